This design comes from an exercise in tuning for small area, a short achievable clock period and few clock cycles per item on the open sky130 flow, not from production work.
The RTL was checked by simulation tests, not by an equivalence proof against the original design.
The runs stand in the order in which they began. Some may have run side by side, so a run need not build on the results above it, and the first need not be the original design.
Some runs may be left out. An edit can pass the tests and still lose a function that they never use.

$ cat flow/config.mk
export PLATFORM = sky130hd
export DESIGN_NAME = divSqrtRecodedFloat64
export DESIGN_NICKNAME = divSqrtRecodedFloat64
export VERILOG_FILES = /design/flow/design.v
export SDC_FILE = /design/flow/constraint.sdc
export NUM_CORES = 4
export LEC_CHECK = 0
export CAP_MARGIN = 20
export CORE_MARGIN = 2
export CORE_UTILIZATION = 45
export PLACE_DENSITY = 0.6
export SLEW_MARGIN = 20
$ cat flow/constraint.sdc
create_clock -name core_clock -period 10.5 [get_ports {clk}]
set_input_delay 2.1000 -clock core_clock [delete_from_list [all_inputs] [get_ports {clk}]]
set_output_delay 2.1000 -clock core_clock [all_outputs]
set_load 0.01 [all_outputs]
$ cat flow/run.sh
#!/bin/bash
# synth_recipe.tcl (not shown) runs the flow's synth.tcl, then flattens the netlist and writes it again
# the make line also repeats each setting of config.mk as NAME=value (left out here)
make -C /OpenROAD-flow-scripts/flow DESIGN_CONFIG=/design/flow/config.mk WORK_HOME=/design/flow/orfs CLKGATE_MAP_FILE= SYNTH_SCRIPT=/design/flow/synth_recipe.tcl finish
$ cat flow/design.v
module divSqrtRecodedFloat64_mulAddZ31(input clk, input reset,
    output io_inReady_div,
    output io_inReady_sqrt,
    input  io_inValid,
    input  io_sqrtOp,
    input [64:0] io_a,
    input [64:0] io_b,
    input [1:0] io_roundingMode,
    output io_outValid_div,
    output io_outValid_sqrt,
    output[64:0] io_out,
    output[4:0] io_exceptionFlags,
    output[3:0] io_usingMulAdd,
    output io_latchMulAddA_0,
    output[53:0] io_mulAddA_0,
    output io_latchMulAddB_0,
    output[53:0] io_mulAddB_0,
    output[104:0] io_mulAddC_2,
    input [104:0] io_mulAddResult_3
);
  wire[104:0] T0;
  wire[104:0] T1049;
  wire[55:0] T1;
  wire[55:0] T2;
  wire[1:0] T3;
  wire[1:0] T4;
  wire T5;
  reg  extraT_E;
  wire T6;
  wire T7;
  wire[53:0] sigT_C1;
  wire[53:0] zComplSigT_C1;
  wire[53:0] T8;
  wire[53:0] T9;
  wire[53:0] T10;
  wire[52:0] T11;
  wire[52:0] T12;
  wire T13;
  wire E_C1_div;
  wire T14;
  wire cyc_C1_div;
  wire T15;
  reg  sqrtOp_PC;
  wire T16;
  wire T17;
  reg  sqrtOp_PB;
  wire T18;
  wire T19;
  reg  sqrtOp_PA;
  wire T20;
  wire entering_PA;
  wire T21;
  wire T22;
  wire T23;
  wire ready_PB;
  wire T24;
  wire valid_leaving_PB;
  wire ready_PC;
  wire T25;
  wire valid_leaving_PC;
  wire cyc_E1;
  wire T26;
  reg [2:0] cycleNum_E;
  wire[2:0] T1050;
  wire[2:0] T27;
  wire[2:0] T28;
  wire[2:0] T29;
  wire T30;
  wire T31;
  wire T32;
  wire normalCase_PC;
  wire T33;
  wire T34;
  wire isZeroB_PC;
  reg [2:0] specialCodeB_PC;
  wire[2:0] T35;
  wire[2:0] T36;
  wire[2:0] specialCodeB_S;
  wire[11:0] expB_S;
  reg [2:0] specialCodeB_PB;
  wire[2:0] T37;
  wire[2:0] T38;
  reg [2:0] specialCodeB_PA;
  wire[2:0] T39;
  wire T40;
  wire T41;
  wire isZeroA_PC;
  reg [2:0] specialCodeA_PC;
  wire[2:0] T42;
  wire[2:0] T43;
  wire[2:0] specialCodeA_S;
  wire[11:0] expA_S;
  reg [2:0] specialCodeA_PB;
  wire[2:0] T44;
  wire[2:0] T45;
  reg [2:0] specialCodeA_PA;
  wire[2:0] T46;
  wire T47;
  wire T48;
  wire T49;
  wire T50;
  wire isSpecialB_PC;
  wire[1:0] T51;
  wire T52;
  wire isSpecialA_PC;
  wire[1:0] T53;
  wire T54;
  wire T55;
  reg  sign_PC;
  wire T56;
  wire T57;
  wire sign_S;
  wire T58;
  wire signA_S;
  wire signB_S;
  reg  sign_PB;
  wire T59;
  wire T60;
  reg  sign_PA;
  wire T61;
  wire T62;
  wire T63;
  wire T64;
  wire T65;
  reg  valid_PC;
  wire T1051;
  wire T66;
  wire T67;
  wire leaving_PC;
  wire T68;
  wire cyc_C3;
  wire T69;
  reg [2:0] cycleNum_C;
  wire[2:0] T1052;
  wire[2:0] T70;
  wire[2:0] T71;
  wire[2:0] T72;
  wire[2:0] T73;
  wire cyc_B1;
  wire T74;
  reg [3:0] cycleNum_B;
  wire[3:0] T1053;
  wire[3:0] T75;
  wire[3:0] T76;
  wire[3:0] T77;
  wire[3:0] T78;
  wire cyc_A1;
  reg [2:0] cycleNum_A;
  wire[2:0] T1054;
  wire[2:0] T79;
  wire[2:0] T80;
  wire[2:0] T81;
  wire[2:0] T82;
  wire T83;
  wire[2:0] T84;
  wire[2:0] T85;
  wire cyc_A7_sqrt;
  wire normalCase_S_sqrt;
  wire T86;
  wire T87;
  wire T88;
  wire isZeroB_S;
  wire T89;
  wire isSpecialB_S;
  wire[1:0] T90;
  wire cyc_S_sqrt;
  wire T91;
  wire[2:0] T1055;
  wire[1:0] T92;
  wire cyc_A4_div;
  wire normalCase_S_div;
  wire T93;
  wire T94;
  wire T95;
  wire isZeroA_S;
  wire T96;
  wire T97;
  wire T98;
  wire isSpecialA_S;
  wire[1:0] T99;
  wire cyc_S_div;
  wire T100;
  wire T101;
  wire T102;
  wire T103;
  wire T104;
  wire T105;
  wire T106;
  wire T107;
  wire normalCase_PB;
  wire T108;
  wire T109;
  wire isZeroB_PB;
  wire T110;
  wire T111;
  wire isZeroA_PB;
  wire T112;
  wire T113;
  wire isSpecialB_PB;
  wire[1:0] T114;
  wire T115;
  wire isSpecialA_PB;
  wire[1:0] T116;
  wire T117;
  wire T118;
  wire T119;
  wire T120;
  wire T121;
  wire T122;
  wire cyc_S;
  wire entering_PA_normalCase;
  reg  valid_PA;
  wire T1056;
  wire T123;
  wire T124;
  wire leaving_PA;
  wire T125;
  wire valid_leaving_PA;
  wire valid_normalCase_leaving_PA;
  wire cyc_B7_sqrt;
  wire T126;
  wire cyc_B4_div;
  wire T127;
  wire T128;
  wire T129;
  wire cyc_B4;
  wire T130;
  wire normalCase_PA;
  wire T131;
  wire T132;
  wire isZeroB_PA;
  wire T133;
  wire T134;
  wire isZeroA_PA;
  wire T135;
  wire T136;
  wire isSpecialB_PA;
  wire[1:0] T137;
  wire T138;
  wire isSpecialA_PA;
  wire[1:0] T139;
  wire T140;
  wire T141;
  wire T142;
  wire T143;
  wire T144;
  wire entering_PB;
  wire entering_PB_S;
  wire T145;
  wire T146;
  wire T147;
  wire T148;
  wire leaving_PB;
  wire T149;
  wire T150;
  wire T151;
  wire T152;
  wire T153;
  wire normalCase_S;
  reg  valid_PB;
  wire T1057;
  wire T154;
  wire T155;
  wire entering_PC;
  wire entering_PC_S;
  wire T156;
  wire T157;
  wire T158;
  wire T159;
  wire T160;
  wire T161;
  wire[53:0] T162;
  wire[53:0] T163;
  wire[53:0] T164;
  wire T165;
  wire cyc_C1_sqrt;
  wire T166;
  wire T167;
  wire cyc_C1;
  wire T168;
  wire[1:0] T169;
  wire[1:0] T170;
  wire T171;
  wire[52:0] sigB_PC;
  wire[51:0] T172;
  reg [50:0] fractB_other_PC;
  wire[50:0] T173;
  reg [50:0] fractB_other_PB;
  wire[50:0] T174;
  reg [50:0] fractB_other_PA;
  wire[50:0] T175;
  wire[50:0] T176;
  wire[51:0] fractB_S;
  wire entering_PB_normalCase;
  wire T177;
  wire entering_PC_normalCase;
  wire T178;
  reg  fractB_51_PC;
  wire T179;
  wire T180;
  wire T181;
  reg  fractB_51_PB;
  wire T182;
  wire T183;
  wire T184;
  reg  fractB_51_PA;
  wire T185;
  wire T186;
  wire T187;
  wire T188;
  wire T189;
  wire[1:0] T190;
  wire T191;
  wire T192;
  reg [13:0] exp_PC;
  wire[13:0] T193;
  reg [13:0] exp_PB;
  wire[13:0] T194;
  reg [13:0] exp_PA;
  wire[13:0] T195;
  wire[13:0] T196;
  wire[13:0] T197;
  wire[13:0] T198;
  wire[10:0] T199;
  wire[10:0] T200;
  wire[2:0] T201;
  wire[2:0] T1058;
  wire T202;
  wire[13:0] T1059;
  wire[13:0] T1060;
  wire cyc_E3_sqrt;
  wire cyc_E3;
  wire T203;
  wire[104:0] T204;
  wire[104:0] T1061;
  wire[53:0] T205;
  wire[53:0] T206;
  reg  fractA_0_PC;
  wire T207;
  reg  fractA_0_PB;
  wire T208;
  wire T209;
  reg [50:0] fractA_other_PA;
  wire[50:0] T210;
  wire[50:0] T211;
  wire[51:0] fractA_S;
  wire T212;
  wire T213;
  reg  E_E_div;
  wire T214;
  wire cyc_E3_div;
  wire T215;
  wire[104:0] T216;
  wire[104:0] T217;
  wire[104:0] T218;
  reg [57:0] sigXN_C;
  wire[57:0] T219;
  wire[57:0] sigXNU_B3_CX;
  wire[57:0] T220;
  wire T221;
  wire cyc_C3_sqrt;
  wire T222;
  wire cyc_C5_div;
  wire T223;
  wire cyc_C5;
  wire T224;
  wire cyc_C6_sqrt;
  wire T225;
  wire cyc_C2;
  wire T226;
  wire cyc_C4_sqrt;
  wire cyc_C4;
  wire T227;
  wire[104:0] T228;
  wire[104:0] T1062;
  wire[103:0] T229;
  wire[103:0] T230;
  reg [57:0] sigX1_B;
  wire[57:0] T231;
  wire cyc_B3;
  wire T232;
  wire[104:0] T233;
  wire[104:0] T234;
  wire[53:0] T235;
  wire[53:0] T1063;
  wire[52:0] T236;
  wire[52:0] T1064;
  wire[32:0] T237;
  reg [32:0] sqrSigma1_C;
  wire[32:0] T238;
  wire[32:0] sqrSigma1_B1;
  wire[52:0] T239;
  wire[52:0] T1065;
  wire[29:0] T240;
  wire[29:0] T241;
  wire[52:0] T242;
  wire[52:0] T1066;
  wire[45:0] zSigma1_B4;
  wire[45:0] T243;
  wire[45:0] T244;
  wire[45:0] T245;
  wire[52:0] T246;
  wire[52:0] T247;
  wire[52:0] T248;
  reg [16:0] ER1_B_sqrt;
  wire[16:0] T249;
  wire[16:0] ER1_A1_sqrt;
  wire[16:0] T1067;
  wire[15:0] r1_A1;
  wire[14:0] fractR1_A1;
  wire[15:0] T250;
  wire[15:0] T251;
  wire[24:0] mulAdd9Out_A;
  wire[17:0] T252;
  wire[18:0] loMulAdd9Out_A;
  wire[18:0] T253;
  wire[17:0] T254;
  wire[24:0] mulAdd9C_A;
  wire[24:0] T1068;
  wire[23:0] T255;
  wire[23:0] T256;
  reg [8:0] fractR0_A;
  wire[8:0] T257;
  wire[8:0] T258;
  wire[8:0] zFractR0_A4_div;
  wire[13:0] T259;
  wire[13:0] T260;
  wire[24:0] T261;
  wire T262;
  wire T263;
  wire[8:0] zFractR0_A6_sqrt;
  wire[14:0] T264;
  wire[14:0] T265;
  wire[24:0] T266;
  wire T267;
  wire T268;
  wire cyc_A6_sqrt;
  wire T269;
  wire cyc_A1_div;
  wire T270;
  wire[24:0] T271;
  wire[24:0] T272;
  wire[24:0] T273;
  wire[24:0] T1069;
  wire[20:0] T274;
  wire[20:0] T275;
  reg [20:0] partNegSigma0_A;
  wire[20:0] T276;
  wire[20:0] T277;
  wire[24:0] T278;
  wire[24:0] T1070;
  wire[15:0] T279;
  wire cyc_A4_sqrt;
  wire T280;
  wire cyc_A3;
  wire T281;
  wire cyc_A2;
  wire cyc_A3_sqrt;
  wire[20:0] T282;
  wire[20:0] T283;
  wire[20:0] T284;
  wire[20:0] T285;
  wire[52:0] sigB_PA;
  wire[51:0] T286;
  wire T287;
  wire cyc_A3_div;
  wire T288;
  wire T289;
  wire T290;
  reg [9:0] hiSqrR0_A_sqrt;
  wire[9:0] T1071;
  wire[15:0] T291;
  wire[15:0] T1072;
  wire[15:0] T292;
  wire[25:0] sqrR0_A5_sqrt;
  wire[25:0] T1073;
  wire[25:0] T293;
  wire T294;
  wire cyc_A5_sqrt;
  wire[20:0] T295;
  wire[20:0] T1074;
  wire[10:0] T296;
  wire T297;
  wire T298;
  wire T299;
  wire[20:0] T300;
  wire[20:0] T1075;
  wire[19:0] T301;
  wire[19:0] T302;
  wire[19:0] T1076;
  wire[18:0] T303;
  wire[20:0] T304;
  wire[20:0] T305;
  wire[19:0] T306;
  wire[7:0] T307;
  wire[7:0] T1077;
  wire[11:0] zComplFractK0_A4_div;
  wire[11:0] T308;
  wire zLinPiece_7_A4_div;
  wire T309;
  wire[2:0] T310;
  wire[11:0] T311;
  wire[11:0] T312;
  wire zLinPiece_6_A4_div;
  wire T313;
  wire[2:0] T314;
  wire[11:0] T315;
  wire[11:0] T316;
  wire zLinPiece_5_A4_div;
  wire T317;
  wire[2:0] T318;
  wire[11:0] T319;
  wire[11:0] T320;
  wire zLinPiece_4_A4_div;
  wire T321;
  wire[2:0] T322;
  wire[11:0] T323;
  wire[11:0] T324;
  wire zLinPiece_3_A4_div;
  wire T325;
  wire[2:0] T326;
  wire[11:0] T327;
  wire[11:0] T328;
  wire zLinPiece_2_A4_div;
  wire T329;
  wire[2:0] T330;
  wire[11:0] T331;
  wire[11:0] T332;
  wire zLinPiece_1_A4_div;
  wire T333;
  wire[2:0] T334;
  wire[11:0] T335;
  wire zLinPiece_0_A4_div;
  wire T336;
  wire[2:0] T337;
  wire[20:0] T1078;
  wire[19:0] T338;
  wire[19:0] T339;
  wire[18:0] T340;
  wire[5:0] T341;
  wire[5:0] T1079;
  wire[12:0] zComplFractK0_A6_sqrt;
  wire[12:0] T342;
  wire zQuadPiece_3_A6_sqrt;
  wire T343;
  wire T344;
  wire T345;
  wire[12:0] T346;
  wire[12:0] T347;
  wire zQuadPiece_2_A6_sqrt;
  wire T348;
  wire T349;
  wire T350;
  wire T351;
  wire[12:0] T352;
  wire[12:0] T353;
  wire zQuadPiece_1_A6_sqrt;
  wire T354;
  wire T355;
  wire T356;
  wire T357;
  wire[12:0] T358;
  wire zQuadPiece_0_A6_sqrt;
  wire T359;
  wire T360;
  wire T361;
  wire T362;
  wire T363;
  wire[19:0] T364;
  wire[9:0] zComplK1_A7_sqrt;
  wire[9:0] T365;
  wire zQuadPiece_3_A7_sqrt;
  wire T366;
  wire T367;
  wire T368;
  wire[9:0] T369;
  wire[9:0] T370;
  wire zQuadPiece_2_A7_sqrt;
  wire T371;
  wire T372;
  wire T373;
  wire T374;
  wire[9:0] T375;
  wire[9:0] T376;
  wire zQuadPiece_1_A7_sqrt;
  wire T377;
  wire T378;
  wire T379;
  wire T380;
  wire[9:0] T381;
  wire zQuadPiece_0_A7_sqrt;
  wire T382;
  wire T383;
  wire T384;
  wire T385;
  wire T386;
  wire[18:0] T1080;
  wire[17:0] T387;
  wire[8:0] mulAdd9B_A;
  wire[8:0] T388;
  reg [8:0] nextMulAdd9B_A;
  wire[8:0] T389;
  wire[8:0] T390;
  wire[8:0] T391;
  wire[8:0] T392;
  wire[7:0] T393;
  wire[8:0] T394;
  wire[8:0] T395;
  wire[8:0] T396;
  wire[8:0] T397;
  wire[8:0] T398;
  wire[8:0] T399;
  wire[8:0] T400;
  wire[8:0] T401;
  wire[8:0] T402;
  wire[51:0] zFractB_A7_sqrt;
  wire T403;
  wire T404;
  wire cyc_A4;
  wire T405;
  wire T406;
  wire T407;
  wire[8:0] T408;
  wire[8:0] T409;
  wire[8:0] zK1_A4_div;
  wire[8:0] T410;
  wire[8:0] T411;
  wire[8:0] T412;
  wire[8:0] T413;
  wire[8:0] T414;
  wire[8:0] T415;
  wire[8:0] T416;
  wire[8:0] T417;
  wire[8:0] T418;
  wire[8:0] T419;
  wire[8:0] T420;
  wire[8:0] T421;
  wire[8:0] T422;
  wire[8:0] T423;
  wire[8:0] mulAdd9A_A;
  wire[8:0] T424;
  reg [8:0] nextMulAdd9A_A;
  wire[8:0] T1081;
  wire[13:0] T425;
  wire[13:0] T1082;
  wire[13:0] T426;
  wire[13:0] T1083;
  wire[8:0] zSigma0_A2;
  wire[22:0] T427;
  wire[22:0] T428;
  wire[24:0] T429;
  wire T430;
  wire T431;
  wire[13:0] T432;
  wire[13:0] T1084;
  wire[8:0] T433;
  wire[8:0] T434;
  wire T435;
  wire[13:0] T436;
  wire[13:0] T1085;
  wire[8:0] T437;
  wire[51:0] zFractB_A4_div;
  wire[13:0] T438;
  wire[13:0] T1086;
  wire[8:0] T439;
  wire[8:0] T440;
  wire[13:0] T441;
  wire[13:0] T1087;
  wire[13:0] T442;
  wire[13:0] T443;
  wire[24:0] T444;
  wire T445;
  wire T446;
  wire T447;
  wire T448;
  wire T449;
  wire T450;
  wire[8:0] T451;
  wire[8:0] zK2_A7_sqrt;
  wire[8:0] T452;
  wire[8:0] T453;
  wire[8:0] T454;
  wire[8:0] T455;
  wire[8:0] T456;
  wire[8:0] T457;
  wire[8:0] T458;
  wire[6:0] T459;
  wire[6:0] T460;
  wire[6:0] T461;
  wire[6:0] T462;
  wire T463;
  wire[15:0] T1088;
  wire[14:0] T464;
  wire[16:0] T465;
  wire T466;
  wire cyc_A1_sqrt;
  wire cyc_B6_sqrt;
  wire T467;
  wire T468;
  wire cyc_B6;
  wire T469;
  wire[52:0] T1089;
  wire[51:0] T470;
  wire[51:0] T1090;
  wire[50:0] T471;
  wire[50:0] T472;
  reg [31:0] ESqrR1_B_sqrt;
  wire[31:0] T473;
  wire[31:0] ESqrR1_B8_sqrt;
  wire cyc_B8_sqrt;
  wire T474;
  wire[51:0] T475;
  wire[51:0] T476;
  wire T477;
  wire T478;
  wire T479;
  wire T480;
  wire T481;
  wire T482;
  wire[53:0] T483;
  wire[53:0] zComplSigT_C1_sqrt;
  wire[53:0] T484;
  wire[53:0] T485;
  wire[53:0] T486;
  wire[53:0] T1091;
  wire[52:0] T487;
  wire[52:0] T488;
  wire[52:0] T489;
  wire[52:0] T1092;
  wire[45:0] T490;
  wire[45:0] T491;
  reg [30:0] u_C_sqrt;
  wire[30:0] T492;
  wire[30:0] T493;
  wire cyc_C5_sqrt;
  wire[52:0] T494;
  wire[52:0] T1093;
  wire[45:0] T495;
  wire[45:0] T496;
  wire[32:0] T497;
  wire cyc_C4_div;
  wire T498;
  wire[52:0] T499;
  wire[52:0] T1094;
  wire[45:0] T500;
  wire[45:0] T501;
  wire T502;
  wire[52:0] T503;
  wire[52:0] T1095;
  wire[33:0] T504;
  wire[52:0] T505;
  wire[52:0] T506;
  wire[52:0] sigA_PA;
  wire[51:0] T507;
  reg  fractA_51_PA;
  wire T508;
  wire T509;
  wire cyc_B6_div;
  wire T510;
  wire T511;
  wire T512;
  wire[52:0] T513;
  wire[52:0] T514;
  wire T515;
  wire[52:0] T516;
  wire[52:0] T517;
  wire T518;
  wire T519;
  wire T520;
  wire T521;
  wire T522;
  wire T523;
  wire T524;
  wire[3:0] T525;
  wire[1:0] T526;
  wire T527;
  wire cyc_B2_sqrt;
  wire T528;
  wire cyc_B2;
  wire T529;
  wire T530;
  wire T531;
  wire T532;
  wire T533;
  wire cyc_B1_sqrt;
  wire T534;
  wire T535;
  wire cyc_B3_sqrt;
  wire T536;
  wire T537;
  wire T538;
  wire cyc_B5;
  wire T539;
  wire T540;
  wire T541;
  wire T542;
  wire[1:0] T543;
  wire T544;
  wire T545;
  wire T546;
  wire cyc_B1_div;
  wire T547;
  wire T548;
  wire T549;
  wire T550;
  wire cyc_B4_sqrt;
  wire T551;
  wire T552;
  wire T553;
  wire T554;
  wire T555;
  wire T556;
  wire cyc_B9_sqrt;
  wire T557;
  wire T558;
  wire cyc_A2_div;
  wire T559;
  wire T560;
  wire T561;
  wire T562;
  wire cyc_B2_div;
  wire T563;
  wire T564;
  wire T565;
  wire T566;
  wire cyc_B5_sqrt;
  wire T567;
  wire T568;
  wire T569;
  wire T570;
  wire T571;
  wire T572;
  wire cyc_B10_sqrt;
  wire T573;
  wire T574;
  wire T575;
  wire[4:0] T576;
  wire[2:0] T577;
  wire[1:0] T578;
  wire inexact_E1;
  wire T579;
  wire inexactY_E1;
  wire anyRoundExtra_E1;
  wire T580;
  wire all1sHiRoundExtraT_E;
  wire[52:0] T581;
  wire[52:0] T1096;
  wire[51:0] T582;
  wire[52:0] roundMask_E;
  wire[26:0] T583;
  wire[13:0] T584;
  wire[6:0] T585;
  wire[3:0] T586;
  wire[1:0] T587;
  wire T588;
  wire[12:0] posExpX_E;
  wire[13:0] sExpX_E;
  wire[13:0] T1097;
  wire[12:0] T589;
  wire[12:0] T590;
  wire[12:0] T591;
  wire[13:0] T592;
  wire[13:0] T593;
  wire[13:0] expP1_PC;
  wire[13:0] T594;
  wire[12:0] T595;
  wire[13:0] T596;
  wire[12:0] T597;
  wire[13:0] expP2_PC;
  wire T598;
  wire T599;
  wire T600;
  wire T601;
  wire[13:0] T602;
  wire T603;
  wire T604;
  wire T605;
  wire[1:0] T606;
  wire posExpX_0001111_E;
  wire[6:0] T607;
  wire T608;
  wire T609;
  wire exp5X_lt_11111_E;
  wire exp3X_lt_111_E;
  wire[2:0] T610;
  wire exp5X_lt_11000_E;
  wire[1:0] T611;
  wire T612;
  wire T613;
  wire[2:0] T614;
  wire[1:0] T615;
  wire T616;
  wire T617;
  wire exp5X_lt_11110_E;
  wire exp3X_lt_110_E;
  wire[2:0] T618;
  wire T619;
  wire T620;
  wire T621;
  wire T622;
  wire exp5X_lt_11101_E;
  wire exp3X_lt_101_E;
  wire[2:0] T623;
  wire T624;
  wire T625;
  wire T626;
  wire T627;
  wire exp5X_lt_11100_E;
  wire exp3X_lt_100_E;
  wire[2:0] T628;
  wire T629;
  wire T630;
  wire[6:0] T631;
  wire[3:0] T632;
  wire[1:0] T633;
  wire T634;
  wire T635;
  wire exp5X_lt_11011_E;
  wire exp3X_lt_011_E;
  wire[2:0] T636;
  wire T637;
  wire T638;
  wire T639;
  wire T640;
  wire exp5X_lt_11010_E;
  wire exp3X_lt_010_E;
  wire[2:0] T641;
  wire T642;
  wire T643;
  wire[1:0] T644;
  wire T645;
  wire T646;
  wire exp5X_lt_11001_E;
  wire exp3X_lt_001_E;
  wire[2:0] T647;
  wire T648;
  wire T649;
  wire T650;
  wire T651;
  wire T652;
  wire T653;
  wire[2:0] T654;
  wire[1:0] T655;
  wire T656;
  wire T657;
  wire exp5X_lt_10111_E;
  wire T658;
  wire exp5X_10_E;
  wire[1:0] T659;
  wire T660;
  wire T661;
  wire T662;
  wire T663;
  wire T664;
  wire T665;
  wire exp5X_lt_10110_E;
  wire T666;
  wire T667;
  wire T668;
  wire T669;
  wire T670;
  wire T671;
  wire T672;
  wire exp5X_lt_10101_E;
  wire T673;
  wire T674;
  wire T675;
  wire T676;
  wire T677;
  wire[12:0] T678;
  wire[6:0] T679;
  wire[3:0] T680;
  wire[1:0] T681;
  wire T682;
  wire T683;
  wire exp5X_lt_10100_E;
  wire T684;
  wire T685;
  wire T686;
  wire T687;
  wire T688;
  wire T689;
  wire T690;
  wire exp5X_lt_10011_E;
  wire T691;
  wire T692;
  wire T693;
  wire T694;
  wire T695;
  wire[1:0] T696;
  wire T697;
  wire T698;
  wire exp5X_lt_10010_E;
  wire T699;
  wire T700;
  wire T701;
  wire T702;
  wire T703;
  wire T704;
  wire T705;
  wire exp5X_lt_10001_E;
  wire T706;
  wire T707;
  wire T708;
  wire T709;
  wire T710;
  wire[2:0] T711;
  wire[1:0] T712;
  wire T713;
  wire T714;
  wire exp5X_lt_10000_E;
  wire T715;
  wire T716;
  wire T717;
  wire T718;
  wire T719;
  wire exp5X_lt_01111_E;
  wire T720;
  wire exp5X_01_E;
  wire[1:0] T721;
  wire exp5X_00_E;
  wire[1:0] T722;
  wire T723;
  wire T724;
  wire T725;
  wire T726;
  wire exp5X_lt_01110_E;
  wire T727;
  wire T728;
  wire T729;
  wire[5:0] T730;
  wire[2:0] T731;
  wire[1:0] T732;
  wire T733;
  wire T734;
  wire exp5X_lt_01101_E;
  wire T735;
  wire T736;
  wire T737;
  wire T738;
  wire T739;
  wire exp5X_lt_01100_E;
  wire T740;
  wire T741;
  wire T742;
  wire T743;
  wire T744;
  wire exp5X_lt_01011_E;
  wire T745;
  wire T746;
  wire T747;
  wire[2:0] T748;
  wire[1:0] T749;
  wire T750;
  wire T751;
  wire exp5X_lt_01010_E;
  wire T752;
  wire T753;
  wire T754;
  wire T755;
  wire T756;
  wire exp5X_lt_01001_E;
  wire T757;
  wire T758;
  wire T759;
  wire T760;
  wire T761;
  wire T762;
  wire T763;
  wire[25:0] T764;
  wire[12:0] T765;
  wire[6:0] T766;
  wire[3:0] T767;
  wire[1:0] T768;
  wire T769;
  wire T770;
  wire exp5X_lt_00111_E;
  wire T771;
  wire T772;
  wire T773;
  wire T774;
  wire exp5X_lt_00110_E;
  wire T775;
  wire T776;
  wire[1:0] T777;
  wire T778;
  wire T779;
  wire exp5X_lt_00101_E;
  wire T780;
  wire T781;
  wire T782;
  wire T783;
  wire exp5X_lt_00100_E;
  wire T784;
  wire T785;
  wire[2:0] T786;
  wire[1:0] T787;
  wire T788;
  wire T789;
  wire exp5X_lt_00011_E;
  wire T790;
  wire T791;
  wire T792;
  wire T793;
  wire exp5X_lt_00010_E;
  wire T794;
  wire T795;
  wire T796;
  wire T797;
  wire exp5X_lt_00001_E;
  wire T798;
  wire T799;
  wire[5:0] T800;
  wire[2:0] T801;
  wire[1:0] T802;
  wire posExpX_00011110_E;
  wire T803;
  wire T804;
  wire T805;
  wire T806;
  wire[2:0] T807;
  wire[1:0] T808;
  wire T809;
  wire T810;
  wire T811;
  wire[12:0] T812;
  wire[6:0] T813;
  wire[3:0] T814;
  wire[1:0] T815;
  wire T816;
  wire T817;
  wire[1:0] T818;
  wire T819;
  wire T820;
  wire[2:0] T821;
  wire[1:0] T822;
  wire T823;
  wire T824;
  wire T825;
  wire[5:0] T826;
  wire[2:0] T827;
  wire[1:0] T828;
  wire T829;
  wire T830;
  wire T831;
  wire[2:0] T832;
  wire[1:0] T833;
  wire posExpX_000111100_E;
  wire T834;
  wire T835;
  wire T836;
  wire T837;
  wire[3:0] T838;
  wire T839;
  wire T840;
  wire[3:0] T841;
  wire[52:0] T842;
  reg [52:0] sigT_E;
  wire[52:0] T843;
  wire[52:0] T844;
  wire T845;
  wire T846;
  wire T847;
  reg  isZeroRemT_E;
  wire T848;
  wire T849;
  wire T850;
  wire T851;
  wire[1:0] T852;
  wire[55:0] remT_E2;
  wire T853;
  wire T854;
  wire[53:0] T855;
  wire cyc_E2;
  wire T856;
  wire hiRoundPosBit_E1;
  wire T857;
  wire T858;
  wire T859;
  wire T860;
  wire trueLtX_E1;
  reg  isNegRemT_E;
  wire T861;
  wire T862;
  wire T863;
  wire T864;
  wire T865;
  wire T866;
  wire T867;
  wire T868;
  wire hiRoundPosBitT_E;
  wire[52:0] T869;
  wire[52:0] T870;
  wire[53:0] incrPosMask_E;
  wire[53:0] T871;
  wire[53:0] T872;
  wire[53:0] T873;
  wire T874;
  wire underflow_E1;
  wire underflowY_E1;
  wire T875;
  wire T876;
  wire totalUnderflowY_E1;
  wire T877;
  wire[12:0] T878;
  wire[13:0] sExpY_E1;
  wire[13:0] T1098;
  wire[12:0] T879;
  wire[12:0] T880;
  wire[12:0] T881;
  wire T882;
  wire T883;
  wire[53:0] sigY_E1;
  wire[53:0] T884;
  wire[53:0] roundEvenMask_E1;
  wire T885;
  wire T886;
  wire T887;
  wire roundingMode_near_even_PC;
  reg [1:0] roundingMode_PC;
  wire[1:0] T888;
  wire[1:0] T889;
  reg [1:0] roundingMode_PB;
  wire[1:0] T890;
  wire[1:0] T891;
  reg [1:0] roundingMode_PA;
  wire[1:0] T892;
  wire[53:0] T893;
  wire[53:0] sigY0_E;
  wire[53:0] T894;
  wire[52:0] T895;
  wire[53:0] sigAdjT_E;
  wire[53:0] T1099;
  wire roundMagUp_PC;
  wire roundingMode_max_PC;
  wire roundingMode_min_PC;
  wire[53:0] T896;
  wire[53:0] T1100;
  wire[53:0] sigY1_E;
  wire[53:0] T897;
  wire[53:0] T898;
  wire T899;
  wire T900;
  wire T901;
  wire T902;
  wire T903;
  wire T904;
  wire T905;
  wire T906;
  wire T907;
  wire T908;
  wire T909;
  wire T910;
  wire T911;
  wire T912;
  wire T913;
  wire T914;
  wire all1sHiRoundT_E;
  wire T915;
  wire T916;
  wire T917;
  wire T918;
  wire T919;
  wire T920;
  wire T921;
  wire T922;
  wire T923;
  wire T924;
  wire T925;
  wire roundMagDown_PC;
  wire T926;
  wire T927;
  wire[13:0] T928;
  wire[13:0] T929;
  wire T930;
  wire T931;
  wire T932;
  wire T933;
  wire T934;
  wire[13:0] T935;
  wire[13:0] T936;
  wire T937;
  wire T938;
  wire T939;
  wire T940;
  wire[13:0] T941;
  wire T942;
  wire T943;
  wire T944;
  wire overflow_E1;
  wire overflowY_E1;
  wire T945;
  wire[2:0] T946;
  wire T947;
  wire T948;
  wire[1:0] T949;
  wire infinity_PC;
  wire T950;
  wire T951;
  wire T952;
  wire T953;
  wire T954;
  wire invalid_PC;
  wire notSigNaN_invalid_PC;
  wire T955;
  wire T956;
  wire isInfB_PC;
  wire T957;
  wire T958;
  wire isInfA_PC;
  wire T959;
  wire T960;
  wire T961;
  wire T962;
  wire T963;
  wire T964;
  wire T965;
  wire isNaNB_PC;
  wire T966;
  wire T967;
  wire isSigNaNB_PC;
  wire T968;
  wire T969;
  wire isSigNaNA_PC;
  wire T970;
  reg  fractA_51_PC;
  wire T971;
  wire T972;
  wire T973;
  reg  fractA_51_PB;
  wire T974;
  wire T975;
  wire T976;
  wire isNaNA_PC;
  wire T977;
  wire T978;
  wire[64:0] T979;
  wire[63:0] T980;
  wire[51:0] fractOut_E1;
  wire[51:0] T981;
  wire T982;
  wire pegMaxFiniteMagOut_E1;
  wire T983;
  wire overflowY_roundMagUp_PC;
  wire isNaNOut_PC;
  wire T984;
  wire T985;
  wire T986;
  wire[51:0] T987;
  wire[51:0] fractY_E1;
  wire T988;
  wire[11:0] expOut_E1;
  wire[11:0] T989;
  wire[11:0] T990;
  wire[11:0] T991;
  wire notNaN_isInfOut_E1;
  wire T992;
  wire T993;
  wire T994;
  wire[11:0] T995;
  wire[11:0] T996;
  wire[11:0] T997;
  wire[11:0] T998;
  wire pegMinFiniteMagOut_E1;
  wire T999;
  wire[11:0] T1000;
  wire[11:0] T1001;
  wire[11:0] T1002;
  wire[11:0] T1003;
  wire[11:0] T1004;
  wire[11:0] T1005;
  wire[11:0] T1006;
  wire[11:0] T1007;
  wire[11:0] T1008;
  wire[11:0] T1009;
  wire[11:0] T1010;
  wire[11:0] T1011;
  wire notSpecial_isZeroOut_E1;
  wire T1012;
  wire T1013;
  wire T1014;
  wire T1015;
  wire[11:0] expY_E1;
  wire signOut_PC;
  wire T1016;
  wire T1017;
  wire T1018;
  wire T1019;
  wire T1020;
  wire T1021;
  wire T1022;
  wire T1023;
  wire T1024;
  wire T1025;
  wire T1026;
  wire T1027;
  wire T1028;
  wire T1029;
  wire T1030;
  wire ready_PA;
  wire T1031;
  wire T1032;
  wire T1033;
  wire T1034;
  wire T1035;
  wire T1036;
  wire T1037;
  wire T1038;
  wire T1039;
  wire T1040;
  wire T1041;
  wire T1042;
  wire T1043;
  wire T1044;
  wire T1045;
  wire T1046;
  wire T1047;
  wire T1048;
  assign io_mulAddC_2 = T0;
  assign T0 = T204 | T1049;
  assign T1049 = {49'h0, T1};
  assign T1 = cyc_E3_sqrt ? T2 : 56'h0;
  assign T2 = T3 << 6'h36;
  assign T3 = T169 ^ T4;
  assign T4 = {T5, 1'h0};
  assign T5 = ~ extraT_E;
  assign T6 = cyc_C1 ? T7 : extraT_E;
  assign T7 = sigT_C1[1'h0:1'h0];
  assign sigT_C1 = ~ zComplSigT_C1;
  assign zComplSigT_C1 = T8;
  assign T8 = T162 | T9;
  assign T9 = T13 ? T10 : 54'h0;
  assign T10 = {1'h0, T11};
  assign T11 = ~ T12;
  assign T12 = io_mulAddResult_3[7'h66:6'h32];
  assign T13 = cyc_C1_div & E_C1_div;
  assign E_C1_div = ~ T14;
  assign T14 = io_mulAddResult_3[7'h68:7'h68];
  assign cyc_C1_div = cyc_C1 & T15;
  assign T15 = ~ sqrtOp_PC;
  assign T16 = entering_PC ? T17 : sqrtOp_PC;
  assign T17 = valid_PB ? sqrtOp_PB : io_sqrtOp;
  assign T18 = entering_PB ? T19 : sqrtOp_PB;
  assign T19 = valid_PA ? sqrtOp_PA : io_sqrtOp;
  assign T20 = entering_PA ? io_sqrtOp : sqrtOp_PA;
  assign entering_PA = entering_PA_normalCase | T21;
  assign T21 = cyc_S & T22;
  assign T22 = valid_PA | T23;
  assign T23 = ~ ready_PB;
  assign ready_PB = T24;
  assign T24 = T122 | valid_leaving_PB;
  assign valid_leaving_PB = normalCase_PB ? cyc_C3 : ready_PC;
  assign ready_PC = T25;
  assign T25 = T65 | valid_leaving_PC;
  assign valid_leaving_PC = T32 | cyc_E1;
  assign cyc_E1 = T26;
  assign T26 = cycleNum_E == 3'h1;
  assign T1050 = reset ? 3'h0 : T27;
  assign T27 = T30 ? T28 : cycleNum_E;
  assign T28 = cyc_C1 ? 3'h4 : T29;
  assign T29 = cycleNum_E - 3'h1;
  assign T30 = cyc_C1 | T31;
  assign T31 = cycleNum_E != 3'h0;
  assign T32 = ~ normalCase_PC;
  assign normalCase_PC = sqrtOp_PC ? T54 : T33;
  assign T33 = T40 & T34;
  assign T34 = ~ isZeroB_PC;
  assign isZeroB_PC = specialCodeB_PC == 3'h0;
  assign T35 = entering_PC ? T36 : specialCodeB_PC;
  assign T36 = valid_PB ? specialCodeB_PB : specialCodeB_S;
  assign specialCodeB_S = expB_S[4'hb:4'h9];
  assign expB_S = io_b[6'h3f:6'h34];
  assign T37 = entering_PB ? T38 : specialCodeB_PB;
  assign T38 = valid_PA ? specialCodeB_PA : specialCodeB_S;
  assign T39 = entering_PA ? specialCodeB_S : specialCodeB_PA;
  assign T40 = T49 & T41;
  assign T41 = ~ isZeroA_PC;
  assign isZeroA_PC = specialCodeA_PC == 3'h0;
  assign T42 = entering_PC ? T43 : specialCodeA_PC;
  assign T43 = valid_PB ? specialCodeA_PB : specialCodeA_S;
  assign specialCodeA_S = expA_S[4'hb:4'h9];
  assign expA_S = io_a[6'h3f:6'h34];
  assign T44 = entering_PB ? T45 : specialCodeA_PB;
  assign T45 = valid_PA ? specialCodeA_PA : specialCodeA_S;
  assign T46 = T47 ? specialCodeA_S : specialCodeA_PA;
  assign T47 = entering_PA & T48;
  assign T48 = ~ io_sqrtOp;
  assign T49 = T52 & T50;
  assign T50 = ~ isSpecialB_PC;
  assign isSpecialB_PC = T51 == 2'h3;
  assign T51 = specialCodeB_PC[2'h2:1'h1];
  assign T52 = ~ isSpecialA_PC;
  assign isSpecialA_PC = T53 == 2'h3;
  assign T53 = specialCodeA_PC[2'h2:1'h1];
  assign T54 = T62 & T55;
  assign T55 = ~ sign_PC;
  assign T56 = entering_PC ? T57 : sign_PC;
  assign T57 = valid_PB ? sign_PB : sign_S;
  assign sign_S = io_sqrtOp ? signB_S : T58;
  assign T58 = signA_S ^ signB_S;
  assign signA_S = io_a[7'h40:7'h40];
  assign signB_S = io_b[7'h40:7'h40];
  assign T59 = entering_PB ? T60 : sign_PB;
  assign T60 = valid_PA ? sign_PA : sign_S;
  assign T61 = entering_PA ? sign_S : sign_PA;
  assign T62 = T64 & T63;
  assign T63 = ~ isZeroB_PC;
  assign T64 = ~ isSpecialB_PC;
  assign T65 = ~ valid_PC;
  assign T1051 = reset ? 1'h0 : T66;
  assign T66 = T67 ? entering_PC : valid_PC;
  assign T67 = entering_PC | leaving_PC;
  assign leaving_PC = T68;
  assign T68 = valid_PC & valid_leaving_PC;
  assign cyc_C3 = T69;
  assign T69 = cycleNum_C == 3'h3;
  assign T1052 = reset ? 3'h0 : T70;
  assign T70 = T106 ? T71 : cycleNum_C;
  assign T71 = cyc_B1 ? T73 : T72;
  assign T72 = cycleNum_C - 3'h1;
  assign T73 = sqrtOp_PB ? 3'h6 : 3'h5;
  assign cyc_B1 = T74;
  assign T74 = cycleNum_B == 4'h1;
  assign T1053 = reset ? 4'h0 : T75;
  assign T75 = T104 ? T76 : cycleNum_B;
  assign T76 = cyc_A1 ? T78 : T77;
  assign T77 = cycleNum_B - 4'h1;
  assign T78 = sqrtOp_PA ? 4'ha : 4'h6;
  assign cyc_A1 = cycleNum_A == 3'h1;
  assign T1054 = reset ? 3'h0 : T79;
  assign T79 = T102 ? T80 : cycleNum_A;
  assign T80 = T84 | T81;
  assign T81 = T83 ? T82 : 3'h0;
  assign T82 = cycleNum_A - 3'h1;
  assign T83 = ~ entering_PA_normalCase;
  assign T84 = T1055 | T85;
  assign T85 = cyc_A7_sqrt ? 3'h6 : 3'h0;
  assign cyc_A7_sqrt = cyc_S_sqrt & normalCase_S_sqrt;
  assign normalCase_S_sqrt = T87 & T86;
  assign T86 = ~ signB_S;
  assign T87 = T89 & T88;
  assign T88 = ~ isZeroB_S;
  assign isZeroB_S = specialCodeB_S == 3'h0;
  assign T89 = ~ isSpecialB_S;
  assign isSpecialB_S = T90 == 2'h3;
  assign T90 = specialCodeB_S[2'h2:1'h1];
  assign cyc_S_sqrt = T91 & io_sqrtOp;
  assign T91 = io_inReady_sqrt & io_inValid;
  assign T1055 = {1'h0, T92};
  assign T92 = cyc_A4_div ? 2'h3 : 2'h0;
  assign cyc_A4_div = cyc_S_div & normalCase_S_div;
  assign normalCase_S_div = T94 & T93;
  assign T93 = ~ isZeroB_S;
  assign T94 = T96 & T95;
  assign T95 = ~ isZeroA_S;
  assign isZeroA_S = specialCodeA_S == 3'h0;
  assign T96 = T98 & T97;
  assign T97 = ~ isSpecialB_S;
  assign T98 = ~ isSpecialA_S;
  assign isSpecialA_S = T99 == 2'h3;
  assign T99 = specialCodeA_S[2'h2:1'h1];
  assign cyc_S_div = T101 & T100;
  assign T100 = ~ io_sqrtOp;
  assign T101 = io_inReady_div & io_inValid;
  assign T102 = entering_PA_normalCase | T103;
  assign T103 = cycleNum_A != 3'h0;
  assign T104 = cyc_A1 | T105;
  assign T105 = cycleNum_B != 4'h0;
  assign T106 = cyc_B1 | T107;
  assign T107 = cycleNum_C != 3'h0;
  assign normalCase_PB = sqrtOp_PB ? T117 : T108;
  assign T108 = T110 & T109;
  assign T109 = ~ isZeroB_PB;
  assign isZeroB_PB = specialCodeB_PB == 3'h0;
  assign T110 = T112 & T111;
  assign T111 = ~ isZeroA_PB;
  assign isZeroA_PB = specialCodeA_PB == 3'h0;
  assign T112 = T115 & T113;
  assign T113 = ~ isSpecialB_PB;
  assign isSpecialB_PB = T114 == 2'h3;
  assign T114 = specialCodeB_PB[2'h2:1'h1];
  assign T115 = ~ isSpecialA_PB;
  assign isSpecialA_PB = T116 == 2'h3;
  assign T116 = specialCodeA_PB[2'h2:1'h1];
  assign T117 = T119 & T118;
  assign T118 = ~ sign_PB;
  assign T119 = T121 & T120;
  assign T120 = ~ isZeroB_PB;
  assign T121 = ~ isSpecialB_PB;
  assign T122 = ~ valid_PB;
  assign cyc_S = cyc_S_div | cyc_S_sqrt;
  assign entering_PA_normalCase = cyc_A4_div | cyc_A7_sqrt;
  assign T1056 = reset ? 1'h0 : T123;
  assign T123 = T124 ? entering_PA : valid_PA;
  assign T124 = entering_PA | leaving_PA;
  assign leaving_PA = T125;
  assign T125 = valid_PA & valid_leaving_PA;
  assign valid_leaving_PA = normalCase_PA ? valid_normalCase_leaving_PA : ready_PB;
  assign valid_normalCase_leaving_PA = cyc_B4_div | cyc_B7_sqrt;
  assign cyc_B7_sqrt = T126;
  assign T126 = cycleNum_B == 4'h7;
  assign cyc_B4_div = T127;
  assign T127 = T129 & T128;
  assign T128 = ~ sqrtOp_PA;
  assign T129 = cyc_B4 & valid_PA;
  assign cyc_B4 = T130;
  assign T130 = cycleNum_B == 4'h4;
  assign normalCase_PA = sqrtOp_PA ? T140 : T131;
  assign T131 = T133 & T132;
  assign T132 = ~ isZeroB_PA;
  assign isZeroB_PA = specialCodeB_PA == 3'h0;
  assign T133 = T135 & T134;
  assign T134 = ~ isZeroA_PA;
  assign isZeroA_PA = specialCodeA_PA == 3'h0;
  assign T135 = T138 & T136;
  assign T136 = ~ isSpecialB_PA;
  assign isSpecialB_PA = T137 == 2'h3;
  assign T137 = specialCodeB_PA[2'h2:1'h1];
  assign T138 = ~ isSpecialA_PA;
  assign isSpecialA_PA = T139 == 2'h3;
  assign T139 = specialCodeA_PA[2'h2:1'h1];
  assign T140 = T142 & T141;
  assign T141 = ~ sign_PA;
  assign T142 = T144 & T143;
  assign T143 = ~ isZeroB_PA;
  assign T144 = ~ isSpecialB_PA;
  assign entering_PB = entering_PB_S | leaving_PA;
  assign entering_PB_S = T150 & T145;
  assign T145 = leaving_PB | T146;
  assign T146 = T148 & T147;
  assign T147 = ~ ready_PC;
  assign T148 = ~ valid_PB;
  assign leaving_PB = T149;
  assign T149 = valid_PB & valid_leaving_PB;
  assign T150 = T152 & T151;
  assign T151 = ~ valid_PA;
  assign T152 = cyc_S & T153;
  assign T153 = ~ normalCase_S;
  assign normalCase_S = io_sqrtOp ? normalCase_S_sqrt : normalCase_S_div;
  assign T1057 = reset ? 1'h0 : T154;
  assign T154 = T155 ? entering_PB : valid_PB;
  assign T155 = entering_PB | leaving_PB;
  assign entering_PC = entering_PC_S | leaving_PB;
  assign entering_PC_S = T156 & ready_PC;
  assign T156 = T158 & T157;
  assign T157 = ~ valid_PB;
  assign T158 = T160 & T159;
  assign T159 = ~ valid_PA;
  assign T160 = cyc_S & T161;
  assign T161 = ~ normalCase_S;
  assign T162 = T165 ? T163 : 54'h0;
  assign T163 = ~ T164;
  assign T164 = io_mulAddResult_3[7'h68:6'h33];
  assign T165 = T166 | cyc_C1_sqrt;
  assign cyc_C1_sqrt = cyc_C1 & sqrtOp_PC;
  assign T166 = cyc_C1_div & T167;
  assign T167 = ~ E_C1_div;
  assign cyc_C1 = T168;
  assign T168 = cycleNum_C == 3'h1;
  assign T169 = T192 ? T190 : T170;
  assign T170 = {T187, T171};
  assign T171 = sigB_PC[1'h0:1'h0];
  assign sigB_PC = {1'h1, T172};
  assign T172 = {fractB_51_PC, fractB_other_PC};
  assign T173 = entering_PC_normalCase ? fractB_other_PB : fractB_other_PC;
  assign T174 = entering_PB_normalCase ? fractB_other_PA : fractB_other_PB;
  assign T175 = entering_PA_normalCase ? T176 : fractB_other_PA;
  assign T176 = fractB_S[6'h32:1'h0];
  assign fractB_S = io_b[6'h33:1'h0];
  assign entering_PB_normalCase = T177 & valid_normalCase_leaving_PA;
  assign T177 = valid_PA & normalCase_PA;
  assign entering_PC_normalCase = T178 & cyc_C3;
  assign T178 = valid_PB & normalCase_PB;
  assign T179 = entering_PC ? T180 : fractB_51_PC;
  assign T180 = valid_PB ? fractB_51_PB : T181;
  assign T181 = fractB_S[6'h33:6'h33];
  assign T182 = entering_PB ? T183 : fractB_51_PB;
  assign T183 = valid_PA ? fractB_51_PA : T184;
  assign T184 = fractB_S[6'h33:6'h33];
  assign T185 = entering_PA ? T186 : fractB_51_PA;
  assign T186 = fractB_S[6'h33:6'h33];
  assign T187 = T189 ^ T188;
  assign T188 = sigB_PC[1'h0:1'h0];
  assign T189 = sigB_PC[1'h1:1'h1];
  assign T190 = {T191, 1'h0};
  assign T191 = sigB_PC[1'h0:1'h0];
  assign T192 = exp_PC[1'h0:1'h0];
  assign T193 = entering_PC_normalCase ? exp_PB : exp_PC;
  assign T194 = entering_PB_normalCase ? exp_PA : exp_PB;
  assign T195 = entering_PA_normalCase ? T196 : exp_PA;
  assign T196 = io_sqrtOp ? T1060 : T197;
  assign T197 = T1059 + T198;
  assign T198 = {T201, T199};
  assign T199 = ~ T200;
  assign T200 = expB_S[4'ha:1'h0];
  assign T201 = 3'h0 - T1058;
  assign T1058 = {2'h0, T202};
  assign T202 = expB_S[4'hb:4'hb];
  assign T1059 = {2'h0, expA_S};
  assign T1060 = {2'h0, expB_S};
  assign cyc_E3_sqrt = cyc_E3 & sqrtOp_PC;
  assign cyc_E3 = T203;
  assign T203 = cycleNum_E == 3'h3;
  assign T204 = T216 | T1061;
  assign T1061 = {51'h0, T205};
  assign T205 = T212 ? T206 : 54'h0;
  assign T206 = fractA_0_PC << 6'h35;
  assign T207 = entering_PC_normalCase ? fractA_0_PB : fractA_0_PC;
  assign T208 = entering_PB_normalCase ? T209 : fractA_0_PB;
  assign T209 = fractA_other_PA[1'h0:1'h0];
  assign T210 = cyc_A4_div ? T211 : fractA_other_PA;
  assign T211 = fractA_S[6'h32:1'h0];
  assign fractA_S = io_a[6'h33:1'h0];
  assign T212 = cyc_E3_div & T213;
  assign T213 = ~ E_E_div;
  assign T214 = cyc_C1 ? E_C1_div : E_E_div;
  assign cyc_E3_div = cyc_E3 & T215;
  assign T215 = ~ sqrtOp_PC;
  assign T216 = T228 | T217;
  assign T217 = T225 ? T218 : 105'h0;
  assign T218 = sigXN_C << 6'h2f;
  assign T219 = T221 ? sigXNU_B3_CX : sigXN_C;
  assign sigXNU_B3_CX = T220;
  assign T220 = io_mulAddResult_3[7'h68:6'h2f];
  assign T221 = T222 | cyc_C3_sqrt;
  assign cyc_C3_sqrt = cyc_C3 & sqrtOp_PB;
  assign T222 = cyc_C6_sqrt | cyc_C5_div;
  assign cyc_C5_div = cyc_C5 & T223;
  assign T223 = ~ sqrtOp_PB;
  assign cyc_C5 = T224;
  assign T224 = cycleNum_C == 3'h5;
  assign cyc_C6_sqrt = cycleNum_C == 3'h6;
  assign T225 = cyc_C4_sqrt | cyc_C2;
  assign cyc_C2 = T226;
  assign T226 = cycleNum_C == 3'h2;
  assign cyc_C4_sqrt = cyc_C4 & sqrtOp_PB;
  assign cyc_C4 = T227;
  assign T227 = cycleNum_C == 3'h4;
  assign T228 = T233 | T1062;
  assign T1062 = {1'h0, T229};
  assign T229 = cyc_C6_sqrt ? T230 : 104'h0;
  assign T230 = sigX1_B << 6'h2e;
  assign T231 = cyc_B3 ? sigXNU_B3_CX : sigX1_B;
  assign cyc_B3 = T232;
  assign T232 = cycleNum_B == 4'h3;
  assign T233 = cyc_B1 ? T234 : 105'h0;
  assign T234 = sigX1_B << 6'h2f;
  assign io_mulAddB_0 = T235;
  assign T235 = T1063 | zComplSigT_C1;
  assign T1063 = {1'h0, T236};
  assign T236 = T239 | T1064;
  assign T1064 = {20'h0, T237};
  assign T237 = cyc_C4 ? sqrSigma1_C : 33'h0;
  assign T238 = cyc_B1 ? sqrSigma1_B1 : sqrSigma1_C;
  assign sqrSigma1_B1 = io_mulAddResult_3[7'h4f:6'h2f];
  assign T239 = T242 | T1065;
  assign T1065 = {23'h0, T240};
  assign T240 = cyc_C6_sqrt ? T241 : 30'h0;
  assign T241 = sqrSigma1_C[5'h1e:1'h1];
  assign T242 = T246 | T1066;
  assign T1066 = {7'h0, zSigma1_B4};
  assign zSigma1_B4 = T243;
  assign T243 = cyc_B4 ? T244 : 46'h0;
  assign T244 = ~ T245;
  assign T245 = io_mulAddResult_3[7'h5a:6'h2d];
  assign T246 = T1089 | T247;
  assign T247 = cyc_B6_sqrt ? T248 : 53'h0;
  assign T248 = ER1_B_sqrt << 6'h24;
  assign T249 = cyc_A1_sqrt ? ER1_A1_sqrt : ER1_B_sqrt;
  assign ER1_A1_sqrt = T466 ? T465 : T1067;
  assign T1067 = {1'h0, r1_A1};
  assign r1_A1 = {1'h1, fractR1_A1};
  assign fractR1_A1 = T250[4'he:1'h0];
  assign T250 = sqrtOp_PA ? T1088 : T251;
  assign T251 = mulAdd9Out_A >> 4'h9;
  assign mulAdd9Out_A = {T459, T252};
  assign T252 = loMulAdd9Out_A[5'h11:1'h0];
  assign loMulAdd9Out_A = T1080 + T253;
  assign T253 = {1'h0, T254};
  assign T254 = mulAdd9C_A[5'h11:1'h0];
  assign mulAdd9C_A = T271 | T1068;
  assign T1068 = {1'h0, T255};
  assign T255 = cyc_A1_div ? T256 : 24'h0;
  assign T256 = fractR0_A << 4'hf;
  assign T257 = T269 ? T258 : fractR0_A;
  assign T258 = zFractR0_A6_sqrt | zFractR0_A4_div;
  assign zFractR0_A4_div = T259[4'h8:1'h0];
  assign T259 = T262 ? T260 : 14'h0;
  assign T260 = T261 >> 4'hb;
  assign T261 = ~ mulAdd9Out_A;
  assign T262 = cyc_A4_div & T263;
  assign T263 = mulAdd9Out_A[5'h14:5'h14];
  assign zFractR0_A6_sqrt = T264[4'h8:1'h0];
  assign T264 = T267 ? T265 : 15'h0;
  assign T265 = T266 >> 4'ha;
  assign T266 = ~ mulAdd9Out_A;
  assign T267 = cyc_A6_sqrt & T268;
  assign T268 = mulAdd9Out_A[5'h13:5'h13];
  assign cyc_A6_sqrt = cycleNum_A == 3'h6;
  assign T269 = cyc_A6_sqrt | cyc_A4_div;
  assign cyc_A1_div = cyc_A1 & T270;
  assign T270 = ~ sqrtOp_PA;
  assign T271 = T1069 | T272;
  assign T272 = cyc_A1_sqrt ? T273 : 25'h0;
  assign T273 = fractR0_A << 5'h10;
  assign T1069 = {4'h0, T274};
  assign T274 = T282 | T275;
  assign T275 = T281 ? partNegSigma0_A : 21'h0;
  assign T276 = T280 ? T277 : partNegSigma0_A;
  assign T277 = T278[5'h14:1'h0];
  assign T278 = cyc_A4_sqrt ? mulAdd9Out_A : T1070;
  assign T1070 = {9'h0, T279};
  assign T279 = mulAdd9Out_A >> 4'h9;
  assign cyc_A4_sqrt = cycleNum_A == 3'h4;
  assign T280 = cyc_A4_sqrt | cyc_A3;
  assign cyc_A3 = cycleNum_A == 3'h3;
  assign T281 = cyc_A3_sqrt | cyc_A2;
  assign cyc_A2 = cycleNum_A == 3'h2;
  assign cyc_A3_sqrt = cyc_A3 & sqrtOp_PA;
  assign T282 = T295 | T283;
  assign T283 = T287 ? T284 : 21'h0;
  assign T284 = T285 + 21'h400;
  assign T285 = sigB_PA[6'h2e:5'h1a];
  assign sigB_PA = {1'h1, T286};
  assign T286 = {fractB_51_PA, fractB_other_PA};
  assign T287 = T289 | cyc_A3_div;
  assign cyc_A3_div = cyc_A3 & T288;
  assign T288 = ~ sqrtOp_PA;
  assign T289 = cyc_A4_sqrt & T290;
  assign T290 = hiSqrR0_A_sqrt[4'h9:4'h9];
  assign T1071 = T291[4'h9:1'h0];
  assign T291 = cyc_A5_sqrt ? T292 : T1072;
  assign T1072 = {6'h0, hiSqrR0_A_sqrt};
  assign T292 = sqrR0_A5_sqrt >> 4'ha;
  assign sqrR0_A5_sqrt = T294 ? T293 : T1073;
  assign T1073 = {1'h0, mulAdd9Out_A};
  assign T293 = mulAdd9Out_A << 1'h1;
  assign T294 = exp_PA[1'h0:1'h0];
  assign cyc_A5_sqrt = cycleNum_A == 3'h5;
  assign T295 = T300 | T1074;
  assign T1074 = {10'h0, T296};
  assign T296 = T297 ? 11'h400 : 11'h0;
  assign T297 = cyc_A4_sqrt & T298;
  assign T298 = ~ T299;
  assign T299 = hiSqrR0_A_sqrt[4'h9:4'h9];
  assign T300 = T304 | T1075;
  assign T1075 = {1'h0, T301};
  assign T301 = cyc_A5_sqrt ? T302 : 20'h0;
  assign T302 = 20'h40000 + T1076;
  assign T1076 = {1'h0, T303};
  assign T303 = fractR0_A << 4'ha;
  assign T304 = T1078 | T305;
  assign T305 = {cyc_A4_div, T306};
  assign T306 = {zComplFractK0_A4_div, T307};
  assign T307 = 8'h0 - T1077;
  assign T1077 = {7'h0, cyc_A4_div};
  assign zComplFractK0_A4_div = T311 | T308;
  assign T308 = zLinPiece_7_A4_div ? 12'hef4 : 12'h0;
  assign zLinPiece_7_A4_div = cyc_A4_div & T309;
  assign T309 = T310 == 3'h7;
  assign T310 = fractB_S[6'h33:6'h31];
  assign T311 = T315 | T312;
  assign T312 = zLinPiece_6_A4_div ? 12'hdbd : 12'h0;
  assign zLinPiece_6_A4_div = cyc_A4_div & T313;
  assign T313 = T314 == 3'h6;
  assign T314 = fractB_S[6'h33:6'h31];
  assign T315 = T319 | T316;
  assign T316 = zLinPiece_5_A4_div ? 12'hc56 : 12'h0;
  assign zLinPiece_5_A4_div = cyc_A4_div & T317;
  assign T317 = T318 == 3'h5;
  assign T318 = fractB_S[6'h33:6'h31];
  assign T319 = T323 | T320;
  assign T320 = zLinPiece_4_A4_div ? 12'hab4 : 12'h0;
  assign zLinPiece_4_A4_div = cyc_A4_div & T321;
  assign T321 = T322 == 3'h4;
  assign T322 = fractB_S[6'h33:6'h31];
  assign T323 = T327 | T324;
  assign T324 = zLinPiece_3_A4_div ? 12'h8c6 : 12'h0;
  assign zLinPiece_3_A4_div = cyc_A4_div & T325;
  assign T325 = T326 == 3'h3;
  assign T326 = fractB_S[6'h33:6'h31];
  assign T327 = T331 | T328;
  assign T328 = zLinPiece_2_A4_div ? 12'h675 : 12'h0;
  assign zLinPiece_2_A4_div = cyc_A4_div & T329;
  assign T329 = T330 == 3'h2;
  assign T330 = fractB_S[6'h33:6'h31];
  assign T331 = T335 | T332;
  assign T332 = zLinPiece_1_A4_div ? 12'h3a2 : 12'h0;
  assign zLinPiece_1_A4_div = cyc_A4_div & T333;
  assign T333 = T334 == 3'h1;
  assign T334 = fractB_S[6'h33:6'h31];
  assign T335 = zLinPiece_0_A4_div ? 12'h1c : 12'h0;
  assign zLinPiece_0_A4_div = cyc_A4_div & T336;
  assign T336 = T337 == 3'h0;
  assign T337 = fractB_S[6'h33:6'h31];
  assign T1078 = {1'h0, T338};
  assign T338 = T364 | T339;
  assign T339 = {cyc_A6_sqrt, T340};
  assign T340 = {zComplFractK0_A6_sqrt, T341};
  assign T341 = 6'h0 - T1079;
  assign T1079 = {5'h0, cyc_A6_sqrt};
  assign zComplFractK0_A6_sqrt = T346 | T342;
  assign T342 = zQuadPiece_3_A6_sqrt ? 13'h1b17 : 13'h0;
  assign zQuadPiece_3_A6_sqrt = T344 & T343;
  assign T343 = sigB_PA[6'h33:6'h33];
  assign T344 = cyc_A6_sqrt & T345;
  assign T345 = exp_PA[1'h0:1'h0];
  assign T346 = T352 | T347;
  assign T347 = zQuadPiece_2_A6_sqrt ? 13'h12d3 : 13'h0;
  assign zQuadPiece_2_A6_sqrt = T350 & T348;
  assign T348 = ~ T349;
  assign T349 = sigB_PA[6'h33:6'h33];
  assign T350 = cyc_A6_sqrt & T351;
  assign T351 = exp_PA[1'h0:1'h0];
  assign T352 = T358 | T353;
  assign T353 = zQuadPiece_1_A6_sqrt ? 13'hbca : 13'h0;
  assign zQuadPiece_1_A6_sqrt = T355 & T354;
  assign T354 = sigB_PA[6'h33:6'h33];
  assign T355 = cyc_A6_sqrt & T356;
  assign T356 = ~ T357;
  assign T357 = exp_PA[1'h0:1'h0];
  assign T358 = zQuadPiece_0_A6_sqrt ? 13'h1a : 13'h0;
  assign zQuadPiece_0_A6_sqrt = T361 & T359;
  assign T359 = ~ T360;
  assign T360 = sigB_PA[6'h33:6'h33];
  assign T361 = cyc_A6_sqrt & T362;
  assign T362 = ~ T363;
  assign T363 = exp_PA[1'h0:1'h0];
  assign T364 = zComplK1_A7_sqrt << 4'ha;
  assign zComplK1_A7_sqrt = T369 | T365;
  assign T365 = zQuadPiece_3_A7_sqrt ? 10'h27e : 10'h0;
  assign zQuadPiece_3_A7_sqrt = T367 & T366;
  assign T366 = fractB_S[6'h33:6'h33];
  assign T367 = cyc_A7_sqrt & T368;
  assign T368 = expB_S[1'h0:1'h0];
  assign T369 = T375 | T370;
  assign T370 = zQuadPiece_2_A7_sqrt ? 10'h14d : 10'h0;
  assign zQuadPiece_2_A7_sqrt = T373 & T371;
  assign T371 = ~ T372;
  assign T372 = fractB_S[6'h33:6'h33];
  assign T373 = cyc_A7_sqrt & T374;
  assign T374 = expB_S[1'h0:1'h0];
  assign T375 = T381 | T376;
  assign T376 = zQuadPiece_1_A7_sqrt ? 10'h1df : 10'h0;
  assign zQuadPiece_1_A7_sqrt = T378 & T377;
  assign T377 = fractB_S[6'h33:6'h33];
  assign T378 = cyc_A7_sqrt & T379;
  assign T379 = ~ T380;
  assign T380 = expB_S[1'h0:1'h0];
  assign T381 = zQuadPiece_0_A7_sqrt ? 10'h2f : 10'h0;
  assign zQuadPiece_0_A7_sqrt = T384 & T382;
  assign T382 = ~ T383;
  assign T383 = fractB_S[6'h33:6'h33];
  assign T384 = cyc_A7_sqrt & T385;
  assign T385 = ~ T386;
  assign T386 = expB_S[1'h0:1'h0];
  assign T1080 = {1'h0, T387};
  assign T387 = mulAdd9A_A * mulAdd9B_A;
  assign mulAdd9B_A = T408 | T388;
  assign T388 = T407 ? nextMulAdd9B_A : 9'h0;
  assign T389 = T403 ? T390 : nextMulAdd9B_A;
  assign T390 = T394 | T391;
  assign T391 = cyc_A2 ? T392 : 9'h0;
  assign T392 = {1'h1, T393};
  assign T393 = fractR0_A[4'h8:1'h1];
  assign T394 = T397 | T395;
  assign T395 = cyc_A4_sqrt ? T396 : 9'h0;
  assign T396 = hiSqrR0_A_sqrt[4'h8:1'h0];
  assign T397 = T398 | zFractR0_A4_div;
  assign T398 = T401 | T399;
  assign T399 = cyc_A5_sqrt ? T400 : 9'h0;
  assign T400 = sqrR0_A5_sqrt[4'h9:1'h1];
  assign T401 = T402 | zFractR0_A6_sqrt;
  assign T402 = zFractB_A7_sqrt[6'h32:6'h2a];
  assign zFractB_A7_sqrt = cyc_A7_sqrt ? fractB_S : 52'h0;
  assign T403 = T404 | cyc_A2;
  assign T404 = T405 | cyc_A4;
  assign cyc_A4 = cyc_A4_sqrt | cyc_A4_div;
  assign T405 = T406 | cyc_A5_sqrt;
  assign T406 = cyc_A7_sqrt | cyc_A6_sqrt;
  assign T407 = ~ cyc_S;
  assign T408 = zK1_A4_div | T409;
  assign T409 = zFractB_A7_sqrt[6'h32:6'h2a];
  assign zK1_A4_div = T411 | T410;
  assign T410 = zLinPiece_7_A4_div ? 9'h89 : 9'h0;
  assign T411 = T413 | T412;
  assign T412 = zLinPiece_6_A4_div ? 9'h9c : 9'h0;
  assign T413 = T415 | T414;
  assign T414 = zLinPiece_5_A4_div ? 9'hb4 : 9'h0;
  assign T415 = T417 | T416;
  assign T416 = zLinPiece_4_A4_div ? 9'hd2 : 9'h0;
  assign T417 = T419 | T418;
  assign T418 = zLinPiece_3_A4_div ? 9'hf8 : 9'h0;
  assign T419 = T421 | T420;
  assign T420 = zLinPiece_2_A4_div ? 9'h12a : 9'h0;
  assign T421 = T423 | T422;
  assign T422 = zLinPiece_1_A4_div ? 9'h16c : 9'h0;
  assign T423 = zLinPiece_0_A4_div ? 9'h1c7 : 9'h0;
  assign mulAdd9A_A = T451 | T424;
  assign T424 = T450 ? nextMulAdd9A_A : 9'h0;
  assign T1081 = T425[4'h8:1'h0];
  assign T425 = T445 ? T426 : T1082;
  assign T1082 = {5'h0, nextMulAdd9A_A};
  assign T426 = T432 | T1083;
  assign T1083 = {5'h0, zSigma0_A2};
  assign zSigma0_A2 = T427[4'h8:1'h0];
  assign T427 = T430 ? T428 : 23'h0;
  assign T428 = T429 >> 2'h2;
  assign T429 = ~ mulAdd9Out_A;
  assign T430 = cyc_A2 & T431;
  assign T431 = mulAdd9Out_A[4'hb:4'hb];
  assign T432 = T436 | T1084;
  assign T1084 = {5'h0, T433};
  assign T433 = T435 ? T434 : 9'h0;
  assign T434 = sigB_PA[6'h34:6'h2c];
  assign T435 = cyc_A5_sqrt | cyc_A3;
  assign T436 = T438 | T1085;
  assign T1085 = {5'h0, T437};
  assign T437 = zFractB_A4_div[6'h2b:6'h23];
  assign zFractB_A4_div = cyc_A4_div ? fractB_S : 52'h0;
  assign T438 = T441 | T1086;
  assign T1086 = {5'h0, T439};
  assign T439 = cyc_A4_sqrt ? T440 : 9'h0;
  assign T440 = sigB_PA[6'h2b:6'h23];
  assign T441 = T442 | T1087;
  assign T1087 = {5'h0, zFractR0_A6_sqrt};
  assign T442 = cyc_A7_sqrt ? T443 : 14'h0;
  assign T443 = T444 >> 4'hb;
  assign T444 = ~ mulAdd9Out_A;
  assign T445 = T446 | cyc_A2;
  assign T446 = T447 | cyc_A3;
  assign T447 = T448 | cyc_A4;
  assign T448 = T449 | cyc_A5_sqrt;
  assign T449 = cyc_A7_sqrt | cyc_A6_sqrt;
  assign T450 = ~ cyc_S;
  assign T451 = T458 | zK2_A7_sqrt;
  assign zK2_A7_sqrt = T453 | T452;
  assign T452 = zQuadPiece_3_A7_sqrt ? 9'h89 : 9'h0;
  assign T453 = T455 | T454;
  assign T454 = zQuadPiece_2_A7_sqrt ? 9'h143 : 9'h0;
  assign T455 = T457 | T456;
  assign T456 = zQuadPiece_1_A7_sqrt ? 9'hc1 : 9'h0;
  assign T457 = zQuadPiece_0_A7_sqrt ? 9'h1c8 : 9'h0;
  assign T458 = zFractB_A4_div[6'h30:6'h28];
  assign T459 = T463 ? T461 : T460;
  assign T460 = mulAdd9C_A[5'h18:5'h12];
  assign T461 = T462 + 7'h1;
  assign T462 = mulAdd9C_A[5'h18:5'h12];
  assign T463 = loMulAdd9Out_A[5'h12:5'h12];
  assign T1088 = {1'h0, T464};
  assign T464 = mulAdd9Out_A >> 4'ha;
  assign T465 = r1_A1 << 1'h1;
  assign T466 = exp_PA[1'h0:1'h0];
  assign cyc_A1_sqrt = cyc_A1 & sqrtOp_PA;
  assign cyc_B6_sqrt = T467;
  assign T467 = T468 & sqrtOp_PB;
  assign T468 = cyc_B6 & valid_PB;
  assign cyc_B6 = T469;
  assign T469 = cycleNum_B == 4'h6;
  assign T1089 = {1'h0, T470};
  assign T470 = T475 | T1090;
  assign T1090 = {1'h0, T471};
  assign T471 = cyc_B7_sqrt ? T472 : 51'h0;
  assign T472 = ESqrR1_B_sqrt << 5'h13;
  assign T473 = cyc_B8_sqrt ? ESqrR1_B8_sqrt : ESqrR1_B_sqrt;
  assign ESqrR1_B8_sqrt = io_mulAddResult_3[7'h67:7'h48];
  assign cyc_B8_sqrt = T474;
  assign T474 = cycleNum_B == 4'h8;
  assign T475 = cyc_A1 ? T476 : 52'h0;
  assign T476 = r1_A1 << 6'h24;
  assign io_latchMulAddB_0 = T477;
  assign T477 = T478 | cyc_C1;
  assign T478 = T479 | cyc_C4;
  assign T479 = T480 | cyc_C6_sqrt;
  assign T480 = T481 | cyc_B4;
  assign T481 = T482 | cyc_B6_sqrt;
  assign T482 = cyc_A1 | cyc_B7_sqrt;
  assign io_mulAddA_0 = T483;
  assign T483 = T1091 | zComplSigT_C1_sqrt;
  assign zComplSigT_C1_sqrt = T484;
  assign T484 = cyc_C1_sqrt ? T485 : 54'h0;
  assign T485 = ~ T486;
  assign T486 = io_mulAddResult_3[7'h68:6'h33];
  assign T1091 = {1'h0, T487};
  assign T487 = T489 | T488;
  assign T488 = cyc_C1_div ? sigB_PC : 53'h0;
  assign T489 = T494 | T1092;
  assign T1092 = {7'h0, T490};
  assign T490 = cyc_C4_sqrt ? T491 : 46'h0;
  assign T491 = u_C_sqrt << 4'hf;
  assign T492 = cyc_C5_sqrt ? T493 : u_C_sqrt;
  assign T493 = sigXNU_B3_CX[6'h38:5'h1a];
  assign cyc_C5_sqrt = cyc_C5 & sqrtOp_PB;
  assign T494 = T499 | T1093;
  assign T1093 = {7'h0, T495};
  assign T495 = cyc_C4_div ? T496 : 46'h0;
  assign T496 = T497 << 4'hd;
  assign T497 = sigXN_C[6'h39:5'h19];
  assign cyc_C4_div = cyc_C4 & T498;
  assign T498 = ~ sqrtOp_PB;
  assign T499 = T503 | T1094;
  assign T1094 = {7'h0, T500};
  assign T500 = T502 ? T501 : 46'h0;
  assign T501 = sigXNU_B3_CX[6'h39:4'hc];
  assign T502 = cyc_B3 | cyc_C6_sqrt;
  assign T503 = T505 | T1095;
  assign T1095 = {19'h0, T504};
  assign T504 = zSigma1_B4[6'h2d:4'hc];
  assign T505 = T513 | T506;
  assign T506 = cyc_B6_div ? sigA_PA : 53'h0;
  assign sigA_PA = {1'h1, T507};
  assign T507 = {fractA_51_PA, fractA_other_PA};
  assign T508 = T47 ? T509 : fractA_51_PA;
  assign T509 = fractA_S[6'h33:6'h33];
  assign cyc_B6_div = T510;
  assign T510 = T512 & T511;
  assign T511 = ~ sqrtOp_PA;
  assign T512 = cyc_B6 & valid_PA;
  assign T513 = T516 | T514;
  assign T514 = T515 ? sigB_PA : 53'h0;
  assign T515 = cyc_B7_sqrt | cyc_A1_div;
  assign T516 = cyc_A1_sqrt ? T517 : 53'h0;
  assign T517 = ER1_A1_sqrt << 6'h24;
  assign io_latchMulAddA_0 = T518;
  assign T518 = T519 | cyc_C1;
  assign T519 = T520 | cyc_C4;
  assign T520 = T521 | cyc_C6_sqrt;
  assign T521 = T522 | cyc_B3;
  assign T522 = T523 | cyc_B4;
  assign T523 = T524 | cyc_B6_div;
  assign T524 = cyc_A1 | cyc_B7_sqrt;
  assign io_usingMulAdd = T525;
  assign T525 = {T543, T526};
  assign T526 = {T531, T527};
  assign T527 = T530 | cyc_B2_sqrt;
  assign cyc_B2_sqrt = T528;
  assign T528 = cyc_B2 & sqrtOp_PB;
  assign cyc_B2 = T529;
  assign T529 = cycleNum_B == 4'h2;
  assign T530 = io_latchMulAddA_0 | cyc_B6;
  assign T531 = T532 | cyc_C2;
  assign T532 = T533 | cyc_C5;
  assign T533 = T535 | cyc_B1_sqrt;
  assign cyc_B1_sqrt = T534;
  assign T534 = cyc_B1 & sqrtOp_PB;
  assign T535 = T537 | cyc_B3_sqrt;
  assign cyc_B3_sqrt = T536;
  assign T536 = cyc_B3 & sqrtOp_PB;
  assign T537 = T538 | cyc_B4;
  assign T538 = T540 | cyc_B5;
  assign cyc_B5 = T539;
  assign T539 = cycleNum_B == 4'h5;
  assign T540 = T541 | cyc_B7_sqrt;
  assign T541 = T542 | cyc_B8_sqrt;
  assign T542 = cyc_A2 | cyc_A1_div;
  assign T543 = {T560, T544};
  assign T544 = T545 | cyc_C3;
  assign T545 = T546 | cyc_C6_sqrt;
  assign T546 = T549 | cyc_B1_div;
  assign cyc_B1_div = T547;
  assign T547 = cyc_B1 & T548;
  assign T548 = ~ sqrtOp_PB;
  assign T549 = T550 | cyc_B2_sqrt;
  assign T550 = T553 | cyc_B4_sqrt;
  assign cyc_B4_sqrt = T551;
  assign T551 = T552 & sqrtOp_PB;
  assign T552 = cyc_B4 & valid_PB;
  assign T553 = T554 | cyc_B5;
  assign T554 = T555 | cyc_B6;
  assign T555 = T556 | cyc_B8_sqrt;
  assign T556 = T558 | cyc_B9_sqrt;
  assign cyc_B9_sqrt = T557;
  assign T557 = cycleNum_B == 4'h9;
  assign T558 = cyc_A3 | cyc_A2_div;
  assign cyc_A2_div = cyc_A2 & T559;
  assign T559 = ~ sqrtOp_PA;
  assign T560 = T561 | cyc_C4;
  assign T561 = T562 | cyc_B1_sqrt;
  assign T562 = T565 | cyc_B2_div;
  assign cyc_B2_div = T563;
  assign T563 = cyc_B2 & T564;
  assign T564 = ~ sqrtOp_PB;
  assign T565 = T566 | cyc_B3_sqrt;
  assign T566 = T569 | cyc_B5_sqrt;
  assign cyc_B5_sqrt = T567;
  assign T567 = T568 & sqrtOp_PB;
  assign T568 = cyc_B5 & valid_PB;
  assign T569 = T570 | cyc_B6;
  assign T570 = T571 | cyc_B7_sqrt;
  assign T571 = T572 | cyc_B9_sqrt;
  assign T572 = T574 | cyc_B10_sqrt;
  assign cyc_B10_sqrt = T573;
  assign T573 = cycleNum_B == 4'ha;
  assign T574 = T575 | cyc_A1_div;
  assign T575 = cyc_A4 | cyc_A3_div;
  assign io_exceptionFlags = T576;
  assign T576 = {T949, T577};
  assign T577 = {overflow_E1, T578};
  assign T578 = {underflow_E1, inexact_E1};
  assign inexact_E1 = T874 | T579;
  assign T579 = normalCase_PC & inexactY_E1;
  assign inexactY_E1 = hiRoundPosBit_E1 | anyRoundExtra_E1;
  assign anyRoundExtra_E1 = T845 | T580;
  assign T580 = ~ all1sHiRoundExtraT_E;
  assign all1sHiRoundExtraT_E = T581 == 53'h0;
  assign T581 = T842 & T1096;
  assign T1096 = {1'h0, T582};
  assign T582 = roundMask_E >> 1'h1;
  assign roundMask_E = {T764, T583};
  assign T583 = {T678, T584};
  assign T584 = {T631, T585};
  assign T585 = {T614, T586};
  assign T586 = {T606, T587};
  assign T587 = {T605, T588};
  assign T588 = posExpX_E < 13'h402;
  assign posExpX_E = sExpX_E[4'hc:1'h0];
  assign sExpX_E = T592 | T1097;
  assign T1097 = {1'h0, T589};
  assign T589 = sqrtOp_PC ? T590 : 13'h0;
  assign T590 = T591 + 13'h400;
  assign T591 = exp_PC >> 1'h1;
  assign T592 = T602 | T593;
  assign T593 = T599 ? expP1_PC : 14'h0;
  assign expP1_PC = T598 ? T596 : T594;
  assign T594 = {T595, 1'h1};
  assign T595 = exp_PC[4'hd:1'h1];
  assign T596 = {T597, 1'h0};
  assign T597 = expP2_PC[4'hd:1'h1];
  assign expP2_PC = exp_PC + 14'h2;
  assign T598 = exp_PC[1'h0:1'h0];
  assign T599 = T601 & T600;
  assign T600 = ~ E_E_div;
  assign T601 = ~ sqrtOp_PC;
  assign T602 = T603 ? exp_PC : 14'h0;
  assign T603 = T604 & E_E_div;
  assign T604 = ~ sqrtOp_PC;
  assign T605 = posExpX_E < 13'h401;
  assign T606 = {T608, posExpX_0001111_E};
  assign posExpX_0001111_E = T607 == 7'hf;
  assign T607 = posExpX_E[4'hc:3'h6];
  assign T608 = posExpX_0001111_E & T609;
  assign T609 = T612 | exp5X_lt_11111_E;
  assign exp5X_lt_11111_E = exp5X_lt_11000_E | exp3X_lt_111_E;
  assign exp3X_lt_111_E = T610 < 3'h7;
  assign T610 = sExpX_E[2'h2:1'h0];
  assign exp5X_lt_11000_E = T611 != 2'h3;
  assign T611 = sExpX_E[3'h4:2'h3];
  assign T612 = ~ T613;
  assign T613 = sExpX_E[3'h5:3'h5];
  assign T614 = {T626, T615};
  assign T615 = {T621, T616};
  assign T616 = posExpX_0001111_E & T617;
  assign T617 = T619 | exp5X_lt_11110_E;
  assign exp5X_lt_11110_E = exp5X_lt_11000_E | exp3X_lt_110_E;
  assign exp3X_lt_110_E = T618 < 3'h6;
  assign T618 = sExpX_E[2'h2:1'h0];
  assign T619 = ~ T620;
  assign T620 = sExpX_E[3'h5:3'h5];
  assign T621 = posExpX_0001111_E & T622;
  assign T622 = T624 | exp5X_lt_11101_E;
  assign exp5X_lt_11101_E = exp5X_lt_11000_E | exp3X_lt_101_E;
  assign exp3X_lt_101_E = T623 < 3'h5;
  assign T623 = sExpX_E[2'h2:1'h0];
  assign T624 = ~ T625;
  assign T625 = sExpX_E[3'h5:3'h5];
  assign T626 = posExpX_0001111_E & T627;
  assign T627 = T629 | exp5X_lt_11100_E;
  assign exp5X_lt_11100_E = exp5X_lt_11000_E | exp3X_lt_100_E;
  assign exp3X_lt_100_E = T628 < 3'h4;
  assign T628 = sExpX_E[2'h2:1'h0];
  assign T629 = ~ T630;
  assign T630 = sExpX_E[3'h5:3'h5];
  assign T631 = {T654, T632};
  assign T632 = {T644, T633};
  assign T633 = {T639, T634};
  assign T634 = posExpX_0001111_E & T635;
  assign T635 = T637 | exp5X_lt_11011_E;
  assign exp5X_lt_11011_E = exp5X_lt_11000_E | exp3X_lt_011_E;
  assign exp3X_lt_011_E = T636 < 3'h3;
  assign T636 = sExpX_E[2'h2:1'h0];
  assign T637 = ~ T638;
  assign T638 = sExpX_E[3'h5:3'h5];
  assign T639 = posExpX_0001111_E & T640;
  assign T640 = T642 | exp5X_lt_11010_E;
  assign exp5X_lt_11010_E = exp5X_lt_11000_E | exp3X_lt_010_E;
  assign exp3X_lt_010_E = T641 < 3'h2;
  assign T641 = sExpX_E[2'h2:1'h0];
  assign T642 = ~ T643;
  assign T643 = sExpX_E[3'h5:3'h5];
  assign T644 = {T650, T645};
  assign T645 = posExpX_0001111_E & T646;
  assign T646 = T648 | exp5X_lt_11001_E;
  assign exp5X_lt_11001_E = exp5X_lt_11000_E | exp3X_lt_001_E;
  assign exp3X_lt_001_E = T647 < 3'h1;
  assign T647 = sExpX_E[2'h2:1'h0];
  assign T648 = ~ T649;
  assign T649 = sExpX_E[3'h5:3'h5];
  assign T650 = posExpX_0001111_E & T651;
  assign T651 = T652 | exp5X_lt_11000_E;
  assign T652 = ~ T653;
  assign T653 = sExpX_E[3'h5:3'h5];
  assign T654 = {T671, T655};
  assign T655 = {T664, T656};
  assign T656 = posExpX_0001111_E & T657;
  assign T657 = T662 | exp5X_lt_10111_E;
  assign exp5X_lt_10111_E = T660 | T658;
  assign T658 = exp5X_10_E & exp3X_lt_111_E;
  assign exp5X_10_E = T659 == 2'h2;
  assign T659 = sExpX_E[3'h4:2'h3];
  assign T660 = ~ T661;
  assign T661 = sExpX_E[3'h4:3'h4];
  assign T662 = ~ T663;
  assign T663 = sExpX_E[3'h5:3'h5];
  assign T664 = posExpX_0001111_E & T665;
  assign T665 = T669 | exp5X_lt_10110_E;
  assign exp5X_lt_10110_E = T667 | T666;
  assign T666 = exp5X_10_E & exp3X_lt_110_E;
  assign T667 = ~ T668;
  assign T668 = sExpX_E[3'h4:3'h4];
  assign T669 = ~ T670;
  assign T670 = sExpX_E[3'h5:3'h5];
  assign T671 = posExpX_0001111_E & T672;
  assign T672 = T676 | exp5X_lt_10101_E;
  assign exp5X_lt_10101_E = T674 | T673;
  assign T673 = exp5X_10_E & exp3X_lt_101_E;
  assign T674 = ~ T675;
  assign T675 = sExpX_E[3'h4:3'h4];
  assign T676 = ~ T677;
  assign T677 = sExpX_E[3'h5:3'h5];
  assign T678 = {T730, T679};
  assign T679 = {T711, T680};
  assign T680 = {T696, T681};
  assign T681 = {T689, T682};
  assign T682 = posExpX_0001111_E & T683;
  assign T683 = T687 | exp5X_lt_10100_E;
  assign exp5X_lt_10100_E = T685 | T684;
  assign T684 = exp5X_10_E & exp3X_lt_100_E;
  assign T685 = ~ T686;
  assign T686 = sExpX_E[3'h4:3'h4];
  assign T687 = ~ T688;
  assign T688 = sExpX_E[3'h5:3'h5];
  assign T689 = posExpX_0001111_E & T690;
  assign T690 = T694 | exp5X_lt_10011_E;
  assign exp5X_lt_10011_E = T692 | T691;
  assign T691 = exp5X_10_E & exp3X_lt_011_E;
  assign T692 = ~ T693;
  assign T693 = sExpX_E[3'h4:3'h4];
  assign T694 = ~ T695;
  assign T695 = sExpX_E[3'h5:3'h5];
  assign T696 = {T704, T697};
  assign T697 = posExpX_0001111_E & T698;
  assign T698 = T702 | exp5X_lt_10010_E;
  assign exp5X_lt_10010_E = T700 | T699;
  assign T699 = exp5X_10_E & exp3X_lt_010_E;
  assign T700 = ~ T701;
  assign T701 = sExpX_E[3'h4:3'h4];
  assign T702 = ~ T703;
  assign T703 = sExpX_E[3'h5:3'h5];
  assign T704 = posExpX_0001111_E & T705;
  assign T705 = T709 | exp5X_lt_10001_E;
  assign exp5X_lt_10001_E = T707 | T706;
  assign T706 = exp5X_10_E & exp3X_lt_001_E;
  assign T707 = ~ T708;
  assign T708 = sExpX_E[3'h4:3'h4];
  assign T709 = ~ T710;
  assign T710 = sExpX_E[3'h5:3'h5];
  assign T711 = {T725, T712};
  assign T712 = {T718, T713};
  assign T713 = posExpX_0001111_E & T714;
  assign T714 = T716 | exp5X_lt_10000_E;
  assign exp5X_lt_10000_E = ~ T715;
  assign T715 = sExpX_E[3'h4:3'h4];
  assign T716 = ~ T717;
  assign T717 = sExpX_E[3'h5:3'h5];
  assign T718 = posExpX_0001111_E & T719;
  assign T719 = T723 | exp5X_lt_01111_E;
  assign exp5X_lt_01111_E = exp5X_00_E | T720;
  assign T720 = exp5X_01_E & exp3X_lt_111_E;
  assign exp5X_01_E = T721 == 2'h1;
  assign T721 = sExpX_E[3'h4:2'h3];
  assign exp5X_00_E = T722 == 2'h0;
  assign T722 = sExpX_E[3'h4:2'h3];
  assign T723 = ~ T724;
  assign T724 = sExpX_E[3'h5:3'h5];
  assign T725 = posExpX_0001111_E & T726;
  assign T726 = T728 | exp5X_lt_01110_E;
  assign exp5X_lt_01110_E = exp5X_00_E | T727;
  assign T727 = exp5X_01_E & exp3X_lt_110_E;
  assign T728 = ~ T729;
  assign T729 = sExpX_E[3'h5:3'h5];
  assign T730 = {T748, T731};
  assign T731 = {T743, T732};
  assign T732 = {T738, T733};
  assign T733 = posExpX_0001111_E & T734;
  assign T734 = T736 | exp5X_lt_01101_E;
  assign exp5X_lt_01101_E = exp5X_00_E | T735;
  assign T735 = exp5X_01_E & exp3X_lt_101_E;
  assign T736 = ~ T737;
  assign T737 = sExpX_E[3'h5:3'h5];
  assign T738 = posExpX_0001111_E & T739;
  assign T739 = T741 | exp5X_lt_01100_E;
  assign exp5X_lt_01100_E = exp5X_00_E | T740;
  assign T740 = exp5X_01_E & exp3X_lt_100_E;
  assign T741 = ~ T742;
  assign T742 = sExpX_E[3'h5:3'h5];
  assign T743 = posExpX_0001111_E & T744;
  assign T744 = T746 | exp5X_lt_01011_E;
  assign exp5X_lt_01011_E = exp5X_00_E | T745;
  assign T745 = exp5X_01_E & exp3X_lt_011_E;
  assign T746 = ~ T747;
  assign T747 = sExpX_E[3'h5:3'h5];
  assign T748 = {T760, T749};
  assign T749 = {T755, T750};
  assign T750 = posExpX_0001111_E & T751;
  assign T751 = T753 | exp5X_lt_01010_E;
  assign exp5X_lt_01010_E = exp5X_00_E | T752;
  assign T752 = exp5X_01_E & exp3X_lt_010_E;
  assign T753 = ~ T754;
  assign T754 = sExpX_E[3'h5:3'h5];
  assign T755 = posExpX_0001111_E & T756;
  assign T756 = T758 | exp5X_lt_01001_E;
  assign exp5X_lt_01001_E = exp5X_00_E | T757;
  assign T757 = exp5X_01_E & exp3X_lt_001_E;
  assign T758 = ~ T759;
  assign T759 = sExpX_E[3'h5:3'h5];
  assign T760 = posExpX_0001111_E & T761;
  assign T761 = T762 | exp5X_00_E;
  assign T762 = ~ T763;
  assign T763 = sExpX_E[3'h5:3'h5];
  assign T764 = {T812, T765};
  assign T765 = {T800, T766};
  assign T766 = {T786, T767};
  assign T767 = {T777, T768};
  assign T768 = {T773, T769};
  assign T769 = posExpX_0001111_E & T770;
  assign T770 = T771 | exp5X_lt_00111_E;
  assign exp5X_lt_00111_E = exp5X_00_E & exp3X_lt_111_E;
  assign T771 = ~ T772;
  assign T772 = sExpX_E[3'h5:3'h5];
  assign T773 = posExpX_0001111_E & T774;
  assign T774 = T775 | exp5X_lt_00110_E;
  assign exp5X_lt_00110_E = exp5X_00_E & exp3X_lt_110_E;
  assign T775 = ~ T776;
  assign T776 = sExpX_E[3'h5:3'h5];
  assign T777 = {T782, T778};
  assign T778 = posExpX_0001111_E & T779;
  assign T779 = T780 | exp5X_lt_00101_E;
  assign exp5X_lt_00101_E = exp5X_00_E & exp3X_lt_101_E;
  assign T780 = ~ T781;
  assign T781 = sExpX_E[3'h5:3'h5];
  assign T782 = posExpX_0001111_E & T783;
  assign T783 = T784 | exp5X_lt_00100_E;
  assign exp5X_lt_00100_E = exp5X_00_E & exp3X_lt_100_E;
  assign T784 = ~ T785;
  assign T785 = sExpX_E[3'h5:3'h5];
  assign T786 = {T796, T787};
  assign T787 = {T792, T788};
  assign T788 = posExpX_0001111_E & T789;
  assign T789 = T790 | exp5X_lt_00011_E;
  assign exp5X_lt_00011_E = exp5X_00_E & exp3X_lt_011_E;
  assign T790 = ~ T791;
  assign T791 = sExpX_E[3'h5:3'h5];
  assign T792 = posExpX_0001111_E & T793;
  assign T793 = T794 | exp5X_lt_00010_E;
  assign exp5X_lt_00010_E = exp5X_00_E & exp3X_lt_010_E;
  assign T794 = ~ T795;
  assign T795 = sExpX_E[3'h5:3'h5];
  assign T796 = posExpX_0001111_E & T797;
  assign T797 = T798 | exp5X_lt_00001_E;
  assign exp5X_lt_00001_E = exp5X_00_E & exp3X_lt_001_E;
  assign T798 = ~ T799;
  assign T799 = sExpX_E[3'h5:3'h5];
  assign T800 = {T807, T801};
  assign T801 = {T806, T802};
  assign T802 = {T805, posExpX_00011110_E};
  assign posExpX_00011110_E = posExpX_0001111_E & T803;
  assign T803 = ~ T804;
  assign T804 = posExpX_E[3'h5:3'h5];
  assign T805 = posExpX_00011110_E & exp5X_lt_11111_E;
  assign T806 = posExpX_00011110_E & exp5X_lt_11110_E;
  assign T807 = {T811, T808};
  assign T808 = {T810, T809};
  assign T809 = posExpX_00011110_E & exp5X_lt_11101_E;
  assign T810 = posExpX_00011110_E & exp5X_lt_11100_E;
  assign T811 = posExpX_00011110_E & exp5X_lt_11011_E;
  assign T812 = {T826, T813};
  assign T813 = {T821, T814};
  assign T814 = {T818, T815};
  assign T815 = {T817, T816};
  assign T816 = posExpX_00011110_E & exp5X_lt_11010_E;
  assign T817 = posExpX_00011110_E & exp5X_lt_11001_E;
  assign T818 = {T820, T819};
  assign T819 = posExpX_00011110_E & exp5X_lt_11000_E;
  assign T820 = posExpX_00011110_E & exp5X_lt_10111_E;
  assign T821 = {T825, T822};
  assign T822 = {T824, T823};
  assign T823 = posExpX_00011110_E & exp5X_lt_10110_E;
  assign T824 = posExpX_00011110_E & exp5X_lt_10101_E;
  assign T825 = posExpX_00011110_E & exp5X_lt_10100_E;
  assign T826 = {T832, T827};
  assign T827 = {T831, T828};
  assign T828 = {T830, T829};
  assign T829 = posExpX_00011110_E & exp5X_lt_10011_E;
  assign T830 = posExpX_00011110_E & exp5X_lt_10010_E;
  assign T831 = posExpX_00011110_E & exp5X_lt_10001_E;
  assign T832 = {T839, T833};
  assign T833 = {T836, posExpX_000111100_E};
  assign posExpX_000111100_E = posExpX_00011110_E & T834;
  assign T834 = ~ T835;
  assign T835 = posExpX_E[3'h4:3'h4];
  assign T836 = posExpX_000111100_E & T837;
  assign T837 = T838 < 4'hf;
  assign T838 = sExpX_E[2'h3:1'h0];
  assign T839 = posExpX_000111100_E & T840;
  assign T840 = T841 < 4'he;
  assign T841 = sExpX_E[2'h3:1'h0];
  assign T842 = ~ sigT_E;
  assign T843 = cyc_C1 ? T844 : sigT_E;
  assign T844 = sigT_C1[6'h35:1'h1];
  assign T845 = T847 | T846;
  assign T846 = ~ extraT_E;
  assign T847 = ~ isZeroRemT_E;
  assign T848 = cyc_E2 ? T849 : isZeroRemT_E;
  assign T849 = T854 & T850;
  assign T850 = T853 | T851;
  assign T851 = T852 == 2'h0;
  assign T852 = remT_E2[6'h37:6'h36];
  assign remT_E2 = io_mulAddResult_3[6'h37:1'h0];
  assign T853 = ~ sqrtOp_PC;
  assign T854 = T855 == 54'h0;
  assign T855 = remT_E2[6'h35:1'h0];
  assign cyc_E2 = T856;
  assign T856 = cycleNum_E == 3'h2;
  assign hiRoundPosBit_E1 = hiRoundPosBitT_E ^ T857;
  assign T857 = T858 & extraT_E;
  assign T858 = T859 & all1sHiRoundExtraT_E;
  assign T859 = T868 & T860;
  assign T860 = ~ trueLtX_E1;
  assign trueLtX_E1 = sqrtOp_PC ? T865 : isNegRemT_E;
  assign T861 = cyc_E2 ? T862 : isNegRemT_E;
  assign T862 = sqrtOp_PC ? T864 : T863;
  assign T863 = remT_E2[6'h35:6'h35];
  assign T864 = remT_E2[6'h37:6'h37];
  assign T865 = T867 & T866;
  assign T866 = ~ isZeroRemT_E;
  assign T867 = ~ isNegRemT_E;
  assign T868 = roundMask_E[1'h0:1'h0];
  assign hiRoundPosBitT_E = T869 != 53'h0;
  assign T869 = sigT_E & T870;
  assign T870 = incrPosMask_E >> 1'h1;
  assign incrPosMask_E = T872 & T871;
  assign T871 = {roundMask_E, 1'h1};
  assign T872 = ~ T873;
  assign T873 = {1'h0, roundMask_E};
  assign T874 = overflow_E1 | underflow_E1;
  assign underflow_E1 = normalCase_PC & underflowY_E1;
  assign underflowY_E1 = totalUnderflowY_E1 | T875;
  assign T875 = T876 & inexactY_E1;
  assign T876 = posExpX_E <= 13'h401;
  assign totalUnderflowY_E1 = T944 | T877;
  assign T877 = T878 < 13'h3ce;
  assign T878 = sExpY_E1[4'hc:1'h0];
  assign sExpY_E1 = T928 | T1098;
  assign T1098 = {1'h0, T879};
  assign T879 = T882 ? T880 : 13'h0;
  assign T880 = T881 + 13'h400;
  assign T881 = expP2_PC >> 1'h1;
  assign T882 = T883 & sqrtOp_PC;
  assign T883 = sigY_E1[6'h35:6'h35];
  assign sigY_E1 = T893 & T884;
  assign T884 = ~ roundEvenMask_E1;
  assign roundEvenMask_E1 = T885 ? incrPosMask_E : 54'h0;
  assign T885 = T887 & T886;
  assign T886 = ~ anyRoundExtra_E1;
  assign T887 = roundingMode_near_even_PC & hiRoundPosBit_E1;
  assign roundingMode_near_even_PC = roundingMode_PC == 2'h0;
  assign T888 = entering_PC ? T889 : roundingMode_PC;
  assign T889 = valid_PB ? roundingMode_PB : io_roundingMode;
  assign T890 = entering_PB ? T891 : roundingMode_PB;
  assign T891 = valid_PA ? roundingMode_PA : io_roundingMode;
  assign T892 = entering_PA ? io_roundingMode : roundingMode_PA;
  assign T893 = T899 ? sigY1_E : sigY0_E;
  assign sigY0_E = sigAdjT_E & T894;
  assign T894 = {1'h1, T895};
  assign T895 = ~ roundMask_E;
  assign sigAdjT_E = T896 + T1099;
  assign T1099 = {53'h0, roundMagUp_PC};
  assign roundMagUp_PC = sign_PC ? roundingMode_min_PC : roundingMode_max_PC;
  assign roundingMode_max_PC = roundingMode_PC == 2'h3;
  assign roundingMode_min_PC = roundingMode_PC == 2'h2;
  assign T896 = 54'h0 + T1100;
  assign T1100 = {1'h0, sigT_E};
  assign sigY1_E = T897 + 54'h1;
  assign T897 = sigAdjT_E | T898;
  assign T898 = {1'h0, roundMask_E};
  assign T899 = T911 | T900;
  assign T900 = roundingMode_near_even_PC & T901;
  assign T901 = T905 | T902;
  assign T902 = T903 & all1sHiRoundExtraT_E;
  assign T903 = extraT_E & T904;
  assign T904 = ~ trueLtX_E1;
  assign T905 = hiRoundPosBitT_E | T906;
  assign T906 = T909 & T907;
  assign T907 = ~ T908;
  assign T908 = roundMask_E[1'h0:1'h0];
  assign T909 = extraT_E | T910;
  assign T910 = ~ trueLtX_E1;
  assign T911 = T922 | T912;
  assign T912 = roundMagUp_PC & T913;
  assign T913 = T918 | T914;
  assign T914 = ~ all1sHiRoundT_E;
  assign all1sHiRoundT_E = T915 & all1sHiRoundExtraT_E;
  assign T915 = T916 | hiRoundPosBitT_E;
  assign T916 = ~ T917;
  assign T917 = roundMask_E[1'h0:1'h0];
  assign T918 = T920 & T919;
  assign T919 = ~ isZeroRemT_E;
  assign T920 = extraT_E & T921;
  assign T921 = ~ trueLtX_E1;
  assign T922 = T923 & all1sHiRoundT_E;
  assign T923 = T925 & T924;
  assign T924 = ~ trueLtX_E1;
  assign T925 = roundMagDown_PC & extraT_E;
  assign roundMagDown_PC = T927 & T926;
  assign T926 = ~ roundingMode_near_even_PC;
  assign T927 = ~ roundMagUp_PC;
  assign T928 = T935 | T929;
  assign T929 = T930 ? expP2_PC : 14'h0;
  assign T930 = T932 & T931;
  assign T931 = ~ E_E_div;
  assign T932 = T934 & T933;
  assign T933 = ~ sqrtOp_PC;
  assign T934 = sigY_E1[6'h35:6'h35];
  assign T935 = T941 | T936;
  assign T936 = T937 ? expP1_PC : 14'h0;
  assign T937 = T938 & E_E_div;
  assign T938 = T940 & T939;
  assign T939 = ~ sqrtOp_PC;
  assign T940 = sigY_E1[6'h35:6'h35];
  assign T941 = T942 ? sExpX_E : 14'h0;
  assign T942 = ~ T943;
  assign T943 = sigY_E1[6'h35:6'h35];
  assign T944 = sExpY_E1[4'hd:4'hd];
  assign overflow_E1 = normalCase_PC & overflowY_E1;
  assign overflowY_E1 = T947 & T945;
  assign T945 = 3'h3 <= T946;
  assign T946 = sExpY_E1[4'hc:4'ha];
  assign T947 = ~ T948;
  assign T948 = sExpY_E1[4'hd:4'hd];
  assign T949 = {invalid_PC, infinity_PC};
  assign infinity_PC = T950 & isZeroB_PC;
  assign T950 = T952 & T951;
  assign T951 = ~ isZeroA_PC;
  assign T952 = T954 & T953;
  assign T953 = ~ isSpecialA_PC;
  assign T954 = ~ sqrtOp_PC;
  assign invalid_PC = T967 | notSigNaN_invalid_PC;
  assign notSigNaN_invalid_PC = sqrtOp_PC ? T962 : T955;
  assign T955 = T961 | T956;
  assign T956 = isInfA_PC & isInfB_PC;
  assign isInfB_PC = isSpecialB_PC & T957;
  assign T957 = ~ T958;
  assign T958 = specialCodeB_PC[1'h0:1'h0];
  assign isInfA_PC = isSpecialA_PC & T959;
  assign T959 = ~ T960;
  assign T960 = specialCodeA_PC[1'h0:1'h0];
  assign T961 = isZeroA_PC & isZeroB_PC;
  assign T962 = T963 & sign_PC;
  assign T963 = T965 & T964;
  assign T964 = ~ isZeroB_PC;
  assign T965 = ~ isNaNB_PC;
  assign isNaNB_PC = isSpecialB_PC & T966;
  assign T966 = specialCodeB_PC[1'h0:1'h0];
  assign T967 = T969 | isSigNaNB_PC;
  assign isSigNaNB_PC = isNaNB_PC & T968;
  assign T968 = ~ fractB_51_PC;
  assign T969 = T978 & isSigNaNA_PC;
  assign isSigNaNA_PC = isNaNA_PC & T970;
  assign T970 = ~ fractA_51_PC;
  assign T971 = entering_PC ? T972 : fractA_51_PC;
  assign T972 = valid_PB ? fractA_51_PB : T973;
  assign T973 = fractA_S[6'h33:6'h33];
  assign T974 = entering_PB ? T975 : fractA_51_PB;
  assign T975 = valid_PA ? fractA_51_PA : T976;
  assign T976 = fractA_S[6'h33:6'h33];
  assign isNaNA_PC = isSpecialA_PC & T977;
  assign T977 = specialCodeA_PC[1'h0:1'h0];
  assign T978 = ~ sqrtOp_PC;
  assign io_out = T979;
  assign T979 = {signOut_PC, T980};
  assign T980 = {expOut_E1, fractOut_E1};
  assign fractOut_E1 = T987 | T981;
  assign T981 = T982 ? 52'hfffffffffffff : 52'h0;
  assign T982 = isNaNOut_PC | pegMaxFiniteMagOut_E1;
  assign pegMaxFiniteMagOut_E1 = overflow_E1 & T983;
  assign T983 = ~ overflowY_roundMagUp_PC;
  assign overflowY_roundMagUp_PC = roundingMode_near_even_PC | roundMagUp_PC;
  assign isNaNOut_PC = T984 | notSigNaN_invalid_PC;
  assign T984 = T985 | isNaNB_PC;
  assign T985 = T986 & isNaNA_PC;
  assign T986 = ~ sqrtOp_PC;
  assign T987 = T988 ? 52'h0 : fractY_E1;
  assign fractY_E1 = sigY_E1[6'h33:1'h0];
  assign T988 = totalUnderflowY_E1 & roundMagUp_PC;
  assign expOut_E1 = T990 | T989;
  assign T989 = isNaNOut_PC ? 12'he00 : 12'h0;
  assign T990 = T995 | T991;
  assign T991 = notNaN_isInfOut_E1 ? 12'hc00 : 12'h0;
  assign notNaN_isInfOut_E1 = sqrtOp_PC ? isInfB_PC : T992;
  assign T992 = T994 | T993;
  assign T993 = overflow_E1 & overflowY_roundMagUp_PC;
  assign T994 = isInfA_PC | isZeroB_PC;
  assign T995 = T997 | T996;
  assign T996 = pegMaxFiniteMagOut_E1 ? 12'hbff : 12'h0;
  assign T997 = T1000 | T998;
  assign T998 = pegMinFiniteMagOut_E1 ? 12'h3ce : 12'h0;
  assign pegMinFiniteMagOut_E1 = T999 & roundMagUp_PC;
  assign T999 = normalCase_PC & totalUnderflowY_E1;
  assign T1000 = T1003 & T1001;
  assign T1001 = ~ T1002;
  assign T1002 = notNaN_isInfOut_E1 ? 12'h200 : 12'h0;
  assign T1003 = T1006 & T1004;
  assign T1004 = ~ T1005;
  assign T1005 = pegMaxFiniteMagOut_E1 ? 12'h400 : 12'h0;
  assign T1006 = T1009 & T1007;
  assign T1007 = ~ T1008;
  assign T1008 = pegMinFiniteMagOut_E1 ? 12'hc31 : 12'h0;
  assign T1009 = expY_E1 & T1010;
  assign T1010 = ~ T1011;
  assign T1011 = notSpecial_isZeroOut_E1 ? 12'he00 : 12'h0;
  assign notSpecial_isZeroOut_E1 = sqrtOp_PC ? isZeroB_PC : T1012;
  assign T1012 = T1015 | T1013;
  assign T1013 = totalUnderflowY_E1 & T1014;
  assign T1014 = ~ roundMagUp_PC;
  assign T1015 = isZeroA_PC | isInfB_PC;
  assign expY_E1 = sExpY_E1[4'hb:1'h0];
  assign signOut_PC = isNaNOut_PC | T1016;
  assign T1016 = sqrtOp_PC ? T1017 : sign_PC;
  assign T1017 = isZeroB_PC & sign_PC;
  assign io_outValid_sqrt = T1018;
  assign T1018 = leaving_PC & sqrtOp_PC;
  assign io_outValid_div = T1019;
  assign T1019 = leaving_PC & T1020;
  assign T1020 = ~ sqrtOp_PC;
  assign io_inReady_sqrt = T1021;
  assign T1021 = T1023 & T1022;
  assign T1022 = ~ cyc_B1_sqrt;
  assign T1023 = T1025 & T1024;
  assign T1024 = ~ cyc_B2_div;
  assign T1025 = T1027 & T1026;
  assign T1026 = ~ cyc_B4_sqrt;
  assign T1027 = T1029 & T1028;
  assign T1028 = ~ cyc_B5_sqrt;
  assign T1029 = ready_PA & T1030;
  assign T1030 = ~ cyc_B6_sqrt;
  assign ready_PA = T1031;
  assign T1031 = T1032 | valid_leaving_PA;
  assign T1032 = ~ valid_PA;
  assign io_inReady_div = T1033;
  assign T1033 = T1035 & T1034;
  assign T1034 = ~ cyc_C4;
  assign T1035 = T1037 & T1036;
  assign T1036 = ~ cyc_C5;
  assign T1037 = T1039 & T1038;
  assign T1038 = ~ cyc_B1_sqrt;
  assign T1039 = T1041 & T1040;
  assign T1040 = ~ cyc_B2;
  assign T1041 = T1043 & T1042;
  assign T1042 = ~ cyc_B3;
  assign T1043 = T1045 & T1044;
  assign T1044 = ~ cyc_B4_sqrt;
  assign T1045 = T1047 & T1046;
  assign T1046 = ~ cyc_B5_sqrt;
  assign T1047 = ready_PA & T1048;
  assign T1048 = ~ cyc_B6_sqrt;
  always @(posedge clk) begin
    if(cyc_C1) begin
      extraT_E <= T7;
    end
    if(entering_PC) begin
      sqrtOp_PC <= T17;
    end
    if(entering_PB) begin
      sqrtOp_PB <= T19;
    end
    if(entering_PA) begin
      sqrtOp_PA <= io_sqrtOp;
    end
    if(reset) begin
      cycleNum_E <= 3'h0;
    end else if(T30) begin
      cycleNum_E <= T28;
    end
    if(entering_PC) begin
      specialCodeB_PC <= T36;
    end
    if(entering_PB) begin
      specialCodeB_PB <= T38;
    end
    if(entering_PA) begin
      specialCodeB_PA <= specialCodeB_S;
    end
    if(entering_PC) begin
      specialCodeA_PC <= T43;
    end
    if(entering_PB) begin
      specialCodeA_PB <= T45;
    end
    if(T47) begin
      specialCodeA_PA <= specialCodeA_S;
    end
    if(entering_PC) begin
      sign_PC <= T57;
    end
    if(entering_PB) begin
      sign_PB <= T60;
    end
    if(entering_PA) begin
      sign_PA <= sign_S;
    end
    if(reset) begin
      valid_PC <= 1'h0;
    end else if(T67) begin
      valid_PC <= entering_PC;
    end
    if(reset) begin
      cycleNum_C <= 3'h0;
    end else if(T106) begin
      cycleNum_C <= T71;
    end
    if(reset) begin
      cycleNum_B <= 4'h0;
    end else if(T104) begin
      cycleNum_B <= T76;
    end
    if(reset) begin
      cycleNum_A <= 3'h0;
    end else if(T102) begin
      cycleNum_A <= T80;
    end
    if(reset) begin
      valid_PA <= 1'h0;
    end else if(T124) begin
      valid_PA <= entering_PA;
    end
    if(reset) begin
      valid_PB <= 1'h0;
    end else if(T155) begin
      valid_PB <= entering_PB;
    end
    if(entering_PC_normalCase) begin
      fractB_other_PC <= fractB_other_PB;
    end
    if(entering_PB_normalCase) begin
      fractB_other_PB <= fractB_other_PA;
    end
    if(entering_PA_normalCase) begin
      fractB_other_PA <= T176;
    end
    if(entering_PC) begin
      fractB_51_PC <= T180;
    end
    if(entering_PB) begin
      fractB_51_PB <= T183;
    end
    if(entering_PA) begin
      fractB_51_PA <= T186;
    end
    if(entering_PC_normalCase) begin
      exp_PC <= exp_PB;
    end
    if(entering_PB_normalCase) begin
      exp_PB <= exp_PA;
    end
    if(entering_PA_normalCase) begin
      exp_PA <= T196;
    end
    if(entering_PC_normalCase) begin
      fractA_0_PC <= fractA_0_PB;
    end
    if(entering_PB_normalCase) begin
      fractA_0_PB <= T209;
    end
    if(cyc_A4_div) begin
      fractA_other_PA <= T211;
    end
    if(cyc_C1) begin
      E_E_div <= E_C1_div;
    end
    if(T221) begin
      sigXN_C <= sigXNU_B3_CX;
    end
    if(cyc_B3) begin
      sigX1_B <= sigXNU_B3_CX;
    end
    if(cyc_B1) begin
      sqrSigma1_C <= sqrSigma1_B1;
    end
    if(cyc_A1_sqrt) begin
      ER1_B_sqrt <= ER1_A1_sqrt;
    end
    if(T269) begin
      fractR0_A <= T258;
    end
    if(T280) begin
      partNegSigma0_A <= T277;
    end
    hiSqrR0_A_sqrt <= T1071;
    if(T403) begin
      nextMulAdd9B_A <= T390;
    end
    nextMulAdd9A_A <= T1081;
    if(cyc_B8_sqrt) begin
      ESqrR1_B_sqrt <= ESqrR1_B8_sqrt;
    end
    if(cyc_C5_sqrt) begin
      u_C_sqrt <= T493;
    end
    if(T47) begin
      fractA_51_PA <= T509;
    end
    if(cyc_C1) begin
      sigT_E <= T844;
    end
    if(cyc_E2) begin
      isZeroRemT_E <= T849;
    end
    if(cyc_E2) begin
      isNegRemT_E <= T862;
    end
    if(entering_PC) begin
      roundingMode_PC <= T889;
    end
    if(entering_PB) begin
      roundingMode_PB <= T891;
    end
    if(entering_PA) begin
      roundingMode_PA <= io_roundingMode;
    end
    if(entering_PC) begin
      fractA_51_PC <= T972;
    end
    if(entering_PB) begin
      fractA_51_PB <= T975;
    end
  end
endmodule
module mul54(input clk,
    input  io_val_s0,
    input  io_latch_a_s0,
    input [53:0] io_a_s0,
    input  io_latch_b_s0,
    input [53:0] io_b_s0,
    input [104:0] io_c_s2,
    output[104:0] io_result_s3
);
  reg [104:0] reg_result_s3;
  wire[104:0] T0;
  wire[104:0] T1;
  wire[104:0] T2;
  wire[107:0] T3;
  reg [53:0] reg_b_s2;
  wire[53:0] T4;
  reg [53:0] reg_b_s1;
  wire[53:0] T5;
  wire T6;
  reg  val_s1;
  reg [53:0] reg_a_s2;
  wire[53:0] T7;
  reg [53:0] reg_a_s1;
  wire[53:0] T8;
  wire T9;
  reg  val_s2;
  assign io_result_s3 = reg_result_s3;
  assign T0 = val_s2 ? T1 : reg_result_s3;
  assign T1 = T2 + io_c_s2;
  assign T2 = T3[7'h68:1'h0];
  assign T3 = reg_a_s2 * reg_b_s2;
  assign T4 = val_s1 ? reg_b_s1 : reg_b_s2;
  assign T5 = T6 ? io_b_s0 : reg_b_s1;
  assign T6 = io_val_s0 & io_latch_b_s0;
  assign T7 = val_s1 ? reg_a_s1 : reg_a_s2;
  assign T8 = T9 ? io_a_s0 : reg_a_s1;
  assign T9 = io_val_s0 & io_latch_a_s0;
  always @(posedge clk) begin
    if(val_s2) begin
      reg_result_s3 <= T1;
    end
    if(val_s1) begin
      reg_b_s2 <= reg_b_s1;
    end
    if(T6) begin
      reg_b_s1 <= io_b_s0;
    end
    val_s1 <= io_val_s0;
    if(val_s1) begin
      reg_a_s2 <= reg_a_s1;
    end
    if(T9) begin
      reg_a_s1 <= io_a_s0;
    end
    val_s2 <= val_s1;
  end
endmodule
module divSqrtRecodedFloat64(input clk, input reset,
    output io_inReady_div,
    output io_inReady_sqrt,
    input  io_inValid,
    input  io_sqrtOp,
    input [64:0] io_a,
    input [64:0] io_b,
    input [1:0] io_roundingMode,
    output io_outValid_div,
    output io_outValid_sqrt,
    output[64:0] io_out,
    output[4:0] io_exceptionFlags
);
  wire T0;
  wire ds_io_inReady_div;
  wire ds_io_inReady_sqrt;
  wire ds_io_outValid_div;
  wire ds_io_outValid_sqrt;
  wire[64:0] ds_io_out;
  wire[4:0] ds_io_exceptionFlags;
  wire[3:0] ds_io_usingMulAdd;
  wire ds_io_latchMulAddA_0;
  wire[53:0] ds_io_mulAddA_0;
  wire ds_io_latchMulAddB_0;
  wire[53:0] ds_io_mulAddB_0;
  wire[104:0] ds_io_mulAddC_2;
  wire[104:0] mul_io_result_s3;
  assign T0 = ds_io_usingMulAdd[1'h0:1'h0];
  assign io_exceptionFlags = ds_io_exceptionFlags;
  assign io_out = ds_io_out;
  assign io_outValid_sqrt = ds_io_outValid_sqrt;
  assign io_outValid_div = ds_io_outValid_div;
  assign io_inReady_sqrt = ds_io_inReady_sqrt;
  assign io_inReady_div = ds_io_inReady_div;
  divSqrtRecodedFloat64_mulAddZ31 ds(.clk(clk), .reset(reset),
       .io_inReady_div( ds_io_inReady_div ),
       .io_inReady_sqrt( ds_io_inReady_sqrt ),
       .io_inValid( io_inValid ),
       .io_sqrtOp( io_sqrtOp ),
       .io_a( io_a ),
       .io_b( io_b ),
       .io_roundingMode( io_roundingMode ),
       .io_outValid_div( ds_io_outValid_div ),
       .io_outValid_sqrt( ds_io_outValid_sqrt ),
       .io_out( ds_io_out ),
       .io_exceptionFlags( ds_io_exceptionFlags ),
       .io_usingMulAdd( ds_io_usingMulAdd ),
       .io_latchMulAddA_0( ds_io_latchMulAddA_0 ),
       .io_mulAddA_0( ds_io_mulAddA_0 ),
       .io_latchMulAddB_0( ds_io_latchMulAddB_0 ),
       .io_mulAddB_0( ds_io_mulAddB_0 ),
       .io_mulAddC_2( ds_io_mulAddC_2 ),
       .io_mulAddResult_3( mul_io_result_s3 )
  );
  mul54 mul(.clk(clk),
       .io_val_s0( T0 ),
       .io_latch_a_s0( ds_io_latchMulAddA_0 ),
       .io_a_s0( ds_io_mulAddA_0 ),
       .io_latch_b_s0( ds_io_latchMulAddB_0 ),
       .io_b_s0( ds_io_mulAddB_0 ),
       .io_c_s2( ds_io_mulAddC_2 ),
       .io_result_s3( mul_io_result_s3 )
  );
endmodule
==> results by group, run 1 <==
Final layout
  • Final nets: 17.8k
  • Area grow syn2layout: 9.30%
  • Most common cell after layout, fill and taps aside: inv_1
  • Share of cells above drive strength 1: 0.0611
  • Sequential cell area: 28,900 um^2
  • Fill count: 28.7k
  • Most frequent cells in the layout: 2,963 x inv_1, 2,827 x fa_1, 2,717 x nand2_1, 949 x edfxtp_1, 640 x and2_1
  • Design Area, Final: 152,000 um^2
  • Area of the multi-input gates: 96,100 um^2

CTS
  • TritonCTS Buffers: 101
  • H-tree Lvls: 3
  • Clock transition at path regs: 60 ps
  • Clock Latency Late Sink: 780 ps
  • Post-CTS Hold Buffers: 0
  • CTS tree: done
  • Root Driver: clkbuf_16
  • Clock sink count: 967
  • CTS Buffer Depth: 3

Logic synthesis
  • Largest family of logic cells by synthesized area: adder cells
  • Cells after Synth: 14.3k
  • Synth unique cells: 114
  • Post-Synthesis Net Count: 17.8k
  • Post-synthesis simple-gate area fraction: 0.136
  • Post-synth EDFFs: 949
  • Compound-cell area share of the yosys netlist: 0.0708
  • Post-synthesis mux area share: 0.00655
  • Synthesized flop and latch total: 967
  • Post-Synth Adder-Cell Area: 0.457
  • Post-synthesis sequential area ratio: 0.207
  • Xor and xnor area share after synthesis: 0.0173
  • Ys flop type: edfxtp_1
  • Ys Warns: 2
  • Synthesized area per cell: 9.75 um^2
  • Fraction of registers with async set/reset: 0
  • Cell area after synthesis: 139,000 um^2

Routing
  • Post-route ant nets: 0
  • DR DRC count: 0
  • Total number of vias: 103k
  • Vias/cell: 5.58
  • Drt wl/cell: 24.5 um
  • Initial DRC count: 10.8k
  • DR pass1 iterations: 19
  • WL final: 453 mm

Die
  • Die height: 560 um
  • Initial Utilization: 0.452
  • Die W: 560 um
  • Cell row count: 204
  • Core box area: 309,000 um^2
  • DIE AREA: 314,000 um^2
  • Number of placed I/O pins: 210

Run status
  • Status: timing/DRC/antenna clean

Worst setup path
  • FF-to-FF path depth: 35
  • Worst path max stage delay: 710 ps
  • Worst EP required: 8400 ps
  • Critical path, cell by cell: buf_6, nor2_1, a221oi_4, buf_4, nand2_1, o21ai_0, a31oi_1, a2111oi_0, and4_1, o21ai_0, or3_1, o31ai_2, mux2i_4, buf_12, o31ai_1, nor4b_1, o31a_2, buf_12, o41ai_1, buf_4, clkdlybuf4s50_1
  • Slowest-stage cell, CP: edfxtp_1
  • Worst Path Arrival: 8100 ps
  • CP max FO: 55
  • CP startpoint kind: flip-flop
  • Setup crit end kind: output port
  • Kind of critical path: flip-flop to output port

Global route
  • Vias in the first global route: 106k
  • Largest net degree at the start of global routing: 87
  • Global Route Usage Sum: 0.292
  • Grt ovf: 0
  • Global-route wire length before repair: 690 mm
  • Initial antenna violation count: 34

STA
  • Hold Slack: 326 ps
  • Max Slew Vio Count: 0
  • PnR worst setup slack: 297 ps
  • Clock Skew: 155 ps
  • Final hold violations: 0
  • Setup TNS: 0 ps
  • Final Setup Violations: 0
  • Slew @ Worst Pin: 1110 ps
  • Crit path time final: 10,200 ps
  • Worst relative slew slack: 0.255
  • FMAX: 98.0 MHz
  • Final cycle utilization of the critical path: 0.972

Worst hold path
  • Hold Crit Class: flip-flop to flip-flop
  • Hold depth: 0

Placement
  • Setup WS pre-CTS: -562 ps
  • Gpl congestion: 0.976
  • IO buf count: 209
  • Detailed Place HPWL: 364 mm
  • Total cell area at the placement stage: 148,000 um^2

Flow run
  • MaxCap Viol Count: 0
[logic make-up (layout without fill, tap and decap cells)]
group | count (synthesis) | after routing
adders and majority gates | 3396 | 3396
and+or+nand+nor | 4256 | 4257
other | 0 | 8
muxes | 85 | 85
buffers and inverters | 3883 | 3924
DFF | 967 | 967
AOI/OAI and AO/OA | 1433 | 1433
xor gates and xnor gates | 276 | 276
[state kept, by name, indices dropped and copies added (netlist names), 32 cells and up]
register            flops
mul.reg_result_s3     105
ds.sigX1_B             58
ds.sigXN_C             58
mul.reg_a_s1           54
mul.reg_a_s2           54
mul.reg_b_s1           54
mul.reg_b_s2           54
ds.sigT_E              53
ds.fractA_other_PA     51
ds.fractB_other_PA     51
ds.fractB_other_PB     51
ds.fractB_other_PC     51
ds.sqrSigma1_C         33
ds.ESqrR1_B_sqrt       32
[metal layers]
layer / wire (um) / GRT usage
met1: 184000 / 0.404
met2: 210000 / 0.468
met3: 40700 / 0.0521
met4: 17000 / 0.0904
met5: 286 / 0
[cell usage after synthesis, drive strengths merged, types with 10 or more instances]
| master | n | area share |
|---|---|---|
| o21bai | 26 | 0.0014 |
| a221o | 22 | 0.0016 |
| nor4 | 35 | 0.0018 |
| nor3 | 87 | 0.0032 |
| o221ai | 12 | 0.00075 |
| inv | 2968 | 0.080 |
| o22ai | 45 | 0.0020 |
| nor2b | 35 | 0.0016 |
| o21a | 22 | 0.0012 |
| or3 | 20 | 0.00090 |
| o2111ai | 18 | 0.0011 |
| nand3 | 118 | 0.0044 |
| a21boi | 12 | 0.00065 |
| a31oi | 52 | 0.0024 |
| edfxtp | 949 | 0.20 |
| o21ai | 324 | 0.012 |
| nand2b | 40 | 0.0018 |
| xor2 | 79 | 0.0050 |
| mux2 | 36 | 0.0029 |
| or2 | 23 | 0.0010 |
| o211ai | 68 | 0.0037 |
| a221oi | 55 | 0.0035 |
| a21oi | 305 | 0.011 |
| and2 | 644 | 0.029 |
| buf | 79 | 0.0028 |
| o31ai | 32 | 0.0018 |
| and4 | 15 | 0.00094 |
| a211oi | 20 | 0.0012 |
| a21o | 82 | 0.0044 |
| and3 | 38 | 0.0017 |
| a222oi | 128 | 0.0092 |
| clkbuf | 835 | 0.023 |
| nor3b | 10 | 0.00057 |
| a22oi | 58 | 0.0031 |
| xnor2 | 197 | 0.012 |
| ha | 568 | 0.051 |
| mux2i | 49 | 0.0036 |
| nor2 | 359 | 0.0097 |
| nand4 | 69 | 0.0032 |
| o22a | 56 | 0.0035 |
| fa | 2827 | 0.41 |
| dfxtp | 18 | 0.0026 |
| nand2 | 2724 | 0.073 |
[worst max-delay path, delay by kind of cell, from the launching register on]
family	cells	cell delay [ps]
DFF	1	710
buffers and inverters	6	1820
AOI/OAI and AO/OA	9	3200
and+or+nand+nor	5	1500
muxes	1	150
[final timing paths]
path,end,slack (ps),start
min,ds.fractB_other_PC[49],330,ds.fractB_other_PB[49]
min reg2reg,ds.fractB_other_PC[49],330,ds.fractB_other_PB[49]
max reg2reg,mul.reg_result_s3[104],360,mul.reg_a_s2[22]
max,io_out[13],300,ds.sqrtOp_PC
[per-stage QoR]
stage          instances  utilization
2_1_floorplan      14300            -
3_3_place_gp       18300        0.481
3_5_place_dp       18300        0.481
4_1_cts            18400        0.492
5_1_grt            18500        0.494
6_report           18500        0.494
[cell type report]
| class | count | share of cell area |
|---|---|---|
| Tap cell | 4120 | 0.0338 |
| Antenna cell | 8 | 0.000131 |
| Sequential cell | 967 | 0.190 |
| Timing Repair Buffer | 766 | 0.0496 |
| Multi-Input combinational cell | 9447 | 0.631 |
| Clock buffer | 114 | 0.0169 |
| Inverter | 2969 | 0.0732 |
| Clock inverter | 75 | 0.00573 |
[what timing repair did]
| action | CTS | global route |
|---|---|---|
| buffers inserted | 0 | 16 |
| pin swaps | 0 | 7 |
| endpoints found under the setup margin | 9 | 90 |
| gates cloned | 0 | 1 |
| resized for setup | 5 | 43 |
Testbench counts, summed over its fixed seeds: cycles 68,371, items 3,200.
Power of run 1 is left out: the tool's default activity adds up to more than one toggle a clock period on the data nets, which glitch-free logic cannot reach.
## Run 2: large edit since run 1, in outline
flow/design.v: 3068 -> 9198 lines; modules unchanged: 2
  mul54: edited, 57 -> 6187 lines, shown in part
==> module mul54, changes in run 2, first 55 of 6223 lines <==
@@ -8,50 +8,6180 @@
     output[104:0] io_result_s3
 );
-  reg [104:0] reg_result_s3;
-  wire[104:0] T0;
-  wire[104:0] T1;
-  wire[104:0] T2;
-  wire[107:0] T3;
-  reg [53:0] reg_b_s2;
-  wire[53:0] T4;
-  reg [53:0] reg_b_s1;
-  wire[53:0] T5;
-  wire T6;
-  reg  val_s1;
-  reg [53:0] reg_a_s2;
-  wire[53:0] T7;
-  reg [53:0] reg_a_s1;
-  wire[53:0] T8;
-  wire T9;
-  reg  val_s2;
+  reg  [53:0] reg_a_s1;
+  reg  [53:0] reg_b_s1;
+  reg         val_s1;
+  reg         val_s2;
+  reg  [104:0] sum_s2;
+  reg  [104:0] car_s2;
+  reg  [104:0] reg_result_s3;
   assign io_result_s3 = reg_result_s3;
-  assign T0 = val_s2 ? T1 : reg_result_s3;
-  assign T1 = T2 + io_c_s2;
-  assign T2 = T3[7'h68:1'h0];
-  assign T3 = reg_a_s2 * reg_b_s2;
-  assign T4 = val_s1 ? reg_b_s1 : reg_b_s2;
-  assign T5 = T6 ? io_b_s0 : reg_b_s1;
-  assign T6 = io_val_s0 & io_latch_b_s0;
-  assign T7 = val_s1 ? reg_a_s1 : reg_a_s2;
-  assign T8 = T9 ? io_a_s0 : reg_a_s1;
-  assign T9 = io_val_s0 & io_latch_a_s0;
+  wire [55:0] bx = {2'b00, reg_b_s1};
+  wire [54:0] a1 = {1'b0, reg_a_s1};
+  wire [54:0] a2 = {reg_a_s1, 1'b0};
+  wire b0_2 = bx[1], b0_1 = bx[0], b0_0 = 1'b0;
+  wire one0 = b0_1 ^ b0_0;
+  wire two0 = (b0_2 & ~b0_1 & ~b0_0) | (~b0_2 & b0_1 & b0_0);
+  wire neg0 = b0_2;
+  wire [55:0] pp0 = {56{neg0}} ^ {1'b0, ({55{one0}} & a1) | ({55{two0}} & a2)};
+  wire b1_2 = bx[3], b1_1 = bx[2], b1_0 = bx[1];
+  wire one1 = b1_1 ^ b1_0;
+  wire two1 = (b1_2 & ~b1_1 & ~b1_0) | (~b1_2 & b1_1 & b1_0);
+  wire neg1 = b1_2;
+  wire [55:0] pp1 = {56{neg1}} ^ {1'b0, ({55{one1}} & a1) | ({55{two1}} & a2)};
+  wire b2_2 = bx[5], b2_1 = bx[4], b2_0 = bx[3];
+  wire one2 = b2_1 ^ b2_0;
+  wire two2 = (b2_2 & ~b2_1 & ~b2_0) | (~b2_2 & b2_1 & b2_0);
+  wire neg2 = b2_2;
==> run 2 against run 1 <==
  * First-iteration DRC count grew 110%
  * Global-route usage grew 9.8 points
  * Sequential share of layout area shrank 0.24 points
  * Critical path type unchanged
  * Final area grew 4.6%
  * Wire length grew 50%
  * Via count grew 46%
  * Setup slack gained 29 ps
  * Non-clock buffer count grew 15
  * Highest routed layer unchanged
  * Clock skew shrank 6.1 ps
  * Core utilization shrank 1.5 points
  * Final cell count grew 23%
  * Hold slack gained 61 ps
  * Critical endpoint is now io_out[43]
==> results by group, run 2 <==
Final layout
  • Share of cells above drive strength 1: 0.0549 (-0.00615)
  • Fill count: 32.5k (+13%)
  • Area grow syn2layout: 5.93%
  • Most frequent cells in the layout: 2,106 x nor2_1, 2,083 x o21ai_0, 1,984 x inv_1, 1,634 x a21oi_1, 1,610 x nand2_1
  • Sequential cell area: 29,800 um^2 (+3.2%)
  • Most common cell after layout, fill and taps aside: nor2_1
  • Largest regs: mul.reg_result_s3 (105), mul.sum_s2 (105), mul.car_s2 (104)
  • Area of the multi-input gates: 105,000 um^2 (+9.2%)
  • Final nets: 20.3k (+14%)

Placement
  • IO buf count: 209 (unchanged)
  • Gpl congestion: 1.00 (+2.5%)
  • Detailed Place HPWL: 472 mm (+30%)

Worst setup path
  • FF-to-FF path depth: 34 (-2.9%)
  • CP max FO: 67 (+22%)
  • Worst Path Arrival: 8070 ps (-30 ps)
  • Kind of critical path: flip-flop to output port
  • Worst EP required: 8400 ps (about the same)
  • R2r setup slk: 610 ps (+250 ps)
  • CP startpoint kind: flip-flop
  • Reg2Reg Launch Point: ds.sqrtOp_PC
  • Setup crit end kind: output port
  • Reg-to-reg endpoint: mul.reg_b_s1[47]

CTS
  • H-tree Lvls: 3 (unchanged)
  • CTS Buffer Depth: 3 (unchanged)
  • Root Driver: clkbuf_16
  • Clock Latency Late Sink: 850 ps (+70 ps)
  • TritonCTS Buffers: 112 (+11%)
  • CTS tree: done
  • Clock sink count: 1,068 (+10%)
  • Post-CTS Hold Buffers: 0 (unchanged)
  • Clock transition at path regs: 70 ps (about the same)

STA
  • Slew @ Worst Pin: 1350 ps (+240 ps)
  • FMAX: 98.3 MHz (+0.29%)
  • Hold Slack: 388 ps (+61.4 ps)
  • Crit path time final: 10,170 ps (-29.4 ps)
  • Worst relative slew slack: 0.0907 (-0.165)
  • Final hold violations: 0 (unchanged)
  • Setup TNS: 0 ps (unchanged)
  • Clock Skew: 149 ps (-6.14 ps)
  • Final Setup Violations: 0 (unchanged)
  • Final cycle utilization of the critical path: 0.969 (-0.00280)
  • Max Slew Vio Count: 0 (unchanged)
  • RSZ-0062 raised after global routing: false

Global route
  • Global-route wire length before repair: 978 mm (+42%)
  • Initial antenna violation count: 52 (+53%)
  • Vias in the first global route: 138k (+29%)
  • Grt ovf: 0 (unchanged)
  • Largest net degree at the start of global routing: 166 (+91%)
  • Global Route Usage Sum: 0.390 (+0.0976)

Die
  • DIE AREA: 339,000 um^2 (+7.8%)
  • Number of placed I/O pins: 210 (unchanged)
  • Initial Utilization: 0.452 (about the same)
  • Die W: 582 um (+3.8%)
  • Die height: 582 um (+3.8%)
  • Core box area: 333,000 um^2 (+7.9%)
  • Cell row count: 212 (+3.9%)

Logic synthesis
  • Synthesized area per cell: 7.67 um^2 (-21%)
  • Synth top area share: 0.201 (-0.205)
  • Cell area after synthesis: 150,000 um^2 (+7.9%)
  • Ys Warns: 2 (unchanged)
  • Synth unique cells: 114 (unchanged)
  • Post-synthesis sequential area ratio: 0.198 (-0.00890)
  • Post-Synthesis Net Count: 21.6k (+21%)
  • Area leader, netlist: fa_1
  • Top-count cell post-synth: nor2_1
  • Top cells by count, synth: 2,134 x nor2_1, 2,085 x o21ai_0, 1,998 x inv_1
  • Top cells by area, synth: fa_1 20%, edfxtp_1 17%, o21ai_0 6.9%, a21oi_1 5.4%, nor2_1 5.3%
  • Post-synth EDFFs: 841 (-11%)
  • Ys flop type: edfxtp_1
  • Cells after Synth: 19.6k (+37%)
  • Synthesized flop and latch total: 1,068 (+10%)
  • Fraction of registers with async set/reset: 0 (unchanged)

Routing
  • Drt wl/cell: 29.9 um (+22%)
  • Total number of vias: 151k (+46%)
  • DR pass1 iterations: 11 (-8)
  • Post-route ant nets: 0 (unchanged)
  • Initial DRC count: 22.3k (+110%)
  • DR DRC count: 0 (unchanged)
  • WL final: 681 mm (+50%)
  • Vias/cell: 6.62 (+19%)

Flow run
  • MaxCap Viol Count: 0 (unchanged)

Worst hold path
  • Hold Path End: ds.fractB_other_PC[33]
  • Hold Crit Class: flip-flop to flip-flop
  • HP Start: ds.fractB_other_PB[33]
  • Hold depth: 0 (unchanged)

Run status
  • Status: timing/DRC/antenna clean
-- run 2: cell types whose count changed after synthesis, sizes merged, moves of 396 or more --
cell	delta
nand3	+452
clkbuf	+901
fa	-1318
a22oi	+563
a21oi	+1331
buf	+396
and2	-533
nor2	+1778
nand2	-1096
a211oi	+631
inv	-952
o21ai	+1773
-- run 2: worst max path at each step --
| stage | start | end | cells after the start |
|---|---|---|---|
| final | ds.sqrtOp_PC | io_out[43] | 20 |
| after global routing | ds.sqrtOp_PC | mul.reg_a_s1[40] | 34 |
| after CTS | ds.sqrtOp_PC | io_out[18] | 20 |
| after detailed placement | io_b[63] | mul.reg_b_s1[48] | 29 |
| after global placement | io_b[63] | mul.reg_b_s1[48] | 29 |
| after floorplan | io_b[63] | ds.fractR0_A[3] | 31 |
-- run 2: critical path: stages (launching register included) --
cell and delay, ps:
edfxtp_1 590, clkbuf_16 330, or4b_1 650, o311ai_4 260
buf_4 300, o22ai_1 80, buf_4 180, and3_1 300
o2111ai_1 370, or4_1 170, and4bb_1 270, o211ai_1 490
o21ba_2 250, o221ai_4 410, or4b_1 620, or2_1 450
nor2_1 270, nand3_1 120, xor2_1 170, o41ai_1 270
clkdlybuf4s50_1 600
-- run 2: layer usage --
metal,track usage,part of all wire
met1,0.499,0.37
met2,0.574,0.42
met3,0.116,0.13
met4,0.244,0.077
met5,0,0.00040
-- run 2: cell type report --
| class | count | share of cell area |
|---|---|---|
| antenna | 20 | 0.000314 |
| clock buffer | 130 | 0.0186 |
| clock inverter | 83 | 0.00812 |
| inverter | 2038 | 0.0481 |
| multi-input combinational | 14300 | 0.659 |
| sequential | 1068 | 0.187 |
| tap | 4387 | 0.0345 |
| timing repair buffer | 781 | 0.0444 |
-- run 2: cells by family after synthesis --
| logic type | count (synthesis) | synth area share |
|---|---|---|
| DFF | 1068 | 0.198 |
| xor gates and xnor gates | 388 | 0.0226 |
| buffers and inverters | 4249 | 0.107 |
| adders and majority gates | 2154 | 0.250 |
| and+or+nand+nor | 4932 | 0.139 |
| muxes | 100 | 0.00701 |
| AOI/OAI and AO/OA | 6706 | 0.277 |
-- run 2: what timing repair did --
| item | 4_1_cts | 5_1_grt |
|---|---|---|
| buffers inserted | 1 | 3 |
| pin swaps | 1 | 2 |
| hold endpoints to repair | 0 | 0 |
| resized for setup | 7 | 18 |
| cloned | 1 | 1 |
| endpoints found under the setup margin | 25 | 92 |
-- run 2: per-stage QoR --
stage	cells	instance area, um^2	util	worst slack [ps]
floorplan	19600	150000	-	221
global placement	22500	155000	0.465	232
detailed placement	22500	155000	0.465	233
CTS	22800	159000	0.478	124
global route	22800	159000	0.478	40.9
finish	22800	159000	0.478	326
Testbench counts for the RTL of run 2, summed over its fixed seeds: cycles 68,371, items 3,200.
Power of run 2 is left out for the same reason.
==> inputs of run 3 (changes only) <==
==> flow/design.v (replaced) <==
module divSqrtRecodedFloat64(input clk, input reset,
    output io_inReady_div,
    output io_inReady_sqrt,
    input  io_inValid,
    input  io_sqrtOp,
    input [64:0] io_a,
    input [64:0] io_b,
    input [1:0] io_roundingMode,
    output io_outValid_div,
    output io_outValid_sqrt,
    output[64:0] io_out,
    output[4:0] io_exceptionFlags
);
  localparam [3:0] S_IDLE  = 4'd0,
                   S_FIRST = 4'd1,
                   S_ITER  = 4'd2,
                   S_ROUND = 4'd3,
                   S_NORM  = 4'd4,
                   S_DONE  = 4'd5,
                   S_SQA   = 4'd6,    
                   S_SQM   = 4'd7,    
                   S_SQR   = 4'd10,   
                   S_SQT   = 4'd8,    
                   S_SQF   = 4'd9;    
  reg  [3:0]  state;
  reg         rdy, vdiv, vsqrt;
  reg         sqrtOp, sign;
  reg  [1:0]  rm;
  reg         normal, nanOut, infOut;
  reg  [4:0]  flags;
  reg  [57:0] R;       
  reg  [53:0] S;       
  reg  [55:0] Q;       
  reg  [13:0] X;       
  reg  [11:0] EB;      
  reg  [5:0]  cnt;     
  reg  [54:0] Cc;      
  reg         cy;      
  reg  [3:0]  sop;     
  reg  [57:0] XR;      
  reg  [45:0] Z;       
  reg  [32:0] S1;      
  reg  [16:0] ER1;     
  reg  [1:0]  sb10;    
  reg  [8:0]  nA, nB, r0;
  reg  [9:0]  hiSq;
  reg  [20:0] pns;
  reg         aph;     
  reg  [18:0] plo;
  reg  [6:0]  phi;
  assign io_inReady_div   = rdy;
  assign io_inReady_sqrt  = rdy;
  assign io_outValid_div  = vdiv;
  assign io_outValid_sqrt = vsqrt;
  assign io_out = {sign, X[11:0], Q[51:0]};
  assign io_exceptionFlags = flags;
  wire        accept = io_inValid & rdy;
  wire        sA = io_a[64], sB = io_b[64];
  wire [11:0] eA = io_a[63:52], eB = io_b[63:52];
  wire [51:0] fA = io_a[51:0], fB = io_b[51:0];
  wire zA = (eA[11:9] == 3'b000), zB = (eB[11:9] == 3'b000);
  wire spA = (eA[11:10] == 2'b11), spB = (eB[11:10] == 2'b11);
  wire nanA = spA & eA[9], nanB = spB & eB[9];
  wire infA = spA & ~eA[9], infB = spB & ~eB[9];
  wire snanA = nanA & ~fA[51], snanB = nanB & ~fB[51];
  wire inv_d = snanA | snanB | (zA & zB) | (infA & infB);
  wire inv_s = snanB | (sB & ~nanB & ~zB);
  wire in_inv    = io_sqrtOp ? inv_s : inv_d;
  wire in_nan    = io_sqrtOp ? (nanB | inv_s) : (nanA | nanB | inv_d);
  wire in_inf    = io_sqrtOp ? infB : (infA | zB);
  wire in_dz     = ~io_sqrtOp & ~spA & ~zA & zB;
  wire in_normal = io_sqrtOp ? (~spB & ~zB & ~sB) : (~spA & ~spB & ~zA & ~zB);
  wire [10:0] hB = eB[11:1];
  wire [62:0] ms, mcar;
  csa8 u_csa (.as_(R[54:0]), .ac(Cc), .mc(S), .mq(Q[7:0]), .s(ms), .c(mcar));
  wire [8:0]  mlo = {1'b0, ms[7:0]} + {1'b0, mcar[7:0]} + {8'd0, cy};
  reg  [58:0] adA, adB;
  reg         adC;
  always @(*) begin
    adA = {3'b000, R[54:0], 1'b0};
    adB = ~{5'b00000, S};
    adC = 1'b1;
    if (state == S_SQR) begin
      adA = {4'd0, R[54:0]};
      adB = {4'd0, Cc};
      adC = cy;
    end else if (state == S_SQT) begin
      adB = {1'b0, XR};
      adC = 1'b0;
      case (sop)
        4'd5:    adA = {R[56:0], Q[55:54]};
        4'd6:    adA = {1'b0, R[56:0], Q[55]};
        4'd7:    adA = {16'd0, R[57:15]};
        default: adA = {1'b0, R};
      endcase
    end
  end
  wire [58:0] sum = adA + adB + {58'd0, adC};
  wire        q = ~sum[58];
  wire [57:0] R_step = q ? {3'b000, sum[54:0]} : {3'b000, R[53:0], 1'b0};
  wire [55:0] Q_step = {Q[54:0], q};
  wire [13:0] Epre  = X - {2'b00, EB} + 14'd2047;
  wire [13:0] EpreP = X - {2'b00, EB} + 14'd2048;
  wire [13:0] d     = X - {2'b00, EB} + 14'd1075;    
  wire        d_neg = d[13];
  wire        d_big = ~d[13] & (d[12:0] >= 13'd54);
  wire [5:0]  rem_d = d_big ? (q ? 6'd53 : 6'd54) : d[5:0];
  wire        rbit   = Q[0];
  wire        lsb    = Q[1];
  wire        sticky = |R[54:0];
  wire        inexact = rbit | sticky;
  wire        magUp  = (rm == 2'd3 & ~sign) | (rm == 2'd2 & sign);
  wire        inc    = (rm == 2'd0) ? (rbit & (sticky | lsb)) : (magUp & inexact);
  wire [53:0] Qr     = {1'b0, Q[53:1]} + {53'd0, inc};
  wire        sub    = X[13] | (X[12:0] < 13'd1026);
  wire [13:0] Ef     = X + {13'd0, Qr[53]};
  wire        ovf    = ~sub & ~Ef[13] & (Ef[12:0] >= 13'd3072);
  wire        e0 = EB[0];
  wire [1:0]  pc = {EB[0], XR[51]};
  reg  [8:0]  k2;
  reg  [9:0]  ck1;
  reg  [12:0] ck0;
  always @(*) begin
    case (pc)
      2'd0: begin k2 = 9'h1c8; ck1 = 10'h2f;  ck0 = 13'h1a;   end
      2'd1: begin k2 = 9'h0c1; ck1 = 10'h1df; ck0 = 13'hbca;  end
      2'd2: begin k2 = 9'h143; ck1 = 10'h14d; ck0 = 13'h12d3; end
      default: begin k2 = 9'h089; ck1 = 10'h27e; ck0 = 13'h1b17; end
    endcase
  end
  reg  [24:0] c9;
  always @(*) begin
    case (cnt[2:0])
      3'd7: c9 = {5'd0, ck1, 10'd0};
      3'd6: c9 = {5'd0, 1'b1, ck0, 6'h3f};
      3'd5: c9 = 25'h40000 + {6'd0, r0, 10'd0};
      3'd4: c9 = hiSq[9] ? {4'd0, XR[46:26] + 21'h400} : 25'h400;
      3'd1: c9 = {r0, 16'd0};
      default: c9 = {4'd0, pns};
    endcase
  end
  wire [8:0]  a9 = (cnt[2:0] == 3'd7) ? k2 : nA;
  wire [8:0]  b9 = (cnt[2:0] == 3'd7) ? XR[50:42] : nB;
  wire [18:0] lo9 = a9 * b9 + {1'b0, c9[17:0]};
  wire [6:0]  hi9 = phi + {6'd0, plo[18]};
  wire [24:0] o9 = {hi9, plo[17:0]};
  wire [24:0] no9 = ~o9;
  wire [25:0] sq9 = e0 ? {o9, 1'b0} : {1'b0, o9};
  wire [8:0]  r0v = o9[19] ? no9[18:10] : 9'd0;
  wire [8:0]  zs0 = o9[11] ? no9[10:2] : 9'd0;
  wire [15:0] r1v = {1'b1, o9[24:10]};
  wire [15:0] r1  = e0 ? ER1[16:1] : ER1[15:0];
  wire [1:0]  cc0   = e0 ? {sb10[0], 1'b0} : {sb10[1] ^ sb10[0], sb10[0]};
  wire        extraT = XR[0];
  wire [1:0]  cc    = cc0 ^ {~extraT, 1'b0};
  wire [1:0]  rtop  = Q[55:54] + cc;
  wire        isNeg = rtop[1];
  wire        isZero = (rtop == 2'b00) & ~|Q[53:0];
  wire        sq_trueLtX = ~isNeg & ~isZero;
  wire        sq_inexact = ~isZero | ~extraT;
  wire        sq_magUp = (rm == 2'd3);
  wire        sq_rne = (rm == 2'd0);
  wire        sq_sel = (~sq_magUp & ~sq_rne & extraT & ~sq_trueLtX)
                     | (sq_magUp & extraT & ~sq_trueLtX & ~isZero)
                     | (sq_rne & (extraT | ~sq_trueLtX));
  wire [53:0] sigY = {1'b0, XR[53:1]} + {52'd0, sq_magUp & sq_sel, sq_magUp ^ sq_sel};
  always @(posedge clk) begin
    if (reset) begin
      state <= S_IDLE;
      rdy   <= 1'b1;
      vdiv  <= 1'b0;
      vsqrt <= 1'b0;
    end else begin
      vdiv  <= 1'b0;
      vsqrt <= 1'b0;
      case (state)
        S_IDLE, S_DONE: begin
          if (accept) begin
            state <= S_FIRST;
            rdy   <= 1'b0;
          end else begin
            state <= S_IDLE;
          end
        end
        S_FIRST: begin
          if (~normal) begin
            state <= S_DONE;
            rdy   <= 1'b1;
            vdiv  <= ~sqrtOp;
            vsqrt <= sqrtOp;
          end else if (sqrtOp) begin
            state <= S_SQA;
          end else if (d_neg || (~d_big && d[5:0] == 6'd0)) begin
            state <= S_ROUND;
          end else begin
            state <= S_ITER;
          end
        end
        S_ITER: begin
          if (cnt == 6'd1) state <= S_ROUND;
        end
        S_ROUND: begin
          if (~ovf & sub & ~Qr[52]) begin
            state <= S_NORM;
          end else begin
            state <= S_DONE;
            rdy   <= 1'b1;
            vdiv  <= 1'b1;
          end
        end
        S_NORM: begin
          if (Q[52] | ~|Q[53:0]) begin
            state <= S_DONE;
            rdy   <= 1'b1;
            vdiv  <= 1'b1;
          end
        end
        S_SQA: begin
          if (aph && cnt[2:0] == 3'd1) state <= S_SQT;
        end
        S_SQM: begin
          if (cnt == 6'd1) state <= (sop == 4'd9) ? S_SQF : S_SQR;
        end
        S_SQR: begin
          state <= S_SQT;
        end
        S_SQT: begin
          if (sop != 4'd5) state <= S_SQM;
        end
        S_SQF: begin
          state <= S_DONE;
          rdy   <= 1'b1;
          vsqrt <= 1'b1;
        end
        default: begin
          state <= S_IDLE;
          rdy   <= 1'b1;
        end
      endcase
    end
  end
  always @(posedge clk) begin
    case (state)
      S_IDLE, S_DONE: begin
        if (accept) begin
          sqrtOp <= io_sqrtOp;
          sign   <= io_sqrtOp ? sB : (sA ^ sB);
          rm     <= io_roundingMode;
          normal <= in_normal;
          nanOut <= in_nan;
          infOut <= in_inf;
          flags  <= {in_inv, in_dz, 3'b000};
          R      <= {5'd0, 1'b1, fA};
          S      <= {1'b1, fB, 1'b0};
          Q      <= 56'd0;
          X      <= io_sqrtOp ? {2'b00, hB[10], ~hB[10], hB[9:0]} : {2'b00, eA};
          EB     <= eB;
          XR     <= {5'd0, 1'b1, fB};
          sb10   <= fB[1:0];
        end
      end
      S_FIRST: begin
        if (~normal) begin
          X <= nanOut ? 14'h0e00 : infOut ? 14'h0c00 : 14'h0000;
        end else if (sqrtOp) begin
          cnt <= 6'd7;
          aph <= 1'b0;
        end else if (d_neg) begin
          X   <= Epre;
        end else begin
          R   <= R_step;
          Q   <= Q_step;
          X   <= q ? EpreP : Epre;
          cnt <= rem_d;
        end
      end
      S_ITER: begin
        R   <= R_step;
        Q   <= Q_step;
        cnt <= cnt - 6'd1;
      end
      S_ROUND: begin
        flags[2] <= ovf;
        flags[1] <= sub & inexact;
        flags[0] <= inexact | ovf;
        if (ovf) begin
          if (rm == 2'd0 | magUp) begin
            X <= 14'h0c00;
          end else begin
            X <= 14'h0bff;
            Q <= {56{1'b1}};
          end
        end else if (sub) begin
          X <= 14'd1026;
          Q <= {2'b00, Qr};
        end else begin
          X <= Ef;
          Q <= {2'b00, Qr};
        end
      end
      S_NORM: begin
        if (~Q[52]) begin
          if (~|Q[53:0]) begin
            X <= 14'h0000;
          end else begin
            Q <= {Q[54:0], 1'b0};
            X <= X - 14'd1;
          end
        end
      end
      S_SQA: begin
        aph <= ~aph;
        if (~aph) begin
          plo <= lo9;
          phi <= c9[24:18];
        end else begin
        cnt <= cnt - 6'd1;
        case (cnt[2:0])
          3'd7: begin nA <= no9[19:11]; nB <= XR[50:42]; end
          3'd6: begin r0 <= r0v; nA <= r0v; nB <= r0v; end
          3'd5: begin hiSq <= sq9[19:10]; nA <= XR[52:44]; nB <= sq9[9:1]; end
          3'd4: begin pns <= o9[20:0]; nA <= XR[43:35]; nB <= hiSq[8:0]; end
          3'd3: begin pns <= o9[24:9] ; nA <= XR[52:44]; end
          3'd2: begin nA <= zs0; nB <= {1'b1, r0[8:1]}; end
          default: begin
            ER1 <= e0 ? {r1v, 1'b0} : {1'b0, r1v};
            sop <= 4'd0;
          end
        endcase
        end
      end
      S_SQM: begin
        R     <= {3'b000, ms[62:8]};
        Cc    <= mcar[62:8];
        Q     <= {mlo[7:0], Q[55:8]};
        cy    <= mlo[8];
        cnt   <= cnt - 6'd1;
      end
      S_SQR: begin
        R     <= {3'b000, sum[54:0]};
      end
      S_SQT: begin
        Cc    <= 55'd0;
        cy    <= 1'b0;
        R     <= 58'd0;
        sop   <= sop + 4'd1;
        case (sop)
          4'd0: begin    
            S <= {37'd0, ER1};
            Q <= {40'd0, r1};
            cnt <= 6'd2;
          end
          4'd1: begin    
            S <= XR[53:0];
            Q <= {24'd0, R[15:0], Q[55:40]};
            cnt <= 6'd4;
          end
          4'd2: begin    
            Z <= ~{R[39:0], Q[55:50]};
            S <= XR[53:0];
            Q <= {39'd0, ER1};
            cnt <= 6'd3;
          end
          4'd3: begin    
            XR <= {R[44:0], Q[55:43]};
            S <= {8'd0, Z};
            Q <= {22'd0, Z[45:12]};
            cnt <= 6'd5;
          end
          4'd4: begin    
            S1 <= R[39:7];
            S <= {8'd0, XR[57:12]};
            Q <= {10'd0, Z};
            cnt <= 6'd6;
          end
          4'd5: begin    
            Z <= {15'd0, sum[57:27]};
            R <= R;
          end
          4'd6: begin    
            XR <= sum[57:0];
            S <= {8'd0, sum[57:12]};
            Q <= {26'd0, S1[30:1]};
            cnt <= 6'd4;
          end
          4'd7: begin    
            XR <= sum[57:0];
            S <= {21'd0, S1};
            Q <= {25'd0, Z[30:0]};
            cnt <= 6'd4;
          end
          default: begin    
            XR <= {4'd0, sum[57:4]};
            S <= ~sum[57:4];
            Q <= {2'b00, ~sum[57:4]};
            cnt <= 6'd7;
          end
        endcase
      end
      S_SQF: begin
        flags[0] <= sq_inexact;
        X <= X + {13'd0, sigY[53]};
        Q <= {4'd0, sigY[51:0]};
      end
      default: ;
    endcase
  end
endmodule
module csa8(input [54:0] as_, input [54:0] ac, input [53:0] mc, input [7:0] mq,
            output [62:0] s, output [62:0] c);
  wire [53:0] pp0 = mc & {54{mq[0]}};
  wire [53:0] pp1 = mc & {54{mq[1]}};
  wire [53:0] pp2 = mc & {54{mq[2]}};
  wire [53:0] pp3 = mc & {54{mq[3]}};
  wire [53:0] pp4 = mc & {54{mq[4]}};
  wire [53:0] pp5 = mc & {54{mq[5]}};
  wire [53:0] pp6 = mc & {54{mq[6]}};
  wire [53:0] pp7 = mc & {54{mq[7]}};
  wire t1;
  wire t2;
  wire t3;
  wire t4;
  wire t5;
  wire t6;
  wire t7;
  wire t8;
  wire t9;
  wire t10;
  wire t11;
  wire t12;
  wire t13;
  wire t14;
  wire t15;
  wire t16;
  wire t17;
  wire t18;
  wire t19;
  wire t20;
  wire t21;
  wire t22;
  wire t23;
  wire t24;
  wire t25;
  wire t26;
  wire t27;
  wire t28;
  wire t29;
  wire t30;
  wire t31;
  wire t32;
  wire t33;
  wire t34;
  wire t35;
  wire t36;
  wire t37;
  wire t38;
  wire t39;
  wire t40;
  wire t41;
  wire t42;
  wire t43;
  wire t44;
  wire t45;
  wire t46;
  wire t47;
  wire t48;
  wire t49;
  wire t50;
  wire t51;
  wire t52;
  wire t53;
  wire t54;
  wire t55;
  wire t56;
  wire t57;
  wire t58;
  wire t59;
  wire t60;
  wire t61;
  wire t62;
  wire t63;
  wire t64;
  wire t65;
  wire t66;
  wire t67;
  wire t68;
  wire t69;
  wire t70;
  wire t71;
  wire t72;
  wire t73;
  wire t74;
  wire t75;
  wire t76;
  wire t77;
  wire t78;
  wire t79;
  wire t80;
  wire t81;
  wire t82;
  wire t83;
  wire t84;
  wire t85;
  wire t86;
  wire t87;
  wire t88;
  wire t89;
  wire t90;
  wire t91;
  wire t92;
  wire t93;
  wire t94;
  wire t95;
  wire t96;
  wire t97;
  wire t98;
  wire t99;
  wire t100;
  wire t101;
  wire t102;
  wire t103;
  wire t104;
  wire t105;
  wire t106;
  wire t107;
  wire t108;
  wire t109;
  wire t110;
  wire t111;
  wire t112;
  wire t113;
  wire t114;
  wire t115;
  wire t116;
  wire t117;
  wire t118;
  wire t119;
  wire t120;
  wire t121;
  wire t122;
  wire t123;
  wire t124;
  wire t125;
  wire t126;
  wire t127;
  wire t128;
  wire t129;
  wire t130;
  wire t131;
  wire t132;
  wire t133;
  wire t134;
  wire t135;
  wire t136;
  wire t137;
  wire t138;
  wire t139;
  wire t140;
  wire t141;
  wire t142;
  wire t143;
  wire t144;
  wire t145;
  wire t146;
  wire t147;
  wire t148;
  wire t149;
  wire t150;
  wire t151;
  wire t152;
  wire t153;
  wire t154;
  wire t155;
  wire t156;
  wire t157;
  wire t158;
  wire t159;
  wire t160;
  wire t161;
  wire t162;
  wire t163;
  wire t164;
  wire t165;
  wire t166;
  wire t167;
  wire t168;
  wire t169;
  wire t170;
  wire t171;
  wire t172;
  wire t173;
  wire t174;
  wire t175;
  wire t176;
  wire t177;
  wire t178;
  wire t179;
  wire t180;
  wire t181;
  wire t182;
  wire t183;
  wire t184;
  wire t185;
  wire t186;
  wire t187;
  wire t188;
  wire t189;
  wire t190;
  wire t191;
  wire t192;
  wire t193;
  wire t194;
  wire t195;
  wire t196;
  wire t197;
  wire t198;
  wire t199;
  wire t200;
  wire t201;
  wire t202;
  wire t203;
  wire t204;
  wire t205;
  wire t206;
  wire t207;
  wire t208;
  wire t209;
  wire t210;
  wire t211;
  wire t212;
  wire t213;
  wire t214;
  wire t215;
  wire t216;
  wire t217;
  wire t218;
  wire t219;
  wire t220;
  wire t221;
  wire t222;
  wire t223;
  wire t224;
  wire t225;
  wire t226;
  wire t227;
  wire t228;
  wire t229;
  wire t230;
  wire t231;
  wire t232;
  wire t233;
  wire t234;
  wire t235;
  wire t236;
  wire t237;
  wire t238;
  wire t239;
  wire t240;
  wire t241;
  wire t242;
  wire t243;
  wire t244;
  wire t245;
  wire t246;
  wire t247;
  wire t248;
  wire t249;
  wire t250;
  wire t251;
  wire t252;
  wire t253;
  wire t254;
  wire t255;
  wire t256;
  wire t257;
  wire t258;
  wire t259;
  wire t260;
  wire t261;
  wire t262;
  wire t263;
  wire t264;
  wire t265;
  wire t266;
  wire t267;
  wire t268;
  wire t269;
  wire t270;
  wire t271;
  wire t272;
  wire t273;
  wire t274;
  wire t275;
  wire t276;
  wire t277;
  wire t278;
  wire t279;
  wire t280;
  wire t281;
  wire t282;
  wire t283;
  wire t284;
  wire t285;
  wire t286;
  wire t287;
  wire t288;
  wire t289;
  wire t290;
  wire t291;
  wire t292;
  wire t293;
  wire t294;
  wire t295;
  wire t296;
  wire t297;
  wire t298;
  wire t299;
  wire t300;
  wire t301;
  wire t302;
  wire t303;
  wire t304;
  wire t305;
  wire t306;
  wire t307;
  wire t308;
  wire t309;
  wire t310;
  wire t311;
  wire t312;
  wire t313;
  wire t314;
  wire t315;
  wire t316;
  wire t317;
  wire t318;
  wire t319;
  wire t320;
  wire t321;
  wire t322;
  wire t323;
  wire t324;
  wire t325;
  wire t326;
  wire t327;
  wire t328;
  wire t329;
  wire t330;
  wire t331;
  wire t332;
  wire t333;
  wire t334;
  wire t335;
  wire t336;
  wire t337;
  wire t338;
  wire t339;
  wire t340;
  wire t341;
  wire t342;
  wire t343;
  wire t344;
  wire t345;
  wire t346;
  wire t347;
  wire t348;
  wire t349;
  wire t350;
  wire t351;
  wire t352;
  wire t353;
  wire t354;
  wire t355;
  wire t356;
  wire t357;
  wire t358;
  wire t359;
  wire t360;
  wire t361;
  wire t362;
  wire t363;
  wire t364;
  wire t365;
  wire t366;
  wire t367;
  wire t368;
  wire t369;
  wire t370;
  wire t371;
  wire t372;
  wire t373;
  wire t374;
  wire t375;
  wire t376;
  wire t377;
  wire t378;
  wire t379;
  wire t380;
  wire t381;
  wire t382;
  wire t383;
  wire t384;
  wire t385;
  wire t386;
  wire t387;
  wire t388;
  wire t389;
  wire t390;
  wire t391;
  wire t392;
  wire t393;
  wire t394;
  wire t395;
  wire t396;
  wire t397;
  wire t398;
  wire t399;
  wire t400;
  wire t401;
  wire t402;
  wire t403;
  wire t404;
  wire t405;
  wire t406;
  wire t407;
  wire t408;
  wire t409;
  wire t410;
  wire t411;
  wire t412;
  wire t413;
  wire t414;
  wire t415;
  wire t416;
  wire t417;
  wire t418;
  wire t419;
  wire t420;
  wire t421;
  wire t422;
  wire t423;
  wire t424;
  wire t425;
  wire t426;
  wire t427;
  wire t428;
  wire t429;
  wire t430;
  wire t431;
  wire t432;
  wire t433;
  wire t434;
  wire t435;
  wire t436;
  wire t437;
  wire t438;
  wire t439;
  wire t440;
  wire t441;
  wire t442;
  wire t443;
  wire t444;
  wire t445;
  wire t446;
  wire t447;
  wire t448;
  wire t449;
  wire t450;
  wire t451;
  wire t452;
  wire t453;
  wire t454;
  wire t455;
  wire t456;
  wire t457;
  wire t458;
  wire t459;
  wire t460;
  wire t461;
  wire t462;
  wire t463;
  wire t464;
  wire t465;
  wire t466;
  wire t467;
  wire t468;
  wire t469;
  wire t470;
  wire t471;
  wire t472;
  wire t473;
  wire t474;
  wire t475;
  wire t476;
  wire t477;
  wire t478;
  wire t479;
  wire t480;
  wire t481;
  wire t482;
  wire t483;
  wire t484;
  wire t485;
  wire t486;
  wire t487;
  wire t488;
  wire t489;
  wire t490;
  wire t491;
  wire t492;
  wire t493;
  wire t494;
  wire t495;
  wire t496;
  wire t497;
  wire t498;
  wire t499;
  wire t500;
  wire t501;
  wire t502;
  wire t503;
  wire t504;
  wire t505;
  wire t506;
  wire t507;
  wire t508;
  wire t509;
  wire t510;
  wire t511;
  wire t512;
  wire t513;
  wire t514;
  wire t515;
  wire t516;
  wire t517;
  wire t518;
  wire t519;
  wire t520;
  wire t521;
  wire t522;
  wire t523;
  wire t524;
  wire t525;
  wire t526;
  wire t527;
  wire t528;
  wire t529;
  wire t530;
  wire t531;
  wire t532;
  wire t533;
  wire t534;
  wire t535;
  wire t536;
  wire t537;
  wire t538;
  wire t539;
  wire t540;
  wire t541;
  wire t542;
  wire t543;
  wire t544;
  wire t545;
  wire t546;
  wire t547;
  wire t548;
  wire t549;
  wire t550;
  wire t551;
  wire t552;
  wire t553;
  wire t554;
  wire t555;
  wire t556;
  wire t557;
  wire t558;
  wire t559;
  wire t560;
  wire t561;
  wire t562;
  wire t563;
  wire t564;
  wire t565;
  wire t566;
  wire t567;
  wire t568;
  wire t569;
  wire t570;
  wire t571;
  wire t572;
  wire t573;
  wire t574;
  wire t575;
  wire t576;
  wire t577;
  wire t578;
  wire t579;
  wire t580;
  wire t581;
  wire t582;
  wire t583;
  wire t584;
  wire t585;
  wire t586;
  wire t587;
  wire t588;
  wire t589;
  wire t590;
  wire t591;
  wire t592;
  wire t593;
  wire t594;
  wire t595;
  wire t596;
  wire t597;
  wire t598;
  wire t599;
  wire t600;
  wire t601;
  wire t602;
  wire t603;
  wire t604;
  wire t605;
  wire t606;
  wire t607;
  wire t608;
  wire t609;
  wire t610;
  wire t611;
  wire t612;
  wire t613;
  wire t614;
  wire t615;
  wire t616;
  wire t617;
  wire t618;
  wire t619;
  wire t620;
  wire t621;
  wire t622;
  wire t623;
  wire t624;
  wire t625;
  wire t626;
  wire t627;
  wire t628;
  wire t629;
  wire t630;
  wire t631;
  wire t632;
  wire t633;
  wire t634;
  wire t635;
  wire t636;
  wire t637;
  wire t638;
  wire t639;
  wire t640;
  wire t641;
  wire t642;
  wire t643;
  wire t644;
  wire t645;
  wire t646;
  wire t647;
  wire t648;
  wire t649;
  wire t650;
  wire t651;
  wire t652;
  wire t653;
  wire t654;
  wire t655;
  wire t656;
  wire t657;
  wire t658;
  wire t659;
  wire t660;
  wire t661;
  wire t662;
  wire t663;
  wire t664;
  wire t665;
  wire t666;
  wire t667;
  wire t668;
  wire t669;
  wire t670;
  wire t671;
  wire t672;
  wire t673;
  wire t674;
  wire t675;
  wire t676;
  wire t677;
  wire t678;
  wire t679;
  wire t680;
  wire t681;
  wire t682;
  wire t683;
  wire t684;
  wire t685;
  wire t686;
  wire t687;
  wire t688;
  wire t689;
  wire t690;
  wire t691;
  wire t692;
  wire t693;
  wire t694;
  wire t695;
  wire t696;
  wire t697;
  wire t698;
  wire t699;
  wire t700;
  wire t701;
  wire t702;
  wire t703;
  wire t704;
  wire t705;
  wire t706;
  wire t707;
  wire t708;
  wire t709;
  wire t710;
  wire t711;
  wire t712;
  wire t713;
  wire t714;
  wire t715;
  wire t716;
  wire t717;
  wire t718;
  wire t719;
  wire t720;
  wire t721;
  wire t722;
  wire t723;
  wire t724;
  wire t725;
  wire t726;
  wire t727;
  wire t728;
  wire t729;
  wire t730;
  wire t731;
  wire t732;
  wire t733;
  wire t734;
  wire t735;
  wire t736;
  wire t737;
  wire t738;
  wire t739;
  wire t740;
  wire t741;
  wire t742;
  wire t743;
  wire t744;
  wire t745;
  wire t746;
  wire t747;
  wire t748;
  wire t749;
  wire t750;
  wire t751;
  wire t752;
  wire t753;
  wire t754;
  wire t755;
  wire t756;
  wire t757;
  wire t758;
  wire t759;
  wire t760;
  wire t761;
  wire t762;
  wire t763;
  wire t764;
  wire t765;
  wire t766;
  wire t767;
  wire t768;
  wire t769;
  wire t770;
  wire t771;
  wire t772;
  wire t773;
  wire t774;
  wire t775;
  wire t776;
  wire t777;
  wire t778;
  wire t779;
  wire t780;
  wire t781;
  wire t782;
  wire t783;
  wire t784;
  wire t785;
  wire t786;
  wire t787;
  wire t788;
  wire t789;
  wire t790;
  wire t791;
  wire t792;
  wire t793;
  wire t794;
  wire t795;
  wire t796;
  wire t797;
  wire t798;
  wire t799;
  wire t800;
  wire t801;
  wire t802;
  wire t803;
  wire t804;
  wire t805;
  wire t806;
  wire t807;
  wire t808;
  wire t809;
  wire t810;
  wire t811;
  wire t812;
  wire t813;
  wire t814;
  wire t815;
  wire t816;
  wire t817;
  wire t818;
  wire t819;
  wire t820;
  wire t821;
  wire t822;
  wire t823;
  wire t824;
  wire t825;
  wire t826;
  wire t827;
  wire t828;
  wire t829;
  wire t830;
  wire t831;
  wire t832;
  wire t833;
  wire t834;
  wire t835;
  wire t836;
  wire t837;
  wire t838;
  wire t839;
  wire t840;
  wire t841;
  wire t842;
  wire t843;
  wire t844;
  wire t845;
  wire t846;
  wire t847;
  wire t848;
  wire t849;
  wire t850;
  wire t851;
  wire t852;
  wire t853;
  wire t854;
  wire t855;
  wire t856;
  wire t857;
  wire t858;
  wire t859;
  wire t860;
  wire t861;
  wire t862;
  wire t863;
  wire t864;
  wire t865;
  wire t866;
  assign t1 = as_[7] ^ ac[7];
  assign t2 = as_[7] & ac[7];
  assign t3 = as_[8] ^ ac[8] ^ pp0[8];
  assign t4 = (as_[8] & ac[8]) | (as_[8] & pp0[8]) | (ac[8] & pp0[8]);
  assign t5 = as_[9] ^ ac[9] ^ pp0[9];
  assign t6 = (as_[9] & ac[9]) | (as_[9] & pp0[9]) | (ac[9] & pp0[9]);
  assign t7 = as_[10] ^ ac[10] ^ pp0[10];
  assign t8 = (as_[10] & ac[10]) | (as_[10] & pp0[10]) | (ac[10] & pp0[10]);
  assign t9 = as_[11] ^ ac[11] ^ pp0[11];
  assign t10 = (as_[11] & ac[11]) | (as_[11] & pp0[11]) | (ac[11] & pp0[11]);
  assign t11 = as_[12] ^ ac[12] ^ pp0[12];
  assign t12 = (as_[12] & ac[12]) | (as_[12] & pp0[12]) | (ac[12] & pp0[12]);
  assign t13 = as_[13] ^ ac[13] ^ pp0[13];
  assign t14 = (as_[13] & ac[13]) | (as_[13] & pp0[13]) | (ac[13] & pp0[13]);
  assign t15 = as_[14] ^ ac[14] ^ pp0[14];
  assign t16 = (as_[14] & ac[14]) | (as_[14] & pp0[14]) | (ac[14] & pp0[14]);
  assign t17 = as_[15] ^ ac[15] ^ pp0[15];
  assign t18 = (as_[15] & ac[15]) | (as_[15] & pp0[15]) | (ac[15] & pp0[15]);
  assign t19 = as_[16] ^ ac[16] ^ pp0[16];
  assign t20 = (as_[16] & ac[16]) | (as_[16] & pp0[16]) | (ac[16] & pp0[16]);
  assign t21 = as_[17] ^ ac[17] ^ pp0[17];
  assign t22 = (as_[17] & ac[17]) | (as_[17] & pp0[17]) | (ac[17] & pp0[17]);
  assign t23 = as_[18] ^ ac[18] ^ pp0[18];
  assign t24 = (as_[18] & ac[18]) | (as_[18] & pp0[18]) | (ac[18] & pp0[18]);
  assign t25 = as_[19] ^ ac[19] ^ pp0[19];
  assign t26 = (as_[19] & ac[19]) | (as_[19] & pp0[19]) | (ac[19] & pp0[19]);
  assign t27 = as_[20] ^ ac[20] ^ pp0[20];
  assign t28 = (as_[20] & ac[20]) | (as_[20] & pp0[20]) | (ac[20] & pp0[20]);
  assign t29 = as_[21] ^ ac[21] ^ pp0[21];
  assign t30 = (as_[21] & ac[21]) | (as_[21] & pp0[21]) | (ac[21] & pp0[21]);
  assign t31 = as_[22] ^ ac[22] ^ pp0[22];
  assign t32 = (as_[22] & ac[22]) | (as_[22] & pp0[22]) | (ac[22] & pp0[22]);
  assign t33 = as_[23] ^ ac[23] ^ pp0[23];
  assign t34 = (as_[23] & ac[23]) | (as_[23] & pp0[23]) | (ac[23] & pp0[23]);
  assign t35 = as_[24] ^ ac[24] ^ pp0[24];
  assign t36 = (as_[24] & ac[24]) | (as_[24] & pp0[24]) | (ac[24] & pp0[24]);
  assign t37 = as_[25] ^ ac[25] ^ pp0[25];
  assign t38 = (as_[25] & ac[25]) | (as_[25] & pp0[25]) | (ac[25] & pp0[25]);
  assign t39 = as_[26] ^ ac[26] ^ pp0[26];
  assign t40 = (as_[26] & ac[26]) | (as_[26] & pp0[26]) | (ac[26] & pp0[26]);
  assign t41 = as_[27] ^ ac[27] ^ pp0[27];
  assign t42 = (as_[27] & ac[27]) | (as_[27] & pp0[27]) | (ac[27] & pp0[27]);
  assign t43 = as_[28] ^ ac[28] ^ pp0[28];
  assign t44 = (as_[28] & ac[28]) | (as_[28] & pp0[28]) | (ac[28] & pp0[28]);
  assign t45 = as_[29] ^ ac[29] ^ pp0[29];
  assign t46 = (as_[29] & ac[29]) | (as_[29] & pp0[29]) | (ac[29] & pp0[29]);
  assign t47 = as_[30] ^ ac[30] ^ pp0[30];
  assign t48 = (as_[30] & ac[30]) | (as_[30] & pp0[30]) | (ac[30] & pp0[30]);
  assign t49 = as_[31] ^ ac[31] ^ pp0[31];
  assign t50 = (as_[31] & ac[31]) | (as_[31] & pp0[31]) | (ac[31] & pp0[31]);
  assign t51 = as_[32] ^ ac[32] ^ pp0[32];
  assign t52 = (as_[32] & ac[32]) | (as_[32] & pp0[32]) | (ac[32] & pp0[32]);
  assign t53 = as_[33] ^ ac[33] ^ pp0[33];
  assign t54 = (as_[33] & ac[33]) | (as_[33] & pp0[33]) | (ac[33] & pp0[33]);
  assign t55 = as_[34] ^ ac[34] ^ pp0[34];
  assign t56 = (as_[34] & ac[34]) | (as_[34] & pp0[34]) | (ac[34] & pp0[34]);
  assign t57 = as_[35] ^ ac[35] ^ pp0[35];
  assign t58 = (as_[35] & ac[35]) | (as_[35] & pp0[35]) | (ac[35] & pp0[35]);
  assign t59 = as_[36] ^ ac[36] ^ pp0[36];
  assign t60 = (as_[36] & ac[36]) | (as_[36] & pp0[36]) | (ac[36] & pp0[36]);
  assign t61 = as_[37] ^ ac[37] ^ pp0[37];
  assign t62 = (as_[37] & ac[37]) | (as_[37] & pp0[37]) | (ac[37] & pp0[37]);
  assign t63 = as_[38] ^ ac[38] ^ pp0[38];
  assign t64 = (as_[38] & ac[38]) | (as_[38] & pp0[38]) | (ac[38] & pp0[38]);
  assign t65 = as_[39] ^ ac[39] ^ pp0[39];
  assign t66 = (as_[39] & ac[39]) | (as_[39] & pp0[39]) | (ac[39] & pp0[39]);
  assign t67 = as_[40] ^ ac[40] ^ pp0[40];
  assign t68 = (as_[40] & ac[40]) | (as_[40] & pp0[40]) | (ac[40] & pp0[40]);
  assign t69 = as_[41] ^ ac[41] ^ pp0[41];
  assign t70 = (as_[41] & ac[41]) | (as_[41] & pp0[41]) | (ac[41] & pp0[41]);
  assign t71 = as_[42] ^ ac[42] ^ pp0[42];
  assign t72 = (as_[42] & ac[42]) | (as_[42] & pp0[42]) | (ac[42] & pp0[42]);
  assign t73 = as_[43] ^ ac[43] ^ pp0[43];
  assign t74 = (as_[43] & ac[43]) | (as_[43] & pp0[43]) | (ac[43] & pp0[43]);
  assign t75 = as_[44] ^ ac[44] ^ pp0[44];
  assign t76 = (as_[44] & ac[44]) | (as_[44] & pp0[44]) | (ac[44] & pp0[44]);
  assign t77 = as_[45] ^ ac[45] ^ pp0[45];
  assign t78 = (as_[45] & ac[45]) | (as_[45] & pp0[45]) | (ac[45] & pp0[45]);
  assign t79 = as_[46] ^ ac[46] ^ pp0[46];
  assign t80 = (as_[46] & ac[46]) | (as_[46] & pp0[46]) | (ac[46] & pp0[46]);
  assign t81 = as_[47] ^ ac[47] ^ pp0[47];
  assign t82 = (as_[47] & ac[47]) | (as_[47] & pp0[47]) | (ac[47] & pp0[47]);
  assign t83 = as_[48] ^ ac[48] ^ pp0[48];
  assign t84 = (as_[48] & ac[48]) | (as_[48] & pp0[48]) | (ac[48] & pp0[48]);
  assign t85 = as_[49] ^ ac[49] ^ pp0[49];
  assign t86 = (as_[49] & ac[49]) | (as_[49] & pp0[49]) | (ac[49] & pp0[49]);
  assign t87 = as_[50] ^ ac[50] ^ pp0[50];
  assign t88 = (as_[50] & ac[50]) | (as_[50] & pp0[50]) | (ac[50] & pp0[50]);
  assign t89 = as_[51] ^ ac[51] ^ pp0[51];
  assign t90 = (as_[51] & ac[51]) | (as_[51] & pp0[51]) | (ac[51] & pp0[51]);
  assign t91 = as_[52] ^ ac[52] ^ pp0[52];
  assign t92 = (as_[52] & ac[52]) | (as_[52] & pp0[52]) | (ac[52] & pp0[52]);
  assign t93 = as_[53] ^ ac[53] ^ pp0[53];
  assign t94 = (as_[53] & ac[53]) | (as_[53] & pp0[53]) | (ac[53] & pp0[53]);
  assign t95 = as_[54] ^ ac[54];
  assign t96 = as_[54] & ac[54];
  assign t97 = as_[4] ^ ac[4];
  assign t98 = as_[4] & ac[4];
  assign t99 = as_[5] ^ ac[5] ^ pp0[5];
  assign t100 = (as_[5] & ac[5]) | (as_[5] & pp0[5]) | (ac[5] & pp0[5]);
  assign t101 = pp1[4] ^ pp2[3];
  assign t102 = pp1[4] & pp2[3];
  assign t103 = as_[6] ^ ac[6] ^ pp0[6];
  assign t104 = (as_[6] & ac[6]) | (as_[6] & pp0[6]) | (ac[6] & pp0[6]);
  assign t105 = pp1[5] ^ pp2[4] ^ pp3[3];
  assign t106 = (pp1[5] & pp2[4]) | (pp1[5] & pp3[3]) | (pp2[4] & pp3[3]);
  assign t107 = pp4[2] ^ pp5[1];
  assign t108 = pp4[2] & pp5[1];
  assign t109 = t1 ^ pp0[7] ^ pp1[6];
  assign t110 = (t1 & pp0[7]) | (t1 & pp1[6]) | (pp0[7] & pp1[6]);
  assign t111 = pp2[5] ^ pp3[4] ^ pp4[3];
  assign t112 = (pp2[5] & pp3[4]) | (pp2[5] & pp4[3]) | (pp3[4] & pp4[3]);
  assign t113 = pp5[2] ^ pp6[1] ^ pp7[0];
  assign t114 = (pp5[2] & pp6[1]) | (pp5[2] & pp7[0]) | (pp6[1] & pp7[0]);
  assign t115 = t2 ^ t3 ^ pp1[7];
  assign t116 = (t2 & t3) | (t2 & pp1[7]) | (t3 & pp1[7]);
  assign t117 = pp2[6] ^ pp3[5] ^ pp4[4];
  assign t118 = (pp2[6] & pp3[5]) | (pp2[6] & pp4[4]) | (pp3[5] & pp4[4]);
  assign t119 = pp5[3] ^ pp6[2] ^ pp7[1];
  assign t120 = (pp5[3] & pp6[2]) | (pp5[3] & pp7[1]) | (pp6[2] & pp7[1]);
  assign t121 = t4 ^ t5 ^ pp1[8];
  assign t122 = (t4 & t5) | (t4 & pp1[8]) | (t5 & pp1[8]);
  assign t123 = pp2[7] ^ pp3[6] ^ pp4[5];
  assign t124 = (pp2[7] & pp3[6]) | (pp2[7] & pp4[5]) | (pp3[6] & pp4[5]);
  assign t125 = pp5[4] ^ pp6[3] ^ pp7[2];
  assign t126 = (pp5[4] & pp6[3]) | (pp5[4] & pp7[2]) | (pp6[3] & pp7[2]);
  assign t127 = t6 ^ t7 ^ pp1[9];
  assign t128 = (t6 & t7) | (t6 & pp1[9]) | (t7 & pp1[9]);
  assign t129 = pp2[8] ^ pp3[7] ^ pp4[6];
  assign t130 = (pp2[8] & pp3[7]) | (pp2[8] & pp4[6]) | (pp3[7] & pp4[6]);
  assign t131 = pp5[5] ^ pp6[4] ^ pp7[3];
  assign t132 = (pp5[5] & pp6[4]) | (pp5[5] & pp7[3]) | (pp6[4] & pp7[3]);
  assign t133 = t8 ^ t9 ^ pp1[10];
  assign t134 = (t8 & t9) | (t8 & pp1[10]) | (t9 & pp1[10]);
  assign t135 = pp2[9] ^ pp3[8] ^ pp4[7];
  assign t136 = (pp2[9] & pp3[8]) | (pp2[9] & pp4[7]) | (pp3[8] & pp4[7]);
  assign t137 = pp5[6] ^ pp6[5] ^ pp7[4];
  assign t138 = (pp5[6] & pp6[5]) | (pp5[6] & pp7[4]) | (pp6[5] & pp7[4]);
  assign t139 = t10 ^ t11 ^ pp1[11];
  assign t140 = (t10 & t11) | (t10 & pp1[11]) | (t11 & pp1[11]);
  assign t141 = pp2[10] ^ pp3[9] ^ pp4[8];
  assign t142 = (pp2[10] & pp3[9]) | (pp2[10] & pp4[8]) | (pp3[9] & pp4[8]);
  assign t143 = pp5[7] ^ pp6[6] ^ pp7[5];
  assign t144 = (pp5[7] & pp6[6]) | (pp5[7] & pp7[5]) | (pp6[6] & pp7[5]);
  assign t145 = t12 ^ t13 ^ pp1[12];
  assign t146 = (t12 & t13) | (t12 & pp1[12]) | (t13 & pp1[12]);
  assign t147 = pp2[11] ^ pp3[10] ^ pp4[9];
  assign t148 = (pp2[11] & pp3[10]) | (pp2[11] & pp4[9]) | (pp3[10] & pp4[9]);
  assign t149 = pp5[8] ^ pp6[7] ^ pp7[6];
  assign t150 = (pp5[8] & pp6[7]) | (pp5[8] & pp7[6]) | (pp6[7] & pp7[6]);
  assign t151 = t14 ^ t15 ^ pp1[13];
  assign t152 = (t14 & t15) | (t14 & pp1[13]) | (t15 & pp1[13]);
  assign t153 = pp2[12] ^ pp3[11] ^ pp4[10];
  assign t154 = (pp2[12] & pp3[11]) | (pp2[12] & pp4[10]) | (pp3[11] & pp4[10]);
  assign t155 = pp5[9] ^ pp6[8] ^ pp7[7];
  assign t156 = (pp5[9] & pp6[8]) | (pp5[9] & pp7[7]) | (pp6[8] & pp7[7]);
  assign t157 = t16 ^ t17 ^ pp1[14];
  assign t158 = (t16 & t17) | (t16 & pp1[14]) | (t17 & pp1[14]);
  assign t159 = pp2[13] ^ pp3[12] ^ pp4[11];
  assign t160 = (pp2[13] & pp3[12]) | (pp2[13] & pp4[11]) | (pp3[12] & pp4[11]);
  assign t161 = pp5[10] ^ pp6[9] ^ pp7[8];
  assign t162 = (pp5[10] & pp6[9]) | (pp5[10] & pp7[8]) | (pp6[9] & pp7[8]);
  assign t163 = t18 ^ t19 ^ pp1[15];
  assign t164 = (t18 & t19) | (t18 & pp1[15]) | (t19 & pp1[15]);
  assign t165 = pp2[14] ^ pp3[13] ^ pp4[12];
  assign t166 = (pp2[14] & pp3[13]) | (pp2[14] & pp4[12]) | (pp3[13] & pp4[12]);
  assign t167 = pp5[11] ^ pp6[10] ^ pp7[9];
  assign t168 = (pp5[11] & pp6[10]) | (pp5[11] & pp7[9]) | (pp6[10] & pp7[9]);
  assign t169 = t20 ^ t21 ^ pp1[16];
  assign t170 = (t20 & t21) | (t20 & pp1[16]) | (t21 & pp1[16]);
  assign t171 = pp2[15] ^ pp3[14] ^ pp4[13];
  assign t172 = (pp2[15] & pp3[14]) | (pp2[15] & pp4[13]) | (pp3[14] & pp4[13]);
  assign t173 = pp5[12] ^ pp6[11] ^ pp7[10];
  assign t174 = (pp5[12] & pp6[11]) | (pp5[12] & pp7[10]) | (pp6[11] & pp7[10]);
  assign t175 = t22 ^ t23 ^ pp1[17];
  assign t176 = (t22 & t23) | (t22 & pp1[17]) | (t23 & pp1[17]);
  assign t177 = pp2[16] ^ pp3[15] ^ pp4[14];
  assign t178 = (pp2[16] & pp3[15]) | (pp2[16] & pp4[14]) | (pp3[15] & pp4[14]);
  assign t179 = pp5[13] ^ pp6[12] ^ pp7[11];
  assign t180 = (pp5[13] & pp6[12]) | (pp5[13] & pp7[11]) | (pp6[12] & pp7[11]);
  assign t181 = t24 ^ t25 ^ pp1[18];
  assign t182 = (t24 & t25) | (t24 & pp1[18]) | (t25 & pp1[18]);
  assign t183 = pp2[17] ^ pp3[16] ^ pp4[15];
  assign t184 = (pp2[17] & pp3[16]) | (pp2[17] & pp4[15]) | (pp3[16] & pp4[15]);
  assign t185 = pp5[14] ^ pp6[13] ^ pp7[12];
  assign t186 = (pp5[14] & pp6[13]) | (pp5[14] & pp7[12]) | (pp6[13] & pp7[12]);
  assign t187 = t26 ^ t27 ^ pp1[19];
  assign t188 = (t26 & t27) | (t26 & pp1[19]) | (t27 & pp1[19]);
  assign t189 = pp2[18] ^ pp3[17] ^ pp4[16];
  assign t190 = (pp2[18] & pp3[17]) | (pp2[18] & pp4[16]) | (pp3[17] & pp4[16]);
  assign t191 = pp5[15] ^ pp6[14] ^ pp7[13];
  assign t192 = (pp5[15] & pp6[14]) | (pp5[15] & pp7[13]) | (pp6[14] & pp7[13]);
  assign t193 = t28 ^ t29 ^ pp1[20];
  assign t194 = (t28 & t29) | (t28 & pp1[20]) | (t29 & pp1[20]);
  assign t195 = pp2[19] ^ pp3[18] ^ pp4[17];
  assign t196 = (pp2[19] & pp3[18]) | (pp2[19] & pp4[17]) | (pp3[18] & pp4[17]);
  assign t197 = pp5[16] ^ pp6[15] ^ pp7[14];
  assign t198 = (pp5[16] & pp6[15]) | (pp5[16] & pp7[14]) | (pp6[15] & pp7[14]);
  assign t199 = t30 ^ t31 ^ pp1[21];
  assign t200 = (t30 & t31) | (t30 & pp1[21]) | (t31 & pp1[21]);
  assign t201 = pp2[20] ^ pp3[19] ^ pp4[18];
  assign t202 = (pp2[20] & pp3[19]) | (pp2[20] & pp4[18]) | (pp3[19] & pp4[18]);
  assign t203 = pp5[17] ^ pp6[16] ^ pp7[15];
  assign t204 = (pp5[17] & pp6[16]) | (pp5[17] & pp7[15]) | (pp6[16] & pp7[15]);
  assign t205 = t32 ^ t33 ^ pp1[22];
  assign t206 = (t32 & t33) | (t32 & pp1[22]) | (t33 & pp1[22]);
  assign t207 = pp2[21] ^ pp3[20] ^ pp4[19];
  assign t208 = (pp2[21] & pp3[20]) | (pp2[21] & pp4[19]) | (pp3[20] & pp4[19]);
  assign t209 = pp5[18] ^ pp6[17] ^ pp7[16];
  assign t210 = (pp5[18] & pp6[17]) | (pp5[18] & pp7[16]) | (pp6[17] & pp7[16]);
  assign t211 = t34 ^ t35 ^ pp1[23];
  assign t212 = (t34 & t35) | (t34 & pp1[23]) | (t35 & pp1[23]);
  assign t213 = pp2[22] ^ pp3[21] ^ pp4[20];
  assign t214 = (pp2[22] & pp3[21]) | (pp2[22] & pp4[20]) | (pp3[21] & pp4[20]);
  assign t215 = pp5[19] ^ pp6[18] ^ pp7[17];
  assign t216 = (pp5[19] & pp6[18]) | (pp5[19] & pp7[17]) | (pp6[18] & pp7[17]);
  assign t217 = t36 ^ t37 ^ pp1[24];
  assign t218 = (t36 & t37) | (t36 & pp1[24]) | (t37 & pp1[24]);
  assign t219 = pp2[23] ^ pp3[22] ^ pp4[21];
  assign t220 = (pp2[23] & pp3[22]) | (pp2[23] & pp4[21]) | (pp3[22] & pp4[21]);
  assign t221 = pp5[20] ^ pp6[19] ^ pp7[18];
  assign t222 = (pp5[20] & pp6[19]) | (pp5[20] & pp7[18]) | (pp6[19] & pp7[18]);
  assign t223 = t38 ^ t39 ^ pp1[25];
  assign t224 = (t38 & t39) | (t38 & pp1[25]) | (t39 & pp1[25]);
  assign t225 = pp2[24] ^ pp3[23] ^ pp4[22];
  assign t226 = (pp2[24] & pp3[23]) | (pp2[24] & pp4[22]) | (pp3[23] & pp4[22]);
  assign t227 = pp5[21] ^ pp6[20] ^ pp7[19];
  assign t228 = (pp5[21] & pp6[20]) | (pp5[21] & pp7[19]) | (pp6[20] & pp7[19]);
  assign t229 = t40 ^ t41 ^ pp1[26];
  assign t230 = (t40 & t41) | (t40 & pp1[26]) | (t41 & pp1[26]);
  assign t231 = pp2[25] ^ pp3[24] ^ pp4[23];
  assign t232 = (pp2[25] & pp3[24]) | (pp2[25] & pp4[23]) | (pp3[24] & pp4[23]);
  assign t233 = pp5[22] ^ pp6[21] ^ pp7[20];
  assign t234 = (pp5[22] & pp6[21]) | (pp5[22] & pp7[20]) | (pp6[21] & pp7[20]);
  assign t235 = t42 ^ t43 ^ pp1[27];
  assign t236 = (t42 & t43) | (t42 & pp1[27]) | (t43 & pp1[27]);
  assign t237 = pp2[26] ^ pp3[25] ^ pp4[24];
  assign t238 = (pp2[26] & pp3[25]) | (pp2[26] & pp4[24]) | (pp3[25] & pp4[24]);
  assign t239 = pp5[23] ^ pp6[22] ^ pp7[21];
  assign t240 = (pp5[23] & pp6[22]) | (pp5[23] & pp7[21]) | (pp6[22] & pp7[21]);
  assign t241 = t44 ^ t45 ^ pp1[28];
  assign t242 = (t44 & t45) | (t44 & pp1[28]) | (t45 & pp1[28]);
  assign t243 = pp2[27] ^ pp3[26] ^ pp4[25];
  assign t244 = (pp2[27] & pp3[26]) | (pp2[27] & pp4[25]) | (pp3[26] & pp4[25]);
  assign t245 = pp5[24] ^ pp6[23] ^ pp7[22];
  assign t246 = (pp5[24] & pp6[23]) | (pp5[24] & pp7[22]) | (pp6[23] & pp7[22]);
  assign t247 = t46 ^ t47 ^ pp1[29];
  assign t248 = (t46 & t47) | (t46 & pp1[29]) | (t47 & pp1[29]);
  assign t249 = pp2[28] ^ pp3[27] ^ pp4[26];
  assign t250 = (pp2[28] & pp3[27]) | (pp2[28] & pp4[26]) | (pp3[27] & pp4[26]);
  assign t251 = pp5[25] ^ pp6[24] ^ pp7[23];
  assign t252 = (pp5[25] & pp6[24]) | (pp5[25] & pp7[23]) | (pp6[24] & pp7[23]);
  assign t253 = t48 ^ t49 ^ pp1[30];
  assign t254 = (t48 & t49) | (t48 & pp1[30]) | (t49 & pp1[30]);
  assign t255 = pp2[29] ^ pp3[28] ^ pp4[27];
  assign t256 = (pp2[29] & pp3[28]) | (pp2[29] & pp4[27]) | (pp3[28] & pp4[27]);
  assign t257 = pp5[26] ^ pp6[25] ^ pp7[24];
  assign t258 = (pp5[26] & pp6[25]) | (pp5[26] & pp7[24]) | (pp6[25] & pp7[24]);
  assign t259 = t50 ^ t51 ^ pp1[31];
  assign t260 = (t50 & t51) | (t50 & pp1[31]) | (t51 & pp1[31]);
  assign t261 = pp2[30] ^ pp3[29] ^ pp4[28];
  assign t262 = (pp2[30] & pp3[29]) | (pp2[30] & pp4[28]) | (pp3[29] & pp4[28]);
  assign t263 = pp5[27] ^ pp6[26] ^ pp7[25];
  assign t264 = (pp5[27] & pp6[26]) | (pp5[27] & pp7[25]) | (pp6[26] & pp7[25]);
  assign t265 = t52 ^ t53 ^ pp1[32];
  assign t266 = (t52 & t53) | (t52 & pp1[32]) | (t53 & pp1[32]);
  assign t267 = pp2[31] ^ pp3[30] ^ pp4[29];
  assign t268 = (pp2[31] & pp3[30]) | (pp2[31] & pp4[29]) | (pp3[30] & pp4[29]);
  assign t269 = pp5[28] ^ pp6[27] ^ pp7[26];
  assign t270 = (pp5[28] & pp6[27]) | (pp5[28] & pp7[26]) | (pp6[27] & pp7[26]);
  assign t271 = t54 ^ t55 ^ pp1[33];
  assign t272 = (t54 & t55) | (t54 & pp1[33]) | (t55 & pp1[33]);
  assign t273 = pp2[32] ^ pp3[31] ^ pp4[30];
  assign t274 = (pp2[32] & pp3[31]) | (pp2[32] & pp4[30]) | (pp3[31] & pp4[30]);
  assign t275 = pp5[29] ^ pp6[28] ^ pp7[27];
  assign t276 = (pp5[29] & pp6[28]) | (pp5[29] & pp7[27]) | (pp6[28] & pp7[27]);
  assign t277 = t56 ^ t57 ^ pp1[34];
  assign t278 = (t56 & t57) | (t56 & pp1[34]) | (t57 & pp1[34]);
  assign t279 = pp2[33] ^ pp3[32] ^ pp4[31];
  assign t280 = (pp2[33] & pp3[32]) | (pp2[33] & pp4[31]) | (pp3[32] & pp4[31]);
  assign t281 = pp5[30] ^ pp6[29] ^ pp7[28];
  assign t282 = (pp5[30] & pp6[29]) | (pp5[30] & pp7[28]) | (pp6[29] & pp7[28]);
  assign t283 = t58 ^ t59 ^ pp1[35];
  assign t284 = (t58 & t59) | (t58 & pp1[35]) | (t59 & pp1[35]);
  assign t285 = pp2[34] ^ pp3[33] ^ pp4[32];
  assign t286 = (pp2[34] & pp3[33]) | (pp2[34] & pp4[32]) | (pp3[33] & pp4[32]);
  assign t287 = pp5[31] ^ pp6[30] ^ pp7[29];
  assign t288 = (pp5[31] & pp6[30]) | (pp5[31] & pp7[29]) | (pp6[30] & pp7[29]);
  assign t289 = t60 ^ t61 ^ pp1[36];
  assign t290 = (t60 & t61) | (t60 & pp1[36]) | (t61 & pp1[36]);
  assign t291 = pp2[35] ^ pp3[34] ^ pp4[33];
  assign t292 = (pp2[35] & pp3[34]) | (pp2[35] & pp4[33]) | (pp3[34] & pp4[33]);
  assign t293 = pp5[32] ^ pp6[31] ^ pp7[30];
  assign t294 = (pp5[32] & pp6[31]) | (pp5[32] & pp7[30]) | (pp6[31] & pp7[30]);
  assign t295 = t62 ^ t63 ^ pp1[37];
  assign t296 = (t62 & t63) | (t62 & pp1[37]) | (t63 & pp1[37]);
  assign t297 = pp2[36] ^ pp3[35] ^ pp4[34];
  assign t298 = (pp2[36] & pp3[35]) | (pp2[36] & pp4[34]) | (pp3[35] & pp4[34]);
  assign t299 = pp5[33] ^ pp6[32] ^ pp7[31];
  assign t300 = (pp5[33] & pp6[32]) | (pp5[33] & pp7[31]) | (pp6[32] & pp7[31]);
  assign t301 = t64 ^ t65 ^ pp1[38];
  assign t302 = (t64 & t65) | (t64 & pp1[38]) | (t65 & pp1[38]);
  assign t303 = pp2[37] ^ pp3[36] ^ pp4[35];
  assign t304 = (pp2[37] & pp3[36]) | (pp2[37] & pp4[35]) | (pp3[36] & pp4[35]);
  assign t305 = pp5[34] ^ pp6[33] ^ pp7[32];
  assign t306 = (pp5[34] & pp6[33]) | (pp5[34] & pp7[32]) | (pp6[33] & pp7[32]);
  assign t307 = t66 ^ t67 ^ pp1[39];
  assign t308 = (t66 & t67) | (t66 & pp1[39]) | (t67 & pp1[39]);
  assign t309 = pp2[38] ^ pp3[37] ^ pp4[36];
  assign t310 = (pp2[38] & pp3[37]) | (pp2[38] & pp4[36]) | (pp3[37] & pp4[36]);
  assign t311 = pp5[35] ^ pp6[34] ^ pp7[33];
  assign t312 = (pp5[35] & pp6[34]) | (pp5[35] & pp7[33]) | (pp6[34] & pp7[33]);
  assign t313 = t68 ^ t69 ^ pp1[40];
  assign t314 = (t68 & t69) | (t68 & pp1[40]) | (t69 & pp1[40]);
  assign t315 = pp2[39] ^ pp3[38] ^ pp4[37];
  assign t316 = (pp2[39] & pp3[38]) | (pp2[39] & pp4[37]) | (pp3[38] & pp4[37]);
  assign t317 = pp5[36] ^ pp6[35] ^ pp7[34];
  assign t318 = (pp5[36] & pp6[35]) | (pp5[36] & pp7[34]) | (pp6[35] & pp7[34]);
  assign t319 = t70 ^ t71 ^ pp1[41];
  assign t320 = (t70 & t71) | (t70 & pp1[41]) | (t71 & pp1[41]);
  assign t321 = pp2[40] ^ pp3[39] ^ pp4[38];
  assign t322 = (pp2[40] & pp3[39]) | (pp2[40] & pp4[38]) | (pp3[39] & pp4[38]);
  assign t323 = pp5[37] ^ pp6[36] ^ pp7[35];
  assign t324 = (pp5[37] & pp6[36]) | (pp5[37] & pp7[35]) | (pp6[36] & pp7[35]);
  assign t325 = t72 ^ t73 ^ pp1[42];
  assign t326 = (t72 & t73) | (t72 & pp1[42]) | (t73 & pp1[42]);
  assign t327 = pp2[41] ^ pp3[40] ^ pp4[39];
  assign t328 = (pp2[41] & pp3[40]) | (pp2[41] & pp4[39]) | (pp3[40] & pp4[39]);
  assign t329 = pp5[38] ^ pp6[37] ^ pp7[36];
  assign t330 = (pp5[38] & pp6[37]) | (pp5[38] & pp7[36]) | (pp6[37] & pp7[36]);
  assign t331 = t74 ^ t75 ^ pp1[43];
  assign t332 = (t74 & t75) | (t74 & pp1[43]) | (t75 & pp1[43]);
  assign t333 = pp2[42] ^ pp3[41] ^ pp4[40];
  assign t334 = (pp2[42] & pp3[41]) | (pp2[42] & pp4[40]) | (pp3[41] & pp4[40]);
  assign t335 = pp5[39] ^ pp6[38] ^ pp7[37];
  assign t336 = (pp5[39] & pp6[38]) | (pp5[39] & pp7[37]) | (pp6[38] & pp7[37]);
  assign t337 = t76 ^ t77 ^ pp1[44];
  assign t338 = (t76 & t77) | (t76 & pp1[44]) | (t77 & pp1[44]);
  assign t339 = pp2[43] ^ pp3[42] ^ pp4[41];
  assign t340 = (pp2[43] & pp3[42]) | (pp2[43] & pp4[41]) | (pp3[42] & pp4[41]);
  assign t341 = pp5[40] ^ pp6[39] ^ pp7[38];
  assign t342 = (pp5[40] & pp6[39]) | (pp5[40] & pp7[38]) | (pp6[39] & pp7[38]);
  assign t343 = t78 ^ t79 ^ pp1[45];
  assign t344 = (t78 & t79) | (t78 & pp1[45]) | (t79 & pp1[45]);
  assign t345 = pp2[44] ^ pp3[43] ^ pp4[42];
  assign t346 = (pp2[44] & pp3[43]) | (pp2[44] & pp4[42]) | (pp3[43] & pp4[42]);
  assign t347 = pp5[41] ^ pp6[40] ^ pp7[39];
  assign t348 = (pp5[41] & pp6[40]) | (pp5[41] & pp7[39]) | (pp6[40] & pp7[39]);
  assign t349 = t80 ^ t81 ^ pp1[46];
  assign t350 = (t80 & t81) | (t80 & pp1[46]) | (t81 & pp1[46]);
  assign t351 = pp2[45] ^ pp3[44] ^ pp4[43];
  assign t352 = (pp2[45] & pp3[44]) | (pp2[45] & pp4[43]) | (pp3[44] & pp4[43]);
  assign t353 = pp5[42] ^ pp6[41] ^ pp7[40];
  assign t354 = (pp5[42] & pp6[41]) | (pp5[42] & pp7[40]) | (pp6[41] & pp7[40]);
  assign t355 = t82 ^ t83 ^ pp1[47];
  assign t356 = (t82 & t83) | (t82 & pp1[47]) | (t83 & pp1[47]);
  assign t357 = pp2[46] ^ pp3[45] ^ pp4[44];
  assign t358 = (pp2[46] & pp3[45]) | (pp2[46] & pp4[44]) | (pp3[45] & pp4[44]);
  assign t359 = pp5[43] ^ pp6[42] ^ pp7[41];
  assign t360 = (pp5[43] & pp6[42]) | (pp5[43] & pp7[41]) | (pp6[42] & pp7[41]);
  assign t361 = t84 ^ t85 ^ pp1[48];
  assign t362 = (t84 & t85) | (t84 & pp1[48]) | (t85 & pp1[48]);
  assign t363 = pp2[47] ^ pp3[46] ^ pp4[45];
  assign t364 = (pp2[47] & pp3[46]) | (pp2[47] & pp4[45]) | (pp3[46] & pp4[45]);
  assign t365 = pp5[44] ^ pp6[43] ^ pp7[42];
  assign t366 = (pp5[44] & pp6[43]) | (pp5[44] & pp7[42]) | (pp6[43] & pp7[42]);
  assign t367 = t86 ^ t87 ^ pp1[49];
  assign t368 = (t86 & t87) | (t86 & pp1[49]) | (t87 & pp1[49]);
  assign t369 = pp2[48] ^ pp3[47] ^ pp4[46];
  assign t370 = (pp2[48] & pp3[47]) | (pp2[48] & pp4[46]) | (pp3[47] & pp4[46]);
  assign t371 = pp5[45] ^ pp6[44] ^ pp7[43];
  assign t372 = (pp5[45] & pp6[44]) | (pp5[45] & pp7[43]) | (pp6[44] & pp7[43]);
  assign t373 = t88 ^ t89 ^ pp1[50];
  assign t374 = (t88 & t89) | (t88 & pp1[50]) | (t89 & pp1[50]);
  assign t375 = pp2[49] ^ pp3[48] ^ pp4[47];
  assign t376 = (pp2[49] & pp3[48]) | (pp2[49] & pp4[47]) | (pp3[48] & pp4[47]);
  assign t377 = pp5[46] ^ pp6[45] ^ pp7[44];
  assign t378 = (pp5[46] & pp6[45]) | (pp5[46] & pp7[44]) | (pp6[45] & pp7[44]);
  assign t379 = t90 ^ t91 ^ pp1[51];
  assign t380 = (t90 & t91) | (t90 & pp1[51]) | (t91 & pp1[51]);
  assign t381 = pp2[50] ^ pp3[49] ^ pp4[48];
  assign t382 = (pp2[50] & pp3[49]) | (pp2[50] & pp4[48]) | (pp3[49] & pp4[48]);
  assign t383 = pp5[47] ^ pp6[46] ^ pp7[45];
  assign t384 = (pp5[47] & pp6[46]) | (pp5[47] & pp7[45]) | (pp6[46] & pp7[45]);
  assign t385 = t92 ^ t93 ^ pp1[52];
  assign t386 = (t92 & t93) | (t92 & pp1[52]) | (t93 & pp1[52]);
  assign t387 = pp2[51] ^ pp3[50] ^ pp4[49];
  assign t388 = (pp2[51] & pp3[50]) | (pp2[51] & pp4[49]) | (pp3[50] & pp4[49]);
  assign t389 = pp5[48] ^ pp6[47] ^ pp7[46];
  assign t390 = (pp5[48] & pp6[47]) | (pp5[48] & pp7[46]) | (pp6[47] & pp7[46]);
  assign t391 = t94 ^ t95 ^ pp1[53];
  assign t392 = (t94 & t95) | (t94 & pp1[53]) | (t95 & pp1[53]);
  assign t393 = pp2[52] ^ pp3[51] ^ pp4[50];
  assign t394 = (pp2[52] & pp3[51]) | (pp2[52] & pp4[50]) | (pp3[51] & pp4[50]);
  assign t395 = pp5[49] ^ pp6[48] ^ pp7[47];
  assign t396 = (pp5[49] & pp6[48]) | (pp5[49] & pp7[47]) | (pp6[48] & pp7[47]);
  assign t397 = t96 ^ pp2[53] ^ pp3[52];
  assign t398 = (t96 & pp2[53]) | (t96 & pp3[52]) | (pp2[53] & pp3[52]);
  assign t399 = pp4[51] ^ pp5[50] ^ pp6[49];
  assign t400 = (pp4[51] & pp5[50]) | (pp4[51] & pp6[49]) | (pp5[50] & pp6[49]);
  assign t401 = pp3[53] ^ pp4[52];
  assign t402 = pp3[53] & pp4[52];
  assign t403 = as_[2] ^ ac[2];
  assign t404 = as_[2] & ac[2];
  assign t405 = as_[3] ^ ac[3] ^ pp0[3];
  assign t406 = (as_[3] & ac[3]) | (as_[3] & pp0[3]) | (ac[3] & pp0[3]);
  assign t407 = pp1[2] ^ pp2[1];
  assign t408 = pp1[2] & pp2[1];
  assign t409 = t97 ^ pp0[4] ^ pp1[3];
  assign t410 = (t97 & pp0[4]) | (t97 & pp1[3]) | (pp0[4] & pp1[3]);
  assign t411 = pp2[2] ^ pp3[1] ^ pp4[0];
  assign t412 = (pp2[2] & pp3[1]) | (pp2[2] & pp4[0]) | (pp3[1] & pp4[0]);
  assign t413 = t98 ^ t99 ^ t101;
  assign t414 = (t98 & t99) | (t98 & t101) | (t99 & t101);
  assign t415 = pp3[2] ^ pp4[1] ^ pp5[0];
  assign t416 = (pp3[2] & pp4[1]) | (pp3[2] & pp5[0]) | (pp4[1] & pp5[0]);
  assign t417 = t100 ^ t102 ^ t103;
  assign t418 = (t100 & t102) | (t100 & t103) | (t102 & t103);
  assign t419 = t105 ^ t107 ^ pp6[0];
  assign t420 = (t105 & t107) | (t105 & pp6[0]) | (t107 & pp6[0]);
  assign t421 = t104 ^ t106 ^ t108;
  assign t422 = (t104 & t106) | (t104 & t108) | (t106 & t108);
  assign t423 = t109 ^ t111 ^ t113;
  assign t424 = (t109 & t111) | (t109 & t113) | (t111 & t113);
  assign t425 = t110 ^ t112 ^ t114;
  assign t426 = (t110 & t112) | (t110 & t114) | (t112 & t114);
  assign t427 = t115 ^ t117 ^ t119;
  assign t428 = (t115 & t117) | (t115 & t119) | (t117 & t119);
  assign t429 = t116 ^ t118 ^ t120;
  assign t430 = (t116 & t118) | (t116 & t120) | (t118 & t120);
  assign t431 = t121 ^ t123 ^ t125;
  assign t432 = (t121 & t123) | (t121 & t125) | (t123 & t125);
  assign t433 = t122 ^ t124 ^ t126;
  assign t434 = (t122 & t124) | (t122 & t126) | (t124 & t126);
  assign t435 = t127 ^ t129 ^ t131;
  assign t436 = (t127 & t129) | (t127 & t131) | (t129 & t131);
  assign t437 = t128 ^ t130 ^ t132;
  assign t438 = (t128 & t130) | (t128 & t132) | (t130 & t132);
  assign t439 = t133 ^ t135 ^ t137;
  assign t440 = (t133 & t135) | (t133 & t137) | (t135 & t137);
  assign t441 = t134 ^ t136 ^ t138;
  assign t442 = (t134 & t136) | (t134 & t138) | (t136 & t138);
  assign t443 = t139 ^ t141 ^ t143;
  assign t444 = (t139 & t141) | (t139 & t143) | (t141 & t143);
  assign t445 = t140 ^ t142 ^ t144;
  assign t446 = (t140 & t142) | (t140 & t144) | (t142 & t144);
  assign t447 = t145 ^ t147 ^ t149;
  assign t448 = (t145 & t147) | (t145 & t149) | (t147 & t149);
  assign t449 = t146 ^ t148 ^ t150;
  assign t450 = (t146 & t148) | (t146 & t150) | (t148 & t150);
  assign t451 = t151 ^ t153 ^ t155;
  assign t452 = (t151 & t153) | (t151 & t155) | (t153 & t155);
  assign t453 = t152 ^ t154 ^ t156;
  assign t454 = (t152 & t154) | (t152 & t156) | (t154 & t156);
  assign t455 = t157 ^ t159 ^ t161;
  assign t456 = (t157 & t159) | (t157 & t161) | (t159 & t161);
  assign t457 = t158 ^ t160 ^ t162;
  assign t458 = (t158 & t160) | (t158 & t162) | (t160 & t162);
  assign t459 = t163 ^ t165 ^ t167;
  assign t460 = (t163 & t165) | (t163 & t167) | (t165 & t167);
  assign t461 = t164 ^ t166 ^ t168;
  assign t462 = (t164 & t166) | (t164 & t168) | (t166 & t168);
  assign t463 = t169 ^ t171 ^ t173;
  assign t464 = (t169 & t171) | (t169 & t173) | (t171 & t173);
  assign t465 = t170 ^ t172 ^ t174;
  assign t466 = (t170 & t172) | (t170 & t174) | (t172 & t174);
  assign t467 = t175 ^ t177 ^ t179;
  assign t468 = (t175 & t177) | (t175 & t179) | (t177 & t179);
  assign t469 = t176 ^ t178 ^ t180;
  assign t470 = (t176 & t178) | (t176 & t180) | (t178 & t180);
  assign t471 = t181 ^ t183 ^ t185;
  assign t472 = (t181 & t183) | (t181 & t185) | (t183 & t185);
  assign t473 = t182 ^ t184 ^ t186;
  assign t474 = (t182 & t184) | (t182 & t186) | (t184 & t186);
  assign t475 = t187 ^ t189 ^ t191;
  assign t476 = (t187 & t189) | (t187 & t191) | (t189 & t191);
  assign t477 = t188 ^ t190 ^ t192;
  assign t478 = (t188 & t190) | (t188 & t192) | (t190 & t192);
  assign t479 = t193 ^ t195 ^ t197;
  assign t480 = (t193 & t195) | (t193 & t197) | (t195 & t197);
  assign t481 = t194 ^ t196 ^ t198;
  assign t482 = (t194 & t196) | (t194 & t198) | (t196 & t198);
  assign t483 = t199 ^ t201 ^ t203;
  assign t484 = (t199 & t201) | (t199 & t203) | (t201 & t203);
  assign t485 = t200 ^ t202 ^ t204;
  assign t486 = (t200 & t202) | (t200 & t204) | (t202 & t204);
  assign t487 = t205 ^ t207 ^ t209;
  assign t488 = (t205 & t207) | (t205 & t209) | (t207 & t209);
  assign t489 = t206 ^ t208 ^ t210;
  assign t490 = (t206 & t208) | (t206 & t210) | (t208 & t210);
  assign t491 = t211 ^ t213 ^ t215;
  assign t492 = (t211 & t213) | (t211 & t215) | (t213 & t215);
  assign t493 = t212 ^ t214 ^ t216;
  assign t494 = (t212 & t214) | (t212 & t216) | (t214 & t216);
  assign t495 = t217 ^ t219 ^ t221;
  assign t496 = (t217 & t219) | (t217 & t221) | (t219 & t221);
  assign t497 = t218 ^ t220 ^ t222;
  assign t498 = (t218 & t220) | (t218 & t222) | (t220 & t222);
  assign t499 = t223 ^ t225 ^ t227;
  assign t500 = (t223 & t225) | (t223 & t227) | (t225 & t227);
  assign t501 = t224 ^ t226 ^ t228;
  assign t502 = (t224 & t226) | (t224 & t228) | (t226 & t228);
  assign t503 = t229 ^ t231 ^ t233;
  assign t504 = (t229 & t231) | (t229 & t233) | (t231 & t233);
  assign t505 = t230 ^ t232 ^ t234;
  assign t506 = (t230 & t232) | (t230 & t234) | (t232 & t234);
  assign t507 = t235 ^ t237 ^ t239;
  assign t508 = (t235 & t237) | (t235 & t239) | (t237 & t239);
  assign t509 = t236 ^ t238 ^ t240;
  assign t510 = (t236 & t238) | (t236 & t240) | (t238 & t240);
  assign t511 = t241 ^ t243 ^ t245;
  assign t512 = (t241 & t243) | (t241 & t245) | (t243 & t245);
  assign t513 = t242 ^ t244 ^ t246;
  assign t514 = (t242 & t244) | (t242 & t246) | (t244 & t246);
  assign t515 = t247 ^ t249 ^ t251;
  assign t516 = (t247 & t249) | (t247 & t251) | (t249 & t251);
  assign t517 = t248 ^ t250 ^ t252;
  assign t518 = (t248 & t250) | (t248 & t252) | (t250 & t252);
  assign t519 = t253 ^ t255 ^ t257;
  assign t520 = (t253 & t255) | (t253 & t257) | (t255 & t257);
  assign t521 = t254 ^ t256 ^ t258;
  assign t522 = (t254 & t256) | (t254 & t258) | (t256 & t258);
  assign t523 = t259 ^ t261 ^ t263;
  assign t524 = (t259 & t261) | (t259 & t263) | (t261 & t263);
  assign t525 = t260 ^ t262 ^ t264;
  assign t526 = (t260 & t262) | (t260 & t264) | (t262 & t264);
  assign t527 = t265 ^ t267 ^ t269;
  assign t528 = (t265 & t267) | (t265 & t269) | (t267 & t269);
  assign t529 = t266 ^ t268 ^ t270;
  assign t530 = (t266 & t268) | (t266 & t270) | (t268 & t270);
  assign t531 = t271 ^ t273 ^ t275;
  assign t532 = (t271 & t273) | (t271 & t275) | (t273 & t275);
  assign t533 = t272 ^ t274 ^ t276;
  assign t534 = (t272 & t274) | (t272 & t276) | (t274 & t276);
  assign t535 = t277 ^ t279 ^ t281;
  assign t536 = (t277 & t279) | (t277 & t281) | (t279 & t281);
  assign t537 = t278 ^ t280 ^ t282;
  assign t538 = (t278 & t280) | (t278 & t282) | (t280 & t282);
  assign t539 = t283 ^ t285 ^ t287;
  assign t540 = (t283 & t285) | (t283 & t287) | (t285 & t287);
  assign t541 = t284 ^ t286 ^ t288;
  assign t542 = (t284 & t286) | (t284 & t288) | (t286 & t288);
  assign t543 = t289 ^ t291 ^ t293;
  assign t544 = (t289 & t291) | (t289 & t293) | (t291 & t293);
  assign t545 = t290 ^ t292 ^ t294;
  assign t546 = (t290 & t292) | (t290 & t294) | (t292 & t294);
  assign t547 = t295 ^ t297 ^ t299;
  assign t548 = (t295 & t297) | (t295 & t299) | (t297 & t299);
  assign t549 = t296 ^ t298 ^ t300;
  assign t550 = (t296 & t298) | (t296 & t300) | (t298 & t300);
  assign t551 = t301 ^ t303 ^ t305;
  assign t552 = (t301 & t303) | (t301 & t305) | (t303 & t305);
  assign t553 = t302 ^ t304 ^ t306;
  assign t554 = (t302 & t304) | (t302 & t306) | (t304 & t306);
  assign t555 = t307 ^ t309 ^ t311;
  assign t556 = (t307 & t309) | (t307 & t311) | (t309 & t311);
  assign t557 = t308 ^ t310 ^ t312;
  assign t558 = (t308 & t310) | (t308 & t312) | (t310 & t312);
  assign t559 = t313 ^ t315 ^ t317;
  assign t560 = (t313 & t315) | (t313 & t317) | (t315 & t317);
  assign t561 = t314 ^ t316 ^ t318;
  assign t562 = (t314 & t316) | (t314 & t318) | (t316 & t318);
  assign t563 = t319 ^ t321 ^ t323;
  assign t564 = (t319 & t321) | (t319 & t323) | (t321 & t323);
  assign t565 = t320 ^ t322 ^ t324;
  assign t566 = (t320 & t322) | (t320 & t324) | (t322 & t324);
  assign t567 = t325 ^ t327 ^ t329;
  assign t568 = (t325 & t327) | (t325 & t329) | (t327 & t329);
  assign t569 = t326 ^ t328 ^ t330;
  assign t570 = (t326 & t328) | (t326 & t330) | (t328 & t330);
  assign t571 = t331 ^ t333 ^ t335;
  assign t572 = (t331 & t333) | (t331 & t335) | (t333 & t335);
  assign t573 = t332 ^ t334 ^ t336;
  assign t574 = (t332 & t334) | (t332 & t336) | (t334 & t336);
  assign t575 = t337 ^ t339 ^ t341;
  assign t576 = (t337 & t339) | (t337 & t341) | (t339 & t341);
  assign t577 = t338 ^ t340 ^ t342;
  assign t578 = (t338 & t340) | (t338 & t342) | (t340 & t342);
  assign t579 = t343 ^ t345 ^ t347;
  assign t580 = (t343 & t345) | (t343 & t347) | (t345 & t347);
  assign t581 = t344 ^ t346 ^ t348;
  assign t582 = (t344 & t346) | (t344 & t348) | (t346 & t348);
  assign t583 = t349 ^ t351 ^ t353;
  assign t584 = (t349 & t351) | (t349 & t353) | (t351 & t353);
  assign t585 = t350 ^ t352 ^ t354;
  assign t586 = (t350 & t352) | (t350 & t354) | (t352 & t354);
  assign t587 = t355 ^ t357 ^ t359;
  assign t588 = (t355 & t357) | (t355 & t359) | (t357 & t359);
  assign t589 = t356 ^ t358 ^ t360;
  assign t590 = (t356 & t358) | (t356 & t360) | (t358 & t360);
  assign t591 = t361 ^ t363 ^ t365;
  assign t592 = (t361 & t363) | (t361 & t365) | (t363 & t365);
  assign t593 = t362 ^ t364 ^ t366;
  assign t594 = (t362 & t364) | (t362 & t366) | (t364 & t366);
  assign t595 = t367 ^ t369 ^ t371;
  assign t596 = (t367 & t369) | (t367 & t371) | (t369 & t371);
  assign t597 = t368 ^ t370 ^ t372;
  assign t598 = (t368 & t370) | (t368 & t372) | (t370 & t372);
  assign t599 = t373 ^ t375 ^ t377;
  assign t600 = (t373 & t375) | (t373 & t377) | (t375 & t377);
  assign t601 = t374 ^ t376 ^ t378;
  assign t602 = (t374 & t376) | (t374 & t378) | (t376 & t378);
  assign t603 = t379 ^ t381 ^ t383;
  assign t604 = (t379 & t381) | (t379 & t383) | (t381 & t383);
  assign t605 = t380 ^ t382 ^ t384;
  assign t606 = (t380 & t382) | (t380 & t384) | (t382 & t384);
  assign t607 = t385 ^ t387 ^ t389;
  assign t608 = (t385 & t387) | (t385 & t389) | (t387 & t389);
  assign t609 = t386 ^ t388 ^ t390;
  assign t610 = (t386 & t388) | (t386 & t390) | (t388 & t390);
  assign t611 = t391 ^ t393 ^ t395;
  assign t612 = (t391 & t393) | (t391 & t395) | (t393 & t395);
  assign t613 = t392 ^ t394 ^ t396;
  assign t614 = (t392 & t394) | (t392 & t396) | (t394 & t396);
  assign t615 = t397 ^ t399 ^ pp7[48];
  assign t616 = (t397 & t399) | (t397 & pp7[48]) | (t399 & pp7[48]);
  assign t617 = t398 ^ t400 ^ t401;
  assign t618 = (t398 & t400) | (t398 & t401) | (t400 & t401);
  assign t619 = pp5[51] ^ pp6[50] ^ pp7[49];
  assign t620 = (pp5[51] & pp6[50]) | (pp5[51] & pp7[49]) | (pp6[50] & pp7[49]);
  assign t621 = t402 ^ pp4[53] ^ pp5[52];
  assign t622 = (t402 & pp4[53]) | (t402 & pp5[52]) | (pp4[53] & pp5[52]);
  assign t623 = pp6[51] ^ pp7[50];
  assign t624 = pp6[51] & pp7[50];
  assign t625 = pp5[53] ^ pp6[52];
  assign t626 = pp5[53] & pp6[52];
  assign t627 = as_[1] ^ ac[1];
  assign t628 = as_[1] & ac[1];
  assign t629 = t403 ^ pp0[2] ^ pp1[1];
  assign t630 = (t403 & pp0[2]) | (t403 & pp1[1]) | (pp0[2] & pp1[1]);
  assign t631 = t404 ^ t405 ^ t407;
  assign t632 = (t404 & t405) | (t404 & t407) | (t405 & t407);
  assign t633 = t406 ^ t408 ^ t409;
  assign t634 = (t406 & t408) | (t406 & t409) | (t408 & t409);
  assign t635 = t410 ^ t412 ^ t413;
  assign t636 = (t410 & t412) | (t410 & t413) | (t412 & t413);
  assign t637 = t414 ^ t416 ^ t417;
  assign t638 = (t414 & t416) | (t414 & t417) | (t416 & t417);
  assign t639 = t418 ^ t420 ^ t421;
  assign t640 = (t418 & t420) | (t418 & t421) | (t420 & t421);
  assign t641 = t422 ^ t424 ^ t425;
  assign t642 = (t422 & t424) | (t422 & t425) | (t424 & t425);
  assign t643 = t426 ^ t428 ^ t429;
  assign t644 = (t426 & t428) | (t426 & t429) | (t428 & t429);
  assign t645 = t430 ^ t432 ^ t433;
  assign t646 = (t430 & t432) | (t430 & t433) | (t432 & t433);
  assign t647 = t434 ^ t436 ^ t437;
  assign t648 = (t434 & t436) | (t434 & t437) | (t436 & t437);
  assign t649 = t438 ^ t440 ^ t441;
  assign t650 = (t438 & t440) | (t438 & t441) | (t440 & t441);
  assign t651 = t442 ^ t444 ^ t445;
  assign t652 = (t442 & t444) | (t442 & t445) | (t444 & t445);
  assign t653 = t446 ^ t448 ^ t449;
  assign t654 = (t446 & t448) | (t446 & t449) | (t448 & t449);
  assign t655 = t450 ^ t452 ^ t453;
  assign t656 = (t450 & t452) | (t450 & t453) | (t452 & t453);
  assign t657 = t454 ^ t456 ^ t457;
  assign t658 = (t454 & t456) | (t454 & t457) | (t456 & t457);
  assign t659 = t458 ^ t460 ^ t461;
  assign t660 = (t458 & t460) | (t458 & t461) | (t460 & t461);
  assign t661 = t462 ^ t464 ^ t465;
  assign t662 = (t462 & t464) | (t462 & t465) | (t464 & t465);
  assign t663 = t466 ^ t468 ^ t469;
  assign t664 = (t466 & t468) | (t466 & t469) | (t468 & t469);
  assign t665 = t470 ^ t472 ^ t473;
  assign t666 = (t470 & t472) | (t470 & t473) | (t472 & t473);
  assign t667 = t474 ^ t476 ^ t477;
  assign t668 = (t474 & t476) | (t474 & t477) | (t476 & t477);
  assign t669 = t478 ^ t480 ^ t481;
  assign t670 = (t478 & t480) | (t478 & t481) | (t480 & t481);
  assign t671 = t482 ^ t484 ^ t485;
  assign t672 = (t482 & t484) | (t482 & t485) | (t484 & t485);
  assign t673 = t486 ^ t488 ^ t489;
  assign t674 = (t486 & t488) | (t486 & t489) | (t488 & t489);
  assign t675 = t490 ^ t492 ^ t493;
  assign t676 = (t490 & t492) | (t490 & t493) | (t492 & t493);
  assign t677 = t494 ^ t496 ^ t497;
  assign t678 = (t494 & t496) | (t494 & t497) | (t496 & t497);
  assign t679 = t498 ^ t500 ^ t501;
  assign t680 = (t498 & t500) | (t498 & t501) | (t500 & t501);
  assign t681 = t502 ^ t504 ^ t505;
  assign t682 = (t502 & t504) | (t502 & t505) | (t504 & t505);
  assign t683 = t506 ^ t508 ^ t509;
  assign t684 = (t506 & t508) | (t506 & t509) | (t508 & t509);
  assign t685 = t510 ^ t512 ^ t513;
  assign t686 = (t510 & t512) | (t510 & t513) | (t512 & t513);
  assign t687 = t514 ^ t516 ^ t517;
  assign t688 = (t514 & t516) | (t514 & t517) | (t516 & t517);
  assign t689 = t518 ^ t520 ^ t521;
  assign t690 = (t518 & t520) | (t518 & t521) | (t520 & t521);
  assign t691 = t522 ^ t524 ^ t525;
  assign t692 = (t522 & t524) | (t522 & t525) | (t524 & t525);
  assign t693 = t526 ^ t528 ^ t529;
  assign t694 = (t526 & t528) | (t526 & t529) | (t528 & t529);
  assign t695 = t530 ^ t532 ^ t533;
  assign t696 = (t530 & t532) | (t530 & t533) | (t532 & t533);
  assign t697 = t534 ^ t536 ^ t537;
  assign t698 = (t534 & t536) | (t534 & t537) | (t536 & t537);
  assign t699 = t538 ^ t540 ^ t541;
  assign t700 = (t538 & t540) | (t538 & t541) | (t540 & t541);
  assign t701 = t542 ^ t544 ^ t545;
  assign t702 = (t542 & t544) | (t542 & t545) | (t544 & t545);
  assign t703 = t546 ^ t548 ^ t549;
  assign t704 = (t546 & t548) | (t546 & t549) | (t548 & t549);
  assign t705 = t550 ^ t552 ^ t553;
  assign t706 = (t550 & t552) | (t550 & t553) | (t552 & t553);
  assign t707 = t554 ^ t556 ^ t557;
  assign t708 = (t554 & t556) | (t554 & t557) | (t556 & t557);
  assign t709 = t558 ^ t560 ^ t561;
  assign t710 = (t558 & t560) | (t558 & t561) | (t560 & t561);
  assign t711 = t562 ^ t564 ^ t565;
  assign t712 = (t562 & t564) | (t562 & t565) | (t564 & t565);
  assign t713 = t566 ^ t568 ^ t569;
  assign t714 = (t566 & t568) | (t566 & t569) | (t568 & t569);
  assign t715 = t570 ^ t572 ^ t573;
  assign t716 = (t570 & t572) | (t570 & t573) | (t572 & t573);
  assign t717 = t574 ^ t576 ^ t577;
  assign t718 = (t574 & t576) | (t574 & t577) | (t576 & t577);
  assign t719 = t578 ^ t580 ^ t581;
  assign t720 = (t578 & t580) | (t578 & t581) | (t580 & t581);
  assign t721 = t582 ^ t584 ^ t585;
  assign t722 = (t582 & t584) | (t582 & t585) | (t584 & t585);
  assign t723 = t586 ^ t588 ^ t589;
  assign t724 = (t586 & t588) | (t586 & t589) | (t588 & t589);
  assign t725 = t590 ^ t592 ^ t593;
  assign t726 = (t590 & t592) | (t590 & t593) | (t592 & t593);
  assign t727 = t594 ^ t596 ^ t597;
  assign t728 = (t594 & t596) | (t594 & t597) | (t596 & t597);
  assign t729 = t598 ^ t600 ^ t601;
  assign t730 = (t598 & t600) | (t598 & t601) | (t600 & t601);
  assign t731 = t602 ^ t604 ^ t605;
  assign t732 = (t602 & t604) | (t602 & t605) | (t604 & t605);
  assign t733 = t606 ^ t608 ^ t609;
  assign t734 = (t606 & t608) | (t606 & t609) | (t608 & t609);
  assign t735 = t610 ^ t612 ^ t613;
  assign t736 = (t610 & t612) | (t610 & t613) | (t612 & t613);
  assign t737 = t614 ^ t616 ^ t617;
  assign t738 = (t614 & t616) | (t614 & t617) | (t616 & t617);
  assign t739 = t618 ^ t620 ^ t621;
  assign t740 = (t618 & t620) | (t618 & t621) | (t620 & t621);
  assign t741 = t622 ^ t624 ^ t625;
  assign t742 = (t622 & t624) | (t622 & t625) | (t624 & t625);
  assign t743 = t626 ^ pp6[53];
  assign t744 = t626 & pp6[53];
  assign t745 = as_[0] ^ ac[0];
  assign t746 = as_[0] & ac[0];
  assign t747 = t627 ^ pp0[1] ^ pp1[0];
  assign t748 = (t627 & pp0[1]) | (t627 & pp1[0]) | (pp0[1] & pp1[0]);
  assign t749 = t628 ^ t629 ^ pp2[0];
  assign t750 = (t628 & t629) | (t628 & pp2[0]) | (t629 & pp2[0]);
  assign t751 = t630 ^ t631 ^ pp3[0];
  assign t752 = (t630 & t631) | (t630 & pp3[0]) | (t631 & pp3[0]);
  assign t753 = t632 ^ t633 ^ t411;
  assign t754 = (t632 & t633) | (t632 & t411) | (t633 & t411);
  assign t755 = t634 ^ t635 ^ t415;
  assign t756 = (t634 & t635) | (t634 & t415) | (t635 & t415);
  assign t757 = t636 ^ t637 ^ t419;
  assign t758 = (t636 & t637) | (t636 & t419) | (t637 & t419);
  assign t759 = t638 ^ t639 ^ t423;
  assign t760 = (t638 & t639) | (t638 & t423) | (t639 & t423);
  assign t761 = t640 ^ t641 ^ t427;
  assign t762 = (t640 & t641) | (t640 & t427) | (t641 & t427);
  assign t763 = t642 ^ t643 ^ t431;
  assign t764 = (t642 & t643) | (t642 & t431) | (t643 & t431);
  assign t765 = t644 ^ t645 ^ t435;
  assign t766 = (t644 & t645) | (t644 & t435) | (t645 & t435);
  assign t767 = t646 ^ t647 ^ t439;
  assign t768 = (t646 & t647) | (t646 & t439) | (t647 & t439);
  assign t769 = t648 ^ t649 ^ t443;
  assign t770 = (t648 & t649) | (t648 & t443) | (t649 & t443);
  assign t771 = t650 ^ t651 ^ t447;
  assign t772 = (t650 & t651) | (t650 & t447) | (t651 & t447);
  assign t773 = t652 ^ t653 ^ t451;
  assign t774 = (t652 & t653) | (t652 & t451) | (t653 & t451);
  assign t775 = t654 ^ t655 ^ t455;
  assign t776 = (t654 & t655) | (t654 & t455) | (t655 & t455);
  assign t777 = t656 ^ t657 ^ t459;
  assign t778 = (t656 & t657) | (t656 & t459) | (t657 & t459);
  assign t779 = t658 ^ t659 ^ t463;
  assign t780 = (t658 & t659) | (t658 & t463) | (t659 & t463);
  assign t781 = t660 ^ t661 ^ t467;
  assign t782 = (t660 & t661) | (t660 & t467) | (t661 & t467);
  assign t783 = t662 ^ t663 ^ t471;
  assign t784 = (t662 & t663) | (t662 & t471) | (t663 & t471);
  assign t785 = t664 ^ t665 ^ t475;
  assign t786 = (t664 & t665) | (t664 & t475) | (t665 & t475);
  assign t787 = t666 ^ t667 ^ t479;
  assign t788 = (t666 & t667) | (t666 & t479) | (t667 & t479);
  assign t789 = t668 ^ t669 ^ t483;
  assign t790 = (t668 & t669) | (t668 & t483) | (t669 & t483);
  assign t791 = t670 ^ t671 ^ t487;
  assign t792 = (t670 & t671) | (t670 & t487) | (t671 & t487);
  assign t793 = t672 ^ t673 ^ t491;
  assign t794 = (t672 & t673) | (t672 & t491) | (t673 & t491);
  assign t795 = t674 ^ t675 ^ t495;
  assign t796 = (t674 & t675) | (t674 & t495) | (t675 & t495);
  assign t797 = t676 ^ t677 ^ t499;
  assign t798 = (t676 & t677) | (t676 & t499) | (t677 & t499);
  assign t799 = t678 ^ t679 ^ t503;
  assign t800 = (t678 & t679) | (t678 & t503) | (t679 & t503);
  assign t801 = t680 ^ t681 ^ t507;
  assign t802 = (t680 & t681) | (t680 & t507) | (t681 & t507);
  assign t803 = t682 ^ t683 ^ t511;
  assign t804 = (t682 & t683) | (t682 & t511) | (t683 & t511);
  assign t805 = t684 ^ t685 ^ t515;
  assign t806 = (t684 & t685) | (t684 & t515) | (t685 & t515);
  assign t807 = t686 ^ t687 ^ t519;
  assign t808 = (t686 & t687) | (t686 & t519) | (t687 & t519);
  assign t809 = t688 ^ t689 ^ t523;
  assign t810 = (t688 & t689) | (t688 & t523) | (t689 & t523);
  assign t811 = t690 ^ t691 ^ t527;
  assign t812 = (t690 & t691) | (t690 & t527) | (t691 & t527);
  assign t813 = t692 ^ t693 ^ t531;
  assign t814 = (t692 & t693) | (t692 & t531) | (t693 & t531);
  assign t815 = t694 ^ t695 ^ t535;
  assign t816 = (t694 & t695) | (t694 & t535) | (t695 & t535);
  assign t817 = t696 ^ t697 ^ t539;
  assign t818 = (t696 & t697) | (t696 & t539) | (t697 & t539);
  assign t819 = t698 ^ t699 ^ t543;
  assign t820 = (t698 & t699) | (t698 & t543) | (t699 & t543);
  assign t821 = t700 ^ t701 ^ t547;
  assign t822 = (t700 & t701) | (t700 & t547) | (t701 & t547);
  assign t823 = t702 ^ t703 ^ t551;
  assign t824 = (t702 & t703) | (t702 & t551) | (t703 & t551);
  assign t825 = t704 ^ t705 ^ t555;
  assign t826 = (t704 & t705) | (t704 & t555) | (t705 & t555);
  assign t827 = t706 ^ t707 ^ t559;
  assign t828 = (t706 & t707) | (t706 & t559) | (t707 & t559);
  assign t829 = t708 ^ t709 ^ t563;
  assign t830 = (t708 & t709) | (t708 & t563) | (t709 & t563);
  assign t831 = t710 ^ t711 ^ t567;
  assign t832 = (t710 & t711) | (t710 & t567) | (t711 & t567);
  assign t833 = t712 ^ t713 ^ t571;
  assign t834 = (t712 & t713) | (t712 & t571) | (t713 & t571);
  assign t835 = t714 ^ t715 ^ t575;
  assign t836 = (t714 & t715) | (t714 & t575) | (t715 & t575);
  assign t837 = t716 ^ t717 ^ t579;
  assign t838 = (t716 & t717) | (t716 & t579) | (t717 & t579);
  assign t839 = t718 ^ t719 ^ t583;
  assign t840 = (t718 & t719) | (t718 & t583) | (t719 & t583);
  assign t841 = t720 ^ t721 ^ t587;
  assign t842 = (t720 & t721) | (t720 & t587) | (t721 & t587);
  assign t843 = t722 ^ t723 ^ t591;
  assign t844 = (t722 & t723) | (t722 & t591) | (t723 & t591);
  assign t845 = t724 ^ t725 ^ t595;
  assign t846 = (t724 & t725) | (t724 & t595) | (t725 & t595);
  assign t847 = t726 ^ t727 ^ t599;
  assign t848 = (t726 & t727) | (t726 & t599) | (t727 & t599);
  assign t849 = t728 ^ t729 ^ t603;
  assign t850 = (t728 & t729) | (t728 & t603) | (t729 & t603);
  assign t851 = t730 ^ t731 ^ t607;
  assign t852 = (t730 & t731) | (t730 & t607) | (t731 & t607);
  assign t853 = t732 ^ t733 ^ t611;
  assign t854 = (t732 & t733) | (t732 & t611) | (t733 & t611);
  assign t855 = t734 ^ t735 ^ t615;
  assign t856 = (t734 & t735) | (t734 & t615) | (t735 & t615);
  assign t857 = t736 ^ t737 ^ t619;
  assign t858 = (t736 & t737) | (t736 & t619) | (t737 & t619);
  assign t859 = t738 ^ t739 ^ t623;
  assign t860 = (t738 & t739) | (t738 & t623) | (t739 & t623);
  assign t861 = t740 ^ t741 ^ pp7[51];
  assign t862 = (t740 & t741) | (t740 & pp7[51]) | (t741 & pp7[51]);
  assign t863 = t742 ^ t743 ^ pp7[52];
  assign t864 = (t742 & t743) | (t742 & pp7[52]) | (t743 & pp7[52]);
  assign t865 = t744 ^ pp7[53];
  assign t866 = t744 & pp7[53];
  assign s = {1'b0, t866, t864, t862, t860, t858, t856, t854, t852, t850, t848, t846, t844, t842, t840, t838, t836, t834, t832, t830, t828, t826, t824, t822, t820, t818, t816, t814, t812, t810, t808, t806, t804, t802, t800, t798, t796, t794, t792, t790, t788, t786, t784, t782, t780, t778, t776, t774, t772, t770, t768, t766, t764, t762, t760, t758, t756, t754, t752, t750, t748, t746, t745};
  assign c = {1'b0, 1'b0, t865, t863, t861, t859, t857, t855, t853, t851, t849, t847, t845, t843, t841, t839, t837, t835, t833, t831, t829, t827, t825, t823, t821, t819, t817, t815, t813, t811, t809, t807, t805, t803, t801, t799, t797, t795, t793, t791, t789, t787, t785, t783, t781, t779, t777, t775, t773, t771, t769, t767, t765, t763, t761, t759, t757, t755, t753, t751, t749, t747, pp0[0]};
endmodule
==> run 3 against run 2 <==
  * Still clean
  * Final area decreased by 61%
  * Clock skew down 120 ps
  * Final cell count shrank 65%
  * Wire length shrank 62%
  * Sequential share of layout area grew 6.3 points
  * Non-clock buffer count shrank 404
  * Synthesized cell count down 68%
  * Setup slack better by 1300 ps
  * Synthesized area decreased by 63%
  * Critical path type is now flip-flop to flip-flop
  * Largest cell class unchanged
  * Highest routed layer unchanged
==> results by group, run 3 <==
Logic synthesis
  • Top-count cell post-synth: inv_1
  • Ys Warns: 1 (-1)
  • Post-Synthesis Net Count: 7,084 (-67%)
  • Synth unique cells: 104 (-8.8%)
  • Post-synthesis sequential area ratio: 0.276 (+0.0777)
  • Ys flop type: edfxtp_1
  • Post-synth EDFFs: 508 (-40%)
  • Fraction of registers with async set/reset: 0 (unchanged)
  • Top cells by area, synth: edfxtp_1 27%, fa_1 17%, inv_1 5.9%, and2_1 5.4%, a21oi_1 4.2%
  • Synthesized flop and latch total: 515 (-52%)
  • Synth top area share: 0.273 (+0.0725)
  • Synthesized area per cell: 8.88 um^2 (+16%)
  • Cell area after synthesis: 55,800 um^2 (-63%)
  • Top cells by count, synth: 883 x inv_1, 508 x edfxtp_1, 487 x fa_1
  • Area leader, netlist: edfxtp_1
  • Cells after Synth: 6,286 (-68%)

Die
  • Die W: 356 um (-39%)
  • Core box area: 123,000 um^2 (-63%)
  • Number of placed I/O pins: 210 (unchanged)
  • Die height: 356 um (-39%)
  • DIE AREA: 127,000 um^2 (-63%)
  • Initial Utilization: 0.453 (+0.000846)
  • Cell row count: 129 (-39%)

Final layout
  • Most frequent cells in the layout: 882 x inv_1, 508 x edfxtp_1, 487 x fa_1, 476 x and2_1, 469 x a21oi_1
  • Most flop-heavy register: XR
  • Design Area, Final: 61,600 um^2 (-61%)
  • Most common cell after layout, fill and taps aside: inv_1
  • Final nets: 7,055 (-65%)
  • Largest regs: XR (58), Q (56), R (55)
  • Share of cells above drive strength 1: 0.0637 (+0.00875)
  • Area grow syn2layout: 10.4%
  • Number of flip-flops in the largest register: 58

Routing
  • Post-route ant nets: 0 (unchanged)
  • Total number of vias: 52.6k (-65%)
  • Initial DRC count: 9,231 (-59%)
  • DR pass1 iterations: 15 (+4)
  • DR DRC count: 0 (unchanged)
  • Drt wl/cell: 32.3 um (+8.2%)
  • WL final: 257 mm (-62%)
  • Vias/cell: 6.62 (about the same)

Global route
  • Global Route Usage Sum: 0.399 (+0.00926)
  • Global-route wire length before repair: 369 mm (-62%)
  • Vias in the first global route: 51.5k (-63%)
  • Initial antenna violation count: 18 (-65%)
  • Largest net degree at the start of global routing: 97 (-42%)
  • Grt ovf: 0 (unchanged)

Worst hold path
  • Hold Crit Class: flip-flop to flip-flop

Worst setup path
  • Worst EP required: 10,820 ps (+2420 ps)
  • Kind of critical path: flip-flop to flip-flop
  • CP startpoint kind: flip-flop
  • CP max FO: 21 (-69%)
  • Worst Path Arrival: 9170 ps (+1100 ps)
  • Setup crit end kind: flip-flop

STA
  • Slew @ Worst Pin: 1260 ps (-90.1 ps)
  • Final hold violations: 0 (unchanged)
  • Setup TNS: 0 ps (unchanged)
  • FMAX: 113 MHz (+15%)
  • RSZ-0062 raised after global routing: false
  • Final cycle utilization of the critical path: 0.843 (-0.126)
  • Final Setup Violations: 0 (unchanged)
  • Clock Skew: 29.0 ps (-120 ps)
  • Worst relative slew slack: 0.150 (+0.0596)
  • Crit path time final: 8850 ps (-1330 ps)
  • Max Slew Vio Count: 0 (unchanged)

Placement
  • IO buf count: 209 (unchanged)
  • Gpl congestion: 1.04 (+4.1%)
  • Detailed Place HPWL: 191 mm (-60%)
  • Total cell area at the placement stage: 59,300 um^2 (-62%)

CTS
  • Clock Latency Late Sink: 670 ps (-180 ps)
  • Clock sink count: 515 (-52%)
  • # resized after CTS: 0 (-7)
  • Root Driver: clkbuf_16
  • H-tree Lvls: 3 (unchanged)
  • Post-CTS Hold Buffers: 0 (unchanged)
  • Clock transition at path regs: 60 ps (about the same)
  • CTS tree: done
  • TritonCTS Buffers: 68 (-39%)
  • CTS Buffer Depth: 3 (unchanged)
  • Post-CTS setup buffers: 0 (-1)

Run status
  • Status: timing/DRC/antenna clean

Flow run
  • MaxCap Viol Count: 0 (unchanged)
==> run 3: cell types whose count changed after synthesis, moves of 373 or more <==
| cell | previous run | this run |
|---|---|---|
| a211oi_1 | 649 | 37 |
| a21oi_1 | 1634 | 472 |
| a22oi_1 | 620 | 126 |
| and2_1 | 105 | 478 |
| buf_1 | 428 | 39 |
| clkbuf_1 | 1736 | 339 |
| fa_1 | 1509 | 487 |
| inv_1 | 1998 | 883 |
| nand2_1 | 1626 | 450 |
| nand3_1 | 569 | 108 |
| nor2_1 | 2134 | 386 |
| o211ai_1 | 461 | 37 |
| o21ai_0 | 2085 | 260 |
==> run 3: logic make-up (layout without fill, tap and decap cells) <==
kind of cell | Yosys count | after routing | synth area share
AND/OR/NAND/NOR | 1799 | 1799 | 0.162
AO/OA/AOI/OAI | 1638 | 1638 | 0.198
buffers and inverters | 1360 | 1385 | 0.0974
adder cells (fa/ha/maj) | 662 | 662 | 0.214
flip-flops | 515 | 515 | 0.276
XOR/XNOR | 217 | 217 | 0.0342
multiplexers | 95 | 95 | 0.0179
other | 0 | 7 | 0
==> run 3: stage by stage <==
stage | std cells | util | hold WS (ps) | worst slack (ps)
floorplan | 6286 | - | 424 | 1670
global placement | 7822 | 0.481 | 565 | 1860
detailed placement | 7823 | 0.481 | 570 | 2000
finish | 7955 | 0.500 | 590 | 1650
global route | 7948 | 0.499 | 622 | 1410
CTS | 7947 | 0.499 | 585 | 1940
==> run 3: worst paths after layout <==
check	start	end	slack, ps	depth (start not counted)
setup / recovery	R[36]	Q[47]	1650	27
hold / removal	pns[19]	phi[1]	590	2
setup reg to reg	R[36]	Q[47]	1650	27
hold reg to reg	pns[19]	phi[1]	590	2
==> run 3: metal layers <==
layer | routed length, um | global-route usage | vias to the layer above
met3 | 34700 | 0.123 | 979
li1 | - | - | 21800
met5 | 89 | 0.000741 | -
met1 | 96500 | 0.527 | 25800
met4 | 18800 | 0.234 | 14
met2 | 107000 | 0.575 | 4063
==> run 3: critical path: stages (launching register included) <==
cell	delay [ps]
edfxtp_1	780
nor4_1	120
nand4_1	360
nor4_2	240
nor2_1	130
nor2_1	50
a311oi_1	300
ha_1	260
nand2_1	130
nor3_1	230
buf_4	190
nand4_1	310
or3_1	420
nor4_1	790
ha_1	350
ha_1	190
and3_1	300
nand3_1	200
a311oi_1	270
a31oi_1	90
o211a_1	410
nand2_1	120
buf_4	360
inv_1	520
a221oi_1	480
o21ai_0	140
a21oi_1	360
o21ai_0	340
==> run 3: final cells by class <==
cell class	count	area, um^2
sequential	515	15400
tap	1637	2050
timing repair buffer	377	3390
clock inverter	40	409
multi-input combinational	4411	35200
clock buffer	84	1830
antenna	7	17.5
inverter	884	3320
fill	11800	61700
Testbench counts for the RTL of run 3, summed over its fixed seeds: cycles 193,994, items 3,200.
Power of run 3 is left out for the same reason.
==> inputs of run 4 (changes only) <==
--- a/flow/config.mk
+++ b/flow/config.mk
@@ -10,3 +10,4 @@
 export CORE_UTILIZATION = 45
 export PLACE_DENSITY = 0.6
+export SETUP_SLACK_MARGIN = 5
 export SLEW_MARGIN = 20
==> run 4 against run 3 <==
  * Global-route usage increased by 3.0 points
  * Non-clock buffer count increased by 253
  * Final cell count increased by 3.4%
  * Synthesized area unchanged
  * Synthesized cell count unchanged
  * Core utilization increased by 4.5 points
  * Register-to-register slack improved by 2400 ps
  * Critical endpoint unchanged
  * Largest cell class unchanged
==> results by group, run 4 <==
Run status
  • Status: timing/DRC/antenna clean

Logic synthesis
  • Synthesized flop and latch total: 515 (unchanged)
  • Post-synthesis sequential area ratio: 0.276 (unchanged)
  • Synth top area share: 0.273 (unchanged)
  • Area leader, netlist: edfxtp_1
  • Post-Synthesis Net Count: 7,084 (unchanged)
  • Ys Warns: 1 (unchanged)
  • Cell area after synthesis: 55,800 um^2 (unchanged)
  • Cells after Synth: 6,286 (unchanged)
  • Post-synth EDFFs: 508 (unchanged)
  • Fraction of registers with async set/reset: 0 (unchanged)
  • Top-count cell post-synth: inv_1
  • Top cells by area, synth: edfxtp_1 27%, fa_1 17%, inv_1 5.9%, and2_1 5.4%, a21oi_1 4.2%
  • Ys flop type: edfxtp_1
  • Synth unique cells: 104 (unchanged)
  • Synthesized area per cell: 8.88 um^2 (unchanged)
  • Top cells by count, synth: 883 x inv_1, 508 x edfxtp_1, 487 x fa_1

Die
  • Die W: 356 um (unchanged)
  • Cell row count: 129 (unchanged)
  • Number of placed I/O pins: 210 (unchanged)
  • Initial Utilization: 0.453 (unchanged)
  • DIE AREA: 127,000 um^2 (unchanged)
  • Core box area: 123,000 um^2 (unchanged)
  • Die height: 356 um (unchanged)

Worst setup path
  • FF-to-FF path depth: 29 (+7.4%)
  • Reg2Reg Launch Point: R[12]
  • Worst Path Arrival: 6860 ps (-2310 ps)
  • Reg-to-reg endpoint: Q[47]
  • Slowest-stage cell, CP: edfxtp_1
  • CP startpoint kind: flip-flop
  • Worst path max stage delay: 510 ps (-280 ps)
  • Crit-path most repeated cell: buf_6
  • Setup crit end kind: flip-flop
  • Worst EP required: 10,880 ps (+60 ps)
  • Kind of critical path: flip-flop to flip-flop
  • R2r setup slk: 4010 ps (+2360 ps)
  • CP max FO: 6 (-71%)

STA
  • Crit path time final: 6490 ps (-2360 ps)
  • FMAX: 154 MHz (+36%)
  • Setup TNS: 0 ps (unchanged)
  • Final Setup Violations: 0 (unchanged)
  • Clock Skew: 42.5 ps (+13.5 ps)
  • Max Slew Vio Count: 0 (unchanged)
  • RSZ-0062 raised after global routing: true
  • Slew @ Worst Pin: 1330 ps (+66.8 ps)
  • Final cycle utilization of the critical path: 0.618 (-0.225)
  • Final hold violations: 0 (unchanged)
  • Worst relative slew slack: 0.113 (-0.0375)

CTS
  • TritonCTS Buffers: 69 (+1.5%)
  • Clock sink count: 515 (unchanged)
  • Root Driver: clkbuf_16
  • CTS Buffer Depth: 3 (unchanged)
  • CTS tree: done
  • H-tree Lvls: 3 (unchanged)
  • Clock transition at path regs: 60 ps (about the same)
  • Clock Latency Late Sink: 680 ps (about the same)

Final layout
  • Area grow syn2layout: 20.3%
  • Most flop-heavy register: XR
  • Final nets: 7,324 (+3.8%)
  • Most common cell after layout, fill and taps aside: inv_1
  • Largest regs: XR (58), Q (56), R (55)
  • Share of cells above drive strength 1: 0.147 (+0.0833)
  • Most frequent cells in the layout: 865 x inv_1, 508 x edfxtp_1, 479 x fa_1, 472 x and2_1, 430 x nand2_1
  • Number of flip-flops in the largest register: 58 (unchanged)

Routing
  • Initial DRC count: 10.7k (+16%)
  • Post-route ant nets: 0 (unchanged)
  • WL final: 280 mm (+8.7%)
  • Drt wl/cell: 34.0 um (+5.1%)
  • DR DRC count: 0 (unchanged)
  • Total number of vias: 55.9k (+6.1%)
  • DR pass1 iterations: 13 (-2)
  • Vias/cell: 6.79 (+2.6%)

Flow run
  • MaxCap Viol Count: 0 (unchanged)

Worst hold path
  • Hold Path End: phi[2]
  • HP Start: pns[20]
  • Hold depth: 2 (unchanged)
  • Hold Crit Class: flip-flop to flip-flop

Global route
  • Vias in the first global route: 53.6k (+4.1%)
  • Initial antenna violation count: 25 (+7)
  • Grt ovf: 0 (unchanged)
  • Global Route Usage Sum: 0.429 (+0.0300)
  • Largest net degree at the start of global routing: 73 (-25%)
  • Global-route wire length before repair: 392 mm (+6.5%)

Placement
  • IO buf count: 209 (unchanged)
  • Detailed Place HPWL: 192 mm (+0.71%)
  • Gpl congestion: 1.05 (+1.1%)
run 4: cell counts after synthesis:
Identical to the previous run, type by type.
run 4: worst max-delay path by stage:
stage	slack, ps	endpoint	cells after the start	start
2_1_floorplan	4900	plo[18]	22	EB[0]
3_3_place_gp	2190	Q[39]	22	R[12]
3_5_place_dp	2180	Q[39]	22	R[12]
4_1_cts	4390	Q[6]	27	R[12]
5_1_grt	4020	X[0]	29	R[12]
6_report	4010	Q[47]	29	R[12]
run 4: worst max-delay path: cells and delay by family, from the launching register on:
family / cells / cell delay (ps)
flops: 1 / 510
simple gates: 13 / 2600
buf+inv: 5 / 880
compound gates: 8 / 1500
fa+ha+maj: 3 / 680
run 4: what timing repair did:
item / CTS / global route
hold endpoints to repair: 0 / 0
pin swaps: 129 / 179
gates resized for setup: 438 / 202
hold buffers: 0 / 0
cloned: 27 / 10
endpoints found under the setup margin: 385 / 313
setup buffers: 187 / 48
run 4: area by class of cell:
cell class | count | area (um^2)
Fill cell | 11200 | 56200
Multi-Input combinational cell | 4426 | 37600
Sequential cell | 515 | 15400
Timing Repair Buffer | 630 | 6420
Inverter | 884 | 3340
Tap cell | 1637 | 2050
Clock buffer | 87 | 1840
Clock inverter | 36 | 397
Antenna cell | 13 | 32.5
run 4: cells by family (layout without fill, tap and decap cells):
kind of cell | count (synthesis) | in the layout | synth area share
simple gates | 1799 | 1814 | 0.162
compound gates | 1638 | 1638 | 0.198
buf+inv | 1360 | 1637 | 0.0974
fa+ha+maj | 662 | 662 | 0.214
flops | 515 | 515 | 0.276
xor+xnor | 217 | 217 | 0.0342
mux | 95 | 95 | 0.0179
other cells | 0 | 13 | 0
run 4: layer usage:
| metal | up-vias | track usage | wire [um] |
|---|---|---|---|
| met5 | - | 0.0144 | 451 |
| met4 | 28 | 0.275 | 24300 |
| met2 | 4741 | 0.615 | 114000 |
| met3 | 1365 | 0.152 | 40500 |
| met1 | 27300 | 0.547 | 101000 |
| li1 | 22400 | - | - |
run 4: stage by stage:
| step | utilization | std cells | hold slack [ps] | setup slack (ps) | instance area, um^2 |
|---|---|---|---|---|---|
| 2_1_floorplan | - | 6286 | 424 | 4900 | 55900 |
| 3_3_place_gp | 0.481 | 7819 | 557 | 2190 | 59400 |
| 3_5_place_dp | 0.482 | 7819 | 573 | 2180 | 59400 |
| 4_1_cts | 0.532 | 8156 | 582 | 4390 | 65600 |
| 5_1_grt | 0.544 | 8217 | 627 | 4020 | 67100 |
| 6_report | 0.544 | 8228 | 587 | 4010 | 67100 |
Power of run 4 is left out for the same reason.
==> inputs of run 5 (changes only) <==
--- a/flow/design.v
+++ b/flow/design.v
@@ -22,5 +22,7 @@
                    S_SQR   = 4'd10,   
                    S_SQT   = 4'd8,    
-                   S_SQF   = 4'd9;    
+                   S_SQF   = 4'd9,    
+                   S_PRE   = 4'd11,   
+                   S_SQP   = 4'd12;   
   reg  [3:0]  state;
   reg         rdy, vdiv, vsqrt;
@@ -45,5 +47,6 @@
   reg  [8:0]  nA, nB, r0;
   reg  [9:0]  hiSq;
-  reg  [20:0] pns;
+  reg  [24:0] c9;      
+  reg         rinc, rinx, rsub, pq52, pq53;    
   reg         aph;     
   reg  [18:0] plo;
@@ -112,7 +115,7 @@
   wire        magUp  = (rm == 2'd3 & ~sign) | (rm == 2'd2 & sign);
   wire        inc    = (rm == 2'd0) ? (rbit & (sticky | lsb)) : (magUp & inexact);
-  wire [53:0] Qr     = {1'b0, Q[53:1]} + {53'd0, inc};
-  wire        sub    = X[13] | (X[12:0] < 13'd1026);
-  wire [13:0] Ef     = X + {13'd0, Qr[53]};
+  wire [53:0] Qr     = {1'b0, Q[53:1]} + {53'd0, rinc};
+  wire        sub    = rsub;
+  wire [13:0] Ef     = X + {13'd0, pq53};
   wire        ovf    = ~sub & ~Ef[13] & (Ef[12:0] >= 13'd3072);
   wire        e0 = EB[0];
@@ -129,18 +132,5 @@
     endcase
   end
-  reg  [24:0] c9;
-  always @(*) begin
-    case (cnt[2:0])
-      3'd7: c9 = {5'd0, ck1, 10'd0};
-      3'd6: c9 = {5'd0, 1'b1, ck0, 6'h3f};
-      3'd5: c9 = 25'h40000 + {6'd0, r0, 10'd0};
-      3'd4: c9 = hiSq[9] ? {4'd0, XR[46:26] + 21'h400} : 25'h400;
-      3'd1: c9 = {r0, 16'd0};
-      default: c9 = {4'd0, pns};
-    endcase
-  end
-  wire [8:0]  a9 = (cnt[2:0] == 3'd7) ? k2 : nA;
-  wire [8:0]  b9 = (cnt[2:0] == 3'd7) ? XR[50:42] : nB;
-  wire [18:0] lo9 = a9 * b9 + {1'b0, c9[17:0]};
+  wire [18:0] lo9 = nA * nB + {1'b0, c9[17:0]};
   wire [6:0]  hi9 = phi + {6'd0, plo[18]};
   wire [24:0] o9 = {hi9, plo[17:0]};
@@ -164,5 +154,5 @@
                      | (sq_magUp & extraT & ~sq_trueLtX & ~isZero)
                      | (sq_rne & (extraT | ~sq_trueLtX));
-  wire [53:0] sigY = {1'b0, XR[53:1]} + {52'd0, sq_magUp & sq_sel, sq_magUp ^ sq_sel};
+  wire [53:0] sigY = {1'b0, XR[53:1]} + {52'd0, sq_magUp & rinc, sq_magUp ^ rinc};
   always @(posedge clk) begin
     if (reset) begin
@@ -192,5 +182,5 @@
             state <= S_SQA;
           end else if (d_neg || (~d_big && d[5:0] == 6'd0)) begin
-            state <= S_ROUND;
+            state <= S_PRE;
           end else begin
             state <= S_ITER;
@@ -198,8 +188,11 @@
         end
         S_ITER: begin
-          if (cnt == 6'd1) state <= S_ROUND;
+          if (cnt == 6'd1) state <= S_PRE;
+        end
+        S_PRE: begin
+          state <= S_ROUND;
         end
         S_ROUND: begin
-          if (~ovf & sub & ~Qr[52]) begin
+          if (~ovf & sub & ~pq52) begin
             state <= S_NORM;
           end else begin
@@ -220,5 +213,5 @@
         end
         S_SQM: begin
-          if (cnt == 6'd1) state <= (sop == 4'd9) ? S_SQF : S_SQR;
+          if (cnt == 6'd1) state <= (sop == 4'd9) ? S_SQP : S_SQR;
         end
         S_SQR: begin
@@ -228,4 +221,7 @@
           if (sop != 4'd5) state <= S_SQM;
         end
+        S_SQP: begin
+          state <= S_SQF;
+        end
         S_SQF: begin
           state <= S_DONE;
@@ -266,4 +262,7 @@
           cnt <= 6'd7;
           aph <= 1'b0;
+          nA  <= k2;
+          nB  <= XR[50:42];
+          c9  <= {5'd0, ck1, 10'd0};
         end else if (d_neg) begin
           X   <= Epre;
@@ -282,6 +281,6 @@
       S_ROUND: begin
         flags[2] <= ovf;
-        flags[1] <= sub & inexact;
-        flags[0] <= inexact | ovf;
+        flags[1] <= sub & rinx;
+        flags[0] <= rinx | ovf;
         if (ovf) begin
           if (rm == 2'd0 | magUp) begin
@@ -317,10 +316,28 @@
         cnt <= cnt - 6'd1;
         case (cnt[2:0])
-          3'd7: begin nA <= no9[19:11]; nB <= XR[50:42]; end
-          3'd6: begin r0 <= r0v; nA <= r0v; nB <= r0v; end
-          3'd5: begin hiSq <= sq9[19:10]; nA <= XR[52:44]; nB <= sq9[9:1]; end
-          3'd4: begin pns <= o9[20:0]; nA <= XR[43:35]; nB <= hiSq[8:0]; end
-          3'd3: begin pns <= o9[24:9] ; nA <= XR[52:44]; end
-          3'd2: begin nA <= zs0; nB <= {1'b1, r0[8:1]}; end
+          3'd7: begin
+            nA <= no9[19:11];
+            c9 <= {5'd0, 1'b1, ck0, 6'h3f};
+          end
+          3'd6: begin
+            r0 <= r0v; nA <= r0v; nB <= r0v;
+            c9 <= 25'h40000 + {6'd0, r0v, 10'd0};
+          end
+          3'd5: begin
+            hiSq <= sq9[19:10]; nA <= XR[52:44]; nB <= sq9[9:1];
+            c9 <= sq9[19] ? {4'd0, XR[46:26] + 21'h400} : 25'h400;
+          end
+          3'd4: begin
+            nA <= XR[43:35]; nB <= hiSq[8:0];
+            c9 <= {4'd0, o9[20:0]};
+          end
+          3'd3: begin
+            nA <= XR[52:44];
+            c9 <= {9'd0, o9[24:9]};
+          end
+          3'd2: begin
+            nA <= zs0; nB <= {1'b1, r0[8:1]};
+            c9 <= {r0, 16'd0};
+          end
           default: begin
             ER1 <= e0 ? {r1v, 1'b0} : {1'b0, r1v};
@@ -398,6 +415,17 @@
         endcase
       end
+      S_PRE: begin
+        rinc <= inc;
+        rinx <= inexact;
+        rsub <= X[13] | (X[12:0] < 13'd1026);
+        pq52 <= Q[53] ^ (inc & (&Q[52:1]));
+        pq53 <= inc & (&Q[53:1]);
+      end
+      S_SQP: begin
+        rinc <= sq_sel;
+        rinx <= sq_inexact;
+      end
       S_SQF: begin
-        flags[0] <= sq_inexact;
+        flags[0] <= rinx;
         X <= X + {13'd0, sigY[53]};
         Q <= {4'd0, sigY[51:0]};
==> run 5 against run 4 <==
  * Synthesized cell count decreased by 0.56%
  * Clock skew increased by 14 ps
  * Fmax is 16% higher
  * Largest cell class unchanged
  * Highest routed layer unchanged
==> results by group, run 5 <==
Final layout
  • Share of cells above drive strength 1: 0.0927 (-0.0543)
  • Most flop-heavy register: XR
  • Most common cell after layout, fill and taps aside: inv_1
  • Area grow syn2layout: 14.2%
  • Final nets: 7,096 (-3.1%)
  • Largest regs: XR (58), Q (56), R (55)
  • Most frequent cells in the layout: 851 x inv_1, 516 x edfxtp_1, 493 x and2_1, 485 x fa_1, 466 x nand2_1
  • Number of flip-flops in the largest register: 58 (unchanged)

Global route
  • GRT busiest layer: met2
  • Largest net degree at the start of global routing: 74 (+1.4%)
  • Grt ovf: 0 (unchanged)
  • Initial antenna violation count: 14 (-44%)
  • Met1 GRT Util: 0.526 (-0.0212)
  • Global Route Usage Sum: 0.403 (-0.0258)
  • Met2 Use GR: 0.589 (-0.0263)
  • Met3 Use GR: 0.125 (-0.0266)
  • Vias in the first global route: 51.5k (-4.0%)
  • Global-route wire length before repair: 371 mm (-5.6%)

STA
  • RSZ-0062 raised after global routing: true
  • Clock Skew: 57.0 ps (+14.5 ps)
  • Slew @ Worst Pin: 1190 ps (-140 ps)
  • Final cycle utilization of the critical path: 0.532 (-0.0855)
  • Final hold violations: 0 (unchanged)
  • Worst relative slew slack: 0.204 (+0.0916)
  • Setup TNS: 0 ps (unchanged)
  • FMAX: 179 MHz (+16%)
  • Hold Slack: 418 ps (-168 ps)
  • Final Setup Violations: 0 (unchanged)
  • Crit path time final: 5590 ps (-898 ps)
  • Max Slew Vio Count: 0 (unchanged)

Worst setup path
  • R2r setup slk: 4910 ps (+900 ps)
  • Worst path max stage delay: 420 ps (-90 ps)
  • Worst Path Arrival: 6080 ps (-780 ps)
  • Slowest-stage cell, CP: edfxtp_1
  • Kind of critical path: flip-flop to flip-flop
  • Crit-path most repeated cell: buf_4
  • CP max FO: 34 (+28)
  • CP startpoint kind: flip-flop
  • Critical path, cell by cell: buf_4, ha_4, nand2_1, buf_6, nand2_1, clkbuf_8, a22oi_1, o22ai_1, ha_1, and2_1, o2111a_1, o31ai_2, buf_4, a31o_4, o21ai_4, and3_4, o211ai_4, buf_12, a21o_4, a21oi_4, buf_4, buf_16, a221oi_1, a21oi_1
  • Worst EP required: 10,990 ps (+110 ps)
  • Setup crit end kind: flip-flop

Die
  • Die height: 356 um (about the same)
  • Core box area: 123,000 um^2 (unchanged)
  • Initial Utilization: 0.452 (-0.000670)
  • Die W: 356 um (about the same)
  • DIE AREA: 127,000 um^2 (-0.15%)
  • Cell row count: 129 (unchanged)
  • Number of placed I/O pins: 210 (unchanged)

Logic synthesis
  • Fraction of registers with async set/reset: 0 (unchanged)
  • Area leader, netlist: edfxtp_1
  • Post-synth EDFFs: 516 (+1.6%)
  • Ys Warns: 1 (unchanged)
  • Synth top area share: 0.278 (+0.00472)
  • Synthesized flop and latch total: 523 (+1.6%)
  • Post-Synthesis Net Count: 7,050 (-0.48%)
  • Top-count cell post-synth: inv_1
  • Top cells by area, synth: edfxtp_1 28%, fa_1 17%, inv_1 5.8%, and2_1 5.6%, ha_1 4.0%
  • Top cells by count, synth: 855 x inv_1, 516 x edfxtp_1, 496 x and2_1
  • Cells after Synth: 6,251 (-0.56%)
  • Post-synthesis sequential area ratio: 0.281 (+0.00472)
  • Cell area after synthesis: 55,700 um^2 (-0.15%)
  • Ys flop type: edfxtp_1
  • Synth unique cells: 99 (-4.8%)
  • Synthesized area per cell: 8.91 um^2 (+0.41%)

Routing
  • WL final: 262 mm (-6.5%)
  • Post-route ant nets: 0 (unchanged)
  • Vias/cell: 6.68 (-1.6%)
  • Drt wl/cell: 32.8 um (-3.7%)
  • Initial DRC count: 9,878 (-7.8%)
  • Total number of vias: 53.4k (-4.4%)
  • DR pass1 iterations: 15 (+2)
  • DR DRC count: 0 (unchanged)

CTS
  • Clock Latency Late Sink: 670 ps (about the same)
  • Post-CTS Hold Buffers: 0 (unchanged)
  • CTS Buffer Depth: 3 (unchanged)
  • Clock transition at path regs: 60 ps (about the same)
  • CTS tree: done
  • Root Driver: clkbuf_16
  • H-tree Lvls: 3 (unchanged)
  • Clock sink count: 523 (+1.6%)
  • TritonCTS Buffers: 68 (-1.4%)

Placement
  • IO buf count: 209 (unchanged)
  • Gpl congestion: 1.06 (+0.42%)
  • Detailed Place HPWL: 187 mm (-2.7%)

Flow run
  • MaxCap Viol Count: 0 (unchanged)

Run status
  • Status: timing/DRC/antenna clean

Worst hold path
  • Hold Crit Class: flip-flop to flip-flop
-- run 5: what timing repair did --
| item | in CTS | in global routing |
|---|---|---|
| cloned | 13 | 3 |
| pin swaps | 27 | 29 |
| setup buffers | 58 | 41 |
| gates resized for setup | 127 | 94 |
| setup endpoints to repair | 367 | 252 |
-- run 5: final cells by class --
class / count / area [um^2]
flip-flops and latches: 523 / 15600
fillers: 11700 / 59700
diodes: 4 / 10.0
well taps: 1637 / 2050
clock buffers: 76 / 1770
multi-input cells: 4376 / 35800
clock inverters: 43 / 546
inverters: 858 / 3220
repair buffers: 470 / 4550
-- run 5: kinds of logic (layout without fill, tap and decap cells) --
group / after synthesis / count (layout) / synth area share
flip-flops: 523 / 523 / 0.281
multiplexers: 48 / 48 / 0.00900
XOR/XNOR: 240 / 240 / 0.0381
AND/OR/NAND/NOR: 1850 / 1855 / 0.166
AO/OA/AOI/OAI: 1568 / 1570 / 0.195
other: 0 / 4 / 0
buffers and inverters: 1359 / 1447 / 0.0962
adder cells (fa/ha/maj): 663 / 663 / 0.214
-- run 5: critical path: cells and delay by family (launching register included) --
family	cells	cell delay (ps)
AO/OA/AOI/OAI	11	2340
buffers and inverters	7	1400
AND/OR/NAND/NOR	4	660
adder cells (fa/ha/maj)	2	550
flip-flops	1	420
-- run 5: per-stage QoR --
step                       util  cell area [um^2]  std cells  worst slack [ps]
final                     0.516             63600       7987              4910
after global routing      0.516             63600       7983              4940
after CTS                 0.510             62800       7939              4950
after detailed placement  0.480             59200       7749              2580
after global placement    0.480             59200       7748              2710
after floorplan               -             55800       6251              4520
-- run 5: path summary, 6_finish.rpt --
kind	startpoint	to	depth (start not counted)
max	sop[1]	R[45]	24
min	c9[22]	phi[4]	0
max reg2reg	sop[1]	R[45]	24
min reg2reg	c9[22]	phi[4]	0
-- run 5: metal layers --
metal  up-vias  part of all wire
met5         -           0.00063
met3      1058              0.14
met1     26200              0.37
li1      21800                 -
met2      4245              0.42
met4        18             0.073
Testbench counts for the RTL of run 5, summed over its fixed seeds: cycles 197,117, items 3,200.
Power of run 5 is left out for the same reason.
==> inputs of run 6 (changes only) <==
--- a/flow/design.v
+++ b/flow/design.v
@@ -48,8 +48,19 @@
   reg  [9:0]  hiSq;
   reg  [24:0] c9;      
+  reg  [8:0]  ik2;     
+  reg  [9:0]  ick1;
+  always @(*) begin
+    case ({eB[0], fB[51]})
+      2'd0: begin ik2 = 9'h1c8; ick1 = 10'h2f;  end
+      2'd1: begin ik2 = 9'h0c1; ick1 = 10'h1df; end
+      2'd2: begin ik2 = 9'h143; ick1 = 10'h14d; end
+      default: begin ik2 = 9'h089; ick1 = 10'h27e; end
+    endcase
+  end
   reg         rinc, rinx, rsub, pq52, pq53;    
   reg         aph;     
-  reg  [18:0] plo;
+  reg  [18:0] ps9, pk9;    
   reg  [6:0]  phi;
+  reg         f_res, f_p5a, f_p5b, f_p7, f_p8;    
   assign io_inReady_div   = rdy;
   assign io_inReady_sqrt  = rdy;
@@ -84,17 +95,15 @@
     adB = ~{5'b00000, S};
     adC = 1'b1;
-    if (state == S_SQR) begin
+    if (f_res) begin
       adA = {4'd0, R[54:0]};
       adB = {4'd0, Cc};
       adC = cy;
-    end else if (state == S_SQT) begin
+    end else if (f_p5a | f_p5b | f_p7 | f_p8) begin
       adB = {1'b0, XR};
       adC = 1'b0;
-      case (sop)
-        4'd5:    adA = {R[56:0], Q[55:54]};
-        4'd6:    adA = {1'b0, R[56:0], Q[55]};
-        4'd7:    adA = {16'd0, R[57:15]};
-        default: adA = {1'b0, R};
-      endcase
+      adA = ({59{f_p5a}} & {R[56:0], Q[55:54]})
+          | ({59{f_p5b}} & {1'b0, R[56:0], Q[55]})
+          | ({59{f_p7}}  & {16'd0, R[57:15]})
+          | ({59{f_p8}}  & {1'b0, R});
     end
   end
@@ -121,16 +130,16 @@
   wire        e0 = EB[0];
   wire [1:0]  pc = {EB[0], XR[51]};
-  reg  [8:0]  k2;
-  reg  [9:0]  ck1;
   reg  [12:0] ck0;
   always @(*) begin
     case (pc)
-      2'd0: begin k2 = 9'h1c8; ck1 = 10'h2f;  ck0 = 13'h1a;   end
-      2'd1: begin k2 = 9'h0c1; ck1 = 10'h1df; ck0 = 13'hbca;  end
-      2'd2: begin k2 = 9'h143; ck1 = 10'h14d; ck0 = 13'h12d3; end
-      default: begin k2 = 9'h089; ck1 = 10'h27e; ck0 = 13'h1b17; end
+      2'd0: ck0 = 13'h1a;
+      2'd1: ck0 = 13'hbca;
+      2'd2: ck0 = 13'h12d3;
+      default: ck0 = 13'h1b17;
     endcase
   end
-  wire [18:0] lo9 = nA * nB + {1'b0, c9[17:0]};
+  wire [18:0] cs9s, cs9k;
+  csa9 u_csa9 (.a(nA), .b(nB), .c(c9[17:0]), .s(cs9s), .k(cs9k));
+  wire [18:0] plo = ps9 + pk9;
   wire [6:0]  hi9 = phi + {6'd0, plo[18]};
   wire [24:0] o9 = {hi9, plo[17:0]};
@@ -156,4 +165,12 @@
   wire [53:0] sigY = {1'b0, XR[53:1]} + {52'd0, sq_magUp & rinc, sq_magUp ^ rinc};
   always @(posedge clk) begin
+    f_res <= (state == S_SQM && cnt == 6'd1 && sop != 4'd9)
+           | (state == S_SQA && aph && cnt[2:0] == 3'd1);
+    f_p5a <= (state == S_SQR && sop == 4'd5);
+    f_p5b <= (state == S_SQT && sop == 4'd5);
+    f_p7  <= (state == S_SQR && sop == 4'd7);
+    f_p8  <= (state == S_SQR && sop == 4'd8);
+  end
+  always @(posedge clk) begin
     if (reset) begin
       state <= S_IDLE;
@@ -167,5 +184,5 @@
         S_IDLE, S_DONE: begin
           if (accept) begin
-            state <= S_FIRST;
+            state <= (io_sqrtOp & in_normal) ? S_SQA : S_FIRST;
             rdy   <= 1'b0;
           end else begin
@@ -179,6 +196,4 @@
             vdiv  <= ~sqrtOp;
             vsqrt <= sqrtOp;
-          end else if (sqrtOp) begin
-            state <= S_SQA;
           end else if (d_neg || (~d_big && d[5:0] == 6'd0)) begin
             state <= S_PRE;
@@ -213,5 +228,5 @@
         end
         S_SQM: begin
-          if (cnt == 6'd1) state <= (sop == 4'd9) ? S_SQP : S_SQR;
+          if (cnt == 6'd1) state <= (sop == 4'd9) ? S_SQP : (sop <= 4'd4) ? S_SQT : S_SQR;
         end
         S_SQR: begin
@@ -254,4 +269,9 @@
           XR     <= {5'd0, 1'b1, fB};
           sb10   <= fB[1:0];
+          cnt    <= 6'd7;
+          aph    <= 1'b0;
+          nA     <= ik2;
+          nB     <= fB[50:42];
+          c9     <= {5'd0, ick1, 10'd0};
         end
       end
@@ -259,10 +279,4 @@
         if (~normal) begin
           X <= nanOut ? 14'h0e00 : infOut ? 14'h0c00 : 14'h0000;
-        end else if (sqrtOp) begin
-          cnt <= 6'd7;
-          aph <= 1'b0;
-          nA  <= k2;
-          nB  <= XR[50:42];
-          c9  <= {5'd0, ck1, 10'd0};
         end else if (d_neg) begin
           X   <= Epre;
@@ -311,5 +325,6 @@
         aph <= ~aph;
         if (~aph) begin
-          plo <= lo9;
+          ps9 <= cs9s;
+          pk9 <= cs9k;
           phi <= c9[24:18];
         end else begin
@@ -370,9 +385,9 @@
           4'd1: begin    
             S <= XR[53:0];
-            Q <= {24'd0, R[15:0], Q[55:40]};
+            Q <= {24'd0, sum[15:0], Q[55:40]};
             cnt <= 6'd4;
           end
           4'd2: begin    
-            Z <= ~{R[39:0], Q[55:50]};
+            Z <= ~{sum[39:0], Q[55:50]};
             S <= XR[53:0];
             Q <= {39'd0, ER1};
@@ -380,5 +395,5 @@
           end
           4'd3: begin    
-            XR <= {R[44:0], Q[55:43]};
+            XR <= {sum[44:0], Q[55:43]};
             S <= {8'd0, Z};
             Q <= {22'd0, Z[45:12]};
@@ -386,5 +401,5 @@
           end
           4'd4: begin    
-            S1 <= R[39:7];
+            S1 <= sum[39:7];
             S <= {8'd0, XR[57:12]};
             Q <= {10'd0, Z};
@@ -2180,2 +2195,294 @@
   assign c = {1'b0, 1'b0, t865, t863, t861, t859, t857, t855, t853, t851, t849, t847, t845, t843, t841, t839, t837, t835, t833, t831, t829, t827, t825, t823, t821, t819, t817, t815, t813, t811, t809, t807, t805, t803, t801, t799, t797, t795, t793, t791, t789, t787, t785, t783, t781, t779, t777, t775, t773, t771, t769, t767, t765, t763, t761, t759, t757, t755, t753, t751, t749, t747, pp0[0]};
 endmodule
+module csa9(input [8:0] a, input [8:0] b, input [17:0] c, output [18:0] s, output [18:0] k);
+  wire u1;
+  wire u2;
+  wire u3;
+  wire u4;
+  wire u5;
+  wire u6;
+  wire u7;
+  wire u8;
+  wire u9;
+  wire u10;
+  wire u11;
+  wire u12;
+  wire u13;
+  wire u14;
+  wire u15;
+  wire u16;
+  wire u17;
+  wire u18;
+  wire u19;
+  wire u20;
+  wire u21;
+  wire u22;
+  wire u23;
+  wire u24;
+  wire u25;
+  wire u26;
+  wire u27;
+  wire u28;
+  wire u29;
+  wire u30;
+  wire u31;
+  wire u32;
+  wire u33;
+  wire u34;
+  wire u35;
+  wire u36;
+  wire u37;
+  wire u38;
+  wire u39;
+  wire u40;
+  wire u41;
+  wire u42;
+  wire u43;
+  wire u44;
+  wire u45;
+  wire u46;
+  wire u47;
+  wire u48;
+  wire u49;
+  wire u50;
+  wire u51;
+  wire u52;
+  wire u53;
+  wire u54;
+  wire u55;
+  wire u56;
+  wire u57;
+  wire u58;
+  wire u59;
+  wire u60;
+  wire u61;
+  wire u62;
+  wire u63;
+  wire u64;
+  wire u65;
+  wire u66;
+  wire u67;
+  wire u68;
+  wire u69;
+  wire u70;
+  wire u71;
+  wire u72;
+  wire u73;
+  wire u74;
+  wire u75;
+  wire u76;
+  wire u77;
+  wire u78;
+  wire u79;
+  wire u80;
+  wire u81;
+  wire u82;
+  wire u83;
+  wire u84;
+  wire u85;
+  wire u86;
+  wire u87;
+  wire u88;
+  wire u89;
+  wire u90;
+  wire u91;
+  wire u92;
+  wire u93;
+  wire u94;
+  wire u95;
+  wire u96;
+  wire u97;
+  wire u98;
+  wire u99;
+  wire u100;
+  wire u101;
+  wire u102;
+  wire u103;
+  wire u104;
+  wire u105;
+  wire u106;
+  wire u107;
+  wire u108;
+  wire u109;
+  wire u110;
+  wire u111;
+  wire u112;
+  wire u113;
+  wire u114;
+  wire u115;
+  wire u116;
+  wire u117;
+  wire u118;
+  wire u119;
+  wire u120;
+  wire u121;
+  wire u122;
+  wire u123;
+  wire u124;
+  wire u125;
+  wire u126;
+  wire u127;
+  wire u128;
+  wire u129;
+  wire u130;
+  wire u131;
+  wire u132;
+  wire u133;
+  wire u134;
+  wire u135;
+  wire u136;
+  wire u137;
+  wire u138;
+  wire u139;
+  wire u140;
+  wire u141;
+  wire u142;
+  wire u143;
+  wire u144;
+  assign u1 = (a[8] & b[0]) ^ (a[7] & b[1]);
+  assign u2 = (a[8] & b[0]) & (a[7] & b[1]);
+  assign u3 = (a[8] & b[1]) ^ (a[7] & b[2]);
+  assign u4 = (a[8] & b[1]) & (a[7] & b[2]);
+  assign u5 = (a[5] & b[0]) ^ (a[4] & b[1]);
+  assign u6 = (a[5] & b[0]) & (a[4] & b[1]);
+  assign u7 = (a[6] & b[0]) ^ (a[5] & b[1]) ^ (a[4] & b[2]);
+  assign u8 = ((a[6] & b[0]) & (a[5] & b[1])) | ((a[6] & b[0]) & (a[4] & b[2])) | ((a[5] & b[1]) & (a[4] & b[2]));
+  assign u9 = (a[3] & b[3]) ^ (a[2] & b[4]);
+  assign u10 = (a[3] & b[3]) & (a[2] & b[4]);
+  assign u11 = (a[7] & b[0]) ^ (a[6] & b[1]) ^ (a[5] & b[2]);
+  assign u12 = ((a[7] & b[0]) & (a[6] & b[1])) | ((a[7] & b[0]) & (a[5] & b[2])) | ((a[6] & b[1]) & (a[5] & b[2]));
+  assign u13 = (a[4] & b[3]) ^ (a[3] & b[4]) ^ (a[2] & b[5]);
+  assign u14 = ((a[4] & b[3]) & (a[3] & b[4])) | ((a[4] & b[3]) & (a[2] & b[5])) | ((a[3] & b[4]) & (a[2] & b[5]));
+  assign u15 = (a[1] & b[6]) ^ (a[0] & b[7]);
+  assign u16 = (a[1] & b[6]) & (a[0] & b[7]);
+  assign u17 = u1 ^ (a[6] & b[2]) ^ (a[5] & b[3]);
+  assign u18 = (u1 & (a[6] & b[2])) | (u1 & (a[5] & b[3])) | ((a[6] & b[2]) & (a[5] & b[3]));
+  assign u19 = (a[4] & b[4]) ^ (a[3] & b[5]) ^ (a[2] & b[6]);
+  assign u20 = ((a[4] & b[4]) & (a[3] & b[5])) | ((a[4] & b[4]) & (a[2] & b[6])) | ((a[3] & b[5]) & (a[2] & b[6]));
+  assign u21 = (a[1] & b[7]) ^ (a[0] & b[8]) ^ c[8];
+  assign u22 = ((a[1] & b[7]) & (a[0] & b[8])) | ((a[1] & b[7]) & c[8]) | ((a[0] & b[8]) & c[8]);
+  assign u23 = u2 ^ u3 ^ (a[6] & b[3]);
+  assign u24 = (u2 & u3) | (u2 & (a[6] & b[3])) | (u3 & (a[6] & b[3]));
+  assign u25 = (a[5] & b[4]) ^ (a[4] & b[5]) ^ (a[3] & b[6]);
+  assign u26 = ((a[5] & b[4]) & (a[4] & b[5])) | ((a[5] & b[4]) & (a[3] & b[6])) | ((a[4] & b[5]) & (a[3] & b[6]));
+  assign u27 = (a[2] & b[7]) ^ (a[1] & b[8]) ^ c[9];
+  assign u28 = ((a[2] & b[7]) & (a[1] & b[8])) | ((a[2] & b[7]) & c[9]) | ((a[1] & b[8]) & c[9]);
+  assign u29 = u4 ^ (a[8] & b[2]) ^ (a[7] & b[3]);
+  assign u30 = (u4 & (a[8] & b[2])) | (u4 & (a[7] & b[3])) | ((a[8] & b[2]) & (a[7] & b[3]));
+  assign u31 = (a[6] & b[4]) ^ (a[5] & b[5]) ^ (a[4] & b[6]);
+  assign u32 = ((a[6] & b[4]) & (a[5] & b[5])) | ((a[6] & b[4]) & (a[4] & b[6])) | ((a[5] & b[5]) & (a[4] & b[6]));
+  assign u33 = (a[3] & b[7]) ^ (a[2] & b[8]) ^ c[10];
+  assign u34 = ((a[3] & b[7]) & (a[2] & b[8])) | ((a[3] & b[7]) & c[10]) | ((a[2] & b[8]) & c[10]);
+  assign u35 = (a[8] & b[3]) ^ (a[7] & b[4]) ^ (a[6] & b[5]);
+  assign u36 = ((a[8] & b[3]) & (a[7] & b[4])) | ((a[8] & b[3]) & (a[6] & b[5])) | ((a[7] & b[4]) & (a[6] & b[5]));
+  assign u37 = (a[5] & b[6]) ^ (a[4] & b[7]) ^ (a[3] & b[8]);
+  assign u38 = ((a[5] & b[6]) & (a[4] & b[7])) | ((a[5] & b[6]) & (a[3] & b[8])) | ((a[4] & b[7]) & (a[3] & b[8]));
+  assign u39 = (a[8] & b[4]) ^ (a[7] & b[5]) ^ (a[6] & b[6]);
+  assign u40 = ((a[8] & b[4]) & (a[7] & b[5])) | ((a[8] & b[4]) & (a[6] & b[6])) | ((a[7] & b[5]) & (a[6] & b[6]));
+  assign u41 = (a[3] & b[0]) ^ (a[2] & b[1]);
+  assign u42 = (a[3] & b[0]) & (a[2] & b[1]);
+  assign u43 = (a[4] & b[0]) ^ (a[3] & b[1]) ^ (a[2] & b[2]);
+  assign u44 = ((a[4] & b[0]) & (a[3] & b[1])) | ((a[4] & b[0]) & (a[2] & b[2])) | ((a[3] & b[1]) & (a[2] & b[2]));
+  assign u45 = (a[1] & b[3]) ^ (a[0] & b[4]);
+  assign u46 = (a[1] & b[3]) & (a[0] & b[4]);
+  assign u47 = u5 ^ (a[3] & b[2]) ^ (a[2] & b[3]);
+  assign u48 = (u5 & (a[3] & b[2])) | (u5 & (a[2] & b[3])) | ((a[3] & b[2]) & (a[2] & b[3]));
+  assign u49 = (a[1] & b[4]) ^ (a[0] & b[5]) ^ c[5];
+  assign u50 = ((a[1] & b[4]) & (a[0] & b[5])) | ((a[1] & b[4]) & c[5]) | ((a[0] & b[5]) & c[5]);
+  assign u51 = u6 ^ u7 ^ u9;
+  assign u52 = (u6 & u7) | (u6 & u9) | (u7 & u9);
+  assign u53 = (a[1] & b[5]) ^ (a[0] & b[6]) ^ c[6];
+  assign u54 = ((a[1] & b[5]) & (a[0] & b[6])) | ((a[1] & b[5]) & c[6]) | ((a[0] & b[6]) & c[6]);
+  assign u55 = u8 ^ u10 ^ u11;
+  assign u56 = (u8 & u10) | (u8 & u11) | (u10 & u11);
+  assign u57 = u13 ^ u15 ^ c[7];
+  assign u58 = (u13 & u15) | (u13 & c[7]) | (u15 & c[7]);
+  assign u59 = u12 ^ u14 ^ u16;
+  assign u60 = (u12 & u14) | (u12 & u16) | (u14 & u16);
+  assign u61 = u17 ^ u19 ^ u21;
+  assign u62 = (u17 & u19) | (u17 & u21) | (u19 & u21);
+  assign u63 = u18 ^ u20 ^ u22;
+  assign u64 = (u18 & u20) | (u18 & u22) | (u20 & u22);
+  assign u65 = u23 ^ u25 ^ u27;
+  assign u66 = (u23 & u25) | (u23 & u27) | (u25 & u27);
+  assign u67 = u24 ^ u26 ^ u28;
+  assign u68 = (u24 & u26) | (u24 & u28) | (u26 & u28);
+  assign u69 = u29 ^ u31 ^ u33;
+  assign u70 = (u29 & u31) | (u29 & u33) | (u31 & u33);
+  assign u71 = u30 ^ u32 ^ u34;
+  assign u72 = (u30 & u32) | (u30 & u34) | (u32 & u34);
+  assign u73 = u35 ^ u37 ^ c[11];
+  assign u74 = (u35 & u37) | (u35 & c[11]) | (u37 & c[11]);
+  assign u75 = u36 ^ u38 ^ u39;
+  assign u76 = (u36 & u38) | (u36 & u39) | (u38 & u39);
+  assign u77 = (a[5] & b[7]) ^ (a[4] & b[8]) ^ c[12];
+  assign u78 = ((a[5] & b[7]) & (a[4] & b[8])) | ((a[5] & b[7]) & c[12]) | ((a[4] & b[8]) & c[12]);
+  assign u79 = u40 ^ (a[8] & b[5]) ^ (a[7] & b[6]);
+  assign u80 = (u40 & (a[8] & b[5])) | (u40 & (a[7] & b[6])) | ((a[8] & b[5]) & (a[7] & b[6]));
+  assign u81 = (a[6] & b[7]) ^ (a[5] & b[8]) ^ c[13];
+  assign u82 = ((a[6] & b[7]) & (a[5] & b[8])) | ((a[6] & b[7]) & c[13]) | ((a[5] & b[8]) & c[13]);
+  assign u83 = (a[8] & b[6]) ^ (a[7] & b[7]) ^ (a[6] & b[8]);
+  assign u84 = ((a[8] & b[6]) & (a[7] & b[7])) | ((a[8] & b[6]) & (a[6] & b[8])) | ((a[7] & b[7]) & (a[6] & b[8]));
+  assign u85 = (a[2] & b[0]) ^ (a[1] & b[1]);
+  assign u86 = (a[2] & b[0]) & (a[1] & b[1]);
+  assign u87 = u41 ^ (a[1] & b[2]) ^ (a[0] & b[3]);
+  assign u88 = (u41 & (a[1] & b[2])) | (u41 & (a[0] & b[3])) | ((a[1] & b[2]) & (a[0] & b[3]));
+  assign u89 = u42 ^ u43 ^ u45;
+  assign u90 = (u42 & u43) | (u42 & u45) | (u43 & u45);
+  assign u91 = u44 ^ u46 ^ u47;
+  assign u92 = (u44 & u46) | (u44 & u47) | (u46 & u47);
+  assign u93 = u48 ^ u50 ^ u51;
+  assign u94 = (u48 & u50) | (u48 & u51) | (u50 & u51);
+  assign u95 = u52 ^ u54 ^ u55;
+  assign u96 = (u52 & u54) | (u52 & u55) | (u54 & u55);
+  assign u97 = u56 ^ u58 ^ u59;
+  assign u98 = (u56 & u58) | (u56 & u59) | (u58 & u59);
+  assign u99 = u60 ^ u62 ^ u63;
+  assign u100 = (u60 & u62) | (u60 & u63) | (u62 & u63);
+  assign u101 = u64 ^ u66 ^ u67;
+  assign u102 = (u64 & u66) | (u64 & u67) | (u66 & u67);
+  assign u103 = u68 ^ u70 ^ u71;
+  assign u104 = (u68 & u70) | (u68 & u71) | (u70 & u71);
+  assign u105 = u72 ^ u74 ^ u75;
+  assign u106 = (u72 & u74) | (u72 & u75) | (u74 & u75);
+  assign u107 = u76 ^ u78 ^ u79;
+  assign u108 = (u76 & u78) | (u76 & u79) | (u78 & u79);
+  assign u109 = u80 ^ u82 ^ u83;
+  assign u110 = (u80 & u82) | (u80 & u83) | (u82 & u83);
+  assign u111 = u84 ^ (a[8] & b[7]) ^ (a[7] & b[8]);
+  assign u112 = (u84 & (a[8] & b[7])) | (u84 & (a[7] & b[8])) | ((a[8] & b[7]) & (a[7] & b[8]));
+  assign u113 = (a[1] & b[0]) ^ (a[0] & b[1]);
+  assign u114 = (a[1] & b[0]) & (a[0] & b[1]);
+  assign u115 = u85 ^ (a[0] & b[2]) ^ c[2];
+  assign u116 = (u85 & (a[0] & b[2])) | (u85 & c[2]) | ((a[0] & b[2]) & c[2]);
+  assign u117 = u86 ^ u87 ^ c[3];
+  assign u118 = (u86 & u87) | (u86 & c[3]) | (u87 & c[3]);
+  assign u119 = u88 ^ u89 ^ c[4];
+  assign u120 = (u88 & u89) | (u88 & c[4]) | (u89 & c[4]);
+  assign u121 = u90 ^ u91 ^ u49;
+  assign u122 = (u90 & u91) | (u90 & u49) | (u91 & u49);
+  assign u123 = u92 ^ u93 ^ u53;
+  assign u124 = (u92 & u93) | (u92 & u53) | (u93 & u53);
+  assign u125 = u94 ^ u95 ^ u57;
+  assign u126 = (u94 & u95) | (u94 & u57) | (u95 & u57);
+  assign u127 = u96 ^ u97 ^ u61;
+  assign u128 = (u96 & u97) | (u96 & u61) | (u97 & u61);
+  assign u129 = u98 ^ u99 ^ u65;
+  assign u130 = (u98 & u99) | (u98 & u65) | (u99 & u65);
+  assign u131 = u100 ^ u101 ^ u69;
+  assign u132 = (u100 & u101) | (u100 & u69) | (u101 & u69);
+  assign u133 = u102 ^ u103 ^ u73;
+  assign u134 = (u102 & u103) | (u102 & u73) | (u103 & u73);
+  assign u135 = u104 ^ u105 ^ u77;
+  assign u136 = (u104 & u105) | (u104 & u77) | (u105 & u77);
+  assign u137 = u106 ^ u107 ^ u81;
+  assign u138 = (u106 & u107) | (u106 & u81) | (u107 & u81);
+  assign u139 = u108 ^ u109 ^ c[14];
+  assign u140 = (u108 & u109) | (u108 & c[14]) | (u109 & c[14]);
+  assign u141 = u110 ^ u111 ^ c[15];
+  assign u142 = (u110 & u111) | (u110 & c[15]) | (u111 & c[15]);
+  assign u143 = u112 ^ (a[8] & b[8]) ^ c[16];
+  assign u144 = (u112 & (a[8] & b[8])) | (u112 & c[16]) | ((a[8] & b[8]) & c[16]);
+  assign s = {1'b0, u144, u142, u140, u138, u136, u134, u132, u130, u128, u126, u124, u122, u120, u118, u116, u114, u113, (a[0] & b[0])};
+  assign k = {1'b0, c[17], u143, u141, u139, u137, u135, u133, u131, u129, u127, u125, u123, u121, u119, u117, u115, c[1], c[0]};
+endmodule
==> run 6 against run 5 <==
  * Non-clock buffer count down 54
  * Wire length down 2.9%
  * Via count down 1.1%
==> results by group, run 6 <==
Run status
  • Status: timing/DRC/antenna clean

Placement
  • IO buf count: 209 (unchanged)
  • Gpl congestion: 1.02 (-3.5%)
  • Detailed Place HPWL: 186 mm (-0.52%)

Logic synthesis
  • Top-count cell post-synth: inv_1
  • Cell area after synthesis: 56,800 um^2 (+1.9%)
  • Top cells by count, synth: 852 x inv_1, 599 x nand2_1, 533 x edfxtp_1
  • Post-synth EDFFs: 533 (+3.3%)
  • Synth unique cells: 94 (-5.1%)
  • Top cells by area, synth: edfxtp_1 28%, fa_1 17%, and2_1 5.7%, inv_1 5.6%, nand2_1 4.0%
  • Cells after Synth: 6,413 (+2.6%)
  • Fraction of registers with async set/reset: 0 (unchanged)
  • Synthesized area per cell: 8.85 um^2 (-0.72%)
  • Post-synthesis sequential area ratio: 0.286 (+0.00566)
  • Ys Warns: 1 (unchanged)
  • Synth top area share: 0.282 (+0.00394)
  • Synthesized flop and latch total: 545 (+4.2%)
  • Area leader, netlist: edfxtp_1
  • Post-Synthesis Net Count: 7,194 (+2.0%)
  • Ys flop type: edfxtp_1

CTS
  • TritonCTS Buffers: 69 (+1.5%)
  • Root Driver: clkbuf_16
  • Clock sink count: 545 (+4.2%)
  • Clock Latency Late Sink: 690 ps (+20 ps)
  • H-tree Lvls: 3 (unchanged)
  • CTS tree: done
  • Post-CTS Hold Buffers: 0 (unchanged)
  • Clock transition at path regs: 60 ps (about the same)
  • CTS Buffer Depth: 3 (unchanged)

Worst hold path
  • Hold Crit Class: flip-flop to flip-flop
  • Hold depth: 0 (unchanged)

Die
  • Die height: 359 um (+0.91%)
  • DIE AREA: 129,000 um^2 (+1.8%)
  • Initial Utilization: 0.453 (+0.000685)
  • Cell row count: 130 (+0.78%)
  • Core box area: 125,000 um^2 (+1.7%)
  • Number of placed I/O pins: 210 (unchanged)
  • Die W: 359 um (+0.91%)

Routing
  • Total number of vias: 52.8k (-1.1%)
  • Drt wl/cell: 31.3 um (-4.3%)
  • Post-route ant nets: 0 (unchanged)
  • Vias/cell: 6.51 (-2.6%)
  • DR pass1 iterations: 13 (-2)
  • WL final: 254 mm (-2.9%)
  • DR DRC count: 0 (unchanged)
  • Initial DRC count: 8,855 (-10%)

Worst setup path
  • CP max FO: 60 (+76%)
  • Worst path top cell family by delay: compound AO/OA/AOI/OAI gates
  • Slowest-stage cell, CP: or4_4
  • R2r setup slk: 5120 ps (+210 ps)
  • Setup crit end kind: flip-flop
  • Worst EP required: 10,920 ps (-70 ps)
  • CP Buf/Inv Count: 3 (-4)
  • Levels on crit path: 17 (-29%)
  • Worst path max stage delay: 570 ps (+150 ps)
  • FF-to-FF path depth: 17 (-29%)
  • Kind of critical path: flip-flop to flip-flop
  • Critical path, cell by cell: buf_12, or4_4, buf_4, a21oi_1, o21ai_0, ha_1, and3_1, nand3_1, a211oi_4, o21ai_2, or4_4, a211o_4, a211o_1, a21oi_2, nor3_2, buf_4, a221o_1
  • CP startpoint kind: flip-flop
  • Worst Path Arrival: 5790 ps (-290 ps)

STA
  • Slew @ Worst Pin: 1180 ps (-6.75 ps)
  • Clock Skew: 33.3 ps (-23.6 ps)
  • Max Slew Vio Count: 0 (unchanged)
  • Final cycle utilization of the critical path: 0.512 (-0.0203)
  • RSZ-0062 raised after global routing: true
  • Worst relative slew slack: 0.204 (-0.000855)
  • Setup TNS: 0 ps (unchanged)
  • Crit path time final: 5380 ps (-213 ps)
  • Final hold violations: 0 (unchanged)
  • FMAX: 186 MHz (+4.0%)
  • Final Setup Violations: 0 (unchanged)

Final layout
  • Most flop-heavy register: XR
  • Area grow syn2layout: 12.0%
  • Share of cells above drive strength 1: 0.0723 (-0.0204)
  • ANT cells: 0 (-4)
  • Most common cell after layout, fill and taps aside: inv_1
  • Final Util: 0.507 (-0.00908)
  • Final nets: 7,187 (+1.3%)
  • Fill count: 11.9k (+1.5%)
  • Largest regs: XR (58), Q (56), R (55)
  • Number of flip-flops in the largest register: 58 (unchanged)
  • Most frequent cells in the layout: 852 x inv_1, 594 x nand2_1, 533 x edfxtp_1, 511 x and2_1, 486 x fa_1

Global route
  • Grt ovf: 0 (unchanged)
  • Initial antenna violation count: 12 (-2)
  • Vias in the first global route: 51.4k (-0.19%)
  • Global-route wire length before repair: 366 mm (-1.3%)
  • Global Route Usage Sum: 0.384 (-0.0186)
  • Largest net degree at the start of global routing: 84 (+14%)

Flow run
  • MaxCap Viol Count: 0 (unchanged)
==> run 6: layout make-up <==
class	instances	area, um^2	area share
timing repair buffer	416	3900	0.0613
multi-input combinational	4521	35800	0.564
clock buffer	87	1850	0.0290
sequential	545	16300	0.256
clock inverter	39	485	0.00764
inverter	853	3200	0.0504
tap	1650	2060	0.0325
==> run 6: final timing paths <==
| path | start | to |
|---|---|---|
| worst min register to register | c9[17] | pk9[17] |
| worst max-delay path | f_p5a | S[53] |
| worst min-delay path | c9[17] | pk9[17] |
| worst max register to register | f_p5a | S[53] |
==> run 6: kinds of logic (layout without fill, tap and decap cells) <==
| group | Yosys count | count (layout) | synth area share |
|---|---|---|---|
| compound gates | 1550 | 1551 | 0.188 |
| xor+xnor | 236 | 236 | 0.0366 |
| fa+ha+maj | 645 | 645 | 0.207 |
| buf+inv | 1349 | 1395 | 0.0941 |
| flops | 545 | 545 | 0.286 |
| mux | 77 | 77 | 0.0140 |
| simple gates | 2011 | 2012 | 0.175 |
==> run 6: per-stage QoR <==
stage,hold WS [ps],setup WS [ps],instance area (um^2),std cells
final,418,5120,63600,8111
after global routing,423,4990,63600,8111
after CTS,419,5000,63100,8090
after detailed placement,406,3390,60300,7944
after global placement,400,3590,60200,7944
after floorplan,400,5070,56800,6413
==> run 6: layer usage <==
metal | up-vias | track usage | share of wire
met5 | - | 0 | 0.00025
met4 | 10 | 0.188 | 0.060
met3 | 734 | 0.111 | 0.13
met2 | 3788 | 0.563 | 0.42
met1 | 26100 | 0.520 | 0.39
li1 | 22200 | - | -
==> run 6: repair_timing <==
action / CTS / global route
resized for setup: 57 / 48
buffers inserted: 18 / 16
cloned: 2 / 2
endpoints found under the setup margin: 406 / 306
pin swaps: 11 / 20
Testbench counts for the RTL of run 6, summed over its fixed seeds: cycles 189,567, items 3,200.
Power of run 6 is left out for the same reason.
==> inputs of run 7 (changes only) <==
==> flow/flow/run.sh (new file) <==
#!/bin/bash
bash standard.sh SETUP_SLACK_MARGIN=6.5 finish > standard.log 2>&1
==> flow/standard.sh (new file) <==
#!/bin/bash
# synth_recipe.tcl (not shown) runs the flow's synth.tcl, then flattens the netlist and writes it again
# the make line also repeats each setting of config.mk as NAME=value (left out here)
make -C /OpenROAD-flow-scripts/flow DESIGN_CONFIG=/design/flow/config.mk WORK_HOME=/design/flow/orfs CLKGATE_MAP_FILE= SYNTH_SCRIPT=/design/flow/synth_recipe.tcl "${@:-finish}"
removed: flow/run.sh
==> run 7 against run 6 <==
  * Still clean
  * Final cell count is 8.5% higher
  * Sequential share of layout area is 4.3 points lower
  * Die area stayed put
  * Synthesized area stayed put
  * Non-clock buffer count is 656 higher
  * Clock skew is 10 ps higher
  * Flip-flop and latch count stayed put
  * Critical path depth is 3 higher
  * Setup slack better by 220 ps
  * Clock-buffer cell count is 2 higher
  * Via count is 11% higher
  * Critical endpoint is now S[45]
  * Highest routed layer unchanged
==> results by group, run 7 <==
Run status
  • Status: timing/DRC/antenna clean

Final layout
  • Most flop-heavy register: XR
  • Area of the multi-input gates: 40,900 um^2 (+14%)
  • Most common cell after layout, fill and taps aside: inv_1
  • Share of cells above drive strength 1: 0.252 (+0.180)
  • Area grow syn2layout: 34.9%
  • Number of flip-flops in the largest register: 58 (unchanged)
  • Final nets: 7,856 (+9.3%)
  • Largest regs: XR (58), Q (56), R (55)
  • Sequential cell area: 16,300 um^2 (about the same)
  • Most frequent cells in the layout: 842 x inv_1, 538 x nand2_1, 533 x edfxtp_1, 502 x and2_1, 481 x fa_1
  • Fill count: 10.5k (-11%)

Logic synthesis
  • Post-synth EDFFs: 533 (unchanged)
  • Fraction of registers with async set/reset: 0 (unchanged)
  • Synthesized flop and latch total: 545 (unchanged)
  • Post-synthesis sequential area ratio: 0.286 (unchanged)
  • Cell area after synthesis: 56,800 um^2 (unchanged)
  • Post-Synthesis Net Count: 7,194 (unchanged)
  • Ys Warns: 1 (unchanged)
  • Synth top area share: 0.282 (unchanged)
  • Top-count cell post-synth: inv_1
  • Cells after Synth: 6,413 (unchanged)
  • Ys flop type: edfxtp_1
  • Top cells by count, synth: 852 x inv_1, 599 x nand2_1, 533 x edfxtp_1
  • Top cells by area, synth: edfxtp_1 28%, fa_1 17%, and2_1 5.7%, inv_1 5.6%, nand2_1 4.0%
  • Synth unique cells: 94 (unchanged)
  • Synthesized area per cell: 8.85 um^2 (unchanged)
  • Area leader, netlist: edfxtp_1

STA
  • Setup TNS: 0 ps (unchanged)
  • Crit path time final: 5160 ps (-219 ps)
  • Clock Skew: 43.5 ps (+10.1 ps)
  • Max Slew Vio Count: 0 (unchanged)
  • Final Setup Violations: 0 (unchanged)
  • Worst relative slew slack: 0.0640 (-0.140)
  • FMAX: 194 MHz (+4.2%)
  • Slew @ Worst Pin: 1400 ps (+220 ps)
  • RSZ-0062 raised after global routing: true
  • Final cycle utilization of the critical path: 0.491 (-0.0209)
  • Final hold violations: 0 (unchanged)

Worst setup path
  • Reg2Reg Launch Point: f_p5a
  • Worst Setup SP: f_p5a
  • Worst EP required: 10,900 ps (-20 ps)
  • FF-to-FF path depth: 20 (+3)
  • Worst path max stage delay: 600 ps (+30 ps)
  • Worst Path Arrival: 5550 ps (-240 ps)
  • Setup crit end kind: flip-flop
  • CP startpoint kind: flip-flop
  • Kind of critical path: flip-flop to flip-flop
  • R2r setup slk: 5340 ps (+220 ps)
  • Reg-to-reg endpoint: S[45]
  • CP max FO: 5 (-92%)
  • Worst Setup EP: S[45]
  • Critical path, cell by cell: buf_12, or4_4, buf_6, nand2b_4, buf_6, buf_16, nand2_1, nand2_1, mux2_2, ha_1, o21a_1, o31ai_4, a211oi_4, o21ai_4, or4_4, a211o_4, a211oi_4, nor4_4, nor3_4, o221ai_2
  • Slowest-stage cell, CP: or4_4

CTS
  • CTS tree: done
  • Clock transition at path regs: 60 ps (about the same)
  • Post-CTS Hold Buffers: 0 (unchanged)
  • H-tree Lvls: 3 (unchanged)
  • Clock sink count: 545 (unchanged)
  • Root Driver: clkbuf_16
  • TritonCTS Buffers: 70 (+1.4%)
  • CTS Buffer Depth: 3 (unchanged)
  • Clock Latency Late Sink: 710 ps (+20 ps)

Routing
  • DR pass1 iterations: 12 (-1)
  • Vias/cell: 6.67 (+2.5%)
  • Initial DRC count: 10.6k (+20%)
  • WL final: 293 mm (+15%)
  • Drt wl/cell: 33.3 um (+6.3%)
  • Total number of vias: 58.8k (+11%)
  • DR DRC count: 0 (unchanged)
  • Post-route ant nets: 0 (unchanged)

Die
  • Number of placed I/O pins: 210 (unchanged)
  • Die W: 359 um (unchanged)
  • DIE AREA: 129,000 um^2 (unchanged)
  • Core box area: 125,000 um^2 (unchanged)
  • Die height: 359 um (unchanged)
  • Cell row count: 130 (unchanged)
  • Initial Utilization: 0.453 (unchanged)

Global route
  • Largest net degree at the start of global routing: 70 (-17%)
  • Initial antenna violation count: 25 (+13)
  • Global-route wire length before repair: 410 mm (+12%)
  • Vias in the first global route: 56.2k (+9.3%)
  • Global Route Usage Sum: 0.440 (+0.0551)
  • Grt ovf: 0 (unchanged)

Placement
  • Gpl congestion: 1.05 (+2.5%)
  • IO buf count: 209 (unchanged)
  • Detailed Place HPWL: 187 mm (+0.39%)

Worst hold path
  • Hold depth: 0 (unchanged)
  • Hold Crit Class: flip-flop to flip-flop

Flow run
  • MaxCap Viol Count: 0 (unchanged)
[run 7: changes by cell type in the layout (fill, tap and decap cells not counted), sizes merged, moves of 3 or more]
cell	change
and2	+3
buf	+638
bufbuf	+17
clkbuf	+3
clkdlybuf4s50	-16
clkinvlp	+4
diode	+22
dlygate4sd2	+6
dlymetal6s2s	+10
nand2b	+6
[run 7: per-stage QoR]
stage / std cells / hold slack, ps / util / setup WS, ps / cell area (um^2)
2_1_floorplan: 6413 / 400 / - / 5530 / 58200
3_3_place_gp: 7942 / 401 / 0.489 / 3600 / 61300
3_5_place_dp: 7943 / 405 / 0.489 / 3480 / 61300
4_1_cts: 8589 / 418 / 0.581 / 5570 / 72800
5_1_grt: 8783 / 425 / 0.610 / 5380 / 76500
6_report: 8803 / 417 / 0.610 / 5340 / 76600
[run 7: routing by layer]
metal	share of wire	track usage	up-vias
li1	-	-	23600
met4	0.084	0.284	28
met3	0.15	0.181	1358
met5	0.0023	0	-
met1	0.36	0.566	28700
met2	0.40	0.604	5094
[run 7: worst min-delay path by stage]
stage	start	to
final	c9[1]	pk9[1]
after global routing	c9[22]	phi[4]
after CTS	c9[1]	pk9[1]
after detailed placement	c9[22]	phi[4]
after global placement	c9[24]	phi[6]
after floorplan	c9[18]	phi[0]
[run 7: critical path: cells and delay by family, from the launching register on]
kind                     cells  cell delay (ps)
AND/OR/NAND/NOR              7             2000
buffers and inverters        4              510
multiplexers                 1              160
AO/OA/AOI/OAI                7             1650
adder cells (fa/ha/maj)      1              170
flip-flops                   1              350
[run 7: kinds of logic after synthesis]
kind of cell,after synthesis,share of synthesized area
xor gates and xnor gates,236,0.0366
adders and majority gates,645,0.207
buffers and inverters,1349,0.0941
AOI/OAI and AO/OA,1550,0.188
and+or+nand+nor,2011,0.175
muxes,77,0.0140
DFF,545,0.286
[run 7: repair_timing]
action / in CTS / in global routing
endpoints found under the setup margin: 607 / 578
buffers inserted: 464 / 186
pin swaps: 323 / 277
gates resized for setup: 862 / 488
cloned: 54 / 6
[run 7: area by class of cell]
type                            count  share of cell area
Sequential cell                   545               0.212
Multi-Input combinational cell   4533               0.534
Clock inverter                     39             0.00543
Tap cell                         1650              0.0270
Timing Repair Buffer             1072               0.153
Antenna cell                       22            0.000719
Clock buffer                       89              0.0252
Inverter                          853              0.0419
Power of run 7 is left out for the same reason.
==> inputs of run 8 (changes only) <==
==> flow/run.sh (new file) <==
#!/bin/bash
# synth_recipe.tcl (not shown) runs the flow's synth.tcl, then flattens the netlist and writes it again
# the make line also repeats each setting of config.mk as NAME=value (left out here)
make -C /OpenROAD-flow-scripts/flow DESIGN_CONFIG=/design/flow/config.mk WORK_HOME=/design/flow/orfs CLKGATE_MAP_FILE= SYNTH_SCRIPT=/design/flow/synth_recipe.tcl finish
--- a/flow/config.mk
+++ b/flow/config.mk
@@ -12,2 +12,3 @@
 export SETUP_SLACK_MARGIN = 5
 export SLEW_MARGIN = 20
+export TNS_END_PERCENT = 0
removed: flow/flow/run.sh
removed: flow/standard.sh
==> run 8 against run 7 <==
  * Synthesized cell count unchanged
  * Critical path type unchanged
  * Setup slack got worse by 460 ps
  * Register-to-register slack got worse by 460 ps
  * Critical endpoint is now Q[49]
  * Critical path depth down 4
  * Hold slack got worse by 0.94 ps
  * Flip-flop and latch count did not move
  * Via count down 9.6%
  * Global-route usage shrank 4.9 points
  * Highest routed layer unchanged
  * Core utilization shrank 10 points
==> results by group, run 8 <==
Run status
  • Status: timing/DRC/antenna clean

Worst setup path
  • CP startpoint kind: flip-flop
  • CP max FO: 61 (+56)
  • Worst Setup SP: f_p5a
  • Kind of critical path: flip-flop to flip-flop
  • Slowest-stage cell, CP: or4_2
  • Worst EP required: 10,930 ps (+30 ps)
  • Worst Path Arrival: 6040 ps (+490 ps)
  • Setup crit end kind: flip-flop
  • Critical path, cell by cell: buf_12, or4_2, nor2_1, a21oi_1, o21ai_0, ha_1, o21a_1, o31ai_2, a211oi_4, o21ai_1, or4_4, a211o_4, a211o_1, nand3_1, a21oi_1, a211o_1
  • Worst path max stage delay: 1030 ps (+430 ps)
  • Reg2Reg Launch Point: f_p5a

Logic synthesis
  • Synthesized flop and latch total: 545 (unchanged)
  • Ys Warns: 1 (unchanged)
  • Synth top area share: 0.282 (unchanged)
  • Synth unique cells: 94 (unchanged)
  • Cell area after synthesis: 56,800 um^2 (unchanged)
  • Top-count cell post-synth: inv_1
  • Post-synthesis sequential area ratio: 0.286 (unchanged)
  • Post-Synthesis Net Count: 7,194 (unchanged)
  • Top cells by area, synth: edfxtp_1 28%, fa_1 17%, and2_1 5.7%, inv_1 5.6%, nand2_1 4.0%
  • Fraction of registers with async set/reset: 0 (unchanged)
  • Cells after Synth: 6,413 (unchanged)
  • Area leader, netlist: edfxtp_1
  • Ys flop type: edfxtp_1
  • Post-synth EDFFs: 533 (unchanged)
  • Top cells by count, synth: 852 x inv_1, 599 x nand2_1, 533 x edfxtp_1
  • Synthesized area per cell: 8.85 um^2 (unchanged)

Flow run
  • MaxCap Viol Count: 0 (unchanged)

Die
  • Die height: 359 um (unchanged)
  • Number of placed I/O pins: 210 (unchanged)
  • Core box area: 125,000 um^2 (unchanged)
  • Initial Utilization: 0.453 (unchanged)
  • DIE AREA: 129,000 um^2 (unchanged)
  • Die W: 359 um (unchanged)
  • Cell row count: 130 (unchanged)

STA
  • Final cycle utilization of the critical path: 0.535 (+0.0434)
  • Slew @ Worst Pin: 1230 ps (-177 ps)
  • Final Setup Violations: 0 (unchanged)
  • Setup TNS: 0 ps (unchanged)
  • Clock Skew: 36.9 ps (-6.52 ps)
  • Final hold violations: 0 (unchanged)
  • Worst relative slew slack: 0.182 (+0.118)
  • FMAX: 178 MHz (-8.1%)
  • RSZ-0062 raised after global routing: true
  • Crit path time final: 5610 ps (+456 ps)
  • Max Slew Vio Count: 0 (unchanged)

Global route
  • Global-route wire length before repair: 371 mm (-9.6%)
  • Vias in the first global route: 51.6k (-8.1%)
  • Global Route Usage Sum: 0.391 (-0.0486)
  • Grt ovf: 0 (unchanged)
  • Initial antenna violation count: 8 (-68%)
  • Largest net degree at the start of global routing: 161 (+130%)

Final layout
  • Number of flip-flops in the largest register: 58 (unchanged)
  • Most frequent cells in the layout: 852 x inv_1, 594 x nand2_1, 533 x edfxtp_1, 511 x and2_1, 487 x fa_1
  • Largest regs: XR (58), Q (56), R (55)
  • Share of cells above drive strength 1: 0.0719 (-0.180)
  • Final nets: 7,190 (-8.5%)
  • Area grow syn2layout: 12.0%
  • Most common cell after layout, fill and taps aside: inv_1
  • Most flop-heavy register: XR

Routing
  • Vias/cell: 6.54 (-2.0%)
  • Total number of vias: 53.1k (-9.6%)
  • DR DRC count: 0 (unchanged)
  • DR pass1 iterations: 11 (-1)
  • Drt wl/cell: 31.8 um (-4.5%)
  • WL final: 258 mm (-12%)
  • Initial DRC count: 9,242 (-13%)
  • Post-route ant nets: 0 (unchanged)

CTS
  • Clock sink count: 545 (unchanged)
  • CTS tree: done
  • Root Driver: clkbuf_16
  • Clock transition at path regs: 70 ps (about the same)
  • TritonCTS Buffers: 71 (+1.4%)
  • CTS Buffer Depth: 3 (unchanged)
  • Clock Latency Late Sink: 680 ps (-30 ps)
  • H-tree Lvls: 3 (unchanged)

Worst hold path
  • HP Start: c9[24]
  • Hold Crit Class: flip-flop to flip-flop

Placement
  • IO buf count: 209 (unchanged)
  • Gpl congestion: 1.04 (-0.77%)
  • Detailed Place HPWL: 188 mm (+0.78%)
run 8: worst paths after layout:
check,slack [ps],end,cells after the start
setup / recovery,4890,Q[49],16
hold / removal,420,phi[6],0
setup reg to reg,4890,Q[49],16
hold reg to reg,420,phi[6],0
run 8: logic make-up (layout without fill, tap and decap cells):
kind of cell / Yosys count / after routing / synth area share
and+or+nand+nor: 2011 / 2014 / 0.175
AOI/OAI and AO/OA: 1550 / 1551 / 0.188
buffers and inverters: 1349 / 1398 / 0.0941
adders and majority gates: 645 / 645 / 0.207
DFF: 545 / 545 / 0.286
xor gates and xnor gates: 236 / 236 / 0.0366
muxes: 77 / 77 / 0.0140
other: 0 / 4 / 0
run 8: area by class of cell:
type                            count  area, um^2
Tap cell                         1650        2060
Sequential cell                   545       16300
Timing Repair Buffer              415        3850
Inverter                          853        3200
Multi-Input combinational cell   4523       35800
Antenna cell                        4        10.0
Clock inverter                     41         437
Clock buffer                       89        1880
Fill cell                       11900       61900
run 8: critical path, delay by kind of cell (launching register included):
family	cells	cell delay, ps
buffers and inverters	1	160
AND/OR/NAND/NOR	4	2200
flip-flops	1	330
AO/OA/AOI/OAI	10	2270
adder cells (fa/ha/maj)	1	300
run 8: what timing repair did:
action                                  CTS  global route
pin swaps                                 8            12
gates resized for setup                  58            41
endpoints found under the setup margin  399           294
gates cloned                              3             3
hold buffers                              0             0
setup buffers                            12            19
run 8: per-layer routing:
metal	global-route usage	vias to the layer above	share of wire	wire, um
met5	0.00370	-	0.00051	132
met4	0.209	12	0.064	16700
met3	0.119	804	0.13	33400
met2	0.558	3900	0.41	107000
met1	0.530	26200	0.39	101000
li1	-	22200	-	-
run 8: per-stage QoR:
stage	utilization	cells	worst slack [ps]	hold WS [ps]	area (um^2)
final	0.507	8120	4890	416	63500
after global routing	0.507	8116	4860	414	63500
after CTS	0.503	8094	4870	413	63100
after detailed placement	0.481	7949	3720	405	60400
after global placement	0.481	7946	3290	401	60300
after floorplan	-	6413	4840	400	56800
Power of run 8 is left out for the same reason.
==> inputs of run 9 (changes only) <==
--- a/flow/config.mk
+++ b/flow/config.mk
@@ -8,7 +8,6 @@
 export CAP_MARGIN = 20
 export CORE_MARGIN = 2
-export CORE_UTILIZATION = 45
-export PLACE_DENSITY = 0.6
+export CORE_UTILIZATION = 60
+export PLACE_DENSITY = 0.75
 export SETUP_SLACK_MARGIN = 5
 export SLEW_MARGIN = 20
-export TNS_END_PERCENT = 0
==> run 9 against run 8 <==
  * Die area is 25% lower
  * Clock skew grew 12 ps
  * Critical path depth grew 3
  * Hold slack better by 5.0 ps
  * Clock-buffer cell count shrank 6
  * Fmax grew 3.1%
  * Critical path type unchanged
  * Largest cell class unchanged
  * Highest routed layer unchanged
==> results by group, run 9 <==
Run status
  • Status: timing/DRC/antenna clean

Die
  • Die W: 312 um (-13%)
  • Number of placed I/O pins: 210 (unchanged)
  • Initial Utilization: 0.607 (+0.155)
  • Core box area: 93,500 um^2 (-25%)
  • DIE AREA: 97,100 um^2 (-25%)
  • Cell row count: 112 (-14%)
  • Die height: 312 um (-13%)

Final layout
  • Number of flip-flops in the largest register: 58 (unchanged)
  • Design Area, Final: 63,000 um^2 (-0.82%)
  • Fill count: 7,552 (-36%)
  • Most flop-heavy register: XR
  • Most common cell after layout, fill and taps aside: inv_1
  • Area grow syn2layout: 11.1%
  • Final nets: 7,179 (-0.15%)
  • Share of cells above drive strength 1: 0.0718 (-0.000109)
  • Largest regs: XR (58), Q (56), R (55)
  • Most frequent cells in the layout: 851 x inv_1, 594 x nand2_1, 533 x edfxtp_1, 512 x and2_1, 486 x fa_1

Logic synthesis
  • Post-Synthesis Net Count: 7,194 (unchanged)
  • Post-synth EDFFs: 533 (unchanged)
  • Synth top area share: 0.282 (unchanged)
  • Synthesized flop and latch total: 545 (unchanged)
  • Fraction of registers with async set/reset: 0 (unchanged)
  • Top cells by area, synth: edfxtp_1 28%, fa_1 17%, and2_1 5.7%, inv_1 5.6%, nand2_1 4.0%
  • Area leader, netlist: edfxtp_1
  • Post-synthesis sequential area ratio: 0.286 (unchanged)
  • Ys Warns: 1 (unchanged)
  • Cell area after synthesis: 56,800 um^2 (unchanged)
  • Synth unique cells: 94 (unchanged)
  • Top-count cell post-synth: inv_1
  • Ys flop type: edfxtp_1
  • Cells after Synth: 6,413 (unchanged)
  • Synthesized area per cell: 8.85 um^2 (unchanged)
  • Top cells by count, synth: 852 x inv_1, 599 x nand2_1, 533 x edfxtp_1

Routing
  • DR pass1 iterations: 17 (+6)
  • Post-route ant nets: 0 (unchanged)
  • Total number of vias: 55.0k (+3.5%)
  • DR DRC count: 0 (unchanged)
  • Drt wl/cell: 31.9 um (+0.11%)
  • Vias/cell: 7.12 (+8.9%)
  • WL final: 246 mm (-4.9%)
  • Initial DRC count: 11.2k (+21%)

STA
  • Clock Skew: 48.5 ps (+11.5 ps)
  • Final Setup Violations: 0 (unchanged)
  • FMAX: 184 MHz (+3.1%)
  • RSZ-0062 raised after global routing: true
  • Final hold violations: 0 (unchanged)
  • Worst relative slew slack: 0.131 (-0.0514)
  • Setup TNS: 0 ps (unchanged)
  • Crit path time final: 5450 ps (-167 ps)
  • Max Slew Vio Count: 0 (unchanged)
  • Final cycle utilization of the critical path: 0.519 (-0.0159)
  • Slew @ Worst Pin: 1290 ps (+63.4 ps)

CTS
  • Clock transition at path regs: 60 ps (about the same)
  • TritonCTS Buffers: 66 (-7.0%)
  • Clock Latency Late Sink: 680 ps (about the same)
  • Root Driver: clkbuf_16
  • H-tree Lvls: 3 (unchanged)
  • CTS tree: done
  • Clock sink count: 545 (unchanged)
  • CTS Buffer Depth: 3 (unchanged)

Worst setup path
  • Reg2Reg Launch Point: f_p8
  • Setup crit end kind: flip-flop
  • Kind of critical path: flip-flop to flip-flop
  • Critical path, cell by cell: or4_4, nand2b_4, buf_12, nand2_1, nand2_1, nor2_1, a21oi_1, ha_2, and3_1, a221o_1, a21o_4, a211oi_4, a21oi_4, a21bo_2, a21boi_1, xnor2_1, buf_4, a222oi_1, a21oi_1
  • FF-to-FF path depth: 19 (+3)
  • CP startpoint kind: flip-flop
  • Worst path max stage delay: 650 ps (-380 ps)
  • Worst Setup SP: f_p8
  • CP max FO: 26 (-57%)
  • Slowest-stage cell, CP: or4_4
  • Worst Path Arrival: 5820 ps (-220 ps)
  • R2r setup slk: 5050 ps (+170 ps)
  • Worst Setup EP: XR[34]
  • Worst EP required: 10,880 ps (-50 ps)
  • Reg-to-reg endpoint: XR[34]

Global route
  • Global Route Usage Sum: 0.493 (+0.102)
  • Initial antenna violation count: 17 (+9)
  • Largest net degree at the start of global routing: 159 (-1.2%)
  • Grt ovf: 0 (unchanged)
  • Vias in the first global route: 52.4k (+1.6%)
  • Global-route wire length before repair: 353 mm (-4.7%)

Placement
  • Gpl congestion: 1.05 (+0.75%)
  • Total cell area at the placement stage: 59,700 um^2 (-1.0%)
  • IO buf count: 209 (unchanged)
  • Detailed Place HPWL: 176 mm (-6.3%)

Worst hold path
  • Hold Crit Class: flip-flop to flip-flop

Flow run
  • MaxCap Viol Count: 0 (unchanged)
run 9: cell types whose count changed in the layout (fill, tap and decap cells not counted), sizes merged:
cell      before  now
inv          857  856
clkinvlp       2    7
clkinv        28   19
diode          4   14
nand2b        36   37
clkbuf        92   87
buf          203  195
or4           13   12
bufbuf         0    2
and2         517  516
bufinv         7    6
run 9: timing repair:
action / CTS / global route
hold buffers: 0 / 0
endpoints found under the setup margin: 411 / 289
pin swaps: 12 / 15
resized for setup: 70 / 52
setup buffers: 20 / 22
gates cloned: 4 / 4
run 9: how the worst min path moves through the flow:
| stage | startpoint | endpoint | slack [ps] | cells after the start |
|---|---|---|---|---|
| floorplan | c9[18] | phi[0] | 400 | 0 |
| global placement | c9[18] | phi[0] | 400 | 0 |
| detailed placement | c9[22] | phi[4] | 410 | 0 |
| CTS | c9[22] | phi[4] | 420 | 0 |
| global route | c9[21] | phi[3] | 420 | 0 |
| finish | c9[20] | phi[2] | 420 | 0 |
run 9: cell families after synthesis:
logic type                 Yosys count  share of synthesized area
and+or+nand+nor                   2011                      0.175
AOI/OAI and AO/OA                 1550                      0.188
buffers and inverters             1349                     0.0941
adders and majority gates          645                      0.207
DFF                                545                      0.286
xor gates and xnor gates           236                     0.0366
muxes                               77                     0.0140
run 9: critical path: cells and delay by family (launching register included):
family,cells,cell delay [ps]
flip-flops,1,450
adder cells (fa/ha/maj),1,340
AND/OR/NAND/NOR,6,1230
buffers and inverters,2,440
AO/OA/AOI/OAI,9,2490
XOR/XNOR,1,190
run 9: through the flow:
stage               cells  setup slack (ps)   util  hold WS, ps
global placement     7534              3750  0.639          401
CTS                  7676              4940  0.669          421
detailed placement   7534              3450  0.639          405
finish               7716              5050  0.674          421
floorplan            6413              5070      -          400
global route         7703              4940  0.674          423
run 9: area by class of cell:
| cell class | count | area (um^2) | area share |
|---|---|---|---|
| timing repair buffer | 410 | 3880 | 0.0615 |
| antenna | 14 | 35.0 | 0.000556 |
| sequential | 545 | 16300 | 0.258 |
| multi-input combinational | 4522 | 35900 | 0.570 |
| clock inverter | 35 | 380 | 0.00604 |
| inverter | 853 | 3200 | 0.0508 |
| tap | 1254 | 1570 | 0.0249 |
| clock buffer | 83 | 1770 | 0.0281 |
run 9: routing by layer:
metal / vias up / global-route usage / share of wire
li1: 22200 / - / -
met4: 14 / 0.298 / 0.081
met3: 1268 / 0.181 / 0.16
met5: - / 0 / 0.0012
met2: 5144 / 0.698 / 0.41
met1: 26400 / 0.644 / 0.35
Power of run 9 is left out for the same reason.
==> inputs of run 10 (changes only) <==
--- a/flow/config.mk
+++ b/flow/config.mk
@@ -6,8 +6,9 @@
 export NUM_CORES = 4
 export LEC_CHECK = 0
+export ABC_AREA = 1
 export CAP_MARGIN = 20
 export CORE_MARGIN = 2
-export CORE_UTILIZATION = 60
-export PLACE_DENSITY = 0.75
+export CORE_UTILIZATION = 45
+export PLACE_DENSITY = 0.6
 export SETUP_SLACK_MARGIN = 5
 export SLEW_MARGIN = 20
==> run 10 against run 9 <==
  * Non-clock buffer count is 61 lower
  * Setup slack worse by 140 ps
  * Clock skew is 4.9 ps lower
  * Global-route usage is 6.1 points lower
  * Register-to-register slack worse by 140 ps
  * Core utilization is 17 points lower
  * Die area is 40% higher
  * Sequential share of layout area is 1.2 points lower
  * Final area is 4.7% higher
  * Synthesized cell count is 25% higher
  * Flip-flop and latch count stayed put
  * Critical endpoint is now S[35]
==> results by group, run 10 <==
CTS
  • CTS tree: done
  • Post-CTS Hold Buffers: 0 (unchanged)
  • CTS Buffer Depth: 3 (unchanged)
  • TritonCTS Buffers: 70 (+6.1%)
  • Root Driver: clkbuf_16
  • H-tree Lvls: 3 (unchanged)
  • Clock transition at path regs: 60 ps (about the same)
  • Clock sink count: 545 (unchanged)
  • Clock Latency Late Sink: 710 ps (+30 ps)

Routing
  • DR DRC count: 0 (unchanged)
  • Vias/cell: 6.15 (-14%)
  • Total number of vias: 60.4k (+9.9%)
  • DR top layer: met5
  • Initial DRC count: 9,143 (-19%)
  • WL met1: 111 mm (+28%)
  • WL final: 297 mm (+21%)
  • Routed length on met2: 130 mm (+29%)
  • DR pass1 iterations: 6 (-11)
  • Met3 routed WL: 34.7 mm (-9.7%)
  • Drt wl/cell: 30.2 um (-5.1%)
  • Post-route ant nets: 0 (unchanged)

Placement
  • Gpl congestion: 1.06 (+1.1%)
  • IO buf count: 209 (unchanged)
  • Detailed Place HPWL: 230 mm (+30%)

STA
  • Worst relative slew slack: 0.137 (+0.00644)
  • FMAX: 179 MHz (-2.6%)
  • RSZ-0062 raised after global routing: true
  • Final Setup Violations: 0 (unchanged)
  • Slew @ Worst Pin: 1290 ps (+0.716 ps)
  • Clock Skew: 43.5 ps (-4.91 ps)
  • Final hold violations: 0 (unchanged)
  • Crit path time final: 5590 ps (+143 ps)
  • Setup TNS: 0 ps (unchanged)
  • Max Slew Vio Count: 0 (unchanged)
  • Final cycle utilization of the critical path: 0.532 (+0.0136)

Die
  • Cell row count: 133 (+19%)
  • Die W: 368 um (+18%)
  • DIE AREA: 135,000 um^2 (+40%)
  • Initial Utilization: 0.454 (-0.153)
  • Number of placed I/O pins: 210 (unchanged)
  • Core box area: 131,000 um^2 (+41%)
  • Die height: 368 um (+18%)

Logic synthesis
  • Fraction of registers with async set/reset: 0 (unchanged)
  • Cell area after synthesis: 59,600 um^2 (+5.1%)
  • Ys flop type: edfxtp_1
  • Post-synthesis sequential area ratio: 0.272 (-0.0139)
  • Synthesized flop and latch total: 545 (unchanged)
  • Top cells by count, synth: 1,883 x inv_1, 1,671 x nand2_1, 534 x nor2_1
  • Synth top area share: 0.268 (-0.0137)
  • Area leader, netlist: edfxtp_1
  • Ys Warns: 1 (unchanged)
  • Top cells by area, synth: edfxtp_1 27%, fa_1 16%, inv_1 12%, nand2_1 11%, o21ai_0 3.5%
  • Post-synth EDFFs: 533 (unchanged)
  • Synthesized area per cell: 7.43 um^2 (-16%)
  • Cells after Synth: 8,022 (+25%)
  • Post-Synthesis Net Count: 8,803 (+22%)
  • Top-count cell post-synth: inv_1
  • Synth unique cells: 74 (-21%)

Worst setup path
  • Setup crit end kind: flip-flop
  • CP startpoint kind: flip-flop
  • Worst Path Arrival: 5990 ps (+170 ps)
  • Worst EP required: 10,900 ps (+20 ps)
  • Reg-to-reg endpoint: S[35]
  • Reg2Reg Launch Point: f_p5a
  • Kind of critical path: flip-flop to flip-flop
  • CP max FO: 41 (+58%)
  • FF-to-FF path depth: 20 (+1)
  • R2r setup slk: 4910 ps (-140 ps)
  • Worst Setup SP: f_p5a

Global route
  • Global Route Usage Sum: 0.432 (-0.0614)
  • Grt ovf: 0 (unchanged)
  • Global-route wire length before repair: 422 mm (+19%)
  • Initial antenna violation count: 8 (-9)
  • Largest net degree at the start of global routing: 79 (-50%)
  • Vias in the first global route: 58.8k (+12%)

Final layout
  • Most common cell after layout, fill and taps aside: inv_1
  • Final Util: 0.502 (-0.172)
  • Most flop-heavy register: XR
  • Area grow syn2layout: 10.7%
  • Largest regs: XR (58), Q (56), R (55)
  • Number of flip-flops in the largest register: 58 (unchanged)
  • Final nets: 8,795 (+23%)
  • Most frequent cells in the layout: 1,874 x inv_1, 1,656 x nand2_1, 533 x edfxtp_1, 516 x nor2_1, 487 x fa_1
  • Share of cells above drive strength 1: 0.0590 (-0.0128)

Worst hold path
  • Hold depth: 0 (unchanged)
  • Hold Path End: pk9[17]
  • HP Start: c9[17]
  • Hold Crit Class: flip-flop to flip-flop

Run status
  • Status: timing/DRC/antenna clean

Flow run
  • MaxCap Viol Count: 0 (unchanged)
run 10: changes by cell type in the layout (fill, tap and decap cells not counted), sizes merged, moves of 100 or more:
cell and change:
nand2 +1096, o21ai +120, inv +1051, xnor2 -100, o22ai +198, and2 -513
nor2 +154, a222oi -154
run 10: area by class of cell:
class,instances,area [um^2]
fill,13200,65500
multi-input combinational,5124,34800
sequential,545,16200
inverter,1923,7270
timing repair buffer,349,3260
tap,1755,2200
clock buffer,83,1820
clock inverter,41,430
antenna,5,12.5
timing repair inverter,1,5.00
run 10: kinds of logic after synthesis:
logic type / synth area share
simple gates: 0.195
buf+inv: 0.154
compound gates: 0.164
fa+ha+maj: 0.197
flops: 0.272
xor+xnor: 0.0174
mux: 0.000168
run 10: what timing repair did:
action	in CTS	in global routing
endpoints found under the setup margin	322	257
setup buffers	16	7
pin swaps	21	11
gates cloned	4	0
resized for setup	69	44
run 10: how the worst max path moves through the flow:
stage / to / slack, ps / cells past startpoint
4_1_cts: X[12] / 4960 / 30
3_5_place_dp: R[44] / 3410 / 25
5_1_grt: S[18] / 4920 / 22
2_1_floorplan: XR[0] / 5160 / 6
3_3_place_gp: R[43] / 3530 / 25
6_report: S[35] / 4910 / 20
run 10: worst max-delay path: stages, from the launching register on:
cell and delay [ps]:
dfxtp_1 300, buf_6 180, inv_12 180, nand3_4 190, nor2_4 200, clkinvlp_4 270
buf_4 350, o22ai_1 170, a21oi_1 60, ha_1 450, nand2_1 160, nor2_1 280
nand2_1 150, nor2_1 290, nand3_1 210, nand3_1 320, xnor2_1 180, buf_4 290
o21ai_0 270, a21oi_1 480, o21ai_0 210
run 10: through the flow:
step                setup slack [ps]  hold slack (ps)  instance area, um^2  instances
floorplan                       5160              400                59700       8022
global placement                3530              401                63000       9669
detailed placement              3410              405                63100       9669
CTS                             4960              413                65800       9813
global route                    4920              427                66000       9821
finish                          4910              410                66000       9826
run 10: metal layers:
layer	up-vias	track usage
met5	-	0
met4	6	0.262
met1	29400	0.553
li1	25700	-
met3	965	0.102
met2	4262	0.662
Power of run 10 is left out for the same reason.

[what the ideal ports hide]
How much do the figures lean on ideal ports? The routed layouts below were timed once more, with nothing changed but the port constraints.
Step 1 sets driving cells, clkbuf_16 on the clock port and buf_2 on the other inputs (assumed; they add their load-dependent delay and slew).
Step 2 adds t to the input delays and takes it off the output delays; t is the mean of the earliest and latest rising clock arrival at the registers after step 1. Input paths then give back, and output paths get back, about the clock's delay inside the block.
a / b / c = no drivers / after step 1 / after step 2; a / b = the first two.
| run | shift t [ns] | slack for setup (ns) | clock arrival spread, ns | worst slew at a driven data input, ns |
|---|---|---|---|---|
| run 1 | 0.802 | 0.297 / 0.201 / -0.091 | 0.156 / 0.157 | 0.08 |
| run 2 | 0.875 | 0.326 / 0.224 / 0.132 | 0.150 / 0.150 | 0.11 |
| run 3 | 0.735 | 1.653 / 1.653 / 1.653 | 0.030 / 0.030 | 0.05 |
| run 4 | 0.735 | 4.013 / 4.013 / 4.013 | 0.043 / 0.042 | 0.06 |
| run 5 | 0.718 | 4.911 / 4.911 / 4.731 | 0.057 / 0.057 | 0.04 |
| run 6 | 0.760 | 5.124 / 5.124 / 4.941 | 0.033 / 0.033 | 0.05 |
| run 7 | 0.769 | 5.343 / 5.343 / 5.343 | 0.048 / 0.048 | 0.05 |
| run 8 | 0.752 | 4.887 / 4.887 / 4.887 | 0.037 / 0.037 | 0.05 |
| run 9 | 0.734 | 5.054 / 5.054 / 4.928 | 0.051 / 0.051 | 0.07 |
| run 10 | 0.759 | 4.911 / 4.911 / 4.467 | 0.044 / 0.044 | 0.06 |
Met with ideal ports but missed after step 2: setup timing in run 1. The setup slack of run 10, which loses most, moves by 0.000 ns with the drivers and by -0.444 ns with both steps.
